What follows belongs to an exercise in optimizing a design on an open flow for small area and few clock cycles; a production flow would make more cautious choices. Where RTL was checked, it was by simulation tests only, not by an equivalence proof against the original. The runs stand in the order in which they began. Some may have run side by side, so a run need not build on the results above it, and the first need not be the original design. Some runs may be left out. An edit can pass the tests and still lose a function that they never use. Only the layout flow was run in runs 9 to 11 and 13; the RTL was not checked for function there. Power and IR drop assume default switching activity.

$ cat design/flow/run.sh
#!/bin/bash
# synth_recipe.tcl (not shown) runs the flow's synth.tcl, then flattens the netlist and writes it again
# the make line also repeats each setting of config.mk as NAME=value (left out here)
make -C /OpenROAD-flow-scripts/flow DESIGN_CONFIG=/design/flow/config.mk WORK_HOME=/design/flow/orfs CLKGATE_MAP_FILE= SYNTH_SCRIPT=/design/flow/synth_recipe.tcl finish
$ cat design/flow/design.v
`timescale 1ns/1ps
`default_nettype none
module CordicRotStage #(
    parameter integer DW = 10,
    parameter integer AW = DW,
    parameter integer STG = 0
)(
    input wire clk, rst,
    input wire signed [DW-1 : 0] xin,       
    input wire signed [DW-1 : 0] yin,       
    input wire signed [AW-1 : 0] ain,       
    input wire                   in_last,
    input wire                   in_valid,
    output wire                  in_ready,
    output logic signed [DW-1 : 0] xout,    
    output logic signed [DW-1 : 0] yout,    
    output logic signed [AW-1 : 0] aout,    
    output logic                   out_last,
    output logic                   out_valid,
    input wire                     out_ready
);
    wire en = in_valid & in_ready;
    wire out_hs = out_valid & out_ready;
    assign in_ready = out_hs | ~out_valid;
    always_ff @(posedge clk) begin : proc_out_valid
        if(rst) out_valid <= 1'b0;
        else if(en) out_valid <= 1'b1;
        else if(out_ready) out_valid <= 1'b0;
    end
    function automatic integer atan_q(input integer stg);
        case (stg)
            0: atan_q = 1024;
            1: atan_q = 605;
            2: atan_q = 319;
            3: atan_q = 162;
            4: atan_q = 81;
            5: atan_q = 41;
            6: atan_q = 20;
            7: atan_q = 10;
            8: atan_q = 5;
            9: atan_q = 3;
            10: atan_q = 1;
            11: atan_q = 1;
            default: atan_q = 0;
        endcase
    endfunction
    wire [AW-1 : 0] theta = AW'(atan_q(STG));
    wire signed [DW-1 : 0] x_shifted = (xin >>> STG);                                    
    wire signed [DW-1 : 0] y_shifted = (yin >>> STG);
    always_ff@(posedge clk) begin
        if(rst) begin
            aout <= 1'b0;
            xout <= 1'b0;
            yout <= 1'b0;
            out_last <= 1'b0;
        end
        else if(en) begin
            out_last <= in_last;
            if(ain > 0) begin
                aout <= ain - theta;
                xout <= xin - y_shifted;
                yout <= yin + x_shifted;
            end
            else begin
                aout <= ain + theta;
                xout <= xin + y_shifted;
                yout <= yin - x_shifted;
            end
        end
    end
endmodule
module CordicVecStage #(
    parameter integer DW = 10,
    parameter integer AW = DW,
    parameter integer STG = 0
)(
    input wire clk, rst,
    input wire        [DW-1 : 0] xin,       
    input wire signed [DW-1 : 0] yin,       
    input wire signed [AW-1 : 0] ain,       
    input wire                   in_last,
    input wire                   in_valid,
    output wire                  in_ready,
    output logic signed [DW-1 : 0] xout,    
    output logic signed [DW-1 : 0] yout,    
    output logic signed [AW-1 : 0] aout,    
    output logic                   out_last,
    output logic                   out_valid,
    input wire                     out_ready
);
    wire en = in_valid & in_ready;
    wire out_hs = out_valid & out_ready;
    assign in_ready = out_hs | ~out_valid;
    always_ff @(posedge clk) begin : proc_out_valid
        if(rst) out_valid <= 1'b0;
        else if(en) out_valid <= 1'b1;
        else if(out_ready) out_valid <= 1'b0;
    end
    function automatic integer atan_q(input integer stg);
        case (stg)
            0: atan_q = 1024;
            1: atan_q = 605;
            2: atan_q = 319;
            3: atan_q = 162;
            4: atan_q = 81;
            5: atan_q = 41;
            6: atan_q = 20;
            7: atan_q = 10;
            8: atan_q = 5;
            9: atan_q = 3;
            10: atan_q = 1;
            11: atan_q = 1;
            default: atan_q = 0;
        endcase
    endfunction
    wire [AW-1 : 0] theta = AW'(atan_q(STG));
    wire        [DW-1 : 0] x_shifted = (xin >>> STG);    
    wire signed [DW-1 : 0] y_shifted = (yin >>> STG);
    always_ff@(posedge clk) begin
        if(rst) begin
            aout <= 1'b0;
            xout <= 1'b0;
            yout <= 1'b0;
            out_last <= 1'b0;
        end
        else if(en) begin
            out_last <= in_last;
            if(yin < 0) begin
                aout <= ain - theta;
                xout <= xin - y_shifted;
                yout <= yin + x_shifted;
            end
            else begin
                aout <= ain + theta;
                xout <= xin + y_shifted;
                yout <= yin - x_shifted;
            end
        end
    end
endmodule
module CordicQuadrantTrans #(
    parameter MODE = "ROT",   
    parameter integer DW = 10, AW = DW
)(
    input wire clk, rst,
    input wire signed [DW-1 : 0] xin,        
    input wire signed [DW-1 : 0] yin,        
    input wire signed [AW-1 : 0] ain,        
    input wire                   in_last,
    input wire                   in_valid,
    output wire                  in_ready,
    output logic signed [DW : 0] xout,       
    output logic signed [DW : 0] yout,       
    output logic signed [AW : 0] aout,       
    output logic                 out_last,
    output logic                 out_valid,
    input wire                   out_ready
);
    wire en = in_valid & in_ready;
    wire out_hs = out_valid & out_ready;
    assign in_ready = out_hs | ~out_valid;
    always_ff @(posedge clk) begin
        if(rst) out_valid <= 1'b0;
        else if(en) out_valid <= 1'b1;
        else if(out_ready) out_valid <= 1'b0;
    end
    generate if(MODE == "ROT") begin
        always_ff @(posedge clk) begin
            if(rst) begin
                xout <= '0;
                yout <= '0;
                aout <= '0;
                out_last <= '0;
            end
            else if(en) begin
                out_last <= in_last;
                if(~^ain[AW-1 -: 2]) begin    
                    xout <= xin;
                    yout <= yin;
                    aout <= ain <<< 1;
                end
                else begin     
                    xout <= -xin;
                    yout <= -yin;
                    aout <= (ain + (AW'(1) << (AW-1))) <<< 1;    
                end
            end
        end
    end
    else if(MODE == "VEC") begin
        always_ff @(posedge clk) begin
            if(rst) begin
                xout <= '0;
                yout <= '0;
                aout <= '0;
                out_last <= '0;
            end
            else if(en) begin
                out_last <= in_last;
                if(~xin[DW-1]) begin     
                    xout <= xin;
                    yout <= yin;
                    aout <= ain <<< 1;
                end
                else begin     
                    xout <= -xin;
                    yout <= -yin;
                    aout <= (ain + (AW'(1) << (AW-1))) <<< 1;    
                end
            end
        end
    end
    endgenerate
endmodule
module CordicStr #(
    parameter MODE = "ROT",       
    parameter integer DW = 10, AW = DW, ITER = DW
)(  
    input  wire                      clk, rst,
    input  wire signed [DW - 1 : 0]  xin,     
    input  wire signed [DW - 1 : 0]  yin,     
    input  wire signed [AW - 1 : 0]  ain,     
    input  wire                      in_last,
    input  wire                      in_valid,
    output wire                      in_ready,
    output logic signed [DW - 1 : 0] xout,  
    output logic signed [DW - 1 : 0] yout,  
    output logic signed [AW - 1 : 0] aout,  
    output logic                     out_last,
    output logic                     out_valid,
    input  wire                      out_ready
);
    wire signed [DW : 0] x [ITER+1];   
    wire signed [DW : 0] y [ITER+1];   
    wire signed [AW : 0] a [ITER+1];   
    wire                 l [ITER+1];
    wire                 v [ITER+1];
    wire                 r [ITER+1];
    CordicQuadrantTrans #(MODE, DW, AW) quadtrans_inst(
        clk, rst,
        xin, yin, ain, in_last, in_valid, in_ready,
        x[0], y[0], a[0], l[0], v[0], r[0]);
    generate for(genvar i = 0; i < ITER; i++)
    begin : stages
        if(MODE == "ROT")
        begin : rot_stages
            CordicRotStage #(DW+1, AW+1, i) cordicStgs(clk, rst,
                x[i],   y[i],   a[i],   l[i],   v[i],   r[i],
                x[i+1], y[i+1], a[i+1], l[i+1], v[i+1], r[i+1]
            );
        end
        else if(MODE == "VEC")
        begin : vec_stages
            CordicVecStage #(DW+1, AW+1, i) cordicStgs(clk, rst,
                x[i],   y[i],   a[i],   l[i],   v[i],   r[i],
                x[i+1], y[i+1], a[i+1], l[i+1], v[i+1], r[i+1]
            );
        end
        else
        begin
            $fatal("Parameter \"MODE\" in module \"CordicDM\" must be \"ROT\" or \"VEC\"");
        end
    end    
    endgenerate
    wire scale_hs = v[ITER] & r[ITER];
    wire out_hs = out_valid & out_ready;
    assign r[ITER] = out_hs | ~out_valid;
    always_ff@(posedge clk) begin
        if(rst) out_valid <= 1'b0;
        else if(scale_hs) out_valid <= 1'b1;
        else if(out_ready) out_valid <= 1'b0;
    end
    wire signed [DW : 0] lam = 13'sd2487;  
    always_ff@(posedge clk) begin
        if(rst) begin
            xout <= 1'b0;
            yout <= 1'b0;
            aout <= 1'b0;
            out_last <= 1'b0;
        end
        else if(scale_hs) begin
            xout <= ((2*DW)'(x[ITER]) * lam) >>> DW;
            yout <= ((2*DW)'(y[ITER]) * lam) >>> DW;
            aout <= a[ITER] >>> 1;
            out_last <= l[ITER];
        end
    end
endmodule
module axi4s_cordic #(
    parameter MODE = "ROT",       
    parameter integer DW = 12,
    parameter integer PAR = 1,
    parameter integer TDW = ((DW + 7) / 8) * 8
)(  
    input  wire clk, resetn,
    input  wire signed [TDW*3*PAR - 1 : 0]  s_axis_tdata,
    input  wire                             s_axis_tlast,
    input  wire                             s_axis_tvalid,
    output wire                             s_axis_tready,
    output logic signed [TDW*3*PAR - 1 : 0] m_axis_tdata,
    output logic                            m_axis_tlast,
    output logic                            m_axis_tvalid,
    input  wire                             m_axis_tready
);
    localparam integer PADW = TDW - DW;
    (* debug = "true" *) wire signed [DW-1:0] xin[PAR];
    (* debug = "true" *) wire signed [DW-1:0] yin[PAR];
    (* debug = "true" *) wire signed [DW-1:0] ain[PAR];
    (* debug = "true" *) wire signed [DW-1:0] xout[PAR];
    (* debug = "true" *) wire signed [DW-1:0] yout[PAR];
    (* debug = "true" *) wire signed [DW-1:0] aout[PAR];
    (* debug = "true" *) wire [PAR-1:0] in_ready;
    (* debug = "true" *) wire [PAR-1:0] out_last;
    (* debug = "true" *) wire [PAR-1:0] out_valid;
    assign s_axis_tready = &in_ready;
    assign m_axis_tvalid = &out_valid;
    assign m_axis_tlast = |out_last;
    generate
        for(genvar i = 0; i < PAR; i++) begin : parallel_units
            assign xin[i] = s_axis_tdata[(i*3+1)*TDW-1 -: DW];
            assign yin[i] = s_axis_tdata[(i*3+2)*TDW-1 -: DW];
            assign ain[i] = s_axis_tdata[(i*3+3)*TDW-1 -: DW];
            assign m_axis_tdata[(i*3)*TDW +: 3*TDW] = PADW ?
                    {aout[i], PADW'(0), yout[i], PADW'(0), xout[i], PADW'(0)} :
                    {aout[i], yout[i], xout[i]};
            CordicStr #(MODE, DW) cordic_inst(  
                clk, ~resetn,
                xin[i], yin[i], ain[i], s_axis_tlast, s_axis_tvalid & s_axis_tready, in_ready[i],
                xout[i], yout[i], aout[i], out_last[i], out_valid[i], m_axis_tready & m_axis_tvalid
            );
        end
    endgenerate
endmodule
`default_nettype wire
$ cat design/flow/config.mk
export PLATFORM = sky130hd
export DESIGN_NAME = axi4s_cordic
export DESIGN_NICKNAME = axi4s_cordic
export VERILOG_FILES = /design/flow/design.v
export SDC_FILE = /design/flow/constraint.sdc
export NUM_CORES = 4
export LEC_CHECK = 0
export CAP_MARGIN = 20
export CORE_MARGIN = 2
export CORE_UTILIZATION = 40
export SLEW_MARGIN = 20
$ cat design/flow/constraint.sdc
create_clock -name core_clock -period 8.0 [get_ports {clk}]
set_input_delay 1.6000 -clock core_clock [delete_from_list [all_inputs] [get_ports {clk}]]
set_output_delay 1.6000 -clock core_clock [all_outputs]
set_load 0.01 [all_outputs]
==> results.txt, run 1 <==
max-cap violation count=0; DRT antenna net count=0; slowest CP cell=clkdlybuf4s50_1; critical path class=in2out; nets=about 6,700; HP Class=reg2reg; CTS clock-pin slew for the worst setup and hold paths=around 0.060 ns; clock latency on the worst-skew pair=between 0.6 and 0.7 ns; footprint of the multi-input gates=around 34,000 um2; Final Hold Viols=0; P&R area growth vs syn=9.57%; gr ovfl total=0; Adder-Cell Fraction of Synth Area=0.222; post-synthesis register bit count=567; Die Y=349 um; fill count=11,900; clock skew=0.0256 ns; Sink Count=about 570; DR vias/cell=about 5.4; die area=122,000 um2; CP Data Required Time=between 6 and 7 ns; Diodes inserted=0; Max VDD drop=0.131 mV; first-pass GRT wire length=~190,000 um; WHS Path Cells=2; routed length per placed instance=15.0 um; Mapped Cells=just under 6,000; post-route cell area=~52,000 um2; Setup TNS=0 ns; Worst slew margin=0.284; vias in the first global route=between 30,000 and 40,000; Syn. warnings=15; HPWL after DPL=86,300 um; H-tree depth=3; CP max FO=8; Worst Max-Slew Pin Slew=around 1.1 ns; R2R Path End=parallel_units[0].cordic_inst.xout[6]; First-pass DRT Iterations=5; most instantiated cells after synthesis=804 x nand2_1, 659 x a21oi_1, 617 x ha_1; Synth top area share=0.238; reg2reg path depth=16; register area=roughly 11,000 um2; initial antenna violation count=0; critical path's largest stage delay=0.56 ns; static leakage=0.0229 uW; fin crit share=0.734; starting density of the core=0.403; Main synth FF type=dfxtp_1; CTS resizes=0; xor/xnor cell area share of the yosys netlist=0.0957; TritonCTS clock tree=built; sequential cell area fraction in the yosys report=0.238; Netlist cell types=89; startpoint types=primary input; Worst R2R Setup Slack=2.61 ns; die width=349 um; status=timing/DRC/antenna clean; number of enable flip-flop cells after synthesis=0; vias=between 40,000 and 50,000; crit path cell chain=clkdlybuf4s50_1, nand4b_2, nor2_2, and3_2, and3_1, nand4_4, clkdlybuf4s50_1; post-synthesis simple-gate area fraction=0.178; PwrDens=155 nW/um2; dominant cells by area after synthesis=dfxtp_1 24%, ha_1 16%, a21oi_1 6.9%; CP most frequent cell=clkdlybuf4s50_1; Slew Limit Fails=0; core area=118,000 um2; asr flop ratio synth=0; proportion of synthesized area in mux cells=0.0143; Compound-Gate Fraction of Synth Area=0.195; largest area contributor in the netlist=dfxtp_1; drt drc=0; dpl cell area=between 40,000 and 50,000 um2; gp weighted congestion=approximately 0.86; Total GRT Usage=0.185; DRT iter0 DRCs=2,068; RSZ-0062 raised after global routing=false; input/output buffers=79; Final setup viols=0; CTS hold repair buffers=0; post-synthesis instance area=47,700 um2; min cycle time layout=roughly 6 ns; largest net degree at the start of global routing=154; Max Clk Rate=170 MHz; mean post-synth cell area=8.00 um2; IO Pins=104; main combinational cell family by area after synthesis=adder cells; FP Rows=about 130; most common cell in the netlist=nand2_1; total CTS buffers=70; # Post-CTS Setup Buffers=0; CP Capture Type=primary output; CTS Buffer Depth=3; Root Buffer=clkbuf_16; layout cells sized above 1=0.0415; WL final=112,000 um; crit path DAT=approximately 4.3 ns
[critical path: cells and delay by family]
kind	cells	cell delay (ns)
buffers and inverters	2	1.02
and+or+nand+nor	5	1.63
[logic make-up after synthesis]
| logic type | count (synthesis) |
|---|---|
| compound gates | 1485 |
| other cells | 1 |
| simple gates | 1880 |
| flops | 567 |
| xor+xnor | 516 |
| mux | 65 |
| fa+ha+maj | 760 |
| buf+inv | 685 |
[placed cells by master (no fill, tap or decap), types with 142 or more instances in the layout]
| cell | Yosys | layout |
|---|---|---|
| nor2_1 | 453 | 452 |
| inv_1 | 433 | 432 |
| ha_1 | 617 | 617 |
| o21ai_0 | 189 | 189 |
| xor2_1 | 165 | 165 |
| a21o_1 | 159 | 159 |
| nor3_1 | 142 | 142 |
| a21oi_1 | 659 | 658 |
| xnor2_1 | 348 | 347 |
| dfxtp_1 | 567 | 567 |
| fa_1 | 143 | 143 |
| nand2_1 | 804 | 804 |
[per-stage QoR]
| stage | hold slack [ns] | total power, uW | cells | worst slack [ns] | utilization |
|---|---|---|---|---|---|
| floorplan | 0.432 | 4460 | 5970 | 3.20 | - |
| global placement | 0.440 | 4800 | 7376 | 2.15 | 0.421 |
| detailed placement | 0.445 | 4820 | 7376 | 2.15 | 0.421 |
| finish | 0.452 | 8110 | 7505 | 2.13 | 0.442 |
| CTS | 0.456 | 8200 | 7503 | 2.13 | 0.441 |
| global route | 0.469 | 8560 | 7505 | 2.03 | 0.442 |
[layer usage]
metal | vias to the layer above | global-route usage | share of wire
met3 | 117 | 0.0221 | 0.032
met1 | 19000 | 0.259 | 0.50
met5 | - | 0 | 0
li1 | 20700 | - | -
met4 | 0 | 0.0377 | 0.016
met2 | 442 | 0.306 | 0.45
[cell type report]
| class | count | share of cell area |
|---|---|---|
| Clock inverter | 31 | 0.00773 |
| Multi-Input combinational cell | 4718 | 0.647 |
| Timing Repair Buffer | 120 | 0.0222 |
| Inverter | 437 | 0.0315 |
| Clock buffer | 96 | 0.0379 |
| Sequential cell | 567 | 0.217 |
| Tap cell | 1536 | 0.0368 |
[worst max path at each step]
stage,startpoint,end
floorplan,register,parallel_units[0].cordic_inst.yout[11]
global placement,m_axis_tready,s_axis_tready
detailed placement,m_axis_tready,s_axis_tready
CTS,m_axis_tready,s_axis_tready
global route,m_axis_tready,s_axis_tready
finish,m_axis_tready,s_axis_tready
[state kept, by name (all words and copies together), names as in the netlist, named ones only]
register,count
parallel_units.cordic_inst.quadtrans_inst.yout,13
parallel_units.cordic_inst.stages.rot_stages.cordicStgs.aout,154
parallel_units.cordic_inst.out_valid,1
parallel_units.cordic_inst.stages.rot_stages.cordicStgs.yout,155
parallel_units.cordic_inst.quadtrans_inst.out_last,1
parallel_units.cordic_inst.quadtrans_inst.out_valid,1
parallel_units.cordic_inst.stages.rot_stages.cordicStgs.xout,156
parallel_units.cordic_inst.out_last,1
parallel_units.cordic_inst.yout,12
parallel_units.cordic_inst.quadtrans_inst.aout,12
parallel_units.cordic_inst.xout,12
parallel_units.cordic_inst.quadtrans_inst.xout,13
parallel_units.cordic_inst.aout,12
[where the power goes]
group / internal [uW] / leakage, uW / switching, uW / total (uW)
sequential: 2890 / 0.00459 / 87.2 / 2970
clock: 2000 / 0.00117 / 1340 / 3340
combinational: 765 / 0.0171 / 1030 / 1790
Testbench counts, summed over its fixed seeds: cycles 12,112.
==> inputs of run 2 (changes only) <==
==> design/flow/design.v (replaced) <==
`timescale 1ns/1ps
`default_nettype none
module axi4s_cordic #(
    parameter MODE = "ROT",       
    parameter integer DW = 12,
    parameter integer PAR = 1,
    parameter integer TDW = ((DW + 7) / 8) * 8
)(
    input  wire clk, resetn,
    input  wire signed [TDW*3*PAR - 1 : 0]  s_axis_tdata,
    input  wire                             s_axis_tlast,
    input  wire                             s_axis_tvalid,
    output wire                             s_axis_tready,
    output logic signed [TDW*3*PAR - 1 : 0] m_axis_tdata,
    output logic                            m_axis_tlast,
    output logic                            m_axis_tvalid,
    input  wire                             m_axis_tready
);
    function automatic [12:0] addsub13(input [12:0] a, input [12:0] b, input sub);
        logic c;
        logic bb;
        begin
            c = sub;
            for (int k = 0; k < 13; k++) begin
                bb = b[k] ^ sub;
                addsub13[k] = a[k] ^ bb ^ c;
                c = (a[k] & bb) | (c & (a[k] ^ bb));
            end
        end
    endfunction
    function automatic [12:0] addsub13bk(input [12:0] a, input [12:0] b, input sub);
        logic [13:0] g, p, G, P;
        logic [12:0] bb;
        begin
            bb = b ^ {13{sub}};
            g = {a & bb, sub};
            p = {a ^ bb, 1'b0};
            G = g; P = p;
            for (int l = 1; l < 14; l = l * 2)
                for (int k = 2 * l - 1; k < 14; k += 2 * l) begin
                    G[k] = G[k] | (P[k] & G[k - l]);
                    P[k] = P[k] & P[k - l];
                end
            for (int l = 4; l >= 1; l = l / 2)
                for (int k = 3 * l - 1; k < 14; k += 2 * l) begin
                    G[k] = G[k] | (P[k] & G[k - l]);
                    P[k] = P[k] & P[k - l];
                end
            addsub13bk = p[13:1] ^ G[12:0];
        end
    endfunction
    logic [9:0] v;
    logic [9:0] l;
    wire en = ~v[9] | m_axis_tready;
    assign s_axis_tready = en;
    assign m_axis_tvalid = v[9];
    assign m_axis_tlast = l[9];
    always_ff @(posedge clk) begin
        if (!resetn) v <= '0;
        else if (en) v <= {v[8:0], s_axis_tvalid};
    end
    always_ff @(posedge clk) begin
        if (en) l <= {l[8:0], s_axis_tlast};
    end
    wire [11:0] x_in = s_axis_tdata[15:4];
    wire [11:0] y_in = s_axis_tdata[31:20];
    wire [10:0] a_in = s_axis_tdata[46:36];
    wire q_in = s_axis_tdata[47] ^ s_axis_tdata[46];   
    wire signed [12:0] ang0 = {a_in[10], a_in, 1'b0};
    wire signed [11:0] ang0n = ang0[11:0];
    wire signed [12:0] x_q = q_in ? -{x_in[11], x_in} : {x_in[11], x_in};
    wire signed [12:0] y_q = q_in ? -{y_in[11], y_in} : {y_in[11], y_in};
    wire d0 = ang0n > 0;
    wire signed [11:0] ang1 = d0 ? 12'(ang0n - 12'sd1024) : 12'(ang0n + 12'sd1024);
    wire signed [11:0] ang1n = ang1[11:0];
    wire signed [12:0] x_1 = addsub13(x_q, 13'(y_q >>> 0), d0);
    wire signed [12:0] y_1 = addsub13(y_q, 13'(x_q >>> 0), ~d0);
    wire d1 = ang1n > 0;
    wire signed [10:0] ang2 = d1 ? 11'(ang1n - 12'sd605) : 11'(ang1n + 12'sd605);
    wire signed [10:0] ang2n = ang2[10:0];
    wire d2 = ang2n > 0;
    wire signed [9:0] ang3 = d2 ? 10'(ang2n - 11'sd319) : 10'(ang2n + 11'sd319);
    wire signed [9:0] ang3n = ang3[9:0];
    logic signed [12:0] x_r0;
    logic signed [12:0] y_r0;
    logic signed [0:0] d1_r0;
    logic signed [0:0] d2_r0;
    logic signed [9:0] ang_r0;
    always_ff @(posedge clk) begin
        if (en) begin
            x_r0 <= x_1;
            y_r0 <= y_1;
            d1_r0 <= d1;
            d2_r0 <= d2;
            ang_r0 <= ang3n;
        end
    end
    wire signed [12:0] x_2 = addsub13(x_r0, 13'(y_r0 >>> 1), d1_r0);
    wire signed [12:0] y_2 = addsub13(y_r0, 13'(x_r0 >>> 1), ~d1_r0);
    wire signed [12:0] x_3 = addsub13(x_2, 13'(y_2 >>> 2), d2_r0);
    wire signed [12:0] y_3 = addsub13(y_2, 13'(x_2 >>> 2), ~d2_r0);
    wire d3 = ang_r0 > 0;
    wire signed [8:0] ang4 = d3 ? 9'(ang_r0 - 10'sd162) : 9'(ang_r0 + 10'sd162);
    wire signed [8:0] ang4n = ang4[8:0];
    wire d4 = ang4n > 0;
    wire signed [7:0] ang5 = d4 ? 8'(ang4n - 9'sd81) : 8'(ang4n + 9'sd81);
    wire signed [7:0] ang5n = ang5[7:0];
    logic signed [12:0] x_r1;
    logic signed [12:0] y_r1;
    logic signed [0:0] d3_r1;
    logic signed [0:0] d4_r1;
    logic signed [7:0] ang_r1;
    always_ff @(posedge clk) begin
        if (en) begin
            x_r1 <= x_3;
            y_r1 <= y_3;
            d3_r1 <= d3;
            d4_r1 <= d4;
            ang_r1 <= ang5n;
        end
    end
    wire signed [12:0] x_4 = addsub13(x_r1, 13'(y_r1 >>> 3), d3_r1);
    wire signed [12:0] y_4 = addsub13(y_r1, 13'(x_r1 >>> 3), ~d3_r1);
    wire signed [12:0] x_5 = addsub13(x_4, 13'(y_4 >>> 4), d4_r1);
    wire signed [12:0] y_5 = addsub13(y_4, 13'(x_4 >>> 4), ~d4_r1);
    wire d5 = ang_r1 > 0;
    wire signed [6:0] ang6 = d5 ? 7'(ang_r1 - 8'sd41) : 7'(ang_r1 + 8'sd41);
    wire signed [6:0] ang6n = ang6[6:0];
    logic signed [12:0] x_r2;
    logic signed [12:0] y_r2;
    logic signed [0:0] d5_r2;
    logic signed [6:0] ang_r2;
    always_ff @(posedge clk) begin
        if (en) begin
            x_r2 <= x_5;
            y_r2 <= y_5;
            d5_r2 <= d5;
            ang_r2 <= ang6n;
        end
    end
    wire signed [12:0] x_6 = addsub13(x_r2, 13'(y_r2 >>> 5), d5_r2);
    wire signed [12:0] y_6 = addsub13(y_r2, 13'(x_r2 >>> 5), ~d5_r2);
    wire d6 = ang_r2 > 0;
    wire signed [5:0] ang7 = d6 ? 6'(ang_r2 - 7'sd20) : 6'(ang_r2 + 7'sd20);
    wire signed [5:0] ang7n = ang7[5:0];
    logic signed [12:0] x_r3;
    logic signed [12:0] y_r3;
    logic signed [0:0] d6_r3;
    logic signed [5:0] ang_r3;
    always_ff @(posedge clk) begin
        if (en) begin
            x_r3 <= x_6;
            y_r3 <= y_6;
            d6_r3 <= d6;
            ang_r3 <= ang7n;
        end
    end
    wire signed [12:0] x_7 = addsub13(x_r3, 13'(y_r3 >>> 6), d6_r3);
    wire signed [12:0] y_7 = addsub13(y_r3, 13'(x_r3 >>> 6), ~d6_r3);
    wire d7 = ang_r3 > 0;
    wire signed [4:0] ang8 = d7 ? 5'(ang_r3 - 6'sd10) : 5'(ang_r3 + 6'sd10);
    wire signed [4:0] ang8n = ang8[4:0];
    logic signed [12:0] x_r4;
    logic signed [12:0] y_r4;
    logic signed [0:0] d7_r4;
    logic signed [4:0] ang_r4;
    always_ff @(posedge clk) begin
        if (en) begin
            x_r4 <= x_7;
            y_r4 <= y_7;
            d7_r4 <= d7;
            ang_r4 <= ang8n;
        end
    end
    wire signed [12:0] x_8 = addsub13(x_r4, 13'(y_r4 >>> 7), d7_r4);
    wire signed [12:0] y_8 = addsub13(y_r4, 13'(x_r4 >>> 7), ~d7_r4);
    wire d8 = ang_r4 > 0;
    wire signed [3:0] ang9 = d8 ? 4'(ang_r4 - 5'sd5) : 4'(ang_r4 + 5'sd5);
    wire signed [3:0] ang9n = ang9[3:0];
    logic signed [12:0] x_r5;
    logic signed [12:0] y_r5;
    logic signed [0:0] d8_r5;
    logic signed [3:0] ang_r5;
    always_ff @(posedge clk) begin
        if (en) begin
            x_r5 <= x_8;
            y_r5 <= y_8;
            d8_r5 <= d8;
            ang_r5 <= ang9n;
        end
    end
    wire signed [12:0] x_9 = addsub13(x_r5, 13'(y_r5 >>> 8), d8_r5);
    wire signed [12:0] y_9 = addsub13(y_r5, 13'(x_r5 >>> 8), ~d8_r5);
    wire d9 = ang_r5 > 0;
    wire signed [2:0] ang10 = d9 ? 3'(ang_r5 - 4'sd3) : 3'(ang_r5 + 4'sd3);
    wire signed [2:0] ang10n = ang10[2:0];
    logic signed [12:0] x_r6;
    logic signed [12:0] y_r6;
    logic signed [0:0] d9_r6;
    logic signed [2:0] ang_r6;
    always_ff @(posedge clk) begin
        if (en) begin
            x_r6 <= x_9;
            y_r6 <= y_9;
            d9_r6 <= d9;
            ang_r6 <= ang10n;
        end
    end
    wire signed [12:0] x_10 = addsub13(x_r6, 13'(y_r6 >>> 9), d9_r6);
    wire signed [12:0] y_10 = addsub13(y_r6, 13'(x_r6 >>> 9), ~d9_r6);
    wire d10 = ang_r6 > 0;
    wire signed [1:0] ang11 = d10 ? 2'(ang_r6 - 3'sd1) : 2'(ang_r6 + 3'sd1);
    wire signed [1:0] ang11n = ang11[1:0];
    logic signed [12:0] x_r7;
    logic signed [12:0] y_r7;
    logic signed [0:0] d10_r7;
    logic signed [1:0] ang_r7;
    always_ff @(posedge clk) begin
        if (en) begin
            x_r7 <= x_10;
            y_r7 <= y_10;
            d10_r7 <= d10;
            ang_r7 <= ang11n;
        end
    end
    wire signed [12:0] x_11 = addsub13(x_r7, 13'(y_r7 >>> 10), d10_r7);
    wire signed [12:0] y_11 = addsub13(y_r7, 13'(x_r7 >>> 10), ~d10_r7);
    wire d11 = ang_r7 > 0;
    logic signed [12:0] x_r8;
    logic signed [12:0] y_r8;
    logic signed [0:0] d11_r8;
    always_ff @(posedge clk) begin
        if (en) begin
            x_r8 <= x_11;
            y_r8 <= y_11;
            d11_r8 <= d11;
        end
    end
    wire signed [12:0] x_12 = addsub13(x_r8, 13'(y_r8 >>> 11), d11_r8);
    wire signed [12:0] y_12 = addsub13(y_r8, 13'(x_r8 >>> 11), ~d11_r8);
    logic signed [12:0] x_r9;
    logic signed [12:0] y_r9;
    always_ff @(posedge clk) begin
        if (en) begin
            x_r9 <= x_12;
            y_r9 <= y_12;
        end
    end
    wire [23:0] x_e = {{11{x_r9[12]}}, x_r9};
    wire [23:0] x_p = (x_e << 11) + (x_e << 9) - (x_e << 6) - (x_e << 3) - x_e;   
    wire [11:0] x_g = x_p[23:12];
    wire [23:0] y_e = {{11{y_r9[12]}}, y_r9};
    wire [23:0] y_p = (y_e << 11) + (y_e << 9) - (y_e << 6) - (y_e << 3) - y_e;   
    wire [11:0] y_g = y_p[23:12];
    assign m_axis_tdata = {12'd0, 4'd0, y_g, 4'd0, x_g, 4'd0};
endmodule
`default_nettype wire
==> run 2 against run 1 <==
  * Still clean on timing, DRC and antenna
  * Via count is 67% lower
  * Fmax down 24%
  * Clock skew is 0.014 ns lower
  * Worst setup slack got worse by 1.9 ns
  * Synthesized area decreased by 48%
  * First-iteration DRC count down 79%
  * Global-route usage fell by 6.0 points
  * Final area is 47% lower
  * Flip-flop and latch count fell by 240
  * Non-clock buffer count fell by 20
  * Critical endpoint is now x_r2[12]
==> results.txt, run 2 <==
status=timing/DRC/antenna clean; DR vias/cell=4.57 (-15%); asr flop ratio synth=0 (unchanged); First-pass DRT Iterations=5 (unchanged); CTS hold repair buffers=0 (unchanged); crit path DAT=8.02 ns (+3.75 ns); WL final=38,000 um (-66%); TritonCTS clock tree=built; first-pass GRT wire length=65,100 um (-66%); Total GRT Usage=0.125 (-0.0604); Syn. warnings=1 (-14); post-synthesis register bit count=327 (-42%); R2R Path End=x_r2[12]; Post-Place Cells=2,816 (-62%); dpl cell area=26,500 um2 (-47%); H-tree depth=2 (-1); Adder-Cell Fraction of Synth Area=0.332 (+0.110); mean post-synth cell area=12.7 um2 (+58%); commonest non-fill, non-tap cell in the layout=inv_1; most frequent cells in the layout=422 x inv_1, 325 x fa_1, 317 x edfxtp_1; dominant cells by area after synthesis=edfxtp_1 38%, fa_1 27%, ha_1 6.5%; die width=253 um (-28%); startpoint types=register; number of enable flip-flop cells after synthesis=317 (+317); core area=61,400 um2 (-48%); nets=2,579 (-62%); critical path class=reg2reg; FP Rows=91 (-28%); min cycle time layout=7.74 ns (+1.87 ns); Final setup viols=0 (unchanged); max-cap violation count=0 (unchanged); proportion of synthesized area in mux cells=0.00617 (-0.00810); post-route cell area=27,600 um2 (-47%); IO Pins=104 (unchanged); layout cells sized above 1=0.0525 (+0.0110); Final Hold Viols=0 (unchanged); Setup TNS=0 ns (unchanged); most instantiated cells after synthesis=422 x inv_1, 329 x fa_1, 317 x edfxtp_1; HP Class=reg2reg; clock skew=0.0118 ns (-0.0138 ns); Worst slew margin=0.304 (+0.0202); post-synthesis instance area=24,700 um2 (-48%); Main synth FF type=edfxtp_1; Max Clk Rate=129 MHz (-24%); CP max FO=4 (-4); input/output buffers=67 (-15%); Synth top area share=0.385 (+0.147); P&R area growth vs syn=11.7%; Root Buffer=clkbuf_16; sequential cell area fraction in the yosys report=0.393 (+0.155); drt drc=0 (unchanged); HPWL after DPL=31,000 um (-64%); initial antenna violation count=0 (unchanged); largest area contributor in the netlist=edfxtp_1; Worst Max-Slew Pin Slew=1.04 ns (-0.0324 ns); total CTS buffers=38 (-46%); Sink Count=327 (-42%); DRT antenna net count=0 (unchanged); vias=13,200 (-67%); Worst R2R Setup Slack=0.26 ns (-2.35 ns); most common cell in the netlist=inv_1; xor/xnor cell area share of the yosys netlist=0.106 (+0.0106); clock latency on the worst-skew pair=0.54 ns (-0.10 ns); fin crit share=0.967 (+0.233); Mapped Cells=1,954 (-67%); gp weighted congestion=0.850 (-1.6%); routed length per placed instance=13.2 um (-12%); main combinational cell family by area after synthesis=adder cells; CP Capture Type=register; Diodes inserted=0 (unchanged); Compound-Gate Fraction of Synth Area=0.0510 (-0.144); starting density of the core=0.403 (-0.000441); Slew Limit Fails=0 (unchanged); CTS clock-pin slew for the worst setup and hold paths=0.06 ns (about the same); Worst Min Path Start=l[3]; die area=63,800 um2 (-48%); gr ovfl total=0 (unchanged); CTS Buffer Depth=3 (unchanged); WHS Path Cells=0 (-2); post-synthesis simple-gate area fraction=0.0363 (-0.142); end of the worst hold path=l[4]; DRT iter0 DRCs=427 (-79%); vias in the first global route=14,500 (-63%); Netlist cell types=68 (-24%); Crit Reg-Reg Startpoint=d3_r1; CP Data Required Time=8.28 ns (+1.88 ns); Layout Cells excl Fill=2,885 (-62%); reg2reg path depth=22 (+6); largest net degree at the start of global routing=90 (-42%); RSZ-0062 raised after global routing=false; Die Y=253 um (-28%)
-- run 2: changes by cell type in the layout (fill, tap and decap cells not counted), moves of 156 or more --
cell,previous run,this run
nor2_1,452,55
ha_1,617,129
o21ai_0,189,33
a21oi_1,658,72
xnor2_1,347,149
nand2_1,804,44
fa_1,143,325
edfxtp_1,0,317
dfxtp_1,567,10
-- run 2: timing repair --
item | in CTS | in global routing
setup endpoints to repair | 0 | 1
setup buffers | 0 | 2
resized for setup | 0 | 4
-- run 2: layout make-up --
cell class / count / area [um2]
Clock inverter: 21 / 135
Inverter: 423 / 1600
Tap cell: 790 / 988
Multi-Input combinational cell: 1178 / 13300
Fill cell: 5554 / 33700
Sequential cell: 327 / 9720
Timing Repair Buffer: 100 / 918
Clock buffer: 46 / 1000
-- run 2: cells by family after synthesis --
family,after synthesis
AOI/OAI and AO/OA,200
and+or+nand+nor,181
buffers and inverters,472
other,1
xor gates and xnor gates,300
muxes,15
DFF,327
adders and majority gates,458
-- run 2: critical path, cell delays in order, from the launching register on --
cell	delay, ns
edfxtp_1	0.44
buf_4	0.17
xnor2_1	0.13
fa_1	0.40
fa_1	0.36
inv_1	0.08
fa_1	0.16
inv_1	0.05
fa_1	0.37
fa_1	0.52
xor2_1	0.19
fa_1	0.45
fa_1	0.42
fa_1	0.40
fa_1	0.39
fa_1	0.39
fa_1	0.39
fa_1	0.40
fa_1	0.41
fa_1	0.39
fa_1	0.40
fa_1	0.38
xor2_1	0.17
-- run 2: how the worst max path moves through the flow --
stage                           startpoint       end  slack (ns)  cells past startpoint
after floorplan                      d3_r1  x_r2[12]        0.13                     23
after global routing                 d3_r1  x_r2[12]       0.007                     22
after global placement    s_axis_tdata[40]  x_r0[12]         0.1                     19
after detailed placement  s_axis_tdata[40]  x_r0[12]        0.07                     19
after CTS                            d3_r1  y_r2[12]        0.15                     19
final                                d3_r1  x_r2[12]        0.26                     22
-- run 2: per-stage QoR --
stage	worst slack, ns	hold WS [ns]	util
after global placement	0.0975	0.401	0.431
after detailed placement	0.0729	0.406	0.431
final	0.261	0.417	0.450
after global routing	0.00710	0.424	0.450
after floorplan	0.128	0.400	-
after CTS	0.153	0.420	0.450
-- run 2: layer usage --
metal  GRT usage  up-vias  routed length [um]
met5           0        -                   0
met4      0.0397        0                1130
met3      0.0201       67                 997
met2       0.258      137               22400
met1       0.124     6541               13400
li1            -     6430                   -
Testbench counts for the RTL of run 2, summed over its fixed seeds: cycles 12,080.
Power of run 2 is left out: the tool's default activity adds up to more than one toggle a clock period on the data nets, which glitch-free logic cannot reach.
==> inputs of run 3 (changes only) <==
==> design/flow/design.v (replaced) <==
`timescale 1ns/1ps
`default_nettype none
module axi4s_cordic #(
    parameter MODE = "ROT",       
    parameter integer DW = 12,
    parameter integer PAR = 1,
    parameter integer TDW = ((DW + 7) / 8) * 8
)(
    input  wire clk, resetn,
    input  wire signed [TDW*3*PAR - 1 : 0]  s_axis_tdata,
    input  wire                             s_axis_tlast,
    input  wire                             s_axis_tvalid,
    output wire                             s_axis_tready,
    output logic signed [TDW*3*PAR - 1 : 0] m_axis_tdata,
    output logic                            m_axis_tlast,
    output logic                            m_axis_tvalid,
    input  wire                             m_axis_tready
);
    function automatic [12:0] addsub13(input [12:0] a, input [12:0] b, input sub);
        logic c;
        logic bb;
        begin
            c = sub;
            for (int k = 0; k < 13; k++) begin
                bb = b[k] ^ sub;
                addsub13[k] = a[k] ^ bb ^ c;
                c = (a[k] & bb) | (c & (a[k] ^ bb));
            end
        end
    endfunction
    function automatic [12:0] addsub13bk(input [12:0] a, input [12:0] b, input sub);
        logic [13:0] g, p, G, P;
        logic [12:0] bb;
        begin
            bb = b ^ {13{sub}};
            g = {a & bb, sub};
            p = {a ^ bb, 1'b0};
            G = g; P = p;
            for (int l = 1; l < 14; l = l * 2)
                for (int k = 2 * l - 1; k < 14; k += 2 * l) begin
                    G[k] = G[k] | (P[k] & G[k - l]);
                    P[k] = P[k] & P[k - l];
                end
            for (int l = 4; l >= 1; l = l / 2)
                for (int k = 3 * l - 1; k < 14; k += 2 * l) begin
                    G[k] = G[k] | (P[k] & G[k - l]);
                    P[k] = P[k] & P[k - l];
                end
            addsub13bk = p[13:1] ^ G[12:0];
        end
    endfunction
    function automatic [12:0] step0(input [12:0] a, input [12:0] b, input sub);
        logic [12:0] bs;
        logic c, k, sb;
        begin
            bs = b >>> 0;
            c = sub;
            for (int j = 0; j < 13; j++) begin
                bs[j] = b[j + 0] ^ sub;
                step0[j] = a[j] ^ bs[j] ^ c;
                c = (a[j] & bs[j]) | (c & (a[j] ^ bs[j]));
            end
        end
    endfunction
    function automatic [12:0] step1(input [12:0] a, input [12:0] b, input sub);
        logic [12:0] bs;
        logic c, k, sb;
        begin
            bs = b >>> 0;
            c = sub;
            for (int j = 0; j < 13; j++) begin
                bs[j] = ((j + 1 < 13) ? b[j + 1] : b[12]) ^ sub;
                step1[j] = a[j] ^ bs[j] ^ c;
                c = (a[j] & bs[j]) | (c & (a[j] ^ bs[j]));
            end
        end
    endfunction
    function automatic [12:0] step2(input [12:0] a, input [12:0] b, input sub);
        logic [12:0] bs;
        logic c, k, sb;
        begin
            bs = b >>> 0;
            c = sub;
            for (int j = 0; j < 11; j++) begin
                bs[j] = b[j + 2] ^ sub;
                step2[j] = a[j] ^ bs[j] ^ c;
                c = (a[j] & bs[j]) | (c & (a[j] ^ bs[j]));
            end
            sb = b[12] ^ sub;
            k = c ^ sb;
            for (int j = 11; j < 13; j++) begin
                step2[j] = a[j] ^ k;
                k = k & (a[j] ^ sb);
            end
        end
    endfunction
    function automatic [12:0] step3(input [12:0] a, input [12:0] b, input sub);
        logic [12:0] bs;
        logic c, k, sb;
        begin
            bs = b >>> 0;
            c = sub;
            for (int j = 0; j < 10; j++) begin
                bs[j] = b[j + 3] ^ sub;
                step3[j] = a[j] ^ bs[j] ^ c;
                c = (a[j] & bs[j]) | (c & (a[j] ^ bs[j]));
            end
            sb = b[12] ^ sub;
            k = c ^ sb;
            for (int j = 10; j < 13; j++) begin
                step3[j] = a[j] ^ k;
                k = k & (a[j] ^ sb);
            end
        end
    endfunction
    function automatic [12:0] step4(input [12:0] a, input [12:0] b, input sub);
        logic [12:0] bs;
        logic c, k, sb;
        begin
            bs = b >>> 0;
            c = sub;
            for (int j = 0; j < 9; j++) begin
                bs[j] = b[j + 4] ^ sub;
                step4[j] = a[j] ^ bs[j] ^ c;
                c = (a[j] & bs[j]) | (c & (a[j] ^ bs[j]));
            end
            sb = b[12] ^ sub;
            k = c ^ sb;
            for (int j = 9; j < 13; j++) begin
                step4[j] = a[j] ^ k;
                k = k & (a[j] ^ sb);
            end
        end
    endfunction
    function automatic [12:0] step5(input [12:0] a, input [12:0] b, input sub);
        logic [12:0] bs;
        logic c, k, sb;
        begin
            bs = b >>> 0;
            c = sub;
            for (int j = 0; j < 8; j++) begin
                bs[j] = b[j + 5] ^ sub;
                step5[j] = a[j] ^ bs[j] ^ c;
                c = (a[j] & bs[j]) | (c & (a[j] ^ bs[j]));
            end
            sb = b[12] ^ sub;
            k = c ^ sb;
            for (int j = 8; j < 13; j++) begin
                step5[j] = a[j] ^ k;
                k = k & (a[j] ^ sb);
            end
        end
    endfunction
    function automatic [12:0] step6(input [12:0] a, input [12:0] b, input sub);
        logic [12:0] bs;
        logic c, k, sb;
        begin
            bs = b >>> 0;
            c = sub;
            for (int j = 0; j < 7; j++) begin
                bs[j] = b[j + 6] ^ sub;
                step6[j] = a[j] ^ bs[j] ^ c;
                c = (a[j] & bs[j]) | (c & (a[j] ^ bs[j]));
            end
            sb = b[12] ^ sub;
            k = c ^ sb;
            for (int j = 7; j < 13; j++) begin
                step6[j] = a[j] ^ k;
                k = k & (a[j] ^ sb);
            end
        end
    endfunction
    function automatic [12:0] step7(input [12:0] a, input [12:0] b, input sub);
        logic [12:0] bs;
        logic c, k, sb;
        begin
            bs = b >>> 0;
            c = sub;
            for (int j = 0; j < 6; j++) begin
                bs[j] = b[j + 7] ^ sub;
                step7[j] = a[j] ^ bs[j] ^ c;
                c = (a[j] & bs[j]) | (c & (a[j] ^ bs[j]));
            end
            sb = b[12] ^ sub;
            k = c ^ sb;
            for (int j = 6; j < 13; j++) begin
                step7[j] = a[j] ^ k;
                k = k & (a[j] ^ sb);
            end
        end
    endfunction
    function automatic [12:0] step8(input [12:0] a, input [12:0] b, input sub);
        logic [12:0] bs;
        logic c, k, sb;
        begin
            bs = b >>> 0;
            c = sub;
            for (int j = 0; j < 5; j++) begin
                bs[j] = b[j + 8] ^ sub;
                step8[j] = a[j] ^ bs[j] ^ c;
                c = (a[j] & bs[j]) | (c & (a[j] ^ bs[j]));
            end
            sb = b[12] ^ sub;
            k = c ^ sb;
            for (int j = 5; j < 13; j++) begin
                step8[j] = a[j] ^ k;
                k = k & (a[j] ^ sb);
            end
        end
    endfunction
    function automatic [12:0] step9(input [12:0] a, input [12:0] b, input sub);
        logic [12:0] bs;
        logic c, k, sb;
        begin
            bs = b >>> 0;
            c = sub;
            for (int j = 0; j < 4; j++) begin
                bs[j] = b[j + 9] ^ sub;
                step9[j] = a[j] ^ bs[j] ^ c;
                c = (a[j] & bs[j]) | (c & (a[j] ^ bs[j]));
            end
            sb = b[12] ^ sub;
            k = c ^ sb;
            for (int j = 4; j < 13; j++) begin
                step9[j] = a[j] ^ k;
                k = k & (a[j] ^ sb);
            end
        end
    endfunction
    function automatic [12:0] step10(input [12:0] a, input [12:0] b, input sub);
        logic [12:0] bs;
        logic c, k, sb;
        begin
            bs = b >>> 0;
            c = sub;
            for (int j = 0; j < 3; j++) begin
                bs[j] = b[j + 10] ^ sub;
                step10[j] = a[j] ^ bs[j] ^ c;
                c = (a[j] & bs[j]) | (c & (a[j] ^ bs[j]));
            end
            sb = b[12] ^ sub;
            k = c ^ sb;
            for (int j = 3; j < 13; j++) begin
                step10[j] = a[j] ^ k;
                k = k & (a[j] ^ sb);
            end
        end
    endfunction
    function automatic [12:0] step11(input [12:0] a, input [12:0] b, input sub);
        logic [12:0] bs;
        logic c, k, sb;
        begin
            bs = b >>> 0;
            c = sub;
            for (int j = 0; j < 2; j++) begin
                bs[j] = b[j + 11] ^ sub;
                step11[j] = a[j] ^ bs[j] ^ c;
                c = (a[j] & bs[j]) | (c & (a[j] ^ bs[j]));
            end
            sb = b[12] ^ sub;
            k = c ^ sb;
            for (int j = 2; j < 13; j++) begin
                step11[j] = a[j] ^ k;
                k = k & (a[j] ^ sb);
            end
        end
    endfunction
    function automatic [12:0] step12(input [12:0] a, input [12:0] b, input sub);
        logic [12:0] bs;
        logic c, k, sb;
        begin
            bs = b >>> 0;
            c = sub;
            for (int j = 0; j < 1; j++) begin
                bs[j] = b[j + 12] ^ sub;
                step12[j] = a[j] ^ bs[j] ^ c;
                c = (a[j] & bs[j]) | (c & (a[j] ^ bs[j]));
            end
            sb = b[12] ^ sub;
            k = c ^ sb;
            for (int j = 1; j < 13; j++) begin
                step12[j] = a[j] ^ k;
                k = k & (a[j] ^ sb);
            end
        end
    endfunction
    logic [5:0] v;
    logic [5:0] l;
    wire en = ~v[5] | m_axis_tready;
    assign s_axis_tready = en;
    assign m_axis_tvalid = v[5];
    assign m_axis_tlast = l[5];
    always_ff @(posedge clk) begin
        if (!resetn) v <= '0;
        else if (en) v <= {v[4:0], s_axis_tvalid};
    end
    always_ff @(posedge clk) begin
        if (en) l <= {l[4:0], s_axis_tlast};
    end
    wire [11:0] x_in = s_axis_tdata[15:4];
    wire [11:0] y_in = s_axis_tdata[31:20];
    wire [10:0] a_in = s_axis_tdata[46:36];
    wire q_in = s_axis_tdata[47] ^ s_axis_tdata[46];   
    wire signed [12:0] ang0 = {a_in[10], a_in, 1'b0};
    wire signed [11:0] ang0n = ang0[11:0];
    wire signed [12:0] x_q = q_in ? -{x_in[11], x_in} : {x_in[11], x_in};
    wire signed [12:0] y_q = q_in ? -{y_in[11], y_in} : {y_in[11], y_in};
    wire d0 = ang0n > 0;
    wire signed [11:0] ang1 = d0 ? 12'(ang0n - 12'sd1024) : 12'(ang0n + 12'sd1024);
    wire signed [11:0] ang1n = ang1[11:0];
    wire signed [12:0] x_1 = step0(x_q, y_q, d0);
    wire signed [12:0] y_1 = step0(y_q, x_q, ~d0);
    wire d1 = ang1n > 0;
    wire signed [10:0] ang2 = d1 ? 11'(ang1n - 12'sd605) : 11'(ang1n + 12'sd605);
    wire signed [10:0] ang2n = ang2[10:0];
    wire d2 = ang2n > 0;
    wire signed [9:0] ang3 = d2 ? 10'(ang2n - 11'sd319) : 10'(ang2n + 11'sd319);
    wire signed [9:0] ang3n = ang3[9:0];
    logic signed [12:0] x_r0;
    logic signed [12:0] y_r0;
    logic signed [0:0] d1_r0;
    logic signed [0:0] d2_r0;
    logic signed [9:0] ang_r0;
    always_ff @(posedge clk) begin
        if (en) begin
            x_r0 <= x_1;
            y_r0 <= y_1;
            d1_r0 <= d1;
            d2_r0 <= d2;
            ang_r0 <= ang3n;
        end
    end
    wire signed [12:0] x_2 = step1(x_r0, y_r0, d1_r0);
    wire signed [12:0] y_2 = step1(y_r0, x_r0, ~d1_r0);
    wire signed [12:0] x_3 = step2(x_2, y_2, d2_r0);
    wire signed [12:0] y_3 = step2(y_2, x_2, ~d2_r0);
    wire d3 = ang_r0 > 0;
    wire signed [8:0] ang4 = d3 ? 9'(ang_r0 - 10'sd162) : 9'(ang_r0 + 10'sd162);
    wire signed [8:0] ang4n = ang4[8:0];
    wire d4 = ang4n > 0;
    wire signed [7:0] ang5 = d4 ? 8'(ang4n - 9'sd81) : 8'(ang4n + 9'sd81);
    wire signed [7:0] ang5n = ang5[7:0];
    logic signed [12:0] x_r1;
    logic signed [12:0] y_r1;
    logic signed [0:0] d3_r1;
    logic signed [0:0] d4_r1;
    logic signed [7:0] ang_r1;
    always_ff @(posedge clk) begin
        if (en) begin
            x_r1 <= x_3;
            y_r1 <= y_3;
            d3_r1 <= d3;
            d4_r1 <= d4;
            ang_r1 <= ang5n;
        end
    end
    wire signed [12:0] x_4 = step3(x_r1, y_r1, d3_r1);
    wire signed [12:0] y_4 = step3(y_r1, x_r1, ~d3_r1);
    wire signed [12:0] x_5 = step4(x_4, y_4, d4_r1);
    wire signed [12:0] y_5 = step4(y_4, x_4, ~d4_r1);
    wire d5 = ang_r1 > 0;
    wire signed [6:0] ang6 = d5 ? 7'(ang_r1 - 8'sd41) : 7'(ang_r1 + 8'sd41);
    wire signed [6:0] ang6n = ang6[6:0];
    wire d6 = ang6n > 0;
    wire signed [5:0] ang7 = d6 ? 6'(ang6n - 7'sd20) : 6'(ang6n + 7'sd20);
    wire signed [5:0] ang7n = ang7[5:0];
    logic signed [12:0] x_r2;
    logic signed [12:0] y_r2;
    logic signed [0:0] d5_r2;
    logic signed [0:0] d6_r2;
    logic signed [5:0] ang_r2;
    always_ff @(posedge clk) begin
        if (en) begin
            x_r2 <= x_5;
            y_r2 <= y_5;
            d5_r2 <= d5;
            d6_r2 <= d6;
            ang_r2 <= ang7n;
        end
    end
    wire signed [12:0] x_6 = step5(x_r2, y_r2, d5_r2);
    wire signed [12:0] y_6 = step5(y_r2, x_r2, ~d5_r2);
    wire signed [12:0] x_7 = step6(x_6, y_6, d6_r2);
    wire signed [12:0] y_7 = step6(y_6, x_6, ~d6_r2);
    wire d7 = ang_r2 > 0;
    wire signed [4:0] ang8 = d7 ? 5'(ang_r2 - 6'sd10) : 5'(ang_r2 + 6'sd10);
    wire signed [4:0] ang8n = ang8[4:0];
    wire d8 = ang8n > 0;
    wire signed [3:0] ang9 = d8 ? 4'(ang8n - 5'sd5) : 4'(ang8n + 5'sd5);
    wire signed [3:0] ang9n = ang9[3:0];
    logic signed [12:0] x_r3;
    logic signed [12:0] y_r3;
    logic signed [0:0] d7_r3;
    logic signed [0:0] d8_r3;
    logic signed [3:0] ang_r3;
    always_ff @(posedge clk) begin
        if (en) begin
            x_r3 <= x_7;
            y_r3 <= y_7;
            d7_r3 <= d7;
            d8_r3 <= d8;
            ang_r3 <= ang9n;
        end
    end
    wire signed [12:0] x_8 = step7(x_r3, y_r3, d7_r3);
    wire signed [12:0] y_8 = step7(y_r3, x_r3, ~d7_r3);
    wire signed [12:0] x_9 = step8(x_8, y_8, d8_r3);
    wire signed [12:0] y_9 = step8(y_8, x_8, ~d8_r3);
    wire d9 = ang_r3 > 0;
    wire signed [2:0] ang10 = d9 ? 3'(ang_r3 - 4'sd3) : 3'(ang_r3 + 4'sd3);
    wire signed [2:0] ang10n = ang10[2:0];
    wire d10 = ang10n > 0;
    wire signed [1:0] ang11 = d10 ? 2'(ang10n - 3'sd1) : 2'(ang10n + 3'sd1);
    wire signed [1:0] ang11n = ang11[1:0];
    wire d11 = ang11n > 0;
    logic signed [12:0] x_r4;
    logic signed [12:0] y_r4;
    logic signed [0:0] d9_r4;
    logic signed [0:0] d10_r4;
    logic signed [0:0] d11_r4;
    always_ff @(posedge clk) begin
        if (en) begin
            x_r4 <= x_9;
            y_r4 <= y_9;
            d9_r4 <= d9;
            d10_r4 <= d10;
            d11_r4 <= d11;
        end
    end
    wire signed [12:0] x_10 = step9(x_r4, y_r4, d9_r4);
    wire signed [12:0] y_10 = step9(y_r4, x_r4, ~d9_r4);
    wire signed [12:0] x_11 = step10(x_10, y_10, d10_r4);
    wire signed [12:0] y_11 = step10(y_10, x_10, ~d10_r4);
    wire signed [12:0] x_12 = step11(x_11, y_11, d11_r4);
    wire signed [12:0] y_12 = step11(y_11, x_11, ~d11_r4);
    logic signed [12:0] x_r5;
    logic signed [12:0] y_r5;
    always_ff @(posedge clk) begin
        if (en) begin
            x_r5 <= x_12;
            y_r5 <= y_12;
        end
    end
    wire [23:0] x_e = {{11{x_r5[12]}}, x_r5};
    wire [23:0] x_p = (x_e << 11) + (x_e << 9) - (x_e << 6) - (x_e << 3) - x_e;   
    wire [11:0] x_g = x_p[23:12];
    wire [23:0] y_e = {{11{y_r5[12]}}, y_r5};
    wire [23:0] y_p = (y_e << 11) + (y_e << 9) - (y_e << 6) - (y_e << 3) - y_e;   
    wire [11:0] y_g = y_p[23:12];
    assign m_axis_tdata = {12'd0, 4'd0, y_g, 4'd0, x_g, 4'd0};
endmodule
`default_nettype wire
==> run 3 against run 2 <==
  * Still clean on timing, DRC and antenna
  * Sequential share of layout area is 10 points lower
  * Final cell count decreased by 4.5%
  * Die area decreased by 13%
  * Flip-flop and latch count fell by 125
==> results.txt, run 3 <==
status=timing/DRC/antenna clean; CP Data Required Time=8.26 ns (-0.02 ns); number of enable flip-flop cells after synthesis=196 (-38%); CP Capture Type=register; routed length per placed instance=14.2 um (+8.0%); Synth top area share=0.274 (-0.111); Mapped Cells=1,960 (+0.31%); die area=55,500 um2 (-13%); post-synthesis register bit count=202 (-38%); post-synthesis instance area=21,500 um2 (-13%); CP max FO=4 (unchanged); worst hold margin=0.418 ns (+0.000689 ns); die width=236 um (-6.8%); Final Hold Viols=0 (unchanged); most common cell in the netlist=xnor2_1; Slew Limit Fails=0 (unchanged); most instantiated cells after synthesis=281 x xnor2_1, 219 x fa_1, 196 x edfxtp_1; Sink Count=202 (-38%); sequential cell area fraction in the yosys report=0.280 (-0.113); Main synth FF type=edfxtp_1; CTS Buffer Depth=3 (unchanged); largest area contributor in the netlist=edfxtp_1; clock skew=0.0162 ns (+0.00441 ns); IO Pins=104 (unchanged); clock latency on the worst-skew pair=0.53 ns (about the same); Root Buffer=clkbuf_16; asr flop ratio synth=0 (unchanged); layout cells sized above 1=0.0774 (+0.0249); initial antenna violation count=0 (unchanged); DRT antenna net count=0 (unchanged); commonest non-fill, non-tap cell in the layout=xnor2_1; Max Clk Rate=132 MHz (+2.3%); input/output buffers=67 (unchanged); CP Launch Point=x_r2[0]; DR vias/cell=4.96 (+8.6%); core area=52,800 um2 (-14%); mean post-synth cell area=10.9 um2 (-14%); HP Class=reg2reg; Die Y=236 um (-6.8%); dominant cells by area after synthesis=edfxtp_1 27%, fa_1 20%, xnor2_1 11%; Netlist cell types=96 (+41%); HPWL after DPL=32,800 um (+5.8%); gp weighted congestion=0.824 (-3.1%); CTS clock-pin slew for the worst setup and hold paths=0.06 ns (about the same); WL final=39,200 um (+3.1%); Worst slew margin=0.437 (+0.133); RSZ-0062 raised after global routing=false; gr ovfl total=0 (unchanged); Syn. warnings=1 (unchanged); TritonCTS clock tree=built; Diodes inserted=0 (unchanged); largest net degree at the start of global routing=68 (-24%); startpoint types=register; crit path DAT=7.83 ns (-0.19 ns); min cycle time layout=7.57 ns (-0.173 ns); H-tree depth=1 (-1); First-pass DRT Iterations=4 (-1); drt drc=0 (unchanged); total CTS buffers=25 (-34%); Worst Min Path Start=l[0]; vias=13,700 (+3.6%); Final setup viols=0 (unchanged); FP Rows=84 (-7.7%); max-cap violation count=0 (unchanged); vias in the first global route=14,200 (-2.0%); Crit Reg-Reg Startpoint=x_r2[0]; Total GRT Usage=0.142 (+0.0173); most frequent cells in the layout=281 x xnor2_1, 215 x fa_1, 196 x edfxtp_1; DRT iter0 DRCs=382 (-11%); Worst Max-Slew Pin Slew=0.844 ns (-0.197 ns); starting density of the core=0.407 (+0.00364); first-pass GRT wire length=65,800 um (+1.1%); P&R area growth vs syn=11.2%; fin crit share=0.946 (-0.0216); nets=2,455 (-4.8%); critical path class=reg2reg
[run 3: changes by cell type after synthesis, sizes merged, moves of 14 or more]
cell,delta
a21oi,+17
clkbuf,+16
edfxtp,-121
fa,-110
inv,-251
mux2i,+24
nand2,+46
nor2,+50
nor3,+32
nor4,+14
o21ai,+16
xnor2,+136
[run 3: layout make-up]
class | instances | area (um2)
fillers | 4959 | 28900
multi-input cells | 1536 | 14600
flip-flops and latches | 202 | 6010
repair buffers | 115 | 1030
well taps | 688 | 861
inverters | 171 | 652
clock buffers | 29 | 641
clock inverters | 13 | 109
[run 3: cells by family after synthesis]
kind of cell	synth area share
buffers and inverters	0.0486
AO/OA/AOI/OAI	0.0793
adder cells (fa/ha/maj)	0.281
flip-flops	0.280
XOR/XNOR	0.189
other	0.000175
multiplexers	0.0265
AND/OR/NAND/NOR	0.0946
[run 3: worst max-delay path, stage by stage (launching register included)]
cell and delay, ns:
edfxtp_1 0.46, mux2_2 0.32, fa_1 0.38, fa_1 0.41, fa_1 0.40, fa_1 0.41
fa_1 0.43, fa_1 0.40, fa_1 0.53, xnor2_1 0.18, fa_1 0.42, fa_1 0.41
fa_1 0.41, fa_1 0.39, fa_1 0.45, fa_1 0.44, nor3_1 0.19, nor2_1 0.12
a21oi_2 0.18, o21ai_0 0.18, xnor2_1 0.17
[run 3: repair_timing]
item	CTS	global route
endpoints found under the setup margin	0	12
gates resized for setup	0	17
setup buffers	0	2
hold endpoints to repair	0	0
hold buffers	0	0
[run 3: per-layer routing]
layer	up-vias	wire length, um	GRT usage	share of wire
li1	6758	-	-	-
met1	6685	14400	0.144	0.37
met2	142	22700	0.294	0.58
met3	70	872	0.0159	0.022
met4	0	1230	0.0477	0.031
met5	-	0	0	0
[run 3: final timing paths]
path / endpoint / cells past startpoint / slack, ns
worst max-delay path: y_r3[12] / 20 / 0.43
worst min-delay path: l[1] / 0 / 0.42
worst max register to register: y_r3[12] / 20 / 0.43
worst min register to register: l[1] / 0 / 0.42
[run 3: metrics by stage]
step           cell area, um2   util  setup TNS (ns)  setup slack (ns)  cells
3_3_place_gp            23000  0.436         -0.0611           -0.0531   2710
3_5_place_dp            23000  0.436         -0.0643           -0.0602   2710
6_report                23900  0.452               0             0.434   2754
5_1_grt                 23900  0.452               0            0.0289   2754
2_1_floorplan           21500      -               0             0.183   1983
4_1_cts                 23800  0.451               0             0.116   2752
Testbench counts for the RTL of run 3, summed over its fixed seeds: cycles 12,048.
Power of run 3 is left out for the same reason.
==> inputs of run 4 (changes only) <==
==> design/flow/design.v (replaced) <==
`timescale 1ns/1ps
`default_nettype none
module axi4s_cordic #(
    parameter MODE = "ROT",       
    parameter integer DW = 12,
    parameter integer PAR = 1,
    parameter integer TDW = ((DW + 7) / 8) * 8
)(
    input  wire clk, resetn,
    input  wire signed [TDW*3*PAR - 1 : 0]  s_axis_tdata,
    input  wire                             s_axis_tlast,
    input  wire                             s_axis_tvalid,
    output wire                             s_axis_tready,
    output logic signed [TDW*3*PAR - 1 : 0] m_axis_tdata,
    output logic                            m_axis_tlast,
    output logic                            m_axis_tvalid,
    input  wire                             m_axis_tready
);
    function automatic [12:0] step0(input [12:0] a, input [12:0] b, input sub);
        logic [12:0] bs;
        logic c, k, sb;
        begin
            bs = b;
            c = sub;
            for (int j = 0; j < 13; j++) begin
                bs[j] = b[j + 0] ^ sub;
                step0[j] = a[j] ^ bs[j] ^ c;
                c = (a[j] & bs[j]) | (c & (a[j] ^ bs[j]));
            end
        end
    endfunction
    function automatic [12:0] step1(input [12:0] a, input [12:0] b, input sub);
        logic [12:0] bs;
        logic c, k, sb;
        begin
            bs = b;
            c = sub;
            for (int j = 0; j < 13; j++) begin
                bs[j] = ((j + 1 < 13) ? b[j + 1] : b[12]) ^ sub;
                step1[j] = a[j] ^ bs[j] ^ c;
                c = (a[j] & bs[j]) | (c & (a[j] ^ bs[j]));
            end
        end
    endfunction
    function automatic [12:0] step2(input [12:0] a, input [12:0] b, input sub);
        logic [12:0] bs;
        logic c, k, sb;
        begin
            bs = b;
            c = sub;
            for (int j = 0; j < 11; j++) begin
                bs[j] = b[j + 2] ^ sub;
                step2[j] = a[j] ^ bs[j] ^ c;
                c = (a[j] & bs[j]) | (c & (a[j] ^ bs[j]));
            end
            sb = b[12] ^ sub;
            k = c ^ sb;
            for (int j = 11; j < 13; j++) begin
                step2[j] = a[j] ^ k;
                k = k & (a[j] ^ sb);
            end
        end
    endfunction
    function automatic [12:0] step3(input [12:0] a, input [12:0] b, input sub);
        logic [12:0] bs;
        logic c, k, sb;
        begin
            bs = b;
            c = sub;
            for (int j = 0; j < 10; j++) begin
                bs[j] = b[j + 3] ^ sub;
                step3[j] = a[j] ^ bs[j] ^ c;
                c = (a[j] & bs[j]) | (c & (a[j] ^ bs[j]));
            end
            sb = b[12] ^ sub;
            k = c ^ sb;
            for (int j = 10; j < 13; j++) begin
                step3[j] = a[j] ^ k;
                k = k & (a[j] ^ sb);
            end
        end
    endfunction
    function automatic [12:0] step4(input [12:0] a, input [12:0] b, input sub);
        logic [12:0] bs;
        logic c, k, sb;
        begin
            bs = b;
            c = sub;
            for (int j = 0; j < 9; j++) begin
                bs[j] = b[j + 4] ^ sub;
                step4[j] = a[j] ^ bs[j] ^ c;
                c = (a[j] & bs[j]) | (c & (a[j] ^ bs[j]));
            end
            sb = b[12] ^ sub;
            k = c ^ sb;
            for (int j = 9; j < 13; j++) begin
                step4[j] = a[j] ^ k;
                k = k & (a[j] ^ sb);
            end
        end
    endfunction
    function automatic [12:0] step5(input [12:0] a, input [12:0] b, input sub);
        logic [12:0] bs;
        logic c, k, sb;
        begin
            bs = b;
            c = sub;
            for (int j = 0; j < 8; j++) begin
                bs[j] = b[j + 5] ^ sub;
                step5[j] = a[j] ^ bs[j] ^ c;
                c = (a[j] & bs[j]) | (c & (a[j] ^ bs[j]));
            end
            sb = b[12] ^ sub;
            k = c ^ sb;
            for (int j = 8; j < 13; j++) begin
                step5[j] = a[j] ^ k;
                k = k & (a[j] ^ sb);
            end
        end
    endfunction
    function automatic [12:0] step6(input [12:0] a, input [12:0] b, input sub);
        logic [12:0] bs;
        logic c, k, sb;
        begin
            bs = b;
            c = sub;
            for (int j = 0; j < 7; j++) begin
                bs[j] = b[j + 6] ^ sub;
                step6[j] = a[j] ^ bs[j] ^ c;
                c = (a[j] & bs[j]) | (c & (a[j] ^ bs[j]));
            end
            sb = b[12] ^ sub;
            k = c ^ sb;
            for (int j = 7; j < 13; j++) begin
                step6[j] = a[j] ^ k;
                k = k & (a[j] ^ sb);
            end
        end
    endfunction
    function automatic [12:0] step7(input [12:0] a, input [12:0] b, input sub);
        logic [12:0] bs;
        logic c, k, sb;
        begin
            bs = b;
            c = sub;
            for (int j = 0; j < 6; j++) begin
                bs[j] = b[j + 7] ^ sub;
                step7[j] = a[j] ^ bs[j] ^ c;
                c = (a[j] & bs[j]) | (c & (a[j] ^ bs[j]));
            end
            sb = b[12] ^ sub;
            k = c ^ sb;
            for (int j = 6; j < 13; j++) begin
                step7[j] = a[j] ^ k;
                k = k & (a[j] ^ sb);
            end
        end
    endfunction
    function automatic [12:0] step8(input [12:0] a, input [12:0] b, input sub);
        logic [12:0] bs;
        logic c, k, sb;
        begin
            bs = b;
            c = sub;
            for (int j = 0; j < 5; j++) begin
                bs[j] = b[j + 8] ^ sub;
                step8[j] = a[j] ^ bs[j] ^ c;
                c = (a[j] & bs[j]) | (c & (a[j] ^ bs[j]));
            end
            sb = b[12] ^ sub;
            k = c ^ sb;
            for (int j = 5; j < 13; j++) begin
                step8[j] = a[j] ^ k;
                k = k & (a[j] ^ sb);
            end
        end
    endfunction
    function automatic [12:0] step9(input [12:0] a, input [12:0] b, input sub);
        logic [12:0] bs;
        logic c, k, sb;
        begin
            bs = b;
            c = sub;
            for (int j = 0; j < 4; j++) begin
                bs[j] = b[j + 9] ^ sub;
                step9[j] = a[j] ^ bs[j] ^ c;
                c = (a[j] & bs[j]) | (c & (a[j] ^ bs[j]));
            end
            sb = b[12] ^ sub;
            k = c ^ sb;
            for (int j = 4; j < 13; j++) begin
                step9[j] = a[j] ^ k;
                k = k & (a[j] ^ sb);
            end
        end
    endfunction
    function automatic [12:0] step10(input [12:0] a, input [12:0] b, input sub);
        logic [12:0] bs;
        logic c, k, sb;
        begin
            bs = b;
            c = sub;
            for (int j = 0; j < 3; j++) begin
                bs[j] = b[j + 10] ^ sub;
                step10[j] = a[j] ^ bs[j] ^ c;
                c = (a[j] & bs[j]) | (c & (a[j] ^ bs[j]));
            end
            sb = b[12] ^ sub;
            k = c ^ sb;
            for (int j = 3; j < 13; j++) begin
                step10[j] = a[j] ^ k;
                k = k & (a[j] ^ sb);
            end
        end
    endfunction
    function automatic [12:0] step11(input [12:0] a, input [12:0] b, input sub);
        logic [12:0] bs;
        logic c, k, sb;
        begin
            bs = b;
            c = sub;
            for (int j = 0; j < 2; j++) begin
                bs[j] = b[j + 11] ^ sub;
                step11[j] = a[j] ^ bs[j] ^ c;
                c = (a[j] & bs[j]) | (c & (a[j] ^ bs[j]));
            end
            sb = b[12] ^ sub;
            k = c ^ sb;
            for (int j = 2; j < 13; j++) begin
                step11[j] = a[j] ^ k;
                k = k & (a[j] ^ sb);
            end
        end
    endfunction
    logic [5:0] v;
    logic [5:0] l;
    wire en = ~v[5] | m_axis_tready;
    assign s_axis_tready = en;
    assign m_axis_tvalid = v[5];
    assign m_axis_tlast = l[5];
    always_ff @(posedge clk) begin
        if (!resetn) v <= '0;
        else if (en) v <= {v[4:0], s_axis_tvalid};
    end
    always_ff @(posedge clk) begin
        if (en) l <= {l[4:0], s_axis_tlast};
    end
    wire [11:0] x_in = s_axis_tdata[15:4];
    wire [11:0] y_in = s_axis_tdata[31:20];
    wire q_in = s_axis_tdata[47] ^ s_axis_tdata[46];   
    wire signed [12:0] x_q = q_in ? -{x_in[11], x_in} : {x_in[11], x_in};
    wire signed [12:0] y_q = q_in ? -{y_in[11], y_in} : {y_in[11], y_in};
    wire signed [11:0] ang_s0 = {s_axis_tdata[46:36], 1'b0};
    wire d0_c1 = (ang_s0 > 14'sd0);
    wire signed [12:0] x_1 = step0(x_q, y_q, d0_c1);
    wire signed [12:0] y_1 = step0(y_q, x_q, ~d0_c1);
    wire [11:0] kk2 = (d0_c1 ? 12'd3072 : 12'd1024);
    wire [11:0] as3;
    wire [12:0] ac4;
    assign ac4[0] = 1'b0;
    assign as3[0] = ang_s0[0] ^ kk2[0] ^ ac4[0];
    assign ac4[1] = (ang_s0[0] & kk2[0]) | (ac4[0] & (ang_s0[0] ^ kk2[0]));
    assign as3[1] = ang_s0[1] ^ kk2[1] ^ ac4[1];
    assign ac4[2] = (ang_s0[1] & kk2[1]) | (ac4[1] & (ang_s0[1] ^ kk2[1]));
    assign as3[2] = ang_s0[2] ^ kk2[2] ^ ac4[2];
    assign ac4[3] = (ang_s0[2] & kk2[2]) | (ac4[2] & (ang_s0[2] ^ kk2[2]));
    assign as3[3] = ang_s0[3] ^ kk2[3] ^ ac4[3];
    assign ac4[4] = (ang_s0[3] & kk2[3]) | (ac4[3] & (ang_s0[3] ^ kk2[3]));
    assign as3[4] = ang_s0[4] ^ kk2[4] ^ ac4[4];
    assign ac4[5] = (ang_s0[4] & kk2[4]) | (ac4[4] & (ang_s0[4] ^ kk2[4]));
    assign as3[5] = ang_s0[5] ^ kk2[5] ^ ac4[5];
    assign ac4[6] = (ang_s0[5] & kk2[5]) | (ac4[5] & (ang_s0[5] ^ kk2[5]));
    assign as3[6] = ang_s0[6] ^ kk2[6] ^ ac4[6];
    assign ac4[7] = (ang_s0[6] & kk2[6]) | (ac4[6] & (ang_s0[6] ^ kk2[6]));
    assign as3[7] = ang_s0[7] ^ kk2[7] ^ ac4[7];
    assign ac4[8] = (ang_s0[7] & kk2[7]) | (ac4[7] & (ang_s0[7] ^ kk2[7]));
    assign as3[8] = ang_s0[8] ^ kk2[8] ^ ac4[8];
    assign ac4[9] = (ang_s0[8] & kk2[8]) | (ac4[8] & (ang_s0[8] ^ kk2[8]));
    assign as3[9] = ang_s0[9] ^ kk2[9] ^ ac4[9];
    assign ac4[10] = (ang_s0[9] & kk2[9]) | (ac4[9] & (ang_s0[9] ^ kk2[9]));
    assign as3[10] = ang_s0[10] ^ kk2[10] ^ ac4[10];
    assign ac4[11] = (ang_s0[10] & kk2[10]) | (ac4[10] & (ang_s0[10] ^ kk2[10]));
    assign as3[11] = ang_s0[11] ^ kk2[11] ^ ac4[11];
    assign ac4[12] = (ang_s0[11] & kk2[11]) | (ac4[11] & (ang_s0[11] ^ kk2[11]));
    wire signed [11:0] ang5 = as3[11:0];
    wire dn6 = ang5 > 0;
    logic signed [12:0] x_r0;
    logic signed [12:0] y_r0;
    logic signed [11:0] ang_r0;
    logic signed [0:0] d_r0;
    always_ff @(posedge clk) begin
        if (en) begin
            x_r0 <= x_1;
            y_r0 <= y_1;
            ang_r0 <= ang5;
            d_r0 <= dn6;
        end
    end
    wire signed [12:0] x_2 = step1(x_r0, y_r0, d_r0);
    wire signed [12:0] y_2 = step1(y_r0, x_r0, ~d_r0);
    wire d2_c7 = (d_r0 ? (ang_r0 > 14'sd605) : (ang_r0 > -14'sd605));
    wire signed [12:0] x_3 = step2(x_2, y_2, d2_c7);
    wire signed [12:0] y_3 = step2(y_2, x_2, ~d2_c7);
    wire [11:0] kk8 = (d_r0 ? (d2_c7 ? 12'd3172 : 12'd3810) : (d2_c7 ? 12'd286 : 12'd924));
    wire [11:0] as9;
    wire [12:0] ac10;
    assign ac10[0] = 1'b0;
    assign as9[0] = ang_r0[0] ^ kk8[0] ^ ac10[0];
    assign ac10[1] = (ang_r0[0] & kk8[0]) | (ac10[0] & (ang_r0[0] ^ kk8[0]));
    assign as9[1] = ang_r0[1] ^ kk8[1] ^ ac10[1];
    assign ac10[2] = (ang_r0[1] & kk8[1]) | (ac10[1] & (ang_r0[1] ^ kk8[1]));
    assign as9[2] = ang_r0[2] ^ kk8[2] ^ ac10[2];
    assign ac10[3] = (ang_r0[2] & kk8[2]) | (ac10[2] & (ang_r0[2] ^ kk8[2]));
    assign as9[3] = ang_r0[3] ^ kk8[3] ^ ac10[3];
    assign ac10[4] = (ang_r0[3] & kk8[3]) | (ac10[3] & (ang_r0[3] ^ kk8[3]));
    assign as9[4] = ang_r0[4] ^ kk8[4] ^ ac10[4];
    assign ac10[5] = (ang_r0[4] & kk8[4]) | (ac10[4] & (ang_r0[4] ^ kk8[4]));
    assign as9[5] = ang_r0[5] ^ kk8[5] ^ ac10[5];
    assign ac10[6] = (ang_r0[5] & kk8[5]) | (ac10[5] & (ang_r0[5] ^ kk8[5]));
    assign as9[6] = ang_r0[6] ^ kk8[6] ^ ac10[6];
    assign ac10[7] = (ang_r0[6] & kk8[6]) | (ac10[6] & (ang_r0[6] ^ kk8[6]));
    assign as9[7] = ang_r0[7] ^ kk8[7] ^ ac10[7];
    assign ac10[8] = (ang_r0[7] & kk8[7]) | (ac10[7] & (ang_r0[7] ^ kk8[7]));
    assign as9[8] = ang_r0[8] ^ kk8[8] ^ ac10[8];
    assign ac10[9] = (ang_r0[8] & kk8[8]) | (ac10[8] & (ang_r0[8] ^ kk8[8]));
    assign as9[9] = ang_r0[9] ^ kk8[9] ^ ac10[9];
    assign ac10[10] = (ang_r0[9] & kk8[9]) | (ac10[9] & (ang_r0[9] ^ kk8[9]));
    assign as9[10] = ang_r0[10] ^ kk8[10] ^ ac10[10];
    assign ac10[11] = (ang_r0[10] & kk8[10]) | (ac10[10] & (ang_r0[10] ^ kk8[10]));
    assign as9[11] = ang_r0[11] ^ kk8[11] ^ ac10[11];
    assign ac10[12] = (ang_r0[11] & kk8[11]) | (ac10[11] & (ang_r0[11] ^ kk8[11]));
    wire signed [9:0] ang11 = as9[9:0];
    wire dn12 = ang11 > 0;
    logic signed [12:0] x_r1;
    logic signed [12:0] y_r1;
    logic signed [9:0] ang_r1;
    logic signed [0:0] d_r1;
    always_ff @(posedge clk) begin
        if (en) begin
            x_r1 <= x_3;
            y_r1 <= y_3;
            ang_r1 <= ang11;
            d_r1 <= dn12;
        end
    end
    wire signed [12:0] x_4 = step3(x_r1, y_r1, d_r1);
    wire signed [12:0] y_4 = step3(y_r1, x_r1, ~d_r1);
    wire d4_c13 = (d_r1 ? (ang_r1 > 14'sd162) : (ang_r1 > -14'sd162));
    wire signed [12:0] x_5 = step4(x_4, y_4, d4_c13);
    wire signed [12:0] y_5 = step4(y_4, x_4, ~d4_c13);
    wire [9:0] kk14 = (d_r1 ? (d4_c13 ? 10'd781 : 10'd943) : (d4_c13 ? 10'd81 : 10'd243));
    wire [9:0] as15;
    wire [10:0] ac16;
    assign ac16[0] = 1'b0;
    assign as15[0] = ang_r1[0] ^ kk14[0] ^ ac16[0];
    assign ac16[1] = (ang_r1[0] & kk14[0]) | (ac16[0] & (ang_r1[0] ^ kk14[0]));
    assign as15[1] = ang_r1[1] ^ kk14[1] ^ ac16[1];
    assign ac16[2] = (ang_r1[1] & kk14[1]) | (ac16[1] & (ang_r1[1] ^ kk14[1]));
    assign as15[2] = ang_r1[2] ^ kk14[2] ^ ac16[2];
    assign ac16[3] = (ang_r1[2] & kk14[2]) | (ac16[2] & (ang_r1[2] ^ kk14[2]));
    assign as15[3] = ang_r1[3] ^ kk14[3] ^ ac16[3];
    assign ac16[4] = (ang_r1[3] & kk14[3]) | (ac16[3] & (ang_r1[3] ^ kk14[3]));
    assign as15[4] = ang_r1[4] ^ kk14[4] ^ ac16[4];
    assign ac16[5] = (ang_r1[4] & kk14[4]) | (ac16[4] & (ang_r1[4] ^ kk14[4]));
    assign as15[5] = ang_r1[5] ^ kk14[5] ^ ac16[5];
    assign ac16[6] = (ang_r1[5] & kk14[5]) | (ac16[5] & (ang_r1[5] ^ kk14[5]));
    assign as15[6] = ang_r1[6] ^ kk14[6] ^ ac16[6];
    assign ac16[7] = (ang_r1[6] & kk14[6]) | (ac16[6] & (ang_r1[6] ^ kk14[6]));
    assign as15[7] = ang_r1[7] ^ kk14[7] ^ ac16[7];
    assign ac16[8] = (ang_r1[7] & kk14[7]) | (ac16[7] & (ang_r1[7] ^ kk14[7]));
    assign as15[8] = ang_r1[8] ^ kk14[8] ^ ac16[8];
    assign ac16[9] = (ang_r1[8] & kk14[8]) | (ac16[8] & (ang_r1[8] ^ kk14[8]));
    assign as15[9] = ang_r1[9] ^ kk14[9] ^ ac16[9];
    assign ac16[10] = (ang_r1[9] & kk14[9]) | (ac16[9] & (ang_r1[9] ^ kk14[9]));
    wire signed [7:0] ang17 = as15[7:0];
    wire dn18 = ang17 > 0;
    logic signed [12:0] x_r2;
    logic signed [12:0] y_r2;
    logic signed [7:0] ang_r2;
    logic signed [0:0] d_r2;
    always_ff @(posedge clk) begin
        if (en) begin
            x_r2 <= x_5;
            y_r2 <= y_5;
            ang_r2 <= ang17;
            d_r2 <= dn18;
        end
    end
    wire signed [12:0] x_6 = step5(x_r2, y_r2, d_r2);
    wire signed [12:0] y_6 = step5(y_r2, x_r2, ~d_r2);
    wire d6_c19 = (d_r2 ? (ang_r2 > 14'sd41) : (ang_r2 > -14'sd41));
    wire signed [12:0] x_7 = step6(x_6, y_6, d6_c19);
    wire signed [12:0] y_7 = step6(y_6, x_6, ~d6_c19);
    wire [7:0] kk20 = (d_r2 ? (d6_c19 ? 8'd195 : 8'd235) : (d6_c19 ? 8'd21 : 8'd61));
    wire [7:0] as21;
    wire [8:0] ac22;
    assign ac22[0] = 1'b0;
    assign as21[0] = ang_r2[0] ^ kk20[0] ^ ac22[0];
    assign ac22[1] = (ang_r2[0] & kk20[0]) | (ac22[0] & (ang_r2[0] ^ kk20[0]));
    assign as21[1] = ang_r2[1] ^ kk20[1] ^ ac22[1];
    assign ac22[2] = (ang_r2[1] & kk20[1]) | (ac22[1] & (ang_r2[1] ^ kk20[1]));
    assign as21[2] = ang_r2[2] ^ kk20[2] ^ ac22[2];
    assign ac22[3] = (ang_r2[2] & kk20[2]) | (ac22[2] & (ang_r2[2] ^ kk20[2]));
    assign as21[3] = ang_r2[3] ^ kk20[3] ^ ac22[3];
    assign ac22[4] = (ang_r2[3] & kk20[3]) | (ac22[3] & (ang_r2[3] ^ kk20[3]));
    assign as21[4] = ang_r2[4] ^ kk20[4] ^ ac22[4];
    assign ac22[5] = (ang_r2[4] & kk20[4]) | (ac22[4] & (ang_r2[4] ^ kk20[4]));
    assign as21[5] = ang_r2[5] ^ kk20[5] ^ ac22[5];
    assign ac22[6] = (ang_r2[5] & kk20[5]) | (ac22[5] & (ang_r2[5] ^ kk20[5]));
    assign as21[6] = ang_r2[6] ^ kk20[6] ^ ac22[6];
    assign ac22[7] = (ang_r2[6] & kk20[6]) | (ac22[6] & (ang_r2[6] ^ kk20[6]));
    assign as21[7] = ang_r2[7] ^ kk20[7] ^ ac22[7];
    assign ac22[8] = (ang_r2[7] & kk20[7]) | (ac22[7] & (ang_r2[7] ^ kk20[7]));
    wire signed [5:0] ang23 = as21[5:0];
    wire dn24 = ang23 > 0;
    logic signed [12:0] x_r3;
    logic signed [12:0] y_r3;
    logic signed [5:0] ang_r3;
    logic signed [0:0] d_r3;
    always_ff @(posedge clk) begin
        if (en) begin
            x_r3 <= x_7;
            y_r3 <= y_7;
            ang_r3 <= ang23;
            d_r3 <= dn24;
        end
    end
    wire signed [12:0] x_8 = step7(x_r3, y_r3, d_r3);
    wire signed [12:0] y_8 = step7(y_r3, x_r3, ~d_r3);
    wire d8_c25 = (d_r3 ? (ang_r3 > 14'sd10) : (ang_r3 > -14'sd10));
    wire signed [12:0] x_9 = step8(x_8, y_8, d8_c25);
    wire signed [12:0] y_9 = step8(y_8, x_8, ~d8_c25);
    wire [5:0] kk26 = (d_r3 ? (d8_c25 ? 6'd49 : 6'd59) : (d8_c25 ? 6'd5 : 6'd15));
    wire [5:0] as27;
    wire [6:0] ac28;
    assign ac28[0] = 1'b0;
    assign as27[0] = ang_r3[0] ^ kk26[0] ^ ac28[0];
    assign ac28[1] = (ang_r3[0] & kk26[0]) | (ac28[0] & (ang_r3[0] ^ kk26[0]));
    assign as27[1] = ang_r3[1] ^ kk26[1] ^ ac28[1];
    assign ac28[2] = (ang_r3[1] & kk26[1]) | (ac28[1] & (ang_r3[1] ^ kk26[1]));
    assign as27[2] = ang_r3[2] ^ kk26[2] ^ ac28[2];
    assign ac28[3] = (ang_r3[2] & kk26[2]) | (ac28[2] & (ang_r3[2] ^ kk26[2]));
    assign as27[3] = ang_r3[3] ^ kk26[3] ^ ac28[3];
    assign ac28[4] = (ang_r3[3] & kk26[3]) | (ac28[3] & (ang_r3[3] ^ kk26[3]));
    assign as27[4] = ang_r3[4] ^ kk26[4] ^ ac28[4];
    assign ac28[5] = (ang_r3[4] & kk26[4]) | (ac28[4] & (ang_r3[4] ^ kk26[4]));
    assign as27[5] = ang_r3[5] ^ kk26[5] ^ ac28[5];
    assign ac28[6] = (ang_r3[5] & kk26[5]) | (ac28[5] & (ang_r3[5] ^ kk26[5]));
    wire signed [3:0] ang29 = as27[3:0];
    wire dn30 = ang29 > 0;
    logic signed [12:0] x_r4;
    logic signed [12:0] y_r4;
    logic signed [3:0] ang_r4;
    logic signed [0:0] d_r4;
    always_ff @(posedge clk) begin
        if (en) begin
            x_r4 <= x_9;
            y_r4 <= y_9;
            ang_r4 <= ang29;
            d_r4 <= dn30;
        end
    end
    wire signed [12:0] x_10 = step9(x_r4, y_r4, d_r4);
    wire signed [12:0] y_10 = step9(y_r4, x_r4, ~d_r4);
    wire d10_c31 = (d_r4 ? (ang_r4 > 14'sd3) : (ang_r4 > -14'sd3));
    wire signed [12:0] x_11 = step10(x_10, y_10, d10_c31);
    wire signed [12:0] y_11 = step10(y_10, x_10, ~d10_c31);
    wire d11_c32 = (d_r4 ? (d10_c31 ? (ang_r4 > 14'sd4) : (ang_r4 > 14'sd2)) : (d10_c31 ? (ang_r4 > -14'sd2) : (ang_r4 > -14'sd4)));
    wire signed [12:0] x_12 = step11(x_11, y_11, d11_c32);
    wire signed [12:0] y_12 = step11(y_11, x_11, ~d11_c32);
    logic signed [12:0] x_r5;
    logic signed [12:0] y_r5;
    always_ff @(posedge clk) begin
        if (en) begin
            x_r5 <= x_12;
            y_r5 <= y_12;
        end
    end
    wire [11:0] x_g;
    wire [12:0] x_v = x_r5;
    wire x_g_t1 = ~x_v[0] ^ ~x_v[3] ^ 1'b1;
    wire x_g_t2 = (~x_v[0] & ~x_v[3]) | (1'b1 & (~x_v[0] ^ ~x_v[3]));
    wire x_g_t3 = ~x_v[0] ^ ~x_v[3] ^ ~x_v[6];
    wire x_g_t4 = (~x_v[0] & ~x_v[3]) | (~x_v[6] & (~x_v[0] ^ ~x_v[3]));
    wire x_g_t5 = ~x_v[1] ^ ~x_v[4] ^ ~x_v[7];
    wire x_g_t6 = (~x_v[1] & ~x_v[4]) | (~x_v[7] & (~x_v[1] ^ ~x_v[4]));
    wire x_g_t7 = ~x_v[2] ^ ~x_v[5] ^ ~x_v[8];
    wire x_g_t8 = (~x_v[2] & ~x_v[5]) | (~x_v[8] & (~x_v[2] ^ ~x_v[5]));
    wire x_g_t9 = x_v[0] ^ ~x_v[3] ^ ~x_v[6];
    wire x_g_t10 = (x_v[0] & ~x_v[3]) | (~x_v[6] & (x_v[0] ^ ~x_v[3]));
    wire x_g_t11 = x_v[1] ^ ~x_v[4] ^ ~x_v[7];
    wire x_g_t12 = (x_v[1] & ~x_v[4]) | (~x_v[7] & (x_v[1] ^ ~x_v[4]));
    wire x_g_t13 = x_v[0] ^ x_v[2] ^ ~x_v[5];
    wire x_g_t14 = (x_v[0] & x_v[2]) | (~x_v[5] & (x_v[0] ^ x_v[2]));
    wire x_g_t15 = x_v[1] ^ x_v[3] ^ ~x_v[6];
    wire x_g_t16 = (x_v[1] & x_v[3]) | (~x_v[6] & (x_v[1] ^ x_v[3]));
    wire x_g_t17 = ~x_v[9] ^ x_v[12] ^ 1'b1;
    wire x_g_t18 = (~x_v[9] & x_v[12]) | (1'b1 & (~x_v[9] ^ x_v[12]));
    wire x_g_t19 = x_v[2] ^ x_v[4] ^ ~x_v[7];
    wire x_g_t20 = (x_v[2] & x_v[4]) | (~x_v[7] & (x_v[2] ^ x_v[4]));
    wire x_g_t21 = x_v[3] ^ x_v[5] ^ ~x_v[8];
    wire x_g_t22 = (x_v[3] & x_v[5]) | (~x_v[8] & (x_v[3] ^ x_v[5]));
    wire x_g_t23 = x_v[4] ^ x_v[6] ^ ~x_v[9];
    wire x_g_t24 = (x_v[4] & x_v[6]) | (~x_v[9] & (x_v[4] ^ x_v[6]));
    wire x_g_t25 = x_v[5] ^ x_v[7] ^ ~x_v[10];
    wire x_g_t26 = (x_v[5] & x_v[7]) | (~x_v[10] & (x_v[5] ^ x_v[7]));
    wire x_g_t27 = x_v[6] ^ x_v[8] ^ ~x_v[11];
    wire x_g_t28 = (x_v[6] & x_v[8]) | (~x_v[11] & (x_v[6] ^ x_v[8]));
    wire x_g_t29 = x_v[7] ^ x_v[9] ^ x_v[12];
    wire x_g_t30 = (x_v[7] & x_v[9]) | (x_v[12] & (x_v[7] ^ x_v[9]));
    wire x_g_t31 = x_v[8] ^ x_v[10] ^ 1'b1;
    wire x_g_t32 = (x_v[8] & x_v[10]) | (1'b1 & (x_v[8] ^ x_v[10]));
    wire x_g_t33 = x_v[9] ^ x_v[11] ^ 1'b1;
    wire x_g_t34 = (x_v[9] & x_v[11]) | (1'b1 & (x_v[9] ^ x_v[11]));
    wire x_g_t35 = x_g_t2 ^ ~x_v[1] ^ ~x_v[4];
    wire x_g_t36 = (x_g_t2 & ~x_v[1]) | (~x_v[4] & (x_g_t2 ^ ~x_v[1]));
    wire x_g_t37 = x_g_t8 ^ x_g_t9 ^ ~x_v[9];
    wire x_g_t38 = (x_g_t8 & x_g_t9) | (~x_v[9] & (x_g_t8 ^ x_g_t9));
    wire x_g_t39 = x_g_t10 ^ x_g_t11 ^ ~x_v[10];
    wire x_g_t40 = (x_g_t10 & x_g_t11) | (~x_v[10] & (x_g_t10 ^ x_g_t11));
    wire x_g_t41 = x_g_t12 ^ x_g_t13 ^ ~x_v[8];
    wire x_g_t42 = (x_g_t12 & x_g_t13) | (~x_v[8] & (x_g_t12 ^ x_g_t13));
    wire x_g_t43 = x_g_t14 ^ x_g_t15 ^ x_g_t17;
    wire x_g_t44 = (x_g_t14 & x_g_t15) | (x_g_t17 & (x_g_t14 ^ x_g_t15));
    wire x_g_t45 = x_g_t16 ^ x_g_t18 ^ x_g_t19;
    wire x_g_t46 = (x_g_t16 & x_g_t18) | (x_g_t19 & (x_g_t16 ^ x_g_t18));
    wire x_g_t47 = x_g_t20 ^ x_g_t21 ^ ~x_v[11];
    wire x_g_t48 = (x_g_t20 & x_g_t21) | (~x_v[11] & (x_g_t20 ^ x_g_t21));
    wire x_g_t49 = x_g_t22 ^ x_g_t23 ^ x_v[12];
    wire x_g_t50 = (x_g_t22 & x_g_t23) | (x_v[12] & (x_g_t22 ^ x_g_t23));
    wire x_g_t51 = x_g_t24 ^ x_g_t25 ^ 1'b1;
    wire x_g_t52 = (x_g_t24 & x_g_t25) | (1'b1 & (x_g_t24 ^ x_g_t25));
    wire x_g_t53 = x_g_t26 ^ x_g_t27 ^ 1'b1;
    wire x_g_t54 = (x_g_t26 & x_g_t27) | (1'b1 & (x_g_t26 ^ x_g_t27));
    wire x_g_t55 = x_g_t34 ^ x_v[10] ^ ~x_v[12];
    wire x_g_t56 = (x_g_t34 & x_v[10]) | (~x_v[12] & (x_g_t34 ^ x_v[10]));
    wire x_g_t57 = x_g_t36 ^ ~x_v[2] ^ ~x_v[5];
    wire x_g_t58 = (x_g_t36 & ~x_v[2]) | (~x_v[5] & (x_g_t36 ^ ~x_v[2]));
    wire x_g_t59 = x_g_t40 ^ x_g_t41 ^ ~x_v[11];
    wire x_g_t60 = (x_g_t40 & x_g_t41) | (~x_v[11] & (x_g_t40 ^ x_g_t41));
    wire x_g_t61 = x_g_t44 ^ x_g_t45 ^ ~x_v[10];
    wire x_g_t62 = (x_g_t44 & x_g_t45) | (~x_v[10] & (x_g_t44 ^ x_g_t45));
    wire x_g_t63 = x_g_t46 ^ x_g_t47 ^ 1'b1;
    wire x_g_t64 = (x_g_t46 & x_g_t47) | (1'b1 & (x_g_t46 ^ x_g_t47));
    wire x_g_t65 = x_g_t54 ^ x_g_t28 ^ x_g_t29;
    wire x_g_t66 = (x_g_t54 & x_g_t28) | (x_g_t29 & (x_g_t54 ^ x_g_t28));
    wire x_g_t67 = x_g_t56 ^ x_v[11] ^ 1'b1;
    wire x_g_t68 = (x_g_t56 & x_v[11]) | (1'b1 & (x_g_t56 ^ x_v[11]));
    wire x_g_t69 = x_g_t58 ^ x_g_t3 ^ 1'b1;
    wire x_g_t70 = (x_g_t58 & x_g_t3) | (1'b1 & (x_g_t58 ^ x_g_t3));
    wire x_g_t71 = x_g_t60 ^ x_g_t42 ^ x_g_t43;
    wire x_g_t72 = (x_g_t60 & x_g_t42) | (x_g_t43 & (x_g_t60 ^ x_g_t42));
    wire x_g_t73 = x_g_t64 ^ x_g_t48 ^ x_g_t49;
    wire x_g_t74 = (x_g_t64 & x_g_t48) | (x_g_t49 & (x_g_t64 ^ x_g_t48));
    wire x_g_t75 = x_g_t66 ^ x_g_t30 ^ x_g_t31;
    wire x_g_t76 = (x_g_t66 & x_g_t30) | (x_g_t31 & (x_g_t66 ^ x_g_t30));
    wire x_g_t77 = x_g_t70 ^ x_g_t4 ^ x_g_t5;
    wire x_g_t78 = (x_g_t70 & x_g_t4) | (x_g_t5 & (x_g_t70 ^ x_g_t4));
    wire x_g_t79 = x_g_t72 ^ x_g_t61 ^ 1'b1;
    wire x_g_t80 = (x_g_t72 & x_g_t61) | (1'b1 & (x_g_t72 ^ x_g_t61));
    wire x_g_t81 = x_g_t74 ^ x_g_t50 ^ x_g_t51;
    wire x_g_t82 = (x_g_t74 & x_g_t50) | (x_g_t51 & (x_g_t74 ^ x_g_t50));
    wire x_g_t83 = x_g_t76 ^ x_g_t32 ^ x_g_t33;
    wire x_g_t84 = (x_g_t76 & x_g_t32) | (x_g_t33 & (x_g_t76 ^ x_g_t32));
    wire x_g_t85 = x_g_t78 ^ x_g_t6 ^ x_g_t7;
    wire x_g_t86 = (x_g_t78 & x_g_t6) | (x_g_t7 & (x_g_t78 ^ x_g_t6));
    wire x_g_t87 = x_g_t80 ^ x_g_t62 ^ x_g_t63;
    wire x_g_t88 = (x_g_t80 & x_g_t62) | (x_g_t63 & (x_g_t80 ^ x_g_t62));
    wire x_g_t89 = x_g_t82 ^ x_g_t52 ^ x_g_t53;
    wire x_g_t90 = (x_g_t82 & x_g_t52) | (x_g_t53 & (x_g_t82 ^ x_g_t52));
    wire [23:0] x_g_a = {x_g_t68, x_g_t67, x_g_t84, x_g_t83, x_g_t75, x_g_t90, x_g_t89, x_g_t81, x_g_t88, x_g_t87, x_g_t79, x_g_t71, x_g_t59, x_g_t38, x_g_t86, x_g_t85, x_g_t77, x_g_t69, x_g_t57, x_g_t35, x_g_t1, ~x_v[2], ~x_v[1], ~x_v[0]};
    wire [23:0] x_g_b = {~x_v[12], 1'b0, x_g_t55, 1'b0, 1'b0, x_g_t65, 1'b0, 1'b0, x_g_t73, 1'b0, 1'b0, 1'b0, 1'b0, x_g_t39, x_g_t37, 1'b0, 1'b0, 1'b0, 1'b0, 1'b0, 1'b0, 1'b0, 1'b0, 1'b1};
    wire [23:0] x_g_g = x_g_a & x_g_b;
    wire [23:0] x_g_q = x_g_a ^ x_g_b;
    wire x_g_t91 = x_g_g[1] | (x_g_q[1] & x_g_g[0]);
    wire x_g_t92 = x_g_q[1] & x_g_q[0];
    wire x_g_t93 = x_g_g[3] | (x_g_q[3] & x_g_g[2]);
    wire x_g_t94 = x_g_q[3] & x_g_q[2];
    wire x_g_t95 = x_g_g[5] | (x_g_q[5] & x_g_g[4]);
    wire x_g_t96 = x_g_q[5] & x_g_q[4];
    wire x_g_t97 = x_g_g[7] | (x_g_q[7] & x_g_g[6]);
    wire x_g_t98 = x_g_q[7] & x_g_q[6];
    wire x_g_t99 = x_g_g[9] | (x_g_q[9] & x_g_g[8]);
    wire x_g_t100 = x_g_q[9] & x_g_q[8];
    wire x_g_t101 = x_g_g[11] | (x_g_q[11] & x_g_g[10]);
    wire x_g_t102 = x_g_q[11] & x_g_q[10];
    wire x_g_t103 = x_g_g[13] | (x_g_q[13] & x_g_g[12]);
    wire x_g_t104 = x_g_q[13] & x_g_q[12];
    wire x_g_t105 = x_g_g[15] | (x_g_q[15] & x_g_g[14]);
    wire x_g_t106 = x_g_q[15] & x_g_q[14];
    wire x_g_t107 = x_g_g[17] | (x_g_q[17] & x_g_g[16]);
    wire x_g_t108 = x_g_q[17] & x_g_q[16];
    wire x_g_t109 = x_g_g[19] | (x_g_q[19] & x_g_g[18]);
    wire x_g_t110 = x_g_q[19] & x_g_q[18];
    wire x_g_t111 = x_g_g[21] | (x_g_q[21] & x_g_g[20]);
    wire x_g_t112 = x_g_q[21] & x_g_q[20];
    wire x_g_t113 = x_g_g[23] | (x_g_q[23] & x_g_g[22]);
    wire x_g_t114 = x_g_q[23] & x_g_q[22];
    wire x_g_t115 = x_g_t93 | (x_g_t94 & x_g_t91);
    wire x_g_t116 = x_g_t94 & x_g_t92;
    wire x_g_t117 = x_g_t97 | (x_g_t98 & x_g_t95);
    wire x_g_t118 = x_g_t98 & x_g_t96;
    wire x_g_t119 = x_g_t101 | (x_g_t102 & x_g_t99);
    wire x_g_t120 = x_g_t102 & x_g_t100;
    wire x_g_t121 = x_g_t105 | (x_g_t106 & x_g_t103);
    wire x_g_t122 = x_g_t106 & x_g_t104;
    wire x_g_t123 = x_g_t109 | (x_g_t110 & x_g_t107);
    wire x_g_t124 = x_g_t110 & x_g_t108;
    wire x_g_t125 = x_g_t113 | (x_g_t114 & x_g_t111);
    wire x_g_t126 = x_g_t114 & x_g_t112;
    wire x_g_t127 = x_g_t117 | (x_g_t118 & x_g_t115);
    wire x_g_t128 = x_g_t118 & x_g_t116;
    wire x_g_t129 = x_g_t121 | (x_g_t122 & x_g_t119);
    wire x_g_t130 = x_g_t122 & x_g_t120;
    wire x_g_t131 = x_g_t125 | (x_g_t126 & x_g_t123);
    wire x_g_t132 = x_g_t126 & x_g_t124;
    wire x_g_t133 = x_g_t129 | (x_g_t130 & x_g_t127);
    wire x_g_t134 = x_g_t130 & x_g_t128;
    wire x_g_t135 = x_g_t131 | (x_g_t132 & x_g_t133);
    wire x_g_t136 = x_g_t132 & x_g_t134;
    wire x_g_t137 = x_g_t119 | (x_g_t120 & x_g_t127);
    wire x_g_t138 = x_g_t120 & x_g_t128;
    wire x_g_t139 = x_g_t123 | (x_g_t124 & x_g_t133);
    wire x_g_t140 = x_g_t124 & x_g_t134;
    wire x_g_t141 = x_g_t95 | (x_g_t96 & x_g_t115);
    wire x_g_t142 = x_g_t96 & x_g_t116;
    wire x_g_t143 = x_g_t99 | (x_g_t100 & x_g_t127);
    wire x_g_t144 = x_g_t100 & x_g_t128;
    wire x_g_t145 = x_g_t103 | (x_g_t104 & x_g_t137);
    wire x_g_t146 = x_g_t104 & x_g_t138;
    wire x_g_t147 = x_g_t107 | (x_g_t108 & x_g_t133);
    wire x_g_t148 = x_g_t108 & x_g_t134;
    wire x_g_t149 = x_g_t111 | (x_g_t112 & x_g_t139);
    wire x_g_t150 = x_g_t112 & x_g_t140;
    wire x_g_t151 = x_g_g[2] | (x_g_q[2] & x_g_t91);
    wire x_g_t152 = x_g_q[2] & x_g_t92;
    wire x_g_t153 = x_g_g[4] | (x_g_q[4] & x_g_t115);
    wire x_g_t154 = x_g_q[4] & x_g_t116;
    wire x_g_t155 = x_g_g[6] | (x_g_q[6] & x_g_t141);
    wire x_g_t156 = x_g_q[6] & x_g_t142;
    wire x_g_t157 = x_g_g[8] | (x_g_q[8] & x_g_t127);
    wire x_g_t158 = x_g_q[8] & x_g_t128;
    wire x_g_t159 = x_g_g[10] | (x_g_q[10] & x_g_t143);
    wire x_g_t160 = x_g_q[10] & x_g_t144;
    wire x_g_t161 = x_g_g[12] | (x_g_q[12] & x_g_t137);
    wire x_g_t162 = x_g_q[12] & x_g_t138;
    wire x_g_t163 = x_g_g[14] | (x_g_q[14] & x_g_t145);
    wire x_g_t164 = x_g_q[14] & x_g_t146;
    wire x_g_t165 = x_g_g[16] | (x_g_q[16] & x_g_t133);
    wire x_g_t166 = x_g_q[16] & x_g_t134;
    wire x_g_t167 = x_g_g[18] | (x_g_q[18] & x_g_t147);
    wire x_g_t168 = x_g_q[18] & x_g_t148;
    wire x_g_t169 = x_g_g[20] | (x_g_q[20] & x_g_t139);
    wire x_g_t170 = x_g_q[20] & x_g_t140;
    wire x_g_t171 = x_g_g[22] | (x_g_q[22] & x_g_t149);
    wire x_g_t172 = x_g_q[22] & x_g_t150;
    wire [23:0] x_g_cc = {x_g_t171, x_g_t149, x_g_t169, x_g_t139, x_g_t167, x_g_t147, x_g_t165, x_g_t133, x_g_t163, x_g_t145, x_g_t161, x_g_t137, x_g_t159, x_g_t143, x_g_t157, x_g_t127, x_g_t155, x_g_t141, x_g_t153, x_g_t115, x_g_t151, x_g_t91, x_g_g[0], 1'b0};
    wire [23:0] x_g_s = x_g_q ^ x_g_cc;
    assign x_g = x_g_s[23:12];
    wire [11:0] y_g;
    wire [12:0] y_v = y_r5;
    wire y_g_t1 = ~y_v[0] ^ ~y_v[3] ^ 1'b1;
    wire y_g_t2 = (~y_v[0] & ~y_v[3]) | (1'b1 & (~y_v[0] ^ ~y_v[3]));
    wire y_g_t3 = ~y_v[0] ^ ~y_v[3] ^ ~y_v[6];
    wire y_g_t4 = (~y_v[0] & ~y_v[3]) | (~y_v[6] & (~y_v[0] ^ ~y_v[3]));
    wire y_g_t5 = ~y_v[1] ^ ~y_v[4] ^ ~y_v[7];
    wire y_g_t6 = (~y_v[1] & ~y_v[4]) | (~y_v[7] & (~y_v[1] ^ ~y_v[4]));
    wire y_g_t7 = ~y_v[2] ^ ~y_v[5] ^ ~y_v[8];
    wire y_g_t8 = (~y_v[2] & ~y_v[5]) | (~y_v[8] & (~y_v[2] ^ ~y_v[5]));
    wire y_g_t9 = y_v[0] ^ ~y_v[3] ^ ~y_v[6];
    wire y_g_t10 = (y_v[0] & ~y_v[3]) | (~y_v[6] & (y_v[0] ^ ~y_v[3]));
    wire y_g_t11 = y_v[1] ^ ~y_v[4] ^ ~y_v[7];
    wire y_g_t12 = (y_v[1] & ~y_v[4]) | (~y_v[7] & (y_v[1] ^ ~y_v[4]));
    wire y_g_t13 = y_v[0] ^ y_v[2] ^ ~y_v[5];
    wire y_g_t14 = (y_v[0] & y_v[2]) | (~y_v[5] & (y_v[0] ^ y_v[2]));
    wire y_g_t15 = y_v[1] ^ y_v[3] ^ ~y_v[6];
    wire y_g_t16 = (y_v[1] & y_v[3]) | (~y_v[6] & (y_v[1] ^ y_v[3]));
    wire y_g_t17 = ~y_v[9] ^ y_v[12] ^ 1'b1;
    wire y_g_t18 = (~y_v[9] & y_v[12]) | (1'b1 & (~y_v[9] ^ y_v[12]));
    wire y_g_t19 = y_v[2] ^ y_v[4] ^ ~y_v[7];
    wire y_g_t20 = (y_v[2] & y_v[4]) | (~y_v[7] & (y_v[2] ^ y_v[4]));
    wire y_g_t21 = y_v[3] ^ y_v[5] ^ ~y_v[8];
    wire y_g_t22 = (y_v[3] & y_v[5]) | (~y_v[8] & (y_v[3] ^ y_v[5]));
    wire y_g_t23 = y_v[4] ^ y_v[6] ^ ~y_v[9];
    wire y_g_t24 = (y_v[4] & y_v[6]) | (~y_v[9] & (y_v[4] ^ y_v[6]));
    wire y_g_t25 = y_v[5] ^ y_v[7] ^ ~y_v[10];
    wire y_g_t26 = (y_v[5] & y_v[7]) | (~y_v[10] & (y_v[5] ^ y_v[7]));
    wire y_g_t27 = y_v[6] ^ y_v[8] ^ ~y_v[11];
    wire y_g_t28 = (y_v[6] & y_v[8]) | (~y_v[11] & (y_v[6] ^ y_v[8]));
    wire y_g_t29 = y_v[7] ^ y_v[9] ^ y_v[12];
    wire y_g_t30 = (y_v[7] & y_v[9]) | (y_v[12] & (y_v[7] ^ y_v[9]));
    wire y_g_t31 = y_v[8] ^ y_v[10] ^ 1'b1;
    wire y_g_t32 = (y_v[8] & y_v[10]) | (1'b1 & (y_v[8] ^ y_v[10]));
    wire y_g_t33 = y_v[9] ^ y_v[11] ^ 1'b1;
    wire y_g_t34 = (y_v[9] & y_v[11]) | (1'b1 & (y_v[9] ^ y_v[11]));
    wire y_g_t35 = y_g_t2 ^ ~y_v[1] ^ ~y_v[4];
    wire y_g_t36 = (y_g_t2 & ~y_v[1]) | (~y_v[4] & (y_g_t2 ^ ~y_v[1]));
    wire y_g_t37 = y_g_t8 ^ y_g_t9 ^ ~y_v[9];
    wire y_g_t38 = (y_g_t8 & y_g_t9) | (~y_v[9] & (y_g_t8 ^ y_g_t9));
    wire y_g_t39 = y_g_t10 ^ y_g_t11 ^ ~y_v[10];
    wire y_g_t40 = (y_g_t10 & y_g_t11) | (~y_v[10] & (y_g_t10 ^ y_g_t11));
    wire y_g_t41 = y_g_t12 ^ y_g_t13 ^ ~y_v[8];
    wire y_g_t42 = (y_g_t12 & y_g_t13) | (~y_v[8] & (y_g_t12 ^ y_g_t13));
    wire y_g_t43 = y_g_t14 ^ y_g_t15 ^ y_g_t17;
    wire y_g_t44 = (y_g_t14 & y_g_t15) | (y_g_t17 & (y_g_t14 ^ y_g_t15));
    wire y_g_t45 = y_g_t16 ^ y_g_t18 ^ y_g_t19;
    wire y_g_t46 = (y_g_t16 & y_g_t18) | (y_g_t19 & (y_g_t16 ^ y_g_t18));
    wire y_g_t47 = y_g_t20 ^ y_g_t21 ^ ~y_v[11];
    wire y_g_t48 = (y_g_t20 & y_g_t21) | (~y_v[11] & (y_g_t20 ^ y_g_t21));
    wire y_g_t49 = y_g_t22 ^ y_g_t23 ^ y_v[12];
    wire y_g_t50 = (y_g_t22 & y_g_t23) | (y_v[12] & (y_g_t22 ^ y_g_t23));
    wire y_g_t51 = y_g_t24 ^ y_g_t25 ^ 1'b1;
    wire y_g_t52 = (y_g_t24 & y_g_t25) | (1'b1 & (y_g_t24 ^ y_g_t25));
    wire y_g_t53 = y_g_t26 ^ y_g_t27 ^ 1'b1;
    wire y_g_t54 = (y_g_t26 & y_g_t27) | (1'b1 & (y_g_t26 ^ y_g_t27));
    wire y_g_t55 = y_g_t34 ^ y_v[10] ^ ~y_v[12];
    wire y_g_t56 = (y_g_t34 & y_v[10]) | (~y_v[12] & (y_g_t34 ^ y_v[10]));
    wire y_g_t57 = y_g_t36 ^ ~y_v[2] ^ ~y_v[5];
    wire y_g_t58 = (y_g_t36 & ~y_v[2]) | (~y_v[5] & (y_g_t36 ^ ~y_v[2]));
    wire y_g_t59 = y_g_t40 ^ y_g_t41 ^ ~y_v[11];
    wire y_g_t60 = (y_g_t40 & y_g_t41) | (~y_v[11] & (y_g_t40 ^ y_g_t41));
    wire y_g_t61 = y_g_t44 ^ y_g_t45 ^ ~y_v[10];
    wire y_g_t62 = (y_g_t44 & y_g_t45) | (~y_v[10] & (y_g_t44 ^ y_g_t45));
    wire y_g_t63 = y_g_t46 ^ y_g_t47 ^ 1'b1;
    wire y_g_t64 = (y_g_t46 & y_g_t47) | (1'b1 & (y_g_t46 ^ y_g_t47));
    wire y_g_t65 = y_g_t54 ^ y_g_t28 ^ y_g_t29;
    wire y_g_t66 = (y_g_t54 & y_g_t28) | (y_g_t29 & (y_g_t54 ^ y_g_t28));
    wire y_g_t67 = y_g_t56 ^ y_v[11] ^ 1'b1;
    wire y_g_t68 = (y_g_t56 & y_v[11]) | (1'b1 & (y_g_t56 ^ y_v[11]));
    wire y_g_t69 = y_g_t58 ^ y_g_t3 ^ 1'b1;
    wire y_g_t70 = (y_g_t58 & y_g_t3) | (1'b1 & (y_g_t58 ^ y_g_t3));
    wire y_g_t71 = y_g_t60 ^ y_g_t42 ^ y_g_t43;
    wire y_g_t72 = (y_g_t60 & y_g_t42) | (y_g_t43 & (y_g_t60 ^ y_g_t42));
    wire y_g_t73 = y_g_t64 ^ y_g_t48 ^ y_g_t49;
    wire y_g_t74 = (y_g_t64 & y_g_t48) | (y_g_t49 & (y_g_t64 ^ y_g_t48));
    wire y_g_t75 = y_g_t66 ^ y_g_t30 ^ y_g_t31;
    wire y_g_t76 = (y_g_t66 & y_g_t30) | (y_g_t31 & (y_g_t66 ^ y_g_t30));
    wire y_g_t77 = y_g_t70 ^ y_g_t4 ^ y_g_t5;
    wire y_g_t78 = (y_g_t70 & y_g_t4) | (y_g_t5 & (y_g_t70 ^ y_g_t4));
    wire y_g_t79 = y_g_t72 ^ y_g_t61 ^ 1'b1;
    wire y_g_t80 = (y_g_t72 & y_g_t61) | (1'b1 & (y_g_t72 ^ y_g_t61));
    wire y_g_t81 = y_g_t74 ^ y_g_t50 ^ y_g_t51;
    wire y_g_t82 = (y_g_t74 & y_g_t50) | (y_g_t51 & (y_g_t74 ^ y_g_t50));
    wire y_g_t83 = y_g_t76 ^ y_g_t32 ^ y_g_t33;
    wire y_g_t84 = (y_g_t76 & y_g_t32) | (y_g_t33 & (y_g_t76 ^ y_g_t32));
    wire y_g_t85 = y_g_t78 ^ y_g_t6 ^ y_g_t7;
    wire y_g_t86 = (y_g_t78 & y_g_t6) | (y_g_t7 & (y_g_t78 ^ y_g_t6));
    wire y_g_t87 = y_g_t80 ^ y_g_t62 ^ y_g_t63;
    wire y_g_t88 = (y_g_t80 & y_g_t62) | (y_g_t63 & (y_g_t80 ^ y_g_t62));
    wire y_g_t89 = y_g_t82 ^ y_g_t52 ^ y_g_t53;
    wire y_g_t90 = (y_g_t82 & y_g_t52) | (y_g_t53 & (y_g_t82 ^ y_g_t52));
    wire [23:0] y_g_a = {y_g_t68, y_g_t67, y_g_t84, y_g_t83, y_g_t75, y_g_t90, y_g_t89, y_g_t81, y_g_t88, y_g_t87, y_g_t79, y_g_t71, y_g_t59, y_g_t38, y_g_t86, y_g_t85, y_g_t77, y_g_t69, y_g_t57, y_g_t35, y_g_t1, ~y_v[2], ~y_v[1], ~y_v[0]};
    wire [23:0] y_g_b = {~y_v[12], 1'b0, y_g_t55, 1'b0, 1'b0, y_g_t65, 1'b0, 1'b0, y_g_t73, 1'b0, 1'b0, 1'b0, 1'b0, y_g_t39, y_g_t37, 1'b0, 1'b0, 1'b0, 1'b0, 1'b0, 1'b0, 1'b0, 1'b0, 1'b1};
    wire [23:0] y_g_g = y_g_a & y_g_b;
    wire [23:0] y_g_q = y_g_a ^ y_g_b;
    wire y_g_t91 = y_g_g[1] | (y_g_q[1] & y_g_g[0]);
    wire y_g_t92 = y_g_q[1] & y_g_q[0];
    wire y_g_t93 = y_g_g[3] | (y_g_q[3] & y_g_g[2]);
    wire y_g_t94 = y_g_q[3] & y_g_q[2];
    wire y_g_t95 = y_g_g[5] | (y_g_q[5] & y_g_g[4]);
    wire y_g_t96 = y_g_q[5] & y_g_q[4];
    wire y_g_t97 = y_g_g[7] | (y_g_q[7] & y_g_g[6]);
    wire y_g_t98 = y_g_q[7] & y_g_q[6];
    wire y_g_t99 = y_g_g[9] | (y_g_q[9] & y_g_g[8]);
    wire y_g_t100 = y_g_q[9] & y_g_q[8];
    wire y_g_t101 = y_g_g[11] | (y_g_q[11] & y_g_g[10]);
    wire y_g_t102 = y_g_q[11] & y_g_q[10];
    wire y_g_t103 = y_g_g[13] | (y_g_q[13] & y_g_g[12]);
    wire y_g_t104 = y_g_q[13] & y_g_q[12];
    wire y_g_t105 = y_g_g[15] | (y_g_q[15] & y_g_g[14]);
    wire y_g_t106 = y_g_q[15] & y_g_q[14];
    wire y_g_t107 = y_g_g[17] | (y_g_q[17] & y_g_g[16]);
    wire y_g_t108 = y_g_q[17] & y_g_q[16];
    wire y_g_t109 = y_g_g[19] | (y_g_q[19] & y_g_g[18]);
    wire y_g_t110 = y_g_q[19] & y_g_q[18];
    wire y_g_t111 = y_g_g[21] | (y_g_q[21] & y_g_g[20]);
    wire y_g_t112 = y_g_q[21] & y_g_q[20];
    wire y_g_t113 = y_g_g[23] | (y_g_q[23] & y_g_g[22]);
    wire y_g_t114 = y_g_q[23] & y_g_q[22];
    wire y_g_t115 = y_g_t93 | (y_g_t94 & y_g_t91);
    wire y_g_t116 = y_g_t94 & y_g_t92;
    wire y_g_t117 = y_g_t97 | (y_g_t98 & y_g_t95);
    wire y_g_t118 = y_g_t98 & y_g_t96;
    wire y_g_t119 = y_g_t101 | (y_g_t102 & y_g_t99);
    wire y_g_t120 = y_g_t102 & y_g_t100;
    wire y_g_t121 = y_g_t105 | (y_g_t106 & y_g_t103);
    wire y_g_t122 = y_g_t106 & y_g_t104;
    wire y_g_t123 = y_g_t109 | (y_g_t110 & y_g_t107);
    wire y_g_t124 = y_g_t110 & y_g_t108;
    wire y_g_t125 = y_g_t113 | (y_g_t114 & y_g_t111);
    wire y_g_t126 = y_g_t114 & y_g_t112;
    wire y_g_t127 = y_g_t117 | (y_g_t118 & y_g_t115);
    wire y_g_t128 = y_g_t118 & y_g_t116;
    wire y_g_t129 = y_g_t121 | (y_g_t122 & y_g_t119);
    wire y_g_t130 = y_g_t122 & y_g_t120;
    wire y_g_t131 = y_g_t125 | (y_g_t126 & y_g_t123);
    wire y_g_t132 = y_g_t126 & y_g_t124;
    wire y_g_t133 = y_g_t129 | (y_g_t130 & y_g_t127);
    wire y_g_t134 = y_g_t130 & y_g_t128;
    wire y_g_t135 = y_g_t131 | (y_g_t132 & y_g_t133);
    wire y_g_t136 = y_g_t132 & y_g_t134;
    wire y_g_t137 = y_g_t119 | (y_g_t120 & y_g_t127);
    wire y_g_t138 = y_g_t120 & y_g_t128;
    wire y_g_t139 = y_g_t123 | (y_g_t124 & y_g_t133);
    wire y_g_t140 = y_g_t124 & y_g_t134;
    wire y_g_t141 = y_g_t95 | (y_g_t96 & y_g_t115);
    wire y_g_t142 = y_g_t96 & y_g_t116;
    wire y_g_t143 = y_g_t99 | (y_g_t100 & y_g_t127);
    wire y_g_t144 = y_g_t100 & y_g_t128;
    wire y_g_t145 = y_g_t103 | (y_g_t104 & y_g_t137);
    wire y_g_t146 = y_g_t104 & y_g_t138;
    wire y_g_t147 = y_g_t107 | (y_g_t108 & y_g_t133);
    wire y_g_t148 = y_g_t108 & y_g_t134;
    wire y_g_t149 = y_g_t111 | (y_g_t112 & y_g_t139);
    wire y_g_t150 = y_g_t112 & y_g_t140;
    wire y_g_t151 = y_g_g[2] | (y_g_q[2] & y_g_t91);
    wire y_g_t152 = y_g_q[2] & y_g_t92;
    wire y_g_t153 = y_g_g[4] | (y_g_q[4] & y_g_t115);
    wire y_g_t154 = y_g_q[4] & y_g_t116;
    wire y_g_t155 = y_g_g[6] | (y_g_q[6] & y_g_t141);
    wire y_g_t156 = y_g_q[6] & y_g_t142;
    wire y_g_t157 = y_g_g[8] | (y_g_q[8] & y_g_t127);
    wire y_g_t158 = y_g_q[8] & y_g_t128;
    wire y_g_t159 = y_g_g[10] | (y_g_q[10] & y_g_t143);
    wire y_g_t160 = y_g_q[10] & y_g_t144;
    wire y_g_t161 = y_g_g[12] | (y_g_q[12] & y_g_t137);
    wire y_g_t162 = y_g_q[12] & y_g_t138;
    wire y_g_t163 = y_g_g[14] | (y_g_q[14] & y_g_t145);
    wire y_g_t164 = y_g_q[14] & y_g_t146;
    wire y_g_t165 = y_g_g[16] | (y_g_q[16] & y_g_t133);
    wire y_g_t166 = y_g_q[16] & y_g_t134;
    wire y_g_t167 = y_g_g[18] | (y_g_q[18] & y_g_t147);
    wire y_g_t168 = y_g_q[18] & y_g_t148;
    wire y_g_t169 = y_g_g[20] | (y_g_q[20] & y_g_t139);
    wire y_g_t170 = y_g_q[20] & y_g_t140;
    wire y_g_t171 = y_g_g[22] | (y_g_q[22] & y_g_t149);
    wire y_g_t172 = y_g_q[22] & y_g_t150;
    wire [23:0] y_g_cc = {y_g_t171, y_g_t149, y_g_t169, y_g_t139, y_g_t167, y_g_t147, y_g_t165, y_g_t133, y_g_t163, y_g_t145, y_g_t161, y_g_t137, y_g_t159, y_g_t143, y_g_t157, y_g_t127, y_g_t155, y_g_t141, y_g_t153, y_g_t115, y_g_t151, y_g_t91, y_g_g[0], 1'b0};
    wire [23:0] y_g_s = y_g_q ^ y_g_cc;
    assign y_g = y_g_s[23:12];
    assign m_axis_tdata = {12'd0, 4'd0, y_g, 4'd0, x_g, 4'd0};
endmodule
`default_nettype wire
==> run 4 against run 3 <==
  * Final area decreased by 7.3%
  * Synthesized cell count decreased by 11%
  * Via count decreased by 13%
  * First-iteration DRC count decreased by 7.6%
==> results.txt, run 4 <==
most instantiated cells after synthesis=244 x fa_1, 229 x xnor2_1, 223 x inv_1; post-synthesis instance area=19,800 um2 (-7.8%); first-pass GRT wire length=58,200 um (-11%); DRT antenna net count=0 (unchanged); max-cap violation count=0 (unchanged); min cycle time layout=7.68 ns (+0.116 ns); RSZ-0062 raised after global routing=false; routed length per placed instance=13.8 um (-3.2%); FP Rows=81 (-3.6%); IO Pins=104 (unchanged); Max Clk Rate=130 MHz (-1.5%); HP Class=reg2reg; most common cell in the netlist=fa_1; Root Buffer=clkbuf_16; largest area contributor in the netlist=edfxtp_1; clock skew=0.0269 ns (+0.0107 ns); dominant cells by area after synthesis=edfxtp_1 31%, fa_1 25%, xnor2_1 10%; drt drc=0 (unchanged); Setup TNS=0 ns (unchanged); P&R area growth vs syn=11.8%; Main synth FF type=edfxtp_1; CP Capture Type=register; Final setup viols=0 (unchanged); Worst Max-Slew Pin Slew=0.987 ns (+0.143 ns); clock latency on the worst-skew pair=0.55 ns (+0.02 ns); H-tree depth=1 (unchanged); vias in the first global route=12,500 (-12%); CTS Buffer Depth=3 (unchanged); most frequent cells in the layout=244 x fa_1, 226 x xnor2_1, 221 x inv_1; gr ovfl total=0 (unchanged); Netlist cell types=84 (-13%); HPWL after DPL=28,500 um (-13%); Mapped Cells=1,738 (-11%); asr flop ratio synth=0 (unchanged); core area=48,800 um2 (-7.4%); total CTS buffers=24 (-4.0%); Total GRT Usage=0.140 (-0.00167); nets=2,168 (-12%); CP Data Required Time=8.25 ns (about the same); largest net degree at the start of global routing=81 (+19%); WL final=34,400 um (-12%); Final Hold Viols=0 (unchanged); die area=51,300 um2 (-7.6%); Worst slew margin=0.342 (-0.0951); fin crit share=0.960 (+0.0145); Sink Count=207 (+2.5%); starting density of the core=0.405 (-0.00149); crit path DAT=7.93 ns (+0.10 ns); Synth top area share=0.305 (+0.0306); DRT iter0 DRCs=353 (-7.6%); number of enable flip-flop cells after synthesis=201 (+2.6%); Diodes inserted=0 (unchanged); First-pass DRT Iterations=4 (unchanged); sequential cell area fraction in the yosys report=0.311 (+0.0311); mean post-synth cell area=11.4 um2 (+4.0%); DR vias/cell=4.75 (-4.2%); startpoint types=register; post-synthesis register bit count=207 (+2.5%); status=timing/DRC/antenna clean; Die Y=226 um (-3.9%); input/output buffers=67 (unchanged); die width=226 um (-3.9%); TritonCTS clock tree=built; Syn. warnings=1 (unchanged); CP max FO=7 (+3); critical path class=reg2reg; gp weighted congestion=0.850 (+3.2%); Slew Limit Fails=0 (unchanged); CTS clock-pin slew for the worst setup and hold paths=0.06 ns (about the same); initial antenna violation count=0 (unchanged); commonest non-fill, non-tap cell in the layout=fa_1; vias=11,900 (-13%); layout cells sized above 1=0.0729 (-0.00454)
run 4: cell count changes in the layout (fill, tap and decap cells not counted), moves of 10 or more:
cell | previous run | this run
ha_1 | 132 | 49
inv_1 | 164 | 221
xnor2_1 | 281 | 226
a21oi_1 | 90 | 37
fa_1 | 215 | 244
nand2_1 | 89 | 62
o21ai_0 | 49 | 28
nor2_1 | 104 | 88
o21bai_1 | 15 | 2
or2_2 | 14 | 3
a21o_1 | 13 | 3
run 4: critical path: stages (launching register included):
cell and delay (ns):
edfxtp_1 0.53, inv_1 0.17, o21ai_0 0.13, fa_1 0.39, fa_1 0.40, fa_1 0.42
fa_1 0.42, fa_1 0.41, fa_1 0.43, fa_1 0.60, xnor2_1 0.13, fa_1 0.42
fa_1 0.39, fa_1 0.39, fa_1 0.40, fa_1 0.45, fa_1 0.47, nor4_1 0.36
mux2i_1 0.21, nor2_1 0.17, xnor2_1 0.09
run 4: through the flow:
| step | utilization | std cells | area, um2 | hold WS [ns] | setup slack, ns |
|---|---|---|---|---|---|
| after floorplan | - | 1761 | 19900 | 0.400 | 0.431 |
| after global placement | 0.435 | 2450 | 21300 | 0.403 | 0.166 |
| after detailed placement | 0.435 | 2450 | 21300 | 0.406 | 0.0859 |
| after CTS | 0.451 | 2492 | 22000 | 0.421 | 0.122 |
| after global routing | 0.453 | 2502 | 22100 | 0.424 | 0.000946 |
| final | 0.453 | 2502 | 22100 | 0.419 | 0.318 |
run 4: logic make-up after synthesis:
logic type	after synthesis	share of synthesized area
AOI/OAI and AO/OA	154	0.0543
xor gates and xnor gates	398	0.180
adders and majority gates	293	0.278
buffers and inverters	298	0.0622
DFF	207	0.311
muxes	44	0.0235
other	1	0.000190
and+or+nand+nor	343	0.0908
run 4: timing repair:
| item | CTS | global route |
|---|---|---|
| hold buffers | 0 | 0 |
| setup endpoints to repair | 0 | 12 |
| gates resized for setup | 0 | 4 |
| setup buffers | 0 | 10 |
run 4: final cells by class:
cell class	count	area, um2
Fill cell	4580	26700
Multi-Input combinational cell	1256	12500
Sequential cell	207	6160
Timing Repair Buffer	106	966
Inverter	227	862
Tap cell	664	831
Clock buffer	27	612
Clock inverter	15	151
run 4: metal layers:
layer	vias to the layer above	share of wire	GRT usage	wire length (um)
met4	0	0.025	0.0414	869
met3	51	0.024	0.0161	824
li1	5836	-	-	-
met2	130	0.59	0.297	20300
met5	-	0	0	0
met1	5862	0.36	0.139	12400
run 4: path summary, 6_finish.rpt:
| check | depth (start not counted) | startpoint | slack [ns] | to |
|---|---|---|---|---|
| max | 20 | d_r2 | 0.32 | y_r3[12] |
| min | 0 | l[0] | 0.42 | l[1] |
| max reg2reg | 20 | d_r2 | 0.32 | y_r3[12] |
| min reg2reg | 0 | l[0] | 0.42 | l[1] |
Testbench counts for the RTL of run 4, summed over its fixed seeds: cycles 12,048.
Power of run 4 is left out for the same reason.
==> inputs of run 5 (changes only) <==
--- a/design/flow/config.mk
+++ b/design/flow/config.mk
@@ -5,6 +5,7 @@
 export SDC_FILE = /design/flow/constraint.sdc
 export NUM_CORES = 4
 export LEC_CHECK = 0
+export ABC_AREA = 1
 export CAP_MARGIN = 20
 export CORE_MARGIN = 2
 export CORE_UTILIZATION = 40
==> run 5 against run 4 <==
  * Worst setup slack better by 0.11 ns
  * Global-route usage up 0.15 points
  * Count of clock-buffer cells in the layout grew 7
  * Hold slack worse by 0.0023 ns
  * Sequential share of layout area increased by 0.14 points
  * Fmax rose by 1.5%
  * Register-to-register slack improved by 0.17 ns
  * Via count grew 1.3%
  * Final area down 0.50%
  * First-iteration DRC count up 0.28%
  * Critical path depth up 3
  * Highest routed layer unchanged
==> results.txt, run 5 <==
CP Data Required Time=6.40 ns (-1.85 ns); crit path cell chain=ha_1, inv_1, fa_1, fa_1, inv_1, ha_1, inv_1, fa_1, fa_1, ha_1, nand4_1, nor4_1, o21a_1, o21a_1, and3b_1, a31o_2, nand4_1, nand2_1, a31o_2, ha_1, xnor2_1, xor2_1, clkdlybuf4s50_1; CTS hold repair buffers=0 (unchanged); Syn. warnings=1 (unchanged); DRT iter0 DRCs=354 (+0.28%); Worst Min Path Start=l[3]; crit path buf inv count=4 (+3); # Post-CTS Setup Buffers=0 (unchanged); startpoint types=register; fill count=4,540 (-0.87%); critical path class=reg2out; CP max FO=6 (-1); H-tree depth=1 (unchanged); FP Rows=81 (unchanged); clock skew=0.0226 ns (-0.00435 ns); initial antenna violation count=0 (unchanged); status=timing/DRC/antenna clean; met3 Resource Use GR=0.0182 (+0.00215); Adder-Cell Fraction of Synth Area=0.279 (+0.00163); Final Hold Viols=0 (unchanged); routed length per placed instance=12.8 um (-6.9%); most frequent cells in the layout=347 x inv_1, 275 x xor2_1, 244 x fa_1; DRT antenna net count=0 (unchanged); largest area contributor in the netlist=edfxtp_1; mean post-synth cell area=10.5 um2 (-8.0%); CTS resizes=0 (unchanged); Max Clk Rate=132 MHz (+1.5%); CTS clock-pin slew for the worst setup and hold paths=0.06 ns (about the same); commonest non-fill, non-tap cell in the layout=inv_1; number of enable flip-flop cells after synthesis=201 (unchanged); CTS Buffer Depth=3 (unchanged); First-pass DRT Iterations=5 (+1); M2 GR Usage=0.300 (+0.00240); nets=2,313 (+6.7%); Final setup viols=0 (unchanged); DR vias/cell=4.54 (-4.4%); Diodes inserted=0 (unchanged); dominant cells by area after synthesis=edfxtp_1 31%, fa_1 25%, xor2_1 12%; IO Pins=104 (unchanged); TritonCTS clock tree=built; first-pass GRT wire length=59,100 um (+1.5%); starting density of the core=0.404 (-0.00152); Root Buffer=clkbuf_16; sequential cell area fraction in the yosys report=0.313 (+0.00182); Worst Max-Slew Pin Slew=0.783 ns (-0.204 ns); Mapped Cells=1,878 (+8.1%); min cycle time layout=7.57 ns (-0.112 ns); most instantiated cells after synthesis=348 x inv_1, 275 x xor2_1, 244 x fa_1; largest net degree at the start of global routing=152 (+88%); vias in the first global route=13,100 (+4.7%); Total GRT Usage=0.142 (+0.00152); die width=226 um (-0.28%); main combinational cell family by area after synthesis=adder cells; RSZ-0062 raised after global routing=false; most used routing layer=met2; Sink Count=207 (unchanged); Setup TNS=0 ns (unchanged); xor/xnor cell area share of the yosys netlist=0.171 (-0.00969); slowest CP cell=edfxtp_1; Compound-Gate Fraction of Synth Area=0.0317 (-0.0225); vias=12,000 (+1.3%); Worst slew margin=0.478 (+0.136); gr ovfl total=0 (unchanged); crit-path leading delay family=adder cells; drt drc=0 (unchanged); post-synthesis simple-gate area fraction=0.119 (+0.0282); WL final=34,000 um (-1.3%); proportion of synthesized area in mux cells=0.00388 (-0.0196); max-cap violation count=0 (unchanged); Die Y=226 um (-0.28%); Netlist cell types=58 (-31%); CP Capture Type=primary output; total CTS buffers=26 (+8.3%); clock latency on the worst-skew pair=0.55 ns (about the same); CP Launch Point=x_r5[3]; critical path's largest stage delay=0.60 ns (about the same); asr flop ratio synth=0 (unchanged); gp weighted congestion=0.848 (-0.26%); input/output buffers=67 (unchanged); HP Class=reg2reg; crit path DAT=5.97 ns (-1.96 ns); layout cells sized above 1=0.0760 (+0.00309); core area=48,700 um2 (-0.21%); post-synthesis register bit count=207 (unchanged); Slew Limit Fails=0 (unchanged); GR Layer Usage met1=0.138 (-0.00132); Crit Reg-Reg Startpoint=d_r2; most common cell in the netlist=inv_1; post-synthesis instance area=19,700 um2 (-0.58%); P&R area growth vs syn=11.8% (about the same); Synth top area share=0.307 (+0.00178); Main synth FF type=edfxtp_1; fin crit share=0.946 (-0.0140); HPWL after DPL=28,400 um (-0.38%); die area=51,000 um2 (-0.57%)
## run 5: layout make-up
cell class / instances / area (um2) / share of cell area
flip-flops and latches: 207 / 6160 / 0.280
clock buffers: 34 / 681 / 0.0309
clock inverters: 14 / 215 / 0.00978
well taps: 664 / 831 / 0.0378
repair buffers: 81 / 788 / 0.0358
inverters: 357 / 1350 / 0.0612
multi-input cells: 1294 / 12000 / 0.545
## run 5: path summary, 6_finish.rpt
path                       to  slack (ns)  cells after the start
max          m_axis_tdata[15]        0.43                     23
min reg2reg              l[4]        0.42                      0
min                      l[4]        0.42                      0
max reg2reg          y_r3[11]        0.49                     21
## run 5: layer usage
layer | wire length (um) | vias to the layer above
li1 | - | 5984
met1 | 11800 | 5847
met2 | 20300 | 136
met3 | 805 | 67
met4 | 1120 | 0
met5 | 0 | -
## run 5: cell families (layout without fill, tap and decap cells)
logic type      Yosys count  after routing
xor+xnor                380            380
other cells               1             24
fa+ha+maj               293            293
simple gates            487            487
compound gates          103            103
buf+inv                 400            486
mux                       7              7
flops                   207            207
## run 5: through the flow
stage,cell area [um2],setup slack [ns],hold WS (ns),util,cells
3_3_place_gp,21100,0.140,0.403,0.433,2603
6_report,22000,0.430,0.417,0.451,2651
2_1_floorplan,19800,0.358,0.400,-,1901
3_5_place_dp,21100,0.0965,0.405,0.433,2603
5_1_grt,22000,0.0195,0.428,0.451,2651
4_1_cts,22000,0.348,0.419,0.451,2651
Power of run 5 is left out for the same reason.
==> inputs of run 6 (changes only) <==
--- a/design/flow/config.mk
+++ b/design/flow/config.mk
@@ -9,4 +9,6 @@
 export CAP_MARGIN = 20
 export CORE_MARGIN = 2
 export CORE_UTILIZATION = 40
+export CTS_CLUSTER_DIAMETER = 60
+export CTS_CLUSTER_SIZE = 30
 export SLEW_MARGIN = 20
==> run 6 against run 5 <==
  * Still clean
  * Synthesized area unchanged
  * Worst setup slack worse by 0.012 ns
  * First-iteration DRC count down 12%
  * Critical path type unchanged
  * Largest cell class unchanged
  * Highest routed layer unchanged
==> results.txt, run 6 <==
WL final=33,800 um (-0.69%); sequential cell area fraction in the yosys report=0.313 (unchanged); CP Capture Type=primary output; startpoint types=register; nets=2,313 (unchanged); critical path class=reg2out; vias=12,000 (-0.61%); H-tree depth=1 (unchanged); CTS resizes=0 (unchanged); CP Data Required Time=6.40 ns (about the same); crit-path leading delay family=adder cells; Syn. warnings=1 (unchanged); fin crit share=0.948 (+0.00149); asr flop ratio synth=0 (unchanged); Slew Limit Fails=0 (unchanged); worst hold margin=0.417 ns (-0.000430 ns); CP max FO=6 (unchanged); initial antenna violation count=0 (unchanged); max-cap violation count=0 (unchanged); post-synthesis instance area=19,700 um2 (unchanged); core area=48,700 um2 (unchanged); critical path's largest stage delay=0.60 ns (about the same); DRT iter0 DRCs=313 (-12%); register area=6160 um2 (unchanged); number of enable flip-flop cells after synthesis=201 (unchanged); min cycle time layout=7.58 ns (+0.0119 ns); DRT antenna net count=0 (unchanged); fill count=4,552 (+0.26%); Diodes inserted=0 (unchanged); crit path cell chain=ha_1, inv_1, fa_1, fa_1, inv_1, ha_1, inv_1, fa_1, fa_1, ha_1, nand4_1, nor4_1, o21a_1, o21a_1, and3b_1, a31o_2, nand4_1, nand2_1, a31o_2, ha_1, xnor2_1, xor2_1, clkdlybuf4s50_1; mean post-synth cell area=10.5 um2 (unchanged); Die Y=226 um (unchanged); status=timing/DRC/antenna clean; Mapped Cells=1,878 (unchanged); Max Clk Rate=132 MHz (-0.16%); max layer used=met4; gr ovfl total=0 (unchanged); FP Rows=81 (unchanged); DR vias/cell=4.51 (-0.61%); largest net degree at the start of global routing=152 (unchanged); most frequent cells in the layout=347 x inv_1, 275 x xor2_1, 244 x fa_1; routed length per placed instance=12.7 um (-0.69%); input/output buffers=67 (unchanged); Netlist cell types=58 (unchanged); RSZ-0062 raised after global routing=false; layout cells sized above 1=0.0790 (+0.00302); Met2 Routed Length=20,300 um (about the same); total CTS buffers=26 (unchanged); crit path buf inv count=4 (unchanged); vias in the first global route=13,000 (-0.20%); First-pass DRT Iterations=5 (unchanged); die area=51,000 um2 (unchanged); die width=226 um (unchanged); HPWL after DPL=28,400 um (unchanged); drt drc=0 (unchanged); most instantiated cells after synthesis=348 x inv_1, 275 x xor2_1, 244 x fa_1; gp weighted congestion=0.848 (unchanged); Final Util=0.452 (+0.000924); CTS Buffer Depth=3 (unchanged); starting density of the core=0.404 (unchanged); first-pass GRT wire length=58,800 um (-0.57%); TritonCTS clock tree=built; Total GRT Usage=0.141 (-0.000871); Setup TNS=0 ns (unchanged); P&R area growth vs syn=12.1%; IO Pins=104 (unchanged); HP Class=reg2reg; crit path DAT=5.98 ns (about the same); most common cell in the netlist=inv_1; clock latency on the worst-skew pair=0.56 ns (about the same); CTS clock-pin slew for the worst setup and hold paths=0.05 ns (about the same); slowest CP cell=edfxtp_1; post-synthesis register bit count=207 (unchanged); met1 WL=11,700 um (-0.98%); Main synth FF type=edfxtp_1; Synth top area share=0.307 (unchanged); clock skew=0.0190 ns (-0.00361 ns); commonest non-fill, non-tap cell in the layout=inv_1; dominant cells by area after synthesis=edfxtp_1 31%, fa_1 25%, xor2_1 12%; routed wl met3=712 um (-12%); CTS hold repair buffers=0 (unchanged); Sink Count=207 (unchanged); Final Hold Viols=0 (unchanged); footprint of the multi-input gates=12,000 um2 (unchanged); Worst slew margin=0.481 (+0.00333); Worst Max-Slew Pin Slew=0.778 ns (-0.00499 ns); Root Buffer=clkbuf_16; # Post-CTS Setup Buffers=0 (unchanged); Final setup viols=0 (unchanged); largest area contributor in the netlist=edfxtp_1
run 6: cell counts after synthesis:
No cell type changed its count.
run 6: worst register-to-register path: stages (launching register included):
cell	delay (ns)
edfxtp_1	0.55
xor2_1	0.23
fa_1	0.42
fa_1	0.41
fa_1	0.40
fa_1	0.42
fa_1	0.44
fa_1	0.40
fa_1	0.53
xor2_1	0.21
fa_1	0.46
fa_1	0.40
fa_1	0.41
fa_1	0.40
fa_1	0.45
fa_1	0.44
xor2_1	0.17
nand2_1	0.12
inv_1	0.10
nand2_1	0.08
a21oi_1	0.16
xnor2_1	0.08
run 6: path summary, 6_finish.rpt:
| check | to | slack [ns] | from | depth (start not counted) |
|---|---|---|---|---|
| max | m_axis_tdata[15] | 0.42 | x_r5[3] | 23 |
| min | l[4] | 0.42 | l[3] | 0 |
| min reg2reg | l[4] | 0.42 | l[3] | 0 |
| max reg2reg | y_r3[11] | 0.45 | d_r2 | 21 |
run 6: layout make-up:
class	count	share of cell area
Multi-Input combinational cell	1294	0.544
Sequential cell	207	0.279
Inverter	357	0.0611
Tap cell	664	0.0377
Timing Repair Buffer	81	0.0358
Clock buffer	27	0.0297
Clock inverter	21	0.0130
run 6: logic make-up (layout without fill, tap and decap cells):
kind of cell | count (synthesis) | after routing | share of synthesized area
and+or+nand+nor | 487 | 487 | 0.119
buffers and inverters | 400 | 486 | 0.0823
xor gates and xnor gates | 380 | 380 | 0.171
adders and majority gates | 293 | 293 | 0.279
DFF | 207 | 207 | 0.313
AOI/OAI and AO/OA | 103 | 103 | 0.0317
muxes | 7 | 7 | 0.00388
other | 1 | 24 | 0.000191
run 6: per-stage QoR:
| stage | setup WS, ns | area, um2 | instances |
|---|---|---|---|
| 4_1_cts | 0.337 | 22000 | 2651 |
| 3_3_place_gp | 0.140 | 21100 | 2603 |
| 6_report | 0.418 | 22000 | 2651 |
| 3_5_place_dp | 0.0965 | 21100 | 2603 |
| 5_1_grt | 0.00682 | 22000 | 2651 |
| 2_1_floorplan | 0.358 | 19800 | 1901 |
run 6: routing by layer:
metal  track usage  vias up
li1              -     5987
met1         0.136     5795
met2         0.300      118
met3        0.0174       60
met4        0.0453        0
met5             0        -
Power of run 6 is left out for the same reason.
==> inputs of run 7 (changes only) <==
--- a/design/flow/config.mk
+++ b/design/flow/config.mk
@@ -9,6 +9,6 @@
 export CAP_MARGIN = 20
 export CORE_MARGIN = 2
 export CORE_UTILIZATION = 40
-export CTS_CLUSTER_DIAMETER = 60
-export CTS_CLUSTER_SIZE = 30
+export CTS_CLUSTER_DIAMETER = 100
+export CTS_CLUSTER_SIZE = 50
 export SLEW_MARGIN = 20
==> run 7 against run 6 <==
  * Still clean
  * Fmax up 0.75%
  * Utilization decreased by 1.0 points
  * Final cell count down 1.1%
  * Critical path type unchanged
  * Critical endpoint unchanged
  * Highest routed layer unchanged
==> results.txt, run 7 <==
Final Util=0.442 (-0.0103); Die Y=226 um (unchanged); commonest non-fill, non-tap cell in the layout=inv_1; input/output buffers=67 (unchanged); gp weighted congestion=0.848 (unchanged); number of enable flip-flop cells after synthesis=201 (unchanged); status=timing/DRC/antenna clean; nets=2,299 (-0.61%); dominant cells by area after synthesis=edfxtp_1 31%, fa_1 25%, xor2_1 12%; Total GRT Usage=0.139 (-0.00190); die area=51,000 um2 (unchanged); initial antenna violation count=0 (unchanged); routed length per placed instance=12.7 um (about the same); Met2 Routed Length=20,200 um (-0.55%); slowest CP cell=edfxtp_1; Slew Limit Fails=0 (unchanged); most frequent cells in the layout=347 x inv_1, 275 x xor2_1, 244 x fa_1; CTS resizes=0 (unchanged); asr flop ratio synth=0 (unchanged); max-cap violation count=0 (unchanged); post-synthesis register bit count=207 (unchanged); post-synthesis instance area=19,700 um2 (unchanged); Crit Reg-Reg Startpoint=d_r2; Root Buffer=clkbuf_16; most instantiated cells after synthesis=348 x inv_1, 275 x xor2_1, 244 x fa_1; mean post-synth cell area=10.5 um2 (unchanged); DRT iter0 DRCs=352 (+12%); crit path DAT=5.93 ns (-0.05 ns); FP Rows=81 (unchanged); clock latency on the worst-skew pair=0.49 ns (-0.07 ns); largest area contributor in the netlist=edfxtp_1; clock skew=0.0270 ns (+0.00803 ns); Final setup viols=0 (unchanged); vias in the first global route=12,900 (-1.2%); HPWL after DPL=28,400 um (unchanged); CP Capture Type=primary output; crit path buf inv count=4 (unchanged); # Post-CTS Setup Buffers=0 (unchanged); max layer used=met4; most common cell in the netlist=inv_1; CTS hold repair buffers=0 (unchanged); Setup TNS=0 ns (unchanged); first-pass GRT wire length=58,100 um (-1.1%); critical path's largest stage delay=0.62 ns (+0.02 ns); Main synth FF type=edfxtp_1; Sink Count=207 (unchanged); CTS clock-pin slew for the worst setup and hold paths=0.09 ns (+0.04 ns); CP Data Required Time=6.40 ns (about the same); CP max FO=6 (unchanged); Mapped Cells=1,878 (unchanged); TritonCTS clock tree=built; Worst slew margin=0.472 (-0.00882); core area=48,700 um2 (unchanged); First-pass DRT Iterations=4 (-1); vias=11,900 (-0.63%); sequential cell area fraction in the yosys report=0.313 (unchanged); layout cells sized above 1=0.0679 (-0.0111); total CTS buffers=12 (-54%); die width=226 um (unchanged); IO Pins=104 (unchanged); DR vias/cell=4.53 (+0.43%); Worst R2R Setup Slack=0.48 ns (+0.03 ns); routed wl met3=592 um (-17%); critical path class=reg2out; WHS Path Cells=0 (unchanged); P&R area growth vs syn=9.52%; DRT antenna net count=0 (unchanged); end of the worst hold path=l[4]; Diodes inserted=0 (unchanged); Final Hold Viols=0 (unchanged); largest net degree at the start of global routing=152 (unchanged); crit-path leading delay family=adder cells; RSZ-0062 raised after global routing=false; reg2reg path depth=21 (unchanged); Worst Max-Slew Pin Slew=0.792 ns (+0.0132 ns); HP Class=reg2reg; Syn. warnings=1 (unchanged); WL final=33,400 um (-0.99%); R2R Path End=y_r3[11]; met1 WL=11,800 um (+0.76%); Synth top area share=0.307 (unchanged); worst hold margin=0.426 ns (+0.00956 ns); starting density of the core=0.404 (unchanged); Netlist cell types=58 (unchanged); Worst Min Path Start=l[3]; fin crit share=0.941 (-0.00707); min cycle time layout=7.53 ns (-0.0565 ns); Post-Place Cells=2,603 (unchanged); H-tree depth=1 (unchanged); Layout Cells excl Fill=2,623 (-1.1%); gr ovfl total=0 (unchanged); startpoint types=register; drt drc=0 (unchanged); crit path cell chain=ha_1, inv_1, fa_1, fa_1, inv_1, ha_1, inv_1, fa_1, fa_1, ha_1, nand4_1, nor4_1, o21a_1, o21a_1, and3b_1, a31o_2, nand4_1, nand2_1, a31o_2, ha_1, xnor2_1, xor2_1, clkdlybuf4s50_1; Max Clk Rate=133 MHz (+0.75%); CTS Buffer Depth=3 (unchanged)
run 7: cell count changes in the layout (fill, tap and decap cells not counted), sizes merged:
cell / change
bufinv: -1
clkbuf: -14
clkinv: -7
inv: -6
run 7: area by class of cell:
| cell class | instances | area, um2 |
|---|---|---|
| well taps | 664 | 831 |
| flip-flops and latches | 207 | 6160 |
| inverters | 357 | 1350 |
| repair buffers | 81 | 788 |
| clock buffers | 13 | 325 |
| fillers | 4582 | 27200 |
| clock inverters | 7 | 114 |
| multi-input cells | 1294 | 12000 |
run 7: metrics by stage:
stage          area [um2]  setup slack, ns
3_3_place_gp        21100            0.140
6_report            21500            0.475
5_1_grt             21500           0.0784
4_1_cts             21500            0.400
2_1_floorplan       19800            0.358
3_5_place_dp        21100           0.0965
run 7: worst max-delay path by stage:
| stage | start | to | slack [ns] | cells past startpoint |
|---|---|---|---|---|
| 3_5_place_dp | s_axis_tdata[36] | y_r0[12] | 0.1 | 19 |
| 4_1_cts | x_r5[3] | m_axis_tdata[15] | 0.40 | 23 |
| 2_1_floorplan | d_r1 | x_r2[12] | 0.36 | 27 |
| 6_report | x_r5[3] | m_axis_tdata[15] | 0.47 | 23 |
| 3_3_place_gp | s_axis_tdata[36] | y_r0[12] | 0.14 | 19 |
| 5_1_grt | x_r5[3] | m_axis_tdata[15] | 0.08 | 23 |
run 7: cells by family (layout without fill, tap and decap cells):
group                    count (synthesis)  after routing  synth area share
XOR/XNOR                               380            380             0.171
other                                    1             24          0.000191
AO/OA/AOI/OAI                          103            103            0.0317
adder cells (fa/ha/maj)                293            293             0.279
buffers and inverters                  400            458            0.0823
flip-flops                             207            207             0.313
multiplexers                             7              7           0.00388
AND/OR/NAND/NOR                        487            487             0.119
run 7: worst register-to-register path, delay by kind of cell, from the launching register on:
kind / cells / cell delay [ns]
fa+ha+maj: 13 / 5.54
xor+xnor: 4 / 0.69
flops: 1 / 0.55
simple gates: 2 / 0.20
compound gates: 1 / 0.16
buf+inv: 1 / 0.10
run 7: routing by layer:
layer | up-vias | global-route usage
met4 | 0 | 0.0414
li1 | 5939 | -
met2 | 107 | 0.298
met3 | 43 | 0.0122
met5 | - | 0
met1 | 5796 | 0.137
Power of run 7 is left out for the same reason.
==> inputs of run 8 (changes only) <==
--- a/design/flow/config.mk
+++ b/design/flow/config.mk
@@ -9,6 +9,6 @@
 export CAP_MARGIN = 20
 export CORE_MARGIN = 2
 export CORE_UTILIZATION = 40
-export CTS_CLUSTER_DIAMETER = 100
-export CTS_CLUSTER_SIZE = 50
+export CTS_CLUSTER_DIAMETER = 80
+export CTS_CLUSTER_SIZE = 40
 export SLEW_MARGIN = 20
==> run 8 against run 7 <==
  * Wire length is 0.56% higher
  * Register-to-register slack hardly changed
  * First-iteration DRC count is 7.4% lower
  * Synthesized cell count stayed put
  * Worst setup slack worse by 0.0095 ns
  * Die area stayed put
  * Fmax is 0.13% lower
==> results.txt, run 8 <==
Final Hold Viols=0 (unchanged); starting density of the core=0.404 (unchanged); CP max FO=7 (+1); WHS Path Cells=0 (unchanged); reg2reg path depth=21 (unchanged); most frequent cells in the layout=347 x inv_1, 275 x xor2_1, 244 x fa_1; critical path's largest stage delay=0.55 ns (-0.07 ns); # Post-CTS Setup Buffers=0 (unchanged); status=timing/DRC/antenna clean; crit path DAT=7.77 ns (+1.84 ns); number of enable flip-flop cells after synthesis=201 (unchanged); Worst slew margin=0.476 (+0.00402); largest area contributor in the netlist=edfxtp_1; CP Capture Type=register; min cycle time layout=7.53 ns (+0.00950 ns); CTS hold repair buffers=0 (unchanged); HPWL after DPL=28,400 um (unchanged); Final setup viols=0 (unchanged); most instantiated cells after synthesis=348 x inv_1, 275 x xor2_1, 244 x fa_1; core area=48,700 um2 (unchanged); most common cell in the netlist=inv_1; RSZ-0062 raised after global routing=false; Root Buffer=clkbuf_16; CP Data Required Time=8.23 ns (+1.83 ns); IO Pins=104 (unchanged); TritonCTS clock tree=built; fin crit share=0.942 (+0.00119); First-pass DRT Iterations=4 (unchanged); post-synthesis instance area=19,700 um2 (unchanged); CTS clock-pin slew for the worst setup and hold paths=0.08 ns (about the same); commonest non-fill, non-tap cell in the layout=inv_1; max-cap violation count=0 (unchanged); CTS resizes=0 (unchanged); WL final=33,600 um (+0.56%); CP most frequent cell=fa_1; CTS Buffer Depth=3 (unchanged); Worst Max-Slew Pin Slew=0.786 ns (-0.00603 ns); FP Rows=81 (unchanged); DRT iter0 DRCs=326 (-7.4%); Total GRT Usage=0.140 (+0.000689); input/output buffers=67 (unchanged); Setup TNS=0 ns (unchanged); Die Y=226 um (unchanged); DRT antenna net count=0 (unchanged); crit-path leading delay family=adder cells; largest net degree at the start of global routing=152 (unchanged); nets=2,304 (+0.22%); slowest CP cell=edfxtp_1; Slew Limit Fails=0 (unchanged); startpoint types=register; post-synthesis register bit count=207 (unchanged); routed length per placed instance=12.8 um (+0.22%); vias=11,900 (+0.35%); die area=51,000 um2 (unchanged); initial antenna violation count=0 (unchanged); DR vias/cell=4.53 (about the same); Diodes inserted=0 (unchanged); Mapped Cells=1,878 (unchanged); Syn. warnings=1 (unchanged); Max Clk Rate=133 MHz (-0.13%); clock skew=0.0380 ns (+0.0110 ns); clock latency on the worst-skew pair=0.52 ns (+0.03 ns); HP Class=reg2reg; Netlist cell types=58 (unchanged); sequential cell area fraction in the yosys report=0.313 (unchanged); dominant cells by area after synthesis=edfxtp_1 31%, fa_1 25%, xor2_1 12%; critical path class=reg2reg; crit path cell chain=xor2_1, fa_1, fa_1, fa_1, fa_1, fa_1, fa_1, fa_1, xor2_1, fa_1, fa_1, fa_1, fa_1, fa_1, fa_1, xor2_1, nand2_1, inv_1, nand2_1, a21oi_1, xnor2_1; P&R area growth vs syn=10.2%; drt drc=0 (unchanged); Sink Count=207 (unchanged); layout cells sized above 1=0.0722 (+0.00426); Worst path depth=21 (-8.7%); crit path buf inv count=1 (-3); vias in the first global route=13,000 (+0.67%); mean post-synth cell area=10.5 um2 (unchanged); die width=226 um (unchanged); asr flop ratio synth=0 (unchanged); gp weighted congestion=0.848 (unchanged); first-pass GRT wire length=58,400 um (+0.42%); total CTS buffers=17 (+5); gr ovfl total=0 (unchanged); Main synth FF type=edfxtp_1; H-tree depth=1 (unchanged); Synth top area share=0.307 (unchanged)
==> run 8: cell counts after synthesis <==
No cell type changed its count.
==> run 8: worst paths after layout <==
path	from	to	slack (ns)
worst max-delay path	d_r2	y_r3[11]	0.47
worst min register to register	l[0]	l[1]	0.42
worst min-delay path	l[0]	l[1]	0.42
worst max register to register	d_r2	y_r3[11]	0.47
==> run 8: area by class of cell <==
| cell class | instances | area, um2 |
|---|---|---|
| Clock buffer | 19 | 453 |
| Clock inverter | 10 | 116 |
| Fill cell | 4574 | 27100 |
| Inverter | 357 | 1350 |
| Multi-Input combinational cell | 1294 | 12000 |
| Sequential cell | 207 | 6160 |
| Tap cell | 664 | 831 |
| Timing Repair Buffer | 81 | 788 |
==> run 8: logic make-up after synthesis <==
logic type      synth area share
compound gates            0.0317
xor+xnor                   0.171
fa+ha+maj                  0.279
buf+inv                   0.0823
flops                      0.313
mux                      0.00388
other cells             0.000191
simple gates               0.119
==> run 8: worst register-to-register path, cell delays in order (launching register included) <==
cell and delay [ns]:
edfxtp_1 0.55, xor2_1 0.23, fa_1 0.42, fa_1 0.41
fa_1 0.40, fa_1 0.41, fa_1 0.43, fa_1 0.40
fa_1 0.53, xor2_1 0.21, fa_1 0.43, fa_1 0.40
fa_1 0.41, fa_1 0.40, fa_1 0.45, fa_1 0.44
xor2_1 0.17, nand2_1 0.12, inv_1 0.10, nand2_1 0.08
a21oi_1 0.16, xnor2_1 0.08
==> run 8: routing by layer <==
metal | global-route usage | share of wire | routed length (um) | vias to the layer above
met3 | 0.0133 | 0.017 | 588 | 57
met4 | 0.0436 | 0.031 | 1040 | 0
met2 | 0.299 | 0.60 | 20200 | 105
met1 | 0.137 | 0.35 | 11700 | 5811
li1 | - | - | - | 5954
met5 | 0 | 0 | 0 | -
==> run 8: stage by stage <==
step / hold slack [ns] / utilization / cells / area (um2) / worst slack [ns]
floorplan: 0.400 / - / 1901 / 19800 / 0.358
global placement: 0.403 / 0.433 / 2603 / 21100 / 0.140
detailed placement: 0.405 / 0.433 / 2603 / 21100 / 0.0965
CTS: 0.418 / 0.445 / 2632 / 21700 / 0.395
global route: 0.428 / 0.445 / 2632 / 21700 / 0.0658
finish: 0.419 / 0.445 / 2632 / 21700 / 0.465
Power of run 8 is left out for the same reason.
==> inputs of run 9 (changes only) <==
--- a/design/flow/design.v
+++ b/design/flow/design.v
@@ -283,25 +283,23 @@
     assign as3[11] = ang_s0[11] ^ kk2[11] ^ ac4[11];
     assign ac4[12] = (ang_s0[11] & kk2[11]) | (ac4[11] & (ang_s0[11] ^ kk2[11]));
     wire signed [11:0] ang5 = as3[11:0];
-    wire dn6 = ang5 > 0;
     logic signed [12:0] x_r0;
     logic signed [12:0] y_r0;
     logic signed [11:0] ang_r0;
-    logic signed [0:0] d_r0;
     always_ff @(posedge clk) begin
         if (en) begin
             x_r0 <= x_1;
             y_r0 <= y_1;
             ang_r0 <= ang5;
-            d_r0 <= dn6;
         end
     end
-    wire signed [12:0] x_2 = step1(x_r0, y_r0, d_r0);
-    wire signed [12:0] y_2 = step1(y_r0, x_r0, ~d_r0);
-    wire d2_c7 = (d_r0 ? (ang_r0 > 14'sd605) : (ang_r0 > -14'sd605));
+    wire d1_c6 = (ang_r0 > 14'sd0);
+    wire signed [12:0] x_2 = step1(x_r0, y_r0, d1_c6);
+    wire signed [12:0] y_2 = step1(y_r0, x_r0, ~d1_c6);
+    wire d2_c7 = (d1_c6 ? (ang_r0 > 14'sd605) : (ang_r0 > -14'sd605));
     wire signed [12:0] x_3 = step2(x_2, y_2, d2_c7);
     wire signed [12:0] y_3 = step2(y_2, x_2, ~d2_c7);
-    wire [11:0] kk8 = (d_r0 ? (d2_c7 ? 12'd3172 : 12'd3810) : (d2_c7 ? 12'd286 : 12'd924));
+    wire [11:0] kk8 = (d1_c6 ? (d2_c7 ? 12'd3172 : 12'd3810) : (d2_c7 ? 12'd286 : 12'd924));
     wire [11:0] as9;
     wire [12:0] ac10;
     assign ac10[0] = 1'b0;
@@ -330,25 +328,23 @@
     assign as9[11] = ang_r0[11] ^ kk8[11] ^ ac10[11];
     assign ac10[12] = (ang_r0[11] & kk8[11]) | (ac10[11] & (ang_r0[11] ^ kk8[11]));
     wire signed [9:0] ang11 = as9[9:0];
-    wire dn12 = ang11 > 0;
     logic signed [12:0] x_r1;
     logic signed [12:0] y_r1;
     logic signed [9:0] ang_r1;
-    logic signed [0:0] d_r1;
     always_ff @(posedge clk) begin
         if (en) begin
             x_r1 <= x_3;
             y_r1 <= y_3;
             ang_r1 <= ang11;
-            d_r1 <= dn12;
         end
     end
-    wire signed [12:0] x_4 = step3(x_r1, y_r1, d_r1);
-    wire signed [12:0] y_4 = step3(y_r1, x_r1, ~d_r1);
-    wire d4_c13 = (d_r1 ? (ang_r1 > 14'sd162) : (ang_r1 > -14'sd162));
+    wire d3_c12 = (ang_r1 > 14'sd0);
+    wire signed [12:0] x_4 = step3(x_r1, y_r1, d3_c12);
+    wire signed [12:0] y_4 = step3(y_r1, x_r1, ~d3_c12);
+    wire d4_c13 = (d3_c12 ? (ang_r1 > 14'sd162) : (ang_r1 > -14'sd162));
     wire signed [12:0] x_5 = step4(x_4, y_4, d4_c13);
     wire signed [12:0] y_5 = step4(y_4, x_4, ~d4_c13);
-    wire [9:0] kk14 = (d_r1 ? (d4_c13 ? 10'd781 : 10'd943) : (d4_c13 ? 10'd81 : 10'd243));
+    wire [9:0] kk14 = (d3_c12 ? (d4_c13 ? 10'd781 : 10'd943) : (d4_c13 ? 10'd81 : 10'd243));
     wire [9:0] as15;
     wire [10:0] ac16;
     assign ac16[0] = 1'b0;
@@ -373,25 +369,23 @@
     assign as15[9] = ang_r1[9] ^ kk14[9] ^ ac16[9];
     assign ac16[10] = (ang_r1[9] & kk14[9]) | (ac16[9] & (ang_r1[9] ^ kk14[9]));
     wire signed [7:0] ang17 = as15[7:0];
-    wire dn18 = ang17 > 0;
     logic signed [12:0] x_r2;
     logic signed [12:0] y_r2;
     logic signed [7:0] ang_r2;
-    logic signed [0:0] d_r2;
     always_ff @(posedge clk) begin
         if (en) begin
             x_r2 <= x_5;
             y_r2 <= y_5;
             ang_r2 <= ang17;
-            d_r2 <= dn18;
         end
     end
-    wire signed [12:0] x_6 = step5(x_r2, y_r2, d_r2);
-    wire signed [12:0] y_6 = step5(y_r2, x_r2, ~d_r2);
-    wire d6_c19 = (d_r2 ? (ang_r2 > 14'sd41) : (ang_r2 > -14'sd41));
+    wire d5_c18 = (ang_r2 > 14'sd0);
+    wire signed [12:0] x_6 = step5(x_r2, y_r2, d5_c18);
+    wire signed [12:0] y_6 = step5(y_r2, x_r2, ~d5_c18);
+    wire d6_c19 = (d5_c18 ? (ang_r2 > 14'sd41) : (ang_r2 > -14'sd41));
     wire signed [12:0] x_7 = step6(x_6, y_6, d6_c19);
     wire signed [12:0] y_7 = step6(y_6, x_6, ~d6_c19);
-    wire [7:0] kk20 = (d_r2 ? (d6_c19 ? 8'd195 : 8'd235) : (d6_c19 ? 8'd21 : 8'd61));
+    wire [7:0] kk20 = (d5_c18 ? (d6_c19 ? 8'd195 : 8'd235) : (d6_c19 ? 8'd21 : 8'd61));
     wire [7:0] as21;
     wire [8:0] ac22;
     assign ac22[0] = 1'b0;
@@ -412,25 +406,23 @@
     assign as21[7] = ang_r2[7] ^ kk20[7] ^ ac22[7];
     assign ac22[8] = (ang_r2[7] & kk20[7]) | (ac22[7] & (ang_r2[7] ^ kk20[7]));
     wire signed [5:0] ang23 = as21[5:0];
-    wire dn24 = ang23 > 0;
     logic signed [12:0] x_r3;
     logic signed [12:0] y_r3;
     logic signed [5:0] ang_r3;
-    logic signed [0:0] d_r3;
     always_ff @(posedge clk) begin
         if (en) begin
             x_r3 <= x_7;
             y_r3 <= y_7;
             ang_r3 <= ang23;
-            d_r3 <= dn24;
         end
     end
-    wire signed [12:0] x_8 = step7(x_r3, y_r3, d_r3);
-    wire signed [12:0] y_8 = step7(y_r3, x_r3, ~d_r3);
-    wire d8_c25 = (d_r3 ? (ang_r3 > 14'sd10) : (ang_r3 > -14'sd10));
+    wire d7_c24 = (ang_r3 > 14'sd0);
+    wire signed [12:0] x_8 = step7(x_r3, y_r3, d7_c24);
+    wire signed [12:0] y_8 = step7(y_r3, x_r3, ~d7_c24);
+    wire d8_c25 = (d7_c24 ? (ang_r3 > 14'sd10) : (ang_r3 > -14'sd10));
     wire signed [12:0] x_9 = step8(x_8, y_8, d8_c25);
     wire signed [12:0] y_9 = step8(y_8, x_8, ~d8_c25);
-    wire [5:0] kk26 = (d_r3 ? (d8_c25 ? 6'd49 : 6'd59) : (d8_c25 ? 6'd5 : 6'd15));
+    wire [5:0] kk26 = (d7_c24 ? (d8_c25 ? 6'd49 : 6'd59) : (d8_c25 ? 6'd5 : 6'd15));
     wire [5:0] as27;
     wire [6:0] ac28;
     assign ac28[0] = 1'b0;
@@ -447,25 +439,23 @@
     assign as27[5] = ang_r3[5] ^ kk26[5] ^ ac28[5];
     assign ac28[6] = (ang_r3[5] & kk26[5]) | (ac28[5] & (ang_r3[5] ^ kk26[5]));
     wire signed [3:0] ang29 = as27[3:0];
-    wire dn30 = ang29 > 0;
     logic signed [12:0] x_r4;
     logic signed [12:0] y_r4;
     logic signed [3:0] ang_r4;
-    logic signed [0:0] d_r4;
     always_ff @(posedge clk) begin
         if (en) begin
             x_r4 <= x_9;
             y_r4 <= y_9;
             ang_r4 <= ang29;
-            d_r4 <= dn30;
         end
     end
-    wire signed [12:0] x_10 = step9(x_r4, y_r4, d_r4);
-    wire signed [12:0] y_10 = step9(y_r4, x_r4, ~d_r4);
-    wire d10_c31 = (d_r4 ? (ang_r4 > 14'sd3) : (ang_r4 > -14'sd3));
+    wire d9_c30 = (ang_r4 > 14'sd0);
+    wire signed [12:0] x_10 = step9(x_r4, y_r4, d9_c30);
+    wire signed [12:0] y_10 = step9(y_r4, x_r4, ~d9_c30);
+    wire d10_c31 = (d9_c30 ? (ang_r4 > 14'sd3) : (ang_r4 > -14'sd3));
     wire signed [12:0] x_11 = step10(x_10, y_10, d10_c31);
     wire signed [12:0] y_11 = step10(y_10, x_10, ~d10_c31);
-    wire d11_c32 = (d_r4 ? (d10_c31 ? (ang_r4 > 14'sd4) : (ang_r4 > 14'sd2)) : (d10_c31 ? (ang_r4 > -14'sd2) : (ang_r4 > -14'sd4)));
+    wire d11_c32 = (d9_c30 ? (d10_c31 ? (ang_r4 > 14'sd4) : (ang_r4 > 14'sd2)) : (d10_c31 ? (ang_r4 > -14'sd2) : (ang_r4 > -14'sd4)));
     wire signed [12:0] x_12 = step11(x_11, y_11, d11_c32);
     wire signed [12:0] y_12 = step11(y_11, x_11, ~d11_c32);
     logic signed [12:0] x_r5;
==> run 9 against run 8 <==
  * Synthesized cell count up 1.3%
  * Register-to-register slack lost 0.19 ns
  * Still clean on timing, DRC and antenna
  * Hold slack worse by 0.0042 ns
  * Wire length grew 1.8%
  * Final cell count hardly changed
  * Clock skew shrank 0.0092 ns
  * Flip-flop and latch count decreased by 5
  * Die area shrank 0.52%
==> results.txt, run 9 <==
crit path DAT=7.98 ns (+0.21 ns); end of the worst hold path=l[3]; slowest CP cell=fa_2; gr ovfl total=0 (unchanged); post-synthesis register bit count=202 (-2.4%); starting density of the core=0.402 (-0.00129); CTS Buffer Depth=3 (unchanged); critical path's largest stage delay=0.61 ns (+0.06 ns); die area=50,700 um2 (-0.52%); Worst slew margin=0.365 (-0.112); Worst Max-Slew Pin Slew=0.953 ns (+0.168 ns); Setup TNS=0 ns (unchanged); core area=48,600 um2 (-0.21%); most instantiated cells after synthesis=360 x inv_1, 272 x xor2_1, 244 x fa_1; asr flop ratio synth=0 (unchanged); mean post-synth cell area=10.3 um2 (-1.8%); DR vias/cell=4.55 (+0.49%); gp weighted congestion=0.835 (-1.5%); largest area contributor in the netlist=edfxtp_1; Sink Count=202 (-2.4%); crit path cell chain=inv_1, or2_2, o21ai_0, inv_1, fa_1, fa_1, fa_1, fa_1, fa_1, fa_1, fa_2, xnor2_1, fa_1, fa_1, fa_1, fa_1, fa_1, fa_1, xor2_2, nand4_1, a21oi_2, nand2_1, xor2_1; post-synthesis instance area=19,600 um2 (-0.53%); die width=225 um (-0.26%); Mapped Cells=1,903 (+1.3%); CP Capture Type=register; DRT antenna net count=0 (unchanged); WL final=34,200 um (+1.8%); fill count=4,576 (+0.044%); Final setup viols=0 (unchanged); CP most frequent cell=fa_1; vias in the first global route=12,900 (-0.52%); sequential cell area fraction in the yosys report=0.307 (-0.00601); P&R area growth vs syn=10.8%; H-tree depth=1 (unchanged); crit path buf inv count=2 (+1); CP Launch Point=y_r2[5]; most frequent cells in the layout=359 x inv_1, 271 x xor2_1, 242 x fa_1; fin crit share=0.965 (+0.0233); HPWL after DPL=29,100 um (+2.4%); CP Data Required Time=8.26 ns (+0.03 ns); Diodes inserted=0 (unchanged); TritonCTS clock tree=built; IO Pins=104 (unchanged); Die Y=225 um (-0.26%); critical path class=reg2reg; final setup margin=0.279 ns (-0.186 ns); commonest non-fill, non-tap cell in the layout=inv_1; dominant cells by area after synthesis=edfxtp_1 30%, fa_1 25%, xor2_1 12%; Setup Slack @ Placement=0.00554 ns (-0.0909 ns); Netlist cell types=55 (-5.2%); routed length per placed instance=13.0 um (+1.8%); number of enable flip-flop cells after synthesis=196 (-2.5%); first-pass GRT wire length=58,800 um (+0.66%); most common cell in the netlist=inv_1; clock latency on the worst-skew pair=0.52 ns (about the same); clock skew=0.0288 ns (-0.00922 ns); status=timing/DRC/antenna clean; nets=2,344 (+1.7%); layout cells sized above 1=0.0786 (+0.00641); DRT iter0 DRCs=423 (+30%); Total GRT Usage=0.142 (+0.00210); initial antenna violation count=0 (unchanged); Main synth FF type=edfxtp_1; input/output buffers=67 (unchanged); Max Clk Rate=130 MHz (-2.4%); largest net degree at the start of global routing=129 (-15%); crit-path leading delay family=adder cells; Worst Min Path Start=l[2]; Synth top area share=0.301 (-0.00604); FP Rows=81 (unchanged); total CTS buffers=18 (+1); vias=12,000 (+0.53%); Syn. warnings=1 (unchanged); HP Class=reg2reg; Slew Limit Fails=0 (unchanged); Crit Reg-Reg Startpoint=y_r2[5]; startpoint types=register; WHS Path Cells=0 (unchanged); CTS clock-pin slew for the worst setup and hold paths=0.08 ns (about the same); Final Hold Viols=0 (unchanged); min cycle time layout=7.72 ns (+0.186 ns); max-cap violation count=0 (unchanged); CP max FO=4 (-3); worst hold margin=0.415 ns (-0.00415 ns); Root Buffer=clkbuf_16; Worst R2R Setup Slack=0.28 ns (-0.19 ns); reg2reg path depth=23 (+9.5%); drt drc=0 (unchanged); R2R Path End=y_r3[12]; First-pass DRT Iterations=4 (unchanged)
run 9: changes by cell type after synthesis, sizes merged, moves of 5 or more:
cell,delta
nand2,+28
inv,+12
a21oi,-9
nand3,+9
nand4,+9
o21ai,+8
nor2,-7
or2,-7
edfxtp,-5
nor3,-5
run 9: cell families (layout without fill, tap and decap cells):
| family | count (synthesis) | count (layout) | share of synthesized area |
|---|---|---|---|
| flops | 202 | 202 | 0.307 |
| buf+inv | 416 | 501 | 0.0859 |
| other cells | 1 | 24 | 0.000192 |
| xor+xnor | 377 | 377 | 0.170 |
| compound gates | 100 | 100 | 0.0306 |
| fa+ha+maj | 292 | 292 | 0.280 |
| simple gates | 514 | 514 | 0.125 |
| mux | 1 | 1 | 0.000575 |
run 9: area by class of cell:
class	count	area [um2]	share of cell area
Tap cell	622	778	0.0359
Inverter	370	1400	0.0644
Multi-Input combinational cell	1308	12000	0.553
Clock inverter	11	114	0.00525
Clock buffer	21	483	0.0223
Timing Repair Buffer	99	911	0.0420
Sequential cell	202	6010	0.277
run 9: worst max-delay path by stage:
| stage | endpoint | depth (start not counted) | slack [ns] |
|---|---|---|---|
| 6_report | y_r3[12] | 23 | 0.28 |
| 2_1_floorplan | y_r2[12] | 28 | 0.18 |
| 3_5_place_dp | x_r0[12] | 18 | 0.006 |
| 4_1_cts | m_axis_tdata[15] | 23 | 0.16 |
| 3_3_place_gp | x_r0[12] | 18 | -0.02 |
| 5_1_grt | y_r3[12] | 23 | -0.01 |
run 9: timing repair:
item,CTS,global route
buffers inserted,0,10
setup endpoints to repair,0,5
hold buffers,0,0
resized for setup,0,5
run 9: worst reg2reg max path, stage by stage (launching register included):
cell      delay, ns
edfxtp_1       0.35
inv_1          0.08
or2_2          0.30
o21ai_0        0.08
inv_1          0.08
fa_1           0.39
fa_1           0.40
fa_1           0.43
fa_1           0.42
fa_1           0.42
fa_1           0.42
fa_2           0.61
xnor2_1        0.11
fa_1           0.42
fa_1           0.41
fa_1           0.39
fa_1           0.46
fa_1           0.41
fa_1           0.45
xor2_2         0.23
nand4_1        0.20
a21oi_2        0.18
nand2_1        0.09
xor2_1         0.14
run 9: metrics by stage:
step           utilization  cell area (um2)  cells
3_5_place_dp         0.431            21000   2591
3_3_place_gp         0.431            21000   2591
6_report             0.446            21700   2633
2_1_floorplan            -            19700   1926
5_1_grt              0.446            21700   2633
4_1_cts              0.444            21600   2623
run 9: routing by layer:
layer	track usage	wire length, um	up-vias
li1	-	-	6034
met1	0.133	11600	5791
met2	0.306	20800	112
met3	0.0192	797	53
met4	0.0451	1040	0
met5	0	0	-
Power of run 9 is left out for the same reason.
==> inputs of run 10 (changes only) <==
--- a/design/flow/design.v
+++ b/design/flow/design.v
@@ -67,17 +67,11 @@
         begin
             bs = b;
             c = sub;
-            for (int j = 0; j < 10; j++) begin
-                bs[j] = b[j + 3] ^ sub;
+            for (int j = 0; j < 13; j++) begin
+                bs[j] = ((j + 3 < 13) ? b[j + 3] : b[12]) ^ sub;
                 step3[j] = a[j] ^ bs[j] ^ c;
                 c = (a[j] & bs[j]) | (c & (a[j] ^ bs[j]));
             end
-            sb = b[12] ^ sub;
-            k = c ^ sb;
-            for (int j = 10; j < 13; j++) begin
-                step3[j] = a[j] ^ k;
-                k = k & (a[j] ^ sb);
-            end
         end
     endfunction
     function automatic [12:0] step4(input [12:0] a, input [12:0] b, input sub);
@@ -105,17 +99,11 @@
         begin
             bs = b;
             c = sub;
-            for (int j = 0; j < 8; j++) begin
-                bs[j] = b[j + 5] ^ sub;
+            for (int j = 0; j < 13; j++) begin
+                bs[j] = ((j + 5 < 13) ? b[j + 5] : b[12]) ^ sub;
                 step5[j] = a[j] ^ bs[j] ^ c;
                 c = (a[j] & bs[j]) | (c & (a[j] ^ bs[j]));
             end
-            sb = b[12] ^ sub;
-            k = c ^ sb;
-            for (int j = 8; j < 13; j++) begin
-                step5[j] = a[j] ^ k;
-                k = k & (a[j] ^ sb);
-            end
         end
     endfunction
     function automatic [12:0] step6(input [12:0] a, input [12:0] b, input sub);
@@ -283,23 +271,25 @@
     assign as3[11] = ang_s0[11] ^ kk2[11] ^ ac4[11];
     assign ac4[12] = (ang_s0[11] & kk2[11]) | (ac4[11] & (ang_s0[11] ^ kk2[11]));
     wire signed [11:0] ang5 = as3[11:0];
+    wire dn6 = ang5 > 0;
     logic signed [12:0] x_r0;
     logic signed [12:0] y_r0;
     logic signed [11:0] ang_r0;
+    logic signed [0:0] d_r0;
     always_ff @(posedge clk) begin
         if (en) begin
             x_r0 <= x_1;
             y_r0 <= y_1;
             ang_r0 <= ang5;
+            d_r0 <= dn6;
         end
     end
-    wire d1_c6 = (ang_r0 > 14'sd0);
-    wire signed [12:0] x_2 = step1(x_r0, y_r0, d1_c6);
-    wire signed [12:0] y_2 = step1(y_r0, x_r0, ~d1_c6);
-    wire d2_c7 = (d1_c6 ? (ang_r0 > 14'sd605) : (ang_r0 > -14'sd605));
+    wire signed [12:0] x_2 = step1(x_r0, y_r0, d_r0);
+    wire signed [12:0] y_2 = step1(y_r0, x_r0, ~d_r0);
+    wire d2_c7 = (d_r0 ? (ang_r0 > 14'sd605) : (ang_r0 > -14'sd605));
     wire signed [12:0] x_3 = step2(x_2, y_2, d2_c7);
     wire signed [12:0] y_3 = step2(y_2, x_2, ~d2_c7);
-    wire [11:0] kk8 = (d1_c6 ? (d2_c7 ? 12'd3172 : 12'd3810) : (d2_c7 ? 12'd286 : 12'd924));
+    wire [11:0] kk8 = (d_r0 ? (d2_c7 ? 12'd3172 : 12'd3810) : (d2_c7 ? 12'd286 : 12'd924));
     wire [11:0] as9;
     wire [12:0] ac10;
     assign ac10[0] = 1'b0;
@@ -328,23 +318,25 @@
     assign as9[11] = ang_r0[11] ^ kk8[11] ^ ac10[11];
     assign ac10[12] = (ang_r0[11] & kk8[11]) | (ac10[11] & (ang_r0[11] ^ kk8[11]));
     wire signed [9:0] ang11 = as9[9:0];
+    wire dn12 = ang11 > 0;
     logic signed [12:0] x_r1;
     logic signed [12:0] y_r1;
     logic signed [9:0] ang_r1;
+    logic signed [0:0] d_r1;
     always_ff @(posedge clk) begin
         if (en) begin
             x_r1 <= x_3;
             y_r1 <= y_3;
             ang_r1 <= ang11;
+            d_r1 <= dn12;
         end
     end
-    wire d3_c12 = (ang_r1 > 14'sd0);
-    wire signed [12:0] x_4 = step3(x_r1, y_r1, d3_c12);
-    wire signed [12:0] y_4 = step3(y_r1, x_r1, ~d3_c12);
-    wire d4_c13 = (d3_c12 ? (ang_r1 > 14'sd162) : (ang_r1 > -14'sd162));
+    wire signed [12:0] x_4 = step3(x_r1, y_r1, d_r1);
+    wire signed [12:0] y_4 = step3(y_r1, x_r1, ~d_r1);
+    wire d4_c13 = (d_r1 ? (ang_r1 > 14'sd162) : (ang_r1 > -14'sd162));
     wire signed [12:0] x_5 = step4(x_4, y_4, d4_c13);
     wire signed [12:0] y_5 = step4(y_4, x_4, ~d4_c13);
-    wire [9:0] kk14 = (d3_c12 ? (d4_c13 ? 10'd781 : 10'd943) : (d4_c13 ? 10'd81 : 10'd243));
+    wire [9:0] kk14 = (d_r1 ? (d4_c13 ? 10'd781 : 10'd943) : (d4_c13 ? 10'd81 : 10'd243));
     wire [9:0] as15;
     wire [10:0] ac16;
     assign ac16[0] = 1'b0;
@@ -369,23 +361,25 @@
     assign as15[9] = ang_r1[9] ^ kk14[9] ^ ac16[9];
     assign ac16[10] = (ang_r1[9] & kk14[9]) | (ac16[9] & (ang_r1[9] ^ kk14[9]));
     wire signed [7:0] ang17 = as15[7:0];
+    wire dn18 = ang17 > 0;
     logic signed [12:0] x_r2;
     logic signed [12:0] y_r2;
     logic signed [7:0] ang_r2;
+    logic signed [0:0] d_r2;
     always_ff @(posedge clk) begin
         if (en) begin
             x_r2 <= x_5;
             y_r2 <= y_5;
             ang_r2 <= ang17;
+            d_r2 <= dn18;
         end
     end
-    wire d5_c18 = (ang_r2 > 14'sd0);
-    wire signed [12:0] x_6 = step5(x_r2, y_r2, d5_c18);
-    wire signed [12:0] y_6 = step5(y_r2, x_r2, ~d5_c18);
-    wire d6_c19 = (d5_c18 ? (ang_r2 > 14'sd41) : (ang_r2 > -14'sd41));
+    wire signed [12:0] x_6 = step5(x_r2, y_r2, d_r2);
+    wire signed [12:0] y_6 = step5(y_r2, x_r2, ~d_r2);
+    wire d6_c19 = (d_r2 ? (ang_r2 > 14'sd41) : (ang_r2 > -14'sd41));
     wire signed [12:0] x_7 = step6(x_6, y_6, d6_c19);
     wire signed [12:0] y_7 = step6(y_6, x_6, ~d6_c19);
-    wire [7:0] kk20 = (d5_c18 ? (d6_c19 ? 8'd195 : 8'd235) : (d6_c19 ? 8'd21 : 8'd61));
+    wire [7:0] kk20 = (d_r2 ? (d6_c19 ? 8'd195 : 8'd235) : (d6_c19 ? 8'd21 : 8'd61));
     wire [7:0] as21;
     wire [8:0] ac22;
     assign ac22[0] = 1'b0;
@@ -406,23 +400,25 @@
     assign as21[7] = ang_r2[7] ^ kk20[7] ^ ac22[7];
     assign ac22[8] = (ang_r2[7] & kk20[7]) | (ac22[7] & (ang_r2[7] ^ kk20[7]));
     wire signed [5:0] ang23 = as21[5:0];
+    wire dn24 = ang23 > 0;
     logic signed [12:0] x_r3;
     logic signed [12:0] y_r3;
     logic signed [5:0] ang_r3;
+    logic signed [0:0] d_r3;
     always_ff @(posedge clk) begin
         if (en) begin
             x_r3 <= x_7;
             y_r3 <= y_7;
             ang_r3 <= ang23;
+            d_r3 <= dn24;
         end
     end
-    wire d7_c24 = (ang_r3 > 14'sd0);
-    wire signed [12:0] x_8 = step7(x_r3, y_r3, d7_c24);
-    wire signed [12:0] y_8 = step7(y_r3, x_r3, ~d7_c24);
-    wire d8_c25 = (d7_c24 ? (ang_r3 > 14'sd10) : (ang_r3 > -14'sd10));
+    wire signed [12:0] x_8 = step7(x_r3, y_r3, d_r3);
+    wire signed [12:0] y_8 = step7(y_r3, x_r3, ~d_r3);
+    wire d8_c25 = (d_r3 ? (ang_r3 > 14'sd10) : (ang_r3 > -14'sd10));
     wire signed [12:0] x_9 = step8(x_8, y_8, d8_c25);
     wire signed [12:0] y_9 = step8(y_8, x_8, ~d8_c25);
-    wire [5:0] kk26 = (d7_c24 ? (d8_c25 ? 6'd49 : 6'd59) : (d8_c25 ? 6'd5 : 6'd15));
+    wire [5:0] kk26 = (d_r3 ? (d8_c25 ? 6'd49 : 6'd59) : (d8_c25 ? 6'd5 : 6'd15));
     wire [5:0] as27;
     wire [6:0] ac28;
     assign ac28[0] = 1'b0;
@@ -439,23 +435,25 @@
     assign as27[5] = ang_r3[5] ^ kk26[5] ^ ac28[5];
     assign ac28[6] = (ang_r3[5] & kk26[5]) | (ac28[5] & (ang_r3[5] ^ kk26[5]));
     wire signed [3:0] ang29 = as27[3:0];
+    wire dn30 = ang29 > 0;
     logic signed [12:0] x_r4;
     logic signed [12:0] y_r4;
     logic signed [3:0] ang_r4;
+    logic signed [0:0] d_r4;
     always_ff @(posedge clk) begin
         if (en) begin
             x_r4 <= x_9;
             y_r4 <= y_9;
             ang_r4 <= ang29;
+            d_r4 <= dn30;
         end
     end
-    wire d9_c30 = (ang_r4 > 14'sd0);
-    wire signed [12:0] x_10 = step9(x_r4, y_r4, d9_c30);
-    wire signed [12:0] y_10 = step9(y_r4, x_r4, ~d9_c30);
-    wire d10_c31 = (d9_c30 ? (ang_r4 > 14'sd3) : (ang_r4 > -14'sd3));
+    wire signed [12:0] x_10 = step9(x_r4, y_r4, d_r4);
+    wire signed [12:0] y_10 = step9(y_r4, x_r4, ~d_r4);
+    wire d10_c31 = (d_r4 ? (ang_r4 > 14'sd3) : (ang_r4 > -14'sd3));
     wire signed [12:0] x_11 = step10(x_10, y_10, d10_c31);
     wire signed [12:0] y_11 = step10(y_10, x_10, ~d10_c31);
-    wire d11_c32 = (d9_c30 ? (d10_c31 ? (ang_r4 > 14'sd4) : (ang_r4 > 14'sd2)) : (d10_c31 ? (ang_r4 > -14'sd2) : (ang_r4 > -14'sd4)));
+    wire d11_c32 = (d_r4 ? (d10_c31 ? (ang_r4 > 14'sd4) : (ang_r4 > 14'sd2)) : (d10_c31 ? (ang_r4 > -14'sd2) : (ang_r4 > -14'sd4)));
     wire signed [12:0] x_12 = step11(x_11, y_11, d11_c32);
     wire signed [12:0] y_12 = step11(y_11, x_11, ~d11_c32);
     logic signed [12:0] x_r5;
==> run 10 against run 9 <==
  * Die area is essentially flat
  * First-iteration DRC count shrank 20%
  * Hold slack gained 0.0022 ns
  * Non-clock buffer count shrank 9
  * Flip-flop and latch count grew 5
  * Global-route usage shrank 0.17 points
  * Synthesized cell count shrank 3.5%
  * Largest cell class unchanged
==> results.txt, run 10 <==
WL final=34,000 um (-0.60%); Worst Min Path Start=l[2]; final setup margin=0.360 ns (+0.0808 ns); critical path class=reg2reg; IO Pins=104 (unchanged); Netlist cell types=52 (-5.5%); post-synthesis register bit count=207 (+2.5%); most common cell in the netlist=inv_1; Syn. warnings=1 (unchanged); First-pass DRT Iterations=4 (unchanged); fin crit share=0.955 (-0.0101); Worst slew margin=0.319 (-0.0459); FP Rows=81 (unchanged); largest area contributor in the netlist=edfxtp_1; drt drc=0 (unchanged); core area=48,600 um2 (unchanged); input/output buffers=67 (unchanged); reg2reg path depth=23 (unchanged); vias=11,800 (-1.4%); Die Y=225 um (about the same); worst setup path end=y_r3[12]; most used routing layer=met2; Max Clk Rate=131 MHz (+1.1%); Final Hold Viols=0 (unchanged); first-pass GRT wire length=57,700 um (-1.9%); M2 GR Usage=0.302 (-0.00388); post-synthesis instance area=19,600 um2 (about the same); gp weighted congestion=0.825 (-1.2%); R2R Path End=y_r3[12]; Worst R2R Setup Slack=0.36 ns (+0.08 ns); CP Data Required Time=8.25 ns (about the same); HPWL after DPL=28,800 um (-1.1%); GR Layer Usage met1=0.132 (-0.000998); die area=50,800 um2 (about the same); max-cap violation count=0 (unchanged); CTS clock-pin slew for the worst setup and hold paths=0.08 ns (about the same); clock skew=0.0113 ns (-0.0175 ns); DRT antenna net count=0 (unchanged); HP Class=reg2reg; vias in the first global route=12,700 (-1.6%); most instantiated cells after synthesis=337 x inv_1, 258 x xor2_1, 256 x fa_1; CP Capture Type=register; layout cells sized above 1=0.0678 (-0.0108); Slew Limit Fails=0 (unchanged); Diodes inserted=0 (unchanged); commonest non-fill, non-tap cell in the layout=inv_1; Final setup viols=0 (unchanged); Crit Reg-Reg Startpoint=d_r2; Sink Count=207 (+2.5%); fill count=4,551 (-0.55%); DRT iter0 DRCs=340 (-20%); total CTS buffers=17 (-1); die width=225 um (about the same); number of enable flip-flop cells after synthesis=201 (+2.6%); most frequent cells in the layout=336 x inv_1, 258 x xor2_1, 256 x fa_1; CP Launch Point=d_r2; routed length per placed instance=13.3 um (+2.4%); Worst Max-Slew Pin Slew=1.02 ns (+0.0688 ns); H-tree depth=1 (unchanged); Setup TNS=0 ns (unchanged); initial antenna violation count=0 (unchanged); Synth top area share=0.308 (+0.00740); starting density of the core=0.403 (about the same); RSZ-0062 raised after global routing=false; gr ovfl total=0 (unchanged); DR vias/cell=4.63 (+1.6%); status=timing/DRC/antenna clean; met3 Resource Use GR=0.0160 (-0.00313); dominant cells by area after synthesis=edfxtp_1 31%, fa_1 26%, xor2_1 12%; sequential cell area fraction in the yosys report=0.314 (+0.00739); asr flop ratio synth=0 (unchanged); mean post-synth cell area=10.7 um2 (+3.7%); Mapped Cells=1,836 (-3.5%); largest net degree at the start of global routing=173 (+34%); Root Buffer=clkbuf_16; TritonCTS clock tree=built; CTS hold repair buffers=0 (unchanged); clock latency on the worst-skew pair=0.51 ns (about the same); min cycle time layout=7.64 ns (-0.0808 ns); CP max FO=5 (+1); CTS Buffer Depth=3 (unchanged); Main synth FF type=edfxtp_1; P&R area growth vs syn=10.2%; startpoint types=register; Total GRT Usage=0.140 (-0.00175); Setup Slack @ Placement=0.0353 ns (+0.0298 ns); crit path DAT=7.89 ns (-0.09 ns); nets=2,281 (-2.7%)
run 10: cell types whose count changed in the layout (fill, tap and decap cells not counted), moves of 5 or more:
| cell | before | now |
|---|---|---|
| o21ai_0 | 53 | 37 |
| xor2_1 | 271 | 258 |
| nand3_1 | 91 | 79 |
| a21oi_1 | 14 | 23 |
| fa_1 | 242 | 256 |
| nand2_1 | 226 | 204 |
| inv_1 | 359 | 336 |
| buf_4 | 32 | 22 |
| edfxtp_1 | 196 | 201 |
| nor2_1 | 79 | 72 |
| o21ai_1 | 2 | 10 |
| nand2_2 | 29 | 19 |
| xnor2_1 | 102 | 115 |
| nand4_1 | 22 | 15 |
run 10: metrics by stage:
| step | cell area, um2 | utilization | instances | hold WS [ns] |
|---|---|---|---|---|
| after floorplan | 19700 | - | 1859 | 0.400 |
| after global placement | 21000 | 0.431 | 2518 | 0.403 |
| after detailed placement | 21000 | 0.431 | 2518 | 0.406 |
| after CTS | 21500 | 0.442 | 2547 | 0.414 |
| after global routing | 21600 | 0.444 | 2555 | 0.431 |
| final | 21600 | 0.444 | 2555 | 0.417 |
run 10: what timing repair did:
action	4_1_cts	5_1_grt
gates resized for setup	0	1
endpoints found under the setup margin	0	2
setup buffers	0	8
run 10: layout make-up:
type	count	area [um2]	share of cell area
Multi-Input combinational cell	1260	11900	0.553
Tap cell	622	778	0.0361
Inverter	347	1310	0.0607
Clock buffer	17	425	0.0197
Clock inverter	12	128	0.00591
Timing Repair Buffer	90	856	0.0396
Sequential cell	207	6160	0.285
run 10: worst min-delay path by stage:
stage / to / slack (ns) / cells past startpoint
after global placement: l[3] / 0.40 / 0
after detailed placement: l[3] / 0.41 / 0
after global routing: l[3] / 0.43 / 0
after CTS: l[3] / 0.41 / 0
after floorplan: l[1] / 0.40 / 0
final: l[3] / 0.42 / 0
run 10: kinds of logic (layout without fill, tap and decap cells):
group / after synthesis / after routing / synth area share
buffers and inverters: 392 / 466 / 0.0809
adders and majority gates: 306 / 306 / 0.293
other: 1 / 24 / 0.000191
muxes: 4 / 4 / 0.00287
DFF: 207 / 207 / 0.314
and+or+nand+nor: 461 / 461 / 0.113
AOI/OAI and AO/OA: 91 / 91 / 0.0266
xor gates and xnor gates: 374 / 374 / 0.168
run 10: routing by layer:
metal  share of wire  routed length [um]
met2            0.60               20400
met5               0                   0
met3           0.020                 672
met4           0.035                1180
met1            0.35               11700
run 10: worst max-delay path: stages (launching register included):
cell	delay [ns]
edfxtp_1	0.47
inv_1	0.19
a21oi_1	0.11
fa_1	0.40
fa_1	0.40
fa_1	0.39
fa_1	0.39
fa_1	0.42
fa_1	0.40
fa_1	0.39
fa_1	0.41
fa_1	0.51
xor2_1	0.23
fa_1	0.48
fa_1	0.43
fa_1	0.40
fa_1	0.42
xor2_1	0.17
nand2_1	0.10
nor2_1	0.16
nand2_1	0.11
nor2_1	0.16
nand3_1	0.11
xor2_1	0.15
Power of run 10 is left out for the same reason.
==> inputs of run 11 (changes only) <==
--- a/design/flow/design.v
+++ b/design/flow/design.v
@@ -239,39 +239,53 @@
     wire signed [12:0] x_q = q_in ? -{x_in[11], x_in} : {x_in[11], x_in};
     wire signed [12:0] y_q = q_in ? -{y_in[11], y_in} : {y_in[11], y_in};
     wire signed [11:0] ang_s0 = {s_axis_tdata[46:36], 1'b0};
-    wire d0_c1 = (ang_s0 > 14'sd0);
+    wire [12:0] gt2;
+    assign gt2[0] = 1'b0;
+    assign gt2[1] = ang_s0[0] | gt2[0];
+    assign gt2[2] = ang_s0[1] | gt2[1];
+    assign gt2[3] = ang_s0[2] | gt2[2];
+    assign gt2[4] = ang_s0[3] | gt2[3];
+    assign gt2[5] = ang_s0[4] | gt2[4];
+    assign gt2[6] = ang_s0[5] | gt2[5];
+    assign gt2[7] = ang_s0[6] | gt2[6];
+    assign gt2[8] = ang_s0[7] | gt2[7];
+    assign gt2[9] = ang_s0[8] | gt2[8];
+    assign gt2[10] = ang_s0[9] | gt2[9];
+    assign gt2[11] = ang_s0[10] | gt2[10];
+    assign gt2[12] = ~ang_s0[11] & gt2[11];
+    wire d0_c1 = gt2[12];
     wire signed [12:0] x_1 = step0(x_q, y_q, d0_c1);
     wire signed [12:0] y_1 = step0(y_q, x_q, ~d0_c1);
-    wire [11:0] kk2 = (d0_c1 ? 12'd3072 : 12'd1024);
-    wire [11:0] as3;
-    wire [12:0] ac4;
-    assign ac4[0] = 1'b0;
-    assign as3[0] = ang_s0[0] ^ kk2[0] ^ ac4[0];
-    assign ac4[1] = (ang_s0[0] & kk2[0]) | (ac4[0] & (ang_s0[0] ^ kk2[0]));
-    assign as3[1] = ang_s0[1] ^ kk2[1] ^ ac4[1];
-    assign ac4[2] = (ang_s0[1] & kk2[1]) | (ac4[1] & (ang_s0[1] ^ kk2[1]));
-    assign as3[2] = ang_s0[2] ^ kk2[2] ^ ac4[2];
-    assign ac4[3] = (ang_s0[2] & kk2[2]) | (ac4[2] & (ang_s0[2] ^ kk2[2]));
-    assign as3[3] = ang_s0[3] ^ kk2[3] ^ ac4[3];
-    assign ac4[4] = (ang_s0[3] & kk2[3]) | (ac4[3] & (ang_s0[3] ^ kk2[3]));
-    assign as3[4] = ang_s0[4] ^ kk2[4] ^ ac4[4];
-    assign ac4[5] = (ang_s0[4] & kk2[4]) | (ac4[4] & (ang_s0[4] ^ kk2[4]));
-    assign as3[5] = ang_s0[5] ^ kk2[5] ^ ac4[5];
-    assign ac4[6] = (ang_s0[5] & kk2[5]) | (ac4[5] & (ang_s0[5] ^ kk2[5]));
-    assign as3[6] = ang_s0[6] ^ kk2[6] ^ ac4[6];
-    assign ac4[7] = (ang_s0[6] & kk2[6]) | (ac4[6] & (ang_s0[6] ^ kk2[6]));
-    assign as3[7] = ang_s0[7] ^ kk2[7] ^ ac4[7];
-    assign ac4[8] = (ang_s0[7] & kk2[7]) | (ac4[7] & (ang_s0[7] ^ kk2[7]));
-    assign as3[8] = ang_s0[8] ^ kk2[8] ^ ac4[8];
-    assign ac4[9] = (ang_s0[8] & kk2[8]) | (ac4[8] & (ang_s0[8] ^ kk2[8]));
-    assign as3[9] = ang_s0[9] ^ kk2[9] ^ ac4[9];
-    assign ac4[10] = (ang_s0[9] & kk2[9]) | (ac4[9] & (ang_s0[9] ^ kk2[9]));
-    assign as3[10] = ang_s0[10] ^ kk2[10] ^ ac4[10];
-    assign ac4[11] = (ang_s0[10] & kk2[10]) | (ac4[10] & (ang_s0[10] ^ kk2[10]));
-    assign as3[11] = ang_s0[11] ^ kk2[11] ^ ac4[11];
-    assign ac4[12] = (ang_s0[11] & kk2[11]) | (ac4[11] & (ang_s0[11] ^ kk2[11]));
-    wire signed [11:0] ang5 = as3[11:0];
-    wire dn6 = ang5 > 0;
+    wire [11:0] kk3 = (d0_c1 ? 12'd3072 : 12'd1024);
+    wire [11:0] as4;
+    wire [12:0] ac5;
+    assign ac5[0] = 1'b0;
+    assign as4[0] = ang_s0[0] ^ kk3[0] ^ ac5[0];
+    assign ac5[1] = (ang_s0[0] & kk3[0]) | (ac5[0] & (ang_s0[0] ^ kk3[0]));
+    assign as4[1] = ang_s0[1] ^ kk3[1] ^ ac5[1];
+    assign ac5[2] = (ang_s0[1] & kk3[1]) | (ac5[1] & (ang_s0[1] ^ kk3[1]));
+    assign as4[2] = ang_s0[2] ^ kk3[2] ^ ac5[2];
+    assign ac5[3] = (ang_s0[2] & kk3[2]) | (ac5[2] & (ang_s0[2] ^ kk3[2]));
+    assign as4[3] = ang_s0[3] ^ kk3[3] ^ ac5[3];
+    assign ac5[4] = (ang_s0[3] & kk3[3]) | (ac5[3] & (ang_s0[3] ^ kk3[3]));
+    assign as4[4] = ang_s0[4] ^ kk3[4] ^ ac5[4];
+    assign ac5[5] = (ang_s0[4] & kk3[4]) | (ac5[4] & (ang_s0[4] ^ kk3[4]));
+    assign as4[5] = ang_s0[5] ^ kk3[5] ^ ac5[5];
+    assign ac5[6] = (ang_s0[5] & kk3[5]) | (ac5[5] & (ang_s0[5] ^ kk3[5]));
+    assign as4[6] = ang_s0[6] ^ kk3[6] ^ ac5[6];
+    assign ac5[7] = (ang_s0[6] & kk3[6]) | (ac5[6] & (ang_s0[6] ^ kk3[6]));
+    assign as4[7] = ang_s0[7] ^ kk3[7] ^ ac5[7];
+    assign ac5[8] = (ang_s0[7] & kk3[7]) | (ac5[7] & (ang_s0[7] ^ kk3[7]));
+    assign as4[8] = ang_s0[8] ^ kk3[8] ^ ac5[8];
+    assign ac5[9] = (ang_s0[8] & kk3[8]) | (ac5[8] & (ang_s0[8] ^ kk3[8]));
+    assign as4[9] = ang_s0[9] ^ kk3[9] ^ ac5[9];
+    assign ac5[10] = (ang_s0[9] & kk3[9]) | (ac5[9] & (ang_s0[9] ^ kk3[9]));
+    assign as4[10] = ang_s0[10] ^ kk3[10] ^ ac5[10];
+    assign ac5[11] = (ang_s0[10] & kk3[10]) | (ac5[10] & (ang_s0[10] ^ kk3[10]));
+    assign as4[11] = ang_s0[11] ^ kk3[11] ^ ac5[11];
+    assign ac5[12] = (ang_s0[11] & kk3[11]) | (ac5[11] & (ang_s0[11] ^ kk3[11]));
+    wire signed [11:0] ang6 = as4[11:0];
+    wire dn7 = ~ang6[11] & (|ang6[10:0]);
     logic signed [12:0] x_r0;
     logic signed [12:0] y_r0;
     logic signed [11:0] ang_r0;
@@ -280,45 +294,73 @@
         if (en) begin
             x_r0 <= x_1;
             y_r0 <= y_1;
-            ang_r0 <= ang5;
-            d_r0 <= dn6;
+            ang_r0 <= ang6;
+            d_r0 <= dn7;
         end
     end
     wire signed [12:0] x_2 = step1(x_r0, y_r0, d_r0);
     wire signed [12:0] y_2 = step1(y_r0, x_r0, ~d_r0);
-    wire d2_c7 = (d_r0 ? (ang_r0 > 14'sd605) : (ang_r0 > -14'sd605));
-    wire signed [12:0] x_3 = step2(x_2, y_2, d2_c7);
-    wire signed [12:0] y_3 = step2(y_2, x_2, ~d2_c7);
-    wire [11:0] kk8 = (d_r0 ? (d2_c7 ? 12'd3172 : 12'd3810) : (d2_c7 ? 12'd286 : 12'd924));
-    wire [11:0] as9;
-    wire [12:0] ac10;
-    assign ac10[0] = 1'b0;
-    assign as9[0] = ang_r0[0] ^ kk8[0] ^ ac10[0];
-    assign ac10[1] = (ang_r0[0] & kk8[0]) | (ac10[0] & (ang_r0[0] ^ kk8[0]));
-    assign as9[1] = ang_r0[1] ^ kk8[1] ^ ac10[1];
-    assign ac10[2] = (ang_r0[1] & kk8[1]) | (ac10[1] & (ang_r0[1] ^ kk8[1]));
-    assign as9[2] = ang_r0[2] ^ kk8[2] ^ ac10[2];
-    assign ac10[3] = (ang_r0[2] & kk8[2]) | (ac10[2] & (ang_r0[2] ^ kk8[2]));
-    assign as9[3] = ang_r0[3] ^ kk8[3] ^ ac10[3];
-    assign ac10[4] = (ang_r0[3] & kk8[3]) | (ac10[3] & (ang_r0[3] ^ kk8[3]));
-    assign as9[4] = ang_r0[4] ^ kk8[4] ^ ac10[4];
-    assign ac10[5] = (ang_r0[4] & kk8[4]) | (ac10[4] & (ang_r0[4] ^ kk8[4]));
-    assign as9[5] = ang_r0[5] ^ kk8[5] ^ ac10[5];
-    assign ac10[6] = (ang_r0[5] & kk8[5]) | (ac10[5] & (ang_r0[5] ^ kk8[5]));
-    assign as9[6] = ang_r0[6] ^ kk8[6] ^ ac10[6];
-    assign ac10[7] = (ang_r0[6] & kk8[6]) | (ac10[6] & (ang_r0[6] ^ kk8[6]));
-    assign as9[7] = ang_r0[7] ^ kk8[7] ^ ac10[7];
-    assign ac10[8] = (ang_r0[7] & kk8[7]) | (ac10[7] & (ang_r0[7] ^ kk8[7]));
-    assign as9[8] = ang_r0[8] ^ kk8[8] ^ ac10[8];
-    assign ac10[9] = (ang_r0[8] & kk8[8]) | (ac10[8] & (ang_r0[8] ^ kk8[8]));
-    assign as9[9] = ang_r0[9] ^ kk8[9] ^ ac10[9];
-    assign ac10[10] = (ang_r0[9] & kk8[9]) | (ac10[9] & (ang_r0[9] ^ kk8[9]));
-    assign as9[10] = ang_r0[10] ^ kk8[10] ^ ac10[10];
-    assign ac10[11] = (ang_r0[10] & kk8[10]) | (ac10[10] & (ang_r0[10] ^ kk8[10]));
-    assign as9[11] = ang_r0[11] ^ kk8[11] ^ ac10[11];
-    assign ac10[12] = (ang_r0[11] & kk8[11]) | (ac10[11] & (ang_r0[11] ^ kk8[11]));
-    wire signed [9:0] ang11 = as9[9:0];
-    wire dn12 = ang11 > 0;
+    wire [12:0] gt9;
+    assign gt9[0] = 1'b0;
+    assign gt9[1] = ang_r0[0] & gt9[0];
+    assign gt9[2] = ang_r0[1] | gt9[1];
+    assign gt9[3] = ang_r0[2] & gt9[2];
+    assign gt9[4] = ang_r0[3] & gt9[3];
+    assign gt9[5] = ang_r0[4] & gt9[4];
+    assign gt9[6] = ang_r0[5] | gt9[5];
+    assign gt9[7] = ang_r0[6] & gt9[6];
+    assign gt9[8] = ang_r0[7] | gt9[7];
+    assign gt9[9] = ang_r0[8] | gt9[8];
+    assign gt9[10] = ang_r0[9] & gt9[9];
+    assign gt9[11] = ang_r0[10] | gt9[10];
+    assign gt9[12] = ~ang_r0[11] & gt9[11];
+    wire [12:0] gt10;
+    assign gt10[0] = 1'b0;
+    assign gt10[1] = ang_r0[0] & gt10[0];
+    assign gt10[2] = ang_r0[1] & gt10[1];
+    assign gt10[3] = ang_r0[2] | gt10[2];
+    assign gt10[4] = ang_r0[3] | gt10[3];
+    assign gt10[5] = ang_r0[4] | gt10[4];
+    assign gt10[6] = ang_r0[5] & gt10[5];
+    assign gt10[7] = ang_r0[6] | gt10[6];
+    assign gt10[8] = ang_r0[7] & gt10[7];
+    assign gt10[9] = ang_r0[8] & gt10[8];
+    assign gt10[10] = ang_r0[9] | gt10[9];
+    assign gt10[11] = ang_r0[10] & gt10[10];
+    assign gt10[12] = ~ang_r0[11] | gt10[11];
+    wire d2_c8 = (d_r0 ? gt9[12] : gt10[12]);
+    wire signed [12:0] x_3 = step2(x_2, y_2, d2_c8);
+    wire signed [12:0] y_3 = step2(y_2, x_2, ~d2_c8);
+    wire [11:0] kk11 = (d_r0 ? (d2_c8 ? 12'd3172 : 12'd3810) : (d2_c8 ? 12'd286 : 12'd924));
+    wire [11:0] as12;
+    wire [12:0] ac13;
+    assign ac13[0] = 1'b0;
+    assign as12[0] = ang_r0[0] ^ kk11[0] ^ ac13[0];
+    assign ac13[1] = (ang_r0[0] & kk11[0]) | (ac13[0] & (ang_r0[0] ^ kk11[0]));
+    assign as12[1] = ang_r0[1] ^ kk11[1] ^ ac13[1];
+    assign ac13[2] = (ang_r0[1] & kk11[1]) | (ac13[1] & (ang_r0[1] ^ kk11[1]));
+    assign as12[2] = ang_r0[2] ^ kk11[2] ^ ac13[2];
+    assign ac13[3] = (ang_r0[2] & kk11[2]) | (ac13[2] & (ang_r0[2] ^ kk11[2]));
+    assign as12[3] = ang_r0[3] ^ kk11[3] ^ ac13[3];
+    assign ac13[4] = (ang_r0[3] & kk11[3]) | (ac13[3] & (ang_r0[3] ^ kk11[3]));
+    assign as12[4] = ang_r0[4] ^ kk11[4] ^ ac13[4];
+    assign ac13[5] = (ang_r0[4] & kk11[4]) | (ac13[4] & (ang_r0[4] ^ kk11[4]));
+    assign as12[5] = ang_r0[5] ^ kk11[5] ^ ac13[5];
+    assign ac13[6] = (ang_r0[5] & kk11[5]) | (ac13[5] & (ang_r0[5] ^ kk11[5]));
+    assign as12[6] = ang_r0[6] ^ kk11[6] ^ ac13[6];
+    assign ac13[7] = (ang_r0[6] & kk11[6]) | (ac13[6] & (ang_r0[6] ^ kk11[6]));
+    assign as12[7] = ang_r0[7] ^ kk11[7] ^ ac13[7];
+    assign ac13[8] = (ang_r0[7] & kk11[7]) | (ac13[7] & (ang_r0[7] ^ kk11[7]));
+    assign as12[8] = ang_r0[8] ^ kk11[8] ^ ac13[8];
+    assign ac13[9] = (ang_r0[8] & kk11[8]) | (ac13[8] & (ang_r0[8] ^ kk11[8]));
+    assign as12[9] = ang_r0[9] ^ kk11[9] ^ ac13[9];
+    assign ac13[10] = (ang_r0[9] & kk11[9]) | (ac13[9] & (ang_r0[9] ^ kk11[9]));
+    assign as12[10] = ang_r0[10] ^ kk11[10] ^ ac13[10];
+    assign ac13[11] = (ang_r0[10] & kk11[10]) | (ac13[10] & (ang_r0[10] ^ kk11[10]));
+    assign as12[11] = ang_r0[11] ^ kk11[11] ^ ac13[11];
+    assign ac13[12] = (ang_r0[11] & kk11[11]) | (ac13[11] & (ang_r0[11] ^ kk11[11]));
+    wire signed [9:0] ang14 = as12[9:0];
+    wire dn15 = ~ang14[9] & (|ang14[8:0]);
     logic signed [12:0] x_r1;
     logic signed [12:0] y_r1;
     logic signed [9:0] ang_r1;
@@ -327,41 +369,65 @@
         if (en) begin
             x_r1 <= x_3;
             y_r1 <= y_3;
-            ang_r1 <= ang11;
-            d_r1 <= dn12;
+            ang_r1 <= ang14;
+            d_r1 <= dn15;
         end
     end
     wire signed [12:0] x_4 = step3(x_r1, y_r1, d_r1);
     wire signed [12:0] y_4 = step3(y_r1, x_r1, ~d_r1);
-    wire d4_c13 = (d_r1 ? (ang_r1 > 14'sd162) : (ang_r1 > -14'sd162));
-    wire signed [12:0] x_5 = step4(x_4, y_4, d4_c13);
-    wire signed [12:0] y_5 = step4(y_4, x_4, ~d4_c13);
-    wire [9:0] kk14 = (d_r1 ? (d4_c13 ? 10'd781 : 10'd943) : (d4_c13 ? 10'd81 : 10'd243));
-    wire [9:0] as15;
-    wire [10:0] ac16;
-    assign ac16[0] = 1'b0;
-    assign as15[0] = ang_r1[0] ^ kk14[0] ^ ac16[0];
-    assign ac16[1] = (ang_r1[0] & kk14[0]) | (ac16[0] & (ang_r1[0] ^ kk14[0]));
-    assign as15[1] = ang_r1[1] ^ kk14[1] ^ ac16[1];
-    assign ac16[2] = (ang_r1[1] & kk14[1]) | (ac16[1] & (ang_r1[1] ^ kk14[1]));
-    assign as15[2] = ang_r1[2] ^ kk14[2] ^ ac16[2];
-    assign ac16[3] = (ang_r1[2] & kk14[2]) | (ac16[2] & (ang_r1[2] ^ kk14[2]));
-    assign as15[3] = ang_r1[3] ^ kk14[3] ^ ac16[3];
-    assign ac16[4] = (ang_r1[3] & kk14[3]) | (ac16[3] & (ang_r1[3] ^ kk14[3]));
-    assign as15[4] = ang_r1[4] ^ kk14[4] ^ ac16[4];
-    assign ac16[5] = (ang_r1[4] & kk14[4]) | (ac16[4] & (ang_r1[4] ^ kk14[4]));
-    assign as15[5] = ang_r1[5] ^ kk14[5] ^ ac16[5];
-    assign ac16[6] = (ang_r1[5] & kk14[5]) | (ac16[5] & (ang_r1[5] ^ kk14[5]));
-    assign as15[6] = ang_r1[6] ^ kk14[6] ^ ac16[6];
-    assign ac16[7] = (ang_r1[6] & kk14[6]) | (ac16[6] & (ang_r1[6] ^ kk14[6]));
-    assign as15[7] = ang_r1[7] ^ kk14[7] ^ ac16[7];
-    assign ac16[8] = (ang_r1[7] & kk14[7]) | (ac16[7] & (ang_r1[7] ^ kk14[7]));
-    assign as15[8] = ang_r1[8] ^ kk14[8] ^ ac16[8];
-    assign ac16[9] = (ang_r1[8] & kk14[8]) | (ac16[8] & (ang_r1[8] ^ kk14[8]));
-    assign as15[9] = ang_r1[9] ^ kk14[9] ^ ac16[9];
-    assign ac16[10] = (ang_r1[9] & kk14[9]) | (ac16[9] & (ang_r1[9] ^ kk14[9]));
-    wire signed [7:0] ang17 = as15[7:0];
-    wire dn18 = ang17 > 0;
+    wire [10:0] gt17;
+    assign gt17[0] = 1'b0;
+    assign gt17[1] = ang_r1[0] | gt17[0];
+    assign gt17[2] = ang_r1[1] & gt17[1];
+    assign gt17[3] = ang_r1[2] | gt17[2];
+    assign gt17[4] = ang_r1[3] | gt17[3];
+    assign gt17[5] = ang_r1[4] | gt17[4];
+    assign gt17[6] = ang_r1[5] & gt17[5];
+    assign gt17[7] = ang_r1[6] | gt17[6];
+    assign gt17[8] = ang_r1[7] & gt17[7];
+    assign gt17[9] = ang_r1[8] | gt17[8];
+    assign gt17[10] = ~ang_r1[9] & gt17[9];
+    wire [10:0] gt18;
+    assign gt18[0] = 1'b0;
+    assign gt18[1] = ang_r1[0] | gt18[0];
+    assign gt18[2] = ang_r1[1] & gt18[1];
+    assign gt18[3] = ang_r1[2] & gt18[2];
+    assign gt18[4] = ang_r1[3] & gt18[3];
+    assign gt18[5] = ang_r1[4] & gt18[4];
+    assign gt18[6] = ang_r1[5] | gt18[5];
+    assign gt18[7] = ang_r1[6] & gt18[6];
+    assign gt18[8] = ang_r1[7] | gt18[7];
+    assign gt18[9] = ang_r1[8] & gt18[8];
+    assign gt18[10] = ~ang_r1[9] | gt18[9];
+    wire d4_c16 = (d_r1 ? gt17[10] : gt18[10]);
+    wire signed [12:0] x_5 = step4(x_4, y_4, d4_c16);
+    wire signed [12:0] y_5 = step4(y_4, x_4, ~d4_c16);
+    wire [9:0] kk19 = (d_r1 ? (d4_c16 ? 10'd781 : 10'd943) : (d4_c16 ? 10'd81 : 10'd243));
+    wire [9:0] as20;
+    wire [10:0] ac21;
+    assign ac21[0] = 1'b0;
+    assign as20[0] = ang_r1[0] ^ kk19[0] ^ ac21[0];
+    assign ac21[1] = (ang_r1[0] & kk19[0]) | (ac21[0] & (ang_r1[0] ^ kk19[0]));
+    assign as20[1] = ang_r1[1] ^ kk19[1] ^ ac21[1];
+    assign ac21[2] = (ang_r1[1] & kk19[1]) | (ac21[1] & (ang_r1[1] ^ kk19[1]));
+    assign as20[2] = ang_r1[2] ^ kk19[2] ^ ac21[2];
+    assign ac21[3] = (ang_r1[2] & kk19[2]) | (ac21[2] & (ang_r1[2] ^ kk19[2]));
+    assign as20[3] = ang_r1[3] ^ kk19[3] ^ ac21[3];
+    assign ac21[4] = (ang_r1[3] & kk19[3]) | (ac21[3] & (ang_r1[3] ^ kk19[3]));
+    assign as20[4] = ang_r1[4] ^ kk19[4] ^ ac21[4];
+    assign ac21[5] = (ang_r1[4] & kk19[4]) | (ac21[4] & (ang_r1[4] ^ kk19[4]));
+    assign as20[5] = ang_r1[5] ^ kk19[5] ^ ac21[5];
+    assign ac21[6] = (ang_r1[5] & kk19[5]) | (ac21[5] & (ang_r1[5] ^ kk19[5]));
+    assign as20[6] = ang_r1[6] ^ kk19[6] ^ ac21[6];
+    assign ac21[7] = (ang_r1[6] & kk19[6]) | (ac21[6] & (ang_r1[6] ^ kk19[6]));
+    assign as20[7] = ang_r1[7] ^ kk19[7] ^ ac21[7];
+    assign ac21[8] = (ang_r1[7] & kk19[7]) | (ac21[7] & (ang_r1[7] ^ kk19[7]));
+    assign as20[8] = ang_r1[8] ^ kk19[8] ^ ac21[8];
+    assign ac21[9] = (ang_r1[8] & kk19[8]) | (ac21[8] & (ang_r1[8] ^ kk19[8]));
+    assign as20[9] = ang_r1[9] ^ kk19[9] ^ ac21[9];
+    assign ac21[10] = (ang_r1[9] & kk19[9]) | (ac21[9] & (ang_r1[9] ^ kk19[9]));
+    wire signed [7:0] ang22 = as20[7:0];
+    wire dn23 = ~ang22[7] & (|ang22[6:0]);
     logic signed [12:0] x_r2;
     logic signed [12:0] y_r2;
     logic signed [7:0] ang_r2;
@@ -370,37 +436,57 @@
         if (en) begin
             x_r2 <= x_5;
             y_r2 <= y_5;
-            ang_r2 <= ang17;
-            d_r2 <= dn18;
+            ang_r2 <= ang22;
+            d_r2 <= dn23;
         end
     end
     wire signed [12:0] x_6 = step5(x_r2, y_r2, d_r2);
     wire signed [12:0] y_6 = step5(y_r2, x_r2, ~d_r2);
-    wire d6_c19 = (d_r2 ? (ang_r2 > 14'sd41) : (ang_r2 > -14'sd41));
-    wire signed [12:0] x_7 = step6(x_6, y_6, d6_c19);
-    wire signed [12:0] y_7 = step6(y_6, x_6, ~d6_c19);
-    wire [7:0] kk20 = (d_r2 ? (d6_c19 ? 8'd195 : 8'd235) : (d6_c19 ? 8'd21 : 8'd61));
-    wire [7:0] as21;
-    wire [8:0] ac22;
-    assign ac22[0] = 1'b0;
-    assign as21[0] = ang_r2[0] ^ kk20[0] ^ ac22[0];
-    assign ac22[1] = (ang_r2[0] & kk20[0]) | (ac22[0] & (ang_r2[0] ^ kk20[0]));
-    assign as21[1] = ang_r2[1] ^ kk20[1] ^ ac22[1];
-    assign ac22[2] = (ang_r2[1] & kk20[1]) | (ac22[1] & (ang_r2[1] ^ kk20[1]));
-    assign as21[2] = ang_r2[2] ^ kk20[2] ^ ac22[2];
-    assign ac22[3] = (ang_r2[2] & kk20[2]) | (ac22[2] & (ang_r2[2] ^ kk20[2]));
-    assign as21[3] = ang_r2[3] ^ kk20[3] ^ ac22[3];
-    assign ac22[4] = (ang_r2[3] & kk20[3]) | (ac22[3] & (ang_r2[3] ^ kk20[3]));
-    assign as21[4] = ang_r2[4] ^ kk20[4] ^ ac22[4];
-    assign ac22[5] = (ang_r2[4] & kk20[4]) | (ac22[4] & (ang_r2[4] ^ kk20[4]));
-    assign as21[5] = ang_r2[5] ^ kk20[5] ^ ac22[5];
-    assign ac22[6] = (ang_r2[5] & kk20[5]) | (ac22[5] & (ang_r2[5] ^ kk20[5]));
-    assign as21[6] = ang_r2[6] ^ kk20[6] ^ ac22[6];
-    assign ac22[7] = (ang_r2[6] & kk20[6]) | (ac22[6] & (ang_r2[6] ^ kk20[6]));
-    assign as21[7] = ang_r2[7] ^ kk20[7] ^ ac22[7];
-    assign ac22[8] = (ang_r2[7] & kk20[7]) | (ac22[7] & (ang_r2[7] ^ kk20[7]));
-    wire signed [5:0] ang23 = as21[5:0];
-    wire dn24 = ang23 > 0;
+    wire [8:0] gt25;
+    assign gt25[0] = 1'b0;
+    assign gt25[1] = ang_r2[0] & gt25[0];
+    assign gt25[2] = ang_r2[1] | gt25[1];
+    assign gt25[3] = ang_r2[2] | gt25[2];
+    assign gt25[4] = ang_r2[3] & gt25[3];
+    assign gt25[5] = ang_r2[4] | gt25[4];
+    assign gt25[6] = ang_r2[5] & gt25[5];
+    assign gt25[7] = ang_r2[6] | gt25[6];
+    assign gt25[8] = ~ang_r2[7] & gt25[7];
+    wire [8:0] gt26;
+    assign gt26[0] = 1'b0;
+    assign gt26[1] = ang_r2[0] & gt26[0];
+    assign gt26[2] = ang_r2[1] & gt26[1];
+    assign gt26[3] = ang_r2[2] & gt26[2];
+    assign gt26[4] = ang_r2[3] | gt26[3];
+    assign gt26[5] = ang_r2[4] & gt26[4];
+    assign gt26[6] = ang_r2[5] | gt26[5];
+    assign gt26[7] = ang_r2[6] & gt26[6];
+    assign gt26[8] = ~ang_r2[7] | gt26[7];
+    wire d6_c24 = (d_r2 ? gt25[8] : gt26[8]);
+    wire signed [12:0] x_7 = step6(x_6, y_6, d6_c24);
+    wire signed [12:0] y_7 = step6(y_6, x_6, ~d6_c24);
+    wire [7:0] kk27 = (d_r2 ? (d6_c24 ? 8'd195 : 8'd235) : (d6_c24 ? 8'd21 : 8'd61));
+    wire [7:0] as28;
+    wire [8:0] ac29;
+    assign ac29[0] = 1'b0;
+    assign as28[0] = ang_r2[0] ^ kk27[0] ^ ac29[0];
+    assign ac29[1] = (ang_r2[0] & kk27[0]) | (ac29[0] & (ang_r2[0] ^ kk27[0]));
+    assign as28[1] = ang_r2[1] ^ kk27[1] ^ ac29[1];
+    assign ac29[2] = (ang_r2[1] & kk27[1]) | (ac29[1] & (ang_r2[1] ^ kk27[1]));
+    assign as28[2] = ang_r2[2] ^ kk27[2] ^ ac29[2];
+    assign ac29[3] = (ang_r2[2] & kk27[2]) | (ac29[2] & (ang_r2[2] ^ kk27[2]));
+    assign as28[3] = ang_r2[3] ^ kk27[3] ^ ac29[3];
+    assign ac29[4] = (ang_r2[3] & kk27[3]) | (ac29[3] & (ang_r2[3] ^ kk27[3]));
+    assign as28[4] = ang_r2[4] ^ kk27[4] ^ ac29[4];
+    assign ac29[5] = (ang_r2[4] & kk27[4]) | (ac29[4] & (ang_r2[4] ^ kk27[4]));
+    assign as28[5] = ang_r2[5] ^ kk27[5] ^ ac29[5];
+    assign ac29[6] = (ang_r2[5] & kk27[5]) | (ac29[5] & (ang_r2[5] ^ kk27[5]));
+    assign as28[6] = ang_r2[6] ^ kk27[6] ^ ac29[6];
+    assign ac29[7] = (ang_r2[6] & kk27[6]) | (ac29[6] & (ang_r2[6] ^ kk27[6]));
+    assign as28[7] = ang_r2[7] ^ kk27[7] ^ ac29[7];
+    assign ac29[8] = (ang_r2[7] & kk27[7]) | (ac29[7] & (ang_r2[7] ^ kk27[7]));
+    wire signed [5:0] ang30 = as28[5:0];
+    wire dn31 = ~ang30[5] & (|ang30[4:0]);
     logic signed [12:0] x_r3;
     logic signed [12:0] y_r3;
     logic signed [5:0] ang_r3;
@@ -409,33 +495,49 @@
         if (en) begin
             x_r3 <= x_7;
             y_r3 <= y_7;
-            ang_r3 <= ang23;
-            d_r3 <= dn24;
+            ang_r3 <= ang30;
+            d_r3 <= dn31;
         end
     end
     wire signed [12:0] x_8 = step7(x_r3, y_r3, d_r3);
     wire signed [12:0] y_8 = step7(y_r3, x_r3, ~d_r3);
-    wire d8_c25 = (d_r3 ? (ang_r3 > 14'sd10) : (ang_r3 > -14'sd10));
-    wire signed [12:0] x_9 = step8(x_8, y_8, d8_c25);
-    wire signed [12:0] y_9 = step8(y_8, x_8, ~d8_c25);
-    wire [5:0] kk26 = (d_r3 ? (d8_c25 ? 6'd49 : 6'd59) : (d8_c25 ? 6'd5 : 6'd15));
-    wire [5:0] as27;
-    wire [6:0] ac28;
-    assign ac28[0] = 1'b0;
-    assign as27[0] = ang_r3[0] ^ kk26[0] ^ ac28[0];
-    assign ac28[1] = (ang_r3[0] & kk26[0]) | (ac28[0] & (ang_r3[0] ^ kk26[0]));
-    assign as27[1] = ang_r3[1] ^ kk26[1] ^ ac28[1];
-    assign ac28[2] = (ang_r3[1] & kk26[1]) | (ac28[1] & (ang_r3[1] ^ kk26[1]));
-    assign as27[2] = ang_r3[2] ^ kk26[2] ^ ac28[2];
-    assign ac28[3] = (ang_r3[2] & kk26[2]) | (ac28[2] & (ang_r3[2] ^ kk26[2]));
-    assign as27[3] = ang_r3[3] ^ kk26[3] ^ ac28[3];
-    assign ac28[4] = (ang_r3[3] & kk26[3]) | (ac28[3] & (ang_r3[3] ^ kk26[3]));
-    assign as27[4] = ang_r3[4] ^ kk26[4] ^ ac28[4];
-    assign ac28[5] = (ang_r3[4] & kk26[4]) | (ac28[4] & (ang_r3[4] ^ kk26[4]));
-    assign as27[5] = ang_r3[5] ^ kk26[5] ^ ac28[5];
-    assign ac28[6] = (ang_r3[5] & kk26[5]) | (ac28[5] & (ang_r3[5] ^ kk26[5]));
-    wire signed [3:0] ang29 = as27[3:0];
-    wire dn30 = ang29 > 0;
+    wire [6:0] gt33;
+    assign gt33[0] = 1'b0;
+    assign gt33[1] = ang_r3[0] | gt33[0];
+    assign gt33[2] = ang_r3[1] & gt33[1];
+    assign gt33[3] = ang_r3[2] | gt33[2];
+    assign gt33[4] = ang_r3[3] & gt33[3];
+    assign gt33[5] = ang_r3[4] | gt33[4];
+    assign gt33[6] = ~ang_r3[5] & gt33[5];
+    wire [6:0] gt34;
+    assign gt34[0] = 1'b0;
+    assign gt34[1] = ang_r3[0] | gt34[0];
+    assign gt34[2] = ang_r3[1] & gt34[1];
+    assign gt34[3] = ang_r3[2] & gt34[2];
+    assign gt34[4] = ang_r3[3] | gt34[3];
+    assign gt34[5] = ang_r3[4] & gt34[4];
+    assign gt34[6] = ~ang_r3[5] | gt34[5];
+    wire d8_c32 = (d_r3 ? gt33[6] : gt34[6]);
+    wire signed [12:0] x_9 = step8(x_8, y_8, d8_c32);
+    wire signed [12:0] y_9 = step8(y_8, x_8, ~d8_c32);
+    wire [5:0] kk35 = (d_r3 ? (d8_c32 ? 6'd49 : 6'd59) : (d8_c32 ? 6'd5 : 6'd15));
+    wire [5:0] as36;
+    wire [6:0] ac37;
+    assign ac37[0] = 1'b0;
+    assign as36[0] = ang_r3[0] ^ kk35[0] ^ ac37[0];
+    assign ac37[1] = (ang_r3[0] & kk35[0]) | (ac37[0] & (ang_r3[0] ^ kk35[0]));
+    assign as36[1] = ang_r3[1] ^ kk35[1] ^ ac37[1];
+    assign ac37[2] = (ang_r3[1] & kk35[1]) | (ac37[1] & (ang_r3[1] ^ kk35[1]));
+    assign as36[2] = ang_r3[2] ^ kk35[2] ^ ac37[2];
+    assign ac37[3] = (ang_r3[2] & kk35[2]) | (ac37[2] & (ang_r3[2] ^ kk35[2]));
+    assign as36[3] = ang_r3[3] ^ kk35[3] ^ ac37[3];
+    assign ac37[4] = (ang_r3[3] & kk35[3]) | (ac37[3] & (ang_r3[3] ^ kk35[3]));
+    assign as36[4] = ang_r3[4] ^ kk35[4] ^ ac37[4];
+    assign ac37[5] = (ang_r3[4] & kk35[4]) | (ac37[4] & (ang_r3[4] ^ kk35[4]));
+    assign as36[5] = ang_r3[5] ^ kk35[5] ^ ac37[5];
+    assign ac37[6] = (ang_r3[5] & kk35[5]) | (ac37[5] & (ang_r3[5] ^ kk35[5]));
+    wire signed [3:0] ang38 = as36[3:0];
+    wire dn39 = ~ang38[3] & (|ang38[2:0]);
     logic signed [12:0] x_r4;
     logic signed [12:0] y_r4;
     logic signed [3:0] ang_r4;
@@ -444,18 +546,54 @@
         if (en) begin
             x_r4 <= x_9;
             y_r4 <= y_9;
-            ang_r4 <= ang29;
-            d_r4 <= dn30;
+            ang_r4 <= ang38;
+            d_r4 <= dn39;
         end
     end
     wire signed [12:0] x_10 = step9(x_r4, y_r4, d_r4);
     wire signed [12:0] y_10 = step9(y_r4, x_r4, ~d_r4);
-    wire d10_c31 = (d_r4 ? (ang_r4 > 14'sd3) : (ang_r4 > -14'sd3));
-    wire signed [12:0] x_11 = step10(x_10, y_10, d10_c31);
-    wire signed [12:0] y_11 = step10(y_10, x_10, ~d10_c31);
-    wire d11_c32 = (d_r4 ? (d10_c31 ? (ang_r4 > 14'sd4) : (ang_r4 > 14'sd2)) : (d10_c31 ? (ang_r4 > -14'sd2) : (ang_r4 > -14'sd4)));
-    wire signed [12:0] x_12 = step11(x_11, y_11, d11_c32);
-    wire signed [12:0] y_12 = step11(y_11, x_11, ~d11_c32);
+    wire [4:0] gt41;
+    assign gt41[0] = 1'b0;
+    assign gt41[1] = ang_r4[0] & gt41[0];
+    assign gt41[2] = ang_r4[1] & gt41[1];
+    assign gt41[3] = ang_r4[2] | gt41[2];
+    assign gt41[4] = ~ang_r4[3] & gt41[3];
+    wire [4:0] gt42;
+    assign gt42[0] = 1'b0;
+    assign gt42[1] = ang_r4[0] & gt42[0];
+    assign gt42[2] = ang_r4[1] | gt42[1];
+    assign gt42[3] = ang_r4[2] & gt42[2];
+    assign gt42[4] = ~ang_r4[3] | gt42[3];
+    wire d10_c40 = (d_r4 ? gt41[4] : gt42[4]);
+    wire signed [12:0] x_11 = step10(x_10, y_10, d10_c40);
+    wire signed [12:0] y_11 = step10(y_10, x_10, ~d10_c40);
+    wire [4:0] gt44;
+    assign gt44[0] = 1'b0;
+    assign gt44[1] = ang_r4[0] | gt44[0];
+    assign gt44[2] = ang_r4[1] | gt44[1];
+    assign gt44[3] = ang_r4[2] & gt44[2];
+    assign gt44[4] = ~ang_r4[3] & gt44[3];
+    wire [4:0] gt45;
+    assign gt45[0] = 1'b0;
+    assign gt45[1] = ang_r4[0] | gt45[0];
+    assign gt45[2] = ang_r4[1] & gt45[1];
+    assign gt45[3] = ang_r4[2] | gt45[2];
+    assign gt45[4] = ~ang_r4[3] & gt45[3];
+    wire [4:0] gt46;
+    assign gt46[0] = 1'b0;
+    assign gt46[1] = ang_r4[0] | gt46[0];
+    assign gt46[2] = ang_r4[1] & gt46[1];
+    assign gt46[3] = ang_r4[2] & gt46[2];
+    assign gt46[4] = ~ang_r4[3] | gt46[3];
+    wire [4:0] gt47;
+    assign gt47[0] = 1'b0;
+    assign gt47[1] = ang_r4[0] | gt47[0];
+    assign gt47[2] = ang_r4[1] | gt47[1];
+    assign gt47[3] = ang_r4[2] & gt47[2];
+    assign gt47[4] = ~ang_r4[3] | gt47[3];
+    wire d11_c43 = (d_r4 ? (d10_c40 ? gt44[4] : gt45[4]) : (d10_c40 ? gt46[4] : gt47[4]));
+    wire signed [12:0] x_12 = step11(x_11, y_11, d11_c43);
+    wire signed [12:0] y_12 = step11(y_11, x_11, ~d11_c43);
     logic signed [12:0] x_r5;
     logic signed [12:0] y_r5;
     always_ff @(posedge clk) begin
==> run 11 against run 10 <==
  * Non-clock buffer count down 4
  * Die area shrank 0.20%
  * Clock skew grew 0.011 ns
  * Via count is 2.0% lower
  * Largest cell class unchanged
==> results.txt, run 11 <==
DR vias/cell=4.55 (-1.6%); drt drc=0 (unchanged); die area=50,600 um2 (-0.20%); Die Y=225 um (-0.10%); P&R area growth vs syn=10.5%; fin crit share=0.952 (-0.00292); crit path DAT=7.89 ns (about the same); CTS clock-pin slew for the worst setup and hold paths=0.08 ns (about the same); clock skew=0.0227 ns (+0.0115 ns); initial antenna violation count=0 (unchanged); CP max FO=4 (-1); clock latency on the worst-skew pair=0.52 ns (about the same); min cycle time layout=7.62 ns (-0.0234 ns); dpl cell area=20,900 um2 (-0.19%); First-pass DRT Iterations=4 (unchanged); GR Layer Usage met1=0.133 (+0.00178); vias in the first global route=12,400 (-2.3%); FP Rows=81 (unchanged); CTS hold repair buffers=0 (unchanged); gr ovfl total=0 (unchanged); CP most frequent cell=fa_1; startpoint types=register; Max Clk Rate=131 MHz (+0.31%); worst hold margin=0.420 ns (+0.00316 ns); Root Buffer=clkbuf_16; HP Class=reg2reg; Mapped Cells=1,828 (-0.44%); post-synthesis register bit count=207 (unchanged); TritonCTS clock tree=built; Worst slew margin=0.319 (+0.000488); Final Util=0.445 (+0.00131); die width=225 um (-0.10%); Worst Max-Slew Pin Slew=1.02 ns (-0.000733 ns); status=timing/DRC/antenna clean; post-synthesis instance area=19,500 um2 (-0.21%); critical path's largest stage delay=0.52 ns (about the same); total CTS buffers=19 (+2); commonest non-fill, non-tap cell in the layout=inv_1; first-pass GRT wire length=55,900 um (-3.1%); DRT antenna net count=0 (unchanged); DRT iter0 DRCs=303 (-11%); most instantiated cells after synthesis=338 x inv_1, 256 x fa_1, 249 x xor2_1; Slew Limit Fails=0 (unchanged); crit path buf inv count=2 (+1); Synth top area share=0.309 (+0.000651); CP Capture Type=register; Final Hold Viols=0 (unchanged); starting density of the core=0.403 (about the same); nets=2,270 (-0.48%); Syn. warnings=1 (unchanged); slowest CP cell=fa_1; M2 GR Usage=0.282 (-0.0201); crit-path leading delay family=adder cells; Main synth FF type=edfxtp_1; post-route cell area=21,600 um2 (about the same); Sink Count=207 (unchanged); gp weighted congestion=0.854 (+3.6%); IO Pins=104 (unchanged); HPWL after DPL=27,500 um (-4.5%); max-cap violation count=0 (unchanged); critical path class=reg2reg; crit path cell chain=inv_1, a21oi_1, fa_1, fa_1, fa_1, fa_1, fa_1, fa_1, fa_1, fa_1, xor2_1, fa_1, fa_1, fa_1, fa_1, fa_1, inv_1, nor2_1, a211oi_2, nand2_1, nor2_1, nand2_1, nor2_1, xor2_1; CP Data Required Time=8.27 ns (+0.02 ns); Diodes inserted=0 (unchanged); number of enable flip-flop cells after synthesis=201 (unchanged); Total GRT Usage=0.134 (-0.00618); sequential cell area fraction in the yosys report=0.315 (+0.000664); most frequent cells in the layout=337 x inv_1, 256 x fa_1, 249 x xor2_1; routed length per placed instance=12.7 um (-4.9%); Netlist cell types=52 (unchanged); Setup TNS=0 ns (unchanged); most common cell in the netlist=inv_1; dominant cells by area after synthesis=edfxtp_1 31%, fa_1 26%, xor2_1 11%; CTS Buffer Depth=3 (unchanged); vias=11,600 (-2.0%); met3 Resource Use GR=0.0171 (+0.00104); most used routing layer=met2; WL final=32,200 um (-5.2%); RSZ-0062 raised after global routing=false; asr flop ratio synth=0 (unchanged); largest area contributor in the netlist=edfxtp_1; input/output buffers=67 (unchanged); layout cells sized above 1=0.0764 (+0.00863); core area=48,500 um2 (-0.21%); H-tree depth=1 (unchanged); largest net degree at the start of global routing=126 (-27%); mean post-synth cell area=10.7 um2 (+0.23%); Final setup viols=0 (unchanged)
[run 11: cell families (layout without fill, tap and decap cells)]
family | count (synthesis) | after routing | share of synthesized area
AO/OA/AOI/OAI | 97 | 97 | 0.0284
XOR/XNOR | 368 | 368 | 0.165
multiplexers | 2 | 2 | 0.00109
flip-flops | 207 | 207 | 0.315
other | 1 | 24 | 0.000192
AND/OR/NAND/NOR | 458 | 458 | 0.116
buffers and inverters | 391 | 464 | 0.0815
adder cells (fa/ha/maj) | 304 | 304 | 0.293
[run 11: path summary, 6_finish.rpt]
| kind | startpoint | to | slack [ns] | depth (start not counted) |
|---|---|---|---|---|
| setup reg to reg | d_r2 | y_r3[12] | 0.38 | 24 |
| hold reg to reg | l[4] | l[5] | 0.42 | 0 |
| setup / recovery | d_r2 | y_r3[12] | 0.38 | 24 |
| hold / removal | l[4] | l[5] | 0.42 | 0 |
[run 11: per-stage QoR]
stage | std cells | worst slack, ns
CTS | 2543 | 0.180
detailed placement | 2511 | 0.101
finish | 2546 | 0.383
global route | 2546 | 0.0182
global placement | 2511 | 0.0767
floorplan | 1851 | 0.193
[run 11: repair_timing]
action                     in CTS  in global routing
setup buffers                   0                  3
setup endpoints to repair       0                  5
gates resized for setup         0                  1
[run 11: worst reg2reg max path, cell delays in order (launching register included)]
cell	delay, ns
edfxtp_1	0.45
inv_1	0.16
a21oi_1	0.10
fa_1	0.39
fa_1	0.40
fa_1	0.41
fa_1	0.40
fa_1	0.43
fa_1	0.42
fa_1	0.39
fa_1	0.52
xor2_1	0.21
fa_1	0.43
fa_1	0.40
fa_1	0.40
fa_1	0.44
fa_1	0.45
inv_1	0.08
nor2_1	0.05
a211oi_2	0.26
nand2_1	0.12
nor2_1	0.17
nand2_1	0.11
nor2_1	0.12
xor2_1	0.07
[run 11: cell type report]
class / instances / area, um2
Multi-Input combinational cell: 1253 / 11900
Tap cell: 622 / 778
Clock inverter: 12 / 165
Sequential cell: 207 / 6160
Fill cell: 4467 / 26900
Inverter: 346 / 1310
Timing Repair Buffer: 86 / 813
Clock buffer: 20 / 479
[run 11: metal layers]
layer,vias up,routed length [um]
met3,46,684
li1,5788,-
met5,-,0
met1,5648,11500
met4,0,846
met2,106,19200
Power of run 11 is left out for the same reason.
==> inputs of run 12 (changes only) <==
--- a/design/flow/design.v
+++ b/design/flow/design.v
@@ -131,17 +131,11 @@
         begin
             bs = b;
             c = sub;
-            for (int j = 0; j < 6; j++) begin
-                bs[j] = b[j + 7] ^ sub;
+            for (int j = 0; j < 13; j++) begin
+                bs[j] = ((j + 7 < 13) ? b[j + 7] : b[12]) ^ sub;
                 step7[j] = a[j] ^ bs[j] ^ c;
                 c = (a[j] & bs[j]) | (c & (a[j] ^ bs[j]));
             end
-            sb = b[12] ^ sub;
-            k = c ^ sb;
-            for (int j = 6; j < 13; j++) begin
-                step7[j] = a[j] ^ k;
-                k = k & (a[j] ^ sb);
-            end
         end
     endfunction
     function automatic [12:0] step8(input [12:0] a, input [12:0] b, input sub);
@@ -239,53 +233,39 @@
     wire signed [12:0] x_q = q_in ? -{x_in[11], x_in} : {x_in[11], x_in};
     wire signed [12:0] y_q = q_in ? -{y_in[11], y_in} : {y_in[11], y_in};
     wire signed [11:0] ang_s0 = {s_axis_tdata[46:36], 1'b0};
-    wire [12:0] gt2;
-    assign gt2[0] = 1'b0;
-    assign gt2[1] = ang_s0[0] | gt2[0];
-    assign gt2[2] = ang_s0[1] | gt2[1];
-    assign gt2[3] = ang_s0[2] | gt2[2];
-    assign gt2[4] = ang_s0[3] | gt2[3];
-    assign gt2[5] = ang_s0[4] | gt2[4];
-    assign gt2[6] = ang_s0[5] | gt2[5];
-    assign gt2[7] = ang_s0[6] | gt2[6];
-    assign gt2[8] = ang_s0[7] | gt2[7];
-    assign gt2[9] = ang_s0[8] | gt2[8];
-    assign gt2[10] = ang_s0[9] | gt2[9];
-    assign gt2[11] = ang_s0[10] | gt2[10];
-    assign gt2[12] = ~ang_s0[11] & gt2[11];
-    wire d0_c1 = gt2[12];
+    wire d0_c1 = (ang_s0 > 14'sd0);
     wire signed [12:0] x_1 = step0(x_q, y_q, d0_c1);
     wire signed [12:0] y_1 = step0(y_q, x_q, ~d0_c1);
-    wire [11:0] kk3 = (d0_c1 ? 12'd3072 : 12'd1024);
-    wire [11:0] as4;
-    wire [12:0] ac5;
-    assign ac5[0] = 1'b0;
-    assign as4[0] = ang_s0[0] ^ kk3[0] ^ ac5[0];
-    assign ac5[1] = (ang_s0[0] & kk3[0]) | (ac5[0] & (ang_s0[0] ^ kk3[0]));
-    assign as4[1] = ang_s0[1] ^ kk3[1] ^ ac5[1];
-    assign ac5[2] = (ang_s0[1] & kk3[1]) | (ac5[1] & (ang_s0[1] ^ kk3[1]));
-    assign as4[2] = ang_s0[2] ^ kk3[2] ^ ac5[2];
-    assign ac5[3] = (ang_s0[2] & kk3[2]) | (ac5[2] & (ang_s0[2] ^ kk3[2]));
-    assign as4[3] = ang_s0[3] ^ kk3[3] ^ ac5[3];
-    assign ac5[4] = (ang_s0[3] & kk3[3]) | (ac5[3] & (ang_s0[3] ^ kk3[3]));
-    assign as4[4] = ang_s0[4] ^ kk3[4] ^ ac5[4];
-    assign ac5[5] = (ang_s0[4] & kk3[4]) | (ac5[4] & (ang_s0[4] ^ kk3[4]));
-    assign as4[5] = ang_s0[5] ^ kk3[5] ^ ac5[5];
-    assign ac5[6] = (ang_s0[5] & kk3[5]) | (ac5[5] & (ang_s0[5] ^ kk3[5]));
-    assign as4[6] = ang_s0[6] ^ kk3[6] ^ ac5[6];
-    assign ac5[7] = (ang_s0[6] & kk3[6]) | (ac5[6] & (ang_s0[6] ^ kk3[6]));
-    assign as4[7] = ang_s0[7] ^ kk3[7] ^ ac5[7];
-    assign ac5[8] = (ang_s0[7] & kk3[7]) | (ac5[7] & (ang_s0[7] ^ kk3[7]));
-    assign as4[8] = ang_s0[8] ^ kk3[8] ^ ac5[8];
-    assign ac5[9] = (ang_s0[8] & kk3[8]) | (ac5[8] & (ang_s0[8] ^ kk3[8]));
-    assign as4[9] = ang_s0[9] ^ kk3[9] ^ ac5[9];
-    assign ac5[10] = (ang_s0[9] & kk3[9]) | (ac5[9] & (ang_s0[9] ^ kk3[9]));
-    assign as4[10] = ang_s0[10] ^ kk3[10] ^ ac5[10];
-    assign ac5[11] = (ang_s0[10] & kk3[10]) | (ac5[10] & (ang_s0[10] ^ kk3[10]));
-    assign as4[11] = ang_s0[11] ^ kk3[11] ^ ac5[11];
-    assign ac5[12] = (ang_s0[11] & kk3[11]) | (ac5[11] & (ang_s0[11] ^ kk3[11]));
-    wire signed [11:0] ang6 = as4[11:0];
-    wire dn7 = ~ang6[11] & (|ang6[10:0]);
+    wire [11:0] kk2 = (d0_c1 ? 12'd3072 : 12'd1024);
+    wire [11:0] as3;
+    wire [12:0] ac4;
+    assign ac4[0] = 1'b0;
+    assign as3[0] = ang_s0[0] ^ kk2[0] ^ ac4[0];
+    assign ac4[1] = (ang_s0[0] & kk2[0]) | (ac4[0] & (ang_s0[0] ^ kk2[0]));
+    assign as3[1] = ang_s0[1] ^ kk2[1] ^ ac4[1];
+    assign ac4[2] = (ang_s0[1] & kk2[1]) | (ac4[1] & (ang_s0[1] ^ kk2[1]));
+    assign as3[2] = ang_s0[2] ^ kk2[2] ^ ac4[2];
+    assign ac4[3] = (ang_s0[2] & kk2[2]) | (ac4[2] & (ang_s0[2] ^ kk2[2]));
+    assign as3[3] = ang_s0[3] ^ kk2[3] ^ ac4[3];
+    assign ac4[4] = (ang_s0[3] & kk2[3]) | (ac4[3] & (ang_s0[3] ^ kk2[3]));
+    assign as3[4] = ang_s0[4] ^ kk2[4] ^ ac4[4];
+    assign ac4[5] = (ang_s0[4] & kk2[4]) | (ac4[4] & (ang_s0[4] ^ kk2[4]));
+    assign as3[5] = ang_s0[5] ^ kk2[5] ^ ac4[5];
+    assign ac4[6] = (ang_s0[5] & kk2[5]) | (ac4[5] & (ang_s0[5] ^ kk2[5]));
+    assign as3[6] = ang_s0[6] ^ kk2[6] ^ ac4[6];
+    assign ac4[7] = (ang_s0[6] & kk2[6]) | (ac4[6] & (ang_s0[6] ^ kk2[6]));
+    assign as3[7] = ang_s0[7] ^ kk2[7] ^ ac4[7];
+    assign ac4[8] = (ang_s0[7] & kk2[7]) | (ac4[7] & (ang_s0[7] ^ kk2[7]));
+    assign as3[8] = ang_s0[8] ^ kk2[8] ^ ac4[8];
+    assign ac4[9] = (ang_s0[8] & kk2[8]) | (ac4[8] & (ang_s0[8] ^ kk2[8]));
+    assign as3[9] = ang_s0[9] ^ kk2[9] ^ ac4[9];
+    assign ac4[10] = (ang_s0[9] & kk2[9]) | (ac4[9] & (ang_s0[9] ^ kk2[9]));
+    assign as3[10] = ang_s0[10] ^ kk2[10] ^ ac4[10];
+    assign ac4[11] = (ang_s0[10] & kk2[10]) | (ac4[10] & (ang_s0[10] ^ kk2[10]));
+    assign as3[11] = ang_s0[11] ^ kk2[11] ^ ac4[11];
+    assign ac4[12] = (ang_s0[11] & kk2[11]) | (ac4[11] & (ang_s0[11] ^ kk2[11]));
+    wire signed [11:0] ang5 = as3[11:0];
+    wire dn6 = ang5 > 0;
     logic signed [12:0] x_r0;
     logic signed [12:0] y_r0;
     logic signed [11:0] ang_r0;
@@ -294,73 +274,45 @@
         if (en) begin
             x_r0 <= x_1;
             y_r0 <= y_1;
-            ang_r0 <= ang6;
-            d_r0 <= dn7;
+            ang_r0 <= ang5;
+            d_r0 <= dn6;
         end
     end
     wire signed [12:0] x_2 = step1(x_r0, y_r0, d_r0);
     wire signed [12:0] y_2 = step1(y_r0, x_r0, ~d_r0);
-    wire [12:0] gt9;
-    assign gt9[0] = 1'b0;
-    assign gt9[1] = ang_r0[0] & gt9[0];
-    assign gt9[2] = ang_r0[1] | gt9[1];
-    assign gt9[3] = ang_r0[2] & gt9[2];
-    assign gt9[4] = ang_r0[3] & gt9[3];
-    assign gt9[5] = ang_r0[4] & gt9[4];
-    assign gt9[6] = ang_r0[5] | gt9[5];
-    assign gt9[7] = ang_r0[6] & gt9[6];
-    assign gt9[8] = ang_r0[7] | gt9[7];
-    assign gt9[9] = ang_r0[8] | gt9[8];
-    assign gt9[10] = ang_r0[9] & gt9[9];
-    assign gt9[11] = ang_r0[10] | gt9[10];
-    assign gt9[12] = ~ang_r0[11] & gt9[11];
-    wire [12:0] gt10;
-    assign gt10[0] = 1'b0;
-    assign gt10[1] = ang_r0[0] & gt10[0];
-    assign gt10[2] = ang_r0[1] & gt10[1];
-    assign gt10[3] = ang_r0[2] | gt10[2];
-    assign gt10[4] = ang_r0[3] | gt10[3];
-    assign gt10[5] = ang_r0[4] | gt10[4];
-    assign gt10[6] = ang_r0[5] & gt10[5];
-    assign gt10[7] = ang_r0[6] | gt10[6];
-    assign gt10[8] = ang_r0[7] & gt10[7];
-    assign gt10[9] = ang_r0[8] & gt10[8];
-    assign gt10[10] = ang_r0[9] | gt10[9];
-    assign gt10[11] = ang_r0[10] & gt10[10];
-    assign gt10[12] = ~ang_r0[11] | gt10[11];
-    wire d2_c8 = (d_r0 ? gt9[12] : gt10[12]);
-    wire signed [12:0] x_3 = step2(x_2, y_2, d2_c8);
-    wire signed [12:0] y_3 = step2(y_2, x_2, ~d2_c8);
-    wire [11:0] kk11 = (d_r0 ? (d2_c8 ? 12'd3172 : 12'd3810) : (d2_c8 ? 12'd286 : 12'd924));
-    wire [11:0] as12;
-    wire [12:0] ac13;
-    assign ac13[0] = 1'b0;
-    assign as12[0] = ang_r0[0] ^ kk11[0] ^ ac13[0];
-    assign ac13[1] = (ang_r0[0] & kk11[0]) | (ac13[0] & (ang_r0[0] ^ kk11[0]));
-    assign as12[1] = ang_r0[1] ^ kk11[1] ^ ac13[1];
-    assign ac13[2] = (ang_r0[1] & kk11[1]) | (ac13[1] & (ang_r0[1] ^ kk11[1]));
-    assign as12[2] = ang_r0[2] ^ kk11[2] ^ ac13[2];
-    assign ac13[3] = (ang_r0[2] & kk11[2]) | (ac13[2] & (ang_r0[2] ^ kk11[2]));
-    assign as12[3] = ang_r0[3] ^ kk11[3] ^ ac13[3];
-    assign ac13[4] = (ang_r0[3] & kk11[3]) | (ac13[3] & (ang_r0[3] ^ kk11[3]));
-    assign as12[4] = ang_r0[4] ^ kk11[4] ^ ac13[4];
-    assign ac13[5] = (ang_r0[4] & kk11[4]) | (ac13[4] & (ang_r0[4] ^ kk11[4]));
-    assign as12[5] = ang_r0[5] ^ kk11[5] ^ ac13[5];
-    assign ac13[6] = (ang_r0[5] & kk11[5]) | (ac13[5] & (ang_r0[5] ^ kk11[5]));
-    assign as12[6] = ang_r0[6] ^ kk11[6] ^ ac13[6];
-    assign ac13[7] = (ang_r0[6] & kk11[6]) | (ac13[6] & (ang_r0[6] ^ kk11[6]));
-    assign as12[7] = ang_r0[7] ^ kk11[7] ^ ac13[7];
-    assign ac13[8] = (ang_r0[7] & kk11[7]) | (ac13[7] & (ang_r0[7] ^ kk11[7]));
-    assign as12[8] = ang_r0[8] ^ kk11[8] ^ ac13[8];
-    assign ac13[9] = (ang_r0[8] & kk11[8]) | (ac13[8] & (ang_r0[8] ^ kk11[8]));
-    assign as12[9] = ang_r0[9] ^ kk11[9] ^ ac13[9];
-    assign ac13[10] = (ang_r0[9] & kk11[9]) | (ac13[9] & (ang_r0[9] ^ kk11[9]));
-    assign as12[10] = ang_r0[10] ^ kk11[10] ^ ac13[10];
-    assign ac13[11] = (ang_r0[10] & kk11[10]) | (ac13[10] & (ang_r0[10] ^ kk11[10]));
-    assign as12[11] = ang_r0[11] ^ kk11[11] ^ ac13[11];
-    assign ac13[12] = (ang_r0[11] & kk11[11]) | (ac13[11] & (ang_r0[11] ^ kk11[11]));
-    wire signed [9:0] ang14 = as12[9:0];
-    wire dn15 = ~ang14[9] & (|ang14[8:0]);
+    wire d2_c7 = (d_r0 ? (ang_r0 > 14'sd605) : (ang_r0 > -14'sd605));
+    wire signed [12:0] x_3 = step2(x_2, y_2, d2_c7);
+    wire signed [12:0] y_3 = step2(y_2, x_2, ~d2_c7);
+    wire [11:0] kk8 = (d_r0 ? (d2_c7 ? 12'd3172 : 12'd3810) : (d2_c7 ? 12'd286 : 12'd924));
+    wire [11:0] as9;
+    wire [12:0] ac10;
+    assign ac10[0] = 1'b0;
+    assign as9[0] = ang_r0[0] ^ kk8[0] ^ ac10[0];
+    assign ac10[1] = (ang_r0[0] & kk8[0]) | (ac10[0] & (ang_r0[0] ^ kk8[0]));
+    assign as9[1] = ang_r0[1] ^ kk8[1] ^ ac10[1];
+    assign ac10[2] = (ang_r0[1] & kk8[1]) | (ac10[1] & (ang_r0[1] ^ kk8[1]));
+    assign as9[2] = ang_r0[2] ^ kk8[2] ^ ac10[2];
+    assign ac10[3] = (ang_r0[2] & kk8[2]) | (ac10[2] & (ang_r0[2] ^ kk8[2]));
+    assign as9[3] = ang_r0[3] ^ kk8[3] ^ ac10[3];
+    assign ac10[4] = (ang_r0[3] & kk8[3]) | (ac10[3] & (ang_r0[3] ^ kk8[3]));
+    assign as9[4] = ang_r0[4] ^ kk8[4] ^ ac10[4];
+    assign ac10[5] = (ang_r0[4] & kk8[4]) | (ac10[4] & (ang_r0[4] ^ kk8[4]));
+    assign as9[5] = ang_r0[5] ^ kk8[5] ^ ac10[5];
+    assign ac10[6] = (ang_r0[5] & kk8[5]) | (ac10[5] & (ang_r0[5] ^ kk8[5]));
+    assign as9[6] = ang_r0[6] ^ kk8[6] ^ ac10[6];
+    assign ac10[7] = (ang_r0[6] & kk8[6]) | (ac10[6] & (ang_r0[6] ^ kk8[6]));
+    assign as9[7] = ang_r0[7] ^ kk8[7] ^ ac10[7];
+    assign ac10[8] = (ang_r0[7] & kk8[7]) | (ac10[7] & (ang_r0[7] ^ kk8[7]));
+    assign as9[8] = ang_r0[8] ^ kk8[8] ^ ac10[8];
+    assign ac10[9] = (ang_r0[8] & kk8[8]) | (ac10[8] & (ang_r0[8] ^ kk8[8]));
+    assign as9[9] = ang_r0[9] ^ kk8[9] ^ ac10[9];
+    assign ac10[10] = (ang_r0[9] & kk8[9]) | (ac10[9] & (ang_r0[9] ^ kk8[9]));
+    assign as9[10] = ang_r0[10] ^ kk8[10] ^ ac10[10];
+    assign ac10[11] = (ang_r0[10] & kk8[10]) | (ac10[10] & (ang_r0[10] ^ kk8[10]));
+    assign as9[11] = ang_r0[11] ^ kk8[11] ^ ac10[11];
+    assign ac10[12] = (ang_r0[11] & kk8[11]) | (ac10[11] & (ang_r0[11] ^ kk8[11]));
+    wire signed [9:0] ang11 = as9[9:0];
+    wire dn12 = ang11 > 0;
     logic signed [12:0] x_r1;
     logic signed [12:0] y_r1;
     logic signed [9:0] ang_r1;
@@ -369,65 +321,41 @@
         if (en) begin
             x_r1 <= x_3;
             y_r1 <= y_3;
-            ang_r1 <= ang14;
-            d_r1 <= dn15;
+            ang_r1 <= ang11;
+            d_r1 <= dn12;
         end
     end
     wire signed [12:0] x_4 = step3(x_r1, y_r1, d_r1);
     wire signed [12:0] y_4 = step3(y_r1, x_r1, ~d_r1);
-    wire [10:0] gt17;
-    assign gt17[0] = 1'b0;
-    assign gt17[1] = ang_r1[0] | gt17[0];
-    assign gt17[2] = ang_r1[1] & gt17[1];
-    assign gt17[3] = ang_r1[2] | gt17[2];
-    assign gt17[4] = ang_r1[3] | gt17[3];
-    assign gt17[5] = ang_r1[4] | gt17[4];
-    assign gt17[6] = ang_r1[5] & gt17[5];
-    assign gt17[7] = ang_r1[6] | gt17[6];
-    assign gt17[8] = ang_r1[7] & gt17[7];
-    assign gt17[9] = ang_r1[8] | gt17[8];
-    assign gt17[10] = ~ang_r1[9] & gt17[9];
-    wire [10:0] gt18;
-    assign gt18[0] = 1'b0;
-    assign gt18[1] = ang_r1[0] | gt18[0];
-    assign gt18[2] = ang_r1[1] & gt18[1];
-    assign gt18[3] = ang_r1[2] & gt18[2];
-    assign gt18[4] = ang_r1[3] & gt18[3];
-    assign gt18[5] = ang_r1[4] & gt18[4];
-    assign gt18[6] = ang_r1[5] | gt18[5];
-    assign gt18[7] = ang_r1[6] & gt18[6];
-    assign gt18[8] = ang_r1[7] | gt18[7];
-    assign gt18[9] = ang_r1[8] & gt18[8];
-    assign gt18[10] = ~ang_r1[9] | gt18[9];
-    wire d4_c16 = (d_r1 ? gt17[10] : gt18[10]);
-    wire signed [12:0] x_5 = step4(x_4, y_4, d4_c16);
-    wire signed [12:0] y_5 = step4(y_4, x_4, ~d4_c16);
-    wire [9:0] kk19 = (d_r1 ? (d4_c16 ? 10'd781 : 10'd943) : (d4_c16 ? 10'd81 : 10'd243));
-    wire [9:0] as20;
-    wire [10:0] ac21;
-    assign ac21[0] = 1'b0;
-    assign as20[0] = ang_r1[0] ^ kk19[0] ^ ac21[0];
-    assign ac21[1] = (ang_r1[0] & kk19[0]) | (ac21[0] & (ang_r1[0] ^ kk19[0]));
-    assign as20[1] = ang_r1[1] ^ kk19[1] ^ ac21[1];
-    assign ac21[2] = (ang_r1[1] & kk19[1]) | (ac21[1] & (ang_r1[1] ^ kk19[1]));
-    assign as20[2] = ang_r1[2] ^ kk19[2] ^ ac21[2];
-    assign ac21[3] = (ang_r1[2] & kk19[2]) | (ac21[2] & (ang_r1[2] ^ kk19[2]));
-    assign as20[3] = ang_r1[3] ^ kk19[3] ^ ac21[3];
-    assign ac21[4] = (ang_r1[3] & kk19[3]) | (ac21[3] & (ang_r1[3] ^ kk19[3]));
-    assign as20[4] = ang_r1[4] ^ kk19[4] ^ ac21[4];
-    assign ac21[5] = (ang_r1[4] & kk19[4]) | (ac21[4] & (ang_r1[4] ^ kk19[4]));
-    assign as20[5] = ang_r1[5] ^ kk19[5] ^ ac21[5];
-    assign ac21[6] = (ang_r1[5] & kk19[5]) | (ac21[5] & (ang_r1[5] ^ kk19[5]));
-    assign as20[6] = ang_r1[6] ^ kk19[6] ^ ac21[6];
-    assign ac21[7] = (ang_r1[6] & kk19[6]) | (ac21[6] & (ang_r1[6] ^ kk19[6]));
-    assign as20[7] = ang_r1[7] ^ kk19[7] ^ ac21[7];
-    assign ac21[8] = (ang_r1[7] & kk19[7]) | (ac21[7] & (ang_r1[7] ^ kk19[7]));
-    assign as20[8] = ang_r1[8] ^ kk19[8] ^ ac21[8];
-    assign ac21[9] = (ang_r1[8] & kk19[8]) | (ac21[8] & (ang_r1[8] ^ kk19[8]));
-    assign as20[9] = ang_r1[9] ^ kk19[9] ^ ac21[9];
-    assign ac21[10] = (ang_r1[9] & kk19[9]) | (ac21[9] & (ang_r1[9] ^ kk19[9]));
-    wire signed [7:0] ang22 = as20[7:0];
-    wire dn23 = ~ang22[7] & (|ang22[6:0]);
+    wire d4_c13 = (d_r1 ? (ang_r1 > 14'sd162) : (ang_r1 > -14'sd162));
+    wire signed [12:0] x_5 = step4(x_4, y_4, d4_c13);
+    wire signed [12:0] y_5 = step4(y_4, x_4, ~d4_c13);
+    wire [9:0] kk14 = (d_r1 ? (d4_c13 ? 10'd781 : 10'd943) : (d4_c13 ? 10'd81 : 10'd243));
+    wire [9:0] as15;
+    wire [10:0] ac16;
+    assign ac16[0] = 1'b0;
+    assign as15[0] = ang_r1[0] ^ kk14[0] ^ ac16[0];
+    assign ac16[1] = (ang_r1[0] & kk14[0]) | (ac16[0] & (ang_r1[0] ^ kk14[0]));
+    assign as15[1] = ang_r1[1] ^ kk14[1] ^ ac16[1];
+    assign ac16[2] = (ang_r1[1] & kk14[1]) | (ac16[1] & (ang_r1[1] ^ kk14[1]));
+    assign as15[2] = ang_r1[2] ^ kk14[2] ^ ac16[2];
+    assign ac16[3] = (ang_r1[2] & kk14[2]) | (ac16[2] & (ang_r1[2] ^ kk14[2]));
+    assign as15[3] = ang_r1[3] ^ kk14[3] ^ ac16[3];
+    assign ac16[4] = (ang_r1[3] & kk14[3]) | (ac16[3] & (ang_r1[3] ^ kk14[3]));
+    assign as15[4] = ang_r1[4] ^ kk14[4] ^ ac16[4];
+    assign ac16[5] = (ang_r1[4] & kk14[4]) | (ac16[4] & (ang_r1[4] ^ kk14[4]));
+    assign as15[5] = ang_r1[5] ^ kk14[5] ^ ac16[5];
+    assign ac16[6] = (ang_r1[5] & kk14[5]) | (ac16[5] & (ang_r1[5] ^ kk14[5]));
+    assign as15[6] = ang_r1[6] ^ kk14[6] ^ ac16[6];
+    assign ac16[7] = (ang_r1[6] & kk14[6]) | (ac16[6] & (ang_r1[6] ^ kk14[6]));
+    assign as15[7] = ang_r1[7] ^ kk14[7] ^ ac16[7];
+    assign ac16[8] = (ang_r1[7] & kk14[7]) | (ac16[7] & (ang_r1[7] ^ kk14[7]));
+    assign as15[8] = ang_r1[8] ^ kk14[8] ^ ac16[8];
+    assign ac16[9] = (ang_r1[8] & kk14[8]) | (ac16[8] & (ang_r1[8] ^ kk14[8]));
+    assign as15[9] = ang_r1[9] ^ kk14[9] ^ ac16[9];
+    assign ac16[10] = (ang_r1[9] & kk14[9]) | (ac16[9] & (ang_r1[9] ^ kk14[9]));
+    wire signed [7:0] ang17 = as15[7:0];
+    wire dn18 = ang17 > 0;
     logic signed [12:0] x_r2;
     logic signed [12:0] y_r2;
     logic signed [7:0] ang_r2;
@@ -436,57 +364,37 @@
         if (en) begin
             x_r2 <= x_5;
             y_r2 <= y_5;
-            ang_r2 <= ang22;
-            d_r2 <= dn23;
+            ang_r2 <= ang17;
+            d_r2 <= dn18;
         end
     end
     wire signed [12:0] x_6 = step5(x_r2, y_r2, d_r2);
     wire signed [12:0] y_6 = step5(y_r2, x_r2, ~d_r2);
-    wire [8:0] gt25;
-    assign gt25[0] = 1'b0;
-    assign gt25[1] = ang_r2[0] & gt25[0];
-    assign gt25[2] = ang_r2[1] | gt25[1];
-    assign gt25[3] = ang_r2[2] | gt25[2];
-    assign gt25[4] = ang_r2[3] & gt25[3];
-    assign gt25[5] = ang_r2[4] | gt25[4];
-    assign gt25[6] = ang_r2[5] & gt25[5];
-    assign gt25[7] = ang_r2[6] | gt25[6];
-    assign gt25[8] = ~ang_r2[7] & gt25[7];
-    wire [8:0] gt26;
-    assign gt26[0] = 1'b0;
-    assign gt26[1] = ang_r2[0] & gt26[0];
-    assign gt26[2] = ang_r2[1] & gt26[1];
-    assign gt26[3] = ang_r2[2] & gt26[2];
-    assign gt26[4] = ang_r2[3] | gt26[3];
-    assign gt26[5] = ang_r2[4] & gt26[4];
-    assign gt26[6] = ang_r2[5] | gt26[5];
-    assign gt26[7] = ang_r2[6] & gt26[6];
-    assign gt26[8] = ~ang_r2[7] | gt26[7];
-    wire d6_c24 = (d_r2 ? gt25[8] : gt26[8]);
-    wire signed [12:0] x_7 = step6(x_6, y_6, d6_c24);
-    wire signed [12:0] y_7 = step6(y_6, x_6, ~d6_c24);
-    wire [7:0] kk27 = (d_r2 ? (d6_c24 ? 8'd195 : 8'd235) : (d6_c24 ? 8'd21 : 8'd61));
-    wire [7:0] as28;
-    wire [8:0] ac29;
-    assign ac29[0] = 1'b0;
-    assign as28[0] = ang_r2[0] ^ kk27[0] ^ ac29[0];
-    assign ac29[1] = (ang_r2[0] & kk27[0]) | (ac29[0] & (ang_r2[0] ^ kk27[0]));
-    assign as28[1] = ang_r2[1] ^ kk27[1] ^ ac29[1];
-    assign ac29[2] = (ang_r2[1] & kk27[1]) | (ac29[1] & (ang_r2[1] ^ kk27[1]));
-    assign as28[2] = ang_r2[2] ^ kk27[2] ^ ac29[2];
-    assign ac29[3] = (ang_r2[2] & kk27[2]) | (ac29[2] & (ang_r2[2] ^ kk27[2]));
-    assign as28[3] = ang_r2[3] ^ kk27[3] ^ ac29[3];
-    assign ac29[4] = (ang_r2[3] & kk27[3]) | (ac29[3] & (ang_r2[3] ^ kk27[3]));
-    assign as28[4] = ang_r2[4] ^ kk27[4] ^ ac29[4];
-    assign ac29[5] = (ang_r2[4] & kk27[4]) | (ac29[4] & (ang_r2[4] ^ kk27[4]));
-    assign as28[5] = ang_r2[5] ^ kk27[5] ^ ac29[5];
-    assign ac29[6] = (ang_r2[5] & kk27[5]) | (ac29[5] & (ang_r2[5] ^ kk27[5]));
-    assign as28[6] = ang_r2[6] ^ kk27[6] ^ ac29[6];
-    assign ac29[7] = (ang_r2[6] & kk27[6]) | (ac29[6] & (ang_r2[6] ^ kk27[6]));
-    assign as28[7] = ang_r2[7] ^ kk27[7] ^ ac29[7];
-    assign ac29[8] = (ang_r2[7] & kk27[7]) | (ac29[7] & (ang_r2[7] ^ kk27[7]));
-    wire signed [5:0] ang30 = as28[5:0];
-    wire dn31 = ~ang30[5] & (|ang30[4:0]);
+    wire d6_c19 = (d_r2 ? (ang_r2 > 14'sd41) : (ang_r2 > -14'sd41));
+    wire signed [12:0] x_7 = step6(x_6, y_6, d6_c19);
+    wire signed [12:0] y_7 = step6(y_6, x_6, ~d6_c19);
+    wire [7:0] kk20 = (d_r2 ? (d6_c19 ? 8'd195 : 8'd235) : (d6_c19 ? 8'd21 : 8'd61));
+    wire [7:0] as21;
+    wire [8:0] ac22;
+    assign ac22[0] = 1'b0;
+    assign as21[0] = ang_r2[0] ^ kk20[0] ^ ac22[0];
+    assign ac22[1] = (ang_r2[0] & kk20[0]) | (ac22[0] & (ang_r2[0] ^ kk20[0]));
+    assign as21[1] = ang_r2[1] ^ kk20[1] ^ ac22[1];
+    assign ac22[2] = (ang_r2[1] & kk20[1]) | (ac22[1] & (ang_r2[1] ^ kk20[1]));
+    assign as21[2] = ang_r2[2] ^ kk20[2] ^ ac22[2];
+    assign ac22[3] = (ang_r2[2] & kk20[2]) | (ac22[2] & (ang_r2[2] ^ kk20[2]));
+    assign as21[3] = ang_r2[3] ^ kk20[3] ^ ac22[3];
+    assign ac22[4] = (ang_r2[3] & kk20[3]) | (ac22[3] & (ang_r2[3] ^ kk20[3]));
+    assign as21[4] = ang_r2[4] ^ kk20[4] ^ ac22[4];
+    assign ac22[5] = (ang_r2[4] & kk20[4]) | (ac22[4] & (ang_r2[4] ^ kk20[4]));
+    assign as21[5] = ang_r2[5] ^ kk20[5] ^ ac22[5];
+    assign ac22[6] = (ang_r2[5] & kk20[5]) | (ac22[5] & (ang_r2[5] ^ kk20[5]));
+    assign as21[6] = ang_r2[6] ^ kk20[6] ^ ac22[6];
+    assign ac22[7] = (ang_r2[6] & kk20[6]) | (ac22[6] & (ang_r2[6] ^ kk20[6]));
+    assign as21[7] = ang_r2[7] ^ kk20[7] ^ ac22[7];
+    assign ac22[8] = (ang_r2[7] & kk20[7]) | (ac22[7] & (ang_r2[7] ^ kk20[7]));
+    wire signed [5:0] ang23 = as21[5:0];
+    wire dn24 = ang23 > 0;
     logic signed [12:0] x_r3;
     logic signed [12:0] y_r3;
     logic signed [5:0] ang_r3;
@@ -495,49 +403,33 @@
         if (en) begin
             x_r3 <= x_7;
             y_r3 <= y_7;
-            ang_r3 <= ang30;
-            d_r3 <= dn31;
+            ang_r3 <= ang23;
+            d_r3 <= dn24;
         end
     end
     wire signed [12:0] x_8 = step7(x_r3, y_r3, d_r3);
     wire signed [12:0] y_8 = step7(y_r3, x_r3, ~d_r3);
-    wire [6:0] gt33;
-    assign gt33[0] = 1'b0;
-    assign gt33[1] = ang_r3[0] | gt33[0];
-    assign gt33[2] = ang_r3[1] & gt33[1];
-    assign gt33[3] = ang_r3[2] | gt33[2];
-    assign gt33[4] = ang_r3[3] & gt33[3];
-    assign gt33[5] = ang_r3[4] | gt33[4];
-    assign gt33[6] = ~ang_r3[5] & gt33[5];
-    wire [6:0] gt34;
-    assign gt34[0] = 1'b0;
-    assign gt34[1] = ang_r3[0] | gt34[0];
-    assign gt34[2] = ang_r3[1] & gt34[1];
-    assign gt34[3] = ang_r3[2] & gt34[2];
-    assign gt34[4] = ang_r3[3] | gt34[3];
-    assign gt34[5] = ang_r3[4] & gt34[4];
-    assign gt34[6] = ~ang_r3[5] | gt34[5];
-    wire d8_c32 = (d_r3 ? gt33[6] : gt34[6]);
-    wire signed [12:0] x_9 = step8(x_8, y_8, d8_c32);
-    wire signed [12:0] y_9 = step8(y_8, x_8, ~d8_c32);
-    wire [5:0] kk35 = (d_r3 ? (d8_c32 ? 6'd49 : 6'd59) : (d8_c32 ? 6'd5 : 6'd15));
-    wire [5:0] as36;
-    wire [6:0] ac37;
-    assign ac37[0] = 1'b0;
-    assign as36[0] = ang_r3[0] ^ kk35[0] ^ ac37[0];
-    assign ac37[1] = (ang_r3[0] & kk35[0]) | (ac37[0] & (ang_r3[0] ^ kk35[0]));
-    assign as36[1] = ang_r3[1] ^ kk35[1] ^ ac37[1];
-    assign ac37[2] = (ang_r3[1] & kk35[1]) | (ac37[1] & (ang_r3[1] ^ kk35[1]));
-    assign as36[2] = ang_r3[2] ^ kk35[2] ^ ac37[2];
-    assign ac37[3] = (ang_r3[2] & kk35[2]) | (ac37[2] & (ang_r3[2] ^ kk35[2]));
-    assign as36[3] = ang_r3[3] ^ kk35[3] ^ ac37[3];
-    assign ac37[4] = (ang_r3[3] & kk35[3]) | (ac37[3] & (ang_r3[3] ^ kk35[3]));
-    assign as36[4] = ang_r3[4] ^ kk35[4] ^ ac37[4];
-    assign ac37[5] = (ang_r3[4] & kk35[4]) | (ac37[4] & (ang_r3[4] ^ kk35[4]));
-    assign as36[5] = ang_r3[5] ^ kk35[5] ^ ac37[5];
-    assign ac37[6] = (ang_r3[5] & kk35[5]) | (ac37[5] & (ang_r3[5] ^ kk35[5]));
-    wire signed [3:0] ang38 = as36[3:0];
-    wire dn39 = ~ang38[3] & (|ang38[2:0]);
+    wire d8_c25 = (d_r3 ? (ang_r3 > 14'sd10) : (ang_r3 > -14'sd10));
+    wire signed [12:0] x_9 = step8(x_8, y_8, d8_c25);
+    wire signed [12:0] y_9 = step8(y_8, x_8, ~d8_c25);
+    wire [5:0] kk26 = (d_r3 ? (d8_c25 ? 6'd49 : 6'd59) : (d8_c25 ? 6'd5 : 6'd15));
+    wire [5:0] as27;
+    wire [6:0] ac28;
+    assign ac28[0] = 1'b0;
+    assign as27[0] = ang_r3[0] ^ kk26[0] ^ ac28[0];
+    assign ac28[1] = (ang_r3[0] & kk26[0]) | (ac28[0] & (ang_r3[0] ^ kk26[0]));
+    assign as27[1] = ang_r3[1] ^ kk26[1] ^ ac28[1];
+    assign ac28[2] = (ang_r3[1] & kk26[1]) | (ac28[1] & (ang_r3[1] ^ kk26[1]));
+    assign as27[2] = ang_r3[2] ^ kk26[2] ^ ac28[2];
+    assign ac28[3] = (ang_r3[2] & kk26[2]) | (ac28[2] & (ang_r3[2] ^ kk26[2]));
+    assign as27[3] = ang_r3[3] ^ kk26[3] ^ ac28[3];
+    assign ac28[4] = (ang_r3[3] & kk26[3]) | (ac28[3] & (ang_r3[3] ^ kk26[3]));
+    assign as27[4] = ang_r3[4] ^ kk26[4] ^ ac28[4];
+    assign ac28[5] = (ang_r3[4] & kk26[4]) | (ac28[4] & (ang_r3[4] ^ kk26[4]));
+    assign as27[5] = ang_r3[5] ^ kk26[5] ^ ac28[5];
+    assign ac28[6] = (ang_r3[5] & kk26[5]) | (ac28[5] & (ang_r3[5] ^ kk26[5]));
+    wire signed [3:0] ang29 = as27[3:0];
+    wire dn30 = ang29 > 0;
     logic signed [12:0] x_r4;
     logic signed [12:0] y_r4;
     logic signed [3:0] ang_r4;
@@ -546,54 +438,18 @@
         if (en) begin
             x_r4 <= x_9;
             y_r4 <= y_9;
-            ang_r4 <= ang38;
-            d_r4 <= dn39;
+            ang_r4 <= ang29;
+            d_r4 <= dn30;
         end
     end
     wire signed [12:0] x_10 = step9(x_r4, y_r4, d_r4);
     wire signed [12:0] y_10 = step9(y_r4, x_r4, ~d_r4);
-    wire [4:0] gt41;
-    assign gt41[0] = 1'b0;
-    assign gt41[1] = ang_r4[0] & gt41[0];
-    assign gt41[2] = ang_r4[1] & gt41[1];
-    assign gt41[3] = ang_r4[2] | gt41[2];
-    assign gt41[4] = ~ang_r4[3] & gt41[3];
-    wire [4:0] gt42;
-    assign gt42[0] = 1'b0;
-    assign gt42[1] = ang_r4[0] & gt42[0];
-    assign gt42[2] = ang_r4[1] | gt42[1];
-    assign gt42[3] = ang_r4[2] & gt42[2];
-    assign gt42[4] = ~ang_r4[3] | gt42[3];
-    wire d10_c40 = (d_r4 ? gt41[4] : gt42[4]);
-    wire signed [12:0] x_11 = step10(x_10, y_10, d10_c40);
-    wire signed [12:0] y_11 = step10(y_10, x_10, ~d10_c40);
-    wire [4:0] gt44;
-    assign gt44[0] = 1'b0;
-    assign gt44[1] = ang_r4[0] | gt44[0];
-    assign gt44[2] = ang_r4[1] | gt44[1];
-    assign gt44[3] = ang_r4[2] & gt44[2];
-    assign gt44[4] = ~ang_r4[3] & gt44[3];
-    wire [4:0] gt45;
-    assign gt45[0] = 1'b0;
-    assign gt45[1] = ang_r4[0] | gt45[0];
-    assign gt45[2] = ang_r4[1] & gt45[1];
-    assign gt45[3] = ang_r4[2] | gt45[2];
-    assign gt45[4] = ~ang_r4[3] & gt45[3];
-    wire [4:0] gt46;
-    assign gt46[0] = 1'b0;
-    assign gt46[1] = ang_r4[0] | gt46[0];
-    assign gt46[2] = ang_r4[1] & gt46[1];
-    assign gt46[3] = ang_r4[2] & gt46[2];
-    assign gt46[4] = ~ang_r4[3] | gt46[3];
-    wire [4:0] gt47;
-    assign gt47[0] = 1'b0;
-    assign gt47[1] = ang_r4[0] | gt47[0];
-    assign gt47[2] = ang_r4[1] | gt47[1];
-    assign gt47[3] = ang_r4[2] & gt47[2];
-    assign gt47[4] = ~ang_r4[3] | gt47[3];
-    wire d11_c43 = (d_r4 ? (d10_c40 ? gt44[4] : gt45[4]) : (d10_c40 ? gt46[4] : gt47[4]));
-    wire signed [12:0] x_12 = step11(x_11, y_11, d11_c43);
-    wire signed [12:0] y_12 = step11(y_11, x_11, ~d11_c43);
+    wire d10_c31 = (d_r4 ? (ang_r4 > 14'sd3) : (ang_r4 > -14'sd3));
+    wire signed [12:0] x_11 = step10(x_10, y_10, d10_c31);
+    wire signed [12:0] y_11 = step10(y_10, x_10, ~d10_c31);
+    wire d11_c32 = (d_r4 ? (d10_c31 ? (ang_r4 > 14'sd4) : (ang_r4 > 14'sd2)) : (d10_c31 ? (ang_r4 > -14'sd2) : (ang_r4 > -14'sd4)));
+    wire signed [12:0] x_12 = step11(x_11, y_11, d11_c32);
+    wire signed [12:0] y_12 = step11(y_11, x_11, ~d11_c32);
     logic signed [12:0] x_r5;
     logic signed [12:0] y_r5;
     always_ff @(posedge clk) begin
--- a/design/flow/config.mk
+++ b/design/flow/config.mk
@@ -9,6 +9,7 @@
 export CAP_MARGIN = 20
 export CORE_MARGIN = 2
 export CORE_UTILIZATION = 40
-export CTS_CLUSTER_DIAMETER = 80
-export CTS_CLUSTER_SIZE = 40
+export CTS_BUF_LIST = sky130_fd_sc_hd__clkbuf_8
+export CTS_CLUSTER_DIAMETER = 60
+export CTS_CLUSTER_SIZE = 30
 export SLEW_MARGIN = 20
==> run 12 against run 11 <==
  * Hold slack improved by 0.0088 ns
  * Final cell count decreased by 1.0%
  * Sequential share of layout area increased by 0.12 points
  * Die area decreased by 0.52%
  * Final area decreased by 0.42%
  * Clock skew increased by 0.046 ns
  * Synthesized area decreased by 0.52%
  * Highest routed layer unchanged
  * Register-to-register slack got worse by 0.06 ns
  * Fmax decreased by 0.74%
  * Critical endpoint unchanged
==> results.txt, run 12 <==
First-pass DRT Iterations=4 (unchanged); Worst R2R Setup Slack=0.33 ns (-0.06 ns); fin crit share=0.959 (+0.00707); post-synthesis instance area=19,400 um2 (-0.52%); TritonCTS clock tree=built; Root Buffer=clkbuf_8; initial antenna violation count=0 (unchanged); Setup TNS=0 ns (unchanged); CP max FO=4 (unchanged); WHS Path Cells=0 (unchanged); HP Class=reg2reg; routed length per placed instance=13.2 um (+3.9%); WL final=33,100 um (+2.8%); largest area contributor in the netlist=edfxtp_1; CP Capture Type=register; reg2reg path depth=21 (-13%); Final setup viols=0 (unchanged); clock latency on the worst-skew pair=0.61 ns (+0.09 ns); dominant cells by area after synthesis=edfxtp_1 31%, fa_1 28%, xor2_1 11%; die width=224 um (-0.26%); H-tree depth=1 (unchanged); max-cap violation count=0 (unchanged); Post-Place Cells=2,472 (-1.6%); mean post-synth cell area=10.9 um2 (+2.0%); input/output buffers=67 (unchanged); Layout Cells excl Fill=2,520 (-1.0%); RSZ-0062 raised after global routing=false; Netlist cell types=51 (-1.9%); end of the worst hold path=l[1]; starting density of the core=0.406 (+0.00374); status=timing/DRC/antenna clean; sequential cell area fraction in the yosys report=0.317 (+0.00166); most common cell in the netlist=inv_1; largest net degree at the start of global routing=80 (-37%); total CTS buffers=22 (+3); first-pass GRT wire length=56,600 um (+1.3%); Total GRT Usage=0.138 (+0.00370); drt drc=0 (unchanged); Sink Count=207 (unchanged); P&R area growth vs syn=10.7%; Worst slew margin=0.352 (+0.0330); Max Clk Rate=130 MHz (-0.74%); core area=47,800 um2 (-1.4%); IO Pins=104 (unchanged); most frequent cells in the layout=333 x inv_1, 267 x fa_1, 246 x xor2_1; DRT antenna net count=0 (unchanged); Main synth FF type=edfxtp_1; number of enable flip-flop cells after synthesis=201 (unchanged); CTS clock-pin slew for the worst setup and hold paths=0.11 ns (+0.03 ns); vias=11,600 (-0.069%); gr ovfl total=0 (unchanged); Crit Reg-Reg Startpoint=d_r2; Syn. warnings=1 (unchanged); layout cells sized above 1=0.0809 (+0.00448); Worst Min Path Start=l[0]; vias in the first global route=12,400 (+0.24%); die area=50,400 um2 (-0.52%); DRT iter0 DRCs=306 (+0.99%); commonest non-fill, non-tap cell in the layout=inv_1; Slew Limit Fails=0 (unchanged); Synth top area share=0.310 (+0.00163); crit path DAT=7.98 ns (+0.09 ns); gp weighted congestion=0.818 (-4.2%); CTS Buffer Depth=3 (unchanged); nets=2,258 (-0.53%); fill count=4,415 (-1.2%); Worst Max-Slew Pin Slew=0.972 ns (-0.0494 ns); post-synthesis register bit count=207 (unchanged); startpoint types=register; Die Y=224 um (-0.26%); DR vias/cell=4.60 (+0.96%); most instantiated cells after synthesis=332 x inv_1, 268 x fa_1, 246 x xor2_1; R2R Path End=y_r3[12]; asr flop ratio synth=0 (unchanged); FP Rows=80 (-1.2%); clock skew=0.0691 ns (+0.0464 ns); HPWL after DPL=28,200 um (+2.7%); critical path class=reg2reg; Final Hold Viols=0 (unchanged); min cycle time layout=7.67 ns (+0.0566 ns); CP Data Required Time=8.31 ns (+0.04 ns); Mapped Cells=1,783 (-2.5%)
## run 12: cell count changes in the layout (fill, tap and decap cells not counted), moves of 4 or more
cell	change
clkbuf_8	+22
clkbuf_16	-19
buf_4	+17
nand2_2	-13
nand2_1	-12
xnor2_1	-12
fa_1	+11
nand3_2	-9
nand2_4	+5
nand3_1	+5
clkinv_8	+4
inv_1	-4
o21ai_0	-4
## run 12: final cells by class
type                       instances  area (um2)  share of cell area
antenna                            1        2.50            0.000116
clock buffer                      22         303              0.0141
clock inverter                    18         225              0.0105
inverter                         337        1270              0.0591
multi-input combinational       1216       11800               0.550
sequential                       207        6160               0.286
tap                              615         769              0.0358
timing repair buffer             104         952              0.0443
## run 12: logic make-up after synthesis
kind of cell / after synthesis / share of synthesized area
flops: 207 / 0.317
buf+inv: 383 / 0.0795
compound gates: 89 / 0.0281
fa+ha+maj: 317 / 0.307
other cells: 1 / 0.000193
xor+xnor: 352 / 0.159
mux: 5 / 0.00283
simple gates: 429 / 0.107
## run 12: worst max-delay path, cell delays in order, from the launching register on
cell	delay, ns
edfxtp_1	0.50
xor2_1	0.22
fa_1	0.44
fa_1	0.40
fa_1	0.40
fa_1	0.42
fa_1	0.43
fa_1	0.40
fa_1	0.39
fa_1	0.39
fa_1	0.41
fa_1	0.52
xor2_1	0.20
fa_1	0.46
fa_1	0.41
fa_1	0.43
xnor2_1	0.18
nor3_2	0.19
nand2_1	0.12
nor2_1	0.17
nand3_1	0.11
xor2_1	0.15
## run 12: metrics by stage
step	hold slack (ns)	setup WS, ns	area [um2]	utilization
floorplan	0.400	0.0803	19500	-
global placement	0.403	-0.0920	20900	0.437
detailed placement	0.407	-0.132	20900	0.437
CTS	0.432	0.178	21400	0.448
global route	0.439	0.0116	21500	0.450
finish	0.429	0.327	21500	0.450
## run 12: per-layer routing
metal	global-route usage	up-vias	part of all wire
met5	0	-	0
met4	0.0464	0	0.032
met3	0.0140	54	0.020
met2	0.289	109	0.59
met1	0.137	5702	0.36
li1	-	5715	-
## run 12: worst max-delay path by stage
stage / start / cells after the start / slack, ns / to
2_1_floorplan: s_axis_tdata[43] / 18 / 0.08 / x_r0[12]
3_3_place_gp: s_axis_tdata[43] / 17 / -0.09 / x_r0[12]
4_1_cts: d_r2 / 21 / 0.18 / y_r3[12]
3_5_place_dp: s_axis_tdata[43] / 17 / -0.13 / x_r0[12]
6_report: d_r2 / 21 / 0.33 / y_r3[12]
5_1_grt: y_r5[3] / 23 / 0.01 / m_axis_tdata[31]
## run 12: repair_timing
action / CTS / global route
setup buffers: 0 / 7
setup endpoints to repair: 0 / 3
hold buffers: 0 / 0
resized for setup: 0 / 5
Testbench counts for the RTL of run 12, summed over its fixed seeds: cycles 12,048.
Power of run 12 is left out for the same reason.
==> inputs of run 13 (changes only) <==
--- a/design/flow/design.v
+++ b/design/flow/design.v
@@ -67,11 +67,17 @@
         begin
             bs = b;
             c = sub;
-            for (int j = 0; j < 13; j++) begin
-                bs[j] = ((j + 3 < 13) ? b[j + 3] : b[12]) ^ sub;
+            for (int j = 0; j < 10; j++) begin
+                bs[j] = b[j + 3] ^ sub;
                 step3[j] = a[j] ^ bs[j] ^ c;
                 c = (a[j] & bs[j]) | (c & (a[j] ^ bs[j]));
             end
+            sb = b[12] ^ sub;
+            k = c ^ sb;
+            for (int j = 10; j < 13; j++) begin
+                step3[j] = a[j] ^ k;
+                k = k & (a[j] ^ sb);
+            end
         end
     endfunction
     function automatic [12:0] step4(input [12:0] a, input [12:0] b, input sub);
@@ -99,11 +105,17 @@
         begin
             bs = b;
             c = sub;
-            for (int j = 0; j < 13; j++) begin
-                bs[j] = ((j + 5 < 13) ? b[j + 5] : b[12]) ^ sub;
+            for (int j = 0; j < 8; j++) begin
+                bs[j] = b[j + 5] ^ sub;
                 step5[j] = a[j] ^ bs[j] ^ c;
                 c = (a[j] & bs[j]) | (c & (a[j] ^ bs[j]));
             end
+            sb = b[12] ^ sub;
+            k = c ^ sb;
+            for (int j = 8; j < 13; j++) begin
+                step5[j] = a[j] ^ k;
+                k = k & (a[j] ^ sb);
+            end
         end
     endfunction
     function automatic [12:0] step6(input [12:0] a, input [12:0] b, input sub);
@@ -131,11 +143,17 @@
         begin
             bs = b;
             c = sub;
-            for (int j = 0; j < 13; j++) begin
-                bs[j] = ((j + 7 < 13) ? b[j + 7] : b[12]) ^ sub;
+            for (int j = 0; j < 6; j++) begin
+                bs[j] = b[j + 7] ^ sub;
                 step7[j] = a[j] ^ bs[j] ^ c;
                 c = (a[j] & bs[j]) | (c & (a[j] ^ bs[j]));
             end
+            sb = b[12] ^ sub;
+            k = c ^ sb;
+            for (int j = 6; j < 13; j++) begin
+                step7[j] = a[j] ^ k;
+                k = k & (a[j] ^ sb);
+            end
         end
     endfunction
     function automatic [12:0] step8(input [12:0] a, input [12:0] b, input sub);
@@ -214,18 +232,18 @@
             end
         end
     endfunction
-    logic [5:0] v;
-    logic [5:0] l;
-    wire en = ~v[5] | m_axis_tready;
+    logic [4:0] v;
+    logic [4:0] l;
+    wire en = ~v[4] | m_axis_tready;
     assign s_axis_tready = en;
-    assign m_axis_tvalid = v[5];
-    assign m_axis_tlast = l[5];
+    assign m_axis_tvalid = v[4];
+    assign m_axis_tlast = l[4];
     always_ff @(posedge clk) begin
         if (!resetn) v <= '0;
-        else if (en) v <= {v[4:0], s_axis_tvalid};
+        else if (en) v <= {v[3:0], s_axis_tvalid};
     end
     always_ff @(posedge clk) begin
-        if (en) l <= {l[4:0], s_axis_tlast};
+        if (en) l <= {l[3:0], s_axis_tlast};
     end
     wire [11:0] x_in = s_axis_tdata[15:4];
     wire [11:0] y_in = s_axis_tdata[31:20];
@@ -270,16 +288,18 @@
     logic signed [12:0] y_r0;
     logic signed [11:0] ang_r0;
     logic signed [0:0] d_r0;
+    logic signed [0:0] dy_r0;
     always_ff @(posedge clk) begin
         if (en) begin
             x_r0 <= x_1;
             y_r0 <= y_1;
             ang_r0 <= ang5;
             d_r0 <= dn6;
+            dy_r0 <= ~dn6;
         end
     end
     wire signed [12:0] x_2 = step1(x_r0, y_r0, d_r0);
-    wire signed [12:0] y_2 = step1(y_r0, x_r0, ~d_r0);
+    wire signed [12:0] y_2 = step1(y_r0, x_r0, dy_r0);
     wire d2_c7 = (d_r0 ? (ang_r0 > 14'sd605) : (ang_r0 > -14'sd605));
     wire signed [12:0] x_3 = step2(x_2, y_2, d2_c7);
     wire signed [12:0] y_3 = step2(y_2, x_2, ~d2_c7);
@@ -317,16 +337,18 @@
     logic signed [12:0] y_r1;
     logic signed [9:0] ang_r1;
     logic signed [0:0] d_r1;
+    logic signed [0:0] dy_r1;
     always_ff @(posedge clk) begin
         if (en) begin
             x_r1 <= x_3;
             y_r1 <= y_3;
             ang_r1 <= ang11;
             d_r1 <= dn12;
+            dy_r1 <= ~dn12;
         end
     end
     wire signed [12:0] x_4 = step3(x_r1, y_r1, d_r1);
-    wire signed [12:0] y_4 = step3(y_r1, x_r1, ~d_r1);
+    wire signed [12:0] y_4 = step3(y_r1, x_r1, dy_r1);
     wire d4_c13 = (d_r1 ? (ang_r1 > 14'sd162) : (ang_r1 > -14'sd162));
     wire signed [12:0] x_5 = step4(x_4, y_4, d4_c13);
     wire signed [12:0] y_5 = step4(y_4, x_4, ~d4_c13);
@@ -360,16 +382,18 @@
     logic signed [12:0] y_r2;
     logic signed [7:0] ang_r2;
     logic signed [0:0] d_r2;
+    logic signed [0:0] dy_r2;
     always_ff @(posedge clk) begin
         if (en) begin
             x_r2 <= x_5;
             y_r2 <= y_5;
             ang_r2 <= ang17;
             d_r2 <= dn18;
+            dy_r2 <= ~dn18;
         end
     end
     wire signed [12:0] x_6 = step5(x_r2, y_r2, d_r2);
-    wire signed [12:0] y_6 = step5(y_r2, x_r2, ~d_r2);
+    wire signed [12:0] y_6 = step5(y_r2, x_r2, dy_r2);
     wire d6_c19 = (d_r2 ? (ang_r2 > 14'sd41) : (ang_r2 > -14'sd41));
     wire signed [12:0] x_7 = step6(x_6, y_6, d6_c19);
     wire signed [12:0] y_7 = step6(y_6, x_6, ~d6_c19);
@@ -399,67 +423,63 @@
     logic signed [12:0] y_r3;
     logic signed [5:0] ang_r3;
     logic signed [0:0] d_r3;
+    logic signed [0:0] dy_r3;
     always_ff @(posedge clk) begin
         if (en) begin
             x_r3 <= x_7;
             y_r3 <= y_7;
             ang_r3 <= ang23;
             d_r3 <= dn24;
+            dy_r3 <= ~dn24;
         end
     end
     wire signed [12:0] x_8 = step7(x_r3, y_r3, d_r3);
-    wire signed [12:0] y_8 = step7(y_r3, x_r3, ~d_r3);
+    wire signed [12:0] y_8 = step7(y_r3, x_r3, dy_r3);
     wire d8_c25 = (d_r3 ? (ang_r3 > 14'sd10) : (ang_r3 > -14'sd10));
     wire signed [12:0] x_9 = step8(x_8, y_8, d8_c25);
     wire signed [12:0] y_9 = step8(y_8, x_8, ~d8_c25);
-    wire [5:0] kk26 = (d_r3 ? (d8_c25 ? 6'd49 : 6'd59) : (d8_c25 ? 6'd5 : 6'd15));
-    wire [5:0] as27;
-    wire [6:0] ac28;
-    assign ac28[0] = 1'b0;
-    assign as27[0] = ang_r3[0] ^ kk26[0] ^ ac28[0];
-    assign ac28[1] = (ang_r3[0] & kk26[0]) | (ac28[0] & (ang_r3[0] ^ kk26[0]));
-    assign as27[1] = ang_r3[1] ^ kk26[1] ^ ac28[1];
-    assign ac28[2] = (ang_r3[1] & kk26[1]) | (ac28[1] & (ang_r3[1] ^ kk26[1]));
-    assign as27[2] = ang_r3[2] ^ kk26[2] ^ ac28[2];
-    assign ac28[3] = (ang_r3[2] & kk26[2]) | (ac28[2] & (ang_r3[2] ^ kk26[2]));
-    assign as27[3] = ang_r3[3] ^ kk26[3] ^ ac28[3];
-    assign ac28[4] = (ang_r3[3] & kk26[3]) | (ac28[3] & (ang_r3[3] ^ kk26[3]));
-    assign as27[4] = ang_r3[4] ^ kk26[4] ^ ac28[4];
-    assign ac28[5] = (ang_r3[4] & kk26[4]) | (ac28[4] & (ang_r3[4] ^ kk26[4]));
-    assign as27[5] = ang_r3[5] ^ kk26[5] ^ ac28[5];
-    assign ac28[6] = (ang_r3[5] & kk26[5]) | (ac28[5] & (ang_r3[5] ^ kk26[5]));
-    wire signed [3:0] ang29 = as27[3:0];
-    wire dn30 = ang29 > 0;
+    wire d9_c26 = (d_r3 ? (d8_c25 ? (ang_r3 > 14'sd15) : (ang_r3 > 14'sd5)) : (d8_c25 ? (ang_r3 > -14'sd5) : (ang_r3 > -14'sd15)));
+    wire signed [12:0] x_10 = step9(x_9, y_9, d9_c26);
+    wire signed [12:0] y_10 = step9(y_9, x_9, ~d9_c26);
+    wire [5:0] kk27 = (d_r3 ? (d8_c25 ? (d9_c26 ? 6'd46 : 6'd52) : (d9_c26 ? 6'd56 : 6'd62)) : (d8_c25 ? (d9_c26 ? 6'd2 : 6'd8) : (d9_c26 ? 6'd12 : 6'd18)));
+    wire [5:0] as28;
+    wire [6:0] ac29;
+    assign ac29[0] = 1'b0;
+    assign as28[0] = ang_r3[0] ^ kk27[0] ^ ac29[0];
+    assign ac29[1] = (ang_r3[0] & kk27[0]) | (ac29[0] & (ang_r3[0] ^ kk27[0]));
+    assign as28[1] = ang_r3[1] ^ kk27[1] ^ ac29[1];
+    assign ac29[2] = (ang_r3[1] & kk27[1]) | (ac29[1] & (ang_r3[1] ^ kk27[1]));
+    assign as28[2] = ang_r3[2] ^ kk27[2] ^ ac29[2];
+    assign ac29[3] = (ang_r3[2] & kk27[2]) | (ac29[2] & (ang_r3[2] ^ kk27[2]));
+    assign as28[3] = ang_r3[3] ^ kk27[3] ^ ac29[3];
+    assign ac29[4] = (ang_r3[3] & kk27[3]) | (ac29[3] & (ang_r3[3] ^ kk27[3]));
+    assign as28[4] = ang_r3[4] ^ kk27[4] ^ ac29[4];
+    assign ac29[5] = (ang_r3[4] & kk27[4]) | (ac29[4] & (ang_r3[4] ^ kk27[4]));
+    assign as28[5] = ang_r3[5] ^ kk27[5] ^ ac29[5];
+    assign ac29[6] = (ang_r3[5] & kk27[5]) | (ac29[5] & (ang_r3[5] ^ kk27[5]));
+    wire signed [2:0] ang30 = as28[2:0];
+    wire dn31 = ang30 > 0;
     logic signed [12:0] x_r4;
     logic signed [12:0] y_r4;
-    logic signed [3:0] ang_r4;
+    logic signed [2:0] ang_r4;
     logic signed [0:0] d_r4;
+    logic signed [0:0] dy_r4;
     always_ff @(posedge clk) begin
         if (en) begin
-            x_r4 <= x_9;
-            y_r4 <= y_9;
-            ang_r4 <= ang29;
-            d_r4 <= dn30;
+            x_r4 <= x_10;
+            y_r4 <= y_10;
+            ang_r4 <= ang30;
+            d_r4 <= dn31;
+            dy_r4 <= ~dn31;
         end
     end
-    wire signed [12:0] x_10 = step9(x_r4, y_r4, d_r4);
-    wire signed [12:0] y_10 = step9(y_r4, x_r4, ~d_r4);
-    wire d10_c31 = (d_r4 ? (ang_r4 > 14'sd3) : (ang_r4 > -14'sd3));
-    wire signed [12:0] x_11 = step10(x_10, y_10, d10_c31);
-    wire signed [12:0] y_11 = step10(y_10, x_10, ~d10_c31);
-    wire d11_c32 = (d_r4 ? (d10_c31 ? (ang_r4 > 14'sd4) : (ang_r4 > 14'sd2)) : (d10_c31 ? (ang_r4 > -14'sd2) : (ang_r4 > -14'sd4)));
+    wire signed [12:0] x_11 = step10(x_r4, y_r4, d_r4);
+    wire signed [12:0] y_11 = step10(y_r4, x_r4, dy_r4);
+    wire d11_c32 = (d_r4 ? (ang_r4 > 14'sd1) : (ang_r4 > -14'sd1));
     wire signed [12:0] x_12 = step11(x_11, y_11, d11_c32);
     wire signed [12:0] y_12 = step11(y_11, x_11, ~d11_c32);
-    logic signed [12:0] x_r5;
-    logic signed [12:0] y_r5;
-    always_ff @(posedge clk) begin
-        if (en) begin
-            x_r5 <= x_12;
-            y_r5 <= y_12;
-        end
-    end
     wire [11:0] x_g;
-    wire [12:0] x_v = x_r5;
+    wire [12:0] x_v = x_12;
     wire x_g_t1 = ~x_v[0] ^ ~x_v[3] ^ 1'b1;
     wire x_g_t2 = (~x_v[0] & ~x_v[3]) | (1'b1 & (~x_v[0] ^ ~x_v[3]));
     wire x_g_t3 = ~x_v[0] ^ ~x_v[3] ^ ~x_v[6];
@@ -640,7 +660,7 @@
     wire [23:0] x_g_s = x_g_q ^ x_g_cc;
     assign x_g = x_g_s[23:12];
     wire [11:0] y_g;
-    wire [12:0] y_v = y_r5;
+    wire [12:0] y_v = y_12;
     wire y_g_t1 = ~y_v[0] ^ ~y_v[3] ^ 1'b1;
     wire y_g_t2 = (~y_v[0] & ~y_v[3]) | (1'b1 & (~y_v[0] ^ ~y_v[3]));
     wire y_g_t3 = ~y_v[0] ^ ~y_v[3] ^ ~y_v[6];
--- a/design/flow/config.mk
+++ b/design/flow/config.mk
@@ -9,7 +9,6 @@
 export CAP_MARGIN = 20
 export CORE_MARGIN = 2
 export CORE_UTILIZATION = 40
-export CTS_BUF_LIST = sky130_fd_sc_hd__clkbuf_8
-export CTS_CLUSTER_DIAMETER = 60
-export CTS_CLUSTER_SIZE = 30
+export CTS_CLUSTER_DIAMETER = 80
+export CTS_CLUSTER_SIZE = 40
 export SLEW_MARGIN = 20
==> run 13 against run 12 <==
  * Now fails the layout checks on setup timing
  * Final cell count is 15% higher
  * Utilization is 6.0 points higher
  * Sequential share of layout area is 6.4 points lower
  * Largest cell class unchanged
==> results.txt, run 13 <==
CP Capture Type=primary output; vias=13,200 (+14%); H-tree depth=4 (+3); CP max FO=4 (unchanged); dpl cell area=22,800 um2 (+9.0%); largest area contributor in the netlist=edfxtp_1; violated checks=setup timing; first-pass GRT wire length=64,400 um (+14%); Worst Min Path Start=l[2]; die area=50,300 um2 (-0.24%); die width=224 um (-0.12%); Final Hold Viols=0 (unchanged); HPWL after DPL=32,400 um (+15%); Final Util=0.509 (+0.0598); DRT antenna net count=0 (unchanged); Worst slew margin=0.469 (+0.117); Compound-Gate Fraction of Synth Area=0.0346 (+0.00659); worst hold margin=0.420 ns (-0.00953 ns); clock latency on the worst-skew pair=0.45 ns (-0.16 ns); FP Rows=80 (unchanged); asr flop ratio synth=0 (unchanged); DRT iter0 DRCs=383 (+25%); Max Clk Rate=107 MHz (-18%); Total GRT Usage=0.160 (+0.0221); proportion of synthesized area in mux cells=0.00174 (-0.00109); critical path class=reg2out; RSZ-0062 raised after global routing=true; CP Launch Point=dy_r4; P&R area growth vs syn=25.7%; startpoint types=register; most common cell in the netlist=inv_1; layout cells sized above 1=0.295 (+0.215); sequential cell area fraction in the yosys report=0.279 (-0.0374); Die Y=224 um (-0.12%); commonest non-fill, non-tap cell in the layout=inv_1; nets=2,608 (+16%); gp weighted congestion=0.842 (+2.9%); post-synthesis register bit count=182 (-12%); xor/xnor cell area share of the yosys netlist=0.177 (+0.0180); Diodes inserted=0 (-1); core area=47,800 um2 (unchanged); final setup margin=-1.36 ns (-1.69 ns); Syn. warnings=1 (unchanged); WL final=38,100 um (+15%); CTS hold repair buffers=0 (unchanged); routed length per placed instance=13.2 um (+0.24%); Mapped Cells=1,910 (+7.1%); largest net degree at the start of global routing=70 (-13%); Worst Max-Slew Pin Slew=0.796 ns (-0.175 ns); fill count=4,260 (-3.5%); post-synthesis simple-gate area fraction=0.143 (+0.0363); vias in the first global route=14,400 (+16%); TritonCTS clock tree=built; main combinational cell family by area after synthesis=adder cells; CP Data Required Time=6.40 ns (-1.91 ns); gr ovfl total=0 (unchanged); mean post-synth cell area=10.2 um2 (-6.9%); Netlist cell types=65 (+27%); input/output buffers=67 (unchanged); Synth top area share=0.274 (-0.0364); fin crit share=1.17 (+0.211); Root Buffer=clkbuf_16; most instantiated cells after synthesis=330 x inv_1, 264 x xor2_1, 253 x nand2_1; clock skew=0.0101 ns (-0.0590 ns); max-cap violation count=0 (unchanged); number of enable flip-flop cells after synthesis=177 (-12%); Sink Count=182 (-12%); drt drc=0 (unchanged); CP most frequent cell=nand2_2; Final setup viols=24 (+24); starting density of the core=0.405 (-0.00102); CTS clock-pin slew for the worst setup and hold paths=0.07 ns (-0.04 ns); critical path's largest stage delay=0.51 ns (about the same); total CTS buffers=17 (-23%); status=complete, but fails checks; IO Pins=104 (unchanged); crit path DAT=7.76 ns (-0.22 ns); initial antenna violation count=0 (unchanged); HP Class=reg2reg; Slew Limit Fails=0 (unchanged); Adder-Cell Fraction of Synth Area=0.280 (-0.0279); CTS Buffer Depth=2 (-1); most frequent cells in the layout=296 x inv_1, 277 x buf_4, 241 x xor2_1; slowest CP cell=fa_1; Main synth FF type=edfxtp_1; Crit Reg-Reg Startpoint=d_r2; post-synthesis instance area=19,400 um2 (-0.25%); post-route cell area=24,400 um2 (+13%); First-pass DRT Iterations=7 (+3); DR vias/cell=4.55 (-0.93%); min cycle time layout=9.36 ns (+1.69 ns); dominant cells by area after synthesis=edfxtp_1 27%, fa_1 25%, xor2_1 12%
==> run 13: cell types whose count changed in the layout (fill, tap and decap cells not counted), moves of 22 or more <==
cell	delta
nand2_2	+32
edfxtp_1	-24
clkbuf_8	-22
xor2_2	+27
fa_2	+45
xnor2_1	-25
nand2_1	+55
inv_1	-37
fa_1	-74
buf_6	+23
buf_4	+241
inv_2	+48
clkdlybuf4s50_1	-24
ha_1	-23
==> run 13: worst paths after layout <==
path,endpoint,slack (ns),cells past startpoint
worst max register to register,y_r3[12],0.31,23
worst max-delay path,m_axis_tdata[15],-1.36,49
worst min-delay path,l[3],0.42,0
worst min register to register,l[3],0.42,0
==> run 13: cell type report <==
class / count / area, um2 / share of cell area
Sequential cell: 182 / 5420 / 0.222
Multi-Input combinational cell: 1349 / 13300 / 0.548
Clock buffer: 18 / 429 / 0.0176
Inverter: 355 / 1340 / 0.0551
Tap cell: 615 / 769 / 0.0316
Timing Repair Buffer: 360 / 2920 / 0.120
Clock inverter: 14 / 148 / 0.00606
==> run 13: kinds of logic after synthesis <==
kind of cell | Yosys count
adder cells (fa/ha/maj) | 290
other | 1
AO/OA/AOI/OAI | 110
XOR/XNOR | 371
buffers and inverters | 402
flip-flops | 182
multiplexers | 3
AND/OR/NAND/NOR | 551
==> run 13: timing repair <==
item,in CTS,in global routing
pin swaps,72,54
setup buffers,49,19
setup endpoints to repair,40,44
resized for setup,188,46
gates cloned,0,0
==> run 13: routing by layer <==
metal / GRT usage / wire length (um) / vias up
met1: 0.147 / 13000 / 6384
met3: 0.0216 / 634 / 82
met2: 0.338 / 22900 / 129
met4: 0.0731 / 1670 / 0
met5: 0 / 0 / -
li1: - / - / 6575
==> run 13: stage by stage <==
stage                     instances  setup slack [ns]  TNS (ns)
after global placement         2796             -1.28    -23.01
after global routing           2893             -1.82    -33.79
final                          2893             -1.36    -23.24
after CTS                      2874             -1.40    -23.04
after floorplan                1933            -0.841     -8.06
after detailed placement       2796             -1.42    -27.15
==> run 13: worst max-delay path: cells and delay by family (launching register included) <==
kind	cells	cell delay [ns]
AOI/OAI and AO/OA	2	0.14
DFF	1	0.45
and+or+nand+nor	22	2.01
xor gates and xnor gates	5	0.80
adders and majority gates	11	3.19
buffers and inverters	9	0.71
Power of run 13 is left out for the same reason.
==> inputs of run 14 (changes only) <==
==> design/flow/design.v: back to that of run 12 <==
==> run 14 against run 13 <==
  * The run now finishes clean
  * Register-to-register slack improved by 0.02 ns
  * First-iteration DRC count decreased by 20%
  * Worst setup slack improved by 1.7 ns
  * Largest cell class unchanged
  * Highest routed layer unchanged
==> results.txt, run 14 <==
input/output buffers=67 (unchanged); Sink Count=207 (+14%); met1 WL=11,900 um (-8.6%); Slew Limit Fails=0 (unchanged); P&R area growth vs syn=10.8%; Max Clk Rate=130 MHz (+22%); max-cap violation count=0 (unchanged); H-tree depth=1 (-3); Worst slew margin=0.346 (-0.123); mean post-synth cell area=10.9 um2 (+7.4%); Final setup viols=0 (-100%); routed length per placed instance=13.2 um (+0.12%); Main synth FF type=edfxtp_1; Syn. warnings=1 (unchanged); Synth top area share=0.310 (+0.0364); routed wl met3=730 um (+15%); FP Rows=80 (unchanged); crit path DAT=7.91 ns (+0.15 ns); fin crit share=0.959 (-0.212); RSZ-0062 raised after global routing=true; IO Pins=104 (unchanged); Met2 Routed Length=19,500 um (-15%); min cycle time layout=7.67 ns (-1.70 ns); Setup Slack @ Placement=-0.132 ns (+1.29 ns); CP max FO=4 (unchanged); most frequent cells in the layout=331 x inv_1, 268 x fa_1, 246 x xor2_1; drt drc=0 (unchanged); gp weighted congestion=0.818 (-2.8%); sequential cell area fraction in the yosys report=0.317 (+0.0374); starting density of the core=0.406 (+0.00102); CTS hold repair buffers=0 (unchanged); critical path class=reg2reg; HPWL after DPL=28,200 um (-13%); nets=2,249 (-14%); First-pass DRT Iterations=4 (-3); commonest non-fill, non-tap cell in the layout=inv_1; number of enable flip-flop cells after synthesis=201 (+14%); Worst Min Path Start=l[0]; Total GRT Usage=0.138 (-0.0213); Root Buffer=clkbuf_16; final setup margin=0.331 ns (+1.70 ns); DRT iter0 DRCs=308 (-20%); most common cell in the netlist=inv_1; Crit Reg-Reg Startpoint=d_r2; Final Hold Viols=0 (unchanged); post-synthesis register bit count=207 (+14%); die width=224 um (+0.12%); Diodes inserted=0 (unchanged); status=timing/DRC/antenna clean; HP Class=reg2reg; CP Data Required Time=8.24 ns (+1.84 ns); first-pass GRT wire length=56,800 um (-12%); fill count=4,416 (+3.7%); total CTS buffers=17 (unchanged); largest area contributor in the netlist=edfxtp_1; initial antenna violation count=0 (unchanged); core area=47,800 um2 (unchanged); vias=11,600 (-12%); most instantiated cells after synthesis=332 x inv_1, 268 x fa_1, 246 x xor2_1; CTS clock-pin slew for the worst setup and hold paths=0.09 ns (+0.02 ns); largest net degree at the start of global routing=80 (+14%); layout cells sized above 1=0.0731 (-0.222); WL final=33,100 um (-13%); DR vias/cell=4.62 (+1.5%); vias in the first global route=12,400 (-14%); clock latency on the worst-skew pair=0.52 ns (+0.07 ns); Worst Max-Slew Pin Slew=0.981 ns (+0.184 ns); CP Capture Type=register; dominant cells by area after synthesis=edfxtp_1 31%, fa_1 28%, xor2_1 11%; post-synthesis instance area=19,400 um2 (+0.25%); max layer used=met4; Mapped Cells=1,783 (-6.6%); DRT antenna net count=0 (unchanged); TritonCTS clock tree=built; CTS Buffer Depth=3 (+1); Worst R2R Setup Slack=0.33 ns (+0.02 ns); asr flop ratio synth=0 (unchanged); gr ovfl total=0 (unchanged); CP Launch Point=d_r2; Die Y=224 um (+0.12%); Netlist cell types=51 (-22%); startpoint types=register; clock skew=0.0346 ns (+0.0245 ns); die area=50,400 um2 (+0.25%)
-- run 14: changes by cell type in the layout (fill, tap and decap cells not counted), moves of 24 or more --
cell and delta:
buf_4 -245, clkdlybuf4s50_1 +24, edfxtp_1 +24, fa_1 +75, fa_2 -46, inv_1 +35, inv_2 -49, nand2_1 -55
nand2_2 -32, xnor2_1 +25, xor2_2 -27
-- run 14: critical path, cell delays in order, from the launching register on --
cell,delay (ns)
edfxtp_1,0.49
xor2_1,0.22
fa_1,0.44
fa_1,0.40
fa_1,0.41
fa_1,0.42
fa_1,0.43
fa_1,0.40
fa_1,0.40
fa_1,0.39
fa_1,0.50
xor2_1,0.22
fa_1,0.49
fa_1,0.41
fa_1,0.42
fa_1,0.43
xnor2_1,0.18
nor3_2,0.18
nand2_1,0.12
nor2_1,0.17
nand3_1,0.11
xor2_1,0.15
-- run 14: logic make-up after synthesis --
logic type / share of synthesized area
simple gates: 0.107
buf+inv: 0.0795
xor+xnor: 0.159
fa+ha+maj: 0.307
flops: 0.317
compound gates: 0.0281
mux: 0.00283
other cells: 0.000193
-- run 14: final cells by class --
type	count	area [um2]	area share
inverter	337	1270	0.0591
timing repair buffer	100	922	0.0428
multi-input combinational	1216	11800	0.549
sequential	207	6160	0.286
tap	615	769	0.0357
clock inverter	10	151	0.00703
clock buffer	19	433	0.0201
-- run 14: path summary, 6_finish.rpt --
path                    to  depth (start not counted)
setup reg to reg  y_r3[12]                         21
hold / removal        l[1]                          0
hold reg to reg       l[1]                          0
setup / recovery  y_r3[12]                         21
-- run 14: per-stage QoR --
| step | cells | TNS (ns) | instance area [um2] | utilization | hold WS [ns] |
|---|---|---|---|---|---|
| 6_report | 2504 | 0 | 21500 | 0.450 | 0.428 |
| 4_1_cts | 2501 | 0 | 21500 | 0.449 | 0.431 |
| 3_5_place_dp | 2472 | -0.301 | 20900 | 0.437 | 0.407 |
| 5_1_grt | 2504 | -0.0617 | 21500 | 0.450 | 0.439 |
| 3_3_place_gp | 2472 | -0.149 | 20900 | 0.437 | 0.403 |
| 2_1_floorplan | 1806 | 0 | 19500 | - | 0.400 |
-- run 14: timing repair --
action                     CTS  global route
setup buffers                0             3
gates resized for setup      0             2
setup endpoints to repair    0             3
-- run 14: per-layer routing --
layer  GRT usage  vias to the layer above
met4      0.0479                        0
met2       0.290                      109
met5           0                        -
met1       0.137                     5712
li1            -                     5698
met3      0.0153                       53
Testbench counts for the RTL of run 14, summed over its fixed seeds: cycles 12,048.
Power of run 14 is left out for the same reason.

## afterwards: timing with drivers on the ports
The results above use ideal ports. As a check the final layouts listed here were re-extracted and re-timed, cells and wires unchanged. Step 1, drivers: a clkbuf_16 drives clk and a buf_2 each remaining input, both assumed. Step 2, shift: input delay + t, output delay - t, t = (earliest + latest rising clock arrival at the registers) / 2. This alone moves slack from input paths to output paths. Three values: no drivers, after step 1, after step 2; two values: the first two.
run	t (ns)	setup slack, ns	clock arrival spread, ns	worst slew at a driven data input, ns
run 1	0.699	2.128 / 2.104 / 2.104	0.028 / 0.027	0.05
run 2	0.591	0.261 / 0.261 / 0.095	0.013 / 0.012	0.03
run 3	0.578	0.434 / 0.434 / -0.010	0.017 / 0.016	0.04
run 4	0.585	0.318 / 0.282 / 0.095	0.027 / 0.027	0.03
run 5	0.589	0.430 / 0.382 / 0.124	0.025 / 0.024	0.03
run 6	0.599	0.418 / 0.370 / 0.125	0.022 / 0.021	0.03
run 7	0.528	0.475 / 0.426 / 0.130	0.034 / 0.035	0.03
run 8	0.550	0.465 / 0.420 / 0.138	0.044 / 0.044	0.04
run 9	0.562	0.279 / 0.279 / 0.082	0.029 / 0.030	0.04
run 10	0.557	0.360 / 0.360 / 0.082	0.012 / 0.012	0.04
run 11	0.567	0.383 / 0.367 / 0.164	0.023 / 0.023	0.04
run 12	0.633	0.327 / 0.298 / -0.095	0.069 / 0.069	0.03
run 13	0.493	-1.364 / -1.414 / -0.921	0.011 / 0.012	0.05
run 14	0.562	0.331 / 0.331 / -0.104	0.037 / 0.036	0.03
Met with ideal ports but missed after step 2: setup timing in run 3, run 12 and run 14. The setup slack of run 3, which loses most, moves by 0.000 ns with the drivers and by -0.444 ns with both steps.
